This is an optimization exercise on Yosys and OpenROAD, whose aim is small area, not a production implementation. At most, simulation tests tie the RTL to the original design; equivalence was not proved. Order is by start time. A run may have started before the one above it ended, and the first run may already hold edits. Some runs may be left out. An edit can pass the tests and still lose a function that they never use. Only the layout flow was run in runs 1, 2, 7, 8, 15 to 17, 22 to 24 and 30; the RTL was not checked for function there. Power figures rest on the tool's default switching activity, not on a simulated workload.

`design.v`:
```
`timescale 1ns / 1ps
module syntropy_core #(
    parameter DATA_WIDTH = 16,
    parameter ADDR_WIDTH = 8,
    parameter THRESHOLD_DEFAULT = 16'hE666,   
    parameter LEARNING_RATE = 16'h0019,      
    parameter MAX_ITERATIONS = 8'd10
)(
    input wire clk,
    input wire rst_n,
    input wire [DATA_WIDTH-1:0] voltage_drift,     
    input wire [DATA_WIDTH-1:0] packet_loss,       
    input wire [DATA_WIDTH-1:0] temp_variance,     
    input wire [DATA_WIDTH-1:0] phase_jitter,      
    input wire [DATA_WIDTH-1:0] threshold,         
    input wire enable_learning,                    
    input wire mesh_broadcast_en,                  
    output reg stable,                             
    output reg [DATA_WIDTH-1:0] flux_value,        
    output reg [DATA_WIDTH-1:0] correction_vector,  
    output reg [DATA_WIDTH-1:0] optimized_params,  
    output reg learning_active,                    
    output reg mesh_broadcast_req,                 
    input wire [DATA_WIDTH-1:0] mesh_flux_in,      
    input wire [DATA_WIDTH-1:0] mesh_correction_in,  
    input wire mesh_valid_in,                      
    output reg [DATA_WIDTH-1:0] mesh_flux_out,     
    output reg [DATA_WIDTH-1:0] mesh_correction_out,  
    output reg mesh_valid_out,                     
    output reg [7:0] iteration_count,              
    output reg [3:0] state,                        
    output reg error_flag                          
);
    localparam IDLE = 4'd0;
    localparam EVALUATE = 4'd1;
    localparam LEARN = 4'd2;
    localparam CORRECT = 4'd3;
    localparam BROADCAST = 4'd4;
    localparam ERROR = 4'd5;
    reg [DATA_WIDTH-1:0] flux_reg;
    reg [DATA_WIDTH-1:0] threshold_reg;
    reg [DATA_WIDTH-1:0] metrics [0:3];   
    reg [DATA_WIDTH-1:0] gradients [0:3];  
    reg [DATA_WIDTH-1:0] params [0:3];    
    reg [7:0] iter_count;
    reg [3:0] current_state;
    reg learning_en;
    reg mesh_en;
    wire [DATA_WIDTH-1:0] flux_calc;
    wire signed [22:0] gradient_calc [0:3];
    wire signed [31:0] scaled_step [0:3];
    wire [DATA_WIDTH-1:0] param_update [0:3];
    wire signed [17:0] flux_error;
    localparam signed [31:0] LEARNING_RATE_S = LEARNING_RATE;
    wire overflow_flag;
    assign flux_calc = 16'h0100 - (voltage_drift + packet_loss + 
                                   (temp_variance >> 8) + phase_jitter);
    assign flux_error = $signed({2'b00, threshold_reg}) - $signed({2'b00, flux_reg});
    assign gradient_calc[0] = -2 * flux_error;  
    assign gradient_calc[1] = -2 * flux_error;  
    assign gradient_calc[2] = (-2 * flux_error) >>> 8;  
    assign gradient_calc[3] = -2 * flux_error;  
    assign scaled_step[0] = (LEARNING_RATE_S * gradient_calc[0]) >>> 8;
    assign scaled_step[1] = (LEARNING_RATE_S * gradient_calc[1]) >>> 8;
    assign scaled_step[2] = (LEARNING_RATE_S * gradient_calc[2]) >>> 8;
    assign scaled_step[3] = (LEARNING_RATE_S * gradient_calc[3]) >>> 8;
    assign param_update[0] = params[0] - scaled_step[0][DATA_WIDTH-1:0];
    assign param_update[1] = params[1] - scaled_step[1][DATA_WIDTH-1:0];
    assign param_update[2] = params[2] - scaled_step[2][DATA_WIDTH-1:0];
    assign param_update[3] = params[3] - scaled_step[3][DATA_WIDTH-1:0];
    assign overflow_flag = (flux_calc[15] == 1'b1) || 
                          (param_update[0][15] == 1'b1) ||
                          (param_update[1][15] == 1'b1) ||
                          (param_update[2][15] == 1'b1) ||
                          (param_update[3][15] == 1'b1);
    always @(posedge clk or negedge rst_n) begin
        if (!rst_n) begin
            stable <= 1'b0;
            flux_value <= 16'h0000;
            correction_vector <= 16'h0000;
            optimized_params <= 16'h0000;
            learning_active <= 1'b0;
            mesh_broadcast_req <= 1'b0;
            mesh_flux_out <= 16'h0000;
            mesh_correction_out <= 16'h0000;
            mesh_valid_out <= 1'b0;
            iteration_count <= 8'd0;
            state <= IDLE;
            error_flag <= 1'b0;
            params[0] <= 16'h0000;  
            params[1] <= 16'h0000;  
            params[2] <= 16'h0000;  
            params[3] <= 16'h0000;  
            threshold_reg <= THRESHOLD_DEFAULT;
            flux_reg <= 16'h0000;
            current_state <= IDLE;
            learning_en <= 1'b0;
            mesh_en <= 1'b0;
            iter_count <= 8'd0;
        end else begin
            threshold_reg <= threshold;
            learning_en <= enable_learning;
            mesh_en <= mesh_broadcast_en;
            metrics[0] <= voltage_drift;
            metrics[1] <= packet_loss;
            metrics[2] <= temp_variance;
            metrics[3] <= phase_jitter;
            case (current_state)
                IDLE: begin
                    stable <= 1'b0;
                    learning_active <= 1'b0;
                    mesh_broadcast_req <= 1'b0;
                    mesh_valid_out <= 1'b0;
                    error_flag <= 1'b0;
                    iter_count <= 8'd0;
                    if (overflow_flag) begin
                        current_state <= ERROR;
                    end else begin
                        current_state <= EVALUATE;
                    end
                end
                EVALUATE: begin
                    flux_reg <= flux_calc;
                    flux_value <= flux_calc;
                    if (flux_calc >= threshold_reg) begin
                        stable <= 1'b1;
                        correction_vector <= 16'h0000;
                        current_state <= IDLE;
                    end else begin
                        stable <= 1'b0;
                        correction_vector <= threshold_reg - flux_calc;
                        if (learning_en) begin
                            current_state <= LEARN;
                        end else begin
                            current_state <= CORRECT;
                        end
                    end
                end
                LEARN: begin
                    learning_active <= 1'b1;
                    if (iter_count < MAX_ITERATIONS) begin
                        gradients[0] <= gradient_calc[0];
                        gradients[1] <= gradient_calc[1];
                        gradients[2] <= gradient_calc[2];
                        gradients[3] <= gradient_calc[3];
                        params[0] <= param_update[0];
                        params[1] <= param_update[1];
                        params[2] <= param_update[2];
                        params[3] <= param_update[3];
                        iter_count <= iter_count + 1;
                        iteration_count <= iter_count + 1;
                        flux_reg <= 16'h0100 - (param_update[0] + param_update[1] + 
                                               (param_update[2] >> 8) + param_update[3]);
                    end else begin
                        learning_active <= 1'b0;
                        optimized_params <= params[0] + params[1] + params[2] + params[3];
                        current_state <= CORRECT;
                    end
                end
                CORRECT: begin
                    if (mesh_en && mesh_valid_in) begin
                        correction_vector <= mesh_correction_in;
                    end
                    current_state <= BROADCAST;
                end
                BROADCAST: begin
                    mesh_flux_out <= flux_reg;
                    mesh_correction_out <= correction_vector;
                    mesh_valid_out <= 1'b1;
                    mesh_broadcast_req <= 1'b1;
                    current_state <= IDLE;
                end
                ERROR: begin
                    error_flag <= 1'b1;
                    stable <= 1'b0;
                    learning_active <= 1'b0;
                    mesh_broadcast_req <= 1'b0;
                    mesh_valid_out <= 1'b0;
                end
                default: begin
                    current_state <= IDLE;
                end
            endcase
            state <= current_state;
        end
    end
    always @(posedge clk) begin
        if (mesh_valid_in && mesh_en) begin
        end
    end
endmodule
```
`run.sh`:
```
#!/bin/bash
# synth_recipe.tcl (not shown) runs the flow's synth.tcl, then flattens the netlist and writes it again
# the make line also repeats each setting of config.mk as NAME=value (left out here)
make -C /OpenROAD-flow-scripts/flow DESIGN_CONFIG=/design/flow/config.mk WORK_HOME=/design/flow/orfs CLKGATE_MAP_FILE= SYNTH_SCRIPT=/design/flow/synth_recipe.tcl finish
```
`config.mk`:
```
export PLATFORM = sky130hd
export DESIGN_NAME = syntropy_core
export DESIGN_NICKNAME = syntropy_core
export VERILOG_FILES = /design/flow/design.v
export SDC_FILE = /design/flow/constraint.sdc
export NUM_CORES = 4
export LEC_CHECK = 0
export CAP_MARGIN = 20
export CORE_MARGIN = 2
export CORE_UTILIZATION = 40
export SLEW_MARGIN = 20
```
`constraint.sdc`:
```
create_clock -name core_clock -period 13.0 [get_ports {clk}]
set_input_delay 2.6000 -clock core_clock [delete_from_list [all_inputs] [get_ports {clk}]]
set_output_delay 2.6000 -clock core_clock [all_outputs]
set_load 0.01 [all_outputs]
```
==> impl_metrics.toml, run 1 <==
[status]
outcome = "timing/DRC/antenna clean"

[cts]
tritoncts = "done"
clock-sinks = 204
cts-root-to-sink-buffers = 3
cts.root.buffer_cell = "sky130_fd_sc_hd__clkbuf_16"
cts_repair_resize_count = 0
hold_buffers = 0
cts_setup_buffers = 0
worst_skew_pair.late_latency_ns = 0.55
clock_tree.htree_level_count = 1
clock_pin_slew_of_the_registers_on_the_worst_case_setup_and_hold_paths_ns = 0.06
numCtsBuffers = 26

[sta]
hold_violations = 0
setup_slack_ns = 0.8589
setup_total_negative_slack_ns = 0
rsz0062_at_grt = "no"
max_slew.worst_pin.slew_ns = 1.056
timing.final.max_slew_violations = 0
finalWorstPathRequiredPeriod_ns = 12.14
final_setup_vio_count = 0
fmax_mhz = 82.36
timing.clock.skew_ns = 0.009682
finalHoldWorstSlack_ns = 0.4728
max-slew-margin-rel = 0.2932
final.period_utilization = 0.9339

[worst_setup_path]
rrSetupSlack_ns = 0.86
max_stage_delay_ns = 0.57
path_max_fanout = 6
cpMostUsedCell = "sky130_fd_sc_hd__ha_1"
crit_buf_inv = 2
ff2ff_path_depth = 48
worst_ep_arrival_time_ns = 12.60
critical_path.slowest_cell = "sky130_fd_sc_hd__dfstp_2"
regToRegEndpoint = "flux_reg[14]"
worst_ep_required_time_ns = 13.46
cp_num_cells = 48
end_kind = "flip-flop"
cp-start-kind = "flip-flop"
worst_setup_path_endpoint = "flux_reg[14]"
path_delay_family = "compound AO/OA/AOI/OAI gates"
setup.worst_path.start = "threshold_reg[1]"
regToRegStartpoint = "threshold_reg[1]"
criticalPathCategory = "flip-flop to flip-flop"

[floorplanning]
chipWidth_um = 222.5
floorplan.core_area_mm2 = 0.04745
core.rowCount = 80
ios = 214
fp.dieArea_mm2 = 0.04950
start_util = 0.4025
die_h_um = 222.5

[detailed_routing]
routed-wl-met3_um = 1849
wl_per_cell_um = 17.47
wirelength_um = 50470
met2WireLength_um = 24620
wirelength_met1_um = 22550
top_signal_layer_used = "met4"
vias = 14850
detailedRoute.firstIterationViolations = 735
detail-route-antenna-nets = 0
detail_route.drc_violations = 0
detail_route.first_pass.iterations = 5
avgViaCountPerCell = 5.141

[yosys]
synth.avg_cell_area_um2 = 9.220
ff_latch_count_synth = 204
yosysWarnings = 4
synth_sequential_area_ratio = 0.2679
edff_count_synth = 0
yosys-top-cells-area = "sky130_fd_sc_hd__dfrtp_1 26%, sky130_fd_sc_hd__ha_1 17%, sky130_fd_sc_hd__fa_1 11%"
synth_async_sr_flop_share = 1.000
synth.cells.most_frequent = "262 x sky130_fd_sc_hd__ha_1, 237 x sky130_fd_sc_hd__inv_1, 223 x sky130_fd_sc_hd__nand2_1, 195 x sky130_fd_sc_hd__dfrtp_1, 152 x sky130_fd_sc_hd__o21ai_0"
yosys.cell_count.top_type = "sky130_fd_sc_hd__ha_1"
mappedNetlistArea_mm2 = 0.01909
synthCells = 2071
synth_top_area_frac = 0.2556
post_synth_num_cell_types = 89
synth_top_cell_by_area = "sky130_fd_sc_hd__dfrtp_1"
synth_top_flop_cell = "sky130_fd_sc_hd__dfrtp_1"

[placement]
port-buffer-count = 188
globalplace.congestion = 0.8324
dp_hpwl_um = 41530
dpl.cell_count = 2840
detailedPlace.worstSlack_ns = 0.5124

[cells_and_area]
final_cell_count_without_fillers = 2889
count_of_filler_cells_inserted_in_the_layout = 4567
area_delta_synth_final_pct = 18.14
post_route_cells_drive_above_1_share = 0.06555
regMostFlops = "params"
largest_register_ff_count = 64
final_nets = 2733

[min_path]
holdCritStartpoint = "optimized_params[0]"
hold_path.class = "flip-flop to flip-flop"

[grt]
global_route.usage.total = 0.2067
grt_start_max_net_pins = 98
grt_pass1_wl_um = 82030
first_global_vias = 15390
globalRoute.totalOverflow = 0
number_of_antenna_violations_at_the_first_check_in_global_routing = 2

[run]
maxCapViolations = 0
metal layers:
layer / vias to the layer above / GRT usage
met2: 199 / 0.3621
met4: 0 / 0.06040
met3: 58 / 0.03147
met5: - / 0
li1: 7459 / -
met1: 7137 / 0.2631
per-stage QoR:
stage / utilization / area (µm²)
after global placement: 0.4567 / 21670
after floorplan: - / 19090
after global routing: 0.4755 / 22560
after CTS: 0.4748 / 22530
final: 0.4755 / 22560
after detailed placement: 0.4567 / 21670
layout make-up:
type	instances	area, µm²	share of cell area
clock inverter	6	68.82	0.003050
timing repair buffer	204	2006	0.08891
tap	615	769.5	0.03411
antenna	1	2.502	0.0001109
clock buffer	42	790.8	0.03505
inverter	238	900.9	0.03993
sequential	204	5116	0.2268
multi-input combinational	1579	12900	0.5720
cells in the final DEF (no fill, tap or decap), types with 55 or more instances in the layout:
| master | n |
|---|---|
| sky130_fd_sc_hd__ha_1 | 262 |
| sky130_fd_sc_hd__inv_1 | 237 |
| sky130_fd_sc_hd__nand2_1 | 222 |
| sky130_fd_sc_hd__dfrtp_1 | 195 |
| sky130_fd_sc_hd__clkdlybuf4s50_1 | 187 |
| sky130_fd_sc_hd__o21ai_0 | 152 |
| sky130_fd_sc_hd__a21oi_1 | 109 |
| sky130_fd_sc_hd__xnor2_1 | 105 |
| sky130_fd_sc_hd__fa_1 | 101 |
| sky130_fd_sc_hd__nor2_1 | 96 |
| sky130_fd_sc_hd__xor2_1 | 55 |
worst register-to-register path: cells and delay by family (launching register included):
family,cells,cell delay [ns]
xor+xnor,2,0.63
simple gates,11,2.13
buf+inv,2,0.19
compound gates,21,4.24
flops,1,0.57
mux,1,0.29
fa+ha+maj,11,4.02
logic make-up after synthesis:
family                     after synthesis  share of synthesized area
other                                    1                  0.0001964
muxes                                   41                    0.02398
xor gates and xnor gates               165                    0.07876
AOI/OAI and AO/OA                      471                     0.1577
adders and majority gates              363                     0.2776
buffers and inverters                  288                    0.05825
DFF                                    204                     0.2679
and+or+nand+nor                        538                     0.1356
worst min-delay path by stage:
stage,to,slack [ns],depth (start not counted)
CTS,optimized_params[0],0.48,2
global route,optimized_params[7],0.49,2
detailed placement,optimized_params[0],0.46,2
floorplan,state[0],0.35,0
finish,optimized_params[0],0.47,2
global placement,optimized_params[11],0.46,1
Power of run 1 is not shown: default switching activity piles up to over one toggle a cycle in this logic, so the estimate is an artifact.
==> run 2, diff against run 1 <==
==> design.v (replaced) <==
`timescale 1ns / 1ps
module syntropy_core (
    input wire clk,
    input wire rst_n,
    input wire [15:0] voltage_drift,
    input wire [15:0] packet_loss,
    input wire [15:0] temp_variance,
    input wire [15:0] phase_jitter,
    input wire [15:0] threshold,
    input wire enable_learning,
    input wire mesh_broadcast_en,
    output wire stable,
    output reg [15:0] flux_value,
    output reg [15:0] correction_vector,
    output reg [15:0] optimized_params,
    output wire learning_active,
    output wire mesh_broadcast_req,
    input wire [15:0] mesh_flux_in,
    input wire [15:0] mesh_correction_in,
    input wire mesh_valid_in,
    output reg [15:0] mesh_flux_out,
    output reg [15:0] mesh_correction_out,
    output wire mesh_valid_out,
    output wire [7:0] iteration_count,
    output wire [3:0] state,
    output wire error_flag
);
    localparam IDLE = 3'd0, EVAL = 3'd1, LEARN = 3'd2, CORR = 3'd3, BCAST = 3'd4, ERR = 3'd5;
    reg [2:0] cs;         
    reg [2:0] ps;         
    reg [3:0] ic;         
    reg       lflag;      
    reg [15:0] p;         
    reg [15:0] q;         
    reg [15:0] thr;
    reg        len, men;
    assign state = {1'b0, ps};
    assign iteration_count = {4'd0, ic};
    assign stable = (ps == EVAL) && (cs == IDLE);
    assign learning_active = (ps == LEARN) && (cs == LEARN);
    assign mesh_broadcast_req = (ps == BCAST);
    assign mesh_valid_out = (ps == BCAST);
    assign error_flag = (ps == ERR);
    wire in_eval  = (cs == EVAL);
    wire in_learn = (cs == LEARN);
    wire first    = (ps == EVAL);
    wire fin      = in_learn && !first && ic[3] && ic[1];
    wire iter     = in_learn && !fin;
    function automatic [23:0] rca(input [23:0] a, input [23:0] b, input ci);
        integer i;
        reg c;
        begin
            c = ci;
            for (i = 0; i < 24; i = i + 1) begin
                rca[i] = a[i] ^ b[i] ^ c;
                c = (a[i] & b[i]) | (c & (a[i] ^ b[i]));
            end
        end
    endfunction
    wire [15:0] s_a = rca(voltage_drift, packet_loss, 1'b0);
    wire [15:0] s_b = rca(s_a, phase_jitter, 1'b0);
    wire [15:0] s_c = rca(s_b, {8'd0, temp_variance[15:8]}, 1'b0);
    wire [15:0] flux_calc = rca(~s_c, 16'h0101, 1'b0);
    wire [15:0] p3 = rca(p, {p[14:0], 1'b0}, 1'b0);
    wire [15:0] x = rca(p3, fin ? q : {8'd0, q[15:8]}, 1'b0);
    wire [15:0] fl = rca(~x, 16'h0101, 1'b0);
    wire [15:0] f = lflag ? fl : flux_value;    
    wire [15:0] m = in_eval ? flux_calc : f;
    wire [16:0] e = rca({1'b0, thr}, {1'b1, ~m}, 1'b1);    
    wire ezero = (e[15:0] == 16'd0);
    wire stable_c = e[16] | ezero;              
    wire [9:0] ea = e[16:7];
    wire [6:0] eb = e[6:0];
    wire [15:0] ea16 = {{6{ea[9]}}, ea};
    wire [11:0] b25 = rca({5'd0, eb}, rca({2'd0, eb, 3'd0}, {1'd0, eb, 4'd0}, 1'b0), 1'b0);
    wire [4:0] cb = rca(b25[11:7], 5'd0, |b25[6:0]);
    wire [15:0] a25 = rca(ea16, rca({ea16[12:0], 3'd0}, {ea16[11:0], 4'd0}, 1'b0), 1'b0);
    wire [15:0] pu = rca(p, a25, 1'b0) ;
    wire [15:0] pu2 = rca(pu, {11'd0, cb}, 1'b0);
    wire [10:0] h = rca({ea[9], ea}, 11'd0, |eb);
    wire [15:0] h16 = {{5{h[10]}}, h};
    wire [15:0] h25 = rca(h16, rca({h16[12:0], 3'd0}, {h16[11:0], 4'd0}, 1'b0), 1'b0);
    wire [7:0] g = rca(h25[15:8], 8'd0, |h25[7:0]);
    wire [15:0] qu = rca(q, {{8{g[7]}}, g}, 1'b0);
    wire ovf = flux_calc[15] | pu2[15] | qu[15];
    always @(posedge clk) begin
        thr <= threshold;
        len <= enable_learning;
        men <= mesh_broadcast_en;
    end
    always @(posedge clk or negedge rst_n) begin
        if (!rst_n) begin
            cs <= IDLE;
            ps <= IDLE;
            ic <= 4'd0;
            lflag <= 1'b0;
            p <= 16'd0;
            q <= 16'd0;
            flux_value <= 16'd0;
            correction_vector <= 16'd0;
            optimized_params <= 16'd0;
            mesh_flux_out <= 16'd0;
            mesh_correction_out <= 16'd0;
        end else begin
            ps <= cs;
            case (cs)
                IDLE: cs <= ovf ? ERR : EVAL;
                EVAL: cs <= stable_c ? IDLE : (len ? LEARN : CORR);
                LEARN: if (fin) cs <= CORR;
                CORR: cs <= BCAST;
                BCAST: cs <= IDLE;
                ERR: cs <= ERR;
                default: cs <= IDLE;
            endcase
            if (in_eval) begin
                flux_value <= flux_calc;
                lflag <= 1'b0;
                correction_vector <= e[16] ? 16'd0 : e[15:0];
            end
            if (iter) begin
                p <= pu2;
                q <= qu;
                lflag <= 1'b1;
                ic <= first ? 4'd1 : ic + 4'd1;
            end
            if (fin) optimized_params <= x;
            if (cs == CORR && men && mesh_valid_in) correction_vector <= mesh_correction_in;
            if (cs == BCAST) begin
                mesh_flux_out <= f;
                mesh_correction_out <= correction_vector;
            end
        end
    end
endmodule
==> impl_metrics.toml, run 2 <==
[worst_setup_path]
cp_num_cells = 52
setup.worst_path.start = "voltage_drift[0]"
cpMostUsedCell = "sky130_fd_sc_hd__fa_2"
worst_ep_required_time_ns = 13.30
rrSetupSlack_ns = -2.97
worst_ep_arrival_time_ns = 17.30
max_stage_delay_ns = 0.57
end_kind = "flip-flop"
crit_buf_inv = 8
path_delay_family = "adder cells"
critical_path.slowest_cell = "sky130_fd_sc_hd__fa_2"
cp-start-kind = "primary input"
ff2ff_path_depth = 52
regToRegStartpoint = "cs[2]"
criticalPathCategory = "primary input to flip-flop"
path_max_fanout = 2
regToRegEndpoint = "cs[2]"
worst_setup_path_endpoint = "cs[2]"

[cells_and_area]
count_of_filler_cells_inserted_in_the_layout = 2411
most_common_library_cell_in_the_layout_ignoring_fill_and_taps = "sky130_fd_sc_hd__clkdlybuf4s50_1"
regArea_mm2 = 0.003438
post_route_cells_drive_above_1_share = 0.2896
area_delta_synth_final_pct = 38.29
fin_util = 0.5581
final_nets = 1688
num_antenna_cells = 0
most-common-layout-cells = "179 x sky130_fd_sc_hd__clkdlybuf4s50_1, 170 x sky130_fd_sc_hd__inv_1, 142 x sky130_fd_sc_hd__buf_4, 123 x sky130_fd_sc_hd__dfrtp_1, 86 x sky130_fd_sc_hd__nand2_1"
multi_input_area_mm2 = 0.007231

[yosys]
synth_top_area_frac = 0.2768
mappedNetlistArea_mm2 = 0.01112
edff_count_synth = 0
yosys-top-cells-area = "sky130_fd_sc_hd__dfrtp_1 28%, sky130_fd_sc_hd__fa_1 27%, sky130_fd_sc_hd__ha_1 11%"
synth_top_flop_cell = "sky130_fd_sc_hd__dfrtp_1"
synthCells = 1012
synth_sequential_area_ratio = 0.3092
yosys.cell_count.top_type = "sky130_fd_sc_hd__inv_1"
yosysWarnings = 1
synth.cells.most_frequent = "192 x sky130_fd_sc_hd__inv_1, 151 x sky130_fd_sc_hd__fa_1, 123 x sky130_fd_sc_hd__dfrtp_1, 100 x sky130_fd_sc_hd__ha_1, 86 x sky130_fd_sc_hd__nand2_1"
synth_async_sr_flop_share = 0.8723
synth_top_cell_by_area = "sky130_fd_sc_hd__dfrtp_1"
ff_latch_count_synth = 141
synth.avg_cell_area_um2 = 10.99
post_synth_num_cell_types = 51

[placement]
detailedPlace.worstSlack_ns = -4.998
dp_hpwl_um = 22820
port-buffer-count = 184
globalplace.congestion = 0.8396

[sta]
hold_violations = 0
timing.clock.skew_ns = 0.01258
setup_slack_ns = -3.999
final_setup_vio_count = 17
finalWorstPathRequiredPeriod_ns = 17.00
finalHoldWorstSlack_ns = 0.4350
max-slew-margin-rel = 0.5015
max_slew.worst_pin.slew_ns = 0.7477
timing.final.max_slew_violations = 0
fmax_mhz = 58.83
rsz0062_at_grt = "yes"
final.period_utilization = 1.308

[cts]
cts-root-to-sink-buffers = 2
clock_tree.htree_level_count = 4
numCtsBuffers = 17
worst_skew_pair.late_latency_ns = 0.43
hold_buffers = 0
tritoncts = "done"
clock_pin_slew_of_the_registers_on_the_worst_case_setup_and_hold_paths_ns = 0.06
cts.root.buffer_cell = "sky130_fd_sc_hd__clkbuf_16"
clock-sinks = 141

[floorplanning]
core.rowCount = 61
floorplan.core_area_mm2 = 0.02755
start_util = 0.4036
die_h_um = 170.7
ios = 214
chipWidth_um = 170.7
fp.dieArea_mm2 = 0.02915

[detailed_routing]
detailedRoute.firstIterationViolations = 264
detail-route-antenna-nets = 0
wirelength_um = 28180
detail_route.first_pass.iterations = 4
detail_route.drc_violations = 0
vias = 7843
avgViaCountPerCell = 4.584
wl_per_cell_um = 16.47

[min_path]
hold_path.class = "flip-flop to flip-flop"

[grt]
grt_use_met3 = 0.04464
first_global_vias = 8492
grt_pass1_wl_um = 45120
grt-busiest-layer = "met2"
grt.met2_usage = 0.3390
number_of_antenna_violations_at_the_first_check_in_global_routing = 1
globalRoute.totalOverflow = 0
grt_start_max_net_pins = 78
global_route.usage.total = 0.2052
globalRouteMet1Util = 0.2691

[status]
outcome = "finished with violations"
so.violations = "setup timing"

[run]
maxCapViolations = 0
[run 2: how the worst min path moves through the flow]
stage	start	to	slack, ns	cells past startpoint
after floorplan	cs[1]	ps[1]	0.35	0
after global placement	len	cs[0]	0.42	1
after detailed placement	len	cs[0]	0.44	1
after CTS	len	cs[0]	0.45	1
after global routing	len	cs[0]	0.46	1
final	len	cs[0]	0.43	1
[run 2: kinds of logic after synthesis]
family,after synthesis,synth area share
XOR/XNOR,25,0.02464
AO/OA/AOI/OAI,112,0.05862
AND/OR/NAND/NOR,193,0.08046
other,1,0.0003372
buffers and inverters,234,0.08901
multiplexers,55,0.05334
adder cells (fa/ha/maj),251,0.3844
flip-flops,141,0.3092
[run 2: final cells by class]
cell class | count | share of cell area
clock buffer | 18 | 0.02791
clock inverter | 14 | 0.01009
inverter | 192 | 0.04687
multi-input combinational | 641 | 0.4702
sequential | 141 | 0.2236
tap | 378 | 0.03076
timing repair buffer | 327 | 0.1906
[run 2: stage by stage]
stage	instances	TNS (ns)	cell area, µm²
after global routing	1711	-37.07	15380
after CTS	1710	-32.85	15320
final	1711	-31.99	15380
after global placement	1675	-46.80	14510
after floorplan	1016	-30.59	11400
after detailed placement	1675	-50.41	14510
[run 2: layer usage]
| metal | vias up | part of all wire |
|---|---|---|
| met2 | 185 | 0.48 |
| met4 | 0 | 0.024 |
| met5 | - | 0 |
| li1 | 3771 | - |
| met1 | 3853 | 0.44 |
| met3 | 34 | 0.056 |
[run 2: what timing repair did]
| action | CTS | global route |
|---|---|---|
| setup buffers | 4 | 1 |
| resized for setup | 58 | 8 |
| pin swaps | 53 | 7 |
| setup endpoints to repair | 19 | 19 |
Power of run 2 is left out for the same reason.
==> run 3, diff against run 2 <==
--- a/design.v
+++ b/design.v
@@ -46,43 +46,20 @@
     wire first    = (ps == EVAL);
     wire fin      = in_learn && !first && ic[3] && ic[1];
     wire iter     = in_learn && !fin;
-    function automatic [23:0] rca(input [23:0] a, input [23:0] b, input ci);
-        integer i;
-        reg c;
-        begin
-            c = ci;
-            for (i = 0; i < 24; i = i + 1) begin
-                rca[i] = a[i] ^ b[i] ^ c;
-                c = (a[i] & b[i]) | (c & (a[i] ^ b[i]));
-            end
-        end
-    endfunction
-    wire [15:0] s_a = rca(voltage_drift, packet_loss, 1'b0);
-    wire [15:0] s_b = rca(s_a, phase_jitter, 1'b0);
-    wire [15:0] s_c = rca(s_b, {8'd0, temp_variance[15:8]}, 1'b0);
-    wire [15:0] flux_calc = rca(~s_c, 16'h0101, 1'b0);
-    wire [15:0] p3 = rca(p, {p[14:0], 1'b0}, 1'b0);
-    wire [15:0] x = rca(p3, fin ? q : {8'd0, q[15:8]}, 1'b0);
-    wire [15:0] fl = rca(~x, 16'h0101, 1'b0);
+    wire [15:0] flux_calc = 16'h0100 - (voltage_drift + packet_loss + {8'd0, temp_variance[15:8]} + phase_jitter);
+    wire [15:0] x = p + {p[14:0], 1'b0} + (fin ? q : {8'd0, q[15:8]});
+    wire [15:0] fl = 16'h0100 - x;
     wire [15:0] f = lflag ? fl : flux_value;    
     wire [15:0] m = in_eval ? flux_calc : f;
-    wire [16:0] e = rca({1'b0, thr}, {1'b1, ~m}, 1'b1);    
+    wire [16:0] e = {1'b0, thr} - {1'b0, m};    
     wire ezero = (e[15:0] == 16'd0);
     wire stable_c = e[16] | ezero;              
-    wire [9:0] ea = e[16:7];
-    wire [6:0] eb = e[6:0];
-    wire [15:0] ea16 = {{6{ea[9]}}, ea};
-    wire [11:0] b25 = rca({5'd0, eb}, rca({2'd0, eb, 3'd0}, {1'd0, eb, 4'd0}, 1'b0), 1'b0);
-    wire [4:0] cb = rca(b25[11:7], 5'd0, |b25[6:0]);
-    wire [15:0] a25 = rca(ea16, rca({ea16[12:0], 3'd0}, {ea16[11:0], 4'd0}, 1'b0), 1'b0);
-    wire [15:0] pu = rca(p, a25, 1'b0) ;
-    wire [15:0] pu2 = rca(pu, {11'd0, cb}, 1'b0);
-    wire [10:0] h = rca({ea[9], ea}, 11'd0, |eb);
-    wire [15:0] h16 = {{5{h[10]}}, h};
-    wire [15:0] h25 = rca(h16, rca({h16[12:0], 3'd0}, {h16[11:0], 4'd0}, 1'b0), 1'b0);
-    wire [7:0] g = rca(h25[15:8], 8'd0, |h25[7:0]);
-    wire [15:0] qu = rca(q, {{8{g[7]}}, g}, 1'b0);
-    wire ovf = flux_calc[15] | pu2[15] | qu[15];
+    wire signed [22:0] e25 = $signed(e) * 23'sd25;
+    wire [15:0] pu = p + e25[22:7] + {15'd0, |e[6:0]};
+    wire signed [10:0] h = $signed({e[16], e[16:7]}) + $signed({10'd0, |e[6:0]});
+    wire signed [14:0] h25 = h * 15'sd25;
+    wire [15:0] qu = q + {{9{h25[14]}}, h25[14:8]} + {15'd0, |h25[7:0]};
+    wire ovf = flux_calc[15] | pu[15] | qu[15];
     always @(posedge clk) begin
         thr <= threshold;
         len <= enable_learning;
@@ -118,7 +95,7 @@
                 correction_vector <= e[16] ? 16'd0 : e[15:0];
             end
             if (iter) begin
-                p <= pu2;
+                p <= pu;
                 q <= qu;
                 lflag <= 1'b1;
                 ic <= first ? 4'd1 : ic + 4'd1;
==> impl_metrics.toml, run 3 <==
[cts]
clock-sinks = 141
clock_tree.htree_level_count = 4
numCtsBuffers = 17
tritoncts = "done"
clock_pin_slew_of_the_registers_on_the_worst_case_setup_and_hold_paths_ns = 0.07
cts.root.buffer_cell = "sky130_fd_sc_hd__clkbuf_16"
worst_skew_pair.late_latency_ns = 0.44
cts-root-to-sink-buffers = 2

[worst_setup_path]
path_delay_family = "adder cells"
regToRegStartpoint = "cs[1]"
cpMostUsedCell = "sky130_fd_sc_hd__ha_1"
rrSetupSlack_ns = 1.38
cp-start-kind = "primary input"
worst_ep_arrival_time_ns = 12.70
ff2ff_path_depth = 51
worst_ep_required_time_ns = 13.33
end_kind = "flip-flop"
criticalPathCategory = "primary input to flip-flop"
max_stage_delay_ns = 0.51
critical_path.slowest_cell = "sky130_fd_sc_hd__fa_1"
crit_buf_inv = 6
path_max_fanout = 5
regToRegEndpoint = "q[15]"

[cells_and_area]
most-common-layout-cells = "224 x sky130_fd_sc_hd__nand2_1, 186 x sky130_fd_sc_hd__ha_1, 183 x sky130_fd_sc_hd__clkdlybuf4s50_1, 131 x sky130_fd_sc_hd__buf_4, 123 x sky130_fd_sc_hd__dfrtp_1"
area_delta_synth_final_pct = 30.84
post_route_cells_drive_above_1_share = 0.1347
most_common_library_cell_in_the_layout_ignoring_fill_and_taps = "sky130_fd_sc_hd__nand2_1"
fin_util = 0.5341
final_nets = 2097
count_of_filler_cells_inserted_in_the_layout = 2890
num_antenna_cells = 0
final_design_area_no_fill_mm2 = 0.01690
final_cell_count_without_fillers = 2139

[detailed_routing]
wirelength_um = 33460
detail_route.first_pass.iterations = 5
avgViaCountPerCell = 5.097
detail-route-antenna-nets = 0
detail_route.drc_violations = 0
wl_per_cell_um = 15.64
vias = 10900
detailedRoute.firstIterationViolations = 486

[status]
outcome = "timing/DRC/antenna clean"

[yosys]
synth_top_area_frac = 0.2383
synthCells = 1426
synth_top_flop_cell = "sky130_fd_sc_hd__dfrtp_1"
yosysWarnings = 1
yosys.cell_count.top_type = "sky130_fd_sc_hd__nand2_1"
synth.avg_cell_area_um2 = 9.057
synth_sequential_area_ratio = 0.2662
post_synth_num_cell_types = 81
mappedNetlistArea_mm2 = 0.01291
synth_async_sr_flop_share = 0.8723
synth.cells.most_frequent = "224 x sky130_fd_sc_hd__nand2_1, 194 x sky130_fd_sc_hd__ha_1, 123 x sky130_fd_sc_hd__dfrtp_1, 121 x sky130_fd_sc_hd__inv_1, 97 x sky130_fd_sc_hd__o21ai_0"
synth_top_cell_by_area = "sky130_fd_sc_hd__dfrtp_1"
edff_count_synth = 0
ff_latch_count_synth = 141
yosys-top-cells-area = "sky130_fd_sc_hd__dfrtp_1 24%, sky130_fd_sc_hd__ha_1 19%, sky130_fd_sc_hd__fa_1 9.6%"

[min_path]
whs_endpoint = "mesh_correction_out[0]"
hold_path.class = "flip-flop to flip-flop"
holdCritStartpoint = "mesh_correction_out[0]"
whs_path_depth = 2

[sta]
max-slew-margin-rel = 0.3865
final_setup_vio_count = 0
timing.clock.skew_ns = 0.01592
hold_violations = 0
final.period_utilization = 0.9522
setup_total_negative_slack_ns = 0
finalWorstPathRequiredPeriod_ns = 12.38
rsz0062_at_grt = "no"
timing.final.max_slew_violations = 0
max_slew.worst_pin.slew_ns = 0.9203
fmax_mhz = 80.78

[placement]
port-buffer-count = 184
dp_hpwl_um = 26920
dpl.cell_count = 2100
globalplace.congestion = 0.8393
place_area_mm2 = 0.01603

[grt]
globalRoute.totalOverflow = 0
first_global_vias = 10710
number_of_antenna_violations_at_the_first_check_in_global_routing = 1
grt_pass1_wl_um = 53740
global_route.usage.total = 0.2005
grt_start_max_net_pins = 70

[floorplanning]
floorplan.core_area_mm2 = 0.03164
ios = 214
chipWidth_um = 183.7
core.rowCount = 65
fp.dieArea_mm2 = 0.03374
die_h_um = 183.7
start_util = 0.4082

[run]
maxCapViolations = 0
[run 3: cell types whose count changed in the layout (fill, tap and decap cells not counted), moves of 17 or more]
cell / change
sky130_fd_sc_hd__inv_2: -22
sky130_fd_sc_hd__o21ai_2: -19
sky130_fd_sc_hd__o21ai_0: +82
sky130_fd_sc_hd__mux2_2: -20
sky130_fd_sc_hd__a21oi_1: +17
sky130_fd_sc_hd__fa_1: -17
sky130_fd_sc_hd__ha_1: +108
sky130_fd_sc_hd__a21o_1: +23
sky130_fd_sc_hd__inv_1: -50
sky130_fd_sc_hd__xor2_1: +34
sky130_fd_sc_hd__nand2_1: +138
sky130_fd_sc_hd__xnor2_1: +44
sky130_fd_sc_hd__fa_2: -72
sky130_fd_sc_hd__nor2_1: +26
[run 3: worst max path at each step]
| stage | startpoint | endpoint | slack, ns | cells past startpoint |
|---|---|---|---|---|
| 6_report | phase_jitter[1] | q[15] | 0.62 | 50 |
| 5_1_grt | phase_jitter[1] | q[15] | 0.02 | 51 |
| 4_1_cts | packet_loss[1] | cs[2] | 0.007 | 48 |
| 3_5_place_dp | packet_loss[1] | cs[2] | -0.76 | 50 |
| 3_3_place_gp | packet_loss[1] | cs[2] | -0.60 | 49 |
| 2_1_floorplan | packet_loss[1] | cs[2] | 0.13 | 50 |
[run 3: repair_timing]
action | in CTS | in global routing
buffers inserted | 1 | 6
hold endpoints to repair | 0 | 0
resized for setup | 11 | 36
endpoints found under the setup margin | 3 | 7
hold buffers | 0 | 0
pin swaps | 8 | 38
[run 3: cell type report]
class / count / area, µm² / share of cell area
multi-input combinational: 1127 / 9079 / 0.5373
sequential: 141 / 3438 / 0.2035
timing repair buffer: 316 / 2838 / 0.1679
tap: 402 / 503.0 / 0.02977
inverter: 121 / 456.7 / 0.02703
clock buffer: 19 / 442.9 / 0.02621
clock inverter: 13 / 140.1 / 0.008293
[run 3: worst min-delay path: stages (launching register included)]
cell and delay (ns):
sky130_fd_sc_hd__dfrtp_1 0.34, sky130_fd_sc_hd__nand2_1 0.05, sky130_fd_sc_hd__nand2_1 0.05
[run 3: logic make-up (layout without fill, tap and decap cells)]
group,after synthesis,in the layout,share of synthesized area
other,1,5,0.0002904
and+or+nand+nor,434,434,0.1549
adders and majority gates,256,256,0.2841
muxes,24,24,0.01986
xor gates and xnor gates,110,110,0.07935
buffers and inverters,162,469,0.04931
AOI/OAI and AO/OA,298,298,0.1460
DFF,141,141,0.2662
[run 3: through the flow]
step | worst slack (ns) | hold slack (ns)
after global placement | -0.6024 | 0.4595
after global routing | 0.02219 | 0.5046
final | 0.6209 | 0.4748
after CTS | 0.007431 | 0.4786
after floorplan | 0.1271 | 0.3487
after detailed placement | -0.7584 | 0.4617
[run 3: layer usage]
metal / vias to the layer above / wire, µm / track usage
met3: 28 / 1748 / 0.03982
met2: 230 / 15620 / 0.3300
met4: 0 / 468 / 0.05280
li1: 5466 / - / -
met1: 5179 / 15620 / 0.2695
met5: - / 0 / 0
Power of run 3 is left out for the same reason.
==> run 4, diff against run 3 <==
--- a/design.v
+++ b/design.v
@@ -46,19 +46,200 @@
     wire first    = (ps == EVAL);
     wire fin      = in_learn && !first && ic[3] && ic[1];
     wire iter     = in_learn && !fin;
-    wire [15:0] flux_calc = 16'h0100 - (voltage_drift + packet_loss + {8'd0, temp_variance[15:8]} + phase_jitter);
-    wire [15:0] x = p + {p[14:0], 1'b0} + (fin ? q : {8'd0, q[15:8]});
-    wire [15:0] fl = 16'h0100 - x;
-    wire [15:0] f = lflag ? fl : flux_value;    
-    wire [15:0] m = in_eval ? flux_calc : f;
-    wire [16:0] e = {1'b0, thr} - {1'b0, m};    
-    wire ezero = (e[15:0] == 16'd0);
-    wire stable_c = e[16] | ezero;              
-    wire signed [22:0] e25 = $signed(e) * 23'sd25;
-    wire [15:0] pu = p + e25[22:7] + {15'd0, |e[6:0]};
-    wire signed [10:0] h = $signed({e[16], e[16:7]}) + $signed({10'd0, |e[6:0]});
-    wire signed [14:0] h25 = h * 15'sd25;
-    wire [15:0] qu = q + {{9{h25[14]}}, h25[14:8]} + {15'd0, |h25[7:0]};
+    function automatic [23:0] rca(input [23:0] a, input [23:0] b, input ci);
+        integer i;
+        reg c;
+        begin
+            c = ci;
+            for (i = 0; i < 24; i = i + 1) begin
+                rca[i] = a[i] ^ b[i] ^ c;
+                c = (a[i] & b[i]) | (c & (a[i] ^ b[i]));
+            end
+        end
+    endfunction
+    function automatic [23:0] csa_s(input [23:0] a, input [23:0] b, input [23:0] c);
+        csa_s = a ^ b ^ c;
+    endfunction
+    function automatic [23:0] csa_c(input [23:0] a, input [23:0] b, input [23:0] c);
+        csa_c = ((a & b) | (a & c) | (b & c)) << 1;
+    endfunction
+    function automatic [4:0] ceil25(input [6:0] b);
+        case (b)
+            7'd0: ceil25 = 5'd0;
+            7'd1: ceil25 = 5'd1;
+            7'd2: ceil25 = 5'd1;
+            7'd3: ceil25 = 5'd1;
+            7'd4: ceil25 = 5'd1;
+            7'd5: ceil25 = 5'd1;
+            7'd6: ceil25 = 5'd2;
+            7'd7: ceil25 = 5'd2;
+            7'd8: ceil25 = 5'd2;
+            7'd9: ceil25 = 5'd2;
+            7'd10: ceil25 = 5'd2;
+            7'd11: ceil25 = 5'd3;
+            7'd12: ceil25 = 5'd3;
+            7'd13: ceil25 = 5'd3;
+            7'd14: ceil25 = 5'd3;
+            7'd15: ceil25 = 5'd3;
+            7'd16: ceil25 = 5'd4;
+            7'd17: ceil25 = 5'd4;
+            7'd18: ceil25 = 5'd4;
+            7'd19: ceil25 = 5'd4;
+            7'd20: ceil25 = 5'd4;
+            7'd21: ceil25 = 5'd5;
+            7'd22: ceil25 = 5'd5;
+            7'd23: ceil25 = 5'd5;
+            7'd24: ceil25 = 5'd5;
+            7'd25: ceil25 = 5'd5;
+            7'd26: ceil25 = 5'd6;
+            7'd27: ceil25 = 5'd6;
+            7'd28: ceil25 = 5'd6;
+            7'd29: ceil25 = 5'd6;
+            7'd30: ceil25 = 5'd6;
+            7'd31: ceil25 = 5'd7;
+            7'd32: ceil25 = 5'd7;
+            7'd33: ceil25 = 5'd7;
+            7'd34: ceil25 = 5'd7;
+            7'd35: ceil25 = 5'd7;
+            7'd36: ceil25 = 5'd8;
+            7'd37: ceil25 = 5'd8;
+            7'd38: ceil25 = 5'd8;
+            7'd39: ceil25 = 5'd8;
+            7'd40: ceil25 = 5'd8;
+            7'd41: ceil25 = 5'd9;
+            7'd42: ceil25 = 5'd9;
+            7'd43: ceil25 = 5'd9;
+            7'd44: ceil25 = 5'd9;
+            7'd45: ceil25 = 5'd9;
+            7'd46: ceil25 = 5'd9;
+            7'd47: ceil25 = 5'd10;
+            7'd48: ceil25 = 5'd10;
+            7'd49: ceil25 = 5'd10;
+            7'd50: ceil25 = 5'd10;
+            7'd51: ceil25 = 5'd10;
+            7'd52: ceil25 = 5'd11;
+            7'd53: ceil25 = 5'd11;
+            7'd54: ceil25 = 5'd11;
+            7'd55: ceil25 = 5'd11;
+            7'd56: ceil25 = 5'd11;
+            7'd57: ceil25 = 5'd12;
+            7'd58: ceil25 = 5'd12;
+            7'd59: ceil25 = 5'd12;
+            7'd60: ceil25 = 5'd12;
+            7'd61: ceil25 = 5'd12;
+            7'd62: ceil25 = 5'd13;
+            7'd63: ceil25 = 5'd13;
+            7'd64: ceil25 = 5'd13;
+            7'd65: ceil25 = 5'd13;
+            7'd66: ceil25 = 5'd13;
+            7'd67: ceil25 = 5'd14;
+            7'd68: ceil25 = 5'd14;
+            7'd69: ceil25 = 5'd14;
+            7'd70: ceil25 = 5'd14;
+            7'd71: ceil25 = 5'd14;
+            7'd72: ceil25 = 5'd15;
+            7'd73: ceil25 = 5'd15;
+            7'd74: ceil25 = 5'd15;
+            7'd75: ceil25 = 5'd15;
+            7'd76: ceil25 = 5'd15;
+            7'd77: ceil25 = 5'd16;
+            7'd78: ceil25 = 5'd16;
+            7'd79: ceil25 = 5'd16;
+            7'd80: ceil25 = 5'd16;
+            7'd81: ceil25 = 5'd16;
+            7'd82: ceil25 = 5'd17;
+            7'd83: ceil25 = 5'd17;
+            7'd84: ceil25 = 5'd17;
+            7'd85: ceil25 = 5'd17;
+            7'd86: ceil25 = 5'd17;
+            7'd87: ceil25 = 5'd17;
+            7'd88: ceil25 = 5'd18;
+            7'd89: ceil25 = 5'd18;
+            7'd90: ceil25 = 5'd18;
+            7'd91: ceil25 = 5'd18;
+            7'd92: ceil25 = 5'd18;
+            7'd93: ceil25 = 5'd19;
+            7'd94: ceil25 = 5'd19;
+            7'd95: ceil25 = 5'd19;
+            7'd96: ceil25 = 5'd19;
+            7'd97: ceil25 = 5'd19;
+            7'd98: ceil25 = 5'd20;
+            7'd99: ceil25 = 5'd20;
+            7'd100: ceil25 = 5'd20;
+            7'd101: ceil25 = 5'd20;
+            7'd102: ceil25 = 5'd20;
+            7'd103: ceil25 = 5'd21;
+            7'd104: ceil25 = 5'd21;
+            7'd105: ceil25 = 5'd21;
+            7'd106: ceil25 = 5'd21;
+            7'd107: ceil25 = 5'd21;
+            7'd108: ceil25 = 5'd22;
+            7'd109: ceil25 = 5'd22;
+            7'd110: ceil25 = 5'd22;
+            7'd111: ceil25 = 5'd22;
+            7'd112: ceil25 = 5'd22;
+            7'd113: ceil25 = 5'd23;
+            7'd114: ceil25 = 5'd23;
+            7'd115: ceil25 = 5'd23;
+            7'd116: ceil25 = 5'd23;
+            7'd117: ceil25 = 5'd23;
+            7'd118: ceil25 = 5'd24;
+            7'd119: ceil25 = 5'd24;
+            7'd120: ceil25 = 5'd24;
+            7'd121: ceil25 = 5'd24;
+            7'd122: ceil25 = 5'd24;
+            7'd123: ceil25 = 5'd25;
+            7'd124: ceil25 = 5'd25;
+            7'd125: ceil25 = 5'd25;
+            7'd126: ceil25 = 5'd25;
+            7'd127: ceil25 = 5'd25;
+            default: ceil25 = 5'd0;
+        endcase
+    endfunction
+    wire [15:0] th = {8'd0, temp_variance[15:8]};
+    wire [15:0] s1 = csa_s(voltage_drift, packet_loss, phase_jitter);
+    wire [15:0] c1 = csa_c(voltage_drift, packet_loss, phase_jitter);
+    wire [15:0] s2 = csa_s(s1, c1, th);
+    wire [15:0] c2 = csa_c(s1, c1, th);
+    wire [15:0] ssum = rca(s2, c2, 1'b0);
+    wire [15:0] flux_calc = rca(~ssum, 16'h0100, 1'b1);      
+    wire [16:0] ev = rca({1'b0, thr}, {1'b1, ~flux_calc}, 1'b1);
+    wire stable_c = ev[16] | (ev[15:0] == 16'd0);            
+    wire [15:0] qx = fin ? q : {8'd0, q[15:8]};
+    wire [15:0] s3 = csa_s(p, {p[14:0], 1'b0}, qx);
+    wire [15:0] c3 = csa_c(p, {p[14:0], 1'b0}, qx);
+    wire [15:0] x  = rca(s3, c3, 1'b0);
+    wire [15:0] fl = rca(~x, 16'h0100, 1'b1);                
+    wire [15:0] f  = lflag ? fl : flux_value;                
+    wire [16:0] e = rca({1'b0, thr}, {1'b1, ~f}, 1'b1);
+    wire [9:0]  a  = e[16:7];
+    wire [6:0]  b  = e[6:0];
+    wire        nz = |b;
+    wire [14:0] as = {{5{a[9]}}, a};
+    wire [14:0] s4 = csa_s(as, {as[11:0], 3'd0}, {as[10:0], 4'd0});
+    wire [14:0] c4 = csa_c(as, {as[11:0], 3'd0}, {as[10:0], 4'd0});
+    wire [14:0] y  = rca(s4, c4, 1'b0);                      
+    wire [4:0]  cb = ceil25(b);
+    wire [15:0] ys = {y[14], y};
+    wire [15:0] s5 = csa_s(p, ys, {11'd0, cb});
+    wire [15:0] c5 = csa_c(p, ys, {11'd0, cb});
+    wire [15:0] pu = rca(s5, c5, 1'b0);
+    wire ylo_nz = |y[7:0];
+    wire ylo_hi = y[7] & y[6] & y[5] & (y[4] | y[3]);        
+    wire cadd   = nz ? ylo_hi : ylo_nz;
+    wire [7:0] qn  = rca({1'b0, q[6:0]}, 8'd0, nz);            
+    wire [7:0] ql  = rca({1'b0, qn[6:0]}, {1'b0, y[14:8]}, cadd);
+    wire qinc = (qn[7] ^ ql[7]) ? ~y[14] : (qn[7] & y[14]);
+    wire qdec = ~qn[7] & ~ql[7] & y[14];
+    wire [8:0] qh = q[15:7];
+    reg  [8:0] qh_new;
+    integer k;
+    always @* begin
+        for (k = 0; k < 9; k = k + 1)
+            qh_new[k] = qh[k] ^ ((qinc & ((qh & ((9'd1 << k) - 9'd1)) == ((9'd1 << k) - 9'd1))) |
+                                 (qdec & ((qh & ((9'd1 << k) - 9'd1)) == 9'd0)));
+    end
+    wire [15:0] qu = {qh_new, ql[6:0]};
     wire ovf = flux_calc[15] | pu[15] | qu[15];
     always @(posedge clk) begin
         thr <= threshold;
@@ -92,7 +273,7 @@
             if (in_eval) begin
                 flux_value <= flux_calc;
                 lflag <= 1'b0;
-                correction_vector <= e[16] ? 16'd0 : e[15:0];
+                correction_vector <= ev[16] ? 16'd0 : ev[15:0];
             end
             if (iter) begin
                 p <= pu;
==> impl_metrics.toml, run 4 <==
[yosys]
yosysWarnings = 1
yosys.cell_count.top_type = "sky130_fd_sc_hd__inv_1"
synth_top_area_frac = 0.2971
synth_top_cell_by_area = "sky130_fd_sc_hd__dfrtp_1"
yosys-top-cells-area = "sky130_fd_sc_hd__dfrtp_1 30%, sky130_fd_sc_hd__fa_1 25%, sky130_fd_sc_hd__ha_1 7.9%"
ff_latch_count_synth = 141
edff_count_synth = 0
synth_top_flop_cell = "sky130_fd_sc_hd__dfrtp_1"
synth_async_sr_flop_share = 0.8723
post_synth_num_cell_types = 62
mappedNetlistArea_mm2 = 0.01036
synth.cells.most_frequent = "164 x sky130_fd_sc_hd__inv_1, 127 x sky130_fd_sc_hd__fa_1, 123 x sky130_fd_sc_hd__dfrtp_1, 93 x sky130_fd_sc_hd__nand2_1, 65 x sky130_fd_sc_hd__ha_1"
synth.avg_cell_area_um2 = 10.72
synth_sequential_area_ratio = 0.3319
synthCells = 966

[cts]
clock_tree.htree_level_count = 4
cts.root.buffer_cell = "sky130_fd_sc_hd__clkbuf_16"
worst_skew_pair.late_latency_ns = 0.43
numCtsBuffers = 17
clock_pin_slew_of_the_registers_on_the_worst_case_setup_and_hold_paths_ns = 0.07
hold_buffers = 0
cts-root-to-sink-buffers = 2
clock-sinks = 141
tritoncts = "done"

[detailed_routing]
detail_route.drc_violations = 0
wirelength_met1_um = 11480
top_signal_layer_used = "met4"
vias = 7431
avgViaCountPerCell = 4.813
detail_route.first_pass.iterations = 5
wirelength_um = 25530
routed-wl-met3_um = 910
detailedRoute.firstIterationViolations = 461
detail-route-antenna-nets = 0
wl_per_cell_um = 16.53
met2WireLength_um = 12790

[sta]
final_setup_vio_count = 0
hold_violations = 0
rsz0062_at_grt = "yes"
finalHoldWorstSlack_ns = 0.4782
finalWorstPathRequiredPeriod_ns = 12.76
timing.clock.skew_ns = 0.01285
final.period_utilization = 0.9819
fmax_mhz = 78.34
max-slew-margin-rel = 0.3750
max_slew.worst_pin.slew_ns = 0.9375
timing.final.max_slew_violations = 0

[status]
outcome = "timing/DRC/antenna clean"

[cells_and_area]
most-common-layout-cells = "183 x sky130_fd_sc_hd__clkdlybuf4s50_1, 155 x sky130_fd_sc_hd__inv_1, 123 x sky130_fd_sc_hd__dfrtp_1, 92 x sky130_fd_sc_hd__fa_1, 91 x sky130_fd_sc_hd__nand2_1"
regArea_mm2 = 0.003438
most_common_library_cell_in_the_layout_ignoring_fill_and_taps = "sky130_fd_sc_hd__clkdlybuf4s50_1"
final_nets = 1510
fin_util = 0.5441
num_antenna_cells = 0
area_delta_synth_final_pct = 33.02
count_of_filler_cells_inserted_in_the_layout = 2234
post_route_cells_drive_above_1_share = 0.1862
multi_input_area_mm2 = 0.006370

[grt]
grt_start_max_net_pins = 70
number_of_antenna_violations_at_the_first_check_in_global_routing = 0
grt_pass1_wl_um = 41350
first_global_vias = 7818
global_route.usage.total = 0.1989
globalRoute.totalOverflow = 0

[worst_setup_path]
end_kind = "flip-flop"
ff2ff_path_depth = 46
worst_ep_required_time_ns = 13.30
path_max_fanout = 4
regToRegStartpoint = "cs[0]"
crit_buf_inv = 6
critical_path.slowest_cell = "sky130_fd_sc_hd__fa_2"
path_delay_family = "adder cells"
cp_num_cells = 46
setup.worst_path.start = "cs[0]"
max_stage_delay_ns = 0.57
regToRegEndpoint = "cs[2]"
cp-start-kind = "flip-flop"
worst_ep_arrival_time_ns = 13.07
rrSetupSlack_ns = 0.24
worst_setup_path_endpoint = "cs[2]"
criticalPathCategory = "flip-flop to flip-flop"
cpMostUsedCell = "sky130_fd_sc_hd__fa_2"

[placement]
port-buffer-count = 184
dp_hpwl_um = 20250
globalplace.congestion = 0.8247

[power]
power_leakage_nw = 6.252
share_comb_of_total_power = 0.380
sequentialPowerShare = 0.293
cell_internal_pwr_mw = 0.9783
power_switching_share = 0.3531
power.ir.vdd_worst_mv = 0.09861
switching_power_mw = 0.5339
clockPowerShare = 0.327
p_per_area_mw_per_mm2 = 109.7

[floorplanning]
chipWidth_um = 164.9
die_h_um = 164.9
start_util = 0.4091
fp.dieArea_mm2 = 0.02720
core.rowCount = 58
floorplan.core_area_mm2 = 0.02533
ios = 214

[run]
maxCapViolations = 0

[min_path]
hold_path.class = "flip-flop to flip-flop"
[run 4: final cells by class]
class / count / area share
Tap cell: 330 / 0.02996
Timing Repair Buffer: 253 / 0.1711
Inverter: 164 / 0.04467
Clock inverter: 14 / 0.01071
Multi-Input combinational cell: 624 / 0.4622
Sequential cell: 141 / 0.2495
Clock buffer: 18 / 0.03187
[run 4: worst min-delay path by stage]
stage	start	end	slack, ns	cells past startpoint
finish	optimized_params[15]	optimized_params[15]	0.48	2
global placement	optimized_params[15]	optimized_params[15]	0.46	2
CTS	optimized_params[15]	optimized_params[15]	0.48	2
floorplan	cs[2]	ps[2]	0.35	0
detailed placement	optimized_params[15]	optimized_params[15]	0.47	2
global route	optimized_params[15]	optimized_params[15]	0.50	2
[run 4: cells by family after synthesis]
group / synth area share
AND/OR/NAND/NOR: 0.09275
adder cells (fa/ha/maj): 0.3268
multiplexers: 0.06063
AO/OA/AOI/OAI: 0.07669
XOR/XNOR: 0.03213
flip-flops: 0.3319
other: 0.0003620
buffers and inverters: 0.07874
[run 4: layer usage]
layer	global-route usage	up-vias
li1	-	3570
met1	0.2716	3691
met2	0.3305	148
met3	0.03466	22
met4	0.04980	0
met5	0	-
[run 4: tightest hold or removal path: cells and delay by family, from the launching register on]
family,cells,cell delay (ns)
flops,1,0.35
simple gates,2,0.10
[run 4: power groups by stage]
stage                     Sequential, mW  Combinational (mW)  Clock [mW]
final                              0.443               0.575       0.495
after global routing               0.443               0.656       0.527
after CTS                          0.443               0.576       0.507
after detailed placement           0.451               0.567           0
after global placement             0.451               0.558           0
after floorplan                    0.451               0.369           0
[run 4: what timing repair did]
item | in CTS | in global routing
pin swaps | 8 | 18
setup buffers | 5 | 4
gates resized for setup | 11 | 32
gates cloned | 0 | 0
endpoints found under the setup margin | 4 | 9
hold endpoints to repair | 0 | 0
[run 4: through the flow]
stage	power (mW)	instance area (µm²)	cells	setup WS (ns)	setup TNS, ns
2_1_floorplan	0.8196	10460	970	0.01996	0
3_3_place_gp	1.009	12960	1503	-0.1504	-0.2367
3_5_place_dp	1.019	12970	1504	-0.1862	-0.3716
4_1_cts	1.526	13630	1541	0.006804	0
5_1_grt	1.625	13780	1544	-0.1116	-0.2762
6_report	1.512	13780	1544	0.2352	0
==> run 5, diff against run 4 <==
--- a/config.mk
+++ b/config.mk
@@ -8,4 +8,6 @@
 export CAP_MARGIN = 20
 export CORE_MARGIN = 2
 export CORE_UTILIZATION = 40
+export CTS_BUF_LIST = sky130_fd_sc_hd__clkbuf_8
+export GPL_TIMING_DRIVEN = 0
 export SLEW_MARGIN = 20
==> impl_metrics.toml, run 5 <==
[status]
outcome = "finished with violations"
so.violations = "setup timing"

[sta]
setup_total_negative_slack_ns = -0.1088
max-slew-margin-rel = 0.3979
setup_slack_ns = -0.05351
hold_violations = 0
finalHoldWorstSlack_ns = 0.4771
timing.clock.skew_ns = 0.01258
final_setup_vio_count = 3
rsz0062_at_grt = "yes"
max_slew.worst_pin.slew_ns = 0.8967
finalWorstPathRequiredPeriod_ns = 13.05
final.period_utilization = 1.004
timing.final.max_slew_violations = 0
fmax_mhz = 76.61

[power]
power_switching_share = 0.3797
clockPowerShare = 0.257
power.total_mw = 1.351
power_leakage_nw = 6.036
p_per_area_mw_per_mm2 = 100.6
switching_power_mw = 0.5128
share_comb_of_total_power = 0.415
sequentialPowerShare = 0.328
cell_internal_pwr_mw = 0.8377
power.ir.vdd_worst_mv = 0.09795

[cells_and_area]
most-common-layout-cells = "183 x sky130_fd_sc_hd__clkdlybuf4s50_1, 154 x sky130_fd_sc_hd__inv_1, 121 x sky130_fd_sc_hd__dfrtp_1, 94 x sky130_fd_sc_hd__fa_1, 90 x sky130_fd_sc_hd__nand2_1"
post_route_cells_drive_above_1_share = 0.1633
final_nets = 1502
fin_util = 0.5302
area_delta_synth_final_pct = 29.63
num_antenna_cells = 0
most_common_library_cell_in_the_layout_ignoring_fill_and_taps = "sky130_fd_sc_hd__clkdlybuf4s50_1"

[worst_setup_path]
end_kind = "flip-flop"
cp-start-kind = "flip-flop"
rrSetupSlack_ns = -0.05
max_stage_delay_ns = 0.57
criticalPathCategory = "flip-flop to flip-flop"
path_delay_family = "adder cells"
crit_buf_inv = 9
critical_path.slowest_cell = "sky130_fd_sc_hd__fa_2"
ff2ff_path_depth = 50
cp_num_cells = 50
worst_ep_arrival_time_ns = 13.40
worst_ep_required_time_ns = 13.35
regToRegEndpoint = "q[14]"
cpMostUsedCell = "sky130_fd_sc_hd__fa_2"
path_max_fanout = 5
regToRegStartpoint = "cs[0]"

[grt]
global_route.usage.total = 0.2048
grt_start_max_net_pins = 63
globalRoute.totalOverflow = 0
first_global_vias = 7832
number_of_antenna_violations_at_the_first_check_in_global_routing = 0
grt_pass1_wl_um = 42280

[cts]
clock_tree.htree_level_count = 4
hold_buffers = 0
clock-sinks = 141
worst_skew_pair.late_latency_ns = 0.46
cts-root-to-sink-buffers = 2
numCtsBuffers = 17
cts.root.buffer_cell = "sky130_fd_sc_hd__clkbuf_8"
tritoncts = "done"
clock_pin_slew_of_the_registers_on_the_worst_case_setup_and_hold_paths_ns = 0.09

[run]
maxCapViolations = 0

[placement]
dp_hpwl_um = 21510
detailedPlace.worstSlack_ns = -0.9874
globalplace.congestion = 0.8719
port-buffer-count = 184

[min_path]
hold_path.class = "flip-flop to flip-flop"
holdCritStartpoint = "cs[0]"
whs_endpoint = "ps[0]"
whs_path_depth = 0

[yosys]
synth_top_cell_by_area = "sky130_fd_sc_hd__dfrtp_1"
yosys.cell_count.top_type = "sky130_fd_sc_hd__inv_1"
post_synth_num_cell_types = 62
synth_async_sr_flop_share = 0.8723
yosysWarnings = 1
yosys-top-cells-area = "sky130_fd_sc_hd__dfrtp_1 30%, sky130_fd_sc_hd__fa_1 25%, sky130_fd_sc_hd__ha_1 7.9%"
synth.cells.most_frequent = "164 x sky130_fd_sc_hd__inv_1, 127 x sky130_fd_sc_hd__fa_1, 123 x sky130_fd_sc_hd__dfrtp_1, 93 x sky130_fd_sc_hd__nand2_1, 65 x sky130_fd_sc_hd__ha_1"
synth_sequential_area_ratio = 0.3319
ff_latch_count_synth = 141
edff_count_synth = 0
synth.avg_cell_area_um2 = 10.72
mappedNetlistArea_mm2 = 0.01036
synth_top_area_frac = 0.2971
synthCells = 966
synth_top_flop_cell = "sky130_fd_sc_hd__dfrtp_1"

[detailed_routing]
detail_route.drc_violations = 0
wirelength_um = 26670
vias = 7530
detail-route-antenna-nets = 0
detail_route.first_pass.iterations = 4
wl_per_cell_um = 17.37
avgViaCountPerCell = 4.902
detailedRoute.firstIterationViolations = 350

[floorplanning]
core.rowCount = 58
chipWidth_um = 164.9
fp.dieArea_mm2 = 0.02720
die_h_um = 164.9
ios = 214
start_util = 0.4091
floorplan.core_area_mm2 = 0.02533
-- run 5: cell types whose count changed in the layout (fill, tap and decap cells not counted), moves of 2 or more --
cell	previous run	this run
sky130_fd_sc_hd__buf_4	70	29
sky130_fd_sc_hd__clkbuf_1	0	22
sky130_fd_sc_hd__clkbuf_16	17	0
sky130_fd_sc_hd__clkbuf_8	1	18
sky130_fd_sc_hd__buf_2	0	7
sky130_fd_sc_hd__a21oi_1	36	34
sky130_fd_sc_hd__clkinvlp_4	3	5
sky130_fd_sc_hd__dfrtp_1	123	121
sky130_fd_sc_hd__dfrtp_2	0	2
sky130_fd_sc_hd__fa_1	92	94
sky130_fd_sc_hd__fa_2	35	33
-- run 5: metal layers --
metal / GRT usage / part of all wire / vias up
met4: 0.04822 / 0.011 / 0
met2: 0.3317 / 0.49 / 193
met1: 0.2904 / 0.46 / 3764
met5: 0 / 0 / -
met3: 0.03214 / 0.045 / 22
li1: - / - / 3551
-- run 5: metrics by stage --
stage	cell area (µm²)	std cells
6_report	13430	1536
5_1_grt	13430	1536
4_1_cts	13340	1529
3_5_place_dp	12740	1485
3_3_place_gp	12710	1484
2_1_floorplan	10460	970
-- run 5: layout make-up --
cell class / count / area, µm²
Fill cell: 2287 / 11900
Multi-Input combinational cell: 624 / 6359
Sequential cell: 141 / 3441
Timing Repair Buffer: 207 / 2039
Inverter: 164 / 619.3
Tap cell: 330 / 412.9
Clock buffer: 18 / 247.7
Buffer: 38 / 185.2
Clock inverter: 14 / 125.1
-- run 5: worst max-delay path by stage --
stage	endpoint	slack [ns]	from
after floorplan	cs[2]	0.02	cs[2]
after global placement	cs[2]	-0.95	cs[1]
after detailed placement	cs[2]	-0.99	cs[1]
after CTS	cs[2]	-0.34	cs[2]
after global routing	q[14]	-0.37	cs[0]
final	q[14]	-0.05	cs[0]
-- run 5: worst register-to-register path: cells and delay by family, from the launching register on --
family	cells	cell delay (ns)
AOI/OAI and AO/OA	2	0.50
xor gates and xnor gates	3	0.52
adders and majority gates	27	9.28
buffers and inverters	9	0.61
DFF	1	0.46
muxes	1	0.13
and+or+nand+nor	8	1.47
-- run 5: logic make-up (layout without fill, tap and decap cells) --
group	after synthesis	in the layout	synth area share
compound gates	124	124	0.07669
other cells	1	5	0.0003620
buf+inv	205	441	0.07874
xor+xnor	38	38	0.03213
simple gates	205	205	0.09275
fa+ha+maj	195	195	0.3268
mux	57	57	0.06063
flops	141	141	0.3319
-- run 5: repair_timing --
item,in CTS,in global routing
gates resized for setup,38,11
pin swaps,24,19
endpoints found under the setup margin,12,12
buffers inserted,13,9
-- run 5: power groups by stage --
stage	Sequential, mW	Combinational (mW)	Clock, mW
after floorplan	0.451	0.369	0
after global placement	0.451	0.546	0
after detailed placement	0.451	0.556	0
after CTS	0.442	0.570	0.353
after global routing	0.443	0.637	0.371
final	0.442	0.560	0.348
==> run 6, diff against run 5 <==
==> flow/run.sh (new file) <==
#!/bin/bash
set -euo pipefail
bash standard.sh synth > synth.log 2>&1
bash standard.sh 'BUFFER_PORTS_ARGS=-buffer_cell sky130_fd_sc_hd__buf_1' finish > layout.log 2>&1
==> standard.sh (new file) <==
#!/bin/bash
# synth_recipe.tcl (not shown) runs the flow's synth.tcl, then flattens the netlist and writes it again
# the make line also repeats each setting of config.mk as NAME=value (left out here)
make -C /OpenROAD-flow-scripts/flow DESIGN_CONFIG=/design/flow/config.mk WORK_HOME=/design/flow/orfs CLKGATE_MAP_FILE= SYNTH_SCRIPT=/design/flow/synth_recipe.tcl "${@:-finish}"
--- a/config.mk
+++ b/config.mk
@@ -8,6 +8,4 @@
 export CAP_MARGIN = 20
 export CORE_MARGIN = 2
 export CORE_UTILIZATION = 40
-export CTS_BUF_LIST = sky130_fd_sc_hd__clkbuf_8
-export GPL_TIMING_DRIVEN = 0
 export SLEW_MARGIN = 20
removed: run.sh
==> impl_metrics.toml, run 6 <==
[floorplanning]
chipWidth_um = 164.9
start_util = 0.4091
floorplan.core_area_mm2 = 0.02533
fp.dieArea_mm2 = 0.02720
die_h_um = 164.9
ios = 214
core.rowCount = 58

[placement]
port-buffer-count = 184
globalplace.congestion = 0.8559
detailedPlace.worstSlack_ns = -0.2067
dpl.cell_count = 1502
dp_hpwl_um = 19740

[worst_setup_path]
regToRegEndpoint = "cs[2]"
worst_ep_required_time_ns = 13.31
rrSetupSlack_ns = 0.15
regToRegStartpoint = "cs[0]"
max_stage_delay_ns = 0.57
worst_ep_arrival_time_ns = 13.16
end_kind = "flip-flop"
path_max_fanout = 4
critical_path.slowest_cell = "sky130_fd_sc_hd__fa_2"
cp-start-kind = "flip-flop"
ff2ff_path_depth = 46
cpMostUsedCell = "sky130_fd_sc_hd__fa_2"
criticalPathCategory = "flip-flop to flip-flop"

[sta]
timing.clock.skew_ns = 0.01254
setup_slack_ns = 0.1521
finalWorstPathRequiredPeriod_ns = 12.85
max-slew-margin-rel = 0.3556
final_setup_vio_count = 0
final.period_utilization = 0.9883
finalHoldWorstSlack_ns = 0.4683
fmax_mhz = 77.83
hold_violations = 0
max_slew.worst_pin.slew_ns = 0.9666
timing.final.max_slew_violations = 0
rsz0062_at_grt = "yes"

[cts]
numCtsBuffers = 17
hold_buffers = 0
clock_pin_slew_of_the_registers_on_the_worst_case_setup_and_hold_paths_ns = 0.06
clock-sinks = 141
cts-root-to-sink-buffers = 2
tritoncts = "done"
worst_skew_pair.late_latency_ns = 0.44
cts.root.buffer_cell = "sky130_fd_sc_hd__clkbuf_16"
clock_tree.htree_level_count = 4

[yosys]
synth_top_area_frac = 0.2971
edff_count_synth = 0
synthCells = 966
synth.cells.most_frequent = "164 x sky130_fd_sc_hd__inv_1, 127 x sky130_fd_sc_hd__fa_1, 123 x sky130_fd_sc_hd__dfrtp_1, 93 x sky130_fd_sc_hd__nand2_1, 65 x sky130_fd_sc_hd__ha_1"
ff_latch_count_synth = 141
yosys.cell_count.top_type = "sky130_fd_sc_hd__inv_1"
post_synth_num_cell_types = 62
synth_top_flop_cell = "sky130_fd_sc_hd__dfrtp_1"
synth_top_cell_by_area = "sky130_fd_sc_hd__dfrtp_1"
synth_async_sr_flop_share = 0.8723
synth_sequential_area_ratio = 0.3319
mappedNetlistArea_mm2 = 0.01036
yosysWarnings = 1
yosys-top-cells-area = "sky130_fd_sc_hd__dfrtp_1 30%, sky130_fd_sc_hd__fa_1 25%, sky130_fd_sc_hd__ha_1 7.9%"
synth.avg_cell_area_um2 = 10.72

[detailed_routing]
detail-route-antenna-nets = 0
detailedRoute.firstIterationViolations = 403
wl_per_cell_um = 16.20
vias = 7512
wirelength_um = 24970
detail_route.first_pass.iterations = 5
avgViaCountPerCell = 4.872
detail_route.drc_violations = 0

[grt]
number_of_antenna_violations_at_the_first_check_in_global_routing = 0
grt_pass1_wl_um = 40230
globalRoute.totalOverflow = 0
global_route.usage.total = 0.1938
grt_start_max_net_pins = 75
first_global_vias = 7584

[cells_and_area]
most-common-layout-cells = "183 x sky130_fd_sc_hd__buf_1, 156 x sky130_fd_sc_hd__inv_1, 123 x sky130_fd_sc_hd__dfrtp_1, 93 x sky130_fd_sc_hd__fa_1, 91 x sky130_fd_sc_hd__nand2_1"
num_antenna_cells = 0
most_common_library_cell_in_the_layout_ignoring_fill_and_taps = "sky130_fd_sc_hd__buf_1"
post_route_cells_drive_above_1_share = 0.1832
area_delta_synth_final_pct = 21.93
final_nets = 1508
final_cell_count_without_fillers = 1542
count_of_filler_cells_inserted_in_the_layout = 2310

[min_path]
hold_path.class = "flip-flop to flip-flop"
holdCritStartpoint = "optimized_params[15]"
whs_path_depth = 2
whs_endpoint = "optimized_params[15]"

[power]
power_leakage_nw = 5.802
p_per_area_mw_per_mm2 = 119.6
power.ir.vdd_worst_mv = 0.09638

[status]
outcome = "timing/DRC/antenna clean"

[run]
maxCapViolations = 0
[run 6: cell count changes in the layout (fill, tap and decap cells not counted), moves of 3 or more]
cell,before,now
sky130_fd_sc_hd__buf_4,29,67
sky130_fd_sc_hd__bufinv_16,0,3
sky130_fd_sc_hd__clkinvlp_4,5,1
sky130_fd_sc_hd__clkdlybuf4s50_1,183,0
sky130_fd_sc_hd__clkbuf_1,22,1
sky130_fd_sc_hd__buf_2,7,0
sky130_fd_sc_hd__clkbuf_8,18,0
sky130_fd_sc_hd__buf_1,1,183
sky130_fd_sc_hd__clkbuf_16,0,17
sky130_fd_sc_hd__clkinv_4,1,4
sky130_fd_sc_hd__inv_8,3,0
[run 6: stage by stage]
step / utilization / total power, mW / instance area (µm²) / setup TNS, ns
2_1_floorplan: - / 0.8196 / 10460 / 0
3_3_place_gp: 0.4662 / 0.9836 / 11810 / -0.1241
3_5_place_dp: 0.4662 / 0.9971 / 11810 / -0.5156
4_1_cts: 0.4936 / 1.523 / 12500 / -0.05779
5_1_grt: 0.4988 / 1.624 / 12630 / -0.5170
6_report: 0.4988 / 1.511 / 12630 / 0
[run 6: what timing repair did]
item	in CTS	in global routing
buffers inserted	3	5
pin swaps	12	16
setup endpoints to repair	4	11
gates resized for setup	15	25
[run 6: worst max-delay path: cells and delay by family (launching register included)]
| kind | cells | cell delay, ns |
|---|---|---|
| and+or+nand+nor | 6 | 1.21 |
| DFF | 1 | 0.38 |
| muxes | 1 | 0.27 |
| AOI/OAI and AO/OA | 3 | 0.73 |
| buffers and inverters | 6 | 0.37 |
| adders and majority gates | 27 | 9.28 |
| xor gates and xnor gates | 3 | 0.51 |
[run 6: cell type report]
cell class / count / area (µm²) / area share
Multi-Input combinational cell: 624 / 6357 / 0.5033
Tap cell: 330 / 412.9 / 0.03269
Inverter: 164 / 615.6 / 0.04873
Timing Repair Buffer: 251 / 1197 / 0.09479
Clock buffer: 18 / 429.2 / 0.03397
Clock inverter: 14 / 181.4 / 0.01436
Sequential cell: 141 / 3438 / 0.2722
[run 6: power breakdown]
| part | leakage (nW) | internal (mW) | switching (mW) |
|---|---|---|---|
| logic | 3.67 | 0.242 | 0.311 |
| clock network | 0.296 | 0.306 | 0.210 |
| registers | 1.84 | 0.441 | 0.00204 |
[run 6: cell families (layout without fill, tap and decap cells)]
family          Yosys count  after routing  synth area share
buf+inv                 205            447           0.07874
other cells               1              5         0.0003620
fa+ha+maj               195            195            0.3268
compound gates          124            124           0.07669
xor+xnor                 38             38           0.03213
simple gates            205            205           0.09275
flops                   141            141            0.3319
mux                      57             57           0.06063
[run 6: worst max-delay path by stage]
stage,slack (ns),to,from,cells after the start
6_report,0.15,cs[2],cs[0],46
5_1_grt,-0.21,cs[2],cs[0],44
4_1_cts,-0.06,cs[2],cs[0],49
3_5_place_dp,-0.21,cs[2],cs[0],44
3_3_place_gp,-0.1,cs[2],cs[0],46
2_1_floorplan,0.02,cs[2],cs[2],48
[run 6: layer usage]
metal | routed length (µm) | global-route usage | part of all wire | vias up
met5 | 0 | 0 | 0 | -
met3 | 1150 | 0.03114 | 0.046 | 29
met2 | 12520 | 0.3235 | 0.50 | 195
met4 | 425 | 0.05375 | 0.017 | 0
met1 | 10880 | 0.2625 | 0.44 | 3725
li1 | - | - | - | 3563
==> run 7, diff against run 6 <==
--- a/design.v
+++ b/design.v
@@ -1,4 +1,23 @@
 `timescale 1ns / 1ps
+module fa (
+    input wire a,
+    input wire b,
+    input wire c,
+    output wire s,
+    output wire co
+);
+    assign s = a ^ b ^ c;
+    assign co = (a & b) | (c & (a ^ b));
+endmodule
+module ha (
+    input wire a,
+    input wire b,
+    output wire s,
+    output wire co
+);
+    assign s = a ^ b;
+    assign co = a & b;
+endmodule
 module syntropy_core (
     input wire clk,
     input wire rst_n,
@@ -29,6 +48,7 @@
     reg [2:0] cs;         
     reg [2:0] ps;         
     reg [3:0] ic;         
+    reg       fin;        
     reg       lflag;      
     reg [15:0] p;         
     reg [15:0] q;         
@@ -44,25 +64,7 @@
     wire in_eval  = (cs == EVAL);
     wire in_learn = (cs == LEARN);
     wire first    = (ps == EVAL);
-    wire fin      = in_learn && !first && ic[3] && ic[1];
     wire iter     = in_learn && !fin;
-    function automatic [23:0] rca(input [23:0] a, input [23:0] b, input ci);
-        integer i;
-        reg c;
-        begin
-            c = ci;
-            for (i = 0; i < 24; i = i + 1) begin
-                rca[i] = a[i] ^ b[i] ^ c;
-                c = (a[i] & b[i]) | (c & (a[i] ^ b[i]));
-            end
-        end
-    endfunction
-    function automatic [23:0] csa_s(input [23:0] a, input [23:0] b, input [23:0] c);
-        csa_s = a ^ b ^ c;
-    endfunction
-    function automatic [23:0] csa_c(input [23:0] a, input [23:0] b, input [23:0] c);
-        csa_c = ((a & b) | (a & c) | (b & c)) << 1;
-    endfunction
     function automatic [4:0] ceil25(input [6:0] b);
         case (b)
             7'd0: ceil25 = 5'd0;
@@ -196,39 +198,420 @@
             default: ceil25 = 5'd0;
         endcase
     endfunction
-    wire [15:0] th = {8'd0, temp_variance[15:8]};
-    wire [15:0] s1 = csa_s(voltage_drift, packet_loss, phase_jitter);
-    wire [15:0] c1 = csa_c(voltage_drift, packet_loss, phase_jitter);
-    wire [15:0] s2 = csa_s(s1, c1, th);
-    wire [15:0] c2 = csa_c(s1, c1, th);
-    wire [15:0] ssum = rca(s2, c2, 1'b0);
-    wire [15:0] flux_calc = rca(~ssum, 16'h0100, 1'b1);      
-    wire [16:0] ev = rca({1'b0, thr}, {1'b1, ~flux_calc}, 1'b1);
+    wire sw_w1 = ~voltage_drift[1];
+    wire sw_w2 = voltage_drift[1];
+    wire sw_w3 = ~(voltage_drift[2] ^ packet_loss[2]);
+    wire sw_w4 = voltage_drift[2] | packet_loss[2];
+    wire sw_w5 = ~(voltage_drift[3] ^ packet_loss[3]);
+    wire sw_w6 = voltage_drift[3] | packet_loss[3];
+    wire sw_w7 = ~(voltage_drift[4] ^ packet_loss[4]);
+    wire sw_w8 = voltage_drift[4] | packet_loss[4];
+    wire sw_w9 = ~(voltage_drift[5] ^ packet_loss[5]);
+    wire sw_w10 = voltage_drift[5] | packet_loss[5];
+    wire sw_w11 = ~(voltage_drift[6] ^ packet_loss[6]);
+    wire sw_w12 = voltage_drift[6] | packet_loss[6];
+    wire sw_w13 = ~(voltage_drift[7] ^ packet_loss[7]);
+    wire sw_w14 = voltage_drift[7] | packet_loss[7];
+    wire sw_w15, sw_w16;
+    ha sw_ha16 (.a(voltage_drift[0]), .b(packet_loss[0]), .s(sw_w15), .co(sw_w16));
+    wire sw_w17, sw_w18;
+    fa sw_fa18 (.a(packet_loss[1]), .b(phase_jitter[1]), .c(temp_variance[9]), .s(sw_w17), .co(sw_w18));
+    wire sw_w19, sw_w20;
+    fa sw_fa20 (.a(phase_jitter[2]), .b(temp_variance[10]), .c(sw_w3), .s(sw_w19), .co(sw_w20));
+    wire sw_w21, sw_w22;
+    fa sw_fa22 (.a(phase_jitter[3]), .b(temp_variance[11]), .c(sw_w5), .s(sw_w21), .co(sw_w22));
+    wire sw_w23, sw_w24;
+    fa sw_fa24 (.a(phase_jitter[4]), .b(temp_variance[12]), .c(sw_w7), .s(sw_w23), .co(sw_w24));
+    wire sw_w25, sw_w26;
+    fa sw_fa26 (.a(phase_jitter[5]), .b(temp_variance[13]), .c(sw_w9), .s(sw_w25), .co(sw_w26));
+    wire sw_w27, sw_w28;
+    fa sw_fa28 (.a(phase_jitter[6]), .b(temp_variance[14]), .c(sw_w11), .s(sw_w27), .co(sw_w28));
+    wire sw_w29, sw_w30;
+    fa sw_fa30 (.a(phase_jitter[7]), .b(temp_variance[15]), .c(sw_w13), .s(sw_w29), .co(sw_w30));
+    wire sw_w31, sw_w32;
+    fa sw_fa32 (.a(voltage_drift[8]), .b(packet_loss[8]), .c(phase_jitter[8]), .s(sw_w31), .co(sw_w32));
+    wire sw_w33 = ~(voltage_drift[9] ^ packet_loss[9]);
+    wire sw_w34 = voltage_drift[9] | packet_loss[9];
+    wire sw_w35 = ~(voltage_drift[10] ^ packet_loss[10]);
+    wire sw_w36 = voltage_drift[10] | packet_loss[10];
+    wire sw_w37 = ~(voltage_drift[11] ^ packet_loss[11]);
+    wire sw_w38 = voltage_drift[11] | packet_loss[11];
+    wire sw_w39 = ~(voltage_drift[12] ^ packet_loss[12]);
+    wire sw_w40 = voltage_drift[12] | packet_loss[12];
+    wire sw_w41 = ~(voltage_drift[13] ^ packet_loss[13]);
+    wire sw_w42 = voltage_drift[13] | packet_loss[13];
+    wire sw_w43 = ~(voltage_drift[14] ^ packet_loss[14]);
+    wire sw_w44 = voltage_drift[14] | packet_loss[14];
+    wire sw_w45 = ~(voltage_drift[15] ^ packet_loss[15]);
+    wire sw_w46 = voltage_drift[15] | packet_loss[15];
+    wire sw_w47, sw_w48;
+    ha sw_ha48 (.a(phase_jitter[0]), .b(temp_variance[8]), .s(sw_w47), .co(sw_w48));
+    wire sw_w49, sw_w50;
+    fa sw_fa50 (.a(sw_w1), .b(sw_w17), .c(sw_w16), .s(sw_w49), .co(sw_w50));
+    wire sw_w51, sw_w52;
+    fa sw_fa52 (.a(sw_w2), .b(sw_w19), .c(sw_w18), .s(sw_w51), .co(sw_w52));
+    wire sw_w53, sw_w54;
+    fa sw_fa54 (.a(sw_w4), .b(sw_w21), .c(sw_w20), .s(sw_w53), .co(sw_w54));
+    wire sw_w55, sw_w56;
+    fa sw_fa56 (.a(sw_w6), .b(sw_w23), .c(sw_w22), .s(sw_w55), .co(sw_w56));
+    wire sw_w57, sw_w58;
+    fa sw_fa58 (.a(sw_w8), .b(sw_w25), .c(sw_w24), .s(sw_w57), .co(sw_w58));
+    wire sw_w59, sw_w60;
+    fa sw_fa60 (.a(sw_w10), .b(sw_w27), .c(sw_w26), .s(sw_w59), .co(sw_w60));
+    wire sw_w61, sw_w62;
+    fa sw_fa62 (.a(sw_w12), .b(sw_w29), .c(sw_w28), .s(sw_w61), .co(sw_w62));
+    wire sw_w63, sw_w64;
+    fa sw_fa64 (.a(sw_w14), .b(sw_w31), .c(sw_w30), .s(sw_w63), .co(sw_w64));
+    wire sw_w65, sw_w66;
+    fa sw_fa66 (.a(phase_jitter[9]), .b(sw_w33), .c(sw_w32), .s(sw_w65), .co(sw_w66));
+    wire sw_w67, sw_w68;
+    fa sw_fa68 (.a(phase_jitter[10]), .b(sw_w35), .c(sw_w34), .s(sw_w67), .co(sw_w68));
+    wire sw_w69, sw_w70;
+    fa sw_fa70 (.a(phase_jitter[11]), .b(sw_w37), .c(sw_w36), .s(sw_w69), .co(sw_w70));
+    wire sw_w71, sw_w72;
+    fa sw_fa72 (.a(phase_jitter[12]), .b(sw_w39), .c(sw_w38), .s(sw_w71), .co(sw_w72));
+    wire sw_w73, sw_w74;
+    fa sw_fa74 (.a(phase_jitter[13]), .b(sw_w41), .c(sw_w40), .s(sw_w73), .co(sw_w74));
+    wire sw_w75, sw_w76;
+    fa sw_fa76 (.a(phase_jitter[14]), .b(sw_w43), .c(sw_w42), .s(sw_w75), .co(sw_w76));
+    wire sw_w77, sw_w78;
+    fa sw_fa78 (.a(phase_jitter[15]), .b(sw_w45), .c(sw_w44), .s(sw_w77), .co(sw_w78));
+    wire sw_w79 = ~(sw_w15 ^ sw_w47);
+    wire sw_w80 = sw_w15 | sw_w47;
+    wire sw_w81, sw_w82;
+    fa sw_fa82 (.a(sw_w49), .b(sw_w48), .c(sw_w80), .s(sw_w81), .co(sw_w82));
+    wire sw_w83, sw_w84;
+    fa sw_fa84 (.a(sw_w51), .b(sw_w50), .c(sw_w82), .s(sw_w83), .co(sw_w84));
+    wire sw_w85, sw_w86;
+    fa sw_fa86 (.a(sw_w53), .b(sw_w52), .c(sw_w84), .s(sw_w85), .co(sw_w86));
+    wire sw_w87, sw_w88;
+    fa sw_fa88 (.a(sw_w55), .b(sw_w54), .c(sw_w86), .s(sw_w87), .co(sw_w88));
+    wire sw_w89, sw_w90;
+    fa sw_fa90 (.a(sw_w57), .b(sw_w56), .c(sw_w88), .s(sw_w89), .co(sw_w90));
+    wire sw_w91, sw_w92;
+    fa sw_fa92 (.a(sw_w59), .b(sw_w58), .c(sw_w90), .s(sw_w91), .co(sw_w92));
+    wire sw_w93, sw_w94;
+    fa sw_fa94 (.a(sw_w61), .b(sw_w60), .c(sw_w92), .s(sw_w93), .co(sw_w94));
+    wire sw_w95, sw_w96;
+    fa sw_fa96 (.a(sw_w63), .b(sw_w62), .c(sw_w94), .s(sw_w95), .co(sw_w96));
+    wire sw_w97, sw_w98;
+    fa sw_fa98 (.a(sw_w65), .b(sw_w64), .c(sw_w96), .s(sw_w97), .co(sw_w98));
+    wire sw_w99, sw_w100;
+    fa sw_fa100 (.a(sw_w67), .b(sw_w66), .c(sw_w98), .s(sw_w99), .co(sw_w100));
+    wire sw_w101, sw_w102;
+    fa sw_fa102 (.a(sw_w69), .b(sw_w68), .c(sw_w100), .s(sw_w101), .co(sw_w102));
+    wire sw_w103, sw_w104;
+    fa sw_fa104 (.a(sw_w71), .b(sw_w70), .c(sw_w102), .s(sw_w103), .co(sw_w104));
+    wire sw_w105, sw_w106;
+    fa sw_fa106 (.a(sw_w73), .b(sw_w72), .c(sw_w104), .s(sw_w105), .co(sw_w106));
+    wire sw_w107, sw_w108;
+    fa sw_fa108 (.a(sw_w75), .b(sw_w74), .c(sw_w106), .s(sw_w107), .co(sw_w108));
+    wire sw_w109, sw_w110;
+    fa sw_fa110 (.a(sw_w77), .b(sw_w76), .c(sw_w108), .s(sw_w109), .co(sw_w110));
+    wire [15:0] nfc = {sw_w109, sw_w107, sw_w105, sw_w103, sw_w101, sw_w99, sw_w97, sw_w95, sw_w93, sw_w91, sw_w89, sw_w87, sw_w85, sw_w83, sw_w81, sw_w79};
+    wire [15:0] flux_calc = ~nfc;
+    wire ev_w1 = ~(thr[0] ^ nfc[0]);
+    wire ev_w2 = thr[0] | nfc[0];
+    wire ev_w3, ev_w4;
+    fa ev_fa4 (.a(thr[1]), .b(nfc[1]), .c(ev_w2), .s(ev_w3), .co(ev_w4));
+    wire ev_w5, ev_w6;
+    fa ev_fa6 (.a(thr[2]), .b(nfc[2]), .c(ev_w4), .s(ev_w5), .co(ev_w6));
+    wire ev_w7, ev_w8;
+    fa ev_fa8 (.a(thr[3]), .b(nfc[3]), .c(ev_w6), .s(ev_w7), .co(ev_w8));
+    wire ev_w9, ev_w10;
+    fa ev_fa10 (.a(thr[4]), .b(nfc[4]), .c(ev_w8), .s(ev_w9), .co(ev_w10));
+    wire ev_w11, ev_w12;
+    fa ev_fa12 (.a(thr[5]), .b(nfc[5]), .c(ev_w10), .s(ev_w11), .co(ev_w12));
+    wire ev_w13, ev_w14;
+    fa ev_fa14 (.a(thr[6]), .b(nfc[6]), .c(ev_w12), .s(ev_w13), .co(ev_w14));
+    wire ev_w15, ev_w16;
+    fa ev_fa16 (.a(thr[7]), .b(nfc[7]), .c(ev_w14), .s(ev_w15), .co(ev_w16));
+    wire ev_w17, ev_w18;
+    fa ev_fa18 (.a(thr[8]), .b(nfc[8]), .c(ev_w16), .s(ev_w17), .co(ev_w18));
+    wire ev_w19, ev_w20;
+    fa ev_fa20 (.a(thr[9]), .b(nfc[9]), .c(ev_w18), .s(ev_w19), .co(ev_w20));
+    wire ev_w21, ev_w22;
+    fa ev_fa22 (.a(thr[10]), .b(nfc[10]), .c(ev_w20), .s(ev_w21), .co(ev_w22));
+    wire ev_w23, ev_w24;
+    fa ev_fa24 (.a(thr[11]), .b(nfc[11]), .c(ev_w22), .s(ev_w23), .co(ev_w24));
+    wire ev_w25, ev_w26;
+    fa ev_fa26 (.a(thr[12]), .b(nfc[12]), .c(ev_w24), .s(ev_w25), .co(ev_w26));
+    wire ev_w27, ev_w28;
+    fa ev_fa28 (.a(thr[13]), .b(nfc[13]), .c(ev_w26), .s(ev_w27), .co(ev_w28));
+    wire ev_w29, ev_w30;
+    fa ev_fa30 (.a(thr[14]), .b(nfc[14]), .c(ev_w28), .s(ev_w29), .co(ev_w30));
+    wire ev_w31, ev_w32;
+    fa ev_fa32 (.a(thr[15]), .b(nfc[15]), .c(ev_w30), .s(ev_w31), .co(ev_w32));
+    wire ev_w33 = ~ev_w32;
+    wire ev_w34 = ev_w32;
+    wire [16:0] ev = {ev_w33, ev_w31, ev_w29, ev_w27, ev_w25, ev_w23, ev_w21, ev_w19, ev_w17, ev_w15, ev_w13, ev_w11, ev_w9, ev_w7, ev_w5, ev_w3, ev_w1};
     wire stable_c = ev[16] | (ev[15:0] == 16'd0);            
-    wire [15:0] qx = fin ? q : {8'd0, q[15:8]};
-    wire [15:0] s3 = csa_s(p, {p[14:0], 1'b0}, qx);
-    wire [15:0] c3 = csa_c(p, {p[14:0], 1'b0}, qx);
-    wire [15:0] x  = rca(s3, c3, 1'b0);
-    wire [15:0] fl = rca(~x, 16'h0100, 1'b1);                
-    wire [15:0] f  = lflag ? fl : flux_value;                
-    wire [16:0] e = rca({1'b0, thr}, {1'b1, ~f}, 1'b1);
-    wire [9:0]  a  = e[16:7];
-    wire [6:0]  b  = e[6:0];
-    wire        nz = |b;
-    wire [14:0] as = {{5{a[9]}}, a};
-    wire [14:0] s4 = csa_s(as, {as[11:0], 3'd0}, {as[10:0], 4'd0});
-    wire [14:0] c4 = csa_c(as, {as[11:0], 3'd0}, {as[10:0], 4'd0});
-    wire [14:0] y  = rca(s4, c4, 1'b0);                      
-    wire [4:0]  cb = ceil25(b);
-    wire [15:0] ys = {y[14], y};
-    wire [15:0] s5 = csa_s(p, ys, {11'd0, cb});
-    wire [15:0] c5 = csa_c(p, ys, {11'd0, cb});
-    wire [15:0] pu = rca(s5, c5, 1'b0);
+    wire [7:0] qhm1;
+    wire [8:0] qhb;
+    assign qhb[0] = 1'b1;
+    genvar gi;
+    generate
+        for (gi = 0; gi < 8; gi = gi + 1) begin : qdecr
+            assign qhm1[gi] = q[8 + gi] ^ qhb[gi];
+            assign qhb[gi + 1] = qhb[gi] & ~q[8 + gi];
+        end
+    endgenerate
+    wire qhz = qhb[8];                                      
+    wire [15:0] qx = fin ? q : {7'h7f, ~qhz, qhz ? 8'hff : qhm1};
+    wire nx_w1, nx_w2;
+    ha nx_ha2 (.a(p[1]), .b(p[0]), .s(nx_w1), .co(nx_w2));
+    wire nx_w3, nx_w4;
+    fa nx_fa4 (.a(p[2]), .b(p[1]), .c(qx[2]), .s(nx_w3), .co(nx_w4));
+    wire nx_w5, nx_w6;
+    fa nx_fa6 (.a(p[3]), .b(p[2]), .c(qx[3]), .s(nx_w5), .co(nx_w6));
+    wire nx_w7, nx_w8;
+    fa nx_fa8 (.a(p[4]), .b(p[3]), .c(qx[4]), .s(nx_w7), .co(nx_w8));
+    wire nx_w9, nx_w10;
+    fa nx_fa10 (.a(p[5]), .b(p[4]), .c(qx[5]), .s(nx_w9), .co(nx_w10));
+    wire nx_w11, nx_w12;
+    fa nx_fa12 (.a(p[6]), .b(p[5]), .c(qx[6]), .s(nx_w11), .co(nx_w12));
+    wire nx_w13, nx_w14;
+    fa nx_fa14 (.a(p[7]), .b(p[6]), .c(qx[7]), .s(nx_w13), .co(nx_w14));
+    wire nx_w15, nx_w16;
+    fa nx_fa16 (.a(p[8]), .b(p[7]), .c(qx[8]), .s(nx_w15), .co(nx_w16));
+    wire nx_w17, nx_w18;
+    fa nx_fa18 (.a(p[9]), .b(p[8]), .c(qx[9]), .s(nx_w17), .co(nx_w18));
+    wire nx_w19, nx_w20;
+    fa nx_fa20 (.a(p[10]), .b(p[9]), .c(qx[10]), .s(nx_w19), .co(nx_w20));
+    wire nx_w21, nx_w22;
+    fa nx_fa22 (.a(p[11]), .b(p[10]), .c(qx[11]), .s(nx_w21), .co(nx_w22));
+    wire nx_w23, nx_w24;
+    fa nx_fa24 (.a(p[12]), .b(p[11]), .c(qx[12]), .s(nx_w23), .co(nx_w24));
+    wire nx_w25, nx_w26;
+    fa nx_fa26 (.a(p[13]), .b(p[12]), .c(qx[13]), .s(nx_w25), .co(nx_w26));
+    wire nx_w27, nx_w28;
+    fa nx_fa28 (.a(p[14]), .b(p[13]), .c(qx[14]), .s(nx_w27), .co(nx_w28));
+    wire nx_w29, nx_w30;
+    fa nx_fa30 (.a(p[15]), .b(p[14]), .c(qx[15]), .s(nx_w29), .co(nx_w30));
+    wire nx_w31, nx_w32;
+    ha nx_ha32 (.a(p[0]), .b(qx[0]), .s(nx_w31), .co(nx_w32));
+    wire nx_w33, nx_w34;
+    fa nx_fa34 (.a(qx[1]), .b(nx_w1), .c(nx_w32), .s(nx_w33), .co(nx_w34));
+    wire nx_w35, nx_w36;
+    fa nx_fa36 (.a(nx_w3), .b(nx_w2), .c(nx_w34), .s(nx_w35), .co(nx_w36));
+    wire nx_w37, nx_w38;
+    fa nx_fa38 (.a(nx_w5), .b(nx_w4), .c(nx_w36), .s(nx_w37), .co(nx_w38));
+    wire nx_w39, nx_w40;
+    fa nx_fa40 (.a(nx_w7), .b(nx_w6), .c(nx_w38), .s(nx_w39), .co(nx_w40));
+    wire nx_w41, nx_w42;
+    fa nx_fa42 (.a(nx_w9), .b(nx_w8), .c(nx_w40), .s(nx_w41), .co(nx_w42));
+    wire nx_w43, nx_w44;
+    fa nx_fa44 (.a(nx_w11), .b(nx_w10), .c(nx_w42), .s(nx_w43), .co(nx_w44));
+    wire nx_w45, nx_w46;
+    fa nx_fa46 (.a(nx_w13), .b(nx_w12), .c(nx_w44), .s(nx_w45), .co(nx_w46));
+    wire nx_w47, nx_w48;
+    fa nx_fa48 (.a(nx_w15), .b(nx_w14), .c(nx_w46), .s(nx_w47), .co(nx_w48));
+    wire nx_w49, nx_w50;
+    fa nx_fa50 (.a(nx_w17), .b(nx_w16), .c(nx_w48), .s(nx_w49), .co(nx_w50));
+    wire nx_w51, nx_w52;
+    fa nx_fa52 (.a(nx_w19), .b(nx_w18), .c(nx_w50), .s(nx_w51), .co(nx_w52));
+    wire nx_w53, nx_w54;
+    fa nx_fa54 (.a(nx_w21), .b(nx_w20), .c(nx_w52), .s(nx_w53), .co(nx_w54));
+    wire nx_w55, nx_w56;
+    fa nx_fa56 (.a(nx_w23), .b(nx_w22), .c(nx_w54), .s(nx_w55), .co(nx_w56));
+    wire nx_w57, nx_w58;
+    fa nx_fa58 (.a(nx_w25), .b(nx_w24), .c(nx_w56), .s(nx_w57), .co(nx_w58));
+    wire nx_w59, nx_w60;
+    fa nx_fa60 (.a(nx_w27), .b(nx_w26), .c(nx_w58), .s(nx_w59), .co(nx_w60));
+    wire nx_w61, nx_w62;
+    fa nx_fa62 (.a(nx_w29), .b(nx_w28), .c(nx_w60), .s(nx_w61), .co(nx_w62));
+    wire [15:0] nx = {nx_w61, nx_w59, nx_w57, nx_w55, nx_w53, nx_w51, nx_w49, nx_w47, nx_w45, nx_w43, nx_w41, nx_w39, nx_w37, nx_w35, nx_w33, nx_w31};
+    wire [15:0] nf = lflag ? nx : ~flux_value;               
+    wire [15:0] f = ~nf;
+    wire er_w1 = ~(thr[0] ^ nf[0]);
+    wire er_w2 = thr[0] | nf[0];
+    wire er_w3, er_w4;
+    fa er_fa4 (.a(thr[1]), .b(nf[1]), .c(er_w2), .s(er_w3), .co(er_w4));
+    wire er_w5, er_w6;
+    fa er_fa6 (.a(thr[2]), .b(nf[2]), .c(er_w4), .s(er_w5), .co(er_w6));
+    wire er_w7, er_w8;
+    fa er_fa8 (.a(thr[3]), .b(nf[3]), .c(er_w6), .s(er_w7), .co(er_w8));
+    wire er_w9, er_w10;
+    fa er_fa10 (.a(thr[4]), .b(nf[4]), .c(er_w8), .s(er_w9), .co(er_w10));
+    wire er_w11, er_w12;
+    fa er_fa12 (.a(thr[5]), .b(nf[5]), .c(er_w10), .s(er_w11), .co(er_w12));
+    wire er_w13, er_w14;
+    fa er_fa14 (.a(thr[6]), .b(nf[6]), .c(er_w12), .s(er_w13), .co(er_w14));
+    wire er_w15, er_w16;
+    fa er_fa16 (.a(thr[7]), .b(nf[7]), .c(er_w14), .s(er_w15), .co(er_w16));
+    wire er_w17, er_w18;
+    fa er_fa18 (.a(thr[8]), .b(nf[8]), .c(er_w16), .s(er_w17), .co(er_w18));
+    wire er_w19, er_w20;
+    fa er_fa20 (.a(thr[9]), .b(nf[9]), .c(er_w18), .s(er_w19), .co(er_w20));
+    wire er_w21, er_w22;
+    fa er_fa22 (.a(thr[10]), .b(nf[10]), .c(er_w20), .s(er_w21), .co(er_w22));
+    wire er_w23, er_w24;
+    fa er_fa24 (.a(thr[11]), .b(nf[11]), .c(er_w22), .s(er_w23), .co(er_w24));
+    wire er_w25, er_w26;
+    fa er_fa26 (.a(thr[12]), .b(nf[12]), .c(er_w24), .s(er_w25), .co(er_w26));
+    wire er_w27, er_w28;
+    fa er_fa28 (.a(thr[13]), .b(nf[13]), .c(er_w26), .s(er_w27), .co(er_w28));
+    wire er_w29, er_w30;
+    fa er_fa30 (.a(thr[14]), .b(nf[14]), .c(er_w28), .s(er_w29), .co(er_w30));
+    wire er_w31, er_w32;
+    fa er_fa32 (.a(thr[15]), .b(nf[15]), .c(er_w30), .s(er_w31), .co(er_w32));
+    wire er_w33 = ~er_w32;
+    wire er_w34 = er_w32;
+    wire [16:0] e = {er_w33, er_w31, er_w29, er_w27, er_w25, er_w23, er_w21, er_w19, er_w17, er_w15, er_w13, er_w11, er_w9, er_w7, er_w5, er_w3, er_w1};
+    wire [6:0] b  = e[6:0];
+    wire       nz = |b;
+    wire [4:0] cb = ceil25(b);
+    wire y_w1 = ~e[16];
+    wire y_w2 = ~y_w1;
+    wire y_w3 = y_w1;
+    wire y_w4 = ~e[14];
+    wire y_w5 = e[14];
+    wire y_w6 = ~e[15];
+    wire y_w7 = e[15];
+    wire y_w8, y_w9;
+    ha y_ha9 (.a(e[11]), .b(e[8]), .s(y_w8), .co(y_w9));
+    wire y_w10, y_w11;
+    fa y_fa11 (.a(e[12]), .b(e[9]), .c(e[8]), .s(y_w10), .co(y_w11));
+    wire y_w12, y_w13;
+    fa y_fa13 (.a(e[13]), .b(e[10]), .c(e[9]), .s(y_w12), .co(y_w13));
+    wire y_w14, y_w15;
+    fa y_fa15 (.a(e[14]), .b(e[11]), .c(e[10]), .s(y_w14), .co(y_w15));
+    wire y_w16, y_w17;
+    fa y_fa17 (.a(e[15]), .b(e[12]), .c(e[11]), .s(y_w16), .co(y_w17));
+    wire y_w18, y_w19;
+    fa y_fa19 (.a(e[13]), .b(e[12]), .c(y_w2), .s(y_w18), .co(y_w19));
+    wire y_w20, y_w21;
+    fa y_fa21 (.a(e[13]), .b(y_w4), .c(y_w3), .s(y_w20), .co(y_w21));
+    wire y_w22, y_w23;
+    fa y_fa23 (.a(e[14]), .b(y_w6), .c(y_w5), .s(y_w22), .co(y_w23));
+    wire y_w24 = ~e[16];
+    wire y_w25, y_w26;
+    fa y_fa26 (.a(y_w24), .b(e[15]), .c(y_w7), .s(y_w25), .co(y_w26));
+    wire y_w27, y_w28;
+    ha y_ha28 (.a(e[10]), .b(e[7]), .s(y_w27), .co(y_w28));
+    wire y_w29, y_w30;
+    fa y_fa30 (.a(e[7]), .b(y_w8), .c(y_w28), .s(y_w29), .co(y_w30));
+    wire y_w31, y_w32;
+    fa y_fa32 (.a(y_w10), .b(y_w9), .c(y_w30), .s(y_w31), .co(y_w32));
+    wire y_w33, y_w34;
+    fa y_fa34 (.a(y_w12), .b(y_w11), .c(y_w32), .s(y_w33), .co(y_w34));
+    wire y_w35, y_w36;
+    fa y_fa36 (.a(y_w14), .b(y_w13), .c(y_w34), .s(y_w35), .co(y_w36));
+    wire y_w37, y_w38;
+    fa y_fa38 (.a(y_w16), .b(y_w15), .c(y_w36), .s(y_w37), .co(y_w38));
+    wire y_w39, y_w40;
+    fa y_fa40 (.a(y_w18), .b(y_w17), .c(y_w38), .s(y_w39), .co(y_w40));
+    wire y_w41, y_w42;
+    fa y_fa42 (.a(y_w20), .b(y_w19), .c(y_w40), .s(y_w41), .co(y_w42));
+    wire y_w43, y_w44;
+    fa y_fa44 (.a(y_w22), .b(y_w21), .c(y_w42), .s(y_w43), .co(y_w44));
+    wire y_w45, y_w46;
+    fa y_fa46 (.a(y_w25), .b(y_w23), .c(y_w44), .s(y_w45), .co(y_w46));
+    wire y_w47 = ~e[16];
+    wire y_w48, y_w49;
+    fa y_fa49 (.a(y_w47), .b(y_w26), .c(y_w46), .s(y_w48), .co(y_w49));
+    wire y_w50 = ~y_w49;
+    wire y_w51 = y_w49;
+    wire [14:0] y = {y_w50, y_w48, y_w45, y_w43, y_w41, y_w39, y_w37, y_w35, y_w33, y_w31, y_w29, y_w27, e[9], e[8], e[7]};
+    wire pu_w1, pu_w2;
+    ha pu_ha2 (.a(p[0]), .b(y[0]), .s(pu_w1), .co(pu_w2));
+    wire pu_w3, pu_w4;
+    fa pu_fa4 (.a(p[1]), .b(y[1]), .c(cb[1]), .s(pu_w3), .co(pu_w4));
+    wire pu_w5, pu_w6;
+    fa pu_fa6 (.a(p[2]), .b(y[2]), .c(cb[2]), .s(pu_w5), .co(pu_w6));
+    wire pu_w7, pu_w8;
+    fa pu_fa8 (.a(p[3]), .b(y[3]), .c(cb[3]), .s(pu_w7), .co(pu_w8));
+    wire pu_w9, pu_w10;
+    fa pu_fa10 (.a(p[4]), .b(y[4]), .c(cb[4]), .s(pu_w9), .co(pu_w10));
+    wire pu_w11, pu_w12;
+    ha pu_ha12 (.a(p[5]), .b(y[5]), .s(pu_w11), .co(pu_w12));
+    wire pu_w13, pu_w14;
+    ha pu_ha14 (.a(p[6]), .b(y[6]), .s(pu_w13), .co(pu_w14));
+    wire pu_w15, pu_w16;
+    ha pu_ha16 (.a(p[7]), .b(y[7]), .s(pu_w15), .co(pu_w16));
+    wire pu_w17, pu_w18;
+    ha pu_ha18 (.a(p[8]), .b(y[8]), .s(pu_w17), .co(pu_w18));
+    wire pu_w19, pu_w20;
+    ha pu_ha20 (.a(p[9]), .b(y[9]), .s(pu_w19), .co(pu_w20));
+    wire pu_w21, pu_w22;
+    ha pu_ha22 (.a(p[10]), .b(y[10]), .s(pu_w21), .co(pu_w22));
+    wire pu_w23, pu_w24;
+    ha pu_ha24 (.a(p[11]), .b(y[11]), .s(pu_w23), .co(pu_w24));
+    wire pu_w25, pu_w26;
+    ha pu_ha26 (.a(p[12]), .b(y[12]), .s(pu_w25), .co(pu_w26));
+    wire pu_w27, pu_w28;
+    ha pu_ha28 (.a(p[13]), .b(y[13]), .s(pu_w27), .co(pu_w28));
+    wire pu_w29 = ~y[14];
+    wire pu_w30 = ~(p[14] ^ pu_w29);
+    wire pu_w31 = p[14] | pu_w29;
+    wire pu_w32 = ~p[15];
+    wire pu_w33 = p[15];
+    wire pu_w34, pu_w35;
+    ha pu_ha35 (.a(cb[0]), .b(pu_w1), .s(pu_w34), .co(pu_w35));
+    wire pu_w36, pu_w37;
+    fa pu_fa37 (.a(pu_w3), .b(pu_w2), .c(pu_w35), .s(pu_w36), .co(pu_w37));
+    wire pu_w38, pu_w39;
+    fa pu_fa39 (.a(pu_w5), .b(pu_w4), .c(pu_w37), .s(pu_w38), .co(pu_w39));
+    wire pu_w40, pu_w41;
+    fa pu_fa41 (.a(pu_w7), .b(pu_w6), .c(pu_w39), .s(pu_w40), .co(pu_w41));
+    wire pu_w42, pu_w43;
+    fa pu_fa43 (.a(pu_w9), .b(pu_w8), .c(pu_w41), .s(pu_w42), .co(pu_w43));
+    wire pu_w44, pu_w45;
+    fa pu_fa45 (.a(pu_w11), .b(pu_w10), .c(pu_w43), .s(pu_w44), .co(pu_w45));
+    wire pu_w46, pu_w47;
+    fa pu_fa47 (.a(pu_w13), .b(pu_w12), .c(pu_w45), .s(pu_w46), .co(pu_w47));
+    wire pu_w48, pu_w49;
+    fa pu_fa49 (.a(pu_w15), .b(pu_w14), .c(pu_w47), .s(pu_w48), .co(pu_w49));
+    wire pu_w50, pu_w51;
+    fa pu_fa51 (.a(pu_w17), .b(pu_w16), .c(pu_w49), .s(pu_w50), .co(pu_w51));
+    wire pu_w52, pu_w53;
+    fa pu_fa53 (.a(pu_w19), .b(pu_w18), .c(pu_w51), .s(pu_w52), .co(pu_w53));
+    wire pu_w54, pu_w55;
+    fa pu_fa55 (.a(pu_w21), .b(pu_w20), .c(pu_w53), .s(pu_w54), .co(pu_w55));
+    wire pu_w56, pu_w57;
+    fa pu_fa57 (.a(pu_w23), .b(pu_w22), .c(pu_w55), .s(pu_w56), .co(pu_w57));
+    wire pu_w58, pu_w59;
+    fa pu_fa59 (.a(pu_w25), .b(pu_w24), .c(pu_w57), .s(pu_w58), .co(pu_w59));
+    wire pu_w60, pu_w61;
+    fa pu_fa61 (.a(pu_w27), .b(pu_w26), .c(pu_w59), .s(pu_w60), .co(pu_w61));
+    wire pu_w62, pu_w63;
+    fa pu_fa63 (.a(pu_w30), .b(pu_w28), .c(pu_w61), .s(pu_w62), .co(pu_w63));
+    wire pu_w64, pu_w65;
+    fa pu_fa65 (.a(pu_w32), .b(pu_w31), .c(pu_w63), .s(pu_w64), .co(pu_w65));
+    wire [15:0] pu = {pu_w64, pu_w62, pu_w60, pu_w58, pu_w56, pu_w54, pu_w52, pu_w50, pu_w48, pu_w46, pu_w44, pu_w42, pu_w40, pu_w38, pu_w36, pu_w34};
     wire ylo_nz = |y[7:0];
     wire ylo_hi = y[7] & y[6] & y[5] & (y[4] | y[3]);        
     wire cadd   = nz ? ylo_hi : ylo_nz;
-    wire [7:0] qn  = rca({1'b0, q[6:0]}, 8'd0, nz);            
-    wire [7:0] ql  = rca({1'b0, qn[6:0]}, {1'b0, y[14:8]}, cadd);
+    wire qn_w1, qn_w2;
+    ha qn_ha2 (.a(q[0]), .b(nz), .s(qn_w1), .co(qn_w2));
+    wire qn_w3, qn_w4;
+    ha qn_ha4 (.a(q[1]), .b(qn_w2), .s(qn_w3), .co(qn_w4));
+    wire qn_w5, qn_w6;
+    ha qn_ha6 (.a(q[2]), .b(qn_w4), .s(qn_w5), .co(qn_w6));
+    wire qn_w7, qn_w8;
+    ha qn_ha8 (.a(q[3]), .b(qn_w6), .s(qn_w7), .co(qn_w8));
+    wire qn_w9, qn_w10;
+    ha qn_ha10 (.a(q[4]), .b(qn_w8), .s(qn_w9), .co(qn_w10));
+    wire qn_w11, qn_w12;
+    ha qn_ha12 (.a(q[5]), .b(qn_w10), .s(qn_w11), .co(qn_w12));
+    wire qn_w13, qn_w14;
+    ha qn_ha14 (.a(q[6]), .b(qn_w12), .s(qn_w13), .co(qn_w14));
+    wire [7:0] qn = {qn_w14, qn_w13, qn_w11, qn_w9, qn_w7, qn_w5, qn_w3, qn_w1};
+    wire ql_w1, ql_w2;
+    fa ql_fa2 (.a(qn[0]), .b(y[8]), .c(cadd), .s(ql_w1), .co(ql_w2));
+    wire ql_w3, ql_w4;
+    fa ql_fa4 (.a(qn[1]), .b(y[9]), .c(ql_w2), .s(ql_w3), .co(ql_w4));
+    wire ql_w5, ql_w6;
+    fa ql_fa6 (.a(qn[2]), .b(y[10]), .c(ql_w4), .s(ql_w5), .co(ql_w6));
+    wire ql_w7, ql_w8;
+    fa ql_fa8 (.a(qn[3]), .b(y[11]), .c(ql_w6), .s(ql_w7), .co(ql_w8));
+    wire ql_w9, ql_w10;
+    fa ql_fa10 (.a(qn[4]), .b(y[12]), .c(ql_w8), .s(ql_w9), .co(ql_w10));
+    wire ql_w11, ql_w12;
+    fa ql_fa12 (.a(qn[5]), .b(y[13]), .c(ql_w10), .s(ql_w11), .co(ql_w12));
+    wire ql_w13, ql_w14;
+    fa ql_fa14 (.a(qn[6]), .b(y[14]), .c(ql_w12), .s(ql_w13), .co(ql_w14));
+    wire [7:0] ql = {ql_w14, ql_w13, ql_w11, ql_w9, ql_w7, ql_w5, ql_w3, ql_w1};
     wire qinc = (qn[7] ^ ql[7]) ? ~y[14] : (qn[7] & y[14]);
     wire qdec = ~qn[7] & ~ql[7] & y[14];
     wire [8:0] qh = q[15:7];
@@ -251,6 +634,7 @@
             cs <= IDLE;
             ps <= IDLE;
             ic <= 4'd0;
+            fin <= 1'b0;
             lflag <= 1'b0;
             p <= 16'd0;
             q <= 16'd0;
@@ -270,6 +654,7 @@
                 ERR: cs <= ERR;
                 default: cs <= IDLE;
             endcase
+            fin <= iter && !first && ic[3] && ic[0];
             if (in_eval) begin
                 flux_value <= flux_calc;
                 lflag <= 1'b0;
@@ -281,7 +666,7 @@
                 lflag <= 1'b1;
                 ic <= first ? 4'd1 : ic + 4'd1;
             end
-            if (fin) optimized_params <= x;
+            if (fin) optimized_params <= nx;
             if (cs == CORR && men && mesh_valid_in) correction_vector <= mesh_correction_in;
             if (cs == BCAST) begin
                 mesh_flux_out <= f;
--- a/config.mk
+++ b/config.mk
@@ -8,4 +8,7 @@
 export CAP_MARGIN = 20
 export CORE_MARGIN = 2
 export CORE_UTILIZATION = 40
+export CTS_BUF_LIST = sky130_fd_sc_hd__clkbuf_8
+export GPL_TIMING_DRIVEN = 0
 export SLEW_MARGIN = 20
+export SYNTH_HIERARCHICAL = 1
==> impl_metrics.toml, run 7 <==
[status]
outcome = "finished with violations"
so.violations = "setup timing"

[yosys]
synthCells = 905
synth_top_area_frac = 0.3114
synth_sequential_area_ratio = 0.3476
synth.cells.most_frequent = "141 x sky130_fd_sc_hd__fa_1, 129 x sky130_fd_sc_hd__nand2_1, 124 x sky130_fd_sc_hd__dfrtp_1, 95 x sky130_fd_sc_hd__inv_1, 49 x sky130_fd_sc_hd__ha_1"
synth_top_cell_by_area = "sky130_fd_sc_hd__dfrtp_1"
yosys-top-cells-area = "sky130_fd_sc_hd__dfrtp_1 31%, sky130_fd_sc_hd__fa_1 28%, sky130_fd_sc_hd__ha_1 6.2%"
post_synth_num_cell_types = 60
yosys.cell_count.top_type = "sky130_fd_sc_hd__fa_1"
synth_top_flop_cell = "sky130_fd_sc_hd__dfrtp_1"
synth.avg_cell_area_um2 = 11.01
synth_async_sr_flop_share = 0.8732
edff_count_synth = 0
ff_latch_count_synth = 142
mappedNetlistArea_mm2 = 0.009965
yosysWarnings = 7

[grt]
grt_pass1_wl_um = 40570
global_route.usage.total = 0.2024
number_of_antenna_violations_at_the_first_check_in_global_routing = 0
first_global_vias = 7501
globalRoute.totalOverflow = 0
grt_start_max_net_pins = 32

[worst_setup_path]
path_max_fanout = 6
cpMostUsedCell = "sky130_fd_sc_hd__fa_2"
cp-start-kind = "flip-flop"
criticalPathCategory = "flip-flop to flip-flop"
regToRegStartpoint = "q[8]"
end_kind = "flip-flop"
regToRegEndpoint = "q[13]"
max_stage_delay_ns = 0.59
setup.worst_path.start = "q[8]"
rrSetupSlack_ns = -0.51
critical_path.slowest_cell = "sky130_fd_sc_hd__fa_2"
worst_ep_arrival_time_ns = 13.90
worst_ep_required_time_ns = 13.39
ff2ff_path_depth = 44

[sta]
max_slew.worst_pin.slew_ns = 0.9681
fmax_mhz = 74.04
setup_slack_ns = -0.5057
timing.final.max_slew_violations = 0
final_setup_vio_count = 9
max-slew-margin-rel = 0.3546
final.period_utilization = 1.039
hold_violations = 0
finalWorstPathRequiredPeriod_ns = 13.51
timing.clock.skew_ns = 0.02564
rsz0062_at_grt = "yes"

[cts]
clock_tree.htree_level_count = 4
cts-root-to-sink-buffers = 2
hold_buffers = 0
worst_skew_pair.late_latency_ns = 0.48
cts.root.buffer_cell = "sky130_fd_sc_hd__clkbuf_8"
clock-sinks = 142
numCtsBuffers = 17
tritoncts = "done"
clock_pin_slew_of_the_registers_on_the_worst_case_setup_and_hold_paths_ns = 0.09

[placement]
globalplace.congestion = 0.8350
detailedPlace.worstSlack_ns = -1.038
port-buffer-count = 184
dp_hpwl_um = 20760

[floorplanning]
fp.dieArea_mm2 = 0.02619
floorplan.core_area_mm2 = 0.02439
die_h_um = 161.8
start_util = 0.4085
chipWidth_um = 161.8
ios = 214
core.rowCount = 57

[cells_and_area]
post_route_cells_drive_above_1_share = 0.1744
count_of_filler_cells_inserted_in_the_layout = 2271
most-common-layout-cells = "186 x sky130_fd_sc_hd__buf_1, 129 x sky130_fd_sc_hd__nand2_1, 123 x sky130_fd_sc_hd__dfrtp_1, 89 x sky130_fd_sc_hd__inv_1, 85 x sky130_fd_sc_hd__fa_1"
multi_input_area_mm2 = 0.006305
final_nets = 1441
most_common_library_cell_in_the_layout_ignoring_fill_and_taps = "sky130_fd_sc_hd__buf_1"
num_antenna_cells = 0
area_delta_synth_final_pct = 20.79
regArea_mm2 = 0.003465

[min_path]
hold_path.class = "flip-flop to flip-flop"
whs_endpoint = "ps[1]"
holdCritStartpoint = "cs[1]"
whs_path_depth = 0

[run]
maxCapViolations = 0

[detailed_routing]
wl_per_cell_um = 17.28
vias = 7254
detailedRoute.firstIterationViolations = 389
detail_route.drc_violations = 0
avgViaCountPerCell = 4.931
wirelength_um = 25420
detail_route.first_pass.iterations = 8
detail-route-antenna-nets = 0
-- run 7: per-stage QoR --
stage / cells / utilization / area, µm² / TNS, ns / hold WS, ns
floorplan: 909 / - / 10200 / -1.330 / 0.3487
global placement: 1417 / 0.4631 / 11290 / -6.901 / 0.3690
detailed placement: 1421 / 0.4667 / 11380 / -8.316 / 0.3789
CTS: 1465 / 0.4887 / 11920 / -4.165 / 0.3929
global route: 1471 / 0.4935 / 12040 / -6.040 / 0.4113
finish: 1471 / 0.4935 / 12040 / -2.672 / 0.3886
-- run 7: critical path: cells and delay by family (launching register included) --
| family | cells | cell delay [ns] |
|---|---|---|
| DFF | 1 | 0.40 |
| xor gates and xnor gates | 1 | 0.12 |
| buffers and inverters | 3 | 0.22 |
| and+or+nand+nor | 2 | 0.71 |
| muxes | 1 | 0.08 |
| adders and majority gates | 34 | 11.10 |
| AOI/OAI and AO/OA | 3 | 0.79 |
-- run 7: per-module statistics from Yosys, one instance, submodules excluded --
module,flip-flops and latches,cells inside
syntropy_core,142,740
fa,0,1
ha,0,1
-- run 7: routing by layer --
layer / global-route usage / part of all wire / vias to the layer above
met1: 0.2860 / 0.46 / 3673
met5: 0 / 0 / -
met4: 0.04505 / 0.013 / 0
met2: 0.3234 / 0.49 / 162
li1: - / - / 3401
met3: 0.04341 / 0.047 / 18
-- run 7: cells by family (layout without fill, tap and decap cells) --
logic type / count (synthesis) / after routing / share of synthesized area
XOR/XNOR: 12 / 12 / 0.01055
AND/OR/NAND/NOR: 247 / 247 / 0.1115
adder cells (fa/ha/maj): 190 / 190 / 0.3448
AO/OA/AOI/OAI: 116 / 116 / 0.06969
buffers and inverters: 144 / 382 / 0.05814
flip-flops: 142 / 142 / 0.3476
multiplexers: 53 / 53 / 0.05738
other: 1 / 5 / 0.0003763
-- run 7: cell type report --
type | count | share of cell area
inverters | 96 | 0.02994
repair buffers | 207 | 0.07661
plain buffers | 47 | 0.01788
clock buffers | 17 | 0.01944
clock inverters | 15 | 0.01081
multi-input cells | 623 | 0.5238
flip-flops and latches | 142 | 0.2878
well taps | 324 | 0.03368
-- run 7: how the worst max path moves through the flow --
stage	end	slack, ns	depth (start not counted)
CTS	q[13]	-0.66	44
floorplan	q[13]	-0.36	45
finish	q[13]	-0.51	44
global route	q[13]	-0.81	44
global placement	q[13]	-0.91	45
detailed placement	q[13]	-1.04	45
-- run 7: repair_timing --
| action | in CTS | in global routing |
|---|---|---|
| pin swaps | 24 | 14 |
| resized for setup | 26 | 19 |
| buffers inserted | 13 | 6 |
| gates cloned | 0 | 0 |
| endpoints found under the setup margin | 12 | 12 |
Power of run 7 is left out: the tool's default activity adds up to more than one toggle a clock period on the data nets, which glitch-free logic cannot reach.
==> run 8, diff against run 7 <==
--- a/config.mk
+++ b/config.mk
@@ -8,7 +8,5 @@
 export CAP_MARGIN = 20
 export CORE_MARGIN = 2
 export CORE_UTILIZATION = 40
-export CTS_BUF_LIST = sky130_fd_sc_hd__clkbuf_8
-export GPL_TIMING_DRIVEN = 0
 export SLEW_MARGIN = 20
 export SYNTH_HIERARCHICAL = 1
==> impl_metrics.toml, run 8 <==
[worst_setup_path]
path_delay_family = "adder cells"
criticalPathCategory = "flip-flop to flip-flop"
worst_ep_arrival_time_ns = 13.83
crit_buf_inv = 3
end_kind = "flip-flop"
critical_path.slowest_cell = "sky130_fd_sc_hd__fa_2"
cp-start-kind = "flip-flop"
worst_ep_required_time_ns = 13.36
regToRegStartpoint = "q[9]"
cpMostUsedCell = "sky130_fd_sc_hd__fa_2"
path_max_fanout = 4
rrSetupSlack_ns = -0.47
ff2ff_path_depth = 44
regToRegEndpoint = "q[13]"
max_stage_delay_ns = 0.57

[detailed_routing]
detail_route.drc_violations = 0
detail_route.first_pass.iterations = 5
wl_per_cell_um = 16.41
avgViaCountPerCell = 4.850
wirelength_um = 24290
detailedRoute.firstIterationViolations = 472
vias = 7178
detail-route-antenna-nets = 0

[cts]
cts-root-to-sink-buffers = 2
clock-sinks = 142
clock_tree.htree_level_count = 4
clock_pin_slew_of_the_registers_on_the_worst_case_setup_and_hold_paths_ns = 0.07
tritoncts = "done"
numCtsBuffers = 17
worst_skew_pair.late_latency_ns = 0.44
cts.root.buffer_cell = "sky130_fd_sc_hd__clkbuf_16"

[yosys]
synth_top_family_by_area = "adder cells"
synth-compound-area-share = 0.06969
synth_top_area_frac = 0.3114
ff_latch_count_synth = 142
edff_count_synth = 0
synthCells = 905
synth.avg_cell_area_um2 = 11.01
post_synth_adder_cell_area = 0.3448
synth-xor-area-share = 0.01055
yosys.cell_count.top_type = "sky130_fd_sc_hd__fa_1"
mappedNetlistArea_mm2 = 0.009965
yosysWarnings = 7
synth_top_cell_by_area = "sky130_fd_sc_hd__dfrtp_1"
post_synth_mux_area_share = 0.05738
synth.cells.most_frequent = "141 x sky130_fd_sc_hd__fa_1, 129 x sky130_fd_sc_hd__nand2_1, 124 x sky130_fd_sc_hd__dfrtp_1, 95 x sky130_fd_sc_hd__inv_1, 49 x sky130_fd_sc_hd__ha_1"
synth_async_sr_flop_share = 0.8732
synth_sequential_area_ratio = 0.3476
synth_simple_gate_area_frac = 0.1115
yosys-top-cells-area = "sky130_fd_sc_hd__dfrtp_1 31%, sky130_fd_sc_hd__fa_1 28%, sky130_fd_sc_hd__ha_1 6.2%"
synth_top_flop_cell = "sky130_fd_sc_hd__dfrtp_1"
post_synth_num_cell_types = 60

[placement]
place_area_mm2 = 0.01160
globalplace.congestion = 0.8138
port-buffer-count = 184
detailedPlace.worstSlack_ns = -0.6981
dp_hpwl_um = 18880

[status]
so.violations = "setup timing"
outcome = "finished with violations"

[floorplanning]
start_util = 0.4085
chipWidth_um = 161.8
fp.dieArea_mm2 = 0.02619
die_h_um = 161.8
core.rowCount = 57
ios = 214
floorplan.core_area_mm2 = 0.02439

[grt]
grt_start_max_net_pins = 66
globalRoute.totalOverflow = 0
global_route.usage.total = 0.1932
first_global_vias = 7292
grt_pass1_wl_um = 39010
number_of_antenna_violations_at_the_first_check_in_global_routing = 0

[sta]
setup_total_negative_slack_ns = -2.483
max_slew.worst_pin.slew_ns = 0.9888
finalWorstPathRequiredPeriod_ns = 13.47
final.period_utilization = 1.036
setup_slack_ns = -0.4744
timing.final.max_slew_violations = 0
timing.clock.skew_ns = 0.01331
hold_violations = 0
max-slew-margin-rel = 0.3408
rsz0062_at_grt = "yes"
final_setup_vio_count = 10
fmax_mhz = 74.22

[cells_and_area]
final_nets = 1450
num_antenna_cells = 0
post_route_cells_drive_above_1_share = 0.2033
final_design_area_no_fill_mm2 = 0.01245
area_delta_synth_final_pct = 24.94
most-common-layout-cells = "183 x sky130_fd_sc_hd__buf_1, 129 x sky130_fd_sc_hd__nand2_1, 124 x sky130_fd_sc_hd__dfrtp_1, 90 x sky130_fd_sc_hd__inv_1, 89 x sky130_fd_sc_hd__fa_1"
most_common_library_cell_in_the_layout_ignoring_fill_and_taps = "sky130_fd_sc_hd__buf_1"
fin_util = 0.5104

[min_path]
whs_endpoint = "q[15]"
hold_path.class = "flip-flop to flip-flop"
holdCritStartpoint = "q[15]"
whs_path_depth = 1

[run]
maxCapViolations = 0
## run 8: cell counts after synthesis
No cell type changed its count.
## run 8: modules after synthesis, one instance, submodules excluded
module | times used | flops+latches
fa | 141 | 0
syntropy_core | 1 | 142
ha | 24 | 0
## run 8: kinds of logic (layout without fill, tap and decap cells)
logic type	count (synthesis)	count (layout)
simple gates	247	247
fa+ha+maj	190	190
compound gates	116	116
xor+xnor	12	12
buf+inv	144	391
flops	142	142
other cells	1	5
mux	53	53
## run 8: layout make-up
type | count | area, µm²
Multi-Input combinational cell | 623 | 6265
Timing Repair Buffer | 263 | 1306
Clock buffer | 17 | 425.4
Sequential cell | 142 | 3463
Inverter | 96 | 360.3
Fill cell | 2252 | 11940
Tap cell | 324 | 405.4
Clock inverter | 15 | 224.0
## run 8: repair_timing
action | in CTS | in global routing
buffers inserted | 5 | 5
gates resized for setup | 16 | 19
endpoints found under the setup margin | 11 | 12
pin swaps | 16 | 13
hold buffers | 0 | 0
hold endpoints to repair | 0 | 0
## run 8: through the flow
| step | instances | hold slack, ns |
|---|---|---|
| final | 1480 | 0.4994 |
| after CTS | 1475 | 0.5044 |
| after detailed placement | 1438 | 0.4874 |
| after global routing | 1480 | 0.5117 |
| after global placement | 1438 | 0.4808 |
| after floorplan | 909 | 0.3487 |
## run 8: how the worst max path moves through the flow
stage / startpoint / end / slack [ns] / depth (start not counted)
after floorplan: q[8] / q[13] / -0.36 / 45
after global placement: q[9] / q[13] / -0.54 / 44
after detailed placement: q[9] / q[13] / -0.70 / 44
after CTS: q[9] / q[13] / -0.53 / 44
after global routing: q[8] / q[13] / -0.81 / 44
final: q[9] / q[13] / -0.47 / 44
## run 8: metal layers
layer	global-route usage	share of wire	vias up
met4	0.05149	0.014	0
met3	0.03422	0.039	20
met2	0.3159	0.49	169
li1	-	-	3426
met5	0	0	-
met1	0.2679	0.45	3563
Power of run 8 is left out for the same reason.
==> run 9, diff against run 8 <==
--- a/design.v
+++ b/design.v
@@ -357,7 +357,7 @@
         end
     endgenerate
     wire qhz = qhb[8];                                      
-    wire [15:0] qx = fin ? q : {7'h7f, ~qhz, qhz ? 8'hff : qhm1};
+    wire [15:0] qx = fin ? q : {7'h7f, ~qhz, qhm1};
     wire nx_w1, nx_w2;
     ha nx_ha2 (.a(p[1]), .b(p[0]), .s(nx_w1), .co(nx_w2));
     wire nx_w3, nx_w4;
--- a/config.mk
+++ b/config.mk
@@ -8,5 +8,7 @@
 export CAP_MARGIN = 20
 export CORE_MARGIN = 2
 export CORE_UTILIZATION = 40
+export CTS_BUF_LIST = sky130_fd_sc_hd__clkbuf_8
+export GPL_TIMING_DRIVEN = 0
 export SLEW_MARGIN = 20
 export SYNTH_HIERARCHICAL = 1
==> impl_metrics.toml, run 9 <==
[worst_setup_path]
critical_path.slowest_cell = "sky130_fd_sc_hd__fa_2"
cp-start-kind = "flip-flop"
end_kind = "flip-flop"
path_max_fanout = 4
cpMostUsedCell = "sky130_fd_sc_hd__fa_2"
worst_ep_required_time_ns = 13.34
path_delay_family = "adder cells"
worst_ep_arrival_time_ns = 13.17
max_stage_delay_ns = 0.59
rrSetupSlack_ns = 0.17
regToRegEndpoint = "q[15]"
criticalPathCategory = "flip-flop to flip-flop"
regToRegStartpoint = "q[8]"
ff2ff_path_depth = 38
crit_buf_inv = 3

[detailed_routing]
avgViaCountPerCell = 4.961
wirelength_um = 24870
detailedRoute.firstIterationViolations = 422
vias = 7080
detail-route-antenna-nets = 0
wl_per_cell_um = 17.43
detail_route.drc_violations = 0
detail_route.first_pass.iterations = 6

[yosys]
yosysWarnings = 7
yosys-top-cells-area = "sky130_fd_sc_hd__dfrtp_1 32%, sky130_fd_sc_hd__fa_1 29%, sky130_fd_sc_hd__ha_1 6.3%"
synth.cells.most_frequent = "141 x sky130_fd_sc_hd__fa_1, 124 x sky130_fd_sc_hd__dfrtp_1, 108 x sky130_fd_sc_hd__inv_1, 105 x sky130_fd_sc_hd__nand2_1, 49 x sky130_fd_sc_hd__ha_1"
synth.avg_cell_area_um2 = 11.34
synth_async_sr_flop_share = 0.8732
synth_top_flop_cell = "sky130_fd_sc_hd__dfrtp_1"
synth_sequential_area_ratio = 0.3533
synthCells = 864
synth_top_cell_by_area = "sky130_fd_sc_hd__dfrtp_1"
edff_count_synth = 0
post_synth_num_cell_types = 59
ff_latch_count_synth = 142
mappedNetlistArea_mm2 = 0.009802
synth_top_area_frac = 0.3166
yosys.cell_count.top_type = "sky130_fd_sc_hd__fa_1"

[min_path]
holdCritStartpoint = "cs[1]"
whs_path_depth = 0
whs_endpoint = "ps[1]"
hold_path.class = "flip-flop to flip-flop"

[cells_and_area]
most-common-layout-cells = "184 x sky130_fd_sc_hd__buf_1, 121 x sky130_fd_sc_hd__dfrtp_1, 104 x sky130_fd_sc_hd__nand2_1, 102 x sky130_fd_sc_hd__inv_1, 96 x sky130_fd_sc_hd__fa_1"
post_route_cells_drive_above_1_share = 0.1614
most_common_library_cell_in_the_layout_ignoring_fill_and_taps = "sky130_fd_sc_hd__buf_1"
area_delta_synth_final_pct = 20.50
regArea_mm2 = 0.003467
multi_input_area_mm2 = 0.006055
fin_util = 0.4885
final_design_area_no_fill_mm2 = 0.01181
count_of_filler_cells_inserted_in_the_layout = 2272
final_nets = 1397
num_antenna_cells = 0

[floorplanning]
start_util = 0.4054
chipWidth_um = 160.5
floorplan.core_area_mm2 = 0.02418
ios = 214
die_h_um = 160.5
fp.dieArea_mm2 = 0.02577
core.rowCount = 57

[sta]
finalWorstPathRequiredPeriod_ns = 12.83
final.period_utilization = 0.9868
timing.clock.skew_ns = 0.01360
max-slew-margin-rel = 0.2531
final_setup_vio_count = 0
timing.final.max_slew_violations = 0
fmax_mhz = 77.95
max_slew.worst_pin.slew_ns = 1.120
hold_violations = 0
rsz0062_at_grt = "yes"

[grt]
number_of_antenna_violations_at_the_first_check_in_global_routing = 0
globalRoute.totalOverflow = 0
grt_start_max_net_pins = 32
first_global_vias = 7418
grt_pass1_wl_um = 40270
global_route.usage.total = 0.2035

[cts]
clock_pin_slew_of_the_registers_on_the_worst_case_setup_and_hold_paths_ns = 0.09
worst_skew_pair.late_latency_ns = 0.45
cts-root-to-sink-buffers = 2
cts.root.buffer_cell = "sky130_fd_sc_hd__clkbuf_8"
clock_tree.htree_level_count = 4
numCtsBuffers = 17
clock-sinks = 142
tritoncts = "done"

[run]
maxCapViolations = 0

[placement]
globalplace.congestion = 0.9059
dp_hpwl_um = 20340
place_area_mm2 = 0.01105
port-buffer-count = 184

[status]
outcome = "timing/DRC/antenna clean"
## run 9: cell types whose count changed in the layout (fill, tap and decap cells not counted), moves of 13 or more
cell | before | now
sky130_fd_sc_hd__a222oi_1 | 0 | 15
sky130_fd_sc_hd__buf_4 | 74 | 20
sky130_fd_sc_hd__nand3_1 | 23 | 7
sky130_fd_sc_hd__a31oi_1 | 15 | 2
sky130_fd_sc_hd__clkbuf_8 | 0 | 18
sky130_fd_sc_hd__nand2_1 | 129 | 104
sky130_fd_sc_hd__clkbuf_1 | 0 | 29
sky130_fd_sc_hd__clkbuf_16 | 17 | 1
## run 9: cell families (layout without fill, tap and decap cells)
| logic type | Yosys count | count (layout) | synth area share |
|---|---|---|---|
| simple gates | 202 | 202 | 0.09191 |
| fa+ha+maj | 190 | 190 | 0.3505 |
| buf+inv | 150 | 385 | 0.05999 |
| flops | 142 | 142 | 0.3533 |
| compound gates | 115 | 115 | 0.07583 |
| mux | 52 | 52 | 0.05731 |
| xor+xnor | 12 | 12 | 0.01072 |
| other cells | 1 | 5 | 0.0003826 |
## run 9: worst max-delay path by stage
stage                       end  startpoint  cells past startpoint
after CTS                 cs[2]         fin                     37
after floorplan           q[13]        q[9]                     38
final                     q[15]        q[8]                     38
after global placement    cs[2]         fin                     37
after detailed placement  q[14]         fin                     37
after global routing      q[15]        q[8]                     38
## run 9: what timing repair did
action | CTS | global route
endpoints found under the hold margin | 0 | 0
resized for setup | 53 | 27
setup buffers | 10 | 5
pin swaps | 29 | 12
hold buffers | 0 | 0
endpoints found under the setup margin | 12 | 6
## run 9: area by class of cell
class                   instances  area share
multi-input cells             576      0.5126
flip-flops and latches        142      0.2935
repair buffers                203     0.07521
inverters                     110     0.03517
well taps                     324     0.03432
clock buffers                  18     0.02097
plain buffers                  40     0.01695
clock inverters                14     0.01123
## run 9: metal layers
metal  vias to the layer above  GRT usage  share of wire
li1                       3266          -              -
met1                      3565     0.2903           0.45
met2                       229     0.3150           0.47
met3                        20    0.04804          0.068
met4                         0    0.05364          0.012
met5                         -          0              0
## run 9: per-module statistics from Yosys, one instance, submodules excluded
module | flops+latches | cells | times used | area, µm²
syntropy_core | 142 | 699 | 1 | 6679
ha | 0 | 1 | 24 | 12.51
fa | 0 | 1 | 141 | 20.02
## run 9: per-stage QoR
step | setup slack (ns) | hold WS, ns | cells | setup TNS, ns
2_1_floorplan | 0.01584 | 0.3487 | 868 | 0
3_3_place_gp | -0.8534 | 0.3554 | 1376 | -6.159
3_5_place_dp | -1.060 | 0.3583 | 1380 | -8.229
4_1_cts | 0.01814 | 0.3827 | 1422 | 0
5_1_grt | -0.1492 | 0.3921 | 1427 | -0.6688
6_report | 0.1718 | 0.3819 | 1427 | 0
Power of run 9 is left out for the same reason.
==> run 10, diff against run 9 <==
--- a/config.mk
+++ b/config.mk
@@ -9,6 +9,5 @@
 export CORE_MARGIN = 2
 export CORE_UTILIZATION = 40
 export CTS_BUF_LIST = sky130_fd_sc_hd__clkbuf_8
-export GPL_TIMING_DRIVEN = 0
 export SLEW_MARGIN = 20
 export SYNTH_HIERARCHICAL = 1
==> impl_metrics.toml, run 10 <==
[status]
outcome = "timing/DRC/antenna clean"

[grt]
grt_pass1_wl_um = 38070
global_route.usage.total = 0.1903
first_global_vias = 7162
grt_start_max_net_pins = 71
number_of_antenna_violations_at_the_first_check_in_global_routing = 0
globalRoute.totalOverflow = 0

[worst_setup_path]
end_kind = "flip-flop"
path_delay_family = "adder cells"
cpMostUsedCell = "sky130_fd_sc_hd__fa_2"
worst_ep_arrival_time_ns = 12.98
cp-start-kind = "flip-flop"
critical_path.slowest_cell = "sky130_fd_sc_hd__fa_2"
crit_buf_inv = 3
max_stage_delay_ns = 0.58
worst_ep_required_time_ns = 13.35
criticalPathCategory = "flip-flop to flip-flop"
path_max_fanout = 4

[detailed_routing]
detailedRoute.firstIterationViolations = 476
detail_route.drc_violations = 0
vias = 6976
wirelength_um = 23340
wl_per_cell_um = 16.29
detail-route-antenna-nets = 0
avgViaCountPerCell = 4.868
detail_route.first_pass.iterations = 6

[cts]
clock_pin_slew_of_the_registers_on_the_worst_case_setup_and_hold_paths_ns = 0.09
clock_tree.htree_level_count = 4
clock-sinks = 142
cts-root-to-sink-buffers = 2
cts.root.buffer_cell = "sky130_fd_sc_hd__clkbuf_8"
tritoncts = "done"
worst_skew_pair.late_latency_ns = 0.46
numCtsBuffers = 17

[min_path]
hold_path.class = "flip-flop to flip-flop"

[yosys]
synth.cells.most_frequent = "141 x sky130_fd_sc_hd__fa_1, 124 x sky130_fd_sc_hd__dfrtp_1, 108 x sky130_fd_sc_hd__inv_1, 105 x sky130_fd_sc_hd__nand2_1, 49 x sky130_fd_sc_hd__ha_1"
yosysWarnings = 7
post_synth_num_cell_types = 59
synth_sequential_area_ratio = 0.3533
synth_top_cell_by_area = "sky130_fd_sc_hd__dfrtp_1"
synth_async_sr_flop_share = 0.8732
synthCells = 864
yosys-top-cells-area = "sky130_fd_sc_hd__dfrtp_1 32%, sky130_fd_sc_hd__fa_1 29%, sky130_fd_sc_hd__ha_1 6.3%"
mappedNetlistArea_mm2 = 0.009802
yosys.cell_count.top_type = "sky130_fd_sc_hd__fa_1"
edff_count_synth = 0
synth_top_area_frac = 0.3166
synth_top_flop_cell = "sky130_fd_sc_hd__dfrtp_1"
ff_latch_count_synth = 142
synth.avg_cell_area_um2 = 11.34

[placement]
dpl.cell_count = 1397
dp_hpwl_um = 18670
port-buffer-count = 184
globalplace.congestion = 0.8462

[cells_and_area]
num_antenna_cells = 0
post_route_cells_drive_above_1_share = 0.1830
final_nets = 1403
most-common-layout-cells = "183 x sky130_fd_sc_hd__buf_1, 123 x sky130_fd_sc_hd__dfrtp_1, 105 x sky130_fd_sc_hd__inv_1, 105 x sky130_fd_sc_hd__nand2_1, 97 x sky130_fd_sc_hd__fa_1"
final_cell_count_without_fillers = 1433
area_delta_synth_final_pct = 21.27
most_common_library_cell_in_the_layout_ignoring_fill_and_taps = "sky130_fd_sc_hd__buf_1"

[floorplanning]
start_util = 0.4054
core.rowCount = 57
ios = 214
fp.dieArea_mm2 = 0.02577
chipWidth_um = 160.5
die_h_um = 160.5
floorplan.core_area_mm2 = 0.02418

[sta]
fmax_mhz = 79.13
max-slew-margin-rel = 0.3833
final.period_utilization = 0.9720
final_setup_vio_count = 0
timing.final.max_slew_violations = 0
max_slew.worst_pin.slew_ns = 0.9251
finalHoldWorstSlack_ns = 0.5026
hold_violations = 0
timing.clock.skew_ns = 0.01698
finalWorstPathRequiredPeriod_ns = 12.64

[run]
maxCapViolations = 0
run 10: final timing paths:
kind	endpoint	start	slack (ns)	cells after the start
worst max-delay path	q[15]	q[8]	0.36	38
worst min-delay path	q[14]	q[14]	0.50	1
worst max register to register	q[15]	q[8]	0.36	38
worst min register to register	q[14]	q[14]	0.50	1
max in group asynchronous	mesh_correction_out[2]	rst_n	9.42	2
min in group asynchronous	ic[0]	rst_n	2.27	1
run 10: per-stage QoR:
step	setup slack, ns	util	instance area, µm²	TNS (ns)
floorplan	0.01584	-	9868	0
detailed placement	-0.5171	0.4659	11260	-2.479
CTS	0.02968	0.4886	11810	0
finish	0.3634	0.4916	11890	0
global route	-0.005750	0.4916	11890	-0.005750
global placement	-0.3828	0.4659	11260	-1.728
run 10: what timing repair did:
item	4_1_cts	5_1_grt
hold buffers	0	0
buffers inserted	4	0
pin swaps	18	11
setup endpoints to repair	8	6
cloned	0	0
gates resized for setup	32	22
run 10: routing by layer:
layer | up-vias | global-route usage | part of all wire
met5 | - | 0 | 0
met4 | 0 | 0.05569 | 0.015
met3 | 20 | 0.04003 | 0.058
met2 | 188 | 0.2933 | 0.47
met1 | 3492 | 0.2733 | 0.46
li1 | 3276 | - | -
run 10: area by class of cell:
cell class / instances / area [µm²]
Sequential cell: 142 / 3465
Clock buffer: 17 / 234.0
Tap cell: 324 / 405.4
Clock inverter: 15 / 183.9
Fill cell: 2230 / 12290
Inverter: 110 / 412.9
Multi-Input combinational cell: 576 / 6000
Timing Repair Buffer: 249 / 1186
run 10: Yosys stat by module (local to each module, per instance):
| module | cell area (µm²) | copies in the design | cells inside |
|---|---|---|---|
| fa | 20.02 | 141 | 1 |
| syntropy_core | 6679 | 1 | 699 |
| ha | 12.51 | 24 | 1 |
run 10: cells by family (layout without fill, tap and decap cells):
kind of cell,Yosys count,in the layout,synth area share
buffers and inverters,150,391,0.05999
multiplexers,52,52,0.05731
flip-flops,142,142,0.3533
other,1,5,0.0003826
AO/OA/AOI/OAI,115,115,0.07583
AND/OR/NAND/NOR,202,202,0.09191
adder cells (fa/ha/maj),190,190,0.3505
XOR/XNOR,12,12,0.01072
Power of run 10 is left out for the same reason.
==> run 11, diff against run 10 <==
--- a/config.mk
+++ b/config.mk
@@ -9,5 +9,8 @@
 export CORE_MARGIN = 2
 export CORE_UTILIZATION = 40
 export CTS_BUF_LIST = sky130_fd_sc_hd__clkbuf_8
+export CTS_CLUSTER_DIAMETER = 100
+export CTS_CLUSTER_SIZE = 30
+export GPL_TIMING_DRIVEN = 0
 export SLEW_MARGIN = 20
 export SYNTH_HIERARCHICAL = 1
==> impl_metrics.toml, run 11 <==
[worst_setup_path]
criticalPathCategory = "flip-flop to flip-flop"
cp-start-kind = "flip-flop"
max_stage_delay_ns = 0.59
worst_ep_arrival_time_ns = 13.17
critical_path.slowest_cell = "sky130_fd_sc_hd__fa_2"
worst_ep_required_time_ns = 13.34
path_max_fanout = 4
end_kind = "flip-flop"
cpMostUsedCell = "sky130_fd_sc_hd__fa_2"

[floorplanning]
fp.dieArea_mm2 = 0.02577
core.rowCount = 57
ios = 214
die_h_um = 160.5
floorplan.core_area_mm2 = 0.02418
chipWidth_um = 160.5
start_util = 0.4054

[yosys]
mappedNetlistArea_mm2 = 0.009802
post_synth_num_cell_types = 59
synth_top_flop_cell = "sky130_fd_sc_hd__dfrtp_1"
synth_async_sr_flop_share = 0.8732
edff_count_synth = 0
synth_top_area_frac = 0.3166
synth.avg_cell_area_um2 = 11.34
synth.cells.most_frequent = "141 x sky130_fd_sc_hd__fa_1, 124 x sky130_fd_sc_hd__dfrtp_1, 108 x sky130_fd_sc_hd__inv_1, 105 x sky130_fd_sc_hd__nand2_1, 49 x sky130_fd_sc_hd__ha_1"
yosys.cell_count.top_type = "sky130_fd_sc_hd__fa_1"
synthCells = 864
synth_top_cell_by_area = "sky130_fd_sc_hd__dfrtp_1"
synth_sequential_area_ratio = 0.3533
yosysWarnings = 7
yosys-top-cells-area = "sky130_fd_sc_hd__dfrtp_1 32%, sky130_fd_sc_hd__fa_1 29%, sky130_fd_sc_hd__ha_1 6.3%"
ff_latch_count_synth = 142

[detailed_routing]
wl_per_cell_um = 17.43
detail_route.first_pass.iterations = 6
wirelength_um = 24870
detail_route.drc_violations = 0
vias = 7080
detail-route-antenna-nets = 0
avgViaCountPerCell = 4.961
detailedRoute.firstIterationViolations = 422

[cts]
worst_skew_pair.late_latency_ns = 0.45
cts-root-to-sink-buffers = 2
clock_pin_slew_of_the_registers_on_the_worst_case_setup_and_hold_paths_ns = 0.09
numCtsBuffers = 17
hold_buffers = 0
tritoncts = "done"
clock-sinks = 142
cts.root.buffer_cell = "sky130_fd_sc_hd__clkbuf_8"
clock_tree.htree_level_count = 4

[grt]
number_of_antenna_violations_at_the_first_check_in_global_routing = 0
grt_start_max_net_pins = 32
grt_pass1_wl_um = 40270
global_route.usage.total = 0.2035
globalRoute.totalOverflow = 0
first_global_vias = 7418

[cells_and_area]
final_nets = 1397
fin_util = 0.4885
most_common_library_cell_in_the_layout_ignoring_fill_and_taps = "sky130_fd_sc_hd__buf_1"
post_route_cells_drive_above_1_share = 0.1614
area_delta_synth_final_pct = 20.50
count_of_filler_cells_inserted_in_the_layout = 2272
most-common-layout-cells = "184 x sky130_fd_sc_hd__buf_1, 121 x sky130_fd_sc_hd__dfrtp_1, 104 x sky130_fd_sc_hd__nand2_1, 102 x sky130_fd_sc_hd__inv_1, 96 x sky130_fd_sc_hd__fa_1"
num_antenna_cells = 0

[sta]
final.period_utilization = 0.9868
final_setup_vio_count = 0
fmax_mhz = 77.95
hold_violations = 0
max-slew-margin-rel = 0.2531
timing.final.max_slew_violations = 0
timing.clock.skew_ns = 0.01360
finalWorstPathRequiredPeriod_ns = 12.83
setup_total_negative_slack_ns = 0
max_slew.worst_pin.slew_ns = 1.120
finalHoldWorstSlack_ns = 0.3819
rsz0062_at_grt = "yes"

[placement]
port-buffer-count = 184
globalplace.congestion = 0.9059
dp_hpwl_um = 20340

[min_path]
hold_path.class = "flip-flop to flip-flop"

[run]
maxCapViolations = 0

[status]
outcome = "timing/DRC/antenna clean"
-- run 11: cell types whose count changed in the layout (fill, tap and decap cells not counted), sizes merged --
cell,before,now
clkbuf,17,49
clkinvlp,2,4
clkinv,4,1
buf,249,212
inv,116,118
bufinv,3,1
-- run 11: worst max-delay path, delay by kind of cell, from the launching register on --
family / cells / cell delay [ns]
and+or+nand+nor: 2 / 0.50
AOI/OAI and AO/OA: 3 / 0.90
buffers and inverters: 3 / 0.21
adders and majority gates: 28 / 10.31
DFF: 1 / 0.43
xor gates and xnor gates: 1 / 0.15
muxes: 1 / 0.18
-- run 11: timing repair --
action / CTS / global route
setup buffers: 10 / 5
pin swaps: 29 / 12
endpoints found under the setup margin: 12 / 6
gates resized for setup: 53 / 27
-- run 11: path summary, 6_finish.rpt --
check                           slack, ns  depth (start not counted)       endpoint  startpoint
max in group asynchronous           10.16                          3  flux_value[4]       rst_n
worst min-delay path                 0.38                          0          ps[1]       cs[1]
worst max-delay path                 0.17                         38          q[15]        q[8]
worst max register to register       0.17                         38          q[15]        q[8]
min in group asynchronous            2.09                          1          q[12]       rst_n
worst min register to register       0.38                          0          ps[1]       cs[1]
-- run 11: through the flow --
stage / instance area [µm²] / setup WS, ns / std cells
floorplan: 9868 / 0.01584 / 868
global placement: 10960 / -0.8534 / 1376
detailed placement: 11050 / -1.060 / 1380
CTS: 11680 / 0.01814 / 1422
global route: 11810 / -0.1492 / 1427
finish: 11810 / 0.1718 / 1427
-- run 11: cell families (layout without fill, tap and decap cells) --
logic type | count (synthesis) | in the layout | share of synthesized area
flip-flops | 142 | 142 | 0.3533
multiplexers | 52 | 52 | 0.05731
buffers and inverters | 150 | 385 | 0.05999
AND/OR/NAND/NOR | 202 | 202 | 0.09191
XOR/XNOR | 12 | 12 | 0.01072
adder cells (fa/ha/maj) | 190 | 190 | 0.3505
other | 1 | 5 | 0.0003826
AO/OA/AOI/OAI | 115 | 115 | 0.07583
-- run 11: per-module statistics from Yosys (local to each module, per instance) --
module,flip-flops and latches,cells inside,copies in the design
syntropy_core,142,699,1
ha,0,1,24
fa,0,1,141
-- run 11: per-layer routing --
| metal | share of wire | GRT usage | up-vias |
|---|---|---|---|
| met4 | 0.012 | 0.05364 | 0 |
| met3 | 0.068 | 0.04804 | 20 |
| met5 | 0 | 0 | - |
| li1 | - | - | 3266 |
| met2 | 0.47 | 0.3150 | 229 |
| met1 | 0.45 | 0.2903 | 3565 |
-- run 11: cell type report --
| class | instances | area, µm² | area share |
|---|---|---|---|
| buffer | 40 | 200.2 | 0.01695 |
| clock inverter | 14 | 132.6 | 0.01123 |
| multi-input combinational | 576 | 6055 | 0.5126 |
| sequential | 142 | 3467 | 0.2935 |
| clock buffer | 18 | 247.7 | 0.02097 |
| inverter | 110 | 415.4 | 0.03517 |
| timing repair buffer | 203 | 888.4 | 0.07521 |
| tap | 324 | 405.4 | 0.03432 |
Power of run 11 is left out for the same reason.
==> run 12, diff against run 11 <==
--- a/config.mk
+++ b/config.mk
@@ -7,10 +7,8 @@
 export LEC_CHECK = 0
 export CAP_MARGIN = 20
 export CORE_MARGIN = 2
-export CORE_UTILIZATION = 40
+export CORE_UTILIZATION = 60
 export CTS_BUF_LIST = sky130_fd_sc_hd__clkbuf_8
-export CTS_CLUSTER_DIAMETER = 100
-export CTS_CLUSTER_SIZE = 30
 export GPL_TIMING_DRIVEN = 0
 export SLEW_MARGIN = 20
 export SYNTH_HIERARCHICAL = 1
==> impl_metrics.toml, run 12 <==
[cts]
cts-root-to-sink-buffers = 2
clock-sinks = 142
numCtsBuffers = 17
tritoncts = "done"
cts.root.buffer_cell = "sky130_fd_sc_hd__clkbuf_8"
hold_buffers = 0
worst_skew_pair.late_latency_ns = 0.46
clock_tree.htree_level_count = 4
clock_pin_slew_of_the_registers_on_the_worst_case_setup_and_hold_paths_ns = 0.09

[placement]
dp_hpwl_um = 19260
port-buffer-count = 184
place_area_mm2 = 0.01091
globalplace.congestion = 0.8632

[detailed_routing]
detail_route.first_pass.iterations = 8
detail-route-antenna-nets = 0
avgViaCountPerCell = 5.410
wl_per_cell_um = 17.73
wirelength_um = 23510
detailedRoute.firstIterationViolations = 436
detail_route.drc_violations = 0
vias = 7174

[grt]
first_global_vias = 7502
number_of_antenna_violations_at_the_first_check_in_global_routing = 0
globalRoute.totalOverflow = 0
grt_pass1_wl_um = 38300
globalRouteMet1Util = 0.3960
grt.met2_usage = 0.4602
grt_start_max_net_pins = 32
grt_use_met3 = 0.07420
grt-busiest-layer = "met2"
global_route.usage.total = 0.2865

[worst_setup_path]
worst_ep_required_time_ns = 13.34
cpMostUsedCell = "sky130_fd_sc_hd__fa_2"
critical_path.slowest_cell = "sky130_fd_sc_hd__fa_2"
worst_setup_path_endpoint = "q[15]"
worst_ep_arrival_time_ns = 13.16
regToRegStartpoint = "fin"
end_kind = "flip-flop"
ff2ff_path_depth = 38
cp-start-kind = "flip-flop"
regToRegEndpoint = "q[15]"
max_stage_delay_ns = 0.61
setup.worst_path.start = "fin"
criticalPathCategory = "flip-flop to flip-flop"
path_max_fanout = 10
rrSetupSlack_ns = 0.18

[yosys]
mappedNetlistArea_mm2 = 0.009802
yosys.cell_count.top_type = "sky130_fd_sc_hd__fa_1"
edff_count_synth = 0
synth_top_cell_by_area = "sky130_fd_sc_hd__dfrtp_1"
yosysWarnings = 7
synth_top_flop_cell = "sky130_fd_sc_hd__dfrtp_1"
synthCells = 864
synth_top_area_frac = 0.3166
synth.cells.most_frequent = "141 x sky130_fd_sc_hd__fa_1, 124 x sky130_fd_sc_hd__dfrtp_1, 108 x sky130_fd_sc_hd__inv_1, 105 x sky130_fd_sc_hd__nand2_1, 49 x sky130_fd_sc_hd__ha_1"
post_synth_num_cell_types = 59
ff_latch_count_synth = 142
synth.avg_cell_area_um2 = 11.34
yosys-top-cells-area = "sky130_fd_sc_hd__dfrtp_1 32%, sky130_fd_sc_hd__fa_1 29%, sky130_fd_sc_hd__ha_1 6.3%"
synth_sequential_area_ratio = 0.3533
synth_async_sr_flop_share = 0.8732

[sta]
timing.final.max_slew_violations = 0
finalWorstPathRequiredPeriod_ns = 12.82
fmax_mhz = 78.01
hold_violations = 0
final_setup_vio_count = 0
rsz0062_at_grt = "yes"
final.period_utilization = 0.9861
max-slew-margin-rel = 0.3288
timing.clock.skew_ns = 0.02014
max_slew.worst_pin.slew_ns = 1.007

[min_path]
hold_path.class = "flip-flop to flip-flop"
holdCritStartpoint = "cs[1]"

[cells_and_area]
area_delta_synth_final_pct = 19.42
most-common-layout-cells = "184 x sky130_fd_sc_hd__buf_1, 122 x sky130_fd_sc_hd__dfrtp_1, 105 x sky130_fd_sc_hd__nand2_1, 100 x sky130_fd_sc_hd__inv_1, 99 x sky130_fd_sc_hd__fa_1"
num_antenna_cells = 0
most_common_library_cell_in_the_layout_ignoring_fill_and_taps = "sky130_fd_sc_hd__buf_1"
final_design_area_no_fill_mm2 = 0.01171
count_of_filler_cells_inserted_in_the_layout = 1177
final_nets = 1404
regArea_mm2 = 0.003466
multi_input_area_mm2 = 0.006002
post_route_cells_drive_above_1_share = 0.1577

[floorplanning]
ios = 214
chipWidth_um = 131.8
start_util = 0.6148
die_h_um = 131.8
floorplan.core_area_mm2 = 0.01594
fp.dieArea_mm2 = 0.01738
core.rowCount = 46

[run]
maxCapViolations = 0

[status]
outcome = "timing/DRC/antenna clean"
==> run 12: cell types whose count changed in the layout (fill, tap and decap cells not counted), moves of 2 or more <==
cell / before / now
sky130_fd_sc_hd__buf_4: 20 / 27
sky130_fd_sc_hd__inv_8: 1 / 7
sky130_fd_sc_hd__mux2i_1: 6 / 11
sky130_fd_sc_hd__mux2i_2: 9 / 5
sky130_fd_sc_hd__clkinvlp_4: 4 / 1
sky130_fd_sc_hd__fa_1: 96 / 99
sky130_fd_sc_hd__fa_2: 45 / 42
sky130_fd_sc_hd__inv_1: 102 / 100
sky130_fd_sc_hd__inv_2: 8 / 10
sky130_fd_sc_hd__inv_6: 6 / 4
==> run 12: worst min path at each step <==
| stage | end | slack, ns | depth (start not counted) |
|---|---|---|---|
| after floorplan | ps[1] | 0.35 | 0 |
| after global placement | ps[1] | 0.35 | 0 |
| after detailed placement | ps[1] | 0.36 | 0 |
| after CTS | ps[1] | 0.38 | 0 |
| after global routing | ps[1] | 0.40 | 0 |
| final | ps[1] | 0.39 | 0 |
==> run 12: repair_timing <==
action,4_1_cts,5_1_grt
endpoints found under the setup margin,11,6
resized for setup,57,7
pin swaps,34,11
hold endpoints to repair,0,0
buffers inserted,18,4
cloned,0,0
==> run 12: metrics by stage <==
stage | utilization | worst slack, ns | hold slack, ns | cells | TNS (ns)
3_3_place_gp | 0.6793 | -0.7773 | 0.3503 | 1268 | -4.581
6_report | 0.7342 | 0.1807 | 0.3863 | 1326 | 0
3_5_place_dp | 0.6844 | -0.9889 | 0.3616 | 1272 | -6.451
5_1_grt | 0.7342 | -0.1116 | 0.4021 | 1326 | -0.4583
2_1_floorplan | - | 0.01584 | 0.3487 | 868 | 0
4_1_cts | 0.7303 | 0.006373 | 0.3834 | 1322 | 0
==> run 12: critical path: cells and delay by family, from the launching register on <==
kind,cells,cell delay [ns]
adders and majority gates,27,10.19
and+or+nand+nor,3,0.60
xor gates and xnor gates,1,0.15
muxes,1,0.09
AOI/OAI and AO/OA,3,0.84
buffers and inverters,3,0.35
DFF,1,0.46
==> run 12: layer usage <==
layer / wire length (µm) / part of all wire
met5: 0 / 0
met4: 419 / 0.018
met3: 1781 / 0.076
met2: 11270 / 0.48
met1: 10040 / 0.43
==> run 12: logic make-up after synthesis <==
family                     after synthesis  synth area share
other                                    1         0.0003826
xor gates and xnor gates                12           0.01072
DFF                                    142            0.3533
muxes                                   52           0.05731
AOI/OAI and AO/OA                      115           0.07583
and+or+nand+nor                        202           0.09191
buffers and inverters                  150           0.05999
adders and majority gates              190            0.3505
==> run 12: cell type report <==
type,instances,area share
plain buffers,40,0.01614
well taps,216,0.02309
inverters,110,0.03528
multi-input cells,576,0.5128
repair buffers,210,0.08038
flip-flops and latches,142,0.2961
clock inverters,15,0.01625
clock buffers,17,0.01999
==> run 12: modules after synthesis, one instance, submodules excluded <==
| module | cell area [µm²] | cells | flops+latches |
|---|---|---|---|
| syntropy_core | 6679 | 699 | 142 |
| fa | 20.02 | 1 | 0 |
| ha | 12.51 | 1 | 0 |
Power of run 12 is left out for the same reason.
==> run 13, diff against run 12 <==
==> flow/run.sh (replaced) <==
#!/bin/bash
set -euo pipefail
bash standard.sh synth > synth.log 2>&1
bash standard.sh 'BUFFER_PORTS_ARGS=-buffer_cell sky130_fd_sc_hd__buf_1' 'RECOVER_POWER=100' finish > layout.log 2>&1
--- a/config.mk
+++ b/config.mk
@@ -7,7 +7,7 @@
 export LEC_CHECK = 0
 export CAP_MARGIN = 20
 export CORE_MARGIN = 2
-export CORE_UTILIZATION = 60
+export CORE_UTILIZATION = 40
 export CTS_BUF_LIST = sky130_fd_sc_hd__clkbuf_8
 export GPL_TIMING_DRIVEN = 0
 export SLEW_MARGIN = 20
==> impl_metrics.toml, run 13 <==
[yosys]
ff_latch_count_synth = 142
synth.cells.most_frequent = "141 x sky130_fd_sc_hd__fa_1, 124 x sky130_fd_sc_hd__dfrtp_1, 108 x sky130_fd_sc_hd__inv_1, 105 x sky130_fd_sc_hd__nand2_1, 49 x sky130_fd_sc_hd__ha_1"
synth_top_flop_cell = "sky130_fd_sc_hd__dfrtp_1"
mappedNetlistArea_mm2 = 0.009802
edff_count_synth = 0
synth.avg_cell_area_um2 = 11.34
synthCells = 864
post_synth_adder_cell_area = 0.3505
synth_top_area_frac = 0.3166
post_synth_num_cell_types = 59
synth_top_family_by_area = "adder cells"
synth-xor-area-share = 0.01072
synth_sequential_area_ratio = 0.3533
post_synth_mux_area_share = 0.05731
synth_top_cell_by_area = "sky130_fd_sc_hd__dfrtp_1"
yosysWarnings = 7
synth_simple_gate_area_frac = 0.09191
yosys-top-cells-area = "sky130_fd_sc_hd__dfrtp_1 32%, sky130_fd_sc_hd__fa_1 29%, sky130_fd_sc_hd__ha_1 6.3%"
yosys.cell_count.top_type = "sky130_fd_sc_hd__fa_1"
synth_async_sr_flop_share = 0.8732
synth-compound-area-share = 0.07582

[grt]
grt_pass1_wl_um = 40270
globalRoute.totalOverflow = 0
globalRouteMet1Util = 0.2903
global_route.usage.total = 0.2035
grt-busiest-layer = "met2"
grt_use_met3 = 0.04804
grt_start_max_net_pins = 32
number_of_antenna_violations_at_the_first_check_in_global_routing = 0
grt.met2_usage = 0.3150
first_global_vias = 7418

[worst_setup_path]
cp-start-kind = "flip-flop"
path_max_fanout = 4
worst_ep_arrival_time_ns = 13.17
cpMostUsedCell = "sky130_fd_sc_hd__fa_2"
max_stage_delay_ns = 0.59
critical_path.slowest_cell = "sky130_fd_sc_hd__fa_2"
criticalPathCategory = "flip-flop to flip-flop"
worst_ep_required_time_ns = 13.34
end_kind = "flip-flop"

[sta]
finalWorstPathRequiredPeriod_ns = 12.82
max-slew-margin-rel = 0.2521
rsz0062_at_grt = "yes"
timing.final.max_slew_violations = 0
setup_total_negative_slack_ns = 0
timing.clock.skew_ns = 0.01330
hold_violations = 0
max_slew.worst_pin.slew_ns = 1.122
final.period_utilization = 0.9864
final_setup_vio_count = 0
fmax_mhz = 77.98

[floorplanning]
start_util = 0.4054
die_h_um = 160.5
fp.dieArea_mm2 = 0.02577
ios = 214
chipWidth_um = 160.5
core.rowCount = 57
floorplan.core_area_mm2 = 0.02418

[cts]
clock-sinks = 142
clock_tree.htree_level_count = 4
cts-root-to-sink-buffers = 2
clock_pin_slew_of_the_registers_on_the_worst_case_setup_and_hold_paths_ns = 0.09
cts.root.buffer_cell = "sky130_fd_sc_hd__clkbuf_8"
tritoncts = "done"
hold_buffers = 0
worst_skew_pair.late_latency_ns = 0.45
numCtsBuffers = 17

[placement]
port-buffer-count = 184
dp_hpwl_um = 20340
dpl.cell_count = 1380
globalplace.congestion = 0.9059

[detailed_routing]
avgViaCountPerCell = 4.950
detail_route.drc_violations = 0
detail_route.first_pass.iterations = 6
vias = 7064
wl_per_cell_um = 17.43
wirelength_um = 24870
detailedRoute.firstIterationViolations = 424
detail-route-antenna-nets = 0

[cells_and_area]
final_cell_count_without_fillers = 1427
area_delta_synth_final_pct = 20.49
most_common_library_cell_in_the_layout_ignoring_fill_and_taps = "sky130_fd_sc_hd__buf_1"
count_of_filler_cells_inserted_in_the_layout = 2272
most-common-layout-cells = "184 x sky130_fd_sc_hd__buf_1, 121 x sky130_fd_sc_hd__dfrtp_1, 104 x sky130_fd_sc_hd__nand2_1, 102 x sky130_fd_sc_hd__inv_1, 96 x sky130_fd_sc_hd__fa_1"
multi_input_area_mm2 = 0.006055
final_nets = 1397
post_route_cells_drive_above_1_share = 0.1605
num_antenna_cells = 0
regArea_mm2 = 0.003467

[min_path]
hold_path.class = "flip-flop to flip-flop"

[run]
maxCapViolations = 0

[status]
outcome = "timing/DRC/antenna clean"
[run 13: critical path: cells and delay by family, from the launching register on]
kind	cells	cell delay, ns
compound gates	3	0.90
xor+xnor	1	0.15
fa+ha+maj	28	10.30
buf+inv	3	0.21
flops	1	0.43
mux	1	0.18
simple gates	2	0.50
[run 13: stage by stage]
| step | util | area, µm² | hold slack, ns | worst slack (ns) |
|---|---|---|---|---|
| 2_1_floorplan | - | 9868 | 0.3487 | 0.01584 |
| 6_report | 0.4885 | 11810 | 0.3894 | 0.1763 |
| 5_1_grt | 0.4885 | 11810 | 0.4065 | -0.1492 |
| 3_5_place_dp | 0.4569 | 11050 | 0.3583 | -1.060 |
| 3_3_place_gp | 0.4535 | 10960 | 0.3554 | -0.8534 |
| 4_1_cts | 0.4831 | 11680 | 0.3827 | 0.01814 |
[run 13: cells by family after synthesis]
group	after synthesis
compound gates	115
simple gates	202
mux	52
fa+ha+maj	190
buf+inv	150
xor+xnor	12
other cells	1
flops	142
[run 13: timing repair]
item	in CTS	in global routing
pin swaps	29	12
buffers inserted	10	5
endpoints found under the hold margin	0	0
resized for setup	53	27
setup endpoints to repair	12	6
[run 13: Yosys stat by module, one instance, submodules excluded]
module         cells inside  times used  area (µm²)
fa                        1         141       20.02
ha                        1          24       12.51
syntropy_core           699           1        6679
[run 13: final timing paths]
path                            startpoint             to  slack [ns]  depth (start not counted)
worst max-delay path                  q[8]          q[15]        0.18                         38
worst min-delay path                 cs[1]          ps[1]        0.39                          0
worst max register to register        q[8]          q[15]        0.18                         38
worst min register to register       cs[1]          ps[1]        0.39                          0
max in group asynchronous            rst_n  flux_value[4]       10.17                          3
min in group asynchronous            rst_n          q[12]        2.09                          1
[run 13: area by class of cell]
| cell class | count | share of cell area |
|---|---|---|
| Clock buffer | 18 | 0.02098 |
| Buffer | 40 | 0.01684 |
| Clock inverter | 14 | 0.01123 |
| Inverter | 110 | 0.03517 |
| Tap cell | 324 | 0.03433 |
| Multi-Input combinational cell | 576 | 0.5127 |
| Sequential cell | 142 | 0.2936 |
| Timing Repair Buffer | 203 | 0.07522 |
[run 13: per-layer routing]
metal  up-vias  routed length (µm)
li1       3265                   -
met1      3563               11200
met2       216               11720
met3        20                1657
met4         0                 291
met5         -                   0
Power of run 13 is left out for the same reason.
==> run 14, diff against run 13 <==
==> flow/run.sh (replaced) <==
#!/bin/bash
set -euo pipefail
bash standard.sh synth > synth.log 2>&1
bash standard.sh 'BUFFER_PORTS_ARGS=-buffer_cell sky130_fd_sc_hd__buf_1' finish > layout.log 2>&1
--- a/config.mk
+++ b/config.mk
@@ -5,10 +5,10 @@
 export SDC_FILE = /design/flow/constraint.sdc
 export NUM_CORES = 4
 export LEC_CHECK = 0
-export CAP_MARGIN = 20
+export CAP_MARGIN = 0
 export CORE_MARGIN = 2
 export CORE_UTILIZATION = 40
 export CTS_BUF_LIST = sky130_fd_sc_hd__clkbuf_8
 export GPL_TIMING_DRIVEN = 0
-export SLEW_MARGIN = 20
+export SLEW_MARGIN = 0
 export SYNTH_HIERARCHICAL = 1
==> impl_metrics.toml, run 14 <==
[status]
outcome = "timing/DRC/antenna clean"

[cells_and_area]
final_design_area_no_fill_mm2 = 0.01184
final_nets = 1402
post_route_cells_drive_above_1_share = 0.1670
num_antenna_cells = 0
most-common-layout-cells = "184 x sky130_fd_sc_hd__buf_1, 122 x sky130_fd_sc_hd__dfrtp_1, 104 x sky130_fd_sc_hd__nand2_1, 98 x sky130_fd_sc_hd__inv_1, 95 x sky130_fd_sc_hd__fa_1"
count_of_filler_cells_inserted_in_the_layout = 2262
area_delta_synth_final_pct = 20.74
most_common_library_cell_in_the_layout_ignoring_fill_and_taps = "sky130_fd_sc_hd__buf_1"

[sta]
hold_violations = 0
setup_total_negative_slack_ns = 0
max_slew.worst_pin.slew_ns = 1.076
finalWorstPathRequiredPeriod_ns = 12.71
final_setup_vio_count = 0
timing.clock.skew_ns = 0.01640
rsz0062_at_grt = "yes"
max-slew-margin-rel = 0.2829
timing.final.max_slew_violations = 0
final.period_utilization = 0.9781
fmax_mhz = 78.65

[cts]
clock-sinks = 142
worst_skew_pair.late_latency_ns = 0.46
cts-root-to-sink-buffers = 2
tritoncts = "done"
cts.root.buffer_cell = "sky130_fd_sc_hd__clkbuf_8"
numCtsBuffers = 17
clock_tree.htree_level_count = 4
clock_pin_slew_of_the_registers_on_the_worst_case_setup_and_hold_paths_ns = 0.10
hold_buffers = 0

[run]
maxCapViolations = 0

[yosys]
yosys-top-cells-area = "sky130_fd_sc_hd__dfrtp_1 32%, sky130_fd_sc_hd__fa_1 29%, sky130_fd_sc_hd__ha_1 6.3%"
synth_sequential_area_ratio = 0.3533
synth_top_area_frac = 0.3166
yosysWarnings = 7
synth.cells.most_frequent = "141 x sky130_fd_sc_hd__fa_1, 124 x sky130_fd_sc_hd__dfrtp_1, 108 x sky130_fd_sc_hd__inv_1, 105 x sky130_fd_sc_hd__nand2_1, 49 x sky130_fd_sc_hd__ha_1"
mappedNetlistArea_mm2 = 0.009802
edff_count_synth = 0
ff_latch_count_synth = 142
synth.avg_cell_area_um2 = 11.34
synth_async_sr_flop_share = 0.8732
synth_top_cell_by_area = "sky130_fd_sc_hd__dfrtp_1"
synthCells = 864
synth_top_flop_cell = "sky130_fd_sc_hd__dfrtp_1"
yosys.cell_count.top_type = "sky130_fd_sc_hd__fa_1"
post_synth_num_cell_types = 59

[placement]
port-buffer-count = 184
globalplace.congestion = 0.9059
place_area_mm2 = 0.01103
dp_hpwl_um = 20300

[grt]
grt_start_max_net_pins = 38
global_route.usage.total = 0.2046
first_global_vias = 7448
globalRoute.totalOverflow = 0
number_of_antenna_violations_at_the_first_check_in_global_routing = 1
grt_pass1_wl_um = 40350

[worst_setup_path]
cp-start-kind = "flip-flop"
end_kind = "flip-flop"
criticalPathCategory = "flip-flop to flip-flop"
path_max_fanout = 3
worst_ep_required_time_ns = 13.35
setup.worst_path.start = "q[9]"
worst_ep_arrival_time_ns = 13.07
max_stage_delay_ns = 0.59
regToRegStartpoint = "q[9]"
cpMostUsedCell = "sky130_fd_sc_hd__fa_1"
critical_path.slowest_cell = "sky130_fd_sc_hd__fa_2"

[floorplanning]
core.rowCount = 57
ios = 214
start_util = 0.4054
floorplan.core_area_mm2 = 0.02418
die_h_um = 160.5
chipWidth_um = 160.5
fp.dieArea_mm2 = 0.02577

[detailed_routing]
avgViaCountPerCell = 4.976
detail_route.first_pass.iterations = 6
wirelength_um = 25220
wl_per_cell_um = 17.61
detailedRoute.firstIterationViolations = 493
vias = 7126
detail_route.drc_violations = 0
detail-route-antenna-nets = 0

[min_path]
holdCritStartpoint = "cs[1]"
hold_path.class = "flip-flop to flip-flop"
[run 14: logic make-up (layout without fill, tap and decap cells)]
family / count (synthesis) / in the layout / synth area share
multiplexers: 52 / 52 / 0.05731
flip-flops: 142 / 142 / 0.3533
XOR/XNOR: 12 / 12 / 0.01072
buffers and inverters: 150 / 390 / 0.05999
adder cells (fa/ha/maj): 190 / 190 / 0.3505
AO/OA/AOI/OAI: 115 / 115 / 0.07583
other: 1 / 5 / 0.0003826
AND/OR/NAND/NOR: 202 / 202 / 0.09191
[run 14: path summary, 6_finish.rpt]
path | endpoint | slack (ns) | cells after the start
setup / recovery | cs[2] | 0.29 | 37
hold / removal | ps[1] | 0.38 | 0
setup reg to reg | cs[2] | 0.29 | 37
hold reg to reg | ps[1] | 0.38 | 0
max in group asynchronous | flux_value[3] | 9.91 | 3
min in group asynchronous | ic[0] | 2.17 | 1
[run 14: what timing repair did]
item / CTS / global route
setup endpoints to repair: 12 / 7
buffers inserted: 11 / 10
resized for setup: 55 / 28
pin swaps: 27 / 8
[run 14: stage by stage]
stage | cells | util | hold slack [ns] | setup slack [ns]
2_1_floorplan | 868 | - | 0.3487 | 0.01584
3_3_place_gp | 1376 | 0.4535 | 0.3554 | -0.8534
3_5_place_dp | 1379 | 0.4560 | 0.3577 | -1.039
4_1_cts | 1422 | 0.4822 | 0.3855 | 0.02910
5_1_grt | 1432 | 0.4895 | 0.4001 | -0.06282
6_report | 1432 | 0.4895 | 0.3833 | 0.2852
[run 14: Yosys stat by module, one instance, submodules excluded]
module	flip-flops and latches	cells inside
fa	0	1
ha	0	1
syntropy_core	142	699
[run 14: cell type report]
cell class | instances | area, µm² | area share
inverters | 110 | 412.9 | 0.03489
flip-flops and latches | 142 | 3466 | 0.2928
well taps | 324 | 405.4 | 0.03425
clock buffers | 17 | 234.0 | 0.01977
plain buffers | 40 | 198.9 | 0.01681
multi-input cells | 576 | 6060 | 0.5120
repair buffers | 208 | 909.6 | 0.07686
clock inverters | 15 | 148.9 | 0.01258
[run 14: routing by layer]
metal  GRT usage  part of all wire  up-vias
met5           0           0.00052        -
met4     0.04914             0.011        2
met3     0.04261             0.061       18
met2      0.3227              0.48      218
met1      0.2923              0.45     3610
li1            -                 -     3278
[run 14: critical path: cells and delay by family (launching register included)]
family	cells	cell delay (ns)
DFF	1	0.40
muxes	1	0.20
AOI/OAI and AO/OA	4	0.43
adders and majority gates	29	11.31
buffers and inverters	3	0.24
Power of run 14 is left out for the same reason.
==> run 15, diff against run 14 <==
--- a/design.v
+++ b/design.v
@@ -612,16 +612,19 @@
     wire ql_w13, ql_w14;
     fa ql_fa14 (.a(qn[6]), .b(y[14]), .c(ql_w12), .s(ql_w13), .co(ql_w14));
     wire [7:0] ql = {ql_w14, ql_w13, ql_w11, ql_w9, ql_w7, ql_w5, ql_w3, ql_w1};
-    wire qinc = (qn[7] ^ ql[7]) ? ~y[14] : (qn[7] & y[14]);
-    wire qdec = ~qn[7] & ~ql[7] & y[14];
     wire [8:0] qh = q[15:7];
-    reg  [8:0] qh_new;
+    reg  [8:0] qh1, qh0;
     integer k;
     always @* begin
-        for (k = 0; k < 9; k = k + 1)
-            qh_new[k] = qh[k] ^ ((qinc & ((qh & ((9'd1 << k) - 9'd1)) == ((9'd1 << k) - 9'd1))) |
-                                 (qdec & ((qh & ((9'd1 << k) - 9'd1)) == 9'd0)));
+        for (k = 0; k < 9; k = k + 1) begin
+            qh1[k] = qh[k] ^ (~(qn[7] ^ y[14]) &
+                              ((qh & ((9'd1 << k) - 9'd1)) == ((9'd1 << k) - 9'd1)));
+            qh0[k] = qh[k] ^ ((qn[7] & ~y[14] &
+                               ((qh & ((9'd1 << k) - 9'd1)) == ((9'd1 << k) - 9'd1))) |
+                              (~qn[7] & y[14] & ((qh & ((9'd1 << k) - 9'd1)) == 9'd0)));
+        end
     end
+    wire [8:0] qh_new = ql[7] ? qh1 : qh0;
     wire [15:0] qu = {qh_new, ql[6:0]};
     wire ovf = flux_calc[15] | pu[15] | qu[15];
     always @(posedge clk) begin
==> flow/run.sh (replaced) <==
#!/bin/bash
set -euo pipefail
bash standard.sh synth > synth.log 2>&1
bash standard.sh 'BUFFER_PORTS_ARGS=-buffer_cell sky130_fd_sc_hd__buf_1' 'RECOVER_POWER=100' finish > layout.log 2>&1
--- a/config.mk
+++ b/config.mk
@@ -5,10 +5,10 @@
 export SDC_FILE = /design/flow/constraint.sdc
 export NUM_CORES = 4
 export LEC_CHECK = 0
-export CAP_MARGIN = 0
+export CAP_MARGIN = 20
 export CORE_MARGIN = 2
 export CORE_UTILIZATION = 40
 export CTS_BUF_LIST = sky130_fd_sc_hd__clkbuf_8
 export GPL_TIMING_DRIVEN = 0
-export SLEW_MARGIN = 0
+export SLEW_MARGIN = 20
 export SYNTH_HIERARCHICAL = 1
==> impl_metrics.toml, run 15 <==
[status]
outcome = "finished with violations"
so.violations = "capacitance limit, slew limit"

[floorplanning]
die_h_um = 161.3
floorplan.core_area_mm2 = 0.02432
chipWidth_um = 161.3
start_util = 0.4072
ios = 214
core.rowCount = 57
fp.dieArea_mm2 = 0.02603

[worst_setup_path]
worst_ep_arrival_time_ns = 13.00
cp-start-kind = "flip-flop"
criticalPathCategory = "flip-flop to flip-flop"
end_kind = "flip-flop"
critical_path.slowest_cell = "sky130_fd_sc_hd__fa_2"
path_max_fanout = 3
worst_ep_required_time_ns = 13.37
cpMostUsedCell = "sky130_fd_sc_hd__fa_2"
max_stage_delay_ns = 0.63

[yosys]
synth_sequential_area_ratio = 0.3498
synth_top_cell_by_area = "sky130_fd_sc_hd__dfrtp_1"
yosysWarnings = 7
synth.cells.most_frequent = "141 x sky130_fd_sc_hd__fa_1, 124 x sky130_fd_sc_hd__dfrtp_1, 110 x sky130_fd_sc_hd__nand2_1, 108 x sky130_fd_sc_hd__inv_1, 50 x sky130_fd_sc_hd__ha_1"
post_synth_num_cell_types = 62
ff_latch_count_synth = 142
synth.avg_cell_area_um2 = 11.45
edff_count_synth = 0
yosys.cell_count.top_type = "sky130_fd_sc_hd__fa_1"
synth_async_sr_flop_share = 0.8732
synthCells = 865
yosys-top-cells-area = "sky130_fd_sc_hd__dfrtp_1 31%, sky130_fd_sc_hd__fa_1 29%, sky130_fd_sc_hd__ha_1 6.3%"
mappedNetlistArea_mm2 = 0.009902
synth_top_area_frac = 0.3134
synth_top_flop_cell = "sky130_fd_sc_hd__dfrtp_1"

[cts]
tritoncts = "done"
numCtsBuffers = 17
cts.root.buffer_cell = "sky130_fd_sc_hd__clkbuf_8"
clock_pin_slew_of_the_registers_on_the_worst_case_setup_and_hold_paths_ns = 0.08
worst_skew_pair.late_latency_ns = 0.47
cts-root-to-sink-buffers = 2
clock-sinks = 142
clock_tree.htree_level_count = 4

[sta]
max-slew-margin-rel = -0.05994
finalWorstPathRequiredPeriod_ns = 12.63
timing.final.max_slew_violations = 29
max_slew.worst_pin.slew_ns = 1.590
timing.clock.skew_ns = 0.02241
hold_violations = 0
final.period_utilization = 0.9717
fmax_mhz = 79.16
final_setup_vio_count = 0

[detailed_routing]
wl_per_cell_um = 17.04
detailedRoute.firstIterationViolations = 515
vias = 7024
wirelength_um = 24360
detail_route.first_pass.iterations = 6
met2WireLength_um = 11590
top_signal_layer_used = "met4"
routed-wl-met3_um = 1453
avgViaCountPerCell = 4.912
detail-route-antenna-nets = 0
detail_route.drc_violations = 0
wirelength_met1_um = 11020

[placement]
port-buffer-count = 184
globalplace.congestion = 0.8600
dp_hpwl_um = 20100
place_area_mm2 = 0.01113

[cells_and_area]
final_design_area_no_fill_mm2 = 0.01176
final_nets = 1401
count_of_filler_cells_inserted_in_the_layout = 2268
post_route_cells_drive_above_1_share = 0.1600
num_antenna_cells = 0
most-common-layout-cells = "184 x sky130_fd_sc_hd__buf_1, 122 x sky130_fd_sc_hd__dfrtp_1, 110 x sky130_fd_sc_hd__nand2_1, 109 x sky130_fd_sc_hd__inv_1, 94 x sky130_fd_sc_hd__fa_1"
most_common_library_cell_in_the_layout_ignoring_fill_and_taps = "sky130_fd_sc_hd__buf_1"
area_delta_synth_final_pct = 18.76

[grt]
grt_start_max_net_pins = 29
number_of_antenna_violations_at_the_first_check_in_global_routing = 0
globalRoute.totalOverflow = 0
grt_pass1_wl_um = 39210
first_global_vias = 7210
global_route.usage.total = 0.1964

[run]
maxCapViolations = 1

[min_path]
hold_path.class = "flip-flop to flip-flop"
run 15: cell types whose count changed after synthesis, sizes merged, moves of 3 or more:
cell | before | now
buf | 9 | 23
nor2 | 45 | 41
o21ai | 27 | 24
nand2b | 2 | 5
nand2 | 105 | 110
o211ai | 4 | 7
clkbuf | 31 | 19
run 15: worst max-delay path, delay by kind of cell (launching register included):
kind	cells	cell delay, ns
AO/OA/AOI/OAI	3	0.46
flip-flops	1	0.37
adder cells (fa/ha/maj)	29	11.22
multiplexers	1	0.17
AND/OR/NAND/NOR	2	0.15
buffers and inverters	2	0.15
run 15: final timing paths:
| kind | start | end | slack [ns] | cells past startpoint |
|---|---|---|---|---|
| max | q[8] | cs[2] | 0.37 | 37 |
| min | cs[0] | ps[0] | 0.38 | 0 |
| max reg2reg | q[8] | cs[2] | 0.37 | 37 |
| min reg2reg | cs[0] | ps[0] | 0.38 | 0 |
| max in group asynchronous | rst_n | mesh_flux_out[7] | 6.84 | 4 |
| min in group asynchronous | rst_n | ic[0] | 2.33 | 1 |
run 15: cell type report:
class                   count  area (µm²)  share of cell area
inverters                 108       405.4             0.03447
flip-flops and latches    142        3466              0.2947
well taps                 324       405.4             0.03447
plain buffers              40       197.7             0.01681
repair buffers            207       844.6             0.07182
clock buffers              18       247.7             0.02107
clock inverters            14       135.1             0.01149
multi-input cells         577        6058              0.5152
run 15: logic make-up (layout without fill, tap and decap cells):
family,after synthesis,in the layout,share of synthesized area
AND/OR/NAND/NOR,201,201,0.09313
adder cells (fa/ha/maj),192,192,0.3493
buffers and inverters,150,387,0.06267
flip-flops,142,142,0.3498
AO/OA/AOI/OAI,115,115,0.07759
multiplexers,51,51,0.05572
XOR/XNOR,13,13,0.01150
other,1,5,0.0003787
run 15: what timing repair did:
item | 4_1_cts | 5_1_grt
buffers inserted | 13 | 5
hold buffers | 0 | 0
pin swaps | 26 | 24
endpoints found under the setup margin | 12 | 5
resized for setup | 53 | 22
run 15: routing by layer:
metal	GRT usage	vias up
met2	0.3104	189
li1	-	3269
met1	0.2812	3545
met4	0.04302	0
met5	0	-
met3	0.04109	21
run 15: modules after synthesis, one instance, submodules excluded:
module	cells	copies in the design	cell area, µm²
ha	1	24	12.51
syntropy_core	700	1	6779
fa	1	141	20.02
run 15: through the flow:
| step | cells | TNS [ns] | hold slack, ns | util | worst slack [ns] |
|---|---|---|---|---|---|
| after global routing | 1430 | -0.004214 | 0.4054 | 0.4836 | -0.004214 |
| after global placement | 1377 | -5.651 | 0.3572 | 0.4528 | -0.9639 |
| after detailed placement | 1382 | -7.859 | 0.3576 | 0.4576 | -1.214 |
| after floorplan | 869 | 0 | 0.3487 | - | 0.06858 |
| final | 1430 | 0 | 0.3811 | 0.4836 | 0.3681 |
| after CTS | 1425 | 0 | 0.3832 | 0.4833 | 0.02272 |
Power of run 15 is left out for the same reason.
==> run 16, diff against run 15 <==
==> flow/run.sh (replaced) <==
#!/bin/bash
set -euo pipefail
bash standard.sh synth > synth.log 2>&1
bash standard.sh 'BUFFER_PORTS_ARGS=-buffer_cell sky130_fd_sc_hd__buf_1' finish > layout.log 2>&1
==> impl_metrics.toml, run 16 <==
[cells_and_area]
count_of_filler_cells_inserted_in_the_layout = 2246
regArea_mm2 = 0.003466
multi_input_area_mm2 = 0.006073
most-common-layout-cells = "184 x sky130_fd_sc_hd__buf_1, 122 x sky130_fd_sc_hd__dfrtp_1, 110 x sky130_fd_sc_hd__nand2_1, 109 x sky130_fd_sc_hd__inv_1, 94 x sky130_fd_sc_hd__fa_1"
post_route_cells_drive_above_1_share = 0.1736
num_antenna_cells = 0
area_delta_synth_final_pct = 20.05
final_nets = 1401
most_common_library_cell_in_the_layout_ignoring_fill_and_taps = "sky130_fd_sc_hd__buf_1"

[floorplanning]
floorplan.core_area_mm2 = 0.02432
start_util = 0.4072
core.rowCount = 57
chipWidth_um = 161.3
ios = 214
fp.dieArea_mm2 = 0.02603
die_h_um = 161.3

[sta]
timing.final.max_slew_violations = 0
timing.clock.skew_ns = 0.02311
fmax_mhz = 79.17
max_slew.worst_pin.slew_ns = 0.8871
rsz0062_at_grt = "no"
finalWorstPathRequiredPeriod_ns = 12.63
final.period_utilization = 0.9716
setup_total_negative_slack_ns = 0
final_setup_vio_count = 0
max-slew-margin-rel = 0.4086
hold_violations = 0
finalHoldWorstSlack_ns = 0.3809

[worst_setup_path]
cp-start-kind = "flip-flop"
worst_ep_arrival_time_ns = 13.00
criticalPathCategory = "flip-flop to flip-flop"
path_max_fanout = 3
end_kind = "flip-flop"
worst_ep_required_time_ns = 13.37
rrSetupSlack_ns = 0.37
cpMostUsedCell = "sky130_fd_sc_hd__fa_2"
critical_path.slowest_cell = "sky130_fd_sc_hd__fa_2"
regToRegStartpoint = "q[8]"
max_stage_delay_ns = 0.63
ff2ff_path_depth = 37
regToRegEndpoint = "cs[2]"

[yosys]
mappedNetlistArea_mm2 = 0.009902
yosys.cell_count.top_type = "sky130_fd_sc_hd__fa_1"
synth_sequential_area_ratio = 0.3498
ff_latch_count_synth = 142
yosys-top-cells-area = "sky130_fd_sc_hd__dfrtp_1 31%, sky130_fd_sc_hd__fa_1 29%, sky130_fd_sc_hd__ha_1 6.3%"
synth_async_sr_flop_share = 0.8732
synthCells = 865
synth_top_cell_by_area = "sky130_fd_sc_hd__dfrtp_1"
post_synth_num_cell_types = 62
synth.avg_cell_area_um2 = 11.45
synth.cells.most_frequent = "141 x sky130_fd_sc_hd__fa_1, 124 x sky130_fd_sc_hd__dfrtp_1, 110 x sky130_fd_sc_hd__nand2_1, 108 x sky130_fd_sc_hd__inv_1, 50 x sky130_fd_sc_hd__ha_1"
yosysWarnings = 7
edff_count_synth = 0
synth_top_flop_cell = "sky130_fd_sc_hd__dfrtp_1"
synth_top_area_frac = 0.3134

[cts]
clock_tree.htree_level_count = 4
cts.root.buffer_cell = "sky130_fd_sc_hd__clkbuf_8"
cts-root-to-sink-buffers = 2
clock-sinks = 142
clock_pin_slew_of_the_registers_on_the_worst_case_setup_and_hold_paths_ns = 0.08
numCtsBuffers = 17
worst_skew_pair.late_latency_ns = 0.48
tritoncts = "done"

[grt]
global_route.usage.total = 0.1964
first_global_vias = 7210
grt-busiest-layer = "met2"
number_of_antenna_violations_at_the_first_check_in_global_routing = 0
globalRoute.totalOverflow = 0
grt_pass1_wl_um = 39210
grt_start_max_net_pins = 29
grt_use_met3 = 0.04109
grt.met2_usage = 0.3104
globalRouteMet1Util = 0.2812

[min_path]
holdCritStartpoint = "cs[0]"
whs_path_depth = 0
whs_endpoint = "ps[0]"
hold_path.class = "flip-flop to flip-flop"

[detailed_routing]
detail_route.first_pass.iterations = 8
wirelength_um = 24380
detail-route-antenna-nets = 0
vias = 7040
avgViaCountPerCell = 4.923
detail_route.drc_violations = 0
detailedRoute.firstIterationViolations = 477
wl_per_cell_um = 17.05

[run]
maxCapViolations = 0

[placement]
globalplace.congestion = 0.8600
port-buffer-count = 184
dp_hpwl_um = 20100

[status]
outcome = "timing/DRC/antenna clean"
## run 16: logic make-up after synthesis
| family | after synthesis | synth area share |
|---|---|---|
| compound gates | 115 | 0.07759 |
| xor+xnor | 13 | 0.01150 |
| fa+ha+maj | 192 | 0.3493 |
| buf+inv | 150 | 0.06267 |
| flops | 142 | 0.3498 |
| mux | 51 | 0.05572 |
| other cells | 1 | 0.0003787 |
| simple gates | 201 | 0.09313 |
## run 16: area by class of cell
| cell class | instances | share of cell area |
|---|---|---|
| Buffer | 40 | 0.01789 |
| Inverter | 108 | 0.03410 |
| Clock inverter | 14 | 0.01137 |
| Tap cell | 324 | 0.03410 |
| Multi-Input combinational cell | 577 | 0.5109 |
| Sequential cell | 142 | 0.2915 |
| Clock buffer | 18 | 0.02084 |
| Timing Repair Buffer | 207 | 0.07925 |
## run 16: per-layer routing
metal  wire length, µm  vias up  part of all wire
met5                 0        -                 0
met4               300        0             0.012
met3              1309       20             0.054
met2             11590      187              0.48
met1             11180     3562              0.46
li1                  -     3271                 -
## run 16: what timing repair did
item,CTS,global route
setup buffers,13,5
setup endpoints to repair,12,5
hold buffers,0,0
resized for setup,53,22
pin swaps,26,24
## run 16: Yosys stat by module (local to each module, per instance)
module	flops+latches	area, µm²	cells
syntropy_core	142	6779	700
fa	0	20.02	1
ha	0	12.51	1
## run 16: worst max-delay path: cells and delay by family, from the launching register on
kind | cells | cell delay, ns
buffers and inverters | 2 | 0.15
AND/OR/NAND/NOR | 2 | 0.15
flip-flops | 1 | 0.37
adder cells (fa/ha/maj) | 29 | 11.22
AO/OA/AOI/OAI | 3 | 0.46
multiplexers | 1 | 0.18
## run 16: worst max-delay path by stage
stage	slack [ns]	startpoint	endpoint	cells past startpoint
2_1_floorplan	0.07	q[8]	cs[2]	37
5_1_grt	0.007	q[8]	q[14]	38
4_1_cts	0.02	q[8]	cs[2]	37
6_report	0.37	q[8]	cs[2]	37
3_3_place_gp	-0.96	fin	cs[2]	37
3_5_place_dp	-1.21	fin	cs[2]	37
## run 16: through the flow
step                std cells  instance area (µm²)  worst slack [ns]  utilization
floorplan                 869                 9917           0.06858            -
global placement         1377                11010           -0.9639       0.4528
detailed placement       1382                11130            -1.214       0.4576
CTS                      1425                11750           0.02272       0.4833
global route             1430                11890          0.006553       0.4888
finish                   1430                11890            0.3695       0.4888
Power of run 16 is left out for the same reason.
==> run 17, diff against run 16 <==
--- a/design.v
+++ b/design.v
@@ -200,18 +200,18 @@
     endfunction
     wire sw_w1 = ~voltage_drift[1];
     wire sw_w2 = voltage_drift[1];
-    wire sw_w3 = ~(voltage_drift[2] ^ packet_loss[2]);
-    wire sw_w4 = voltage_drift[2] | packet_loss[2];
-    wire sw_w5 = ~(voltage_drift[3] ^ packet_loss[3]);
-    wire sw_w6 = voltage_drift[3] | packet_loss[3];
-    wire sw_w7 = ~(voltage_drift[4] ^ packet_loss[4]);
-    wire sw_w8 = voltage_drift[4] | packet_loss[4];
-    wire sw_w9 = ~(voltage_drift[5] ^ packet_loss[5]);
-    wire sw_w10 = voltage_drift[5] | packet_loss[5];
-    wire sw_w11 = ~(voltage_drift[6] ^ packet_loss[6]);
-    wire sw_w12 = voltage_drift[6] | packet_loss[6];
-    wire sw_w13 = ~(voltage_drift[7] ^ packet_loss[7]);
-    wire sw_w14 = voltage_drift[7] | packet_loss[7];
+    wire sw_w3, sw_w4;
+    fa sw_fa4 (.a(voltage_drift[2]), .b(packet_loss[2]), .c(1'b1), .s(sw_w3), .co(sw_w4));
+    wire sw_w5, sw_w6;
+    fa sw_fa6 (.a(voltage_drift[3]), .b(packet_loss[3]), .c(1'b1), .s(sw_w5), .co(sw_w6));
+    wire sw_w7, sw_w8;
+    fa sw_fa8 (.a(voltage_drift[4]), .b(packet_loss[4]), .c(1'b1), .s(sw_w7), .co(sw_w8));
+    wire sw_w9, sw_w10;
+    fa sw_fa10 (.a(voltage_drift[5]), .b(packet_loss[5]), .c(1'b1), .s(sw_w9), .co(sw_w10));
+    wire sw_w11, sw_w12;
+    fa sw_fa12 (.a(voltage_drift[6]), .b(packet_loss[6]), .c(1'b1), .s(sw_w11), .co(sw_w12));
+    wire sw_w13, sw_w14;
+    fa sw_fa14 (.a(voltage_drift[7]), .b(packet_loss[7]), .c(1'b1), .s(sw_w13), .co(sw_w14));
     wire sw_w15, sw_w16;
     ha sw_ha16 (.a(voltage_drift[0]), .b(packet_loss[0]), .s(sw_w15), .co(sw_w16));
     wire sw_w17, sw_w18;
@@ -230,20 +230,20 @@
     fa sw_fa30 (.a(phase_jitter[7]), .b(temp_variance[15]), .c(sw_w13), .s(sw_w29), .co(sw_w30));
     wire sw_w31, sw_w32;
     fa sw_fa32 (.a(voltage_drift[8]), .b(packet_loss[8]), .c(phase_jitter[8]), .s(sw_w31), .co(sw_w32));
-    wire sw_w33 = ~(voltage_drift[9] ^ packet_loss[9]);
-    wire sw_w34 = voltage_drift[9] | packet_loss[9];
-    wire sw_w35 = ~(voltage_drift[10] ^ packet_loss[10]);
-    wire sw_w36 = voltage_drift[10] | packet_loss[10];
-    wire sw_w37 = ~(voltage_drift[11] ^ packet_loss[11]);
-    wire sw_w38 = voltage_drift[11] | packet_loss[11];
-    wire sw_w39 = ~(voltage_drift[12] ^ packet_loss[12]);
-    wire sw_w40 = voltage_drift[12] | packet_loss[12];
-    wire sw_w41 = ~(voltage_drift[13] ^ packet_loss[13]);
-    wire sw_w42 = voltage_drift[13] | packet_loss[13];
-    wire sw_w43 = ~(voltage_drift[14] ^ packet_loss[14]);
-    wire sw_w44 = voltage_drift[14] | packet_loss[14];
-    wire sw_w45 = ~(voltage_drift[15] ^ packet_loss[15]);
-    wire sw_w46 = voltage_drift[15] | packet_loss[15];
+    wire sw_w33, sw_w34;
+    fa sw_fa34 (.a(voltage_drift[9]), .b(packet_loss[9]), .c(1'b1), .s(sw_w33), .co(sw_w34));
+    wire sw_w35, sw_w36;
+    fa sw_fa36 (.a(voltage_drift[10]), .b(packet_loss[10]), .c(1'b1), .s(sw_w35), .co(sw_w36));
+    wire sw_w37, sw_w38;
+    fa sw_fa38 (.a(voltage_drift[11]), .b(packet_loss[11]), .c(1'b1), .s(sw_w37), .co(sw_w38));
+    wire sw_w39, sw_w40;
+    fa sw_fa40 (.a(voltage_drift[12]), .b(packet_loss[12]), .c(1'b1), .s(sw_w39), .co(sw_w40));
+    wire sw_w41, sw_w42;
+    fa sw_fa42 (.a(voltage_drift[13]), .b(packet_loss[13]), .c(1'b1), .s(sw_w41), .co(sw_w42));
+    wire sw_w43, sw_w44;
+    fa sw_fa44 (.a(voltage_drift[14]), .b(packet_loss[14]), .c(1'b1), .s(sw_w43), .co(sw_w44));
+    wire sw_w45, sw_w46;
+    fa sw_fa46 (.a(voltage_drift[15]), .b(packet_loss[15]), .c(1'b1), .s(sw_w45), .co(sw_w46));
     wire sw_w47, sw_w48;
     ha sw_ha48 (.a(phase_jitter[0]), .b(temp_variance[8]), .s(sw_w47), .co(sw_w48));
     wire sw_w49, sw_w50;
@@ -276,8 +276,8 @@
     fa sw_fa76 (.a(phase_jitter[14]), .b(sw_w43), .c(sw_w42), .s(sw_w75), .co(sw_w76));
     wire sw_w77, sw_w78;
     fa sw_fa78 (.a(phase_jitter[15]), .b(sw_w45), .c(sw_w44), .s(sw_w77), .co(sw_w78));
-    wire sw_w79 = ~(sw_w15 ^ sw_w47);
-    wire sw_w80 = sw_w15 | sw_w47;
+    wire sw_w79, sw_w80;
+    fa sw_fa80 (.a(sw_w15), .b(sw_w47), .c(1'b1), .s(sw_w79), .co(sw_w80));
     wire sw_w81, sw_w82;
     fa sw_fa82 (.a(sw_w49), .b(sw_w48), .c(sw_w80), .s(sw_w81), .co(sw_w82));
     wire sw_w83, sw_w84;
@@ -310,8 +310,8 @@
     fa sw_fa110 (.a(sw_w77), .b(sw_w76), .c(sw_w108), .s(sw_w109), .co(sw_w110));
     wire [15:0] nfc = {sw_w109, sw_w107, sw_w105, sw_w103, sw_w101, sw_w99, sw_w97, sw_w95, sw_w93, sw_w91, sw_w89, sw_w87, sw_w85, sw_w83, sw_w81, sw_w79};
     wire [15:0] flux_calc = ~nfc;
-    wire ev_w1 = ~(thr[0] ^ nfc[0]);
-    wire ev_w2 = thr[0] | nfc[0];
+    wire ev_w1, ev_w2;
+    fa ev_fa2 (.a(thr[0]), .b(nfc[0]), .c(1'b1), .s(ev_w1), .co(ev_w2));
     wire ev_w3, ev_w4;
     fa ev_fa4 (.a(thr[1]), .b(nfc[1]), .c(ev_w2), .s(ev_w3), .co(ev_w4));
     wire ev_w5, ev_w6;
@@ -423,8 +423,8 @@
     wire [15:0] nx = {nx_w61, nx_w59, nx_w57, nx_w55, nx_w53, nx_w51, nx_w49, nx_w47, nx_w45, nx_w43, nx_w41, nx_w39, nx_w37, nx_w35, nx_w33, nx_w31};
     wire [15:0] nf = lflag ? nx : ~flux_value;               
     wire [15:0] f = ~nf;
-    wire er_w1 = ~(thr[0] ^ nf[0]);
-    wire er_w2 = thr[0] | nf[0];
+    wire er_w1, er_w2;
+    fa er_fa2 (.a(thr[0]), .b(nf[0]), .c(1'b1), .s(er_w1), .co(er_w2));
     wire er_w3, er_w4;
     fa er_fa4 (.a(thr[1]), .b(nf[1]), .c(er_w2), .s(er_w3), .co(er_w4));
     wire er_w5, er_w6;
@@ -542,8 +542,8 @@
     wire pu_w27, pu_w28;
     ha pu_ha28 (.a(p[13]), .b(y[13]), .s(pu_w27), .co(pu_w28));
     wire pu_w29 = ~y[14];
-    wire pu_w30 = ~(p[14] ^ pu_w29);
-    wire pu_w31 = p[14] | pu_w29;
+    wire pu_w30, pu_w31;
+    fa pu_fa31 (.a(p[14]), .b(pu_w29), .c(1'b1), .s(pu_w30), .co(pu_w31));
     wire pu_w32 = ~p[15];
     wire pu_w33 = p[15];
     wire pu_w34, pu_w35;
@@ -612,19 +612,16 @@
     wire ql_w13, ql_w14;
     fa ql_fa14 (.a(qn[6]), .b(y[14]), .c(ql_w12), .s(ql_w13), .co(ql_w14));
     wire [7:0] ql = {ql_w14, ql_w13, ql_w11, ql_w9, ql_w7, ql_w5, ql_w3, ql_w1};
+    wire qinc = (qn[7] ^ ql[7]) ? ~y[14] : (qn[7] & y[14]);
+    wire qdec = ~qn[7] & ~ql[7] & y[14];
     wire [8:0] qh = q[15:7];
-    reg  [8:0] qh1, qh0;
+    reg  [8:0] qh_new;
     integer k;
     always @* begin
-        for (k = 0; k < 9; k = k + 1) begin
-            qh1[k] = qh[k] ^ (~(qn[7] ^ y[14]) &
-                              ((qh & ((9'd1 << k) - 9'd1)) == ((9'd1 << k) - 9'd1)));
-            qh0[k] = qh[k] ^ ((qn[7] & ~y[14] &
-                               ((qh & ((9'd1 << k) - 9'd1)) == ((9'd1 << k) - 9'd1))) |
-                              (~qn[7] & y[14] & ((qh & ((9'd1 << k) - 9'd1)) == 9'd0)));
-        end
+        for (k = 0; k < 9; k = k + 1)
+            qh_new[k] = qh[k] ^ ((qinc & ((qh & ((9'd1 << k) - 9'd1)) == ((9'd1 << k) - 9'd1))) |
+                                 (qdec & ((qh & ((9'd1 << k) - 9'd1)) == 9'd0)));
     end
-    wire [8:0] qh_new = ql[7] ? qh1 : qh0;
     wire [15:0] qu = {qh_new, ql[6:0]};
     wire ovf = flux_calc[15] | pu[15] | qu[15];
     always @(posedge clk) begin
==> impl_metrics.toml, run 17 <==
[grt]
grt_start_max_net_pins = 32
globalRoute.totalOverflow = 0
global_route.usage.total = 0.1974
number_of_antenna_violations_at_the_first_check_in_global_routing = 0
grt_pass1_wl_um = 38870
first_global_vias = 7211

[yosys]
yosysWarnings = 7
synthCells = 807
ff_latch_count_synth = 142
synth_top_flop_cell = "sky130_fd_sc_hd__dfrtp_1"
synth.cells.most_frequent = "158 x sky130_fd_sc_hd__fa_1, 124 x sky130_fd_sc_hd__dfrtp_1, 101 x sky130_fd_sc_hd__nand2_1, 55 x sky130_fd_sc_hd__inv_1, 50 x sky130_fd_sc_hd__nor2_1"
synth_sequential_area_ratio = 0.3566
synth_async_sr_flop_share = 0.8732
synth.avg_cell_area_um2 = 12.03
mappedNetlistArea_mm2 = 0.009712
synth_top_cell_by_area = "sky130_fd_sc_hd__fa_1"
yosys-top-cells-area = "sky130_fd_sc_hd__fa_1 33%, sky130_fd_sc_hd__dfrtp_1 32%, sky130_fd_sc_hd__ha_1 4.3%"
edff_count_synth = 0
yosys.cell_count.top_type = "sky130_fd_sc_hd__fa_1"
post_synth_num_cell_types = 52
synth_top_area_frac = 0.3257

[worst_setup_path]
criticalPathCategory = "flip-flop to flip-flop"
crit_buf_inv = 3
worst_ep_arrival_time_ns = 13.07
end_kind = "flip-flop"
worst_setup_path_endpoint = "cs[2]"
critical_path.slowest_cell = "sky130_fd_sc_hd__fa_2"
path_delay_family = "adder cells"
max_stage_delay_ns = 0.56
cpMostUsedCell = "sky130_fd_sc_hd__fa_2"
rrSetupSlack_ns = 0.34
ff2ff_path_depth = 38
setup.worst_path.start = "q[8]"
cp-start-kind = "flip-flop"
regToRegEndpoint = "cs[2]"
regToRegStartpoint = "q[8]"
cp_num_cells = 38
worst_ep_required_time_ns = 13.41
path_max_fanout = 4

[sta]
setup_slack_ns = 0.3394
max_slew.worst_pin.slew_ns = 0.9623
finalWorstPathRequiredPeriod_ns = 12.66
timing.clock.skew_ns = 0.01764
final_setup_vio_count = 0
max-slew-margin-rel = 0.3585
hold_violations = 0
timing.final.max_slew_violations = 0
fmax_mhz = 78.99
final.period_utilization = 0.9739

[detailed_routing]
wl_per_cell_um = 17.39
detail-route-antenna-nets = 0
detail_route.first_pass.iterations = 6
wirelength_um = 24200
detail_route.drc_violations = 0
detailedRoute.firstIterationViolations = 531
avgViaCountPerCell = 4.978
vias = 6925

[floorplanning]
ios = 214
floorplan.core_area_mm2 = 0.02411
fp.dieArea_mm2 = 0.02554
core.rowCount = 57
chipWidth_um = 159.8
die_h_um = 159.8
start_util = 0.4029

[cells_and_area]
area_delta_synth_final_pct = 21.39
fin_util = 0.4890
post_route_cells_drive_above_1_share = 0.1425
most-common-layout-cells = "185 x sky130_fd_sc_hd__buf_1, 122 x sky130_fd_sc_hd__dfrtp_1, 112 x sky130_fd_sc_hd__fa_1, 101 x sky130_fd_sc_hd__nand2_1, 52 x sky130_fd_sc_hd__inv_1"
final_nets = 1362
final_design_area_no_fill_mm2 = 0.01179
most_common_library_cell_in_the_layout_ignoring_fill_and_taps = "sky130_fd_sc_hd__buf_1"
count_of_filler_cells_inserted_in_the_layout = 2263
num_antenna_cells = 0

[placement]
detailedPlace.worstSlack_ns = -1.269
place_area_mm2 = 0.01096
globalplace.congestion = 0.8268
dp_hpwl_um = 19790
port-buffer-count = 184

[power]
power.total_mw = 1.430
power.ir.vdd_worst_mv = 0.07093
power_leakage_nw = 4.949
p_per_area_mw_per_mm2 = 121.3

[run]
maxCapViolations = 0

[cts]
cts-root-to-sink-buffers = 2
clock_tree.htree_level_count = 4
clock_pin_slew_of_the_registers_on_the_worst_case_setup_and_hold_paths_ns = 0.10
tritoncts = "done"
cts.root.buffer_cell = "sky130_fd_sc_hd__clkbuf_8"
clock-sinks = 142
numCtsBuffers = 17
worst_skew_pair.late_latency_ns = 0.47
hold_buffers = 0

[status]
outcome = "timing/DRC/antenna clean"

[min_path]
hold_path.class = "flip-flop to flip-flop"
-- run 17: worst min path at each step --
stage	from	to	slack, ns	cells past startpoint
detailed placement	cs[1]	ps[1]	0.36	0
CTS	cs[1]	ps[1]	0.37	0
floorplan	cs[1]	ps[1]	0.35	0
global route	cs[1]	ps[1]	0.38	0
global placement	cs[2]	ps[2]	0.35	0
finish	cs[1]	ps[1]	0.37	0
-- run 17: per-layer routing --
| metal | GRT usage | up-vias | part of all wire |
|---|---|---|---|
| li1 | - | 3155 | - |
| met3 | 0.04571 | 28 | 0.061 |
| met5 | 0 | - | 0 |
| met2 | 0.3111 | 220 | 0.49 |
| met4 | 0.05528 | 0 | 0.018 |
| met1 | 0.2765 | 3522 | 0.43 |
-- run 17: power by group --
group	internal, mW	total, mW	switching [mW]	leakage [nW]
registers	0.443	0.447	0.00357	1.65
logic	0.270	0.609	0.339	3.10
clock network	0.162	0.375	0.212	0.205
-- run 17: modules after synthesis, one instance, submodules excluded --
module         flops+latches  area, µm²  cells  times used
fa                         0      20.02      1         158
ha                         0      12.51      1          24
syntropy_core            142       6248    625           1
-- run 17: area by class of cell --
class / count / area [µm²] / share of cell area
sequential: 142 / 3466 / 0.2940
buffer: 40 / 197.7 / 0.01677
multi-input combinational: 589 / 6177 / 0.5240
clock inverter: 15 / 170.2 / 0.01443
tap: 324 / 405.4 / 0.03439
inverter: 55 / 209.0 / 0.01772
clock buffer: 17 / 234.0 / 0.01985
timing repair buffer: 209 / 929.6 / 0.07886
-- run 17: worst reg2reg max path, delay by kind of cell, from the launching register on --
family	cells	cell delay, ns
fa+ha+maj	28	10.52
compound gates	2	0.36
flops	1	0.44
mux	2	0.55
simple gates	3	0.50
buf+inv	3	0.21
-- run 17: what timing repair did --
item	CTS	global route
cloned	0	0
hold endpoints to repair	0	0
resized for setup	49	28
setup endpoints to repair	14	10
pin swaps	24	24
setup buffers	16	5
-- run 17: cell families (layout without fill, tap and decap cells) --
kind of cell	Yosys count	in the layout	share of synthesized area
AO/OA/AOI/OAI	113	113	0.07343
XOR/XNOR	10	10	0.009019
adder cells (fa/ha/maj)	191	191	0.3682
buffers and inverters	96	336	0.04123
flip-flops	142	142	0.3566
multiplexers	52	52	0.05785
other	2	22	0.0007733
AND/OR/NAND/NOR	201	201	0.09289
-- run 17: metrics by stage --
stage          TNS (ns)  hold WS [ns]  std cells
6_report              0        0.3700       1391
5_1_grt        -0.01047        0.3762       1391
4_1_cts               0        0.3658       1386
3_5_place_dp     -12.08        0.3597       1339
3_3_place_gp     -10.27        0.3548       1335
2_1_floorplan         0        0.3487        827
==> run 18, diff against run 17 <==
--- a/design.v
+++ b/design.v
@@ -612,16 +612,19 @@
     wire ql_w13, ql_w14;
     fa ql_fa14 (.a(qn[6]), .b(y[14]), .c(ql_w12), .s(ql_w13), .co(ql_w14));
     wire [7:0] ql = {ql_w14, ql_w13, ql_w11, ql_w9, ql_w7, ql_w5, ql_w3, ql_w1};
-    wire qinc = (qn[7] ^ ql[7]) ? ~y[14] : (qn[7] & y[14]);
-    wire qdec = ~qn[7] & ~ql[7] & y[14];
     wire [8:0] qh = q[15:7];
-    reg  [8:0] qh_new;
+    reg  [8:0] qh1, qh0;
     integer k;
     always @* begin
-        for (k = 0; k < 9; k = k + 1)
-            qh_new[k] = qh[k] ^ ((qinc & ((qh & ((9'd1 << k) - 9'd1)) == ((9'd1 << k) - 9'd1))) |
-                                 (qdec & ((qh & ((9'd1 << k) - 9'd1)) == 9'd0)));
+        for (k = 0; k < 9; k = k + 1) begin
+            qh1[k] = qh[k] ^ (~(qn[7] ^ y[14]) &
+                              ((qh & ((9'd1 << k) - 9'd1)) == ((9'd1 << k) - 9'd1)));
+            qh0[k] = qh[k] ^ ((qn[7] & ~y[14] &
+                               ((qh & ((9'd1 << k) - 9'd1)) == ((9'd1 << k) - 9'd1))) |
+                              (~qn[7] & y[14] & ((qh & ((9'd1 << k) - 9'd1)) == 9'd0)));
+        end
     end
+    wire [8:0] qh_new = ql[7] ? qh1 : qh0;
     wire [15:0] qu = {qh_new, ql[6:0]};
     wire ovf = flux_calc[15] | pu[15] | qu[15];
     always @(posedge clk) begin
==> impl_metrics.toml, run 18 <==
[yosys]
synth_top_family_by_area = "adder cells"
synth-compound-area-share = 0.08251
synth_async_sr_flop_share = 0.8732
yosys-top-cells-area = "sky130_fd_sc_hd__fa_1 32%, sky130_fd_sc_hd__dfrtp_1 32%, sky130_fd_sc_hd__ha_1 4.4%"
synth_simple_gate_area_frac = 0.09906
synth-xor-area-share = 0.008982
mappedNetlistArea_mm2 = 0.009751
synth_sequential_area_ratio = 0.3552
synthCells = 813
yosysWarnings = 7
edff_count_synth = 0
ff_latch_count_synth = 142
synth.avg_cell_area_um2 = 11.99
synth_top_area_frac = 0.3244
synth_top_cell_by_area = "sky130_fd_sc_hd__fa_1"
post_synth_adder_cell_area = 0.3690
synth.cells.most_frequent = "158 x sky130_fd_sc_hd__fa_1, 124 x sky130_fd_sc_hd__dfrtp_1, 94 x sky130_fd_sc_hd__nand2_1, 64 x sky130_fd_sc_hd__a21oi_1, 62 x sky130_fd_sc_hd__nor2_1"
synth_top_flop_cell = "sky130_fd_sc_hd__dfrtp_1"
yosys.cell_count.top_type = "sky130_fd_sc_hd__fa_1"
post_synth_mux_area_share = 0.04427
post_synth_num_cell_types = 57

[placement]
detailedPlace.worstSlack_ns = -1.121
port-buffer-count = 184
dp_hpwl_um = 19930
globalplace.congestion = 0.8644

[sta]
hold_violations = 0
finalWorstPathRequiredPeriod_ns = 12.63
rsz0062_at_grt = "no"
setup_slack_ns = 0.3689
finalHoldWorstSlack_ns = 0.3812
max-slew-margin-rel = 0.5482
final.period_utilization = 0.9716
fmax_mhz = 79.17
setup_total_negative_slack_ns = 0
timing.clock.skew_ns = 0.01979
timing.final.max_slew_violations = 0
final_setup_vio_count = 0
max_slew.worst_pin.slew_ns = 0.6777

[floorplanning]
fp.dieArea_mm2 = 0.02564
core.rowCount = 57
die_h_um = 160.1
chipWidth_um = 160.1
start_util = 0.4045
floorplan.core_area_mm2 = 0.02411
ios = 214

[cts]
cts.root.buffer_cell = "sky130_fd_sc_hd__clkbuf_8"
tritoncts = "done"
clock_tree.htree_level_count = 4
numCtsBuffers = 17
worst_skew_pair.late_latency_ns = 0.46
clock_pin_slew_of_the_registers_on_the_worst_case_setup_and_hold_paths_ns = 0.09
cts-root-to-sink-buffers = 2
clock-sinks = 142

[grt]
number_of_antenna_violations_at_the_first_check_in_global_routing = 0
globalRoute.totalOverflow = 0
grt_start_max_net_pins = 32
grt_pass1_wl_um = 38630
global_route.usage.total = 0.1964
first_global_vias = 7105

[run]
maxCapViolations = 0

[detailed_routing]
detail-route-antenna-nets = 0
detail_route.first_pass.iterations = 7
wl_per_cell_um = 17.22
met2WireLength_um = 11350
detail_route.drc_violations = 0
wirelength_um = 23900
detailedRoute.firstIterationViolations = 475
vias = 6946
wirelength_met1_um = 10680
top_signal_layer_used = "met4"
routed-wl-met3_um = 1308
avgViaCountPerCell = 5.004

[worst_setup_path]
cpMostUsedCell = "sky130_fd_sc_hd__fa_2"
worst_ep_required_time_ns = 13.34
path_max_fanout = 9
critical_path.slowest_cell = "sky130_fd_sc_hd__fa_2"
max_stage_delay_ns = 0.57
cp-start-kind = "flip-flop"
criticalPathCategory = "flip-flop to flip-flop"
end_kind = "flip-flop"
worst_ep_arrival_time_ns = 12.97

[cells_and_area]
post_route_cells_drive_above_1_share = 0.1541
most-common-layout-cells = "184 x sky130_fd_sc_hd__buf_1, 123 x sky130_fd_sc_hd__dfrtp_1, 121 x sky130_fd_sc_hd__fa_1, 94 x sky130_fd_sc_hd__nand2_1, 62 x sky130_fd_sc_hd__nor2_1"
num_antenna_cells = 0
final_nets = 1360
fin_util = 0.4848
count_of_filler_cells_inserted_in_the_layout = 2249
area_delta_synth_final_pct = 19.86
most_common_library_cell_in_the_layout_ignoring_fill_and_taps = "sky130_fd_sc_hd__buf_1"

[min_path]
hold_path.class = "flip-flop to flip-flop"

[status]
outcome = "timing/DRC/antenna clean"
==> run 18: cell types whose count changed in the layout (fill, tap and decap cells not counted), moves of 12 or more <==
cell | previous run | this run
sky130_fd_sc_hd__mux2_1 | 33 | 0
sky130_fd_sc_hd__mux2_2 | 0 | 33
sky130_fd_sc_hd__o21ai_0 | 7 | 26
sky130_fd_sc_hd__o21ai_1 | 18 | 2
sky130_fd_sc_hd__a21oi_1 | 47 | 59
sky130_fd_sc_hd__nor2_1 | 50 | 62
==> run 18: logic make-up after synthesis <==
kind of cell / after synthesis
fa+ha+maj: 193
xor+xnor: 10
other cells: 2
simple gates: 211
mux: 39
flops: 142
compound gates: 130
buf+inv: 86
==> run 18: modules after synthesis, one instance, submodules excluded <==
module / cells inside / flops+latches
syntropy_core: 631 / 142
ha: 1 / 0
fa: 1 / 0
==> run 18: what timing repair did <==
| item | 4_1_cts | 5_1_grt |
|---|---|---|
| setup endpoints to repair | 12 | 8 |
| hold buffers | 0 | 0 |
| setup buffers | 8 | 4 |
| pin swaps | 16 | 23 |
| hold endpoints to repair | 0 | 0 |
| gates cloned | 0 | 0 |
| gates resized for setup | 41 | 14 |
==> run 18: layout make-up <==
class,instances,area (µm²),share of cell area
inverter,42,157.7,0.01349
multi-input combinational,605,6115,0.5232
tap,324,405.4,0.03469
clock inverter,14,191.4,0.01638
sequential,142,3465,0.2964
clock buffer,18,247.7,0.02120
timing repair buffer,200,862.1,0.07376
buffer,43,244.0,0.02088
==> run 18: worst max-delay path: cells and delay by family, from the launching register on <==
kind,cells,cell delay [ns]
adder cells (fa/ha/maj),29,11.17
flip-flops,1,0.35
AO/OA/AOI/OAI,3,0.30
AND/OR/NAND/NOR,2,0.28
multiplexers,1,0.21
buffers and inverters,2,0.20
==> run 18: stage by stage <==
step,area [µm²],cells
2_1_floorplan,9826,833
3_3_place_gp,10920,1341
3_5_place_dp,11000,1345
4_1_cts,11610,1384
5_1_grt,11690,1388
6_report,11690,1388
==> run 18: path summary, 6_finish.rpt <==
kind | cells after the start | from | to | slack [ns]
setup reg to reg | 37 | q[8] | cs[2] | 0.37
hold / removal | 0 | cs[2] | ps[2] | 0.38
setup / recovery | 37 | q[8] | cs[2] | 0.37
max in group asynchronous | 3 | rst_n | correction_vector[5] | 10.15
min in group asynchronous | 1 | rst_n | q[12] | 2.09
hold reg to reg | 0 | cs[2] | ps[2] | 0.38
==> run 18: layer usage <==
metal  vias to the layer above  GRT usage
li1                       3186          -
met1                      3511     0.2725
met2                       217     0.3146
met3                        32    0.03610
met4                         0    0.06429
met5                         -          0
Power of run 18 is left out: the tool's default activity adds up to more than one toggle a clock period on the data nets, which glitch-free logic cannot reach.
==> run 19, diff against run 18 <==
==> flow/run.sh (replaced) <==
#!/bin/bash
set -euo pipefail
bash standard.sh synth > synth.log 2>&1
bash standard.sh \
  'BUFFER_PORTS_ARGS=-buffer_cell sky130_fd_sc_hd__buf_1' \
  'CTS_ARGS=-sink_clustering_enable -repair_clock_nets -buf_list sky130_fd_sc_hd__clkbuf_8 -dont_use_dummy_load' \
  finish > layout.log 2>&1
==> impl_metrics.toml, run 19 <==
[status]
outcome = "timing/DRC/antenna clean"

[cells_and_area]
count_of_filler_cells_inserted_in_the_layout = 2264
final_nets = 1360
post_route_cells_drive_above_1_share = 0.1468
area_delta_synth_final_pct = 17.93
fin_util = 0.4770
most_common_library_cell_in_the_layout_ignoring_fill_and_taps = "sky130_fd_sc_hd__buf_1"
num_antenna_cells = 0
most-common-layout-cells = "184 x sky130_fd_sc_hd__buf_1, 123 x sky130_fd_sc_hd__dfrtp_1, 117 x sky130_fd_sc_hd__fa_1, 94 x sky130_fd_sc_hd__nand2_1, 61 x sky130_fd_sc_hd__nor2_1"

[placement]
dp_hpwl_um = 19930
globalplace.congestion = 0.8644
port-buffer-count = 184

[sta]
max-slew-margin-rel = 0.5482
final_setup_vio_count = 0
timing.clock.skew_ns = 0.03863
fmax_mhz = 78.89
finalWorstPathRequiredPeriod_ns = 12.68
setup_total_negative_slack_ns = 0
final.period_utilization = 0.9751
hold_violations = 0
max_slew.worst_pin.slew_ns = 0.6778
timing.final.max_slew_violations = 0

[worst_setup_path]
end_kind = "flip-flop"
critical_path.slowest_cell = "sky130_fd_sc_hd__fa_2"
criticalPathCategory = "flip-flop to flip-flop"
path_delay_family = "adder cells"
worst_ep_required_time_ns = 13.32
path_max_fanout = 9
max_stage_delay_ns = 0.62
crit_buf_inv = 2
cpMostUsedCell = "sky130_fd_sc_hd__fa_2"
worst_ep_arrival_time_ns = 13.00
cp-start-kind = "flip-flop"

[cts]
numCtsBuffers = 17
worst_skew_pair.late_latency_ns = 0.46
clock-sinks = 142
clock_pin_slew_of_the_registers_on_the_worst_case_setup_and_hold_paths_ns = 0.08
tritoncts = "done"
cts-root-to-sink-buffers = 2
cts.root.buffer_cell = "sky130_fd_sc_hd__clkbuf_8"
hold_buffers = 0
clock_tree.htree_level_count = 4

[detailed_routing]
wl_per_cell_um = 17.39
wirelength_um = 23880
detail-route-antenna-nets = 0
detail_route.drc_violations = 0
vias = 6892
detail_route.first_pass.iterations = 8
detailedRoute.firstIterationViolations = 512
avgViaCountPerCell = 5.020

[yosys]
synthCells = 813
yosys-top-cells-area = "sky130_fd_sc_hd__fa_1 32%, sky130_fd_sc_hd__dfrtp_1 32%, sky130_fd_sc_hd__ha_1 4.4%"
yosysWarnings = 7
synth.cells.most_frequent = "158 x sky130_fd_sc_hd__fa_1, 124 x sky130_fd_sc_hd__dfrtp_1, 94 x sky130_fd_sc_hd__nand2_1, 64 x sky130_fd_sc_hd__a21oi_1, 62 x sky130_fd_sc_hd__nor2_1"
synth_sequential_area_ratio = 0.3552
synth_top_cell_by_area = "sky130_fd_sc_hd__fa_1"
synth_top_area_frac = 0.3244
edff_count_synth = 0
mappedNetlistArea_mm2 = 0.009751
yosys.cell_count.top_type = "sky130_fd_sc_hd__fa_1"
synth_top_flop_cell = "sky130_fd_sc_hd__dfrtp_1"
synth_async_sr_flop_share = 0.8732
post_synth_num_cell_types = 57
synth.avg_cell_area_um2 = 11.99
ff_latch_count_synth = 142

[floorplanning]
start_util = 0.4045
ios = 214
fp.dieArea_mm2 = 0.02564
core.rowCount = 57
chipWidth_um = 160.1
die_h_um = 160.1
floorplan.core_area_mm2 = 0.02411

[run]
maxCapViolations = 0

[grt]
global_route.usage.total = 0.1951
number_of_antenna_violations_at_the_first_check_in_global_routing = 0
grt_start_max_net_pins = 32
first_global_vias = 7068
grt_pass1_wl_um = 38390
globalRoute.totalOverflow = 0

[min_path]
hold_path.class = "flip-flop to flip-flop"
run 19: changes by cell type in the layout (fill, tap and decap cells not counted), sizes merged:
cell      change
clkinv        -1
inv           -8
clkbuf        -1
bufinv        -3
clkinvlp      -2
run 19: metal layers:
layer / vias to the layer above / global-route usage / routed length (µm)
met5: - / 0 / 0
li1: 3163 / - / -
met2: 212 / 0.3137 / 11370
met1: 3486 / 0.2723 / 10740
met4: 0 / 0.06061 / 558
met3: 31 / 0.03429 / 1208
run 19: final timing paths:
path,endpoint,depth (start not counted),start,slack (ns)
setup / recovery,cs[2],36,q[8],0.32
hold / removal,ps[2],0,cs[2],0.38
setup reg to reg,cs[2],36,q[8],0.32
hold reg to reg,ps[2],0,cs[2],0.38
max in group asynchronous,correction_vector[5],3,rst_n,10.13
min in group asynchronous,q[12],1,rst_n,2.10
run 19: layout make-up:
class / instances / area [µm²] / area share
buffer: 43 / 244.0 / 0.02122
clock buffer: 17 / 234.0 / 0.02035
inverter: 42 / 157.7 / 0.01371
multi-input combinational: 605 / 6131 / 0.5332
sequential: 142 / 3465 / 0.3013
tap: 324 / 405.4 / 0.03526
timing repair buffer: 200 / 862.1 / 0.07497
run 19: logic make-up after synthesis:
kind of cell	synth area share
buffers and inverters	0.04016
and+or+nand+nor	0.09906
DFF	0.3552
muxes	0.04427
other	0.0007702
adders and majority gates	0.3690
xor gates and xnor gates	0.008982
AOI/OAI and AO/OA	0.08251
run 19: Yosys stat by module (local to each module, per instance):
module / flip-flops and latches / times used / area (µm²)
syntropy_core: 142 / 1 / 6287
ha: 0 / 24 / 12.51
fa: 0 / 158 / 20.02
run 19: repair_timing:
action | 4_1_cts | 5_1_grt
setup buffers | 8 | 4
setup endpoints to repair | 12 | 7
endpoints found under the hold margin | 0 | 0
gates resized for setup | 42 | 19
pin swaps | 16 | 25
run 19: per-stage QoR:
stage	std cells	hold slack [ns]	area (µm²)	worst slack [ns]
global route	1373	0.3863	11500	-0.005876
global placement	1341	0.3602	10920	-0.9600
floorplan	833	0.3548	9826	0.04524
finish	1373	0.3768	11500	0.3242
detailed placement	1345	0.3627	11000	-1.121
CTS	1369	0.3789	11410	0.02814
Power of run 19 is left out for the same reason.
==> run 20, diff against run 19 <==
--- a/config.mk
+++ b/config.mk
@@ -10,5 +10,6 @@
 export CORE_UTILIZATION = 40
 export CTS_BUF_LIST = sky130_fd_sc_hd__clkbuf_8
 export GPL_TIMING_DRIVEN = 0
+export SETUP_SLACK_MARGIN = -0.2
 export SLEW_MARGIN = 20
 export SYNTH_HIERARCHICAL = 1
==> impl_metrics.toml, run 20 <==
[worst_setup_path]
rrSetupSlack_ns = 0.17
crit_buf_inv = 1
regToRegStartpoint = "q[8]"
critical_path.slowest_cell = "sky130_fd_sc_hd__fa_2"
end_kind = "flip-flop"
criticalPathCategory = "flip-flop to flip-flop"
cpMostUsedCell = "sky130_fd_sc_hd__fa_1"
path_max_fanout = 3
setup.worst_path.start = "q[8]"
cp-start-kind = "flip-flop"
worst_ep_required_time_ns = 13.33
path_delay_family = "adder cells"
worst_ep_arrival_time_ns = 13.16
regToRegEndpoint = "cs[2]"
ff2ff_path_depth = 36
max_stage_delay_ns = 0.58

[detailed_routing]
detail_route.first_pass.iterations = 6
detailedRoute.firstIterationViolations = 506
wl_per_cell_um = 17.49
avgViaCountPerCell = 5.057
vias = 6933
wirelength_um = 23980
detail_route.drc_violations = 0
detail-route-antenna-nets = 0

[min_path]
whs_path_depth = 0
whs_endpoint = "ps[2]"
hold_path.class = "flip-flop to flip-flop"
holdCritStartpoint = "cs[2]"

[yosys]
yosysWarnings = 7
synth.cells.most_frequent = "158 x sky130_fd_sc_hd__fa_1, 124 x sky130_fd_sc_hd__dfrtp_1, 94 x sky130_fd_sc_hd__nand2_1, 64 x sky130_fd_sc_hd__a21oi_1, 62 x sky130_fd_sc_hd__nor2_1"
post_synth_mux_area_share = 0.04427
synth-xor-area-share = 0.008982
synth-compound-area-share = 0.08251
synth_top_cell_by_area = "sky130_fd_sc_hd__fa_1"
synth_top_family_by_area = "adder cells"
yosys-top-cells-area = "sky130_fd_sc_hd__fa_1 32%, sky130_fd_sc_hd__dfrtp_1 32%, sky130_fd_sc_hd__ha_1 4.4%"
post_synth_num_cell_types = 57
yosys.cell_count.top_type = "sky130_fd_sc_hd__fa_1"
synth.avg_cell_area_um2 = 11.99
post_synth_adder_cell_area = 0.3690
synth_top_flop_cell = "sky130_fd_sc_hd__dfrtp_1"
mappedNetlistArea_mm2 = 0.009751
synth_sequential_area_ratio = 0.3552
synthCells = 813
synth_simple_gate_area_frac = 0.09906
synth_async_sr_flop_share = 0.8732
edff_count_synth = 0
ff_latch_count_synth = 142
synth_top_area_frac = 0.3244

[cells_and_area]
area_delta_synth_final_pct = 17.19
count_of_filler_cells_inserted_in_the_layout = 2272
num_antenna_cells = 0
post_route_cells_drive_above_1_share = 0.1289
final_nets = 1358
regArea_mm2 = 0.003465
multi_input_area_mm2 = 0.006077
final_cell_count_without_fillers = 1371
most-common-layout-cells = "184 x sky130_fd_sc_hd__buf_1, 131 x sky130_fd_sc_hd__fa_1, 123 x sky130_fd_sc_hd__dfrtp_1, 94 x sky130_fd_sc_hd__nand2_1, 62 x sky130_fd_sc_hd__nor2_1"
most_common_library_cell_in_the_layout_ignoring_fill_and_taps = "sky130_fd_sc_hd__buf_1"

[cts]
tritoncts = "done"
clock_pin_slew_of_the_registers_on_the_worst_case_setup_and_hold_paths_ns = 0.08
numCtsBuffers = 17
worst_skew_pair.late_latency_ns = 0.46
cts-root-to-sink-buffers = 2
clock-sinks = 142
clock_tree.htree_level_count = 4
cts.root.buffer_cell = "sky130_fd_sc_hd__clkbuf_8"
hold_buffers = 0

[grt]
globalRoute.totalOverflow = 0
grt_pass1_wl_um = 38300
first_global_vias = 7029
global_route.usage.total = 0.1947
number_of_antenna_violations_at_the_first_check_in_global_routing = 0
grt_start_max_net_pins = 32

[sta]
hold_violations = 0
final_setup_vio_count = 0
final.period_utilization = 0.9869
fmax_mhz = 77.94
timing.clock.skew_ns = 0.03882
timing.final.max_slew_violations = 0
setup_slack_ns = 0.1697
finalWorstPathRequiredPeriod_ns = 12.83
max-slew-margin-rel = 0.5466
max_slew.worst_pin.slew_ns = 0.6802

[placement]
dp_hpwl_um = 19930
globalplace.congestion = 0.8644
detailedPlace.worstSlack_ns = -1.121
port-buffer-count = 184
dpl.cell_count = 1345

[floorplanning]
floorplan.core_area_mm2 = 0.02411
chipWidth_um = 160.1
fp.dieArea_mm2 = 0.02564
core.rowCount = 57
ios = 214
start_util = 0.4045
die_h_um = 160.1

[run]
maxCapViolations = 0

[status]
outcome = "timing/DRC/antenna clean"
## run 20: worst max-delay path by stage
stage	end	cells after the start	slack, ns
floorplan	cs[2]	35	0.05
global placement	cs[2]	36	-0.96
detailed placement	cs[2]	36	-1.12
CTS	cs[2]	36	-0.18
global route	cs[2]	36	-0.19
finish	cs[2]	36	0.17
## run 20: cells by family (layout without fill, tap and decap cells)
group           count (synthesis)  in the layout
other cells                     2             22
xor+xnor                       10             10
buf+inv                        86            300
flops                         142            142
simple gates                  211            211
compound gates                130            130
fa+ha+maj                     193            193
mux                            39             39
## run 20: what timing repair did
action / CTS / global route
setup endpoints to repair: 12 / 6
buffers inserted: 4 / 7
gates resized for setup: 27 / 15
pin swaps: 4 / 15
## run 20: per-layer routing
layer	track usage	vias up	wire length, µm
met1	0.2708	3526	10760
met5	0	-	0
met2	0.3129	212	11400
li1	-	3158	-
met3	0.03506	37	1266
met4	0.06183	0	561
## run 20: Yosys stat by module, one instance, submodules excluded
module         cells inside  cell area [µm²]  flip-flops and latches
syntropy_core           631             6287                     142
fa                        1            20.02                       0
ha                        1            12.51                       0
## run 20: metrics by stage
| step | instance area, µm² | TNS (ns) | hold slack [ns] | utilization |
|---|---|---|---|---|
| 2_1_floorplan | 9826 | 0 | 0.3548 | - |
| 3_3_place_gp | 10920 | -6.270 | 0.3602 | 0.4531 |
| 3_5_place_dp | 11000 | -7.772 | 0.3627 | 0.4565 |
| 4_1_cts | 11340 | -0.1849 | 0.3789 | 0.4704 |
| 5_1_grt | 11430 | -0.3300 | 0.3863 | 0.4740 |
| 6_report | 11430 | 0 | 0.3773 | 0.4740 |
## run 20: layout make-up
type | instances | area share
Multi-Input combinational cell | 605 | 0.5318
Sequential cell | 142 | 0.3032
Timing Repair Buffer | 199 | 0.07478
Tap cell | 324 | 0.03548
Clock buffer | 17 | 0.02048
Buffer | 42 | 0.02048
Inverter | 42 | 0.01380
## run 20: worst register-to-register path, delay by kind of cell, from the launching register on
family                   cells  cell delay (ns)
adder cells (fa/ha/maj)     29            11.42
flip-flops                   1             0.38
AO/OA/AOI/OAI                3             0.38
AND/OR/NAND/NOR              2             0.24
multiplexers                 1             0.21
buffers and inverters        1             0.06
Power of run 20 is left out for the same reason.
==> run 21, diff against run 20 <==
--- a/config.mk
+++ b/config.mk
@@ -7,9 +7,8 @@
 export LEC_CHECK = 0
 export CAP_MARGIN = 20
 export CORE_MARGIN = 2
-export CORE_UTILIZATION = 40
+export CORE_UTILIZATION = 55
 export CTS_BUF_LIST = sky130_fd_sc_hd__clkbuf_8
 export GPL_TIMING_DRIVEN = 0
-export SETUP_SLACK_MARGIN = -0.2
 export SLEW_MARGIN = 20
 export SYNTH_HIERARCHICAL = 1
==> impl_metrics.toml, run 21 <==
[placement]
dp_hpwl_um = 19590
place_area_mm2 = 0.01091
globalplace.congestion = 0.8867
port-buffer-count = 184

[floorplanning]
start_util = 0.5637
floorplan.core_area_mm2 = 0.01730
fp.dieArea_mm2 = 0.01881
ios = 214
core.rowCount = 48
chipWidth_um = 137.1
die_h_um = 137.1

[yosys]
synth_simple_gate_area_frac = 0.09906
post_synth_adder_cell_area = 0.3690
mappedNetlistArea_mm2 = 0.009751
synth_top_family_by_area = "adder cells"
yosysWarnings = 7
synthCells = 813
synth_top_flop_cell = "sky130_fd_sc_hd__dfrtp_1"
post_synth_num_cell_types = 57
synth-xor-area-share = 0.008982
ff_latch_count_synth = 142
yosys.cell_count.top_type = "sky130_fd_sc_hd__fa_1"
synth.avg_cell_area_um2 = 11.99
yosys-top-cells-area = "sky130_fd_sc_hd__fa_1 32%, sky130_fd_sc_hd__dfrtp_1 32%, sky130_fd_sc_hd__ha_1 4.4%"
synth_sequential_area_ratio = 0.3552
edff_count_synth = 0
synth_async_sr_flop_share = 0.8732
synth-compound-area-share = 0.08251
post_synth_mux_area_share = 0.04427
synth_top_cell_by_area = "sky130_fd_sc_hd__fa_1"
synth.cells.most_frequent = "158 x sky130_fd_sc_hd__fa_1, 124 x sky130_fd_sc_hd__dfrtp_1, 94 x sky130_fd_sc_hd__nand2_1, 64 x sky130_fd_sc_hd__a21oi_1, 62 x sky130_fd_sc_hd__nor2_1"
synth_top_area_frac = 0.3244

[worst_setup_path]
worst_ep_arrival_time_ns = 13.03
ff2ff_path_depth = 36
criticalPathCategory = "flip-flop to flip-flop"
rrSetupSlack_ns = 0.29
critical_path.slowest_cell = "sky130_fd_sc_hd__fa_2"
crit_buf_inv = 1
max_stage_delay_ns = 0.59
path_delay_family = "adder cells"
worst_ep_required_time_ns = 13.32
path_max_fanout = 7
cp-start-kind = "flip-flop"
cpMostUsedCell = "sky130_fd_sc_hd__fa_2"
regToRegStartpoint = "q[9]"
end_kind = "flip-flop"
regToRegEndpoint = "cs[2]"

[sta]
final_setup_vio_count = 0
max_slew.worst_pin.slew_ns = 0.6432
fmax_mhz = 78.69
final.period_utilization = 0.9775
timing.clock.skew_ns = 0.02648
finalHoldWorstSlack_ns = 0.3797
timing.final.max_slew_violations = 0
finalWorstPathRequiredPeriod_ns = 12.71
setup_total_negative_slack_ns = 0
max-slew-margin-rel = 0.5673
hold_violations = 0

[cells_and_area]
most_common_library_cell_in_the_layout_ignoring_fill_and_taps = "sky130_fd_sc_hd__buf_1"
most-common-layout-cells = "184 x sky130_fd_sc_hd__buf_1, 123 x sky130_fd_sc_hd__dfrtp_1, 109 x sky130_fd_sc_hd__fa_1, 94 x sky130_fd_sc_hd__nand2_1, 60 x sky130_fd_sc_hd__nor2_1"
final_nets = 1366
final_design_area_no_fill_mm2 = 0.01158
count_of_filler_cells_inserted_in_the_layout = 1374
fin_util = 0.6693
num_antenna_cells = 0
post_route_cells_drive_above_1_share = 0.1706
area_delta_synth_final_pct = 18.72

[detailed_routing]
detail-route-antenna-nets = 0
vias = 6997
wl_per_cell_um = 18.46
detail_route.drc_violations = 0
detailedRoute.firstIterationViolations = 621
wirelength_um = 23630
detail_route.first_pass.iterations = 8
avgViaCountPerCell = 5.466

[grt]
global_route.usage.total = 0.2656
globalRoute.totalOverflow = 0
first_global_vias = 6861
grt_start_max_net_pins = 29
grt_pass1_wl_um = 36690
number_of_antenna_violations_at_the_first_check_in_global_routing = 0

[cts]
tritoncts = "done"
cts-root-to-sink-buffers = 2
cts.root.buffer_cell = "sky130_fd_sc_hd__clkbuf_8"
clock_tree.htree_level_count = 4
worst_skew_pair.late_latency_ns = 0.45
numCtsBuffers = 17
clock_pin_slew_of_the_registers_on_the_worst_case_setup_and_hold_paths_ns = 0.07
clock-sinks = 142

[run]
maxCapViolations = 0

[min_path]
holdCritStartpoint = "cs[1]"
hold_path.class = "flip-flop to flip-flop"
whs_endpoint = "ps[1]"
whs_path_depth = 0

[status]
outcome = "timing/DRC/antenna clean"
[run 21: cell types whose count changed in the layout (fill, tap and decap cells not counted), sizes merged]
cell,previous run,this run
buf,224,231
clkbuf,34,35
[run 21: repair_timing]
action	4_1_cts	5_1_grt
gates resized for setup	53	38
endpoints found under the setup margin	14	9
setup buffers	10	7
pin swaps	22	29
hold buffers	0	0
[run 21: worst max path at each step]
| stage | start | to | slack (ns) | cells past startpoint |
|---|---|---|---|---|
| floorplan | fin | cs[2] | 0.05 | 35 |
| global route | q[9] | cs[2] | -0.02 | 36 |
| finish | q[9] | cs[2] | 0.29 | 36 |
| detailed placement | fin | cs[2] | -1.37 | 36 |
| global placement | fin | cs[2] | -1.22 | 36 |
| CTS | q[8] | cs[2] | 0.03 | 38 |
[run 21: modules after synthesis (local to each module, per instance)]
module         times used  cells
fa                    158      1
ha                     24      1
syntropy_core           1    631
[run 21: layer usage]
layer | vias up | track usage | part of all wire
met2 | 259 | 0.4030 | 0.48
met1 | 3530 | 0.3919 | 0.44
met4 | 0 | 0.08305 | 0.024
li1 | 3173 | - | -
met5 | - | 0 | 0
met3 | 35 | 0.04926 | 0.061
[run 21: worst reg2reg max path: cells and delay by family, from the launching register on]
kind                     cells  cell delay (ns)
flip-flops                   1             0.45
multiplexers                 1             0.20
adder cells (fa/ha/maj)     29            11.22
AO/OA/AOI/OAI                3             0.33
buffers and inverters        1             0.13
AND/OR/NAND/NOR              2             0.30
[run 21: layout make-up]
cell class / instances / area (µm²) / share of cell area
plain buffers: 43 / 250.2 / 0.02162
well taps: 225 / 281.5 / 0.02432
clock buffers: 17 / 234.0 / 0.02021
multi-input cells: 605 / 6261 / 0.5409
flip-flops and latches: 142 / 3465 / 0.2993
inverters: 42 / 157.7 / 0.01362
repair buffers: 206 / 927.1 / 0.08009
[run 21: metrics by stage]
stage	setup WS (ns)	std cells
floorplan	0.04524	833
global placement	-1.217	1242
detailed placement	-1.365	1247
CTS	0.03084	1273
global route	-0.02230	1280
finish	0.2921	1280
[run 21: cell families after synthesis]
logic type,count (synthesis)
AO/OA/AOI/OAI,130
XOR/XNOR,10
multiplexers,39
flip-flops,142
other,2
adder cells (fa/ha/maj),193
AND/OR/NAND/NOR,211
buffers and inverters,86
Power of run 21 is left out for the same reason.
==> run 22, diff against run 21 <==
--- a/design.v
+++ b/design.v
@@ -65,139 +65,6 @@
     wire in_learn = (cs == LEARN);
     wire first    = (ps == EVAL);
     wire iter     = in_learn && !fin;
-    function automatic [4:0] ceil25(input [6:0] b);
-        case (b)
-            7'd0: ceil25 = 5'd0;
-            7'd1: ceil25 = 5'd1;
-            7'd2: ceil25 = 5'd1;
-            7'd3: ceil25 = 5'd1;
-            7'd4: ceil25 = 5'd1;
-            7'd5: ceil25 = 5'd1;
-            7'd6: ceil25 = 5'd2;
-            7'd7: ceil25 = 5'd2;
-            7'd8: ceil25 = 5'd2;
-            7'd9: ceil25 = 5'd2;
-            7'd10: ceil25 = 5'd2;
-            7'd11: ceil25 = 5'd3;
-            7'd12: ceil25 = 5'd3;
-            7'd13: ceil25 = 5'd3;
-            7'd14: ceil25 = 5'd3;
-            7'd15: ceil25 = 5'd3;
-            7'd16: ceil25 = 5'd4;
-            7'd17: ceil25 = 5'd4;
-            7'd18: ceil25 = 5'd4;
-            7'd19: ceil25 = 5'd4;
-            7'd20: ceil25 = 5'd4;
-            7'd21: ceil25 = 5'd5;
-            7'd22: ceil25 = 5'd5;
-            7'd23: ceil25 = 5'd5;
-            7'd24: ceil25 = 5'd5;
-            7'd25: ceil25 = 5'd5;
-            7'd26: ceil25 = 5'd6;
-            7'd27: ceil25 = 5'd6;
-            7'd28: ceil25 = 5'd6;
-            7'd29: ceil25 = 5'd6;
-            7'd30: ceil25 = 5'd6;
-            7'd31: ceil25 = 5'd7;
-            7'd32: ceil25 = 5'd7;
-            7'd33: ceil25 = 5'd7;
-            7'd34: ceil25 = 5'd7;
-            7'd35: ceil25 = 5'd7;
-            7'd36: ceil25 = 5'd8;
-            7'd37: ceil25 = 5'd8;
-            7'd38: ceil25 = 5'd8;
-            7'd39: ceil25 = 5'd8;
-            7'd40: ceil25 = 5'd8;
-            7'd41: ceil25 = 5'd9;
-            7'd42: ceil25 = 5'd9;
-            7'd43: ceil25 = 5'd9;
-            7'd44: ceil25 = 5'd9;
-            7'd45: ceil25 = 5'd9;
-            7'd46: ceil25 = 5'd9;
-            7'd47: ceil25 = 5'd10;
-            7'd48: ceil25 = 5'd10;
-            7'd49: ceil25 = 5'd10;
-            7'd50: ceil25 = 5'd10;
-            7'd51: ceil25 = 5'd10;
-            7'd52: ceil25 = 5'd11;
-            7'd53: ceil25 = 5'd11;
-            7'd54: ceil25 = 5'd11;
-            7'd55: ceil25 = 5'd11;
-            7'd56: ceil25 = 5'd11;
-            7'd57: ceil25 = 5'd12;
-            7'd58: ceil25 = 5'd12;
-            7'd59: ceil25 = 5'd12;
-            7'd60: ceil25 = 5'd12;
-            7'd61: ceil25 = 5'd12;
-            7'd62: ceil25 = 5'd13;
-            7'd63: ceil25 = 5'd13;
-            7'd64: ceil25 = 5'd13;
-            7'd65: ceil25 = 5'd13;
-            7'd66: ceil25 = 5'd13;
-            7'd67: ceil25 = 5'd14;
-            7'd68: ceil25 = 5'd14;
-            7'd69: ceil25 = 5'd14;
-            7'd70: ceil25 = 5'd14;
-            7'd71: ceil25 = 5'd14;
-            7'd72: ceil25 = 5'd15;
-            7'd73: ceil25 = 5'd15;
-            7'd74: ceil25 = 5'd15;
-            7'd75: ceil25 = 5'd15;
-            7'd76: ceil25 = 5'd15;
-            7'd77: ceil25 = 5'd16;
-            7'd78: ceil25 = 5'd16;
-            7'd79: ceil25 = 5'd16;
-            7'd80: ceil25 = 5'd16;
-            7'd81: ceil25 = 5'd16;
-            7'd82: ceil25 = 5'd17;
-            7'd83: ceil25 = 5'd17;
-            7'd84: ceil25 = 5'd17;
-            7'd85: ceil25 = 5'd17;
-            7'd86: ceil25 = 5'd17;
-            7'd87: ceil25 = 5'd17;
-            7'd88: ceil25 = 5'd18;
-            7'd89: ceil25 = 5'd18;
-            7'd90: ceil25 = 5'd18;
-            7'd91: ceil25 = 5'd18;
-            7'd92: ceil25 = 5'd18;
-            7'd93: ceil25 = 5'd19;
-            7'd94: ceil25 = 5'd19;
-            7'd95: ceil25 = 5'd19;
-            7'd96: ceil25 = 5'd19;
-            7'd97: ceil25 = 5'd19;
-            7'd98: ceil25 = 5'd20;
-            7'd99: ceil25 = 5'd20;
-            7'd100: ceil25 = 5'd20;
-            7'd101: ceil25 = 5'd20;
-            7'd102: ceil25 = 5'd20;
-            7'd103: ceil25 = 5'd21;
-            7'd104: ceil25 = 5'd21;
-            7'd105: ceil25 = 5'd21;
-            7'd106: ceil25 = 5'd21;
-            7'd107: ceil25 = 5'd21;
-            7'd108: ceil25 = 5'd22;
-            7'd109: ceil25 = 5'd22;
-            7'd110: ceil25 = 5'd22;
-            7'd111: ceil25 = 5'd22;
-            7'd112: ceil25 = 5'd22;
-            7'd113: ceil25 = 5'd23;
-            7'd114: ceil25 = 5'd23;
-            7'd115: ceil25 = 5'd23;
-            7'd116: ceil25 = 5'd23;
-            7'd117: ceil25 = 5'd23;
-            7'd118: ceil25 = 5'd24;
-            7'd119: ceil25 = 5'd24;
-            7'd120: ceil25 = 5'd24;
-            7'd121: ceil25 = 5'd24;
-            7'd122: ceil25 = 5'd24;
-            7'd123: ceil25 = 5'd25;
-            7'd124: ceil25 = 5'd25;
-            7'd125: ceil25 = 5'd25;
-            7'd126: ceil25 = 5'd25;
-            7'd127: ceil25 = 5'd25;
-            default: ceil25 = 5'd0;
-        endcase
-    endfunction
     wire sw_w1 = ~voltage_drift[1];
     wire sw_w2 = voltage_drift[1];
     wire sw_w3, sw_w4;
@@ -460,7 +327,36 @@
     wire [16:0] e = {er_w33, er_w31, er_w29, er_w27, er_w25, er_w23, er_w21, er_w19, er_w17, er_w15, er_w13, er_w11, er_w9, er_w7, er_w5, er_w3, er_w1};
     wire [6:0] b  = e[6:0];
     wire       nz = |b;
-    wire [4:0] cb = ceil25(b);
+    wire cb_w1, cb_w2;
+    ha cb_ha2 (.a(b[4]), .b(b[1]), .s(cb_w1), .co(cb_w2));
+    wire cb_w3, cb_w4;
+    fa cb_fa4 (.a(b[5]), .b(b[2]), .c(b[1]), .s(cb_w3), .co(cb_w4));
+    wire cb_w5, cb_w6;
+    fa cb_fa6 (.a(b[6]), .b(b[3]), .c(b[2]), .s(cb_w5), .co(cb_w6));
+    wire cb_w7, cb_w8;
+    fa cb_fa8 (.a(b[4]), .b(b[3]), .c(nz), .s(cb_w7), .co(cb_w8));
+    wire cb_w9, cb_w10;
+    ha cb_ha10 (.a(b[5]), .b(b[4]), .s(cb_w9), .co(cb_w10));
+    wire cb_w11, cb_w12;
+    ha cb_ha12 (.a(b[6]), .b(b[5]), .s(cb_w11), .co(cb_w12));
+    wire cb_w13, cb_w14;
+    ha cb_ha14 (.a(b[3]), .b(b[0]), .s(cb_w13), .co(cb_w14));
+    wire cb_w15, cb_w16;
+    fa cb_fa16 (.a(b[0]), .b(cb_w1), .c(cb_w14), .s(cb_w15), .co(cb_w16));
+    wire cb_w17, cb_w18;
+    fa cb_fa18 (.a(cb_w3), .b(cb_w2), .c(cb_w16), .s(cb_w17), .co(cb_w18));
+    wire cb_w19, cb_w20;
+    fa cb_fa20 (.a(cb_w5), .b(cb_w4), .c(cb_w18), .s(cb_w19), .co(cb_w20));
+    wire cb_w21, cb_w22;
+    fa cb_fa22 (.a(cb_w7), .b(cb_w6), .c(cb_w20), .s(cb_w21), .co(cb_w22));
+    wire cb_w23, cb_w24;
+    fa cb_fa24 (.a(cb_w9), .b(cb_w8), .c(cb_w22), .s(cb_w23), .co(cb_w24));
+    wire cb_w25, cb_w26;
+    fa cb_fa26 (.a(cb_w11), .b(cb_w10), .c(cb_w24), .s(cb_w25), .co(cb_w26));
+    wire cb_w27, cb_w28;
+    fa cb_fa28 (.a(b[6]), .b(cb_w12), .c(cb_w26), .s(cb_w27), .co(cb_w28));
+    wire [11:0] cb25 = {cb_w28, cb_w27, cb_w25, cb_w23, cb_w21, cb_w19, cb_w17, cb_w15, cb_w13, b[2], b[1], b[0]};
+    wire [4:0] cb = cb25[11:7];                              
     wire y_w1 = ~e[16];
     wire y_w2 = ~y_w1;
     wire y_w3 = y_w1;
--- a/config.mk
+++ b/config.mk
@@ -7,7 +7,7 @@
 export LEC_CHECK = 0
 export CAP_MARGIN = 20
 export CORE_MARGIN = 2
-export CORE_UTILIZATION = 55
+export CORE_UTILIZATION = 40
 export CTS_BUF_LIST = sky130_fd_sc_hd__clkbuf_8
 export GPL_TIMING_DRIVEN = 0
 export SLEW_MARGIN = 20
==> impl_metrics.toml, run 22 <==
[yosys]
synth.cells.most_frequent = "168 x sky130_fd_sc_hd__fa_1, 124 x sky130_fd_sc_hd__dfrtp_1, 89 x sky130_fd_sc_hd__nand2_1, 53 x sky130_fd_sc_hd__inv_1, 42 x sky130_fd_sc_hd__nor2_1"
synth_top_area_frac = 0.3489
synth_top_flop_cell = "sky130_fd_sc_hd__dfrtp_1"
yosys-top-cells-area = "sky130_fd_sc_hd__fa_1 35%, sky130_fd_sc_hd__dfrtp_1 32%, sky130_fd_sc_hd__ha_1 4.9%"
synth.avg_cell_area_um2 = 12.78
synth_sequential_area_ratio = 0.3593
ff_latch_count_synth = 142
yosysWarnings = 7
yosys.cell_count.top_type = "sky130_fd_sc_hd__fa_1"
post_synth_num_cell_types = 46
synth_top_cell_by_area = "sky130_fd_sc_hd__fa_1"
synth_async_sr_flop_share = 0.8732
synthCells = 754
edff_count_synth = 0
mappedNetlistArea_mm2 = 0.009639

[detailed_routing]
detailedRoute.firstIterationViolations = 547
vias = 6558
wl_per_cell_um = 17.52
detail-route-antenna-nets = 0
wirelength_um = 23360
detail_route.first_pass.iterations = 8
detail_route.drc_violations = 0
avgViaCountPerCell = 4.920

[sta]
hold_violations = 0
max-slew-margin-rel = 0.4562
finalWorstPathRequiredPeriod_ns = 12.61
timing.clock.skew_ns = 0.03202
rsz0062_at_grt = "no"
max_slew.worst_pin.slew_ns = 0.8157
final_setup_vio_count = 0
timing.final.max_slew_violations = 0
setup_total_negative_slack_ns = 0
final.period_utilization = 0.9700
fmax_mhz = 79.30

[worst_setup_path]
criticalPathCategory = "flip-flop to flip-flop"
worst_ep_arrival_time_ns = 12.99
worst_ep_required_time_ns = 13.38
regToRegStartpoint = "q[8]"
critical_path.slowest_cell = "sky130_fd_sc_hd__fa_2"
setup.worst_path.start = "q[8]"
path_max_fanout = 9
regToRegEndpoint = "q[14]"
max_stage_delay_ns = 0.56
end_kind = "flip-flop"
rrSetupSlack_ns = 0.39
path_delay_family = "adder cells"
ff2ff_path_depth = 36
crit_buf_inv = 3
cp-start-kind = "flip-flop"
cpMostUsedCell = "sky130_fd_sc_hd__fa_2"

[min_path]
hold_path.class = "flip-flop to flip-flop"
whs_endpoint = "ps[1]"
whs_path_depth = 0
holdCritStartpoint = "cs[1]"

[cts]
cts-root-to-sink-buffers = 2
clock_pin_slew_of_the_registers_on_the_worst_case_setup_and_hold_paths_ns = 0.08
cts.root.buffer_cell = "sky130_fd_sc_hd__clkbuf_8"
clock_tree.htree_level_count = 4
numCtsBuffers = 17
worst_skew_pair.late_latency_ns = 0.46
clock-sinks = 142
tritoncts = "done"
hold_buffers = 0

[cells_and_area]
final_nets = 1339
post_route_cells_drive_above_1_share = 0.1805
most_common_library_cell_in_the_layout_ignoring_fill_and_taps = "sky130_fd_sc_hd__buf_1"
regArea_mm2 = 0.003463
area_delta_synth_final_pct = 20.47
count_of_filler_cells_inserted_in_the_layout = 2190
most-common-layout-cells = "183 x sky130_fd_sc_hd__buf_1, 124 x sky130_fd_sc_hd__dfrtp_1, 111 x sky130_fd_sc_hd__fa_1, 89 x sky130_fd_sc_hd__nand2_1, 57 x sky130_fd_sc_hd__fa_2"
multi_input_area_mm2 = 0.006093
num_antenna_cells = 0

[floorplanning]
fp.dieArea_mm2 = 0.02536
core.rowCount = 56
die_h_um = 159.2
floorplan.core_area_mm2 = 0.02354
start_util = 0.4094
ios = 214
chipWidth_um = 159.2

[placement]
port-buffer-count = 184
dp_hpwl_um = 19370
globalplace.congestion = 0.8177

[grt]
grt_use_met3 = 0.03829
first_global_vias = 6873
grt-busiest-layer = "met2"
global_route.usage.total = 0.1953
grt.met2_usage = 0.3097
number_of_antenna_violations_at_the_first_check_in_global_routing = 0
globalRouteMet1Util = 0.2800
globalRoute.totalOverflow = 0
grt_pass1_wl_um = 38070
grt_start_max_net_pins = 33

[status]
outcome = "timing/DRC/antenna clean"

[run]
maxCapViolations = 0
run 22: cell types whose count changed in the layout (fill, tap and decap cells not counted), sizes merged, moves of 8 or more:
cell,change
buf,+8
inv,+11
fa,+10
a21oi,-26
o21ai,-12
nor2,-21
mux2i,+15
run 22: worst reg2reg max path, delay by kind of cell (launching register included):
family,cells,cell delay [ns]
XOR/XNOR,1,0.14
AO/OA/AOI/OAI,1,0.26
AND/OR/NAND/NOR,2,0.90
buffers and inverters,3,0.27
adder cells (fa/ha/maj),27,10.13
multiplexers,2,0.50
flip-flops,1,0.34
run 22: cell type report:
class                   instances  share of cell area
plain buffers                  34             0.01562
clock buffers                  17             0.02015
inverters                      53             0.01713
multi-input cells             545              0.5247
flip-flops and latches        142              0.2982
well taps                     319             0.03437
repair buffers                223             0.08975
run 22: layer usage:
metal,vias to the layer above,wire (µm)
met2,185,11320
li1,2967,-
met1,3385,10540
met3,21,1188
met5,-,0
met4,0,308
run 22: metrics by stage:
| stage | worst slack [ns] | cell area, µm² | cells | hold WS [ns] | utilization |
|---|---|---|---|---|---|
| floorplan | -0.01242 | 9728 | 774 | 0.3487 | - |
| global placement | -1.051 | 10820 | 1277 | 0.3644 | 0.4595 |
| detailed placement | -1.148 | 10910 | 1281 | 0.3575 | 0.4633 |
| CTS | 0.02710 | 11500 | 1326 | 0.3833 | 0.4884 |
| global route | 0.02008 | 11610 | 1333 | 0.3985 | 0.4933 |
| finish | 0.3894 | 11610 | 1333 | 0.3799 | 0.4933 |
run 22: worst max path at each step:
stage,endpoint,slack [ns],cells after the start
6_report,q[14],0.39,36
5_1_grt,cs[2],0.02,37
4_1_cts,cs[2],0.03,37
3_5_place_dp,q[14],-1.15,35
3_3_place_gp,q[14],-1.05,35
2_1_floorplan,q[14],-0.01,36
run 22: Yosys stat by module, one instance, submodules excluded:
module,flip-flops and latches,cell area (µm²),cells inside,times used
ha,0,12.51,1,28
fa,0,20.02,1,168
syntropy_core,142,5926,558,1
run 22: cell families (layout without fill, tap and decap cells):
family / Yosys count / count (layout) / share of synthesized area
flops: 142 / 142 / 0.3593
compound gates: 79 / 79 / 0.05257
simple gates: 174 / 174 / 0.08243
mux: 54 / 54 / 0.06036
fa+ha+maj: 206 / 206 / 0.3982
other cells: 2 / 22 / 0.0007791
xor+xnor: 10 / 10 / 0.009087
buf+inv: 87 / 327 / 0.03725
run 22: what timing repair did:
action | 4_1_cts | 5_1_grt
setup endpoints to repair | 14 | 7
cloned | 0 | 0
pin swaps | 30 | 30
gates resized for setup | 58 | 20
setup buffers | 28 | 7
Power of run 22 is left out for the same reason.
==> run 23, diff against run 22 <==
--- a/config.mk
+++ b/config.mk
@@ -9,6 +9,7 @@
 export CORE_MARGIN = 2
 export CORE_UTILIZATION = 40
 export CTS_BUF_LIST = sky130_fd_sc_hd__clkbuf_8
-export GPL_TIMING_DRIVEN = 0
+export GPL_TIMING_DRIVEN = 1
+export SETUP_SLACK_MARGIN = -0.2
 export SLEW_MARGIN = 20
 export SYNTH_HIERARCHICAL = 1
==> impl_metrics.toml, run 23 <==
[placement]
place_area_mm2 = 0.01121
globalplace.congestion = 0.7947
detailedPlace.worstSlack_ns = -0.5985
dp_hpwl_um = 17860
dpl.cell_count = 1315
port-buffer-count = 184

[detailed_routing]
wirelength_met1_um = 9719
wirelength_um = 21960
met2WireLength_um = 10870
wl_per_cell_um = 16.37
vias = 6513
detail_route.drc_violations = 0
detailedRoute.firstIterationViolations = 530
avgViaCountPerCell = 4.853
detail_route.first_pass.iterations = 7
detail-route-antenna-nets = 0
top_signal_layer_used = "met4"
routed-wl-met3_um = 1131

[yosys]
post_synth_num_cell_types = 46
synth_async_sr_flop_share = 0.8732
synth.cells.most_frequent = "168 x sky130_fd_sc_hd__fa_1, 124 x sky130_fd_sc_hd__dfrtp_1, 89 x sky130_fd_sc_hd__nand2_1, 53 x sky130_fd_sc_hd__inv_1, 42 x sky130_fd_sc_hd__nor2_1"
edff_count_synth = 0
synth_top_cell_by_area = "sky130_fd_sc_hd__fa_1"
ff_latch_count_synth = 142
synth_top_area_frac = 0.3489
synth_sequential_area_ratio = 0.3593
synthCells = 754
synth.avg_cell_area_um2 = 12.78
yosys.cell_count.top_type = "sky130_fd_sc_hd__fa_1"
yosys-top-cells-area = "sky130_fd_sc_hd__fa_1 35%, sky130_fd_sc_hd__dfrtp_1 32%, sky130_fd_sc_hd__ha_1 4.9%"
mappedNetlistArea_mm2 = 0.009639
yosysWarnings = 7
synth_top_flop_cell = "sky130_fd_sc_hd__dfrtp_1"

[cts]
clock_pin_slew_of_the_registers_on_the_worst_case_setup_and_hold_paths_ns = 0.07
clock-sinks = 142
numCtsBuffers = 17
clock_tree.htree_level_count = 4
tritoncts = "done"
hold_buffers = 0
worst_skew_pair.late_latency_ns = 0.44
cts-root-to-sink-buffers = 2
cts.root.buffer_cell = "sky130_fd_sc_hd__clkbuf_8"

[sta]
final_setup_vio_count = 0
finalWorstPathRequiredPeriod_ns = 12.76
fmax_mhz = 78.36
timing.final.max_slew_violations = 0
hold_violations = 0
setup_slack_ns = 0.2378
max-slew-margin-rel = 0.2672
max_slew.worst_pin.slew_ns = 1.099
final.period_utilization = 0.9817
timing.clock.skew_ns = 0.03027

[grt]
grt_pass1_wl_um = 36590
grt_start_max_net_pins = 70
global_route.usage.total = 0.1839
first_global_vias = 6921
globalRoute.totalOverflow = 0
number_of_antenna_violations_at_the_first_check_in_global_routing = 0

[worst_setup_path]
path_delay_family = "adder cells"
crit_buf_inv = 3
regToRegEndpoint = "q[14]"
worst_ep_required_time_ns = 13.36
setup.worst_path.start = "q[9]"
end_kind = "flip-flop"
max_stage_delay_ns = 0.56
cpMostUsedCell = "sky130_fd_sc_hd__fa_2"
cp-start-kind = "flip-flop"
regToRegStartpoint = "q[9]"
criticalPathCategory = "flip-flop to flip-flop"
path_max_fanout = 2
ff2ff_path_depth = 36
critical_path.slowest_cell = "sky130_fd_sc_hd__fa_2"
cp_num_cells = 36
worst_ep_arrival_time_ns = 13.12
worst_setup_path_endpoint = "q[14]"
rrSetupSlack_ns = 0.24

[cells_and_area]
final_nets = 1348
most-common-layout-cells = "183 x sky130_fd_sc_hd__buf_1, 131 x sky130_fd_sc_hd__fa_1, 124 x sky130_fd_sc_hd__dfrtp_1, 89 x sky130_fd_sc_hd__nand2_1, 82 x sky130_fd_sc_hd__buf_4"
fin_util = 0.4955
count_of_filler_cells_inserted_in_the_layout = 2177
post_route_cells_drive_above_1_share = 0.1838
most_common_library_cell_in_the_layout_ignoring_fill_and_taps = "sky130_fd_sc_hd__buf_1"
num_antenna_cells = 0
final_design_area_no_fill_mm2 = 0.01166
area_delta_synth_final_pct = 21.01
final_cell_count_without_fillers = 1342

[floorplanning]
floorplan.core_area_mm2 = 0.02354
die_h_um = 159.2
fp.dieArea_mm2 = 0.02536
start_util = 0.4094
ios = 214
core.rowCount = 56
chipWidth_um = 159.2

[min_path]
hold_path.class = "flip-flop to flip-flop"

[run]
maxCapViolations = 0

[status]
outcome = "timing/DRC/antenna clean"
run 23: cell types whose count changed in the layout (fill, tap and decap cells not counted), sizes merged:
cell    before  now
clkbuf      35   18
buf        239  265
run 23: worst min-delay path by stage:
stage | from | endpoint | slack [ns] | cells past startpoint
after floorplan | cs[1] | ps[1] | 0.35 | 0
after global placement | mesh_correction_out[4] | mesh_correction_out[4] | 0.49 | 1
after detailed placement | q[15] | q[15] | 0.49 | 1
after CTS | q[15] | q[15] | 0.51 | 1
after global routing | q[15] | q[15] | 0.52 | 1
final | optimized_params[3] | optimized_params[3] | 0.51 | 1
run 23: per-module statistics from Yosys, one instance, submodules excluded:
module	area [µm²]	times used	flops+latches
syntropy_core	5926	1	142
fa	20.02	168	0
ha	12.51	28	0
run 23: cell families after synthesis:
logic type / count (synthesis) / share of synthesized area
flops: 142 / 0.3593
mux: 54 / 0.06036
buf+inv: 87 / 0.03725
simple gates: 174 / 0.08243
fa+ha+maj: 206 / 0.3982
other cells: 2 / 0.0007791
compound gates: 79 / 0.05257
xor+xnor: 10 / 0.009087
run 23: through the flow:
stage	setup TNS [ns]	hold WS, ns
global placement	-2.801	0.4893
floorplan	-0.3705	0.3487
detailed placement	-3.350	0.4931
CTS	-0.4054	0.5081
global route	-0.4406	0.5203
finish	0	0.5068
run 23: cell type report:
class                   count  area, µm²  share of cell area
repair buffers            266       1310              0.1123
flip-flops and latches    142       3463              0.2969
clock buffers              17      234.0             0.02006
inverters                  53      198.9             0.01705
multi-input cells         545       6060              0.5195
well taps                 319      399.1             0.03422
run 23: layer usage:
layer,vias up,global-route usage
met1,3324,0.2558
li1,2983,-
met2,189,0.3010
met4,0,0.04587
met5,-,0
met3,17,0.03386
run 23: what timing repair did:
item                                    in CTS  in global routing
pin swaps                                   20                 19
setup buffers                                3                  7
cloned                                       0                  0
endpoints found under the setup margin       9                  8
gates resized for setup                     27                 23
run 23: worst reg2reg max path: cells and delay by family (launching register included):
| family | cells | cell delay, ns |
|---|---|---|
| fa+ha+maj | 27 | 10.48 |
| compound gates | 2 | 0.38 |
| mux | 1 | 0.20 |
| simple gates | 2 | 0.91 |
| buf+inv | 3 | 0.24 |
| flops | 1 | 0.36 |
| xor+xnor | 1 | 0.16 |
Power of run 23 is left out for the same reason.
==> run 24, diff against run 23 <==
--- a/config.mk
+++ b/config.mk
@@ -9,7 +9,7 @@
 export CORE_MARGIN = 2
 export CORE_UTILIZATION = 40
 export CTS_BUF_LIST = sky130_fd_sc_hd__clkbuf_8
-export GPL_TIMING_DRIVEN = 1
+export GPL_TIMING_DRIVEN = 0
 export SETUP_SLACK_MARGIN = -0.2
 export SLEW_MARGIN = 20
 export SYNTH_HIERARCHICAL = 1
==> impl_metrics.toml, run 24 <==
[sta]
final.period_utilization = 0.9819
timing.clock.skew_ns = 0.02495
finalHoldWorstSlack_ns = 0.3814
final_setup_vio_count = 0
timing.final.max_slew_violations = 0
fmax_mhz = 78.34
max-slew-margin-rel = 0.4661
setup_total_negative_slack_ns = 0
max_slew.worst_pin.slew_ns = 0.8008
hold_violations = 0
finalWorstPathRequiredPeriod_ns = 12.77
setup_slack_ns = 0.2347

[worst_setup_path]
max_stage_delay_ns = 0.57
path_max_fanout = 3
critical_path.slowest_cell = "sky130_fd_sc_hd__fa_2"
criticalPathCategory = "flip-flop to flip-flop"
crit_buf_inv = 2
cpMostUsedCell = "sky130_fd_sc_hd__fa_2"
worst_ep_required_time_ns = 13.34
rrSetupSlack_ns = 0.23
ff2ff_path_depth = 36
regToRegStartpoint = "q[8]"
path_delay_family = "adder cells"
regToRegEndpoint = "cs[2]"
end_kind = "flip-flop"
cp-start-kind = "flip-flop"
worst_ep_arrival_time_ns = 13.10

[cells_and_area]
area_delta_synth_final_pct = 19.57
most-common-layout-cells = "183 x sky130_fd_sc_hd__buf_1, 122 x sky130_fd_sc_hd__dfrtp_1, 116 x sky130_fd_sc_hd__fa_1, 89 x sky130_fd_sc_hd__nand2_1, 53 x sky130_fd_sc_hd__inv_1"
regArea_mm2 = 0.003466
most_common_library_cell_in_the_layout_ignoring_fill_and_taps = "sky130_fd_sc_hd__buf_1"
final_nets = 1328
post_route_cells_drive_above_1_share = 0.1635
multi_input_area_mm2 = 0.006097
count_of_filler_cells_inserted_in_the_layout = 2244
final_design_area_no_fill_mm2 = 0.01153
num_antenna_cells = 0

[yosys]
synth-xor-area-share = 0.009086
synth-compound-area-share = 0.05257
synth.cells.most_frequent = "168 x sky130_fd_sc_hd__fa_1, 124 x sky130_fd_sc_hd__dfrtp_1, 89 x sky130_fd_sc_hd__nand2_1, 53 x sky130_fd_sc_hd__inv_1, 42 x sky130_fd_sc_hd__nor2_1"
post_synth_num_cell_types = 46
synth_top_area_frac = 0.3489
synth_simple_gate_area_frac = 0.08242
yosys.cell_count.top_type = "sky130_fd_sc_hd__fa_1"
synth_top_family_by_area = "adder cells"
synthCells = 754
synth_async_sr_flop_share = 0.8732
yosysWarnings = 7
synth_top_cell_by_area = "sky130_fd_sc_hd__fa_1"
ff_latch_count_synth = 142
synth.avg_cell_area_um2 = 12.78
post_synth_adder_cell_area = 0.3982
post_synth_mux_area_share = 0.06036
edff_count_synth = 0
mappedNetlistArea_mm2 = 0.009639
yosys-top-cells-area = "sky130_fd_sc_hd__fa_1 35%, sky130_fd_sc_hd__dfrtp_1 32%, sky130_fd_sc_hd__ha_1 4.9%"
synth_top_flop_cell = "sky130_fd_sc_hd__dfrtp_1"
synth_sequential_area_ratio = 0.3593

[cts]
clock_pin_slew_of_the_registers_on_the_worst_case_setup_and_hold_paths_ns = 0.08
cts.root.buffer_cell = "sky130_fd_sc_hd__clkbuf_8"
clock-sinks = 142
cts-root-to-sink-buffers = 2
worst_skew_pair.late_latency_ns = 0.45
clock_tree.htree_level_count = 4
hold_buffers = 0
numCtsBuffers = 17
tritoncts = "done"

[detailed_routing]
vias = 6568
detail_route.first_pass.iterations = 9
wl_per_cell_um = 17.75
detailedRoute.firstIterationViolations = 434
detail_route.drc_violations = 0
wirelength_um = 23470
detail-route-antenna-nets = 0
avgViaCountPerCell = 4.968

[floorplanning]
ios = 214
fp.dieArea_mm2 = 0.02536
start_util = 0.4094
chipWidth_um = 159.2
floorplan.core_area_mm2 = 0.02354
die_h_um = 159.2
core.rowCount = 56

[status]
outcome = "timing/DRC/antenna clean"

[placement]
dp_hpwl_um = 19540
detailedPlace.worstSlack_ns = -1.447
place_area_mm2 = 0.01089
port-buffer-count = 184
globalplace.congestion = 0.7972

[grt]
first_global_vias = 7055
globalRoute.totalOverflow = 0
grt_pass1_wl_um = 38610
grt_start_max_net_pins = 33
number_of_antenna_violations_at_the_first_check_in_global_routing = 0
global_route.usage.total = 0.1967

[min_path]
whs_endpoint = "ps[1]"
holdCritStartpoint = "cs[1]"
hold_path.class = "flip-flop to flip-flop"
whs_path_depth = 0

[run]
maxCapViolations = 0
[run 24: changes by cell type in the layout (fill, tap and decap cells not counted), moves of 2 or more]
cell	delta
sky130_fd_sc_hd__buf_12	+3
sky130_fd_sc_hd__buf_2	+8
sky130_fd_sc_hd__buf_4	-50
sky130_fd_sc_hd__clkbuf_1	+17
sky130_fd_sc_hd__dfrtp_1	-2
sky130_fd_sc_hd__dfrtp_2	+2
sky130_fd_sc_hd__fa_1	-15
sky130_fd_sc_hd__fa_2	+15
[run 24: through the flow]
step / cells / utilization
detailed placement: 1281 / 0.4627
global placement: 1277 / 0.4589
finish: 1322 / 0.4896
global route: 1322 / 0.4896
CTS: 1317 / 0.4833
floorplan: 774 / -
[run 24: area by class of cell]
type	instances	share of cell area
Buffer	32	0.01357
Tap cell	319	0.03463
Clock buffer	17	0.02030
Inverter	53	0.01726
Timing Repair Buffer	214	0.08456
Multi-Input combinational cell	545	0.5290
Sequential cell	142	0.3007
[run 24: how the worst max path moves through the flow]
stage | endpoint | depth (start not counted) | start | slack, ns
after CTS | q[14] | 35 | q[8] | -0.21
final | cs[2] | 36 | q[8] | 0.23
after global placement | q[14] | 34 | fin | -1.27
after global routing | q[14] | 35 | q[8] | -0.20
after detailed placement | q[14] | 34 | fin | -1.45
after floorplan | q[14] | 34 | fin | -0.19
[run 24: logic make-up after synthesis]
family	count (synthesis)
mux	54
compound gates	79
flops	142
buf+inv	87
other cells	2
xor+xnor	10
simple gates	174
fa+ha+maj	206
[run 24: Yosys stat by module (local to each module, per instance)]
module / copies in the design / flops+latches / area [µm²] / cells
ha: 28 / 0 / 12.51 / 1
syntropy_core: 1 / 142 / 5926 / 558
fa: 168 / 0 / 20.02 / 1
[run 24: timing repair]
action	4_1_cts	5_1_grt
gates resized for setup	40	31
endpoints found under the setup margin	14	10
pin swaps	20	18
setup buffers	21	5
[run 24: per-layer routing]
layer  track usage  wire length [µm]
met4       0.05744               478
met1        0.2831             10690
met5             0                 0
met2        0.3091             11140
met3       0.03386              1155
Power of run 24 is left out for the same reason.
==> run 25, diff against run 24 <==
==> design.v: back to that of run 18 <==
--- a/config.mk
+++ b/config.mk
@@ -10,6 +10,6 @@
 export CORE_UTILIZATION = 40
 export CTS_BUF_LIST = sky130_fd_sc_hd__clkbuf_8
 export GPL_TIMING_DRIVEN = 0
-export SETUP_SLACK_MARGIN = -0.2
+export SETUP_SLACK_MARGIN = -0.1
 export SLEW_MARGIN = 20
 export SYNTH_HIERARCHICAL = 1
==> impl_metrics.toml, run 25 <==
[sta]
setup_total_negative_slack_ns = 0
setup_slack_ns = 0.2560
fmax_mhz = 78.47
finalWorstPathRequiredPeriod_ns = 12.74
hold_violations = 0
final.period_utilization = 0.9803
final_setup_vio_count = 0
timing.final.max_slew_violations = 0
timing.clock.skew_ns = 0.04005
finalHoldWorstSlack_ns = 0.3772
max-slew-margin-rel = 0.5470
max_slew.worst_pin.slew_ns = 0.6795

[cts]
tritoncts = "done"
hold_buffers = 0
clock-sinks = 142
clock_tree.htree_level_count = 4
cts.root.buffer_cell = "sky130_fd_sc_hd__clkbuf_8"
cts-root-to-sink-buffers = 2
worst_skew_pair.late_latency_ns = 0.46
numCtsBuffers = 17
clock_pin_slew_of_the_registers_on_the_worst_case_setup_and_hold_paths_ns = 0.08

[cells_and_area]
num_antenna_cells = 0
most_common_library_cell_in_the_layout_ignoring_fill_and_taps = "sky130_fd_sc_hd__buf_1"
post_route_cells_drive_above_1_share = 0.1384
area_delta_synth_final_pct = 17.61
count_of_filler_cells_inserted_in_the_layout = 2268
most-common-layout-cells = "184 x sky130_fd_sc_hd__buf_1, 124 x sky130_fd_sc_hd__fa_1, 123 x sky130_fd_sc_hd__dfrtp_1, 94 x sky130_fd_sc_hd__nand2_1, 62 x sky130_fd_sc_hd__nor2_1"
final_nets = 1359

[yosys]
yosys-top-cells-area = "sky130_fd_sc_hd__fa_1 32%, sky130_fd_sc_hd__dfrtp_1 32%, sky130_fd_sc_hd__ha_1 4.4%"
yosysWarnings = 7
synth_sequential_area_ratio = 0.3552
synth.cells.most_frequent = "158 x sky130_fd_sc_hd__fa_1, 124 x sky130_fd_sc_hd__dfrtp_1, 94 x sky130_fd_sc_hd__nand2_1, 64 x sky130_fd_sc_hd__a21oi_1, 62 x sky130_fd_sc_hd__nor2_1"
edff_count_synth = 0
post_synth_num_cell_types = 57
synth_top_area_frac = 0.3244
synth_top_flop_cell = "sky130_fd_sc_hd__dfrtp_1"
yosys.cell_count.top_type = "sky130_fd_sc_hd__fa_1"
synth_top_cell_by_area = "sky130_fd_sc_hd__fa_1"
synth.avg_cell_area_um2 = 11.99
ff_latch_count_synth = 142
mappedNetlistArea_mm2 = 0.009751
synth_async_sr_flop_share = 0.8732
synthCells = 813

[placement]
detailedPlace.worstSlack_ns = -1.121
dp_hpwl_um = 19930
globalplace.congestion = 0.8644
port-buffer-count = 184

[floorplanning]
fp.dieArea_mm2 = 0.02564
floorplan.core_area_mm2 = 0.02411
start_util = 0.4045
core.rowCount = 57
die_h_um = 160.1
ios = 214
chipWidth_um = 160.1

[grt]
global_route.usage.total = 0.1947
first_global_vias = 7029
number_of_antenna_violations_at_the_first_check_in_global_routing = 0
grt_start_max_net_pins = 32
grt_pass1_wl_um = 38290
globalRoute.totalOverflow = 0

[detailed_routing]
wirelength_um = 24010
detail_route.first_pass.iterations = 5
detail_route.drc_violations = 0
vias = 6912
wl_per_cell_um = 17.50
detail-route-antenna-nets = 0
detailedRoute.firstIterationViolations = 530
avgViaCountPerCell = 5.038

[worst_setup_path]
cpMostUsedCell = "sky130_fd_sc_hd__fa_2"
path_delay_family = "adder cells"
max_stage_delay_ns = 0.59
worst_ep_arrival_time_ns = 13.07
worst_ep_required_time_ns = 13.32
cp-start-kind = "flip-flop"
crit_buf_inv = 1
criticalPathCategory = "flip-flop to flip-flop"
end_kind = "flip-flop"
path_max_fanout = 2
rrSetupSlack_ns = 0.26
critical_path.slowest_cell = "sky130_fd_sc_hd__fa_2"

[status]
outcome = "timing/DRC/antenna clean"

[run]
maxCapViolations = 0

[min_path]
hold_path.class = "flip-flop to flip-flop"
[run 25: cell types whose count changed in the layout (fill, tap and decap cells not counted), sizes merged, moves of 3 or more]
cell   change
a21oi     +26
nor2      +21
mux2i     -15
o21ai     +12
inv       -11
fa        -10
nand2      +5
nor2b      +5
or3        +5
ha         -4
buf        -3
nor3       +3
[run 25: kinds of logic (layout without fill, tap and decap cells)]
| logic type | Yosys count | in the layout | synth area share |
|---|---|---|---|
| compound gates | 130 | 130 | 0.08251 |
| flops | 142 | 142 | 0.3552 |
| buf+inv | 86 | 301 | 0.04016 |
| fa+ha+maj | 193 | 193 | 0.3690 |
| xor+xnor | 10 | 10 | 0.008982 |
| simple gates | 211 | 211 | 0.09906 |
| other cells | 2 | 22 | 0.0007702 |
| mux | 39 | 39 | 0.04427 |
[run 25: repair_timing]
action,CTS,global route
hold endpoints to repair,0,0
resized for setup,30,22
buffers inserted,4,8
pin swaps,7,17
endpoints found under the setup margin,12,7
gates cloned,0,0
[run 25: modules after synthesis, one instance, submodules excluded]
module / flip-flops and latches / copies in the design / area (µm²) / cells inside
ha: 0 / 24 / 12.51 / 1
fa: 0 / 158 / 20.02 / 1
syntropy_core: 142 / 1 / 6287 / 631
[run 25: stage by stage]
stage / utilization / instances / instance area, µm²
floorplan: - / 833 / 9826
global placement: 0.4531 / 1341 / 10920
detailed placement: 0.4565 / 1345 / 11000
CTS: 0.4706 / 1364 / 11340
global route: 0.4757 / 1372 / 11470
finish: 0.4757 / 1372 / 11470
[run 25: worst paths after layout]
| path | end | cells after the start | from |
|---|---|---|---|
| setup / recovery | cs[2] | 36 | q[9] |
| hold / removal | ps[2] | 0 | cs[2] |
| setup reg to reg | cs[2] | 36 | q[9] |
| hold reg to reg | ps[2] | 0 | cs[2] |
| max in group asynchronous | correction_vector[5] | 3 | rst_n |
| min in group asynchronous | q[12] | 1 | rst_n |
[run 25: cell type report]
cell class                      count  area (µm²)  area share
Tap cell                          324       405.4     0.03535
Inverter                           42       157.7     0.01375
Multi-Input combinational cell    605        6107      0.5326
Clock buffer                       17       234.0     0.02040
Timing Repair Buffer              200       862.1     0.07518
Buffer                             42       236.5     0.02062
Sequential cell                   142        3465      0.3021
[run 25: layer usage]
metal / track usage / part of all wire
met4: 0.06183 / 0.022
met2: 0.3129 / 0.48
met5: 0 / 0
met3: 0.03506 / 0.050
met1: 0.2707 / 0.45
Power of run 25 is left out for the same reason.
==> run 26, diff against run 25 <==
--- a/config.mk
+++ b/config.mk
@@ -7,9 +7,9 @@
 export LEC_CHECK = 0
 export CAP_MARGIN = 20
 export CORE_MARGIN = 2
-export CORE_UTILIZATION = 40
+export CORE_UTILIZATION = 35
 export CTS_BUF_LIST = sky130_fd_sc_hd__clkbuf_8
 export GPL_TIMING_DRIVEN = 0
-export SETUP_SLACK_MARGIN = -0.1
+export SETUP_SLACK_MARGIN = -0.2
 export SLEW_MARGIN = 20
 export SYNTH_HIERARCHICAL = 1
==> impl_metrics.toml, run 26 <==
[yosys]
synth_async_sr_flop_share = 0.8732
post_synth_adder_cell_area = 0.3690
yosys-top-cells-area = "sky130_fd_sc_hd__fa_1 32%, sky130_fd_sc_hd__dfrtp_1 32%, sky130_fd_sc_hd__ha_1 4.4%"
synth.avg_cell_area_um2 = 11.99
synth_sequential_area_ratio = 0.3552
synth_top_cell_by_area = "sky130_fd_sc_hd__fa_1"
yosysWarnings = 7
synth.cells.most_frequent = "158 x sky130_fd_sc_hd__fa_1, 124 x sky130_fd_sc_hd__dfrtp_1, 94 x sky130_fd_sc_hd__nand2_1, 64 x sky130_fd_sc_hd__a21oi_1, 62 x sky130_fd_sc_hd__nor2_1"
yosys.cell_count.top_type = "sky130_fd_sc_hd__fa_1"
synth_top_family_by_area = "adder cells"
synthCells = 813
edff_count_synth = 0
post_synth_mux_area_share = 0.04427
post_synth_num_cell_types = 57
ff_latch_count_synth = 142
synth_top_flop_cell = "sky130_fd_sc_hd__dfrtp_1"
mappedNetlistArea_mm2 = 0.009751
synth_top_area_frac = 0.3244
synth-compound-area-share = 0.08251
synth_simple_gate_area_frac = 0.09906
synth-xor-area-share = 0.008982

[grt]
globalRoute.totalOverflow = 0
first_global_vias = 6975
number_of_antenna_violations_at_the_first_check_in_global_routing = 0
grt_pass1_wl_um = 38640
grt_start_max_net_pins = 31
global_route.usage.total = 0.1742

[detailed_routing]
wirelength_met1_um = 10980
met2WireLength_um = 12220
routed-wl-met3_um = 1221
vias = 6923
detail_route.drc_violations = 0
top_signal_layer_used = "met4"
wl_per_cell_um = 17.20
detail_route.first_pass.iterations = 6
detail-route-antenna-nets = 0
detailedRoute.firstIterationViolations = 391
avgViaCountPerCell = 4.831
wirelength_um = 24640

[floorplanning]
chipWidth_um = 170.9
die_h_um = 170.9
floorplan.core_area_mm2 = 0.02763
ios = 214
fp.dieArea_mm2 = 0.02921
core.rowCount = 61
start_util = 0.3529

[placement]
detailedPlace.worstSlack_ns = -1.100
dp_hpwl_um = 20260
port-buffer-count = 184
globalplace.congestion = 0.8413

[worst_setup_path]
worst_ep_arrival_time_ns = 13.13
end_kind = "flip-flop"
critical_path.slowest_cell = "sky130_fd_sc_hd__fa_2"
criticalPathCategory = "flip-flop to flip-flop"
worst_ep_required_time_ns = 13.31
cp-start-kind = "flip-flop"
path_max_fanout = 3
cpMostUsedCell = "sky130_fd_sc_hd__fa_1"
max_stage_delay_ns = 0.61

[cells_and_area]
final_nets = 1366
most_common_library_cell_in_the_layout_ignoring_fill_and_taps = "sky130_fd_sc_hd__buf_1"
area_delta_synth_final_pct = 19.03
count_of_filler_cells_inserted_in_the_layout = 2712
fin_util = 0.4201
most-common-layout-cells = "184 x sky130_fd_sc_hd__buf_1, 125 x sky130_fd_sc_hd__fa_1, 122 x sky130_fd_sc_hd__dfrtp_1, 94 x sky130_fd_sc_hd__nand2_1, 62 x sky130_fd_sc_hd__nor2_1"
num_antenna_cells = 0
post_route_cells_drive_above_1_share = 0.1460

[sta]
max_slew.worst_pin.slew_ns = 0.6440
setup_slack_ns = 0.1804
fmax_mhz = 78.01
timing.final.max_slew_violations = 0
hold_violations = 0
timing.clock.skew_ns = 0.04651
finalWorstPathRequiredPeriod_ns = 12.82
setup_total_negative_slack_ns = 0
final_setup_vio_count = 0
max-slew-margin-rel = 0.5697
final.period_utilization = 0.9861

[cts]
clock_pin_slew_of_the_registers_on_the_worst_case_setup_and_hold_paths_ns = 0.08
tritoncts = "done"
hold_buffers = 0
worst_skew_pair.late_latency_ns = 0.45
numCtsBuffers = 17
clock-sinks = 142
cts.root.buffer_cell = "sky130_fd_sc_hd__clkbuf_8"
cts-root-to-sink-buffers = 2
clock_tree.htree_level_count = 4

[status]
outcome = "timing/DRC/antenna clean"

[run]
maxCapViolations = 0

[min_path]
hold_path.class = "flip-flop to flip-flop"
run 26: cell counts after synthesis:
Identical to the previous run, type by type.
run 26: cell families (layout without fill, tap and decap cells):
group,after synthesis,in the layout
adders and majority gates,193,193
buffers and inverters,86,308
muxes,39,39
xor gates and xnor gates,10,10
AOI/OAI and AO/OA,130,130
other,2,22
and+or+nand+nor,211,211
DFF,142,142
run 26: layer usage:
metal,vias up,global-route usage
met4,0,0.04164
met5,-,0
met3,12,0.03215
met1,3536,0.2465
li1,3176,-
met2,199,0.2788
run 26: layout make-up:
class | count | area, µm² | share of cell area
Buffer | 42 | 232.7 | 0.02005
Clock buffer | 17 | 234.0 | 0.02016
Inverter | 42 | 157.7 | 0.01358
Multi-Input combinational cell | 605 | 6121 | 0.5274
Sequential cell | 142 | 3466 | 0.2986
Tap cell | 378 | 473.0 | 0.04075
Timing Repair Buffer | 207 | 922.1 | 0.07945
run 26: final timing paths:
check | start | end | slack [ns] | cells past startpoint
worst min register to register | cs[2] | ps[2] | 0.38 | 0
worst min-delay path | cs[2] | ps[2] | 0.38 | 0
min in group asynchronous | rst_n | p[13] | 2.18 | 1
worst max register to register | q[8] | cs[2] | 0.18 | 36
worst max-delay path | q[8] | cs[2] | 0.18 | 36
max in group asynchronous | rst_n | p[5] | 9.98 | 3
run 26: worst max-delay path, delay by kind of cell (launching register included):
family | cells | cell delay (ns)
DFF | 1 | 0.37
adders and majority gates | 29 | 11.42
buffers and inverters | 1 | 0.06
and+or+nand+nor | 2 | 0.23
AOI/OAI and AO/OA | 3 | 0.41
muxes | 1 | 0.21
run 26: Yosys stat by module (local to each module, per instance):
module | cells | flip-flops and latches
fa | 1 | 0
ha | 1 | 0
syntropy_core | 631 | 142
run 26: what timing repair did:
action                                  4_1_cts  5_1_grt
hold endpoints to repair                      0        0
pin swaps                                    11       19
endpoints found under the setup margin       12       10
buffers inserted                             10        9
gates resized for setup                      28       24
run 26: stage by stage:
stage | instance area (µm²) | instances | hold WS, ns
CTS | 11470 | 1424 | 0.3825
global route | 11610 | 1433 | 0.3914
detailed placement | 11080 | 1399 | 0.3643
finish | 11610 | 1433 | 0.3793
global placement | 10990 | 1395 | 0.3621
floorplan | 9826 | 833 | 0.3548
Power of run 26 is left out for the same reason.
==> run 27, diff against run 26 <==
==> flow/run.sh (replaced) <==
#!/bin/bash
set -euo pipefail
bash standard.sh synth > synth.log 2>&1
bash standard.sh \
  'BUFFER_PORTS_ARGS=-buffer_cell sky130_fd_sc_hd__buf_1' \
  'CTS_ARGS=-sink_clustering_enable -sink_clustering_size 30 -sink_clustering_max_diameter 150 -repair_clock_nets -buf_list sky130_fd_sc_hd__clkbuf_8 -dont_use_dummy_load' \
  finish > layout.log 2>&1
--- a/config.mk
+++ b/config.mk
@@ -7,9 +7,9 @@
 export LEC_CHECK = 0
 export CAP_MARGIN = 20
 export CORE_MARGIN = 2
-export CORE_UTILIZATION = 35
+export CORE_UTILIZATION = 40
 export CTS_BUF_LIST = sky130_fd_sc_hd__clkbuf_8
 export GPL_TIMING_DRIVEN = 0
-export SETUP_SLACK_MARGIN = -0.2
+export SETUP_SLACK_MARGIN = -0.1
 export SLEW_MARGIN = 20
 export SYNTH_HIERARCHICAL = 1
==> impl_metrics.toml, run 27 <==
[worst_setup_path]
cpMostUsedCell = "sky130_fd_sc_hd__fa_2"
criticalPathCategory = "flip-flop to flip-flop"
path_max_fanout = 2
critical_path.slowest_cell = "sky130_fd_sc_hd__fa_2"
end_kind = "flip-flop"
crit_buf_inv = 1
worst_ep_required_time_ns = 13.32
max_stage_delay_ns = 0.59
worst_ep_arrival_time_ns = 13.07
path_delay_family = "adder cells"
cp-start-kind = "flip-flop"

[detailed_routing]
detailedRoute.firstIterationViolations = 530
wirelength_met1_um = 10770
detail_route.drc_violations = 0
top_signal_layer_used = "met4"
vias = 6912
wl_per_cell_um = 17.50
detail_route.first_pass.iterations = 5
routed-wl-met3_um = 1199
met2WireLength_um = 11500
wirelength_um = 24010
detail-route-antenna-nets = 0
avgViaCountPerCell = 5.038

[floorplanning]
die_h_um = 160.1
fp.dieArea_mm2 = 0.02564
core.rowCount = 57
floorplan.core_area_mm2 = 0.02411
chipWidth_um = 160.1
ios = 214
start_util = 0.4045

[sta]
hold_violations = 0
max-slew-margin-rel = 0.5470
final_setup_vio_count = 0
setup_slack_ns = 0.2560
fmax_mhz = 78.47
timing.final.max_slew_violations = 0
timing.clock.skew_ns = 0.04005
final.period_utilization = 0.9803
finalHoldWorstSlack_ns = 0.3772
finalWorstPathRequiredPeriod_ns = 12.74
max_slew.worst_pin.slew_ns = 0.6795

[yosys]
synth_top_area_frac = 0.3244
ff_latch_count_synth = 142
synth_top_flop_cell = "sky130_fd_sc_hd__dfrtp_1"
synth_top_cell_by_area = "sky130_fd_sc_hd__fa_1"
synth_sequential_area_ratio = 0.3552
yosys.cell_count.top_type = "sky130_fd_sc_hd__fa_1"
synth.cells.most_frequent = "158 x sky130_fd_sc_hd__fa_1, 124 x sky130_fd_sc_hd__dfrtp_1, 94 x sky130_fd_sc_hd__nand2_1, 64 x sky130_fd_sc_hd__a21oi_1, 62 x sky130_fd_sc_hd__nor2_1"
post_synth_num_cell_types = 57
edff_count_synth = 0
yosys-top-cells-area = "sky130_fd_sc_hd__fa_1 32%, sky130_fd_sc_hd__dfrtp_1 32%, sky130_fd_sc_hd__ha_1 4.4%"
synth_async_sr_flop_share = 0.8732
yosysWarnings = 7
mappedNetlistArea_mm2 = 0.009751
synthCells = 813
synth.avg_cell_area_um2 = 11.99

[placement]
detailedPlace.worstSlack_ns = -1.121
port-buffer-count = 184
dp_hpwl_um = 19930
globalplace.congestion = 0.8644

[cells_and_area]
area_delta_synth_final_pct = 17.61
post_route_cells_drive_above_1_share = 0.1384
final_nets = 1359
num_antenna_cells = 0
most_common_library_cell_in_the_layout_ignoring_fill_and_taps = "sky130_fd_sc_hd__buf_1"
most-common-layout-cells = "184 x sky130_fd_sc_hd__buf_1, 124 x sky130_fd_sc_hd__fa_1, 123 x sky130_fd_sc_hd__dfrtp_1, 94 x sky130_fd_sc_hd__nand2_1, 62 x sky130_fd_sc_hd__nor2_1"

[cts]
clock-sinks = 142
worst_skew_pair.late_latency_ns = 0.46
cts.root.buffer_cell = "sky130_fd_sc_hd__clkbuf_8"
clock_pin_slew_of_the_registers_on_the_worst_case_setup_and_hold_paths_ns = 0.08
tritoncts = "done"
clock_tree.htree_level_count = 4
numCtsBuffers = 17
hold_buffers = 0
cts-root-to-sink-buffers = 2

[grt]
number_of_antenna_violations_at_the_first_check_in_global_routing = 0
first_global_vias = 7029
global_route.usage.total = 0.1947
grt_start_max_net_pins = 32
globalRoute.totalOverflow = 0
grt_pass1_wl_um = 38290

[status]
outcome = "timing/DRC/antenna clean"

[run]
maxCapViolations = 0

[min_path]
hold_path.class = "flip-flop to flip-flop"
run 27: final cells by class:
| type | instances | area [µm²] |
|---|---|---|
| plain buffers | 42 | 236.5 |
| flip-flops and latches | 142 | 3465 |
| repair buffers | 200 | 862.1 |
| fillers | 2268 | 12640 |
| clock buffers | 17 | 234.0 |
| multi-input cells | 605 | 6107 |
| inverters | 42 | 157.7 |
| well taps | 324 | 405.4 |
run 27: worst paths after layout:
| kind | depth (start not counted) | end | slack [ns] | startpoint |
|---|---|---|---|---|
| max in group asynchronous | 3 | correction_vector[5] | 10.12 | rst_n |
| setup / recovery | 36 | cs[2] | 0.26 | q[9] |
| hold / removal | 0 | ps[2] | 0.38 | cs[2] |
| hold reg to reg | 0 | ps[2] | 0.38 | cs[2] |
| min in group asynchronous | 1 | q[12] | 2.10 | rst_n |
| setup reg to reg | 36 | cs[2] | 0.26 | q[9] |
run 27: repair_timing:
| item | in CTS | in global routing |
|---|---|---|
| gates resized for setup | 30 | 22 |
| pin swaps | 7 | 17 |
| cloned | 0 | 0 |
| endpoints found under the setup margin | 12 | 7 |
| endpoints found under the hold margin | 0 | 0 |
| buffers inserted | 4 | 8 |
run 27: metrics by stage:
step,cells,cell area (µm²),util,setup TNS (ns)
floorplan,833,9826,-,0
detailed placement,1345,11000,0.4565,-7.772
finish,1372,11470,0.4757,0
CTS,1364,11340,0.4706,-0.06511
global route,1372,11470,0.4757,-0.09376
global placement,1341,10920,0.4531,-6.270
run 27: kinds of logic (layout without fill, tap and decap cells):
family | after synthesis | after routing | share of synthesized area
compound gates | 130 | 130 | 0.08251
xor+xnor | 10 | 10 | 0.008982
fa+ha+maj | 193 | 193 | 0.3690
buf+inv | 86 | 301 | 0.04016
flops | 142 | 142 | 0.3552
mux | 39 | 39 | 0.04427
other cells | 2 | 22 | 0.0007702
simple gates | 211 | 211 | 0.09906
run 27: Yosys stat by module (local to each module, per instance):
module	times used	cell area, µm²	flip-flops and latches	cells
fa	158	20.02	0	1
ha	24	12.51	0	1
syntropy_core	1	6287	142	631
run 27: layer usage:
layer,GRT usage,vias up
li1,-,3163
met1,0.2707,3512
met2,0.3129,207
met3,0.03506,30
met4,0.06183,0
met5,0,-
Power of run 27 is left out for the same reason.
==> run 28, diff against run 27 <==
==> flow/run.sh (replaced) <==
#!/bin/bash
set -euo pipefail
bash standard.sh synth > synth.log 2>&1
bash standard.sh \
  'BUFFER_PORTS_ARGS=-buffer_cell sky130_fd_sc_hd__buf_1' \
  'CTS_ARGS=-repair_clock_nets -buf_list sky130_fd_sc_hd__clkbuf_8 -dont_use_dummy_load' \
  finish > layout.log 2>&1
==> impl_metrics.toml, run 28 <==
[yosys]
yosys-top-cells-area = "sky130_fd_sc_hd__fa_1 32%, sky130_fd_sc_hd__dfrtp_1 32%, sky130_fd_sc_hd__ha_1 4.4%"
synth_sequential_area_ratio = 0.3552
synthCells = 813
ff_latch_count_synth = 142
synth.avg_cell_area_um2 = 11.99
synth_async_sr_flop_share = 0.8732
synth.cells.most_frequent = "158 x sky130_fd_sc_hd__fa_1, 124 x sky130_fd_sc_hd__dfrtp_1, 94 x sky130_fd_sc_hd__nand2_1, 64 x sky130_fd_sc_hd__a21oi_1, 62 x sky130_fd_sc_hd__nor2_1"
synth_top_area_frac = 0.3244
synth_top_cell_by_area = "sky130_fd_sc_hd__fa_1"
yosysWarnings = 7
synth_top_flop_cell = "sky130_fd_sc_hd__dfrtp_1"
mappedNetlistArea_mm2 = 0.009751
edff_count_synth = 0
yosys.cell_count.top_type = "sky130_fd_sc_hd__fa_1"
post_synth_num_cell_types = 57

[detailed_routing]
wirelength_um = 24010
wl_per_cell_um = 17.50
detail_route.first_pass.iterations = 5
avgViaCountPerCell = 5.038
detail-route-antenna-nets = 0
vias = 6912
detailedRoute.firstIterationViolations = 530
detail_route.drc_violations = 0

[placement]
dp_hpwl_um = 19930
dpl.cell_count = 1345
place_area_mm2 = 0.01100
port-buffer-count = 184
globalplace.congestion = 0.8644

[worst_setup_path]
worst_ep_required_time_ns = 13.32
cpMostUsedCell = "sky130_fd_sc_hd__fa_2"
cp-start-kind = "flip-flop"
worst_ep_arrival_time_ns = 13.07
end_kind = "flip-flop"
critical_path.slowest_cell = "sky130_fd_sc_hd__fa_2"
path_max_fanout = 2
criticalPathCategory = "flip-flop to flip-flop"
max_stage_delay_ns = 0.59

[sta]
max-slew-margin-rel = 0.5470
setup_total_negative_slack_ns = 0
final_setup_vio_count = 0
hold_violations = 0
final.period_utilization = 0.9803
max_slew.worst_pin.slew_ns = 0.6795
timing.final.max_slew_violations = 0
timing.clock.skew_ns = 0.04005
fmax_mhz = 78.47
finalWorstPathRequiredPeriod_ns = 12.74

[grt]
grt.met2_usage = 0.3129
grt-busiest-layer = "met2"
grt_pass1_wl_um = 38290
first_global_vias = 7029
global_route.usage.total = 0.1947
number_of_antenna_violations_at_the_first_check_in_global_routing = 0
grt_use_met3 = 0.03506
globalRoute.totalOverflow = 0
grt_start_max_net_pins = 32
globalRouteMet1Util = 0.2707

[floorplanning]
start_util = 0.4045
ios = 214
floorplan.core_area_mm2 = 0.02411
die_h_um = 160.1
chipWidth_um = 160.1
core.rowCount = 57
fp.dieArea_mm2 = 0.02564

[cts]
tritoncts = "done"
cts-root-to-sink-buffers = 2
clock_pin_slew_of_the_registers_on_the_worst_case_setup_and_hold_paths_ns = 0.08
hold_buffers = 0
cts.root.buffer_cell = "sky130_fd_sc_hd__clkbuf_8"
clock-sinks = 142
clock_tree.htree_level_count = 4
worst_skew_pair.late_latency_ns = 0.46
numCtsBuffers = 17

[cells_and_area]
final_nets = 1359
multi_input_area_mm2 = 0.006107
most-common-layout-cells = "184 x sky130_fd_sc_hd__buf_1, 124 x sky130_fd_sc_hd__fa_1, 123 x sky130_fd_sc_hd__dfrtp_1, 94 x sky130_fd_sc_hd__nand2_1, 62 x sky130_fd_sc_hd__nor2_1"
num_antenna_cells = 0
count_of_filler_cells_inserted_in_the_layout = 2268
final_design_area_no_fill_mm2 = 0.01147
final_cell_count_without_fillers = 1372
most_common_library_cell_in_the_layout_ignoring_fill_and_taps = "sky130_fd_sc_hd__buf_1"
post_route_cells_drive_above_1_share = 0.1384
regArea_mm2 = 0.003465
area_delta_synth_final_pct = 17.61

[min_path]
hold_path.class = "flip-flop to flip-flop"

[status]
outcome = "timing/DRC/antenna clean"

[run]
maxCapViolations = 0
[run 28: cell counts after synthesis]
No cell type changed its count.
[run 28: final timing paths]
kind,from,endpoint,slack [ns],depth (start not counted)
min in group asynchronous,rst_n,q[12],2.10,1
max in group asynchronous,rst_n,correction_vector[5],10.12,3
worst max-delay path,q[9],cs[2],0.26,36
worst max register to register,q[9],cs[2],0.26,36
worst min-delay path,cs[2],ps[2],0.38,0
worst min register to register,cs[2],ps[2],0.38,0
[run 28: layout make-up]
type,count,share of cell area
Inverter,42,0.01375
Clock buffer,17,0.02040
Tap cell,324,0.03535
Multi-Input combinational cell,605,0.5326
Timing Repair Buffer,200,0.07518
Buffer,42,0.02062
Sequential cell,142,0.3021
[run 28: critical path: cells and delay by family, from the launching register on]
family | cells | cell delay, ns
fa+ha+maj | 29 | 11.35
flops | 1 | 0.38
compound gates | 3 | 0.29
simple gates | 2 | 0.29
mux | 1 | 0.20
buf+inv | 1 | 0.07
[run 28: per-layer routing]
metal	part of all wire	vias to the layer above
met3	0.050	30
met2	0.48	207
met1	0.45	3512
met5	0	-
li1	-	3163
met4	0.022	0
[run 28: per-module statistics from Yosys, one instance, submodules excluded]
module / flops+latches / cell area (µm²) / cells / times used
ha: 0 / 12.51 / 1 / 24
fa: 0 / 20.02 / 1 / 158
syntropy_core: 142 / 6287 / 631 / 1
[run 28: through the flow]
step | setup WS (ns) | hold slack (ns) | util
3_3_place_gp | -0.9600 | 0.3602 | 0.4531
5_1_grt | -0.09376 | 0.3863 | 0.4757
4_1_cts | -0.06511 | 0.3789 | 0.4706
3_5_place_dp | -1.121 | 0.3627 | 0.4565
6_report | 0.2560 | 0.3772 | 0.4757
2_1_floorplan | 0.04524 | 0.3548 | -
[run 28: cell families after synthesis]
kind of cell / count (synthesis) / share of synthesized area
flip-flops: 142 / 0.3552
AND/OR/NAND/NOR: 211 / 0.09906
AO/OA/AOI/OAI: 130 / 0.08251
other: 2 / 0.0007702
multiplexers: 39 / 0.04427
adder cells (fa/ha/maj): 193 / 0.3690
buffers and inverters: 86 / 0.04016
XOR/XNOR: 10 / 0.008982
[run 28: repair_timing]
item	CTS	global route
resized for setup	30	22
pin swaps	7	17
setup buffers	4	8
endpoints found under the setup margin	12	7
Power of run 28 is left out for the same reason.
==> run 29, diff against run 28 <==
==> flow/run.sh (replaced) <==
#!/bin/bash
set -euo pipefail
bash standard.sh synth > synth.log 2>&1
bash standard.sh \
  'BUFFER_PORTS_ARGS=-buffer_cell sky130_fd_sc_hd__buf_1' \
  'CTS_ARGS=-sink_clustering_enable -repair_clock_nets -buf_list sky130_fd_sc_hd__clkbuf_8 -dont_use_dummy_load' \
  finish > layout.log 2>&1
--- a/config.mk
+++ b/config.mk
@@ -10,6 +10,7 @@
 export CORE_UTILIZATION = 40
 export CTS_BUF_LIST = sky130_fd_sc_hd__clkbuf_8
 export GPL_TIMING_DRIVEN = 0
+export PLACE_DENSITY = 0.75
 export SETUP_SLACK_MARGIN = -0.1
 export SLEW_MARGIN = 20
 export SYNTH_HIERARCHICAL = 1
==> impl_metrics.toml, run 29 <==
[yosys]
synth_async_sr_flop_share = 0.8732
post_synth_mux_area_share = 0.04427
post_synth_num_cell_types = 57
synth.avg_cell_area_um2 = 11.99
post_synth_adder_cell_area = 0.3690
edff_count_synth = 0
yosys.cell_count.top_type = "sky130_fd_sc_hd__fa_1"
synth.cells.most_frequent = "158 x sky130_fd_sc_hd__fa_1, 124 x sky130_fd_sc_hd__dfrtp_1, 94 x sky130_fd_sc_hd__nand2_1, 64 x sky130_fd_sc_hd__a21oi_1, 62 x sky130_fd_sc_hd__nor2_1"
synth_top_flop_cell = "sky130_fd_sc_hd__dfrtp_1"
yosysWarnings = 7
synth_top_cell_by_area = "sky130_fd_sc_hd__fa_1"
synth-compound-area-share = 0.08251
synth-xor-area-share = 0.008982
yosys-top-cells-area = "sky130_fd_sc_hd__fa_1 32%, sky130_fd_sc_hd__dfrtp_1 32%, sky130_fd_sc_hd__ha_1 4.4%"
mappedNetlistArea_mm2 = 0.009751
synth_sequential_area_ratio = 0.3552
synth_top_area_frac = 0.3244
synthCells = 813
ff_latch_count_synth = 142
synth_simple_gate_area_frac = 0.09906
synth_top_family_by_area = "adder cells"

[detailed_routing]
detailedRoute.firstIterationViolations = 544
vias = 7033
detail_route.drc_violations = 0
avgViaCountPerCell = 5.096
wirelength_um = 24560
wl_per_cell_um = 17.80
detail-route-antenna-nets = 0
detail_route.first_pass.iterations = 6

[grt]
first_global_vias = 7352
globalRoute.totalOverflow = 0
grt_pass1_wl_um = 39350
grt_start_max_net_pins = 32
number_of_antenna_violations_at_the_first_check_in_global_routing = 0
global_route.usage.total = 0.1984

[placement]
port-buffer-count = 184
globalplace.congestion = 0.8804
dp_hpwl_um = 20000

[sta]
timing.clock.skew_ns = 0.03408
finalWorstPathRequiredPeriod_ns = 12.76
max-slew-margin-rel = 0.5592
final.period_utilization = 0.9812
final_setup_vio_count = 0
timing.final.max_slew_violations = 0
hold_violations = 0
max_slew.worst_pin.slew_ns = 0.6611
fmax_mhz = 78.40

[status]
outcome = "timing/DRC/antenna clean"

[worst_setup_path]
path_delay_family = "adder cells"
worst_ep_required_time_ns = 13.34
crit_buf_inv = 1
cpMostUsedCell = "sky130_fd_sc_hd__fa_2"
max_stage_delay_ns = 0.59
cp-start-kind = "flip-flop"
worst_ep_arrival_time_ns = 13.10
path_max_fanout = 2
end_kind = "flip-flop"
critical_path.slowest_cell = "sky130_fd_sc_hd__fa_2"
criticalPathCategory = "flip-flop to flip-flop"

[cells_and_area]
final_nets = 1367
area_delta_synth_final_pct = 18.59
multi_input_area_mm2 = 0.006147
most_common_library_cell_in_the_layout_ignoring_fill_and_taps = "sky130_fd_sc_hd__buf_1"
num_antenna_cells = 0
count_of_filler_cells_inserted_in_the_layout = 2198
most-common-layout-cells = "184 x sky130_fd_sc_hd__buf_1, 123 x sky130_fd_sc_hd__dfrtp_1, 120 x sky130_fd_sc_hd__fa_1, 94 x sky130_fd_sc_hd__nand2_1, 60 x sky130_fd_sc_hd__nor2_1"
post_route_cells_drive_above_1_share = 0.1525
regArea_mm2 = 0.003465
fin_util = 0.4797

[min_path]
hold_path.class = "flip-flop to flip-flop"

[floorplanning]
fp.dieArea_mm2 = 0.02564
die_h_um = 160.1
chipWidth_um = 160.1
start_util = 0.4045
ios = 214
floorplan.core_area_mm2 = 0.02411
core.rowCount = 57

[cts]
clock-sinks = 142
worst_skew_pair.late_latency_ns = 0.47
cts.root.buffer_cell = "sky130_fd_sc_hd__clkbuf_8"
numCtsBuffers = 17
cts-root-to-sink-buffers = 2
clock_tree.htree_level_count = 4
clock_pin_slew_of_the_registers_on_the_worst_case_setup_and_hold_paths_ns = 0.07
tritoncts = "done"

[run]
maxCapViolations = 0
run 29: kinds of logic after synthesis:
group,Yosys count
AO/OA/AOI/OAI,130
XOR/XNOR,10
adder cells (fa/ha/maj),193
buffers and inverters,86
flip-flops,142
multiplexers,39
other,2
AND/OR/NAND/NOR,211
run 29: final timing paths:
check | startpoint | to | slack, ns | cells after the start
min reg2reg | cs[1] | ps[1] | 0.39 | 0
min in group asynchronous | rst_n | ic[2] | 2.01 | 1
max | q[8] | cs[2] | 0.24 | 36
min | cs[1] | ps[1] | 0.39 | 0
max reg2reg | q[8] | cs[2] | 0.24 | 36
max in group asynchronous | rst_n | mesh_flux_out[8] | 10.06 | 4
run 29: what timing repair did:
item	4_1_cts	5_1_grt
setup endpoints to repair	12	11
pin swaps	19	8
hold endpoints to repair	0	0
buffers inserted	17	3
resized for setup	42	16
hold buffers	0	0
run 29: area by class of cell:
type | count | share of cell area
Buffer | 42 | 0.02013
Clock buffer | 17 | 0.02023
Inverter | 42 | 0.01363
Multi-Input combinational cell | 605 | 0.5316
Sequential cell | 142 | 0.2996
Tap cell | 324 | 0.03506
Timing Repair Buffer | 208 | 0.07974
run 29: metrics by stage:
stage               instance area, µm²  cells  worst slack (ns)  hold slack, ns  setup TNS [ns]
finish                           11560   1380            0.2449          0.3871               0
global route                     11560   1380          -0.08191          0.3976         -0.1185
CTS                              11490   1377          -0.08995          0.3879        -0.08995
detailed placement               11000   1345           -0.9903          0.3711          -6.730
global placement                 10920   1341           -0.8272          0.3587          -4.597
floorplan                         9826    833           0.04524          0.3548               0
run 29: per-layer routing:
layer	global-route usage	vias up	routed length, µm
li1	-	3164	-
met4	0.06143	0	574
met2	0.3235	247	12020
met1	0.2657	3582	10360
met5	0	-	0
met3	0.04623	40	1604
run 29: worst register-to-register path, delay by kind of cell, from the launching register on:
kind | cells | cell delay, ns
simple gates | 2 | 0.23
fa+ha+maj | 29 | 11.40
mux | 1 | 0.20
buf+inv | 1 | 0.06
flops | 1 | 0.38
compound gates | 3 | 0.41
run 29: modules after synthesis, one instance, submodules excluded:
module	flip-flops and latches	copies in the design	cells	cell area, µm²
fa	0	158	1	20.02
syntropy_core	142	1	631	6287
ha	0	24	1	12.51
Power of run 29 is left out for the same reason.
==> run 30, diff against run 29 <==
==> design.v: back to that of run 22 <==
--- a/config.mk
+++ b/config.mk
@@ -10,7 +10,6 @@
 export CORE_UTILIZATION = 40
 export CTS_BUF_LIST = sky130_fd_sc_hd__clkbuf_8
 export GPL_TIMING_DRIVEN = 0
-export PLACE_DENSITY = 0.75
 export SETUP_SLACK_MARGIN = -0.1
 export SLEW_MARGIN = 20
 export SYNTH_HIERARCHICAL = 1
==> impl_metrics.toml, run 30 <==
[floorplanning]
core.rowCount = 56
die_h_um = 159.2
floorplan.core_area_mm2 = 0.02354
chipWidth_um = 159.2
ios = 214
start_util = 0.4094
fp.dieArea_mm2 = 0.02536

[sta]
fmax_mhz = 78.39
max-slew-margin-rel = 0.4462
hold_violations = 0
finalWorstPathRequiredPeriod_ns = 12.76
final.period_utilization = 0.9813
timing.final.max_slew_violations = 0
rsz0062_at_grt = "yes"
final_setup_vio_count = 0
max_slew.worst_pin.slew_ns = 0.8307
timing.clock.skew_ns = 0.03504

[cells_and_area]
post_route_cells_drive_above_1_share = 0.1598
most-common-layout-cells = "183 x sky130_fd_sc_hd__buf_1, 122 x sky130_fd_sc_hd__dfrtp_1, 118 x sky130_fd_sc_hd__fa_1, 89 x sky130_fd_sc_hd__nand2_1, 53 x sky130_fd_sc_hd__inv_1"
final_design_area_no_fill_mm2 = 0.01147
fin_util = 0.4872
final_nets = 1326
area_delta_synth_final_pct = 19.00
most_common_library_cell_in_the_layout_ignoring_fill_and_taps = "sky130_fd_sc_hd__buf_1"
num_antenna_cells = 0

[worst_setup_path]
cpMostUsedCell = "sky130_fd_sc_hd__fa_2"
critical_path.slowest_cell = "sky130_fd_sc_hd__fa_2"
worst_ep_arrival_time_ns = 13.13
max_stage_delay_ns = 0.60
regToRegStartpoint = "q[8]"
criticalPathCategory = "flip-flop to flip-flop"
end_kind = "flip-flop"
cp-start-kind = "flip-flop"
path_max_fanout = 5
worst_ep_required_time_ns = 13.38
setup.worst_path.start = "q[8]"

[cts]
worst_skew_pair.late_latency_ns = 0.46
clock-sinks = 142
cts.root.buffer_cell = "sky130_fd_sc_hd__clkbuf_8"
numCtsBuffers = 17
cts-root-to-sink-buffers = 2
tritoncts = "done"
clock_pin_slew_of_the_registers_on_the_worst_case_setup_and_hold_paths_ns = 0.08
clock_tree.htree_level_count = 4

[yosys]
synth.avg_cell_area_um2 = 12.78
yosys-top-cells-area = "sky130_fd_sc_hd__fa_1 35%, sky130_fd_sc_hd__dfrtp_1 32%, sky130_fd_sc_hd__ha_1 4.9%"
synth_top_area_frac = 0.3489
mappedNetlistArea_mm2 = 0.009639
yosysWarnings = 7
synth.cells.most_frequent = "168 x sky130_fd_sc_hd__fa_1, 124 x sky130_fd_sc_hd__dfrtp_1, 89 x sky130_fd_sc_hd__nand2_1, 53 x sky130_fd_sc_hd__inv_1, 42 x sky130_fd_sc_hd__nor2_1"
synth_async_sr_flop_share = 0.8732
synth_top_cell_by_area = "sky130_fd_sc_hd__fa_1"
synth_sequential_area_ratio = 0.3593
ff_latch_count_synth = 142
edff_count_synth = 0
post_synth_num_cell_types = 46
synth_top_flop_cell = "sky130_fd_sc_hd__dfrtp_1"
yosys.cell_count.top_type = "sky130_fd_sc_hd__fa_1"
synthCells = 754

[placement]
globalplace.congestion = 0.8047
dp_hpwl_um = 19180
port-buffer-count = 184
place_area_mm2 = 0.01089

[grt]
number_of_antenna_violations_at_the_first_check_in_global_routing = 0
globalRoute.totalOverflow = 0
grt_pass1_wl_um = 38030
grt_start_max_net_pins = 32
global_route.usage.total = 0.1928
first_global_vias = 6989

[detailed_routing]
detailedRoute.firstIterationViolations = 388
wirelength_um = 22920
vias = 6498
avgViaCountPerCell = 4.923
detail_route.drc_violations = 0
detail_route.first_pass.iterations = 7
detail-route-antenna-nets = 0
wl_per_cell_um = 17.36

[min_path]
hold_path.class = "flip-flop to flip-flop"
holdCritStartpoint = "cs[1]"

[status]
outcome = "timing/DRC/antenna clean"

[run]
maxCapViolations = 0
run 30: cell count changes in the layout (fill, tap and decap cells not counted), moves of 7 or more:
cell,before,now
sky130_fd_sc_hd__inv_1,42,53
sky130_fd_sc_hd__o21ai_0,27,13
sky130_fd_sc_hd__a21oi_2,7,0
sky130_fd_sc_hd__mux2i_1,4,14
sky130_fd_sc_hd__a21oi_1,59,40
sky130_fd_sc_hd__nor2_1,60,42
sky130_fd_sc_hd__fa_2,38,50
run 30: per-module statistics from Yosys (local to each module, per instance):
module,cells inside,copies in the design
syntropy_core,558,1
fa,1,168
ha,1,28
run 30: through the flow:
| step | setup slack, ns | hold slack, ns | TNS (ns) | cells |
|---|---|---|---|---|
| 2_1_floorplan | -0.08336 | 0.3487 | -0.09662 | 774 |
| 3_3_place_gp | -1.153 | 0.3603 | -8.493 | 1277 |
| 3_5_place_dp | -1.250 | 0.3575 | -9.858 | 1281 |
| 4_1_cts | -0.09622 | 0.3825 | -0.1794 | 1312 |
| 5_1_grt | -0.1096 | 0.3880 | -0.1863 | 1320 |
| 6_report | 0.2432 | 0.3793 | 0 | 1320 |
run 30: area by class of cell:
type | instances | area, µm²
Fill cell | 2210 | 12070
Tap cell | 319 | 399.1
Buffer | 32 | 153.9
Inverter | 53 | 198.9
Clock buffer | 17 | 234.0
Multi-Input combinational cell | 545 | 6067
Timing Repair Buffer | 212 | 952.2
Sequential cell | 142 | 3466
run 30: final timing paths:
kind,cells past startpoint,endpoint,slack [ns]
setup / recovery,35,q[14],0.24
hold / removal,0,ps[1],0.38
setup reg to reg,35,q[14],0.24
hold reg to reg,0,ps[1],0.38
max in group asynchronous,3,flux_value[4],10.11
min in group asynchronous,1,ic[2],2.11
run 30: worst max-delay path: cells and delay by family, from the launching register on:
family | cells | cell delay [ns]
compound gates | 2 | 0.45
flops | 1 | 0.36
fa+ha+maj | 27 | 10.54
xor+xnor | 1 | 0.14
simple gates | 2 | 0.94
mux | 1 | 0.08
buf+inv | 2 | 0.19
run 30: layer usage:
metal | GRT usage | vias to the layer above | part of all wire
met4 | 0.04793 | 0 | 0.018
met5 | 0 | - | 0
met3 | 0.03100 | 27 | 0.053
met2 | 0.3002 | 205 | 0.47
met1 | 0.2852 | 3334 | 0.46
li1 | - | 2932 | -
run 30: cell families after synthesis:
logic type	count (synthesis)	share of synthesized area
fa+ha+maj	206	0.3982
mux	54	0.06036
xor+xnor	10	0.009087
compound gates	79	0.05257
buf+inv	87	0.03725
flops	142	0.3593
other cells	2	0.0007791
simple gates	174	0.08243
run 30: timing repair:
| action | in CTS | in global routing |
|---|---|---|
| hold buffers | 0 | 0 |
| gates resized for setup | 44 | 19 |
| setup endpoints to repair | 13 | 8 |
| setup buffers | 16 | 8 |
| pin swaps | 30 | 23 |
Power of run 30 is left out for the same reason.
==> run 31, diff against run 30 <==
==> design.v: back to that of run 18 <==
--- a/config.mk
+++ b/config.mk
@@ -7,9 +7,9 @@
 export LEC_CHECK = 0
 export CAP_MARGIN = 20
 export CORE_MARGIN = 2
-export CORE_UTILIZATION = 40
+export CORE_UTILIZATION = 45
 export CTS_BUF_LIST = sky130_fd_sc_hd__clkbuf_8
 export GPL_TIMING_DRIVEN = 0
-export SETUP_SLACK_MARGIN = -0.1
+export SETUP_SLACK_MARGIN = -0.2
 export SLEW_MARGIN = 20
 export SYNTH_HIERARCHICAL = 1
==> impl_metrics.toml, run 31 <==
[status]
outcome = "timing/DRC/antenna clean"

[floorplanning]
chipWidth_um = 151.2
core.rowCount = 53
fp.dieArea_mm2 = 0.02286
die_h_um = 151.2
ios = 214
floorplan.core_area_mm2 = 0.02115
start_util = 0.4609

[cells_and_area]
most_common_library_cell_in_the_layout_ignoring_fill_and_taps = "sky130_fd_sc_hd__buf_1"
final_nets = 1371
num_antenna_cells = 0
fin_util = 0.5452
area_delta_synth_final_pct = 18.29
post_route_cells_drive_above_1_share = 0.1566
most-common-layout-cells = "184 x sky130_fd_sc_hd__buf_1, 123 x sky130_fd_sc_hd__dfrtp_1, 116 x sky130_fd_sc_hd__fa_1, 94 x sky130_fd_sc_hd__nand2_1, 61 x sky130_fd_sc_hd__nor2_1"

[sta]
final.period_utilization = 0.9854
final_setup_vio_count = 0
fmax_mhz = 78.06
finalWorstPathRequiredPeriod_ns = 12.81
max_slew.worst_pin.slew_ns = 0.6552
timing.clock.skew_ns = 0.03925
timing.final.max_slew_violations = 0
hold_violations = 0
max-slew-margin-rel = 0.5632

[cts]
cts-root-to-sink-buffers = 2
cts.root.buffer_cell = "sky130_fd_sc_hd__clkbuf_8"
hold_buffers = 0
worst_skew_pair.late_latency_ns = 0.45
numCtsBuffers = 17
clock_tree.htree_level_count = 4
clock_pin_slew_of_the_registers_on_the_worst_case_setup_and_hold_paths_ns = 0.08
clock-sinks = 142
tritoncts = "done"

[detailed_routing]
vias = 6956
routed-wl-met3_um = 1326
detail-route-antenna-nets = 0
wirelength_met1_um = 10900
wl_per_cell_um = 18.32
detailedRoute.firstIterationViolations = 430
detail_route.drc_violations = 0
met2WireLength_um = 11980
top_signal_layer_used = "met4"
wirelength_um = 24450
detail_route.first_pass.iterations = 7
avgViaCountPerCell = 5.210

[worst_setup_path]
criticalPathCategory = "flip-flop to flip-flop"
critical_path.slowest_cell = "sky130_fd_sc_hd__fa_2"
path_max_fanout = 3
end_kind = "flip-flop"
worst_ep_required_time_ns = 13.31
cpMostUsedCell = "sky130_fd_sc_hd__fa_2"
cp-start-kind = "flip-flop"
worst_ep_arrival_time_ns = 13.12
max_stage_delay_ns = 0.59

[grt]
grt_start_max_net_pins = 30
grt_pass1_wl_um = 39080
first_global_vias = 7188
global_route.usage.total = 0.2266
globalRoute.totalOverflow = 0
number_of_antenna_violations_at_the_first_check_in_global_routing = 0

[yosys]
edff_count_synth = 0
synth_top_flop_cell = "sky130_fd_sc_hd__dfrtp_1"
yosys.cell_count.top_type = "sky130_fd_sc_hd__fa_1"
synth.cells.most_frequent = "158 x sky130_fd_sc_hd__fa_1, 124 x sky130_fd_sc_hd__dfrtp_1, 94 x sky130_fd_sc_hd__nand2_1, 64 x sky130_fd_sc_hd__a21oi_1, 62 x sky130_fd_sc_hd__nor2_1"
post_synth_num_cell_types = 57
yosys-top-cells-area = "sky130_fd_sc_hd__fa_1 32%, sky130_fd_sc_hd__dfrtp_1 32%, sky130_fd_sc_hd__ha_1 4.4%"
synth.avg_cell_area_um2 = 11.99
ff_latch_count_synth = 142
synth_top_area_frac = 0.3244
synth_top_cell_by_area = "sky130_fd_sc_hd__fa_1"
synth_async_sr_flop_share = 0.8732
synth_sequential_area_ratio = 0.3552
yosysWarnings = 7
mappedNetlistArea_mm2 = 0.009751
synthCells = 813

[min_path]
hold_path.class = "flip-flop to flip-flop"

[placement]
port-buffer-count = 184
globalplace.congestion = 0.8314
dp_hpwl_um = 20030

[run]
maxCapViolations = 0
## run 31: cell count changes after synthesis, sizes merged, moves of 3 or more
cell and delta:
a21oi +26, buf +11, fa -10, ha -4, inv -11, mux2i -15
nand2 +5, nor2 +21, nor2b +5, nor3 +3, o21ai +12, or3 +5
## run 31: kinds of logic after synthesis
group	count (synthesis)	synth area share
AND/OR/NAND/NOR	211	0.09906
XOR/XNOR	10	0.008982
flip-flops	142	0.3552
buffers and inverters	86	0.04016
other	2	0.0007702
adder cells (fa/ha/maj)	193	0.3690
AO/OA/AOI/OAI	130	0.08251
multiplexers	39	0.04427
## run 31: timing repair
item	4_1_cts	5_1_grt
endpoints found under the setup margin	12	10
gates cloned	0	0
buffers inserted	16	7
gates resized for setup	39	21
pin swaps	23	15
## run 31: area by class of cell
type | instances | area (µm²)
inverters | 42 | 157.7
multi-input cells | 605 | 6121
flip-flops and latches | 142 | 3465
well taps | 275 | 344.1
plain buffers | 42 | 232.7
fillers | 1884 | 9620
clock buffers | 17 | 234.0
repair buffers | 212 | 979.7
## run 31: per-stage QoR
stage,setup TNS (ns),cells,hold WS (ns),cell area [µm²],worst slack (ns)
final,0,1335,0.3745,11530,0.1893
after global routing,-0.2539,1335,0.3972,11530,-0.1726
after CTS,-0.3206,1328,0.3789,11430,-0.1905
after detailed placement,-7.811,1297,0.3599,10980,-1.134
after global placement,-6.362,1292,0.3657,10860,-0.9963
after floorplan,0,833,0.3548,9826,0.04524
## run 31: worst max-delay path, delay by kind of cell, from the launching register on
family,cells,cell delay (ns)
buffers and inverters,2,0.21
AOI/OAI and AO/OA,3,0.35
adders and majority gates,27,10.60
muxes,2,0.53
and+or+nand+nor,3,0.60
DFF,1,0.37
## run 31: metal layers
layer  track usage  vias to the layer above
met3       0.03886                       16
met1        0.3259                     3543
li1              -                     3173
met2        0.3643                      224
met4       0.04860                        0
met5             0                        -
## run 31: worst paths after layout
| path | depth (start not counted) | slack [ns] | end | start |
|---|---|---|---|---|
| setup / recovery | 37 | 0.19 | cs[2] | q[8] |
| hold / removal | 0 | 0.37 | ps[1] | cs[1] |
| setup reg to reg | 37 | 0.19 | cs[2] | q[8] |
| hold reg to reg | 0 | 0.37 | ps[1] | cs[1] |
| max in group asynchronous | 4 | 10.01 | flux_value[6] | rst_n |
| min in group asynchronous | 1 | 2.13 | q[3] | rst_n |
## run 31: modules after synthesis, one instance, submodules excluded
module | flip-flops and latches | times used | cells inside
fa | 0 | 158 | 1
syntropy_core | 142 | 1 | 631
ha | 0 | 24 | 1
Power of run 31 is left out for the same reason.
==> run 32, diff against run 31 <==
--- a/config.mk
+++ b/config.mk
@@ -7,8 +7,9 @@
 export LEC_CHECK = 0
 export CAP_MARGIN = 20
 export CORE_MARGIN = 2
-export CORE_UTILIZATION = 45
+export CORE_UTILIZATION = 40
 export CTS_BUF_LIST = sky130_fd_sc_hd__clkbuf_8
+export GPL_ROUTABILITY_DRIVEN = 0
 export GPL_TIMING_DRIVEN = 0
 export SETUP_SLACK_MARGIN = -0.2
 export SLEW_MARGIN = 20
==> impl_metrics.toml, run 32 <==
[sta]
max_slew.worst_pin.slew_ns = 0.6321
hold_violations = 0
setup_slack_ns = 0.2075
final_setup_vio_count = 0
max-slew-margin-rel = 0.5782
finalHoldWorstSlack_ns = 0.3827
fmax_mhz = 78.17
timing.clock.skew_ns = 0.02765
finalWorstPathRequiredPeriod_ns = 12.79
final.period_utilization = 0.9840
timing.final.max_slew_violations = 0

[floorplanning]
die_h_um = 160.1
chipWidth_um = 160.1
floorplan.core_area_mm2 = 0.02411
ios = 214
core.rowCount = 57
start_util = 0.4045
fp.dieArea_mm2 = 0.02564

[yosys]
synth_top_flop_cell = "sky130_fd_sc_hd__dfrtp_1"
edff_count_synth = 0
synth.avg_cell_area_um2 = 11.99
synth.cells.most_frequent = "158 x sky130_fd_sc_hd__fa_1, 124 x sky130_fd_sc_hd__dfrtp_1, 94 x sky130_fd_sc_hd__nand2_1, 64 x sky130_fd_sc_hd__a21oi_1, 62 x sky130_fd_sc_hd__nor2_1"
yosys-top-cells-area = "sky130_fd_sc_hd__fa_1 32%, sky130_fd_sc_hd__dfrtp_1 32%, sky130_fd_sc_hd__ha_1 4.4%"
yosysWarnings = 7
synth_top_cell_by_area = "sky130_fd_sc_hd__fa_1"
synth_async_sr_flop_share = 0.8732
synthCells = 813
ff_latch_count_synth = 142
synth_sequential_area_ratio = 0.3552
post_synth_num_cell_types = 57
synth_top_area_frac = 0.3244
yosys.cell_count.top_type = "sky130_fd_sc_hd__fa_1"
mappedNetlistArea_mm2 = 0.009751

[cts]
clock_tree.htree_level_count = 4
clock-sinks = 142
cts-root-to-sink-buffers = 2
worst_skew_pair.late_latency_ns = 0.46
clock_pin_slew_of_the_registers_on_the_worst_case_setup_and_hold_paths_ns = 0.07
cts.root.buffer_cell = "sky130_fd_sc_hd__clkbuf_8"
numCtsBuffers = 17
hold_buffers = 0
tritoncts = "done"

[detailed_routing]
vias = 6949
detailedRoute.firstIterationViolations = 517
detail-route-antenna-nets = 0
detail_route.first_pass.iterations = 6
wirelength_um = 23990
avgViaCountPerCell = 5.050
wl_per_cell_um = 17.43
detail_route.drc_violations = 0

[cells_and_area]
count_of_filler_cells_inserted_in_the_layout = 2295
final_cell_count_without_fillers = 1376
most-common-layout-cells = "184 x sky130_fd_sc_hd__buf_1, 130 x sky130_fd_sc_hd__fa_1, 123 x sky130_fd_sc_hd__dfrtp_1, 94 x sky130_fd_sc_hd__nand2_1, 62 x sky130_fd_sc_hd__nor2_1"
num_antenna_cells = 0
most_common_library_cell_in_the_layout_ignoring_fill_and_taps = "sky130_fd_sc_hd__buf_1"
final_nets = 1363
post_route_cells_drive_above_1_share = 0.1378
area_delta_synth_final_pct = 18.07

[grt]
grt_pass1_wl_um = 38490
grt.met2_usage = 0.3076
globalRouteMet1Util = 0.2803
global_route.usage.total = 0.1959
globalRoute.totalOverflow = 0
grt_start_max_net_pins = 32
first_global_vias = 6988
grt-busiest-layer = "met2"
grt_use_met3 = 0.03506
number_of_antenna_violations_at_the_first_check_in_global_routing = 0

[worst_setup_path]
criticalPathCategory = "flip-flop to flip-flop"
end_kind = "flip-flop"
max_stage_delay_ns = 0.61
cpMostUsedCell = "sky130_fd_sc_hd__fa_1"
worst_ep_required_time_ns = 13.33
worst_ep_arrival_time_ns = 13.12
critical_path.slowest_cell = "sky130_fd_sc_hd__fa_1"
cp-start-kind = "flip-flop"
path_max_fanout = 3

[min_path]
hold_path.class = "flip-flop to flip-flop"

[status]
outcome = "timing/DRC/antenna clean"

[placement]
dp_hpwl_um = 19660
detailedPlace.worstSlack_ns = -1.099
dpl.cell_count = 1346
port-buffer-count = 184

[run]
maxCapViolations = 0
[run 32: cell count changes in the layout (fill, tap and decap cells not counted), sizes merged]
cell	previous run	this run
buf	237	229
[run 32: Yosys stat by module (local to each module, per instance)]
module         copies in the design  area (µm²)  cells
syntropy_core                     1        6287    631
fa                              158       20.02      1
ha                               24       12.51      1
[run 32: cells by family (layout without fill, tap and decap cells)]
kind of cell    Yosys count  count (layout)  synth area share
simple gates            211             211           0.09906
mux                      39              39           0.04427
compound gates          130             130           0.08251
other cells               2              22         0.0007702
buf+inv                  86             305           0.04016
xor+xnor                 10              10          0.008982
flops                   142             142            0.3552
fa+ha+maj               193             193            0.3690
[run 32: repair_timing]
action / CTS / global route
pin swaps: 4 / 16
endpoints found under the setup margin: 12 / 7
buffers inserted: 2 / 13
gates resized for setup: 28 / 18
[run 32: worst max-delay path, delay by kind of cell, from the launching register on]
| kind | cells | cell delay, ns |
|---|---|---|
| adders and majority gates | 29 | 11.37 |
| buffers and inverters | 1 | 0.06 |
| and+or+nand+nor | 2 | 0.25 |
| muxes | 1 | 0.21 |
| DFF | 1 | 0.38 |
| AOI/OAI and AO/OA | 3 | 0.41 |
[run 32: final timing paths]
check,from,to,slack [ns],depth (start not counted)
min,cs[1],ps[1],0.38,0
min reg2reg,cs[1],ps[1],0.38,0
max in group asynchronous,rst_n,optimized_params[1],10.26,4
max reg2reg,q[8],cs[2],0.21,36
max,q[8],cs[2],0.21,36
min in group asynchronous,rst_n,mesh_flux_out[15],2.09,2
[run 32: cell type report]
type | instances | area, µm² | area share
flip-flops and latches | 142 | 3465 | 0.3009
multi-input cells | 605 | 6108 | 0.5306
clock buffers | 17 | 234.0 | 0.02032
plain buffers | 42 | 230.2 | 0.02000
well taps | 324 | 405.4 | 0.03521
repair buffers | 204 | 912.1 | 0.07923
inverters | 42 | 157.7 | 0.01369
[run 32: layer usage]
layer  routed length [µm]  part of all wire
met1                10650              0.44
met2                11470              0.48
met3                 1356             0.057
met4                  509             0.021
met5                    0                 0
[run 32: metrics by stage]
step	area [µm²]	util	setup TNS, ns
global placement	10920	0.4531	-6.578
finish	11510	0.4776	0
CTS	11350	0.4710	-0.1564
detailed placement	11030	0.4576	-7.599
global route	11510	0.4776	-0.2992
floorplan	9826	-	0
Power of run 32 is left out for the same reason.
==> run 33, diff against run 32 <==
--- a/config.mk
+++ b/config.mk
@@ -9,8 +9,8 @@
 export CORE_MARGIN = 2
 export CORE_UTILIZATION = 40
 export CTS_BUF_LIST = sky130_fd_sc_hd__clkbuf_8
-export GPL_ROUTABILITY_DRIVEN = 0
 export GPL_TIMING_DRIVEN = 0
 export SETUP_SLACK_MARGIN = -0.2
 export SLEW_MARGIN = 20
 export SYNTH_HIERARCHICAL = 1
+export TNS_END_PERCENT = 50
==> impl_metrics.toml, run 33 <==
[status]
outcome = "timing/DRC/antenna clean"

[min_path]
whs_path_depth = 0
hold_path.class = "flip-flop to flip-flop"
holdCritStartpoint = "cs[2]"
whs_endpoint = "ps[2]"

[yosys]
synth_top_family_by_area = "adder cells"
synth.cells.most_frequent = "158 x sky130_fd_sc_hd__fa_1, 124 x sky130_fd_sc_hd__dfrtp_1, 94 x sky130_fd_sc_hd__nand2_1, 64 x sky130_fd_sc_hd__a21oi_1, 62 x sky130_fd_sc_hd__nor2_1"
ff_latch_count_synth = 142
synth-compound-area-share = 0.08251
synth.avg_cell_area_um2 = 11.99
yosys.cell_count.top_type = "sky130_fd_sc_hd__fa_1"
post_synth_adder_cell_area = 0.3690
post_synth_num_cell_types = 57
mappedNetlistArea_mm2 = 0.009751
yosys-top-cells-area = "sky130_fd_sc_hd__fa_1 32%, sky130_fd_sc_hd__dfrtp_1 32%, sky130_fd_sc_hd__ha_1 4.4%"
yosysWarnings = 7
synth_async_sr_flop_share = 0.8732
synthCells = 813
synth_top_flop_cell = "sky130_fd_sc_hd__dfrtp_1"
synth_simple_gate_area_frac = 0.09906
synth_top_area_frac = 0.3244
post_synth_mux_area_share = 0.04427
edff_count_synth = 0
synth_sequential_area_ratio = 0.3552
synth-xor-area-share = 0.008982
synth_top_cell_by_area = "sky130_fd_sc_hd__fa_1"

[cts]
clock_tree.htree_level_count = 4
clock-sinks = 142
clock_pin_slew_of_the_registers_on_the_worst_case_setup_and_hold_paths_ns = 0.08
cts-root-to-sink-buffers = 2
worst_skew_pair.late_latency_ns = 0.46
tritoncts = "done"
numCtsBuffers = 17
hold_buffers = 0
cts.root.buffer_cell = "sky130_fd_sc_hd__clkbuf_8"

[worst_setup_path]
worst_ep_arrival_time_ns = 13.16
worst_ep_required_time_ns = 13.33
max_stage_delay_ns = 0.58
end_kind = "flip-flop"
regToRegEndpoint = "cs[2]"
critical_path.slowest_cell = "sky130_fd_sc_hd__fa_2"
ff2ff_path_depth = 36
cp-start-kind = "flip-flop"
criticalPathCategory = "flip-flop to flip-flop"
rrSetupSlack_ns = 0.17
setup.worst_path.start = "q[8]"
path_max_fanout = 3
regToRegStartpoint = "q[8]"
cpMostUsedCell = "sky130_fd_sc_hd__fa_1"

[sta]
timing.clock.skew_ns = 0.03882
timing.final.max_slew_violations = 0
max_slew.worst_pin.slew_ns = 0.6802
hold_violations = 0
fmax_mhz = 77.94
finalWorstPathRequiredPeriod_ns = 12.83
setup_total_negative_slack_ns = 0
final.period_utilization = 0.9869
final_setup_vio_count = 0
max-slew-margin-rel = 0.5466

[cells_and_area]
final_design_area_no_fill_mm2 = 0.01143
most-common-layout-cells = "184 x sky130_fd_sc_hd__buf_1, 131 x sky130_fd_sc_hd__fa_1, 123 x sky130_fd_sc_hd__dfrtp_1, 94 x sky130_fd_sc_hd__nand2_1, 62 x sky130_fd_sc_hd__nor2_1"
count_of_filler_cells_inserted_in_the_layout = 2272
area_delta_synth_final_pct = 17.19
num_antenna_cells = 0
post_route_cells_drive_above_1_share = 0.1289
final_nets = 1358
final_cell_count_without_fillers = 1371
most_common_library_cell_in_the_layout_ignoring_fill_and_taps = "sky130_fd_sc_hd__buf_1"

[floorplanning]
floorplan.core_area_mm2 = 0.02411
die_h_um = 160.1
fp.dieArea_mm2 = 0.02564
chipWidth_um = 160.1
core.rowCount = 57
start_util = 0.4045
ios = 214

[grt]
global_route.usage.total = 0.1947
globalRoute.totalOverflow = 0
number_of_antenna_violations_at_the_first_check_in_global_routing = 0
first_global_vias = 7029
grt_start_max_net_pins = 32
grt_pass1_wl_um = 38300

[detailed_routing]
wl_per_cell_um = 17.49
wirelength_um = 23980
wirelength_met1_um = 10760
met2WireLength_um = 11400
detail_route.first_pass.iterations = 6
vias = 6933
detailedRoute.firstIterationViolations = 506
detail_route.drc_violations = 0
routed-wl-met3_um = 1266
avgViaCountPerCell = 5.057
detail-route-antenna-nets = 0
top_signal_layer_used = "met4"

[placement]
place_area_mm2 = 0.01100
port-buffer-count = 184
dpl.cell_count = 1345
dp_hpwl_um = 19930
globalplace.congestion = 0.8644

[run]
maxCapViolations = 0
==> run 33: critical path, delay by kind of cell, from the launching register on <==
family | cells | cell delay [ns]
adders and majority gates | 29 | 11.41
DFF | 1 | 0.38
AOI/OAI and AO/OA | 3 | 0.38
and+or+nand+nor | 2 | 0.24
muxes | 1 | 0.21
buffers and inverters | 1 | 0.06
==> run 33: how the worst max path moves through the flow <==
stage / cells after the start / slack (ns) / to
finish: 36 / 0.17 / cs[2]
detailed placement: 36 / -1.12 / cs[2]
global placement: 36 / -0.96 / cs[2]
global route: 36 / -0.19 / cs[2]
floorplan: 35 / 0.05 / cs[2]
CTS: 36 / -0.18 / cs[2]
==> run 33: kinds of logic (layout without fill, tap and decap cells) <==
kind of cell | count (synthesis) | after routing
and+or+nand+nor | 211 | 211
adders and majority gates | 193 | 193
DFF | 142 | 142
AOI/OAI and AO/OA | 130 | 130
buffers and inverters | 86 | 300
muxes | 39 | 39
xor gates and xnor gates | 10 | 10
other | 2 | 22
==> run 33: stage by stage <==
step	utilization	setup WS [ns]	hold WS, ns
finish	0.4740	0.1697	0.3773
global route	0.4740	-0.1875	0.3863
CTS	0.4704	-0.1808	0.3789
detailed placement	0.4565	-1.121	0.3627
global placement	0.4531	-0.9600	0.3602
floorplan	-	0.04524	0.3548
==> run 33: final cells by class <==
cell class                 count  area (µm²)  area share
multi-input combinational    605        6077      0.5318
sequential                   142        3465      0.3032
timing repair buffer         199       854.6     0.07478
tap                          324       405.4     0.03548
clock buffer                  17       234.0     0.02048
buffer                        42       234.0     0.02048
inverter                      42       157.7     0.01380
==> run 33: per-module statistics from Yosys, one instance, submodules excluded <==
module         cells  area [µm²]
fa                 1       20.02
syntropy_core    631        6287
ha                 1       12.51
==> run 33: routing by layer <==
layer	GRT usage	up-vias
li1	-	3158
met1	0.2708	3526
met2	0.3129	212
met3	0.03506	37
met4	0.06183	0
met5	0	-
==> run 33: repair_timing <==
| item | 4_1_cts | 5_1_grt |
|---|---|---|
| pin swaps | 4 | 15 |
| endpoints found under the setup margin | 12 | 6 |
| buffers inserted | 4 | 7 |
| gates cloned | 0 | 0 |
| resized for setup | 27 | 15 |
Power of run 33 is left out for the same reason.
==> run 34, diff against run 33 <==
--- a/flow/run.sh
+++ b/flow/run.sh
@@ -4,4 +4,5 @@
 bash standard.sh \
   'BUFFER_PORTS_ARGS=-buffer_cell sky130_fd_sc_hd__buf_1' \
   'CTS_ARGS=-sink_clustering_enable -repair_clock_nets -buf_list sky130_fd_sc_hd__clkbuf_8 -dont_use_dummy_load' \
+  'RECOVER_POWER=50' \
   finish > layout.log 2>&1
--- a/config.mk
+++ b/config.mk
@@ -10,7 +10,5 @@
 export CORE_UTILIZATION = 40
 export CTS_BUF_LIST = sky130_fd_sc_hd__clkbuf_8
 export GPL_TIMING_DRIVEN = 0
-export SETUP_SLACK_MARGIN = -0.2
 export SLEW_MARGIN = 20
 export SYNTH_HIERARCHICAL = 1
-export TNS_END_PERCENT = 50
==> impl_metrics.toml, run 34 <==
[status]
outcome = "finished with violations"
so.violations = "capacitance limit, slew limit"

[sta]
fmax_mhz = 78.86
max-slew-margin-rel = -0.09615
timing.clock.skew_ns = 0.03890
setup_total_negative_slack_ns = 0
finalHoldWorstSlack_ns = 0.3775
hold_violations = 0
finalWorstPathRequiredPeriod_ns = 12.68
final_setup_vio_count = 0
max_slew.worst_pin.slew_ns = 1.644
timing.final.max_slew_violations = 91
final.period_utilization = 0.9754

[worst_setup_path]
regToRegStartpoint = "q[8]"
setup.worst_path.start = "q[8]"
critical_path.slowest_cell = "sky130_fd_sc_hd__fa_2"
ff2ff_path_depth = 36
criticalPathCategory = "flip-flop to flip-flop"
regToRegEndpoint = "cs[2]"
max_stage_delay_ns = 0.62
path_max_fanout = 9
cp-start-kind = "flip-flop"
rrSetupSlack_ns = 0.32
worst_setup_path_endpoint = "cs[2]"
end_kind = "flip-flop"
worst_ep_required_time_ns = 13.32
worst_ep_arrival_time_ns = 13.00
cpMostUsedCell = "sky130_fd_sc_hd__fa_2"

[yosys]
synth_top_area_frac = 0.3244
synth_async_sr_flop_share = 0.8732
synthCells = 813
yosys.cell_count.top_type = "sky130_fd_sc_hd__fa_1"
synth.cells.most_frequent = "158 x sky130_fd_sc_hd__fa_1, 124 x sky130_fd_sc_hd__dfrtp_1, 94 x sky130_fd_sc_hd__nand2_1, 64 x sky130_fd_sc_hd__a21oi_1, 62 x sky130_fd_sc_hd__nor2_1"
synth.avg_cell_area_um2 = 11.99
edff_count_synth = 0
yosys-top-cells-area = "sky130_fd_sc_hd__fa_1 32%, sky130_fd_sc_hd__dfrtp_1 32%, sky130_fd_sc_hd__ha_1 4.4%"
synth_top_cell_by_area = "sky130_fd_sc_hd__fa_1"
post_synth_num_cell_types = 57
yosysWarnings = 7
mappedNetlistArea_mm2 = 0.009751
synth_sequential_area_ratio = 0.3552
synth_top_flop_cell = "sky130_fd_sc_hd__dfrtp_1"
ff_latch_count_synth = 142

[cts]
worst_skew_pair.late_latency_ns = 0.46
numCtsBuffers = 17
clock_tree.htree_level_count = 4
clock-sinks = 142
cts-root-to-sink-buffers = 2
clock_pin_slew_of_the_registers_on_the_worst_case_setup_and_hold_paths_ns = 0.08
hold_buffers = 0
cts.root.buffer_cell = "sky130_fd_sc_hd__clkbuf_8"
tritoncts = "done"

[placement]
globalplace.congestion = 0.8644
port-buffer-count = 184
dp_hpwl_um = 19930

[cells_and_area]
most-common-layout-cells = "184 x sky130_fd_sc_hd__buf_1, 123 x sky130_fd_sc_hd__dfrtp_1, 117 x sky130_fd_sc_hd__fa_1, 94 x sky130_fd_sc_hd__nand2_1, 61 x sky130_fd_sc_hd__nor2_1"
regArea_mm2 = 0.003465
final_nets = 1360
count_of_filler_cells_inserted_in_the_layout = 2281
num_antenna_cells = 0
multi_input_area_mm2 = 0.006118
post_route_cells_drive_above_1_share = 0.1354
most_common_library_cell_in_the_layout_ignoring_fill_and_taps = "sky130_fd_sc_hd__buf_1"
fin_util = 0.4734
area_delta_synth_final_pct = 17.03

[grt]
grt_start_max_net_pins = 32
first_global_vias = 7068
grt_pass1_wl_um = 38390
global_route.usage.total = 0.1951
globalRoute.totalOverflow = 0
number_of_antenna_violations_at_the_first_check_in_global_routing = 0

[detailed_routing]
wirelength_um = 23860
vias = 6897
avgViaCountPerCell = 5.023
wl_per_cell_um = 17.38
detail-route-antenna-nets = 0
detailedRoute.firstIterationViolations = 502
detail_route.drc_violations = 0
detail_route.first_pass.iterations = 6

[floorplanning]
start_util = 0.4045
fp.dieArea_mm2 = 0.02564
core.rowCount = 57
chipWidth_um = 160.1
floorplan.core_area_mm2 = 0.02411
die_h_um = 160.1
ios = 214

[min_path]
hold_path.class = "flip-flop to flip-flop"

[run]
maxCapViolations = 4
run 34: through the flow:
step,cells,cell area [µm²],setup WS (ns)
3_3_place_gp,1341,10920,-0.9600
3_5_place_dp,1345,11000,-1.121
6_report,1373,11410,0.3197
5_1_grt,1373,11410,-0.005876
2_1_floorplan,833,9826,0.04524
4_1_cts,1369,11410,0.02814
run 34: repair_timing:
item                       4_1_cts  5_1_grt
buffers inserted                 8        4
resized for setup               42       19
setup endpoints to repair       12        7
pin swaps                       16       25
run 34: how the worst min path moves through the flow:
stage,cells after the start,to,slack (ns),from
2_1_floorplan,0,ps[1],0.35,cs[1]
3_3_place_gp,0,ps[2],0.36,cs[2]
3_5_place_dp,0,ps[2],0.36,cs[2]
4_1_cts,0,ps[2],0.38,cs[2]
5_1_grt,0,ps[2],0.39,cs[2]
6_report,0,ps[2],0.38,cs[2]
run 34: cells by family after synthesis:
| kind of cell | count (synthesis) | share of synthesized area |
|---|---|---|
| AO/OA/AOI/OAI | 130 | 0.08251 |
| XOR/XNOR | 10 | 0.008982 |
| other | 2 | 0.0007702 |
| flip-flops | 142 | 0.3552 |
| adder cells (fa/ha/maj) | 193 | 0.3690 |
| buffers and inverters | 86 | 0.04016 |
| multiplexers | 39 | 0.04427 |
| AND/OR/NAND/NOR | 211 | 0.09906 |
run 34: metal layers:
layer | wire, µm | share of wire | global-route usage | up-vias
met5 | 0 | 0 | 0 | -
met2 | 11450 | 0.48 | 0.3137 | 204
met4 | 540 | 0.023 | 0.06061 | 0
met1 | 10600 | 0.44 | 0.2723 | 3501
li1 | - | - | - | 3159
met3 | 1267 | 0.053 | 0.03429 | 33
run 34: worst max-delay path, delay by kind of cell (launching register included):
family          cells  cell delay (ns)
buf+inv             2             0.20
mux                 2             0.51
compound gates      2             0.21
flops               1             0.34
fa+ha+maj          29            11.08
simple gates        1             0.17
run 34: layout make-up:
| cell class | count | area share |
|---|---|---|
| plain buffers | 43 | 0.02061 |
| clock buffers | 17 | 0.02050 |
| inverters | 42 | 0.01382 |
| multi-input cells | 605 | 0.5362 |
| flip-flops and latches | 142 | 0.3036 |
| well taps | 324 | 0.03553 |
| repair buffers | 200 | 0.06974 |
run 34: Yosys stat by module (local to each module, per instance):
module         copies in the design  cells inside  flip-flops and latches
syntropy_core                     1           631                     142
fa                              158             1                       0
ha                               24             1                       0
Power of run 34 is left out for the same reason.

-- re-timing with driven ports --
In the flow no input, the clock included, has a driving cell. The finished layouts below were timed again as built, in two steps. Step 1: set_driving_cell puts a clkbuf_16 on clk and a buf_2 on each other input, an assumption about the parent block. Step 2, shift: input delay + t, output delay - t, t = (earliest + latest rising clock arrival at the registers) / 2. This alone moves slack from input paths to output paths. Slacks: no drivers / after step 1 / after step 2; pairs: no drivers / after step 1.
run | t (ns) | setup slack, ns | hold slack, ns
run 1 | 0.599 | 0.859 / 0.859 / 0.859 | 0.473 / 0.473 / 0.473
run 2 | 0.473 | -3.999 / -3.982 / -4.454 | 0.435 / 0.435 / 0.435
run 3 | 0.484 | 0.621 / 0.643 / 0.159 | 0.475 / 0.475 / 0.475
run 4 | 0.471 | 0.235 / 0.235 / 0.235 | 0.478 / 0.478 / 0.478
run 5 | 0.493 | -0.054 / -0.054 / -0.054 | 0.477 / 0.477 / 0.477
run 6 | 0.476 | 0.152 / 0.152 / 0.152 | 0.468 / 0.468 / 0.468
run 7 | 0.515 | -0.506 / -0.506 / -0.506 | 0.389 / 0.389 / 0.389
run 8 | 0.475 | -0.474 / -0.474 / -0.474 | 0.499 / 0.499 / 0.499
run 9 | 0.488 | 0.172 / 0.172 / 0.172 | 0.382 / 0.382 / 0.382
run 10 | 0.490 | 0.363 / 0.363 / 0.363 | 0.503 / 0.503 / 0.503
run 11 | 0.488 | 0.172 / 0.172 / 0.172 | 0.382 / 0.382 / 0.382
run 12 | 0.493 | 0.181 / 0.181 / 0.181 | 0.386 / 0.386 / 0.386
run 13 | 0.487 | 0.176 / 0.176 / 0.176 | 0.389 / 0.389 / 0.389
run 14 | 0.496 | 0.285 / 0.285 / 0.285 | 0.383 / 0.383 / 0.383
run 15 | 0.502 | 0.368 / 0.368 / 0.368 | 0.381 / 0.381 / 0.381
run 16 | 0.504 | 0.369 / 0.369 / 0.369 | 0.381 / 0.381 / 0.381
run 17 | 0.504 | 0.339 / 0.339 / 0.339 | 0.370 / 0.370 / 0.370
run 18 | 0.492 | 0.369 / 0.369 / 0.369 | 0.381 / 0.381 / 0.381
run 19 | 0.476 | 0.324 / 0.324 / 0.324 | 0.377 / 0.377 / 0.377
run 20 | 0.479 | 0.170 / 0.170 / 0.170 | 0.377 / 0.377 / 0.377
run 21 | 0.479 | 0.292 / 0.292 / 0.292 | 0.380 / 0.380 / 0.380
run 22 | 0.479 | 0.389 / 0.389 / 0.389 | 0.380 / 0.380 / 0.380
run 23 | 0.468 | 0.238 / 0.238 / 0.238 | 0.507 / 0.507 / 0.507
run 24 | 0.479 | 0.235 / 0.235 / 0.235 | 0.381 / 0.381 / 0.381
run 25 | 0.479 | 0.256 / 0.256 / 0.256 | 0.377 / 0.377 / 0.377
run 26 | 0.469 | 0.180 / 0.180 / 0.180 | 0.379 / 0.379 / 0.379
run 27 | 0.479 | 0.256 / 0.256 / 0.256 | 0.377 / 0.377 / 0.377
run 28 | 0.479 | 0.256 / 0.256 / 0.256 | 0.377 / 0.377 / 0.377
run 29 | 0.491 | 0.245 / 0.245 / 0.245 | 0.387 / 0.387 / 0.387
run 30 | 0.476 | 0.243 / 0.243 / 0.243 | 0.379 / 0.379 / 0.379
run 31 | 0.467 | 0.189 / 0.189 / 0.189 | 0.374 / 0.374 / 0.374
run 32 | 0.486 | 0.208 / 0.208 / 0.208 | 0.383 / 0.383 / 0.383
run 33 | 0.479 | 0.170 / 0.170 / 0.170 | 0.377 / 0.377 / 0.377
run 34 | 0.476 | 0.320 / 0.320 / 0.320 | 0.377 / 0.377 / 0.377
The setup slack of run 3, which loses most, moves by +0.022 ns with the drivers and by -0.462 ns with both steps.
